Background: an optimization exercise with open tools, aiming at small area and a short achievable clock period. Do not read the settings as production practice. At most, simulation tests tie the RTL to the original design; equivalence was not proved. The runs stand in the order in which they began. Some may have run side by side, so a run need not build on the results above it, and the first need not be the original design. Not every run is shown, and edits may drop behaviour that the tests do not exercise. Only the layout flow was run in runs 3 to 5, 7, 9 to 14, 16 to 21 and 25; the RTL was not checked for function there. Power figures rest on the tool's default switching activity, not on a simulated workload.

## config.mk

```make
export PLATFORM = sky130hd
export DESIGN_NAME = fused_multiply_add
export DESIGN_NICKNAME = fused_multiply_add
export VERILOG_FILES = /design/flow/design.v
export SDC_FILE = /design/flow/constraint.sdc
export NUM_CORES = 4
export LEC_CHECK = 0
export ABC_AREA = 1
export CAP_MARGIN = 20
export CORE_MARGIN = 2
export CORE_UTILIZATION = 40
export SLEW_MARGIN = 20
export SYNTH_HIERARCHICAL = 1
export SYNTH_MINIMUM_KEEP_SIZE = 0
```

## constraint.sdc

```tcl
create_clock -name core_clock -period 8.0 [get_ports {clk}]
set_input_delay 1.6000 -clock core_clock [delete_from_list [all_inputs] [get_ports {clk}]]
set_output_delay 1.6000 -clock core_clock [all_outputs]
set_load 0.01 [all_outputs]
```

## design.v

```verilog
module fused_multiply_add
(
     input                                   clk
   , input                                   rst
   , input                                   cntrl_load
   , input        [31:0]                     cntrl_init
   , input                                   pass
   , input        [15:0]                     m
   , input        [15:0]                     x
   , input        [15:0]                     c
   , output logic                            y_valid_r
   , output logic [31:0]                     y_w
);
  logic [31:0] ys_r, yc_r;
  wire [15:0] cg = {16{pass}} & c;
  wire [15:0] xg = {16{pass}} & x;
  wire [16:-1] xe = {1'b0, xg, 1'b0};
  wire [15:-1] me = {m, 1'b0};
  wire one0 = (me[0] ^ me[-1]);
  wire two0 = ((me[1] & ~me[0] & ~me[-1]) | (~me[1] & me[0] & me[-1]));
  wire neg0 = me[1];
  wire [16:0] pp0;
  assign pp0[0] = ((one0 & xe[0]) | (two0 & xe[-1])) ^ neg0;
  assign pp0[1] = ((one0 & xe[1]) | (two0 & xe[0])) ^ neg0;
  assign pp0[2] = ((one0 & xe[2]) | (two0 & xe[1])) ^ neg0;
  assign pp0[3] = ((one0 & xe[3]) | (two0 & xe[2])) ^ neg0;
  assign pp0[4] = ((one0 & xe[4]) | (two0 & xe[3])) ^ neg0;
  assign pp0[5] = ((one0 & xe[5]) | (two0 & xe[4])) ^ neg0;
  assign pp0[6] = ((one0 & xe[6]) | (two0 & xe[5])) ^ neg0;
  assign pp0[7] = ((one0 & xe[7]) | (two0 & xe[6])) ^ neg0;
  assign pp0[8] = ((one0 & xe[8]) | (two0 & xe[7])) ^ neg0;
  assign pp0[9] = ((one0 & xe[9]) | (two0 & xe[8])) ^ neg0;
  assign pp0[10] = ((one0 & xe[10]) | (two0 & xe[9])) ^ neg0;
  assign pp0[11] = ((one0 & xe[11]) | (two0 & xe[10])) ^ neg0;
  assign pp0[12] = ((one0 & xe[12]) | (two0 & xe[11])) ^ neg0;
  assign pp0[13] = ((one0 & xe[13]) | (two0 & xe[12])) ^ neg0;
  assign pp0[14] = ((one0 & xe[14]) | (two0 & xe[13])) ^ neg0;
  assign pp0[15] = ((one0 & xe[15]) | (two0 & xe[14])) ^ neg0;
  assign pp0[16] = ((one0 & xe[16]) | (two0 & xe[15])) ^ neg0;
  wire one1 = (me[2] ^ me[1]);
  wire two1 = ((me[3] & ~me[2] & ~me[1]) | (~me[3] & me[2] & me[1]));
  wire neg1 = me[3];
  wire [16:0] pp1;
  assign pp1[0] = ((one1 & xe[0]) | (two1 & xe[-1])) ^ neg1;
  assign pp1[1] = ((one1 & xe[1]) | (two1 & xe[0])) ^ neg1;
  assign pp1[2] = ((one1 & xe[2]) | (two1 & xe[1])) ^ neg1;
  assign pp1[3] = ((one1 & xe[3]) | (two1 & xe[2])) ^ neg1;
  assign pp1[4] = ((one1 & xe[4]) | (two1 & xe[3])) ^ neg1;
  assign pp1[5] = ((one1 & xe[5]) | (two1 & xe[4])) ^ neg1;
  assign pp1[6] = ((one1 & xe[6]) | (two1 & xe[5])) ^ neg1;
  assign pp1[7] = ((one1 & xe[7]) | (two1 & xe[6])) ^ neg1;
  assign pp1[8] = ((one1 & xe[8]) | (two1 & xe[7])) ^ neg1;
  assign pp1[9] = ((one1 & xe[9]) | (two1 & xe[8])) ^ neg1;
  assign pp1[10] = ((one1 & xe[10]) | (two1 & xe[9])) ^ neg1;
  assign pp1[11] = ((one1 & xe[11]) | (two1 & xe[10])) ^ neg1;
  assign pp1[12] = ((one1 & xe[12]) | (two1 & xe[11])) ^ neg1;
  assign pp1[13] = ((one1 & xe[13]) | (two1 & xe[12])) ^ neg1;
  assign pp1[14] = ((one1 & xe[14]) | (two1 & xe[13])) ^ neg1;
  assign pp1[15] = ((one1 & xe[15]) | (two1 & xe[14])) ^ neg1;
  assign pp1[16] = ((one1 & xe[16]) | (two1 & xe[15])) ^ neg1;
  wire one2 = (me[4] ^ me[3]);
  wire two2 = ((me[5] & ~me[4] & ~me[3]) | (~me[5] & me[4] & me[3]));
  wire neg2 = me[5];
  wire [16:0] pp2;
  assign pp2[0] = ((one2 & xe[0]) | (two2 & xe[-1])) ^ neg2;
  assign pp2[1] = ((one2 & xe[1]) | (two2 & xe[0])) ^ neg2;
  assign pp2[2] = ((one2 & xe[2]) | (two2 & xe[1])) ^ neg2;
  assign pp2[3] = ((one2 & xe[3]) | (two2 & xe[2])) ^ neg2;
  assign pp2[4] = ((one2 & xe[4]) | (two2 & xe[3])) ^ neg2;
  assign pp2[5] = ((one2 & xe[5]) | (two2 & xe[4])) ^ neg2;
  assign pp2[6] = ((one2 & xe[6]) | (two2 & xe[5])) ^ neg2;
  assign pp2[7] = ((one2 & xe[7]) | (two2 & xe[6])) ^ neg2;
  assign pp2[8] = ((one2 & xe[8]) | (two2 & xe[7])) ^ neg2;
  assign pp2[9] = ((one2 & xe[9]) | (two2 & xe[8])) ^ neg2;
  assign pp2[10] = ((one2 & xe[10]) | (two2 & xe[9])) ^ neg2;
  assign pp2[11] = ((one2 & xe[11]) | (two2 & xe[10])) ^ neg2;
  assign pp2[12] = ((one2 & xe[12]) | (two2 & xe[11])) ^ neg2;
  assign pp2[13] = ((one2 & xe[13]) | (two2 & xe[12])) ^ neg2;
  assign pp2[14] = ((one2 & xe[14]) | (two2 & xe[13])) ^ neg2;
  assign pp2[15] = ((one2 & xe[15]) | (two2 & xe[14])) ^ neg2;
  assign pp2[16] = ((one2 & xe[16]) | (two2 & xe[15])) ^ neg2;
  wire one3 = (me[6] ^ me[5]);
  wire two3 = ((me[7] & ~me[6] & ~me[5]) | (~me[7] & me[6] & me[5]));
  wire neg3 = me[7];
  wire [16:0] pp3;
  assign pp3[0] = ((one3 & xe[0]) | (two3 & xe[-1])) ^ neg3;
  assign pp3[1] = ((one3 & xe[1]) | (two3 & xe[0])) ^ neg3;
  assign pp3[2] = ((one3 & xe[2]) | (two3 & xe[1])) ^ neg3;
  assign pp3[3] = ((one3 & xe[3]) | (two3 & xe[2])) ^ neg3;
  assign pp3[4] = ((one3 & xe[4]) | (two3 & xe[3])) ^ neg3;
  assign pp3[5] = ((one3 & xe[5]) | (two3 & xe[4])) ^ neg3;
  assign pp3[6] = ((one3 & xe[6]) | (two3 & xe[5])) ^ neg3;
  assign pp3[7] = ((one3 & xe[7]) | (two3 & xe[6])) ^ neg3;
  assign pp3[8] = ((one3 & xe[8]) | (two3 & xe[7])) ^ neg3;
  assign pp3[9] = ((one3 & xe[9]) | (two3 & xe[8])) ^ neg3;
  assign pp3[10] = ((one3 & xe[10]) | (two3 & xe[9])) ^ neg3;
  assign pp3[11] = ((one3 & xe[11]) | (two3 & xe[10])) ^ neg3;
  assign pp3[12] = ((one3 & xe[12]) | (two3 & xe[11])) ^ neg3;
  assign pp3[13] = ((one3 & xe[13]) | (two3 & xe[12])) ^ neg3;
  assign pp3[14] = ((one3 & xe[14]) | (two3 & xe[13])) ^ neg3;
  assign pp3[15] = ((one3 & xe[15]) | (two3 & xe[14])) ^ neg3;
  assign pp3[16] = ((one3 & xe[16]) | (two3 & xe[15])) ^ neg3;
  wire one4 = (me[8] ^ me[7]);
  wire two4 = ((me[9] & ~me[8] & ~me[7]) | (~me[9] & me[8] & me[7]));
  wire neg4 = me[9];
  wire [16:0] pp4;
  assign pp4[0] = ((one4 & xe[0]) | (two4 & xe[-1])) ^ neg4;
  assign pp4[1] = ((one4 & xe[1]) | (two4 & xe[0])) ^ neg4;
  assign pp4[2] = ((one4 & xe[2]) | (two4 & xe[1])) ^ neg4;
  assign pp4[3] = ((one4 & xe[3]) | (two4 & xe[2])) ^ neg4;
  assign pp4[4] = ((one4 & xe[4]) | (two4 & xe[3])) ^ neg4;
  assign pp4[5] = ((one4 & xe[5]) | (two4 & xe[4])) ^ neg4;
  assign pp4[6] = ((one4 & xe[6]) | (two4 & xe[5])) ^ neg4;
  assign pp4[7] = ((one4 & xe[7]) | (two4 & xe[6])) ^ neg4;
  assign pp4[8] = ((one4 & xe[8]) | (two4 & xe[7])) ^ neg4;
  assign pp4[9] = ((one4 & xe[9]) | (two4 & xe[8])) ^ neg4;
  assign pp4[10] = ((one4 & xe[10]) | (two4 & xe[9])) ^ neg4;
  assign pp4[11] = ((one4 & xe[11]) | (two4 & xe[10])) ^ neg4;
  assign pp4[12] = ((one4 & xe[12]) | (two4 & xe[11])) ^ neg4;
  assign pp4[13] = ((one4 & xe[13]) | (two4 & xe[12])) ^ neg4;
  assign pp4[14] = ((one4 & xe[14]) | (two4 & xe[13])) ^ neg4;
  assign pp4[15] = ((one4 & xe[15]) | (two4 & xe[14])) ^ neg4;
  assign pp4[16] = ((one4 & xe[16]) | (two4 & xe[15])) ^ neg4;
  wire one5 = (me[10] ^ me[9]);
  wire two5 = ((me[11] & ~me[10] & ~me[9]) | (~me[11] & me[10] & me[9]));
  wire neg5 = me[11];
  wire [16:0] pp5;
  assign pp5[0] = ((one5 & xe[0]) | (two5 & xe[-1])) ^ neg5;
  assign pp5[1] = ((one5 & xe[1]) | (two5 & xe[0])) ^ neg5;
  assign pp5[2] = ((one5 & xe[2]) | (two5 & xe[1])) ^ neg5;
  assign pp5[3] = ((one5 & xe[3]) | (two5 & xe[2])) ^ neg5;
  assign pp5[4] = ((one5 & xe[4]) | (two5 & xe[3])) ^ neg5;
  assign pp5[5] = ((one5 & xe[5]) | (two5 & xe[4])) ^ neg5;
  assign pp5[6] = ((one5 & xe[6]) | (two5 & xe[5])) ^ neg5;
  assign pp5[7] = ((one5 & xe[7]) | (two5 & xe[6])) ^ neg5;
  assign pp5[8] = ((one5 & xe[8]) | (two5 & xe[7])) ^ neg5;
  assign pp5[9] = ((one5 & xe[9]) | (two5 & xe[8])) ^ neg5;
  assign pp5[10] = ((one5 & xe[10]) | (two5 & xe[9])) ^ neg5;
  assign pp5[11] = ((one5 & xe[11]) | (two5 & xe[10])) ^ neg5;
  assign pp5[12] = ((one5 & xe[12]) | (two5 & xe[11])) ^ neg5;
  assign pp5[13] = ((one5 & xe[13]) | (two5 & xe[12])) ^ neg5;
  assign pp5[14] = ((one5 & xe[14]) | (two5 & xe[13])) ^ neg5;
  assign pp5[15] = ((one5 & xe[15]) | (two5 & xe[14])) ^ neg5;
  assign pp5[16] = ((one5 & xe[16]) | (two5 & xe[15])) ^ neg5;
  wire one6 = (me[12] ^ me[11]);
  wire two6 = ((me[13] & ~me[12] & ~me[11]) | (~me[13] & me[12] & me[11]));
  wire neg6 = me[13];
  wire [16:0] pp6;
  assign pp6[0] = ((one6 & xe[0]) | (two6 & xe[-1])) ^ neg6;
  assign pp6[1] = ((one6 & xe[1]) | (two6 & xe[0])) ^ neg6;
  assign pp6[2] = ((one6 & xe[2]) | (two6 & xe[1])) ^ neg6;
  assign pp6[3] = ((one6 & xe[3]) | (two6 & xe[2])) ^ neg6;
  assign pp6[4] = ((one6 & xe[4]) | (two6 & xe[3])) ^ neg6;
  assign pp6[5] = ((one6 & xe[5]) | (two6 & xe[4])) ^ neg6;
  assign pp6[6] = ((one6 & xe[6]) | (two6 & xe[5])) ^ neg6;
  assign pp6[7] = ((one6 & xe[7]) | (two6 & xe[6])) ^ neg6;
  assign pp6[8] = ((one6 & xe[8]) | (two6 & xe[7])) ^ neg6;
  assign pp6[9] = ((one6 & xe[9]) | (two6 & xe[8])) ^ neg6;
  assign pp6[10] = ((one6 & xe[10]) | (two6 & xe[9])) ^ neg6;
  assign pp6[11] = ((one6 & xe[11]) | (two6 & xe[10])) ^ neg6;
  assign pp6[12] = ((one6 & xe[12]) | (two6 & xe[11])) ^ neg6;
  assign pp6[13] = ((one6 & xe[13]) | (two6 & xe[12])) ^ neg6;
  assign pp6[14] = ((one6 & xe[14]) | (two6 & xe[13])) ^ neg6;
  assign pp6[15] = ((one6 & xe[15]) | (two6 & xe[14])) ^ neg6;
  assign pp6[16] = ((one6 & xe[16]) | (two6 & xe[15])) ^ neg6;
  wire one7 = (me[14] ^ me[13]);
  wire two7 = ((me[15] & ~me[14] & ~me[13]) | (~me[15] & me[14] & me[13]));
  wire neg7 = me[15];
  wire [16:0] pp7;
  assign pp7[0] = ((one7 & xe[0]) | (two7 & xe[-1])) ^ neg7;
  assign pp7[1] = ((one7 & xe[1]) | (two7 & xe[0])) ^ neg7;
  assign pp7[2] = ((one7 & xe[2]) | (two7 & xe[1])) ^ neg7;
  assign pp7[3] = ((one7 & xe[3]) | (two7 & xe[2])) ^ neg7;
  assign pp7[4] = ((one7 & xe[4]) | (two7 & xe[3])) ^ neg7;
  assign pp7[5] = ((one7 & xe[5]) | (two7 & xe[4])) ^ neg7;
  assign pp7[6] = ((one7 & xe[6]) | (two7 & xe[5])) ^ neg7;
  assign pp7[7] = ((one7 & xe[7]) | (two7 & xe[6])) ^ neg7;
  assign pp7[8] = ((one7 & xe[8]) | (two7 & xe[7])) ^ neg7;
  assign pp7[9] = ((one7 & xe[9]) | (two7 & xe[8])) ^ neg7;
  assign pp7[10] = ((one7 & xe[10]) | (two7 & xe[9])) ^ neg7;
  assign pp7[11] = ((one7 & xe[11]) | (two7 & xe[10])) ^ neg7;
  assign pp7[12] = ((one7 & xe[12]) | (two7 & xe[11])) ^ neg7;
  assign pp7[13] = ((one7 & xe[13]) | (two7 & xe[12])) ^ neg7;
  assign pp7[14] = ((one7 & xe[14]) | (two7 & xe[13])) ^ neg7;
  assign pp7[15] = ((one7 & xe[15]) | (two7 & xe[14])) ^ neg7;
  assign pp7[16] = ((one7 & xe[16]) | (two7 & xe[15])) ^ neg7;
  wire s1, c2;
  fma_fa u_s1 (.a(ys_r[0]), .b(yc_r[0]), .ci(cg[0]), .s(s1), .co(c2));
  wire s3 = s1 ^ neg0;
  wire c4 = s1 & neg0;
  wire s5, c6;
  fma_fa u_s5 (.a(ys_r[1]), .b(yc_r[1]), .ci(cg[1]), .s(s5), .co(c6));
  wire s7, c8;
  fma_fa u_s7 (.a(c2), .b(s5), .ci(c4), .s(s7), .co(c8));
  wire s9, c10;
  fma_fa u_s9 (.a(ys_r[2]), .b(yc_r[2]), .ci(cg[2]), .s(s9), .co(c10));
  wire s11, c12;
  fma_fa u_s11 (.a(c6), .b(s9), .ci(neg1), .s(s11), .co(c12));
  wire s13, c14;
  fma_fa u_s13 (.a(pp0[2]), .b(pp1[0]), .ci(s11), .s(s13), .co(c14));
  wire s15, c16;
  fma_fa u_s15 (.a(ys_r[3]), .b(yc_r[3]), .ci(cg[3]), .s(s15), .co(c16));
  wire s17, c18;
  fma_fa u_s17 (.a(c10), .b(s15), .ci(pp0[3]), .s(s17), .co(c18));
  wire s19, c20;
  fma_fa u_s19 (.a(pp1[1]), .b(c12), .ci(s17), .s(s19), .co(c20));
  wire s21, c22;
  fma_fa u_s21 (.a(ys_r[4]), .b(yc_r[4]), .ci(cg[4]), .s(s21), .co(c22));
  wire s23, c24;
  fma_fa u_s23 (.a(c16), .b(s21), .ci(neg2), .s(s23), .co(c24));
  wire s25, c26;
  fma_fa u_s25 (.a(pp0[4]), .b(pp1[2]), .ci(pp2[0]), .s(s25), .co(c26));
  wire s27, c28;
  fma_fa u_s27 (.a(s23), .b(c18), .ci(s25), .s(s27), .co(c28));
  wire s29, c30;
  fma_fa u_s29 (.a(ys_r[5]), .b(yc_r[5]), .ci(cg[5]), .s(s29), .co(c30));
  wire s31, c32;
  fma_fa u_s31 (.a(c22), .b(s29), .ci(pp0[5]), .s(s31), .co(c32));
  wire s33, c34;
  fma_fa u_s33 (.a(pp1[3]), .b(pp2[1]), .ci(c24), .s(s33), .co(c34));
  wire s35, c36;
  fma_fa u_s35 (.a(c26), .b(s31), .ci(s33), .s(s35), .co(c36));
  wire s37, c38;
  fma_fa u_s37 (.a(ys_r[6]), .b(yc_r[6]), .ci(cg[6]), .s(s37), .co(c38));
  wire s39, c40;
  fma_fa u_s39 (.a(c30), .b(s37), .ci(neg3), .s(s39), .co(c40));
  wire s41, c42;
  fma_fa u_s41 (.a(pp0[6]), .b(pp1[4]), .ci(pp2[2]), .s(s41), .co(c42));
  wire s43, c44;
  fma_fa u_s43 (.a(pp3[0]), .b(s39), .ci(c32), .s(s43), .co(c44));
  wire s45, c46;
  fma_fa u_s45 (.a(s41), .b(c34), .ci(s43), .s(s45), .co(c46));
  wire s47, c48;
  fma_fa u_s47 (.a(ys_r[7]), .b(yc_r[7]), .ci(cg[7]), .s(s47), .co(c48));
  wire s49, c50;
  fma_fa u_s49 (.a(c38), .b(s47), .ci(pp0[7]), .s(s49), .co(c50));
  wire s51, c52;
  fma_fa u_s51 (.a(pp1[5]), .b(pp2[3]), .ci(pp3[1]), .s(s51), .co(c52));
  wire s53, c54;
  fma_fa u_s53 (.a(c40), .b(c42), .ci(s49), .s(s53), .co(c54));
  wire s55, c56;
  fma_fa u_s55 (.a(s51), .b(c44), .ci(s53), .s(s55), .co(c56));
  wire s57, c58;
  fma_fa u_s57 (.a(ys_r[8]), .b(yc_r[8]), .ci(cg[8]), .s(s57), .co(c58));
  wire s59, c60;
  fma_fa u_s59 (.a(c48), .b(s57), .ci(neg4), .s(s59), .co(c60));
  wire s61, c62;
  fma_fa u_s61 (.a(pp0[8]), .b(pp1[6]), .ci(pp2[4]), .s(s61), .co(c62));
  wire s63, c64;
  fma_fa u_s63 (.a(pp3[2]), .b(pp4[0]), .ci(s59), .s(s63), .co(c64));
  wire s65, c66;
  fma_fa u_s65 (.a(c50), .b(c52), .ci(s61), .s(s65), .co(c66));
  wire s67, c68;
  fma_fa u_s67 (.a(s63), .b(c54), .ci(s65), .s(s67), .co(c68));
  wire s69, c70;
  fma_fa u_s69 (.a(ys_r[9]), .b(yc_r[9]), .ci(cg[9]), .s(s69), .co(c70));
  wire s71, c72;
  fma_fa u_s71 (.a(c58), .b(s69), .ci(pp0[9]), .s(s71), .co(c72));
  wire s73, c74;
  fma_fa u_s73 (.a(pp1[7]), .b(pp2[5]), .ci(pp3[3]), .s(s73), .co(c74));
  wire s75, c76;
  fma_fa u_s75 (.a(pp4[1]), .b(c60), .ci(c62), .s(s75), .co(c76));
  wire s77, c78;
  fma_fa u_s77 (.a(s71), .b(s73), .ci(c64), .s(s77), .co(c78));
  wire s79, c80;
  fma_fa u_s79 (.a(s75), .b(c66), .ci(s77), .s(s79), .co(c80));
  wire s81, c82;
  fma_fa u_s81 (.a(ys_r[10]), .b(yc_r[10]), .ci(cg[10]), .s(s81), .co(c82));
  wire s83, c84;
  fma_fa u_s83 (.a(c70), .b(s81), .ci(neg5), .s(s83), .co(c84));
  wire s85, c86;
  fma_fa u_s85 (.a(pp0[10]), .b(pp1[8]), .ci(pp2[6]), .s(s85), .co(c86));
  wire s87, c88;
  fma_fa u_s87 (.a(pp3[4]), .b(pp4[2]), .ci(pp5[0]), .s(s87), .co(c88));
  wire s89, c90;
  fma_fa u_s89 (.a(s83), .b(c72), .ci(c74), .s(s89), .co(c90));
  wire s91, c92;
  fma_fa u_s91 (.a(s85), .b(s87), .ci(c76), .s(s91), .co(c92));
  wire s93, c94;
  fma_fa u_s93 (.a(s89), .b(c78), .ci(s91), .s(s93), .co(c94));
  wire s95, c96;
  fma_fa u_s95 (.a(ys_r[11]), .b(yc_r[11]), .ci(cg[11]), .s(s95), .co(c96));
  wire s97, c98;
  fma_fa u_s97 (.a(c82), .b(s95), .ci(pp0[11]), .s(s97), .co(c98));
  wire s99, c100;
  fma_fa u_s99 (.a(pp1[9]), .b(pp2[7]), .ci(pp3[5]), .s(s99), .co(c100));
  wire s101, c102;
  fma_fa u_s101 (.a(pp4[3]), .b(pp5[1]), .ci(c84), .s(s101), .co(c102));
  wire s103, c104;
  fma_fa u_s103 (.a(c86), .b(c88), .ci(s97), .s(s103), .co(c104));
  wire s105, c106;
  fma_fa u_s105 (.a(s99), .b(s101), .ci(c90), .s(s105), .co(c106));
  wire s107, c108;
  fma_fa u_s107 (.a(s103), .b(c92), .ci(s105), .s(s107), .co(c108));
  wire s109, c110;
  fma_fa u_s109 (.a(ys_r[12]), .b(yc_r[12]), .ci(cg[12]), .s(s109), .co(c110));
  wire s111, c112;
  fma_fa u_s111 (.a(c96), .b(s109), .ci(neg6), .s(s111), .co(c112));
  wire s113, c114;
  fma_fa u_s113 (.a(pp0[12]), .b(pp1[10]), .ci(pp2[8]), .s(s113), .co(c114));
  wire s115, c116;
  fma_fa u_s115 (.a(pp3[6]), .b(pp4[4]), .ci(pp5[2]), .s(s115), .co(c116));
  wire s117, c118;
  fma_fa u_s117 (.a(pp6[0]), .b(s111), .ci(c98), .s(s117), .co(c118));
  wire s119, c120;
  fma_fa u_s119 (.a(c100), .b(s113), .ci(s115), .s(s119), .co(c120));
  wire s121, c122;
  fma_fa u_s121 (.a(c102), .b(s117), .ci(c104), .s(s121), .co(c122));
  wire s123, c124;
  fma_fa u_s123 (.a(s119), .b(c106), .ci(s121), .s(s123), .co(c124));
  wire s125, c126;
  fma_fa u_s125 (.a(ys_r[13]), .b(yc_r[13]), .ci(cg[13]), .s(s125), .co(c126));
  wire s127, c128;
  fma_fa u_s127 (.a(c110), .b(s125), .ci(pp0[13]), .s(s127), .co(c128));
  wire s129, c130;
  fma_fa u_s129 (.a(pp1[11]), .b(pp2[9]), .ci(pp3[7]), .s(s129), .co(c130));
  wire s131, c132;
  fma_fa u_s131 (.a(pp4[5]), .b(pp5[3]), .ci(pp6[1]), .s(s131), .co(c132));
  wire s133, c134;
  fma_fa u_s133 (.a(c112), .b(c114), .ci(c116), .s(s133), .co(c134));
  wire s135, c136;
  fma_fa u_s135 (.a(s127), .b(s129), .ci(s131), .s(s135), .co(c136));
  wire s137, c138;
  fma_fa u_s137 (.a(c118), .b(s133), .ci(c120), .s(s137), .co(c138));
  wire s139, c140;
  fma_fa u_s139 (.a(s135), .b(c122), .ci(s137), .s(s139), .co(c140));
  wire s141, c142;
  fma_fa u_s141 (.a(ys_r[14]), .b(yc_r[14]), .ci(cg[14]), .s(s141), .co(c142));
  wire s143, c144;
  fma_fa u_s143 (.a(c126), .b(s141), .ci(neg7), .s(s143), .co(c144));
  wire s145, c146;
  fma_fa u_s145 (.a(pp0[14]), .b(pp1[12]), .ci(pp2[10]), .s(s145), .co(c146));
  wire s147, c148;
  fma_fa u_s147 (.a(pp3[8]), .b(pp4[6]), .ci(pp5[4]), .s(s147), .co(c148));
  wire s149, c150;
  fma_fa u_s149 (.a(pp6[2]), .b(pp7[0]), .ci(s143), .s(s149), .co(c150));
  wire s151, c152;
  fma_fa u_s151 (.a(c128), .b(c130), .ci(c132), .s(s151), .co(c152));
  wire s153, c154;
  fma_fa u_s153 (.a(s145), .b(s147), .ci(s149), .s(s153), .co(c154));
  wire s155, c156;
  fma_fa u_s155 (.a(c134), .b(s151), .ci(c136), .s(s155), .co(c156));
  wire s157, c158;
  fma_fa u_s157 (.a(s153), .b(c138), .ci(s155), .s(s157), .co(c158));
  wire s159, c160;
  fma_fa u_s159 (.a(ys_r[15]), .b(yc_r[15]), .ci(cg[15]), .s(s159), .co(c160));
  wire s161, c162;
  fma_fa u_s161 (.a(c142), .b(s159), .ci(pp0[15]), .s(s161), .co(c162));
  wire s163, c164;
  fma_fa u_s163 (.a(pp1[13]), .b(pp2[11]), .ci(pp3[9]), .s(s163), .co(c164));
  wire s165, c166;
  fma_fa u_s165 (.a(pp4[7]), .b(pp5[5]), .ci(pp6[3]), .s(s165), .co(c166));
  wire s167, c168;
  fma_fa u_s167 (.a(pp7[1]), .b(c144), .ci(c146), .s(s167), .co(c168));
  wire s169, c170;
  fma_fa u_s169 (.a(c148), .b(s161), .ci(s163), .s(s169), .co(c170));
  wire s171, c172;
  fma_fa u_s171 (.a(s165), .b(c150), .ci(c152), .s(s171), .co(c172));
  wire s173, c174;
  fma_fa u_s173 (.a(s167), .b(s169), .ci(c154), .s(s173), .co(c174));
  wire s175, c176;
  fma_fa u_s175 (.a(c156), .b(s171), .ci(s173), .s(s175), .co(c176));
  wire s177, c178;
  fma_fa u_s177 (.a(ys_r[16]), .b(yc_r[16]), .ci(c160), .s(s177), .co(c178));
  wire s179, c180;
  fma_fa u_s179 (.a(s177), .b(pp0[16]), .ci(pp1[14]), .s(s179), .co(c180));
  wire s181, c182;
  fma_fa u_s181 (.a(pp2[12]), .b(pp3[10]), .ci(pp4[8]), .s(s181), .co(c182));
  wire s183, c184;
  fma_fa u_s183 (.a(pp5[6]), .b(pp6[4]), .ci(pp7[2]), .s(s183), .co(c184));
  wire s185, c186;
  fma_fa u_s185 (.a(c162), .b(c164), .ci(c166), .s(s185), .co(c186));
  wire s187, c188;
  fma_fa u_s187 (.a(s179), .b(s181), .ci(s183), .s(s187), .co(c188));
  wire s189, c190;
  fma_fa u_s189 (.a(c168), .b(s185), .ci(c170), .s(s189), .co(c190));
  wire s191, c192;
  fma_fa u_s191 (.a(s187), .b(c172), .ci(s189), .s(s191), .co(c192));
  wire s193 = c174 ^ s191;
  wire c194 = c174 & s191;
  wire s195 = 1'b1 ^ ys_r[17] ^ yc_r[17];
  wire c196 = (1'b1 & ys_r[17]) | (1'b1 & yc_r[17]) | (ys_r[17] & yc_r[17]);
  wire s197, c198;
  fma_fa u_s197 (.a(s195), .b(~neg0), .ci(c178), .s(s197), .co(c198));
  wire s199, c200;
  fma_fa u_s199 (.a(pp1[15]), .b(pp2[13]), .ci(pp3[11]), .s(s199), .co(c200));
  wire s201, c202;
  fma_fa u_s201 (.a(pp4[9]), .b(pp5[7]), .ci(pp6[5]), .s(s201), .co(c202));
  wire s203, c204;
  fma_fa u_s203 (.a(pp7[3]), .b(s197), .ci(c180), .s(s203), .co(c204));
  wire s205, c206;
  fma_fa u_s205 (.a(c182), .b(c184), .ci(s199), .s(s205), .co(c206));
  wire s207, c208;
  fma_fa u_s207 (.a(s201), .b(c186), .ci(s203), .s(s207), .co(c208));
  wire s209, c210;
  fma_fa u_s209 (.a(c188), .b(s205), .ci(c190), .s(s209), .co(c210));
  wire s211, c212;
  fma_fa u_s211 (.a(s207), .b(c192), .ci(s209), .s(s211), .co(c212));
  wire s213 = 1'b1 ^ ys_r[18] ^ yc_r[18];
  wire c214 = (1'b1 & ys_r[18]) | (1'b1 & yc_r[18]) | (ys_r[18] & yc_r[18]);
  wire s215, c216;
  fma_fa u_s215 (.a(c196), .b(s213), .ci(pp1[16]), .s(s215), .co(c216));
  wire s217, c218;
  fma_fa u_s217 (.a(pp2[14]), .b(pp3[12]), .ci(pp4[10]), .s(s217), .co(c218));
  wire s219, c220;
  fma_fa u_s219 (.a(pp5[8]), .b(pp6[6]), .ci(pp7[4]), .s(s219), .co(c220));
  wire s221, c222;
  fma_fa u_s221 (.a(c198), .b(c200), .ci(c202), .s(s221), .co(c222));
  wire s223, c224;
  fma_fa u_s223 (.a(s215), .b(s217), .ci(s219), .s(s223), .co(c224));
  wire s225, c226;
  fma_fa u_s225 (.a(c204), .b(s221), .ci(c206), .s(s225), .co(c226));
  wire s227, c228;
  fma_fa u_s227 (.a(s223), .b(c208), .ci(s225), .s(s227), .co(c228));
  wire s229 = c210 ^ s227;
  wire c230 = c210 & s227;
  wire s231, c232;
  fma_fa u_s231 (.a(ys_r[19]), .b(yc_r[19]), .ci(c214), .s(s231), .co(c232));
  wire s233, c234;
  fma_fa u_s233 (.a(s231), .b(~neg1), .ci(pp2[15]), .s(s233), .co(c234));
  wire s235, c236;
  fma_fa u_s235 (.a(pp3[13]), .b(pp4[11]), .ci(pp5[9]), .s(s235), .co(c236));
  wire s237, c238;
  fma_fa u_s237 (.a(pp6[7]), .b(pp7[5]), .ci(c216), .s(s237), .co(c238));
  wire s239, c240;
  fma_fa u_s239 (.a(c218), .b(c220), .ci(s233), .s(s239), .co(c240));
  wire s241, c242;
  fma_fa u_s241 (.a(s235), .b(c222), .ci(s237), .s(s241), .co(c242));
  wire s243, c244;
  fma_fa u_s243 (.a(c224), .b(s239), .ci(c226), .s(s243), .co(c244));
  wire s245, c246;
  fma_fa u_s245 (.a(s241), .b(c228), .ci(s243), .s(s245), .co(c246));
  wire s247 = 1'b1 ^ ys_r[20] ^ yc_r[20];
  wire c248 = (1'b1 & ys_r[20]) | (1'b1 & yc_r[20]) | (ys_r[20] & yc_r[20]);
  wire s249, c250;
  fma_fa u_s249 (.a(s247), .b(c232), .ci(pp2[16]), .s(s249), .co(c250));
  wire s251, c252;
  fma_fa u_s251 (.a(pp3[14]), .b(pp4[12]), .ci(pp5[10]), .s(s251), .co(c252));
  wire s253, c254;
  fma_fa u_s253 (.a(pp6[8]), .b(pp7[6]), .ci(c234), .s(s253), .co(c254));
  wire s255, c256;
  fma_fa u_s255 (.a(c236), .b(s249), .ci(s251), .s(s255), .co(c256));
  wire s257, c258;
  fma_fa u_s257 (.a(c238), .b(s253), .ci(c240), .s(s257), .co(c258));
  wire s259, c260;
  fma_fa u_s259 (.a(s255), .b(c242), .ci(s257), .s(s259), .co(c260));
  wire s261 = c244 ^ s259;
  wire c262 = c244 & s259;
  wire s263, c264;
  fma_fa u_s263 (.a(ys_r[21]), .b(yc_r[21]), .ci(c248), .s(s263), .co(c264));
  wire s265, c266;
  fma_fa u_s265 (.a(s263), .b(~neg2), .ci(pp3[15]), .s(s265), .co(c266));
  wire s267, c268;
  fma_fa u_s267 (.a(pp4[13]), .b(pp5[11]), .ci(pp6[9]), .s(s267), .co(c268));
  wire s269, c270;
  fma_fa u_s269 (.a(pp7[7]), .b(c250), .ci(c252), .s(s269), .co(c270));
  wire s271, c272;
  fma_fa u_s271 (.a(s265), .b(s267), .ci(c254), .s(s271), .co(c272));
  wire s273, c274;
  fma_fa u_s273 (.a(s269), .b(c256), .ci(c258), .s(s273), .co(c274));
  wire s275, c276;
  fma_fa u_s275 (.a(s271), .b(c260), .ci(s273), .s(s275), .co(c276));
  wire s277 = 1'b1 ^ ys_r[22] ^ yc_r[22];
  wire c278 = (1'b1 & ys_r[22]) | (1'b1 & yc_r[22]) | (ys_r[22] & yc_r[22]);
  wire s279, c280;
  fma_fa u_s279 (.a(s277), .b(c264), .ci(pp3[16]), .s(s279), .co(c280));
  wire s281, c282;
  fma_fa u_s281 (.a(pp4[14]), .b(pp5[12]), .ci(pp6[10]), .s(s281), .co(c282));
  wire s283, c284;
  fma_fa u_s283 (.a(pp7[8]), .b(c266), .ci(c268), .s(s283), .co(c284));
  wire s285, c286;
  fma_fa u_s285 (.a(s279), .b(s281), .ci(c270), .s(s285), .co(c286));
  wire s287, c288;
  fma_fa u_s287 (.a(s283), .b(c272), .ci(s285), .s(s287), .co(c288));
  wire s289 = c274 ^ s287;
  wire c290 = c274 & s287;
  wire s291, c292;
  fma_fa u_s291 (.a(ys_r[23]), .b(yc_r[23]), .ci(c278), .s(s291), .co(c292));
  wire s293, c294;
  fma_fa u_s293 (.a(s291), .b(~neg3), .ci(pp4[15]), .s(s293), .co(c294));
  wire s295, c296;
  fma_fa u_s295 (.a(pp5[13]), .b(pp6[11]), .ci(pp7[9]), .s(s295), .co(c296));
  wire s297, c298;
  fma_fa u_s297 (.a(c280), .b(c282), .ci(s293), .s(s297), .co(c298));
  wire s299, c300;
  fma_fa u_s299 (.a(s295), .b(c284), .ci(s297), .s(s299), .co(c300));
  wire s301, c302;
  fma_fa u_s301 (.a(c286), .b(s299), .ci(c288), .s(s301), .co(c302));
  wire s303 = 1'b1 ^ ys_r[24] ^ yc_r[24];
  wire c304 = (1'b1 & ys_r[24]) | (1'b1 & yc_r[24]) | (ys_r[24] & yc_r[24]);
  wire s305, c306;
  fma_fa u_s305 (.a(s303), .b(c292), .ci(pp4[16]), .s(s305), .co(c306));
  wire s307, c308;
  fma_fa u_s307 (.a(pp5[14]), .b(pp6[12]), .ci(pp7[10]), .s(s307), .co(c308));
  wire s309, c310;
  fma_fa u_s309 (.a(c294), .b(c296), .ci(s305), .s(s309), .co(c310));
  wire s311, c312;
  fma_fa u_s311 (.a(s307), .b(c298), .ci(s309), .s(s311), .co(c312));
  wire s313 = c300 ^ s311;
  wire c314 = c300 & s311;
  wire s315, c316;
  fma_fa u_s315 (.a(ys_r[25]), .b(yc_r[25]), .ci(c304), .s(s315), .co(c316));
  wire s317, c318;
  fma_fa u_s317 (.a(s315), .b(~neg4), .ci(pp5[15]), .s(s317), .co(c318));
  wire s319, c320;
  fma_fa u_s319 (.a(pp6[13]), .b(pp7[11]), .ci(c306), .s(s319), .co(c320));
  wire s321, c322;
  fma_fa u_s321 (.a(c308), .b(s317), .ci(s319), .s(s321), .co(c322));
  wire s323, c324;
  fma_fa u_s323 (.a(c310), .b(c312), .ci(s321), .s(s323), .co(c324));
  wire s325 = 1'b1 ^ ys_r[26] ^ yc_r[26];
  wire c326 = (1'b1 & ys_r[26]) | (1'b1 & yc_r[26]) | (ys_r[26] & yc_r[26]);
  wire s327, c328;
  fma_fa u_s327 (.a(s325), .b(c316), .ci(pp5[16]), .s(s327), .co(c328));
  wire s329, c330;
  fma_fa u_s329 (.a(pp6[14]), .b(pp7[12]), .ci(c318), .s(s329), .co(c330));
  wire s331, c332;
  fma_fa u_s331 (.a(s327), .b(c320), .ci(s329), .s(s331), .co(c332));
  wire s333 = c322 ^ s331;
  wire c334 = c322 & s331;
  wire s335, c336;
  fma_fa u_s335 (.a(ys_r[27]), .b(yc_r[27]), .ci(c326), .s(s335), .co(c336));
  wire s337, c338;
  fma_fa u_s337 (.a(s335), .b(~neg5), .ci(pp6[15]), .s(s337), .co(c338));
  wire s339, c340;
  fma_fa u_s339 (.a(pp7[13]), .b(c328), .ci(s337), .s(s339), .co(c340));
  wire s341, c342;
  fma_fa u_s341 (.a(c330), .b(s339), .ci(c332), .s(s341), .co(c342));
  wire s343 = 1'b1 ^ ys_r[28] ^ yc_r[28];
  wire c344 = (1'b1 & ys_r[28]) | (1'b1 & yc_r[28]) | (ys_r[28] & yc_r[28]);
  wire s345, c346;
  fma_fa u_s345 (.a(s343), .b(c336), .ci(pp6[16]), .s(s345), .co(c346));
  wire s347, c348;
  fma_fa u_s347 (.a(pp7[14]), .b(c338), .ci(s345), .s(s347), .co(c348));
  wire s349 = c340 ^ s347;
  wire c350 = c340 & s347;
  wire s351, c352;
  fma_fa u_s351 (.a(ys_r[29]), .b(yc_r[29]), .ci(c344), .s(s351), .co(c352));
  wire s353, c354;
  fma_fa u_s353 (.a(s351), .b(~neg6), .ci(pp7[15]), .s(s353), .co(c354));
  wire s355, c356;
  fma_fa u_s355 (.a(c346), .b(s353), .ci(c348), .s(s355), .co(c356));
  wire s357 = 1'b1 ^ ys_r[30] ^ yc_r[30];
  wire c358 = (1'b1 & ys_r[30]) | (1'b1 & yc_r[30]) | (ys_r[30] & yc_r[30]);
  wire s359, c360;
  fma_fa u_s359 (.a(s357), .b(c352), .ci(pp7[16]), .s(s359), .co(c360));
  wire s361 = c354 ^ s359;
  wire c362 = c354 & s359;
  wire s363, c364;
  fma_fa u_s363 (.a(ys_r[31]), .b(yc_r[31]), .ci(c358), .s(s363), .co(c364));
  wire s365, c366;
  fma_fa u_s365 (.a(s363), .b(~neg7), .ci(c360), .s(s365), .co(c366));
  wire [31:0] r0 = {c362, c356, c350, c342, c334, c324, c314, c302, c290, c276, c262, c246, c230, c212, c194, c176, c158, c140, c124, c108, c94, c80, c68, c56, c46, c36, c28, c20, c14, c8, pp0[1], pp0[0]};
  wire [31:0] r1 = {s365, s361, s355, s349, s341, s333, s323, s313, s301, s289, s275, s261, s245, s229, s211, s193, s175, s157, s139, s123, s107, s93, s79, s67, s55, s45, s35, s27, s19, s13, s7, s3};
  always_ff @(posedge clk)
    if (rst) y_valid_r <= 1'b0;
    else     y_valid_r <= pass;
  always_ff @(posedge clk)
    if (cntrl_load) begin
      ys_r <= cntrl_init;
      yc_r <= 32'd0;
    end
    else begin
      ys_r <= r0;
      yc_r <= r1;
    end
  assign y_w = ys_r + yc_r;
endmodule
module fma_fa (input a, input b, input ci, output s, output co);
  assign s  = a ^ b ^ ci;
  assign co = (a & b) | (a & ci) | (b & ci);
endmodule
```

## flow/run.sh

```bash
#!/bin/bash
export BUFFER_PORTS_ARGS="-buffer_cell sky130_fd_sc_hd__buf_2"
bash standard.sh > standard.log 2>&1
```

## standard.sh

```bash
#!/bin/bash
# synth_recipe.tcl (not shown) runs the flow's synth.tcl, then flattens the netlist and writes it again
# the make line also repeats each setting of config.mk as NAME=value (left out here)
make -C /OpenROAD-flow-scripts/flow DESIGN_CONFIG=/design/flow/config.mk WORK_HOME=/design/flow/orfs CLKGATE_MAP_FILE= SYNTH_SCRIPT=/design/flow/synth_recipe.tcl "${@:-finish}"
```

==> results.py, run 1 <==
metrics = {
    "timing": {
        "min_period_over_period": 0.6972,
        "setup-tns-final_ns": 0,
        "timing.fmax_mhz": 179.3,
        "report.final.hold_viol_count": 0,
        "final_setup_violations": 0,
        "timing.clock.skew_ns": 0.006809,
        "tightestPinTransition_ns": 0.7759,
        "rsz_0062_raised_after_global_routing": "false",
        "max_slew_margin": 0.4815,
        "finalCriticalPeriod_ns": 5.578,
        "timing_max_transition_violations_final": 0,
    },
    "clock_tree": {
        "ctsRootBufferMaster": "clkbuf_16",
        "insertion_delay_ns": 0.33,
        "numClockSinks": 65,
        "cts_repair_resize_count": 0,
        "htreeDepth": 3,
        "tritoncts.num_buffers": 9,
        "cts_tree": "built",
        "cts_max_path_buffers": 2,
        "post_cts.repair.setup_buffers": 0,
        "worst_setup_hold_path_clk_slew_ns": 0.06,
        "cts.hold.buffers_added": 0,
    },
    "floorplan": {
        "die_width_um": 166.4,
        "core.rowCount": 59,
        "fp.coreArea_um2": 25980,
        "io_pins": 117,
        "die_h_um": 166.4,
        "initial_core_util": 0.4059,
        "design.die.area_um2": 27680,
    },
    "worst_setup_path": {
        "cp_launch_type": "primary input",
        "timing.critical_path.to_type": "register",
        "cp_max_fo": 23,
        "critPathKind": "in -> reg",
        "timing.critical_path.required_ns": 8.19,
        "worst-endpoint-arrival_ns": 5.77,
    },
    "logic_synthesis": {
        "netlist.top_cell.by_area": "fa_1",
        "synth-main-ff-cell": "dfxtp_1",
        "post_synth.cell_area_avg_um2": 7.721,
        "yosysWarnings": 7,
        "ys_seq_area_frac": 0.1234,
        "async_reset_ff_frac": 0,
        "netlist-cell-type-count": 26,
        "post_synth_instance_area_um2": 10550,
        "synthesis.instances": 1366,
        "synth_enable_flop_cells": 0,
        "synth.top_cell.area_share": 0.3170,
        "synth_seq_cells": 65,
        "synth_area_leaders": "fa_1 (32%), nand2_1 (14%), dfxtp_1 (12%), xor2_1 (12%), inv_1 (7.2%)",
    },
    "detailed_routing": {
        "route.detailed.drc": 0,
        "route.detailed.vias_per_inst": 5.151,
        "first_iter_violations": 867,
        "antenna_viol_nets_final": 0,
        "wl_um": 30570,
        "routedWlPerCell_um": 17.20,
        "vias": 9154,
        "drt_first_pass_iters": 7,
    },
    "placement": {
        "dp_hpwl_um": 24470,
        "port-buffer-count": 116,
        "place_congestion": 0.8786,
    },
    "min_path": {
        "hold_path.class": "reg -> reg",
    },
    "power": {
        "static_leakage_power_nw": 6.176,
        "power.density_cell_area_nw_per_um2": 518.1,
        "peakVddDrop_v": 0.0002106,
    },
    "finish": {
        "n_fill_cell": 2701,
        "area_growth_from_synthesis_to_final_layout_pct": 10.50,
        "nNetsFinal": 1736,
        "fraction_of_layout_instances_using_a_drive_strength_above_1": 0.09917,
        "multi_input_area_um2": 8182,
        "n_antenna_cell": 0,
        "seqCellArea_um2": 1301,
        "fin_util": 0.4485,
    },
    "global_route": {
        "grt_first_pass_wirelength_um": 49130,
        "antenna_violations_before_repair": 1,
        "globalRouteTotalUtil": 0.2236,
        "total_congestion_overflow_after_global_routing": 0,
        "number_of_global_route_vias_before_repair": 9068,
        "grt_max_degree": 65,
    },
    "flow_run": {
        "drv.max_cap_violation_count": 0,
    },
    "outcome": {
        "status": "timing/DRC/antenna clean",
    },
}
[per-stage QoR]
| step | total power [mW] | hold WS (ns) | setup WS (ns) | area [um2] | std cells |
|---|---|---|---|---|---|
| after detailed placement | 5.556 | 0.8295 | 1.873 | 11280 | 1761 |
| after CTS | 6.078 | 0.8905 | 2.209 | 11650 | 1777 |
| final | 6.038 | 0.8741 | 2.422 | 11650 | 1777 |
| after global placement | 5.461 | 0.8476 | 1.969 | 11280 | 1761 |
| after floorplan | 4.262 | 0.7273 | 2.956 | 10550 | 1366 |
| after global routing | 6.959 | 0.9394 | 2.193 | 11650 | 1777 |
[routing by layer]
metal,part of all wire,vias up,global-route usage
li1,-,4369,-
met1,0.48,4351,0.3445
met2,0.43,395,0.3329
met3,0.076,37,0.03098
met4,0.016,2,0.04948
met5,0.00043,-,0
[power breakdown]
| part | switching (mW) | total, mW | internal (mW) |
|---|---|---|---|
| Sequential | 0.128 | 0.644 | 0.515 |
| Combinational | 2.82 | 4.91 | 2.09 |
| Clock | 0.146 | 0.482 | 0.336 |
| Total | 3.10 | 6.04 | 2.94 |
[sequential cells by signal, indices dropped and copies added (netlist names)]
signal,flops
y_valid_r,1
yc_r,32
ys_r,32
[layout make-up]
class / count / share of cell area
clock buffer: 9 / 0.01933
clock inverter: 7 / 0.01224
multi-input combinational: 1037 / 0.7021
inverter: 202 / 0.06506
sequential: 65 / 0.1117
timing repair buffer: 122 / 0.05368
tap: 335 / 0.03597
[cells by family (layout without fill, tap and decap cells)]
kind of cell,after synthesis,count (layout),share of synthesized area
AO/OA/AOI/OAI,162,162,0.09289
buffers and inverters,264,340,0.1012
adder cells (fa/ha/maj),215,215,0.3739
flip-flops,65,65,0.1234
XOR/XNOR,142,142,0.1179
AND/OR/NAND/NOR,518,518,0.1907
[per-module statistics from Yosys, one instance, submodules excluded]
module | cell area (um2) | times used
fma_fa | 20.02 | 166
fused_multiply_add | 7223 | 1
[cell usage after synthesis, types with 2 or more instances]
master	n
nor2_1	91
inv_1	202
a21oi_1	27
nand2_2	3
o21ai_0	10
nand4_1	4
dfxtp_1	65
buf_1	4
nand3_1	27
o22ai_1	118
buf_2	28
o21bai_1	2
nand2_1	384
or2_1	2
buf_4	11
nor3_1	6
xor2_1	141
ha_1	48
fa_1	167
o31ai_1	2
clkbuf_1	19
[worst max-delay path: stages]
cell and delay (ns):
buf_2 0.56, nand2_1 0.20, nand2_1 0.10, nand2_1 0.36
o22ai_1 0.31, xor2_1 0.32, fa_1 0.50, fa_1 0.40
fa_1 0.39, fa_1 0.51, fa_1 0.40, inv_1 0.06
nor2_1 0.03
[path summary, 6_finish.rpt]
kind                                          from                  end  slack, ns  cells after the start
worst min-delay path            yc_r[0]$_SDFF_PP0_      ys_r[2]$_DFF_P_       0.87                      4
worst max register to register    ys_r[15]$_DFF_P_  yc_r[19]$_SDFF_PP0_       4.23                      9
worst min register to register  yc_r[0]$_SDFF_PP0_      ys_r[2]$_DFF_P_       0.87                      4
worst max-delay path                          m[5]  yc_r[17]$_SDFF_PP0_       2.42                     13
[placed cells by master, fill, tap and decap left out, types with 2 or more instances in the layout]
| master | instances |
|---|---|
| nand2_1 | 384 |
| inv_1 | 202 |
| fa_1 | 167 |
| xor2_1 | 141 |
| o22ai_1 | 118 |
| buf_2 | 116 |
| nor2_1 | 91 |
| dfxtp_1 | 65 |
| ha_1 | 48 |
| nand3_1 | 27 |
| a21oi_1 | 26 |
| o21ai_0 | 10 |
| clkbuf_16 | 9 |
| nor3_1 | 6 |
| buf_4 | 6 |
| nand4_1 | 4 |
| bufinv_16 | 4 |
| nand2_2 | 3 |
| o21bai_1 | 2 |
| or2_1 | 2 |
| o31ai_1 | 2 |
| clkinv_4 | 2 |
==> inputs of run 2 (changes only) <==
--- a/config.mk
+++ b/config.mk
@@ -10,4 +10,5 @@
 export CORE_MARGIN = 2
 export CORE_UTILIZATION = 40
+export SETUP_SLACK_MARGIN = 3.5
 export SLEW_MARGIN = 20
 export SYNTH_HIERARCHICAL = 1
==> run 2 against run 1 <==
Still clean. Fmax increased by 17%. Power increased by 10%. Clock skew increased by 0.0029 ns. Synthesized cell count unchanged. Critical path type unchanged. Largest cell class unchanged. Highest routed layer is now met4.
==> results.py, run 2 <==
metrics = {
    "outcome": {
        "status": "timing/DRC/antenna clean",
    },
    "detailed_routing": {
        "antenna_viol_nets_final": 0,
        "first_iter_violations": 726,
        "route.detailed.drc": 0,
        "drt_first_pass_iters": 5,
        "routedWlPerCell_um": 18.40,
        "vias": 9524,
        "route.detailed.vias_per_inst": 5.170,
        "wl_um": 33890,
    },
    "timing": {
        "finalCriticalPeriod_ns": 4.782,
        "tightestPinTransition_ns": 0.7056,
        "hold_slack_ns": 0.8671,
        "max_slew_margin": 0.5296,
        "report.final.hold_viol_count": 0,
        "final_setup_violations": 0,
        "min_period_over_period": 0.5978,
        "timing.fmax_mhz": 209.1,
        "timing.clock.skew_ns": 0.009728,
        "rsz_0062_raised_after_global_routing": "true",
        "setup-tns-final_ns": 0,
        "timing_max_transition_violations_final": 0,
    },
    "flow_run": {
        "drv.max_cap_violation_count": 0,
    },
    "clock_tree": {
        "htreeDepth": 3,
        "tritoncts.num_buffers": 9,
        "insertion_delay_ns": 0.33,
        "cts_tree": "built",
        "cts_max_path_buffers": 2,
        "ctsRootBufferMaster": "clkbuf_16",
        "worst_setup_hold_path_clk_slew_ns": 0.06,
        "numClockSinks": 65,
    },
    "worst_setup_path": {
        "cp_launch_type": "primary input",
        "timing.critical_path.to_type": "register",
        "worst-endpoint-arrival_ns": 4.97,
        "cp_max_fo": 8,
        "regToRegStartpoint": "ys_r[18]$_DFF_P_",
        "worstRegToRegCells": 11,
        "ff2ff_setup_slack_ns": 4.36,
        "timing.critical_path.required_ns": 8.19,
        "worst_r2r_endpoint": "yc_r[21]$_SDFF_PP0_",
        "critPathKind": "in -> reg",
    },
    "logic_synthesis": {
        "synth_xor_area_frac": 0.1179,
        "synth-main-ff-cell": "dfxtp_1",
        "synth_enable_flop_cells": 0,
        "yosysMostFrequentCell": "nand2_1",
        "synth_seq_cells": 65,
        "netlist-cell-type-count": 26,
        "yosysWarnings": 7,
        "post_synth_mux_area_share": 0,
        "yosys-top-cells-count": "nand2_1 (384), inv_1 (202), fa_1 (167)",
        "post_synth.cell_area_avg_um2": 7.721,
        "post_synth_instance_area_um2": 10550,
        "synth_top_family_by_area": "adder cells",
        "synthAdderAreaFrac": 0.3739,
        "synth_area_leaders": "fa_1 (32%), nand2_1 (14%), dfxtp_1 (12%), xor2_1 (12%), inv_1 (7.2%)",
        "synthesis.instances": 1366,
        "async_reset_ff_frac": 0,
        "netlist.top_cell.by_area": "fa_1",
        "synth-compound-area-share": 0.09289,
        "ys_seq_area_frac": 0.1234,
        "synthSimpleGateAreaFrac": 0.1907,
        "synth.top_cell.area_share": 0.3170,
    },
    "finish": {
        "most_frequent_cells_in_the_layout": "nand2_1 (346), inv_1 (197), xor2_1 (129)",
        "n_antenna_cell": 0,
        "nNetsFinal": 1801,
        "finish.cell_count_without_fillers": 1842,
        "area_growth_from_synthesis_to_final_layout_pct": 28.12,
        "fraction_of_layout_instances_using_a_drive_strength_above_1": 0.2541,
        "mostFrequentLayoutCell": "nand2_1",
        "reg_top3": "yc_r x32, ys_r x32, y_valid_r x1",
    },
    "global_route": {
        "globalRouteTotalUtil": 0.2388,
        "antenna_violations_before_repair": 0,
        "total_congestion_overflow_after_global_routing": 0,
        "number_of_global_route_vias_before_repair": 9323,
        "grt_first_pass_wirelength_um": 51740,
        "grt_max_degree": 65,
    },
    "power": {
        "power.density_cell_area_nw_per_um2": 493.5,
        "peakVddDrop_v": 0.0002714,
        "static_leakage_power_nw": 6.687,
    },
    "floorplan": {
        "fp.coreArea_um2": 25980,
        "die_h_um": 166.4,
        "die_width_um": 166.4,
        "design.die.area_um2": 27680,
        "initial_core_util": 0.4059,
        "io_pins": 117,
        "core.rowCount": 59,
    },
    "min_path": {
        "hold_path.class": "reg -> reg",
        "hold_path_startpoint": "yc_r[0]$_SDFF_PP0_",
        "min_delay_worst_endpoint": "ys_r[2]$_DFF_P_",
        "worst_hold_path.num_cells": 4,
    },
    "placement": {
        "place.detailed.instances": 1758,
        "port-buffer-count": 116,
        "dp_hpwl_um": 25630,
        "place_congestion": 0.8976,
    },
}
-- run 2: cell counts after synthesis --
Identical to the previous run, type by type.
-- run 2: worst max-delay path by stage --
stage	startpoint	endpoint	slack (ns)	cells past startpoint
2_1_floorplan	pass	yc_r[19]$_SDFF_PP0_	3.13	12
3_3_place_gp	pass	yc_r[19]$_SDFF_PP0_	2.32	12
3_5_place_dp	pass	yc_r[21]$_SDFF_PP0_	2.25	12
4_1_cts	pass	yc_r[19]$_SDFF_PP0_	3.22	13
5_1_grt	pass	yc_r[19]$_SDFF_PP0_	3.12	13
6_report	pass	yc_r[15]$_SDFF_PP0_	3.22	13
-- run 2: final cells by class --
class | instances | area (um2)
fill | 2438 | 12470
multi-input combinational | 1038 | 9254
timing repair buffer | 185 | 1423
sequential | 65 | 1301
inverter | 202 | 765.7
tap | 335 | 419.2
clock buffer | 10 | 229.0
clock inverter | 6 | 115.1
timing repair inverter | 1 | 5.005
-- run 2: repair_timing --
| action | CTS | global route |
|---|---|---|
| hold buffers | 0 | 0 |
| gates resized for setup | 108 | 122 |
| pin swaps | 26 | 34 |
| buffers inserted | 34 | 29 |
| setup endpoints to repair | 41 | 31 |
| cloned | 1 | 4 |
-- run 2: metrics by stage --
stage / instance area (um2) / power [mW] / utilization / worst slack, ns
floorplan: 10880 / 4.433 / - / 3.131
global placement: 11480 / 5.765 / 0.4420 / 2.318
detailed placement: 11480 / 5.863 / 0.4420 / 2.248
CTS: 12620 / 6.474 / 0.4858 / 3.220
global route: 13510 / 7.587 / 0.5200 / 3.119
finish: 13510 / 6.669 / 0.5200 / 3.218
-- run 2: logic make-up after synthesis --
kind of cell,count (synthesis)
DFF,65
AOI/OAI and AO/OA,162
buffers and inverters,264
adders and majority gates,215
and+or+nand+nor,518
xor gates and xnor gates,142
-- run 2: report_power, final --
group	leakage [nW]	internal [mW]	total, mW	switching (mW)
Clock	0.163	0.306	0.459	0.152
Combinational	5.98	2.47	5.58	3.11
Sequential	0.544	0.515	0.634	0.118
Total	6.69	3.29	6.67	3.38
-- run 2: per-module statistics from Yosys, one instance, submodules excluded --
| module | cells | flip-flops and latches |
|---|---|---|
| fused_multiply_add | 1200 | 65 |
| fma_fa | 1 | 0 |
-- run 2: worst max-delay path, stage by stage --
cell and delay [ns]:
buf_12 0.12, buf_16 0.15, buf_16 0.18, nand2_4 0.07, inv_2 0.04, fa_2 0.53
fa_2 0.44, fa_1 0.46, fa_2 0.35, fa_1 0.51, fa_2 0.43, inv_1 0.06
nor2_1 0.03
-- run 2: routing by layer --
layer  wire length, um  GRT usage
met5                 0          0
met1             15280     0.3454
met4               853    0.05247
met2             15250     0.3825
met3              2502    0.03241
==> inputs of run 3 (changes only) <==
==> design.v (replaced) <==
module fused_multiply_add
(
     input                                   clk
   , input                                   rst
   , input                                   cntrl_load
   , input        [31:0]                     cntrl_init
   , input                                   pass
   , input        [15:0]                     m
   , input        [15:0]                     x
   , input        [15:0]                     c
   , output logic                            y_valid_r
   , output logic [31:0]                     y_w
);
  logic [31:0] ys_r, yc_r;
  wire        opnd_en = pass;
  wire [15:0] cg = {16{opnd_en}} & c;
  wire [15:0] xg = {16{opnd_en}} & x;
  wire [16:-1] xe = {1'b0, xg, 1'b0};
  wire [15:-1] me = {m, 1'b0};
  wire one0 = me[0] ^ me[-1];
  wire two0 = (me[1] & ~me[0] & ~me[-1]) | (~me[1] & me[0] & me[-1]);
  wire neg0 = me[1];
  wire [16:0] pp0;
  fma_bsel u_b0_0 (.one(one0), .two(two0), .neg(neg0), .xa(xe[0]), .xb(xe[-1]), .p(pp0[0]));
  fma_bsel u_b0_1 (.one(one0), .two(two0), .neg(neg0), .xa(xe[1]), .xb(xe[0]), .p(pp0[1]));
  fma_bsel u_b0_2 (.one(one0), .two(two0), .neg(neg0), .xa(xe[2]), .xb(xe[1]), .p(pp0[2]));
  fma_bsel u_b0_3 (.one(one0), .two(two0), .neg(neg0), .xa(xe[3]), .xb(xe[2]), .p(pp0[3]));
  fma_bsel u_b0_4 (.one(one0), .two(two0), .neg(neg0), .xa(xe[4]), .xb(xe[3]), .p(pp0[4]));
  fma_bsel u_b0_5 (.one(one0), .two(two0), .neg(neg0), .xa(xe[5]), .xb(xe[4]), .p(pp0[5]));
  fma_bsel u_b0_6 (.one(one0), .two(two0), .neg(neg0), .xa(xe[6]), .xb(xe[5]), .p(pp0[6]));
  fma_bsel u_b0_7 (.one(one0), .two(two0), .neg(neg0), .xa(xe[7]), .xb(xe[6]), .p(pp0[7]));
  fma_bsel u_b0_8 (.one(one0), .two(two0), .neg(neg0), .xa(xe[8]), .xb(xe[7]), .p(pp0[8]));
  fma_bsel u_b0_9 (.one(one0), .two(two0), .neg(neg0), .xa(xe[9]), .xb(xe[8]), .p(pp0[9]));
  fma_bsel u_b0_10 (.one(one0), .two(two0), .neg(neg0), .xa(xe[10]), .xb(xe[9]), .p(pp0[10]));
  fma_bsel u_b0_11 (.one(one0), .two(two0), .neg(neg0), .xa(xe[11]), .xb(xe[10]), .p(pp0[11]));
  fma_bsel u_b0_12 (.one(one0), .two(two0), .neg(neg0), .xa(xe[12]), .xb(xe[11]), .p(pp0[12]));
  fma_bsel u_b0_13 (.one(one0), .two(two0), .neg(neg0), .xa(xe[13]), .xb(xe[12]), .p(pp0[13]));
  fma_bsel u_b0_14 (.one(one0), .two(two0), .neg(neg0), .xa(xe[14]), .xb(xe[13]), .p(pp0[14]));
  fma_bsel u_b0_15 (.one(one0), .two(two0), .neg(neg0), .xa(xe[15]), .xb(xe[14]), .p(pp0[15]));
  fma_bsel u_b0_16 (.one(one0), .two(two0), .neg(neg0), .xa(xe[16]), .xb(xe[15]), .p(pp0[16]));
  wire one1 = me[2] ^ me[1];
  wire two1 = (me[3] & ~me[2] & ~me[1]) | (~me[3] & me[2] & me[1]);
  wire neg1 = me[3];
  wire [16:0] pp1;
  fma_bsel u_b1_0 (.one(one1), .two(two1), .neg(neg1), .xa(xe[0]), .xb(xe[-1]), .p(pp1[0]));
  fma_bsel u_b1_1 (.one(one1), .two(two1), .neg(neg1), .xa(xe[1]), .xb(xe[0]), .p(pp1[1]));
  fma_bsel u_b1_2 (.one(one1), .two(two1), .neg(neg1), .xa(xe[2]), .xb(xe[1]), .p(pp1[2]));
  fma_bsel u_b1_3 (.one(one1), .two(two1), .neg(neg1), .xa(xe[3]), .xb(xe[2]), .p(pp1[3]));
  fma_bsel u_b1_4 (.one(one1), .two(two1), .neg(neg1), .xa(xe[4]), .xb(xe[3]), .p(pp1[4]));
  fma_bsel u_b1_5 (.one(one1), .two(two1), .neg(neg1), .xa(xe[5]), .xb(xe[4]), .p(pp1[5]));
  fma_bsel u_b1_6 (.one(one1), .two(two1), .neg(neg1), .xa(xe[6]), .xb(xe[5]), .p(pp1[6]));
  fma_bsel u_b1_7 (.one(one1), .two(two1), .neg(neg1), .xa(xe[7]), .xb(xe[6]), .p(pp1[7]));
  fma_bsel u_b1_8 (.one(one1), .two(two1), .neg(neg1), .xa(xe[8]), .xb(xe[7]), .p(pp1[8]));
  fma_bsel u_b1_9 (.one(one1), .two(two1), .neg(neg1), .xa(xe[9]), .xb(xe[8]), .p(pp1[9]));
  fma_bsel u_b1_10 (.one(one1), .two(two1), .neg(neg1), .xa(xe[10]), .xb(xe[9]), .p(pp1[10]));
  fma_bsel u_b1_11 (.one(one1), .two(two1), .neg(neg1), .xa(xe[11]), .xb(xe[10]), .p(pp1[11]));
  fma_bsel u_b1_12 (.one(one1), .two(two1), .neg(neg1), .xa(xe[12]), .xb(xe[11]), .p(pp1[12]));
  fma_bsel u_b1_13 (.one(one1), .two(two1), .neg(neg1), .xa(xe[13]), .xb(xe[12]), .p(pp1[13]));
  fma_bsel u_b1_14 (.one(one1), .two(two1), .neg(neg1), .xa(xe[14]), .xb(xe[13]), .p(pp1[14]));
  fma_bsel u_b1_15 (.one(one1), .two(two1), .neg(neg1), .xa(xe[15]), .xb(xe[14]), .p(pp1[15]));
  fma_bsel u_b1_16 (.one(one1), .two(two1), .neg(neg1), .xa(xe[16]), .xb(xe[15]), .p(pp1[16]));
  wire one2 = me[4] ^ me[3];
  wire two2 = (me[5] & ~me[4] & ~me[3]) | (~me[5] & me[4] & me[3]);
  wire neg2 = me[5];
  wire [16:0] pp2;
  fma_bsel u_b2_0 (.one(one2), .two(two2), .neg(neg2), .xa(xe[0]), .xb(xe[-1]), .p(pp2[0]));
  fma_bsel u_b2_1 (.one(one2), .two(two2), .neg(neg2), .xa(xe[1]), .xb(xe[0]), .p(pp2[1]));
  fma_bsel u_b2_2 (.one(one2), .two(two2), .neg(neg2), .xa(xe[2]), .xb(xe[1]), .p(pp2[2]));
  fma_bsel u_b2_3 (.one(one2), .two(two2), .neg(neg2), .xa(xe[3]), .xb(xe[2]), .p(pp2[3]));
  fma_bsel u_b2_4 (.one(one2), .two(two2), .neg(neg2), .xa(xe[4]), .xb(xe[3]), .p(pp2[4]));
  fma_bsel u_b2_5 (.one(one2), .two(two2), .neg(neg2), .xa(xe[5]), .xb(xe[4]), .p(pp2[5]));
  fma_bsel u_b2_6 (.one(one2), .two(two2), .neg(neg2), .xa(xe[6]), .xb(xe[5]), .p(pp2[6]));
  fma_bsel u_b2_7 (.one(one2), .two(two2), .neg(neg2), .xa(xe[7]), .xb(xe[6]), .p(pp2[7]));
  fma_bsel u_b2_8 (.one(one2), .two(two2), .neg(neg2), .xa(xe[8]), .xb(xe[7]), .p(pp2[8]));
  fma_bsel u_b2_9 (.one(one2), .two(two2), .neg(neg2), .xa(xe[9]), .xb(xe[8]), .p(pp2[9]));
  fma_bsel u_b2_10 (.one(one2), .two(two2), .neg(neg2), .xa(xe[10]), .xb(xe[9]), .p(pp2[10]));
  fma_bsel u_b2_11 (.one(one2), .two(two2), .neg(neg2), .xa(xe[11]), .xb(xe[10]), .p(pp2[11]));
  fma_bsel u_b2_12 (.one(one2), .two(two2), .neg(neg2), .xa(xe[12]), .xb(xe[11]), .p(pp2[12]));
  fma_bsel u_b2_13 (.one(one2), .two(two2), .neg(neg2), .xa(xe[13]), .xb(xe[12]), .p(pp2[13]));
  fma_bsel u_b2_14 (.one(one2), .two(two2), .neg(neg2), .xa(xe[14]), .xb(xe[13]), .p(pp2[14]));
  fma_bsel u_b2_15 (.one(one2), .two(two2), .neg(neg2), .xa(xe[15]), .xb(xe[14]), .p(pp2[15]));
  fma_bsel u_b2_16 (.one(one2), .two(two2), .neg(neg2), .xa(xe[16]), .xb(xe[15]), .p(pp2[16]));
  wire one3 = me[6] ^ me[5];
  wire two3 = (me[7] & ~me[6] & ~me[5]) | (~me[7] & me[6] & me[5]);
  wire neg3 = me[7];
  wire [16:0] pp3;
  fma_bsel u_b3_0 (.one(one3), .two(two3), .neg(neg3), .xa(xe[0]), .xb(xe[-1]), .p(pp3[0]));
  fma_bsel u_b3_1 (.one(one3), .two(two3), .neg(neg3), .xa(xe[1]), .xb(xe[0]), .p(pp3[1]));
  fma_bsel u_b3_2 (.one(one3), .two(two3), .neg(neg3), .xa(xe[2]), .xb(xe[1]), .p(pp3[2]));
  fma_bsel u_b3_3 (.one(one3), .two(two3), .neg(neg3), .xa(xe[3]), .xb(xe[2]), .p(pp3[3]));
  fma_bsel u_b3_4 (.one(one3), .two(two3), .neg(neg3), .xa(xe[4]), .xb(xe[3]), .p(pp3[4]));
  fma_bsel u_b3_5 (.one(one3), .two(two3), .neg(neg3), .xa(xe[5]), .xb(xe[4]), .p(pp3[5]));
  fma_bsel u_b3_6 (.one(one3), .two(two3), .neg(neg3), .xa(xe[6]), .xb(xe[5]), .p(pp3[6]));
  fma_bsel u_b3_7 (.one(one3), .two(two3), .neg(neg3), .xa(xe[7]), .xb(xe[6]), .p(pp3[7]));
  fma_bsel u_b3_8 (.one(one3), .two(two3), .neg(neg3), .xa(xe[8]), .xb(xe[7]), .p(pp3[8]));
  fma_bsel u_b3_9 (.one(one3), .two(two3), .neg(neg3), .xa(xe[9]), .xb(xe[8]), .p(pp3[9]));
  fma_bsel u_b3_10 (.one(one3), .two(two3), .neg(neg3), .xa(xe[10]), .xb(xe[9]), .p(pp3[10]));
  fma_bsel u_b3_11 (.one(one3), .two(two3), .neg(neg3), .xa(xe[11]), .xb(xe[10]), .p(pp3[11]));
  fma_bsel u_b3_12 (.one(one3), .two(two3), .neg(neg3), .xa(xe[12]), .xb(xe[11]), .p(pp3[12]));
  fma_bsel u_b3_13 (.one(one3), .two(two3), .neg(neg3), .xa(xe[13]), .xb(xe[12]), .p(pp3[13]));
  fma_bsel u_b3_14 (.one(one3), .two(two3), .neg(neg3), .xa(xe[14]), .xb(xe[13]), .p(pp3[14]));
  fma_bsel u_b3_15 (.one(one3), .two(two3), .neg(neg3), .xa(xe[15]), .xb(xe[14]), .p(pp3[15]));
  fma_bsel u_b3_16 (.one(one3), .two(two3), .neg(neg3), .xa(xe[16]), .xb(xe[15]), .p(pp3[16]));
  wire one4 = me[8] ^ me[7];
  wire two4 = (me[9] & ~me[8] & ~me[7]) | (~me[9] & me[8] & me[7]);
  wire neg4 = me[9];
  wire [16:0] pp4;
  fma_bsel u_b4_0 (.one(one4), .two(two4), .neg(neg4), .xa(xe[0]), .xb(xe[-1]), .p(pp4[0]));
  fma_bsel u_b4_1 (.one(one4), .two(two4), .neg(neg4), .xa(xe[1]), .xb(xe[0]), .p(pp4[1]));
  fma_bsel u_b4_2 (.one(one4), .two(two4), .neg(neg4), .xa(xe[2]), .xb(xe[1]), .p(pp4[2]));
  fma_bsel u_b4_3 (.one(one4), .two(two4), .neg(neg4), .xa(xe[3]), .xb(xe[2]), .p(pp4[3]));
  fma_bsel u_b4_4 (.one(one4), .two(two4), .neg(neg4), .xa(xe[4]), .xb(xe[3]), .p(pp4[4]));
  fma_bsel u_b4_5 (.one(one4), .two(two4), .neg(neg4), .xa(xe[5]), .xb(xe[4]), .p(pp4[5]));
  fma_bsel u_b4_6 (.one(one4), .two(two4), .neg(neg4), .xa(xe[6]), .xb(xe[5]), .p(pp4[6]));
  fma_bsel u_b4_7 (.one(one4), .two(two4), .neg(neg4), .xa(xe[7]), .xb(xe[6]), .p(pp4[7]));
  fma_bsel u_b4_8 (.one(one4), .two(two4), .neg(neg4), .xa(xe[8]), .xb(xe[7]), .p(pp4[8]));
  fma_bsel u_b4_9 (.one(one4), .two(two4), .neg(neg4), .xa(xe[9]), .xb(xe[8]), .p(pp4[9]));
  fma_bsel u_b4_10 (.one(one4), .two(two4), .neg(neg4), .xa(xe[10]), .xb(xe[9]), .p(pp4[10]));
  fma_bsel u_b4_11 (.one(one4), .two(two4), .neg(neg4), .xa(xe[11]), .xb(xe[10]), .p(pp4[11]));
  fma_bsel u_b4_12 (.one(one4), .two(two4), .neg(neg4), .xa(xe[12]), .xb(xe[11]), .p(pp4[12]));
  fma_bsel u_b4_13 (.one(one4), .two(two4), .neg(neg4), .xa(xe[13]), .xb(xe[12]), .p(pp4[13]));
  fma_bsel u_b4_14 (.one(one4), .two(two4), .neg(neg4), .xa(xe[14]), .xb(xe[13]), .p(pp4[14]));
  fma_bsel u_b4_15 (.one(one4), .two(two4), .neg(neg4), .xa(xe[15]), .xb(xe[14]), .p(pp4[15]));
  fma_bsel u_b4_16 (.one(one4), .two(two4), .neg(neg4), .xa(xe[16]), .xb(xe[15]), .p(pp4[16]));
  wire one5 = me[10] ^ me[9];
  wire two5 = (me[11] & ~me[10] & ~me[9]) | (~me[11] & me[10] & me[9]);
  wire neg5 = me[11];
  wire [16:0] pp5;
  fma_bsel u_b5_0 (.one(one5), .two(two5), .neg(neg5), .xa(xe[0]), .xb(xe[-1]), .p(pp5[0]));
  fma_bsel u_b5_1 (.one(one5), .two(two5), .neg(neg5), .xa(xe[1]), .xb(xe[0]), .p(pp5[1]));
  fma_bsel u_b5_2 (.one(one5), .two(two5), .neg(neg5), .xa(xe[2]), .xb(xe[1]), .p(pp5[2]));
  fma_bsel u_b5_3 (.one(one5), .two(two5), .neg(neg5), .xa(xe[3]), .xb(xe[2]), .p(pp5[3]));
  fma_bsel u_b5_4 (.one(one5), .two(two5), .neg(neg5), .xa(xe[4]), .xb(xe[3]), .p(pp5[4]));
  fma_bsel u_b5_5 (.one(one5), .two(two5), .neg(neg5), .xa(xe[5]), .xb(xe[4]), .p(pp5[5]));
  fma_bsel u_b5_6 (.one(one5), .two(two5), .neg(neg5), .xa(xe[6]), .xb(xe[5]), .p(pp5[6]));
  fma_bsel u_b5_7 (.one(one5), .two(two5), .neg(neg5), .xa(xe[7]), .xb(xe[6]), .p(pp5[7]));
  fma_bsel u_b5_8 (.one(one5), .two(two5), .neg(neg5), .xa(xe[8]), .xb(xe[7]), .p(pp5[8]));
  fma_bsel u_b5_9 (.one(one5), .two(two5), .neg(neg5), .xa(xe[9]), .xb(xe[8]), .p(pp5[9]));
  fma_bsel u_b5_10 (.one(one5), .two(two5), .neg(neg5), .xa(xe[10]), .xb(xe[9]), .p(pp5[10]));
  fma_bsel u_b5_11 (.one(one5), .two(two5), .neg(neg5), .xa(xe[11]), .xb(xe[10]), .p(pp5[11]));
  fma_bsel u_b5_12 (.one(one5), .two(two5), .neg(neg5), .xa(xe[12]), .xb(xe[11]), .p(pp5[12]));
  fma_bsel u_b5_13 (.one(one5), .two(two5), .neg(neg5), .xa(xe[13]), .xb(xe[12]), .p(pp5[13]));
  fma_bsel u_b5_14 (.one(one5), .two(two5), .neg(neg5), .xa(xe[14]), .xb(xe[13]), .p(pp5[14]));
  fma_bsel u_b5_15 (.one(one5), .two(two5), .neg(neg5), .xa(xe[15]), .xb(xe[14]), .p(pp5[15]));
  fma_bsel u_b5_16 (.one(one5), .two(two5), .neg(neg5), .xa(xe[16]), .xb(xe[15]), .p(pp5[16]));
  wire one6 = me[12] ^ me[11];
  wire two6 = (me[13] & ~me[12] & ~me[11]) | (~me[13] & me[12] & me[11]);
  wire neg6 = me[13];
  wire [16:0] pp6;
  fma_bsel u_b6_0 (.one(one6), .two(two6), .neg(neg6), .xa(xe[0]), .xb(xe[-1]), .p(pp6[0]));
  fma_bsel u_b6_1 (.one(one6), .two(two6), .neg(neg6), .xa(xe[1]), .xb(xe[0]), .p(pp6[1]));
  fma_bsel u_b6_2 (.one(one6), .two(two6), .neg(neg6), .xa(xe[2]), .xb(xe[1]), .p(pp6[2]));
  fma_bsel u_b6_3 (.one(one6), .two(two6), .neg(neg6), .xa(xe[3]), .xb(xe[2]), .p(pp6[3]));
  fma_bsel u_b6_4 (.one(one6), .two(two6), .neg(neg6), .xa(xe[4]), .xb(xe[3]), .p(pp6[4]));
  fma_bsel u_b6_5 (.one(one6), .two(two6), .neg(neg6), .xa(xe[5]), .xb(xe[4]), .p(pp6[5]));
  fma_bsel u_b6_6 (.one(one6), .two(two6), .neg(neg6), .xa(xe[6]), .xb(xe[5]), .p(pp6[6]));
  fma_bsel u_b6_7 (.one(one6), .two(two6), .neg(neg6), .xa(xe[7]), .xb(xe[6]), .p(pp6[7]));
  fma_bsel u_b6_8 (.one(one6), .two(two6), .neg(neg6), .xa(xe[8]), .xb(xe[7]), .p(pp6[8]));
  fma_bsel u_b6_9 (.one(one6), .two(two6), .neg(neg6), .xa(xe[9]), .xb(xe[8]), .p(pp6[9]));
  fma_bsel u_b6_10 (.one(one6), .two(two6), .neg(neg6), .xa(xe[10]), .xb(xe[9]), .p(pp6[10]));
  fma_bsel u_b6_11 (.one(one6), .two(two6), .neg(neg6), .xa(xe[11]), .xb(xe[10]), .p(pp6[11]));
  fma_bsel u_b6_12 (.one(one6), .two(two6), .neg(neg6), .xa(xe[12]), .xb(xe[11]), .p(pp6[12]));
  fma_bsel u_b6_13 (.one(one6), .two(two6), .neg(neg6), .xa(xe[13]), .xb(xe[12]), .p(pp6[13]));
  fma_bsel u_b6_14 (.one(one6), .two(two6), .neg(neg6), .xa(xe[14]), .xb(xe[13]), .p(pp6[14]));
  fma_bsel u_b6_15 (.one(one6), .two(two6), .neg(neg6), .xa(xe[15]), .xb(xe[14]), .p(pp6[15]));
  fma_bsel u_b6_16 (.one(one6), .two(two6), .neg(neg6), .xa(xe[16]), .xb(xe[15]), .p(pp6[16]));
  wire one7 = me[14] ^ me[13];
  wire two7 = (me[15] & ~me[14] & ~me[13]) | (~me[15] & me[14] & me[13]);
  wire neg7 = me[15];
  wire [16:0] pp7;
  fma_bsel u_b7_0 (.one(one7), .two(two7), .neg(neg7), .xa(xe[0]), .xb(xe[-1]), .p(pp7[0]));
  fma_bsel u_b7_1 (.one(one7), .two(two7), .neg(neg7), .xa(xe[1]), .xb(xe[0]), .p(pp7[1]));
  fma_bsel u_b7_2 (.one(one7), .two(two7), .neg(neg7), .xa(xe[2]), .xb(xe[1]), .p(pp7[2]));
  fma_bsel u_b7_3 (.one(one7), .two(two7), .neg(neg7), .xa(xe[3]), .xb(xe[2]), .p(pp7[3]));
  fma_bsel u_b7_4 (.one(one7), .two(two7), .neg(neg7), .xa(xe[4]), .xb(xe[3]), .p(pp7[4]));
  fma_bsel u_b7_5 (.one(one7), .two(two7), .neg(neg7), .xa(xe[5]), .xb(xe[4]), .p(pp7[5]));
  fma_bsel u_b7_6 (.one(one7), .two(two7), .neg(neg7), .xa(xe[6]), .xb(xe[5]), .p(pp7[6]));
  fma_bsel u_b7_7 (.one(one7), .two(two7), .neg(neg7), .xa(xe[7]), .xb(xe[6]), .p(pp7[7]));
  fma_bsel u_b7_8 (.one(one7), .two(two7), .neg(neg7), .xa(xe[8]), .xb(xe[7]), .p(pp7[8]));
  fma_bsel u_b7_9 (.one(one7), .two(two7), .neg(neg7), .xa(xe[9]), .xb(xe[8]), .p(pp7[9]));
  fma_bsel u_b7_10 (.one(one7), .two(two7), .neg(neg7), .xa(xe[10]), .xb(xe[9]), .p(pp7[10]));
  fma_bsel u_b7_11 (.one(one7), .two(two7), .neg(neg7), .xa(xe[11]), .xb(xe[10]), .p(pp7[11]));
  fma_bsel u_b7_12 (.one(one7), .two(two7), .neg(neg7), .xa(xe[12]), .xb(xe[11]), .p(pp7[12]));
  fma_bsel u_b7_13 (.one(one7), .two(two7), .neg(neg7), .xa(xe[13]), .xb(xe[12]), .p(pp7[13]));
  fma_bsel u_b7_14 (.one(one7), .two(two7), .neg(neg7), .xa(xe[14]), .xb(xe[13]), .p(pp7[14]));
  fma_bsel u_b7_15 (.one(one7), .two(two7), .neg(neg7), .xa(xe[15]), .xb(xe[14]), .p(pp7[15]));
  fma_bsel u_b7_16 (.one(one7), .two(two7), .neg(neg7), .xa(xe[16]), .xb(xe[15]), .p(pp7[16]));
  wire s1, c2;
  fma_fa u_s1 (.a(ys_r[0]), .b(yc_r[0]), .ci(cg[0]), .s(s1), .co(c2));
  wire s3 = neg0 ^ s1;
  wire c4 = neg0 & s1;
  wire s5, c6;
  fma_fa u_s5 (.a(ys_r[1]), .b(yc_r[1]), .ci(cg[1]), .s(s5), .co(c6));
  wire s7, c8;
  fma_fa u_s7 (.a(c2), .b(s5), .ci(c4), .s(s7), .co(c8));
  wire s9, c10;
  fma_fa u_s9 (.a(ys_r[2]), .b(yc_r[2]), .ci(cg[2]), .s(s9), .co(c10));
  wire s11, c12;
  fma_fa u_s11 (.a(neg1), .b(c6), .ci(s9), .s(s11), .co(c12));
  wire s13, c14;
  fma_fa u_s13 (.a(s11), .b(pp0[2]), .ci(pp1[0]), .s(s13), .co(c14));
  wire s15, c16;
  fma_fa u_s15 (.a(ys_r[3]), .b(yc_r[3]), .ci(cg[3]), .s(s15), .co(c16));
  wire s17, c18;
  fma_fa u_s17 (.a(c10), .b(s15), .ci(c12), .s(s17), .co(c18));
  wire s19, c20;
  fma_fa u_s19 (.a(pp0[3]), .b(pp1[1]), .ci(s17), .s(s19), .co(c20));
  wire s21, c22;
  fma_fa u_s21 (.a(ys_r[4]), .b(yc_r[4]), .ci(cg[4]), .s(s21), .co(c22));
  wire s23, c24;
  fma_fa u_s23 (.a(neg2), .b(c16), .ci(s21), .s(s23), .co(c24));
  wire s25, c26;
  fma_fa u_s25 (.a(s23), .b(pp0[4]), .ci(pp1[2]), .s(s25), .co(c26));
  wire s27, c28;
  fma_fa u_s27 (.a(pp2[0]), .b(c18), .ci(s25), .s(s27), .co(c28));
  wire s29, c30;
  fma_fa u_s29 (.a(ys_r[5]), .b(yc_r[5]), .ci(cg[5]), .s(s29), .co(c30));
  wire s31, c32;
  fma_fa u_s31 (.a(c22), .b(s29), .ci(c24), .s(s31), .co(c32));
  wire s33, c34;
  fma_fa u_s33 (.a(pp0[5]), .b(pp1[3]), .ci(pp2[1]), .s(s33), .co(c34));
  wire s35, c36;
  fma_fa u_s35 (.a(s31), .b(c26), .ci(s33), .s(s35), .co(c36));
  wire s37, c38;
  fma_fa u_s37 (.a(ys_r[6]), .b(yc_r[6]), .ci(cg[6]), .s(s37), .co(c38));
  wire s39, c40;
  fma_fa u_s39 (.a(neg3), .b(c30), .ci(s37), .s(s39), .co(c40));
  wire s41, c42;
  fma_fa u_s41 (.a(s39), .b(pp0[6]), .ci(pp1[4]), .s(s41), .co(c42));
  wire s43, c44;
  fma_fa u_s43 (.a(pp2[2]), .b(pp3[0]), .ci(c32), .s(s43), .co(c44));
  wire s45, c46;
  fma_fa u_s45 (.a(c34), .b(s41), .ci(s43), .s(s45), .co(c46));
  wire s47, c48;
  fma_fa u_s47 (.a(ys_r[7]), .b(yc_r[7]), .ci(cg[7]), .s(s47), .co(c48));
  wire s49, c50;
  fma_fa u_s49 (.a(c38), .b(s47), .ci(c40), .s(s49), .co(c50));
  wire s51, c52;
  fma_fa u_s51 (.a(pp0[7]), .b(pp1[5]), .ci(pp2[3]), .s(s51), .co(c52));
  wire s53, c54;
  fma_fa u_s53 (.a(pp3[1]), .b(s49), .ci(c42), .s(s53), .co(c54));
  wire s55, c56;
  fma_fa u_s55 (.a(s51), .b(c44), .ci(s53), .s(s55), .co(c56));
  wire s57, c58;
  fma_fa u_s57 (.a(ys_r[8]), .b(yc_r[8]), .ci(cg[8]), .s(s57), .co(c58));
  wire s59, c60;
  fma_fa u_s59 (.a(neg4), .b(c48), .ci(s57), .s(s59), .co(c60));
  wire s61, c62;
  fma_fa u_s61 (.a(s59), .b(pp0[8]), .ci(pp1[6]), .s(s61), .co(c62));
  wire s63, c64;
  fma_fa u_s63 (.a(pp2[4]), .b(pp3[2]), .ci(pp4[0]), .s(s63), .co(c64));
  wire s65, c66;
  fma_fa u_s65 (.a(c50), .b(c52), .ci(s61), .s(s65), .co(c66));
  wire s67, c68;
  fma_fa u_s67 (.a(s63), .b(c54), .ci(s65), .s(s67), .co(c68));
  wire s69, c70;
  fma_fa u_s69 (.a(ys_r[9]), .b(yc_r[9]), .ci(cg[9]), .s(s69), .co(c70));
  wire s71, c72;
  fma_fa u_s71 (.a(c58), .b(s69), .ci(c60), .s(s71), .co(c72));
  wire s73, c74;
  fma_fa u_s73 (.a(pp0[9]), .b(pp1[7]), .ci(pp2[5]), .s(s73), .co(c74));
  wire s75, c76;
  fma_fa u_s75 (.a(pp3[3]), .b(pp4[1]), .ci(s71), .s(s75), .co(c76));
  wire s77, c78;
  fma_fa u_s77 (.a(c62), .b(c64), .ci(s73), .s(s77), .co(c78));
  wire s79, c80;
  fma_fa u_s79 (.a(s75), .b(c66), .ci(s77), .s(s79), .co(c80));
  wire s81, c82;
  fma_fa u_s81 (.a(ys_r[10]), .b(yc_r[10]), .ci(cg[10]), .s(s81), .co(c82));
  wire s83, c84;
  fma_fa u_s83 (.a(neg5), .b(c70), .ci(s81), .s(s83), .co(c84));
  wire s85, c86;
  fma_fa u_s85 (.a(s83), .b(pp0[10]), .ci(pp1[8]), .s(s85), .co(c86));
  wire s87, c88;
  fma_fa u_s87 (.a(pp2[6]), .b(pp3[4]), .ci(pp4[2]), .s(s87), .co(c88));
  wire s89, c90;
  fma_fa u_s89 (.a(pp5[0]), .b(c72), .ci(c74), .s(s89), .co(c90));
  wire s91, c92;
  fma_fa u_s91 (.a(s85), .b(s87), .ci(c76), .s(s91), .co(c92));
  wire s93, c94;
  fma_fa u_s93 (.a(c78), .b(s89), .ci(s91), .s(s93), .co(c94));
  wire s95, c96;
  fma_fa u_s95 (.a(ys_r[11]), .b(yc_r[11]), .ci(cg[11]), .s(s95), .co(c96));
  wire s97, c98;
  fma_fa u_s97 (.a(c82), .b(s95), .ci(c84), .s(s97), .co(c98));
  wire s99, c100;
  fma_fa u_s99 (.a(pp0[11]), .b(pp1[9]), .ci(pp2[7]), .s(s99), .co(c100));
  wire s101, c102;
  fma_fa u_s101 (.a(pp3[5]), .b(pp4[3]), .ci(pp5[1]), .s(s101), .co(c102));
  wire s103, c104;
  fma_fa u_s103 (.a(s97), .b(c86), .ci(c88), .s(s103), .co(c104));
  wire s105, c106;
  fma_fa u_s105 (.a(s99), .b(s101), .ci(c90), .s(s105), .co(c106));
  wire s107, c108;
  fma_fa u_s107 (.a(s103), .b(c92), .ci(s105), .s(s107), .co(c108));
  wire s109, c110;
  fma_fa u_s109 (.a(ys_r[12]), .b(yc_r[12]), .ci(cg[12]), .s(s109), .co(c110));
  wire s111, c112;
  fma_fa u_s111 (.a(neg6), .b(c96), .ci(s109), .s(s111), .co(c112));
  wire s113, c114;
  fma_fa u_s113 (.a(s111), .b(pp0[12]), .ci(pp1[10]), .s(s113), .co(c114));
  wire s115, c116;
  fma_fa u_s115 (.a(pp2[8]), .b(pp3[6]), .ci(pp4[4]), .s(s115), .co(c116));
  wire s117, c118;
  fma_fa u_s117 (.a(pp5[2]), .b(pp6[0]), .ci(c98), .s(s117), .co(c118));
  wire s119, c120;
  fma_fa u_s119 (.a(c100), .b(c102), .ci(s113), .s(s119), .co(c120));
  wire s121, c122;
  fma_fa u_s121 (.a(s115), .b(s117), .ci(c104), .s(s121), .co(c122));
  wire s123, c124;
  fma_fa u_s123 (.a(s119), .b(c106), .ci(s121), .s(s123), .co(c124));
  wire s125, c126;
  fma_fa u_s125 (.a(ys_r[13]), .b(yc_r[13]), .ci(cg[13]), .s(s125), .co(c126));
  wire s127, c128;
  fma_fa u_s127 (.a(c110), .b(s125), .ci(c112), .s(s127), .co(c128));
  wire s129, c130;
  fma_fa u_s129 (.a(pp0[13]), .b(pp1[11]), .ci(pp2[9]), .s(s129), .co(c130));
  wire s131, c132;
  fma_fa u_s131 (.a(pp3[7]), .b(pp4[5]), .ci(pp5[3]), .s(s131), .co(c132));
  wire s133, c134;
  fma_fa u_s133 (.a(pp6[1]), .b(s127), .ci(c114), .s(s133), .co(c134));
  wire s135, c136;
  fma_fa u_s135 (.a(c116), .b(s129), .ci(s131), .s(s135), .co(c136));
  wire s137, c138;
  fma_fa u_s137 (.a(c118), .b(c120), .ci(s133), .s(s137), .co(c138));
  wire s139, c140;
  fma_fa u_s139 (.a(s135), .b(c122), .ci(s137), .s(s139), .co(c140));
  wire s141, c142;
  fma_fa u_s141 (.a(ys_r[14]), .b(yc_r[14]), .ci(cg[14]), .s(s141), .co(c142));
  wire s143, c144;
  fma_fa u_s143 (.a(neg7), .b(c126), .ci(s141), .s(s143), .co(c144));
  wire s145, c146;
  fma_fa u_s145 (.a(s143), .b(pp0[14]), .ci(pp1[12]), .s(s145), .co(c146));
  wire s147, c148;
  fma_fa u_s147 (.a(pp2[10]), .b(pp3[8]), .ci(pp4[6]), .s(s147), .co(c148));
  wire s149, c150;
  fma_fa u_s149 (.a(pp5[4]), .b(pp6[2]), .ci(pp7[0]), .s(s149), .co(c150));
  wire s151, c152;
  fma_fa u_s151 (.a(c128), .b(c130), .ci(c132), .s(s151), .co(c152));
  wire s153, c154;
  fma_fa u_s153 (.a(s145), .b(s147), .ci(s149), .s(s153), .co(c154));
  wire s155, c156;
  fma_fa u_s155 (.a(c134), .b(c136), .ci(s151), .s(s155), .co(c156));
  wire s157, c158;
  fma_fa u_s157 (.a(s153), .b(c138), .ci(s155), .s(s157), .co(c158));
  wire s159, c160;
  fma_fa u_s159 (.a(ys_r[15]), .b(yc_r[15]), .ci(cg[15]), .s(s159), .co(c160));
  wire s161, c162;
  fma_fa u_s161 (.a(c142), .b(s159), .ci(c144), .s(s161), .co(c162));
  wire s163, c164;
  fma_fa u_s163 (.a(pp0[15]), .b(pp1[13]), .ci(pp2[11]), .s(s163), .co(c164));
  wire s165, c166;
  fma_fa u_s165 (.a(pp3[9]), .b(pp4[7]), .ci(pp5[5]), .s(s165), .co(c166));
  wire s167, c168;
  fma_fa u_s167 (.a(pp6[3]), .b(pp7[1]), .ci(s161), .s(s167), .co(c168));
  wire s169, c170;
  fma_fa u_s169 (.a(c146), .b(c148), .ci(c150), .s(s169), .co(c170));
  wire s171, c172;
  fma_fa u_s171 (.a(s163), .b(s165), .ci(s167), .s(s171), .co(c172));
  wire s173, c174;
  fma_fa u_s173 (.a(c152), .b(c154), .ci(s169), .s(s173), .co(c174));
  wire s175, c176;
  fma_fa u_s175 (.a(s171), .b(c156), .ci(s173), .s(s175), .co(c176));
  wire s177, c178;
  fma_fa u_s177 (.a(ys_r[16]), .b(yc_r[16]), .ci(c160), .s(s177), .co(c178));
  wire s179, c180;
  fma_fa u_s179 (.a(s177), .b(pp0[16]), .ci(pp1[14]), .s(s179), .co(c180));
  wire s181, c182;
  fma_fa u_s181 (.a(pp2[12]), .b(pp3[10]), .ci(pp4[8]), .s(s181), .co(c182));
  wire s183, c184;
  fma_fa u_s183 (.a(pp5[6]), .b(pp6[4]), .ci(pp7[2]), .s(s183), .co(c184));
  wire s185, c186;
  fma_fa u_s185 (.a(c162), .b(c164), .ci(c166), .s(s185), .co(c186));
  wire s187, c188;
  fma_fa u_s187 (.a(s179), .b(s181), .ci(s183), .s(s187), .co(c188));
  wire s189, c190;
  fma_fa u_s189 (.a(c168), .b(c170), .ci(s185), .s(s189), .co(c190));
  wire s191, c192;
  fma_fa u_s191 (.a(s187), .b(c172), .ci(c174), .s(s191), .co(c192));
  wire s193, c194;
  fma_fa u_s193 (.a(s189), .b(c176), .ci(s191), .s(s193), .co(c194));
  wire s195 = 1'b1 ^ ys_r[17] ^ yc_r[17];
  wire c196 = (1'b1 & ys_r[17]) | (1'b1 & yc_r[17]) | (ys_r[17] & yc_r[17]);
  wire s197, c198;
  fma_fa u_s197 (.a(s195), .b(~neg0), .ci(c178), .s(s197), .co(c198));
  wire s199, c200;
  fma_fa u_s199 (.a(pp1[15]), .b(pp2[13]), .ci(pp3[11]), .s(s199), .co(c200));
  wire s201, c202;
  fma_fa u_s201 (.a(pp4[9]), .b(pp5[7]), .ci(pp6[5]), .s(s201), .co(c202));
  wire s203, c204;
  fma_fa u_s203 (.a(pp7[3]), .b(s197), .ci(c180), .s(s203), .co(c204));
  wire s205, c206;
  fma_fa u_s205 (.a(c182), .b(c184), .ci(s199), .s(s205), .co(c206));
  wire s207, c208;
  fma_fa u_s207 (.a(s201), .b(c186), .ci(c188), .s(s207), .co(c208));
  wire s209, c210;
  fma_fa u_s209 (.a(s203), .b(s205), .ci(c190), .s(s209), .co(c210));
  wire s211, c212;
  fma_fa u_s211 (.a(s207), .b(c192), .ci(s209), .s(s211), .co(c212));
  wire s213 = 1'b1 ^ ys_r[18] ^ yc_r[18];
  wire c214 = (1'b1 & ys_r[18]) | (1'b1 & yc_r[18]) | (ys_r[18] & yc_r[18]);
  wire s215, c216;
  fma_fa u_s215 (.a(c196), .b(s213), .ci(pp1[16]), .s(s215), .co(c216));
  wire s217, c218;
  fma_fa u_s217 (.a(pp2[14]), .b(pp3[12]), .ci(pp4[10]), .s(s217), .co(c218));
  wire s219, c220;
  fma_fa u_s219 (.a(pp5[8]), .b(pp6[6]), .ci(pp7[4]), .s(s219), .co(c220));
  wire s221, c222;
  fma_fa u_s221 (.a(c198), .b(c200), .ci(c202), .s(s221), .co(c222));
  wire s223, c224;
  fma_fa u_s223 (.a(s215), .b(s217), .ci(s219), .s(s223), .co(c224));
  wire s225, c226;
  fma_fa u_s225 (.a(c204), .b(c206), .ci(s221), .s(s225), .co(c226));
  wire s227, c228;
  fma_fa u_s227 (.a(s223), .b(c208), .ci(s225), .s(s227), .co(c228));
  wire s229 = c210 ^ s227;
  wire c230 = c210 & s227;
  wire s231, c232;
  fma_fa u_s231 (.a(ys_r[19]), .b(yc_r[19]), .ci(c214), .s(s231), .co(c232));
  wire s233, c234;
  fma_fa u_s233 (.a(s231), .b(~neg1), .ci(pp2[15]), .s(s233), .co(c234));
  wire s235, c236;
  fma_fa u_s235 (.a(pp3[13]), .b(pp4[11]), .ci(pp5[9]), .s(s235), .co(c236));
  wire s237, c238;
  fma_fa u_s237 (.a(pp6[7]), .b(pp7[5]), .ci(c216), .s(s237), .co(c238));
  wire s239, c240;
  fma_fa u_s239 (.a(c218), .b(c220), .ci(s233), .s(s239), .co(c240));
  wire s241, c242;
  fma_fa u_s241 (.a(s235), .b(c222), .ci(c224), .s(s241), .co(c242));
  wire s243, c244;
  fma_fa u_s243 (.a(s237), .b(s239), .ci(c226), .s(s243), .co(c244));
  wire s245, c246;
  fma_fa u_s245 (.a(s241), .b(c228), .ci(s243), .s(s245), .co(c246));
  wire s247 = 1'b1 ^ ys_r[20] ^ yc_r[20];
  wire c248 = (1'b1 & ys_r[20]) | (1'b1 & yc_r[20]) | (ys_r[20] & yc_r[20]);
  wire s249, c250;
  fma_fa u_s249 (.a(s247), .b(c232), .ci(pp2[16]), .s(s249), .co(c250));
  wire s251, c252;
  fma_fa u_s251 (.a(pp3[14]), .b(pp4[12]), .ci(pp5[10]), .s(s251), .co(c252));
  wire s253, c254;
  fma_fa u_s253 (.a(pp6[8]), .b(pp7[6]), .ci(c234), .s(s253), .co(c254));
  wire s255, c256;
  fma_fa u_s255 (.a(c236), .b(s249), .ci(s251), .s(s255), .co(c256));
  wire s257, c258;
  fma_fa u_s257 (.a(c238), .b(c240), .ci(s253), .s(s257), .co(c258));
  wire s259, c260;
  fma_fa u_s259 (.a(s255), .b(c242), .ci(s257), .s(s259), .co(c260));
  wire s261 = c244 ^ s259;
  wire c262 = c244 & s259;
  wire s263, c264;
  fma_fa u_s263 (.a(ys_r[21]), .b(yc_r[21]), .ci(c248), .s(s263), .co(c264));
  wire s265, c266;
  fma_fa u_s265 (.a(s263), .b(~neg2), .ci(pp3[15]), .s(s265), .co(c266));
  wire s267, c268;
  fma_fa u_s267 (.a(pp4[13]), .b(pp5[11]), .ci(pp6[9]), .s(s267), .co(c268));
  wire s269, c270;
  fma_fa u_s269 (.a(pp7[7]), .b(c250), .ci(c252), .s(s269), .co(c270));
  wire s271, c272;
  fma_fa u_s271 (.a(s265), .b(s267), .ci(c254), .s(s271), .co(c272));
  wire s273, c274;
  fma_fa u_s273 (.a(c256), .b(s269), .ci(c258), .s(s273), .co(c274));
  wire s275, c276;
  fma_fa u_s275 (.a(s271), .b(c260), .ci(s273), .s(s275), .co(c276));
  wire s277 = 1'b1 ^ ys_r[22] ^ yc_r[22];
  wire c278 = (1'b1 & ys_r[22]) | (1'b1 & yc_r[22]) | (ys_r[22] & yc_r[22]);
  wire s279, c280;
  fma_fa u_s279 (.a(s277), .b(c264), .ci(pp3[16]), .s(s279), .co(c280));
  wire s281, c282;
  fma_fa u_s281 (.a(pp4[14]), .b(pp5[12]), .ci(pp6[10]), .s(s281), .co(c282));
  wire s283, c284;
  fma_fa u_s283 (.a(pp7[8]), .b(c266), .ci(c268), .s(s283), .co(c284));
  wire s285, c286;
  fma_fa u_s285 (.a(s279), .b(s281), .ci(c270), .s(s285), .co(c286));
  wire s287, c288;
  fma_fa u_s287 (.a(s283), .b(c272), .ci(s285), .s(s287), .co(c288));
  wire s289 = c274 ^ s287;
  wire c290 = c274 & s287;
  wire s291, c292;
  fma_fa u_s291 (.a(ys_r[23]), .b(yc_r[23]), .ci(c278), .s(s291), .co(c292));
  wire s293, c294;
  fma_fa u_s293 (.a(s291), .b(~neg3), .ci(pp4[15]), .s(s293), .co(c294));
  wire s295, c296;
  fma_fa u_s295 (.a(pp5[13]), .b(pp6[11]), .ci(pp7[9]), .s(s295), .co(c296));
  wire s297, c298;
  fma_fa u_s297 (.a(c280), .b(c282), .ci(s293), .s(s297), .co(c298));
  wire s299, c300;
  fma_fa u_s299 (.a(s295), .b(c284), .ci(s297), .s(s299), .co(c300));
  wire s301, c302;
  fma_fa u_s301 (.a(c286), .b(s299), .ci(c288), .s(s301), .co(c302));
  wire s303 = 1'b1 ^ ys_r[24] ^ yc_r[24];
  wire c304 = (1'b1 & ys_r[24]) | (1'b1 & yc_r[24]) | (ys_r[24] & yc_r[24]);
  wire s305, c306;
  fma_fa u_s305 (.a(s303), .b(c292), .ci(pp4[16]), .s(s305), .co(c306));
  wire s307, c308;
  fma_fa u_s307 (.a(pp5[14]), .b(pp6[12]), .ci(pp7[10]), .s(s307), .co(c308));
  wire s309, c310;
  fma_fa u_s309 (.a(c294), .b(c296), .ci(s305), .s(s309), .co(c310));
  wire s311, c312;
  fma_fa u_s311 (.a(s307), .b(c298), .ci(s309), .s(s311), .co(c312));
  wire s313 = c300 ^ s311;
  wire c314 = c300 & s311;
  wire s315, c316;
  fma_fa u_s315 (.a(ys_r[25]), .b(yc_r[25]), .ci(c304), .s(s315), .co(c316));
  wire s317, c318;
  fma_fa u_s317 (.a(s315), .b(~neg4), .ci(pp5[15]), .s(s317), .co(c318));
  wire s319, c320;
  fma_fa u_s319 (.a(pp6[13]), .b(pp7[11]), .ci(c306), .s(s319), .co(c320));
  wire s321, c322;
  fma_fa u_s321 (.a(c308), .b(s317), .ci(c310), .s(s321), .co(c322));
  wire s323, c324;
  fma_fa u_s323 (.a(s319), .b(c312), .ci(s321), .s(s323), .co(c324));
  wire s325 = 1'b1 ^ ys_r[26] ^ yc_r[26];
  wire c326 = (1'b1 & ys_r[26]) | (1'b1 & yc_r[26]) | (ys_r[26] & yc_r[26]);
  wire s327, c328;
  fma_fa u_s327 (.a(s325), .b(c316), .ci(pp5[16]), .s(s327), .co(c328));
  wire s329, c330;
  fma_fa u_s329 (.a(pp6[14]), .b(pp7[12]), .ci(c318), .s(s329), .co(c330));
  wire s331, c332;
  fma_fa u_s331 (.a(s327), .b(c320), .ci(s329), .s(s331), .co(c332));
  wire s333 = c322 ^ s331;
  wire c334 = c322 & s331;
  wire s335, c336;
  fma_fa u_s335 (.a(ys_r[27]), .b(yc_r[27]), .ci(c326), .s(s335), .co(c336));
  wire s337, c338;
  fma_fa u_s337 (.a(s335), .b(~neg5), .ci(pp6[15]), .s(s337), .co(c338));
  wire s339, c340;
  fma_fa u_s339 (.a(pp7[13]), .b(c328), .ci(s337), .s(s339), .co(c340));
  wire s341, c342;
  fma_fa u_s341 (.a(c330), .b(s339), .ci(c332), .s(s341), .co(c342));
  wire s343 = 1'b1 ^ ys_r[28] ^ yc_r[28];
  wire c344 = (1'b1 & ys_r[28]) | (1'b1 & yc_r[28]) | (ys_r[28] & yc_r[28]);
  wire s345, c346;
  fma_fa u_s345 (.a(s343), .b(c336), .ci(pp6[16]), .s(s345), .co(c346));
  wire s347, c348;
  fma_fa u_s347 (.a(pp7[14]), .b(c338), .ci(s345), .s(s347), .co(c348));
  wire s349 = c340 ^ s347;
  wire c350 = c340 & s347;
  wire s351, c352;
  fma_fa u_s351 (.a(ys_r[29]), .b(yc_r[29]), .ci(c344), .s(s351), .co(c352));
  wire s353, c354;
  fma_fa u_s353 (.a(s351), .b(~neg6), .ci(pp7[15]), .s(s353), .co(c354));
  wire s355, c356;
  fma_fa u_s355 (.a(c346), .b(s353), .ci(c348), .s(s355), .co(c356));
  wire s357 = 1'b1 ^ ys_r[30] ^ yc_r[30];
  wire c358 = (1'b1 & ys_r[30]) | (1'b1 & yc_r[30]) | (ys_r[30] & yc_r[30]);
  wire s359, c360;
  fma_fa u_s359 (.a(s357), .b(c352), .ci(pp7[16]), .s(s359), .co(c360));
  wire s361 = c354 ^ s359;
  wire c362 = c354 & s359;
  wire s363, c364;
  fma_fa u_s363 (.a(ys_r[31]), .b(yc_r[31]), .ci(c358), .s(s363), .co(c364));
  wire s365, c366;
  fma_fa u_s365 (.a(s363), .b(~neg7), .ci(c360), .s(s365), .co(c366));
  wire [31:0] r0 = {c362, c356, c350, c342, c334, c324, c314, c302, c290, c276, c262, c246, c230, c212, c194, s193, c158, c140, c124, c108, c94, c80, c68, c56, c46, c36, c28, c20, c14, c8, pp0[1], pp0[0]};
  wire [31:0] r1 = {s365, s361, s355, s349, s341, s333, s323, s313, s301, s289, s275, s261, s245, s229, s211, 1'b0, s175, s157, s139, s123, s107, s93, s79, s67, s55, s45, s35, s27, s19, s13, s7, s3};
  always_ff @(posedge clk)
    if (rst) y_valid_r <= 1'b0;
    else     y_valid_r <= pass;
  wire [31:0] ya_g, ya_p, ya;
  fma_ha u_ya_h0 (.a(ys_r[0]), .b(yc_r[0]), .s(ya_p[0]), .co(ya_g[0]));
  fma_ha u_ya_h1 (.a(ys_r[1]), .b(yc_r[1]), .s(ya_p[1]), .co(ya_g[1]));
  fma_ha u_ya_h2 (.a(ys_r[2]), .b(yc_r[2]), .s(ya_p[2]), .co(ya_g[2]));
  fma_ha u_ya_h3 (.a(ys_r[3]), .b(yc_r[3]), .s(ya_p[3]), .co(ya_g[3]));
  fma_ha u_ya_h4 (.a(ys_r[4]), .b(yc_r[4]), .s(ya_p[4]), .co(ya_g[4]));
  fma_ha u_ya_h5 (.a(ys_r[5]), .b(yc_r[5]), .s(ya_p[5]), .co(ya_g[5]));
  fma_ha u_ya_h6 (.a(ys_r[6]), .b(yc_r[6]), .s(ya_p[6]), .co(ya_g[6]));
  fma_ha u_ya_h7 (.a(ys_r[7]), .b(yc_r[7]), .s(ya_p[7]), .co(ya_g[7]));
  fma_ha u_ya_h8 (.a(ys_r[8]), .b(yc_r[8]), .s(ya_p[8]), .co(ya_g[8]));
  fma_ha u_ya_h9 (.a(ys_r[9]), .b(yc_r[9]), .s(ya_p[9]), .co(ya_g[9]));
  fma_ha u_ya_h10 (.a(ys_r[10]), .b(yc_r[10]), .s(ya_p[10]), .co(ya_g[10]));
  fma_ha u_ya_h11 (.a(ys_r[11]), .b(yc_r[11]), .s(ya_p[11]), .co(ya_g[11]));
  fma_ha u_ya_h12 (.a(ys_r[12]), .b(yc_r[12]), .s(ya_p[12]), .co(ya_g[12]));
  fma_ha u_ya_h13 (.a(ys_r[13]), .b(yc_r[13]), .s(ya_p[13]), .co(ya_g[13]));
  fma_ha u_ya_h14 (.a(ys_r[14]), .b(yc_r[14]), .s(ya_p[14]), .co(ya_g[14]));
  fma_ha u_ya_h15 (.a(ys_r[15]), .b(yc_r[15]), .s(ya_p[15]), .co(ya_g[15]));
  fma_ha u_ya_h16 (.a(ys_r[16]), .b(yc_r[16]), .s(ya_p[16]), .co(ya_g[16]));
  fma_ha u_ya_h17 (.a(ys_r[17]), .b(yc_r[17]), .s(ya_p[17]), .co(ya_g[17]));
  fma_ha u_ya_h18 (.a(ys_r[18]), .b(yc_r[18]), .s(ya_p[18]), .co(ya_g[18]));
  fma_ha u_ya_h19 (.a(ys_r[19]), .b(yc_r[19]), .s(ya_p[19]), .co(ya_g[19]));
  fma_ha u_ya_h20 (.a(ys_r[20]), .b(yc_r[20]), .s(ya_p[20]), .co(ya_g[20]));
  fma_ha u_ya_h21 (.a(ys_r[21]), .b(yc_r[21]), .s(ya_p[21]), .co(ya_g[21]));
  fma_ha u_ya_h22 (.a(ys_r[22]), .b(yc_r[22]), .s(ya_p[22]), .co(ya_g[22]));
  fma_ha u_ya_h23 (.a(ys_r[23]), .b(yc_r[23]), .s(ya_p[23]), .co(ya_g[23]));
  fma_ha u_ya_h24 (.a(ys_r[24]), .b(yc_r[24]), .s(ya_p[24]), .co(ya_g[24]));
  fma_ha u_ya_h25 (.a(ys_r[25]), .b(yc_r[25]), .s(ya_p[25]), .co(ya_g[25]));
  fma_ha u_ya_h26 (.a(ys_r[26]), .b(yc_r[26]), .s(ya_p[26]), .co(ya_g[26]));
  fma_ha u_ya_h27 (.a(ys_r[27]), .b(yc_r[27]), .s(ya_p[27]), .co(ya_g[27]));
  fma_ha u_ya_h28 (.a(ys_r[28]), .b(yc_r[28]), .s(ya_p[28]), .co(ya_g[28]));
  fma_ha u_ya_h29 (.a(ys_r[29]), .b(yc_r[29]), .s(ya_p[29]), .co(ya_g[29]));
  fma_ha u_ya_h30 (.a(ys_r[30]), .b(yc_r[30]), .s(ya_p[30]), .co(ya_g[30]));
  fma_ha u_ya_h31 (.a(ys_r[31]), .b(yc_r[31]), .s(ya_p[31]), .co(ya_g[31]));
  wire ya_G1;
  fma_gc u_ya_n1 (.gh(ya_g[1]), .ph(ya_p[1]), .gl(ya_g[0]), .g(ya_G1));
  wire ya_G2, ya_P2;
  fma_gpc u_ya_n2 (.gh(ya_g[3]), .ph(ya_p[3]), .gl(ya_g[2]), .pl(ya_p[2]), .g(ya_G2), .p(ya_P2));
  wire ya_G3, ya_P3;
  fma_gpc u_ya_n3 (.gh(ya_g[5]), .ph(ya_p[5]), .gl(ya_g[4]), .pl(ya_p[4]), .g(ya_G3), .p(ya_P3));
  wire ya_G4, ya_P4;
  fma_gpc u_ya_n4 (.gh(ya_g[7]), .ph(ya_p[7]), .gl(ya_g[6]), .pl(ya_p[6]), .g(ya_G4), .p(ya_P4));
  wire ya_G5, ya_P5;
  fma_gpc u_ya_n5 (.gh(ya_g[9]), .ph(ya_p[9]), .gl(ya_g[8]), .pl(ya_p[8]), .g(ya_G5), .p(ya_P5));
  wire ya_G6, ya_P6;
  fma_gpc u_ya_n6 (.gh(ya_g[11]), .ph(ya_p[11]), .gl(ya_g[10]), .pl(ya_p[10]), .g(ya_G6), .p(ya_P6));
  wire ya_G7, ya_P7;
  fma_gpc u_ya_n7 (.gh(ya_g[13]), .ph(ya_p[13]), .gl(ya_g[12]), .pl(ya_p[12]), .g(ya_G7), .p(ya_P7));
  wire ya_G8, ya_P8;
  fma_gpc u_ya_n8 (.gh(ya_g[15]), .ph(ya_p[15]), .gl(ya_g[14]), .pl(ya_p[14]), .g(ya_G8), .p(ya_P8));
  wire ya_G9, ya_P9;
  fma_gpc u_ya_n9 (.gh(ya_g[17]), .ph(ya_p[17]), .gl(ya_g[16]), .pl(ya_p[16]), .g(ya_G9), .p(ya_P9));
  wire ya_G10, ya_P10;
  fma_gpc u_ya_n10 (.gh(ya_g[19]), .ph(ya_p[19]), .gl(ya_g[18]), .pl(ya_p[18]), .g(ya_G10), .p(ya_P10));
  wire ya_G11, ya_P11;
  fma_gpc u_ya_n11 (.gh(ya_g[21]), .ph(ya_p[21]), .gl(ya_g[20]), .pl(ya_p[20]), .g(ya_G11), .p(ya_P11));
  wire ya_G12, ya_P12;
  fma_gpc u_ya_n12 (.gh(ya_g[23]), .ph(ya_p[23]), .gl(ya_g[22]), .pl(ya_p[22]), .g(ya_G12), .p(ya_P12));
  wire ya_G13, ya_P13;
  fma_gpc u_ya_n13 (.gh(ya_g[25]), .ph(ya_p[25]), .gl(ya_g[24]), .pl(ya_p[24]), .g(ya_G13), .p(ya_P13));
  wire ya_G14, ya_P14;
  fma_gpc u_ya_n14 (.gh(ya_g[27]), .ph(ya_p[27]), .gl(ya_g[26]), .pl(ya_p[26]), .g(ya_G14), .p(ya_P14));
  wire ya_G15, ya_P15;
  fma_gpc u_ya_n15 (.gh(ya_g[29]), .ph(ya_p[29]), .gl(ya_g[28]), .pl(ya_p[28]), .g(ya_G15), .p(ya_P15));
  wire ya_G16, ya_P16;
  fma_gpc u_ya_n16 (.gh(ya_g[31]), .ph(ya_p[31]), .gl(ya_g[30]), .pl(ya_p[30]), .g(ya_G16), .p(ya_P16));
  wire ya_G17;
  fma_gc u_ya_n17 (.gh(ya_G2), .ph(ya_P2), .gl(ya_G1), .g(ya_G17));
  wire ya_G18, ya_P18;
  fma_gpc u_ya_n18 (.gh(ya_G4), .ph(ya_P4), .gl(ya_G3), .pl(ya_P3), .g(ya_G18), .p(ya_P18));
  wire ya_G19, ya_P19;
  fma_gpc u_ya_n19 (.gh(ya_G6), .ph(ya_P6), .gl(ya_G5), .pl(ya_P5), .g(ya_G19), .p(ya_P19));
  wire ya_G20, ya_P20;
  fma_gpc u_ya_n20 (.gh(ya_G8), .ph(ya_P8), .gl(ya_G7), .pl(ya_P7), .g(ya_G20), .p(ya_P20));
  wire ya_G21, ya_P21;
  fma_gpc u_ya_n21 (.gh(ya_G10), .ph(ya_P10), .gl(ya_G9), .pl(ya_P9), .g(ya_G21), .p(ya_P21));
  wire ya_G22, ya_P22;
  fma_gpc u_ya_n22 (.gh(ya_G12), .ph(ya_P12), .gl(ya_G11), .pl(ya_P11), .g(ya_G22), .p(ya_P22));
  wire ya_G23, ya_P23;
  fma_gpc u_ya_n23 (.gh(ya_G14), .ph(ya_P14), .gl(ya_G13), .pl(ya_P13), .g(ya_G23), .p(ya_P23));
  wire ya_G24, ya_P24;
  fma_gpc u_ya_n24 (.gh(ya_G16), .ph(ya_P16), .gl(ya_G15), .pl(ya_P15), .g(ya_G24), .p(ya_P24));
  wire ya_G25;
  fma_gc u_ya_n25 (.gh(ya_G18), .ph(ya_P18), .gl(ya_G17), .g(ya_G25));
  wire ya_G26, ya_P26;
  fma_gpc u_ya_n26 (.gh(ya_G20), .ph(ya_P20), .gl(ya_G19), .pl(ya_P19), .g(ya_G26), .p(ya_P26));
  wire ya_G27, ya_P27;
  fma_gpc u_ya_n27 (.gh(ya_G22), .ph(ya_P22), .gl(ya_G21), .pl(ya_P21), .g(ya_G27), .p(ya_P27));
  wire ya_G28, ya_P28;
  fma_gpc u_ya_n28 (.gh(ya_G24), .ph(ya_P24), .gl(ya_G23), .pl(ya_P23), .g(ya_G28), .p(ya_P28));
  wire ya_G29;
  fma_gc u_ya_n29 (.gh(ya_G26), .ph(ya_P26), .gl(ya_G25), .g(ya_G29));
  wire ya_G30, ya_P30;
  fma_gpc u_ya_n30 (.gh(ya_G28), .ph(ya_P28), .gl(ya_G27), .pl(ya_P27), .g(ya_G30), .p(ya_P30));
  wire ya_G31;
  fma_gc u_ya_n31 (.gh(ya_G30), .ph(ya_P30), .gl(ya_G29), .g(ya_G31));
  wire ya_G32;
  fma_gc u_ya_n32 (.gh(ya_G27), .ph(ya_P27), .gl(ya_G29), .g(ya_G32));
  wire ya_G33;
  fma_gc u_ya_n33 (.gh(ya_G19), .ph(ya_P19), .gl(ya_G25), .g(ya_G33));
  wire ya_G34;
  fma_gc u_ya_n34 (.gh(ya_G21), .ph(ya_P21), .gl(ya_G29), .g(ya_G34));
  wire ya_G35;
  fma_gc u_ya_n35 (.gh(ya_G23), .ph(ya_P23), .gl(ya_G32), .g(ya_G35));
  wire ya_G36;
  fma_gc u_ya_n36 (.gh(ya_G3), .ph(ya_P3), .gl(ya_G17), .g(ya_G36));
  wire ya_G37;
  fma_gc u_ya_n37 (.gh(ya_G5), .ph(ya_P5), .gl(ya_G25), .g(ya_G37));
  wire ya_G38;
  fma_gc u_ya_n38 (.gh(ya_G7), .ph(ya_P7), .gl(ya_G33), .g(ya_G38));
  wire ya_G39;
  fma_gc u_ya_n39 (.gh(ya_G9), .ph(ya_P9), .gl(ya_G29), .g(ya_G39));
  wire ya_G40;
  fma_gc u_ya_n40 (.gh(ya_G11), .ph(ya_P11), .gl(ya_G34), .g(ya_G40));
  wire ya_G41;
  fma_gc u_ya_n41 (.gh(ya_G13), .ph(ya_P13), .gl(ya_G32), .g(ya_G41));
  wire ya_G42;
  fma_gc u_ya_n42 (.gh(ya_G15), .ph(ya_P15), .gl(ya_G35), .g(ya_G42));
  wire ya_G43;
  fma_gc u_ya_n43 (.gh(ya_g[2]), .ph(ya_p[2]), .gl(ya_G1), .g(ya_G43));
  wire ya_G44;
  fma_gc u_ya_n44 (.gh(ya_g[4]), .ph(ya_p[4]), .gl(ya_G17), .g(ya_G44));
  wire ya_G45;
  fma_gc u_ya_n45 (.gh(ya_g[6]), .ph(ya_p[6]), .gl(ya_G36), .g(ya_G45));
  wire ya_G46;
  fma_gc u_ya_n46 (.gh(ya_g[8]), .ph(ya_p[8]), .gl(ya_G25), .g(ya_G46));
  wire ya_G47;
  fma_gc u_ya_n47 (.gh(ya_g[10]), .ph(ya_p[10]), .gl(ya_G37), .g(ya_G47));
  wire ya_G48;
  fma_gc u_ya_n48 (.gh(ya_g[12]), .ph(ya_p[12]), .gl(ya_G33), .g(ya_G48));
  wire ya_G49;
  fma_gc u_ya_n49 (.gh(ya_g[14]), .ph(ya_p[14]), .gl(ya_G38), .g(ya_G49));
  wire ya_G50;
  fma_gc u_ya_n50 (.gh(ya_g[16]), .ph(ya_p[16]), .gl(ya_G29), .g(ya_G50));
  wire ya_G51;
  fma_gc u_ya_n51 (.gh(ya_g[18]), .ph(ya_p[18]), .gl(ya_G39), .g(ya_G51));
  wire ya_G52;
  fma_gc u_ya_n52 (.gh(ya_g[20]), .ph(ya_p[20]), .gl(ya_G34), .g(ya_G52));
  wire ya_G53;
  fma_gc u_ya_n53 (.gh(ya_g[22]), .ph(ya_p[22]), .gl(ya_G40), .g(ya_G53));
  wire ya_G54;
  fma_gc u_ya_n54 (.gh(ya_g[24]), .ph(ya_p[24]), .gl(ya_G32), .g(ya_G54));
  wire ya_G55;
  fma_gc u_ya_n55 (.gh(ya_g[26]), .ph(ya_p[26]), .gl(ya_G41), .g(ya_G55));
  wire ya_G56;
  fma_gc u_ya_n56 (.gh(ya_g[28]), .ph(ya_p[28]), .gl(ya_G35), .g(ya_G56));
  wire ya_G57;
  fma_gc u_ya_n57 (.gh(ya_g[30]), .ph(ya_p[30]), .gl(ya_G42), .g(ya_G57));
  assign ya[0] = ya_p[0];
  assign ya[1] = ya_p[1] ^ ya_g[0];
  assign ya[2] = ya_p[2] ^ ya_G1;
  assign ya[3] = ya_p[3] ^ ya_G43;
  assign ya[4] = ya_p[4] ^ ya_G17;
  assign ya[5] = ya_p[5] ^ ya_G44;
  assign ya[6] = ya_p[6] ^ ya_G36;
  assign ya[7] = ya_p[7] ^ ya_G45;
  assign ya[8] = ya_p[8] ^ ya_G25;
  assign ya[9] = ya_p[9] ^ ya_G46;
  assign ya[10] = ya_p[10] ^ ya_G37;
  assign ya[11] = ya_p[11] ^ ya_G47;
  assign ya[12] = ya_p[12] ^ ya_G33;
  assign ya[13] = ya_p[13] ^ ya_G48;
  assign ya[14] = ya_p[14] ^ ya_G38;
  assign ya[15] = ya_p[15] ^ ya_G49;
  assign ya[16] = ya_p[16] ^ ya_G29;
  assign ya[17] = ya_p[17] ^ ya_G50;
  assign ya[18] = ya_p[18] ^ ya_G39;
  assign ya[19] = ya_p[19] ^ ya_G51;
  assign ya[20] = ya_p[20] ^ ya_G34;
  assign ya[21] = ya_p[21] ^ ya_G52;
  assign ya[22] = ya_p[22] ^ ya_G40;
  assign ya[23] = ya_p[23] ^ ya_G53;
  assign ya[24] = ya_p[24] ^ ya_G32;
  assign ya[25] = ya_p[25] ^ ya_G54;
  assign ya[26] = ya_p[26] ^ ya_G41;
  assign ya[27] = ya_p[27] ^ ya_G55;
  assign ya[28] = ya_p[28] ^ ya_G35;
  assign ya[29] = ya_p[29] ^ ya_G56;
  assign ya[30] = ya_p[30] ^ ya_G42;
  assign ya[31] = ya_p[31] ^ ya_G57;
  always_ff @(posedge clk)
    if (cntrl_load) begin
      ys_r <= cntrl_init;
      yc_r <= '0;
    end else begin
      ys_r <= r0;
      yc_r <= r1;
    end
  assign y_w = ya;
endmodule
module fma_fa (input a, input b, input ci, output s, output co);
  assign s  = a ^ b ^ ci;
  assign co = (a & b) | (a & ci) | (b & ci);
endmodule
module fma_ha (input a, input b, output s, output co);
  assign s  = a ^ b;
  assign co = a & b;
endmodule
module fma_gc (input gh, input ph, input gl, output g);
  assign g = gh | (ph & gl);
endmodule
module fma_gpc (input gh, input ph, input gl, input pl, output g, output p);
  assign g = gh | (ph & gl);
  assign p = ph & pl;
endmodule
module fma_bsel (input one, input two, input neg, input xa, input xb, output p);
  assign p = ((one & xa) | (two & xb)) ^ neg;
endmodule
==> flow/run.sh (replaced) <==
#!/bin/bash
# The standard layout (standard.sh), with two changes:
#  - synthesis maps logic with ABC's &nf mapper (flow/abc_map.script) in place of
#    ORFS's abc_area.script, which maps XOR-heavy logic to NAND2 trees;
#  - the port buffers are plain buf_2 cells instead of the default choice.
set -u
WORK=$(pwd)
rm -rf "$WORK/scripts"
cp -r "$FLOW_HOME/scripts" "$WORK/scripts"
cp "$WORK/flow/abc_map.script" "$WORK/scripts/abc_area.script"
export SCRIPTS_DIR="$WORK/scripts"
export BUFFER_PORTS_ARGS="-buffer_cell sky130_fd_sc_hd__buf_2"
bash standard.sh > standard.log 2>&1
==> flow/abc_map.script (new file) <==
strash
&get -n
&fraig -x
&put
scorr
dc2
dretime
strash
&get -n
&dch -f
&nf {D}
&put
--- a/config.mk
+++ b/config.mk
@@ -10,5 +10,5 @@
 export CORE_MARGIN = 2
 export CORE_UTILIZATION = 40
-export SETUP_SLACK_MARGIN = 3.5
+export SETUP_SLACK_MARGIN = 1.0
 export SLEW_MARGIN = 20
 export SYNTH_HIERARCHICAL = 1
==> run 3 against run 2 <==
Still clean. Final cell count decreased by 29%. Sequential cell count decreased by 1. Die area decreased by 11%. Critical path type unchanged. Critical endpoint is now ys_r[16]$_DFF_P_.
==> results.py, run 3 <==
metrics = {
    "outcome": {
        "status": "timing/DRC/antenna clean",
    },
    "clock_tree": {
        "htreeDepth": 3,
        "tritoncts.num_buffers": 9,
        "cts.hold.buffers_added": 0,
        "post_cts.repair.setup_buffers": 0,
        "cts_tree": "built",
        "insertion_delay_ns": 0.34,
        "worst_setup_hold_path_clk_slew_ns": 0.05,
        "cts_repair_resize_count": 0,
        "numClockSinks": 64,
        "cts_max_path_buffers": 2,
        "ctsRootBufferMaster": "clkbuf_16",
    },
    "logic_synthesis": {
        "synth.top_cell.area_share": 0.3580,
        "netlist-cell-type-count": 16,
        "synth_seq_cells": 64,
        "yosys-top-cells-count": "fa_1 (167), a22oi_1 (136), xnor2_1 (136)",
        "yosysMostFrequentCell": "fa_1",
        "post_synth_instance_area_um2": 9338,
        "synthesis.instances": 823,
        "ys_seq_area_frac": 0.1372,
        "synth-main-ff-cell": "dfxtp_1",
        "netlist.top_cell.by_area": "fa_1",
        "async_reset_ff_frac": 0,
        "synth_area_leaders": "fa_1 (36%), dfxtp_1 (14%), xnor2_1 (13%), a22oi_1 (11%), ha_1 (6.4%)",
        "synth_enable_flop_cells": 0,
        "yosysWarnings": 7,
        "post_synth.cell_area_avg_um2": 11.35,
    },
    "power": {
        "power_frac_clock": 0.077,
        "intPower_mw": 3.146,
        "switching_power_share_of_the_total": 0.4429,
        "static_leakage_power_nw": 4.635,
        "p_sw_mw": 2.502,
        "peakVddDrop_v": 0.0003246,
        "pwr-share-comb": 0.810,
        "power_mw": 5.648,
        "sequentialPowerShare": 0.113,
        "power.density_cell_area_nw_per_um2": 519.5,
    },
    "worst_setup_path": {
        "worstSetupEndpoint": "ys_r[16]$_DFF_P_",
        "critPathKind": "in -> reg",
        "cp_launch_type": "primary input",
        "cp_max_fo": 22,
        "timing.critical_path.required_ns": 8.23,
        "timing.critical_path.to_type": "register",
        "worstRegToRegCells": 8,
        "ff2ff_setup_slack_ns": 3.89,
        "worst_setup_path_start": "m[1]",
        "worst_r2r_endpoint": "ys_r[16]$_DFF_P_",
        "regToRegStartpoint": "ys_r[14]$_DFF_P_",
        "worst-endpoint-arrival_ns": 6.31,
    },
    "min_path": {
        "hold_path.class": "reg -> reg",
        "hold_path_startpoint": "yc_r[0]$_SDFF_PP0_",
    },
    "finish": {
        "nNetsFinal": 1289,
        "reg_top3": "ys_r x32, yc_r x31, y_valid_r x1",
        "area_growth_from_synthesis_to_final_layout_pct": 16.44,
        "registers.top_by_ff_count": "ys_r",
        "n_fill_cell": 2160,
        "mostFrequentLayoutCell": "fa_1",
        "most_frequent_cells_in_the_layout": "fa_1 (167), a22oi_1 (136), xnor2_1 (136)",
        "fraction_of_layout_instances_using_a_drive_strength_above_1": 0.1559,
        "largest_register_ff_count": 32,
    },
    "placement": {
        "port-buffer-count": 116,
        "dp_hpwl_um": 18400,
        "place_congestion": 0.8829,
    },
    "timing": {
        "timing_max_transition_violations_final": 0,
        "report.final.hold_viol_count": 0,
        "final_setup_violations": 0,
        "tightestPinTransition_ns": 1.086,
        "finalCriticalPeriod_ns": 6.089,
        "timing.fmax_mhz": 164.2,
        "rsz_0062_raised_after_global_routing": "false",
        "setup-tns-final_ns": 0,
        "timing.clock.skew_ns": 0.005160,
        "min_period_over_period": 0.7611,
        "max_slew_margin": 0.2759,
    },
    "floorplan": {
        "io_pins": 117,
        "fp.coreArea_um2": 22780,
        "die_width_um": 156.8,
        "initial_core_util": 0.4099,
        "die_h_um": 156.8,
        "core.rowCount": 55,
        "design.die.area_um2": 24580,
    },
    "global_route": {
        "total_congestion_overflow_after_global_routing": 0,
        "grt_first_pass_wirelength_um": 38370,
        "globalRouteTotalUtil": 0.2020,
        "grt_max_degree": 64,
        "number_of_global_route_vias_before_repair": 7219,
        "antenna_violations_before_repair": 2,
    },
    "detailed_routing": {
        "drt_first_pass_iters": 6,
        "routedWlPerCell_um": 18.07,
        "wl_um": 23640,
        "vias": 6853,
        "route.detailed.drc": 0,
        "route.detailed.vias_per_inst": 5.239,
        "first_iter_violations": 453,
        "antenna_viol_nets_final": 0,
    },
    "flow_run": {
        "drv.max_cap_violation_count": 0,
    },
}
==> run 3: cell types whose count changed in the layout (fill, tap and decap cells not counted), moves of 40 or more <==
cell and change:
a21o_1 +51, a22oi_1 +136, and2_0 +54, clkinv_1 +40, fa_1 +68, fa_2 -68, inv_1 -197, nand2_1 -346
nor2_1 -74, o22ai_1 -88, xnor2_1 +135, xor2_1 -91
==> run 3: area by class of cell <==
| cell class | instances | area [um2] | area share |
|---|---|---|---|
| multi-input combinational | 735 | 7965 | 0.7326 |
| sequential | 64 | 1281 | 0.1178 |
| timing repair buffer | 140 | 760.7 | 0.06997 |
| tap | 313 | 391.6 | 0.03602 |
| clock buffer | 12 | 256.5 | 0.02359 |
| inverter | 40 | 150.1 | 0.01381 |
| clock inverter | 3 | 65.06 | 0.005984 |
| antenna | 1 | 2.502 | 0.0002302 |
==> run 3: Yosys stat by module, one instance, submodules excluded <==
module              cell area [um2]  flip-flops and latches  copies in the design
fma_gc                        7.507                       0                    30
fused_multiply_add             2854                      64                     1
fma_fa                        20.02                       0                   167
fma_bsel                      16.27                       0                   136
fma_ha                        12.51                       0                    32
fma_gpc                       13.76                       0                    22
==> run 3: per-layer routing <==
layer / part of all wire / up-vias / track usage
met4: 0.020 / 2 / 0.05330
li1: - / 3171 / -
met2: 0.50 / 203 / 0.3415
met3: 0.050 / 38 / 0.03129
met1: 0.43 / 3439 / 0.2704
met5: 0.00047 / - / 0
==> run 3: through the flow <==
| step | hold WS [ns] | instance area, um2 | util | setup slack (ns) | cells |
|---|---|---|---|---|---|
| final | 0.8281 | 10870 | 0.4773 | 1.911 | 1308 |
| after global routing | 0.8958 | 10870 | 0.4773 | 1.664 | 1308 |
| after CTS | 0.8241 | 10860 | 0.4768 | 1.915 | 1306 |
| after detailed placement | 0.8080 | 10540 | 0.4627 | 1.586 | 1291 |
| after global placement | 0.8033 | 10540 | 0.4627 | 1.729 | 1291 |
| after floorplan | 0.7323 | 9402 | - | 2.671 | 840 |
==> run 3: logic make-up (layout without fill, tap and decap cells) <==
kind of cell               after synthesis  after routing  synth area share
AOI/OAI and AO/OA                      202            202            0.1605
xor gates and xnor gates               174            174            0.1632
adders and majority gates              215            215            0.4224
buffers and inverters                   41            195           0.01688
DFF                                     64             64            0.1372
muxes                                   32             32           0.03859
other                                    1             19         0.0004016
and+or+nand+nor                         94             94           0.06083
==> run 3: how the worst min path moves through the flow <==
stage	end	slack, ns	depth (start not counted)
floorplan	yc_r[0]$_SDFF_PP0_	0.73	3
global placement	yc_r[0]$_SDFF_PP0_	0.80	3
detailed placement	yc_r[0]$_SDFF_PP0_	0.81	3
CTS	yc_r[0]$_SDFF_PP0_	0.82	3
global route	yc_r[0]$_SDFF_PP0_	0.90	3
finish	yc_r[0]$_SDFF_PP0_	0.83	3
==> run 3: power by group through the flow <==
stage / Clock, mW / Combinational [mW] / Sequential, mW
3_3_place_gp: 0 / 4.61 / 0.647
3_5_place_dp: 0 / 4.67 / 0.649
6_report: 0.436 / 4.57 / 0.640
2_1_floorplan: 0 / 3.46 / 0.624
5_1_grt: 0.460 / 5.39 / 0.667
4_1_cts: 0.448 / 4.72 / 0.644
==> run 3: worst max-delay path, cell delays in order <==
cell,delay (ns)
buf_2,0.48
clkinv_1,0.25
nor2_1,0.87
a22oi_1,0.21
xnor2_1,0.29
fa_1,0.49
fa_1,0.46
fa_1,0.43
fa_1,0.52
fa_1,0.41
mux2_1,0.29
==> inputs of run 4 (changes only) <==
--- a/design.v
+++ b/design.v
@@ -623,117 +623,163 @@
   fma_gpc u_ya_n16 (.gh(ya_g[31]), .ph(ya_p[31]), .gl(ya_g[30]), .pl(ya_p[30]), .g(ya_G16), .p(ya_P16));
   wire ya_G17;
-  fma_gc u_ya_n17 (.gh(ya_G2), .ph(ya_P2), .gl(ya_G1), .g(ya_G17));
-  wire ya_G18, ya_P18;
-  fma_gpc u_ya_n18 (.gh(ya_G4), .ph(ya_P4), .gl(ya_G3), .pl(ya_P3), .g(ya_G18), .p(ya_P18));
+  fma_gc u_ya_n17 (.gh(ya_g[2]), .ph(ya_p[2]), .gl(ya_G1), .g(ya_G17));
+  wire ya_G18;
+  fma_gc u_ya_n18 (.gh(ya_G2), .ph(ya_P2), .gl(ya_G1), .g(ya_G18));
   wire ya_G19, ya_P19;
-  fma_gpc u_ya_n19 (.gh(ya_G6), .ph(ya_P6), .gl(ya_G5), .pl(ya_P5), .g(ya_G19), .p(ya_P19));
+  fma_gpc u_ya_n19 (.gh(ya_g[6]), .ph(ya_p[6]), .gl(ya_G3), .pl(ya_P3), .g(ya_G19), .p(ya_P19));
   wire ya_G20, ya_P20;
-  fma_gpc u_ya_n20 (.gh(ya_G8), .ph(ya_P8), .gl(ya_G7), .pl(ya_P7), .g(ya_G20), .p(ya_P20));
+  fma_gpc u_ya_n20 (.gh(ya_G4), .ph(ya_P4), .gl(ya_G3), .pl(ya_P3), .g(ya_G20), .p(ya_P20));
   wire ya_G21, ya_P21;
-  fma_gpc u_ya_n21 (.gh(ya_G10), .ph(ya_P10), .gl(ya_G9), .pl(ya_P9), .g(ya_G21), .p(ya_P21));
+  fma_gpc u_ya_n21 (.gh(ya_g[10]), .ph(ya_p[10]), .gl(ya_G5), .pl(ya_P5), .g(ya_G21), .p(ya_P21));
   wire ya_G22, ya_P22;
-  fma_gpc u_ya_n22 (.gh(ya_G12), .ph(ya_P12), .gl(ya_G11), .pl(ya_P11), .g(ya_G22), .p(ya_P22));
+  fma_gpc u_ya_n22 (.gh(ya_G6), .ph(ya_P6), .gl(ya_G5), .pl(ya_P5), .g(ya_G22), .p(ya_P22));
   wire ya_G23, ya_P23;
-  fma_gpc u_ya_n23 (.gh(ya_G14), .ph(ya_P14), .gl(ya_G13), .pl(ya_P13), .g(ya_G23), .p(ya_P23));
+  fma_gpc u_ya_n23 (.gh(ya_g[14]), .ph(ya_p[14]), .gl(ya_G7), .pl(ya_P7), .g(ya_G23), .p(ya_P23));
   wire ya_G24, ya_P24;
-  fma_gpc u_ya_n24 (.gh(ya_G16), .ph(ya_P16), .gl(ya_G15), .pl(ya_P15), .g(ya_G24), .p(ya_P24));
-  wire ya_G25;
-  fma_gc u_ya_n25 (.gh(ya_G18), .ph(ya_P18), .gl(ya_G17), .g(ya_G25));
+  fma_gpc u_ya_n24 (.gh(ya_G8), .ph(ya_P8), .gl(ya_G7), .pl(ya_P7), .g(ya_G24), .p(ya_P24));
+  wire ya_G25, ya_P25;
+  fma_gpc u_ya_n25 (.gh(ya_g[18]), .ph(ya_p[18]), .gl(ya_G9), .pl(ya_P9), .g(ya_G25), .p(ya_P25));
   wire ya_G26, ya_P26;
-  fma_gpc u_ya_n26 (.gh(ya_G20), .ph(ya_P20), .gl(ya_G19), .pl(ya_P19), .g(ya_G26), .p(ya_P26));
+  fma_gpc u_ya_n26 (.gh(ya_G10), .ph(ya_P10), .gl(ya_G9), .pl(ya_P9), .g(ya_G26), .p(ya_P26));
   wire ya_G27, ya_P27;
-  fma_gpc u_ya_n27 (.gh(ya_G22), .ph(ya_P22), .gl(ya_G21), .pl(ya_P21), .g(ya_G27), .p(ya_P27));
+  fma_gpc u_ya_n27 (.gh(ya_g[22]), .ph(ya_p[22]), .gl(ya_G11), .pl(ya_P11), .g(ya_G27), .p(ya_P27));
   wire ya_G28, ya_P28;
-  fma_gpc u_ya_n28 (.gh(ya_G24), .ph(ya_P24), .gl(ya_G23), .pl(ya_P23), .g(ya_G28), .p(ya_P28));
-  wire ya_G29;
-  fma_gc u_ya_n29 (.gh(ya_G26), .ph(ya_P26), .gl(ya_G25), .g(ya_G29));
+  fma_gpc u_ya_n28 (.gh(ya_G12), .ph(ya_P12), .gl(ya_G11), .pl(ya_P11), .g(ya_G28), .p(ya_P28));
+  wire ya_G29, ya_P29;
+  fma_gpc u_ya_n29 (.gh(ya_g[26]), .ph(ya_p[26]), .gl(ya_G13), .pl(ya_P13), .g(ya_G29), .p(ya_P29));
   wire ya_G30, ya_P30;
-  fma_gpc u_ya_n30 (.gh(ya_G28), .ph(ya_P28), .gl(ya_G27), .pl(ya_P27), .g(ya_G30), .p(ya_P30));
-  wire ya_G31;
-  fma_gc u_ya_n31 (.gh(ya_G30), .ph(ya_P30), .gl(ya_G29), .g(ya_G31));
-  wire ya_G32;
-  fma_gc u_ya_n32 (.gh(ya_G27), .ph(ya_P27), .gl(ya_G29), .g(ya_G32));
+  fma_gpc u_ya_n30 (.gh(ya_G14), .ph(ya_P14), .gl(ya_G13), .pl(ya_P13), .g(ya_G30), .p(ya_P30));
+  wire ya_G31, ya_P31;
+  fma_gpc u_ya_n31 (.gh(ya_g[30]), .ph(ya_p[30]), .gl(ya_G15), .pl(ya_P15), .g(ya_G31), .p(ya_P31));
+  wire ya_G32, ya_P32;
+  fma_gpc u_ya_n32 (.gh(ya_G16), .ph(ya_P16), .gl(ya_G15), .pl(ya_P15), .g(ya_G32), .p(ya_P32));
   wire ya_G33;
-  fma_gc u_ya_n33 (.gh(ya_G19), .ph(ya_P19), .gl(ya_G25), .g(ya_G33));
+  fma_gc u_ya_n33 (.gh(ya_g[4]), .ph(ya_p[4]), .gl(ya_G18), .g(ya_G33));
   wire ya_G34;
-  fma_gc u_ya_n34 (.gh(ya_G21), .ph(ya_P21), .gl(ya_G29), .g(ya_G34));
+  fma_gc u_ya_n34 (.gh(ya_G3), .ph(ya_P3), .gl(ya_G18), .g(ya_G34));
   wire ya_G35;
-  fma_gc u_ya_n35 (.gh(ya_G23), .ph(ya_P23), .gl(ya_G32), .g(ya_G35));
+  fma_gc u_ya_n35 (.gh(ya_G19), .ph(ya_P19), .gl(ya_G18), .g(ya_G35));
   wire ya_G36;
-  fma_gc u_ya_n36 (.gh(ya_G3), .ph(ya_P3), .gl(ya_G17), .g(ya_G36));
-  wire ya_G37;
-  fma_gc u_ya_n37 (.gh(ya_G5), .ph(ya_P5), .gl(ya_G25), .g(ya_G37));
-  wire ya_G38;
-  fma_gc u_ya_n38 (.gh(ya_G7), .ph(ya_P7), .gl(ya_G33), .g(ya_G38));
-  wire ya_G39;
-  fma_gc u_ya_n39 (.gh(ya_G9), .ph(ya_P9), .gl(ya_G29), .g(ya_G39));
-  wire ya_G40;
-  fma_gc u_ya_n40 (.gh(ya_G11), .ph(ya_P11), .gl(ya_G34), .g(ya_G40));
-  wire ya_G41;
-  fma_gc u_ya_n41 (.gh(ya_G13), .ph(ya_P13), .gl(ya_G32), .g(ya_G41));
-  wire ya_G42;
-  fma_gc u_ya_n42 (.gh(ya_G15), .ph(ya_P15), .gl(ya_G35), .g(ya_G42));
-  wire ya_G43;
-  fma_gc u_ya_n43 (.gh(ya_g[2]), .ph(ya_p[2]), .gl(ya_G1), .g(ya_G43));
-  wire ya_G44;
-  fma_gc u_ya_n44 (.gh(ya_g[4]), .ph(ya_p[4]), .gl(ya_G17), .g(ya_G44));
-  wire ya_G45;
-  fma_gc u_ya_n45 (.gh(ya_g[6]), .ph(ya_p[6]), .gl(ya_G36), .g(ya_G45));
-  wire ya_G46;
-  fma_gc u_ya_n46 (.gh(ya_g[8]), .ph(ya_p[8]), .gl(ya_G25), .g(ya_G46));
-  wire ya_G47;
-  fma_gc u_ya_n47 (.gh(ya_g[10]), .ph(ya_p[10]), .gl(ya_G37), .g(ya_G47));
-  wire ya_G48;
-  fma_gc u_ya_n48 (.gh(ya_g[12]), .ph(ya_p[12]), .gl(ya_G33), .g(ya_G48));
+  fma_gc u_ya_n36 (.gh(ya_G20), .ph(ya_P20), .gl(ya_G18), .g(ya_G36));
+  wire ya_G37, ya_P37;
+  fma_gpc u_ya_n37 (.gh(ya_g[12]), .ph(ya_p[12]), .gl(ya_G22), .pl(ya_P22), .g(ya_G37), .p(ya_P37));
+  wire ya_G38, ya_P38;
+  fma_gpc u_ya_n38 (.gh(ya_G7), .ph(ya_P7), .gl(ya_G22), .pl(ya_P22), .g(ya_G38), .p(ya_P38));
+  wire ya_G39, ya_P39;
+  fma_gpc u_ya_n39 (.gh(ya_G23), .ph(ya_P23), .gl(ya_G22), .pl(ya_P22), .g(ya_G39), .p(ya_P39));
+  wire ya_G40, ya_P40;
+  fma_gpc u_ya_n40 (.gh(ya_G24), .ph(ya_P24), .gl(ya_G22), .pl(ya_P22), .g(ya_G40), .p(ya_P40));
+  wire ya_G41, ya_P41;
+  fma_gpc u_ya_n41 (.gh(ya_g[20]), .ph(ya_p[20]), .gl(ya_G26), .pl(ya_P26), .g(ya_G41), .p(ya_P41));
+  wire ya_G42, ya_P42;
+  fma_gpc u_ya_n42 (.gh(ya_G11), .ph(ya_P11), .gl(ya_G26), .pl(ya_P26), .g(ya_G42), .p(ya_P42));
+  wire ya_G43, ya_P43;
+  fma_gpc u_ya_n43 (.gh(ya_G27), .ph(ya_P27), .gl(ya_G26), .pl(ya_P26), .g(ya_G43), .p(ya_P43));
+  wire ya_G44, ya_P44;
+  fma_gpc u_ya_n44 (.gh(ya_G28), .ph(ya_P28), .gl(ya_G26), .pl(ya_P26), .g(ya_G44), .p(ya_P44));
+  wire ya_G45, ya_P45;
+  fma_gpc u_ya_n45 (.gh(ya_g[28]), .ph(ya_p[28]), .gl(ya_G30), .pl(ya_P30), .g(ya_G45), .p(ya_P45));
+  wire ya_G46, ya_P46;
+  fma_gpc u_ya_n46 (.gh(ya_G15), .ph(ya_P15), .gl(ya_G30), .pl(ya_P30), .g(ya_G46), .p(ya_P46));
+  wire ya_G47, ya_P47;
+  fma_gpc u_ya_n47 (.gh(ya_G31), .ph(ya_P31), .gl(ya_G30), .pl(ya_P30), .g(ya_G47), .p(ya_P47));
+  wire ya_G48, ya_P48;
+  fma_gpc u_ya_n48 (.gh(ya_G32), .ph(ya_P32), .gl(ya_G30), .pl(ya_P30), .g(ya_G48), .p(ya_P48));
   wire ya_G49;
-  fma_gc u_ya_n49 (.gh(ya_g[14]), .ph(ya_p[14]), .gl(ya_G38), .g(ya_G49));
+  fma_gc u_ya_n49 (.gh(ya_g[8]), .ph(ya_p[8]), .gl(ya_G36), .g(ya_G49));
   wire ya_G50;
-  fma_gc u_ya_n50 (.gh(ya_g[16]), .ph(ya_p[16]), .gl(ya_G29), .g(ya_G50));
+  fma_gc u_ya_n50 (.gh(ya_G5), .ph(ya_P5), .gl(ya_G36), .g(ya_G50));
   wire ya_G51;
-  fma_gc u_ya_n51 (.gh(ya_g[18]), .ph(ya_p[18]), .gl(ya_G39), .g(ya_G51));
+  fma_gc u_ya_n51 (.gh(ya_G21), .ph(ya_P21), .gl(ya_G36), .g(ya_G51));
   wire ya_G52;
-  fma_gc u_ya_n52 (.gh(ya_g[20]), .ph(ya_p[20]), .gl(ya_G34), .g(ya_G52));
+  fma_gc u_ya_n52 (.gh(ya_G22), .ph(ya_P22), .gl(ya_G36), .g(ya_G52));
   wire ya_G53;
-  fma_gc u_ya_n53 (.gh(ya_g[22]), .ph(ya_p[22]), .gl(ya_G40), .g(ya_G53));
+  fma_gc u_ya_n53 (.gh(ya_G37), .ph(ya_P37), .gl(ya_G36), .g(ya_G53));
   wire ya_G54;
-  fma_gc u_ya_n54 (.gh(ya_g[24]), .ph(ya_p[24]), .gl(ya_G32), .g(ya_G54));
+  fma_gc u_ya_n54 (.gh(ya_G38), .ph(ya_P38), .gl(ya_G36), .g(ya_G54));
   wire ya_G55;
-  fma_gc u_ya_n55 (.gh(ya_g[26]), .ph(ya_p[26]), .gl(ya_G41), .g(ya_G55));
+  fma_gc u_ya_n55 (.gh(ya_G39), .ph(ya_P39), .gl(ya_G36), .g(ya_G55));
   wire ya_G56;
-  fma_gc u_ya_n56 (.gh(ya_g[28]), .ph(ya_p[28]), .gl(ya_G35), .g(ya_G56));
-  wire ya_G57;
-  fma_gc u_ya_n57 (.gh(ya_g[30]), .ph(ya_p[30]), .gl(ya_G42), .g(ya_G57));
+  fma_gc u_ya_n56 (.gh(ya_G40), .ph(ya_P40), .gl(ya_G36), .g(ya_G56));
+  wire ya_G57, ya_P57;
+  fma_gpc u_ya_n57 (.gh(ya_g[24]), .ph(ya_p[24]), .gl(ya_G44), .pl(ya_P44), .g(ya_G57), .p(ya_P57));
+  wire ya_G58, ya_P58;
+  fma_gpc u_ya_n58 (.gh(ya_G13), .ph(ya_P13), .gl(ya_G44), .pl(ya_P44), .g(ya_G58), .p(ya_P58));
+  wire ya_G59, ya_P59;
+  fma_gpc u_ya_n59 (.gh(ya_G29), .ph(ya_P29), .gl(ya_G44), .pl(ya_P44), .g(ya_G59), .p(ya_P59));
+  wire ya_G60, ya_P60;
+  fma_gpc u_ya_n60 (.gh(ya_G30), .ph(ya_P30), .gl(ya_G44), .pl(ya_P44), .g(ya_G60), .p(ya_P60));
+  wire ya_G61, ya_P61;
+  fma_gpc u_ya_n61 (.gh(ya_G45), .ph(ya_P45), .gl(ya_G44), .pl(ya_P44), .g(ya_G61), .p(ya_P61));
+  wire ya_G62, ya_P62;
+  fma_gpc u_ya_n62 (.gh(ya_G46), .ph(ya_P46), .gl(ya_G44), .pl(ya_P44), .g(ya_G62), .p(ya_P62));
+  wire ya_G63, ya_P63;
+  fma_gpc u_ya_n63 (.gh(ya_G47), .ph(ya_P47), .gl(ya_G44), .pl(ya_P44), .g(ya_G63), .p(ya_P63));
+  wire ya_G64, ya_P64;
+  fma_gpc u_ya_n64 (.gh(ya_G48), .ph(ya_P48), .gl(ya_G44), .pl(ya_P44), .g(ya_G64), .p(ya_P64));
+  wire ya_G65;
+  fma_gc u_ya_n65 (.gh(ya_g[16]), .ph(ya_p[16]), .gl(ya_G56), .g(ya_G65));
+  wire ya_G66;
+  fma_gc u_ya_n66 (.gh(ya_G9), .ph(ya_P9), .gl(ya_G56), .g(ya_G66));
+  wire ya_G67;
+  fma_gc u_ya_n67 (.gh(ya_G25), .ph(ya_P25), .gl(ya_G56), .g(ya_G67));
+  wire ya_G68;
+  fma_gc u_ya_n68 (.gh(ya_G26), .ph(ya_P26), .gl(ya_G56), .g(ya_G68));
+  wire ya_G69;
+  fma_gc u_ya_n69 (.gh(ya_G41), .ph(ya_P41), .gl(ya_G56), .g(ya_G69));
+  wire ya_G70;
+  fma_gc u_ya_n70 (.gh(ya_G42), .ph(ya_P42), .gl(ya_G56), .g(ya_G70));
+  wire ya_G71;
+  fma_gc u_ya_n71 (.gh(ya_G43), .ph(ya_P43), .gl(ya_G56), .g(ya_G71));
+  wire ya_G72;
+  fma_gc u_ya_n72 (.gh(ya_G44), .ph(ya_P44), .gl(ya_G56), .g(ya_G72));
+  wire ya_G73;
+  fma_gc u_ya_n73 (.gh(ya_G57), .ph(ya_P57), .gl(ya_G56), .g(ya_G73));
+  wire ya_G74;
+  fma_gc u_ya_n74 (.gh(ya_G58), .ph(ya_P58), .gl(ya_G56), .g(ya_G74));
+  wire ya_G75;
+  fma_gc u_ya_n75 (.gh(ya_G59), .ph(ya_P59), .gl(ya_G56), .g(ya_G75));
+  wire ya_G76;
+  fma_gc u_ya_n76 (.gh(ya_G60), .ph(ya_P60), .gl(ya_G56), .g(ya_G76));
+  wire ya_G77;
+  fma_gc u_ya_n77 (.gh(ya_G61), .ph(ya_P61), .gl(ya_G56), .g(ya_G77));
+  wire ya_G78;
+  fma_gc u_ya_n78 (.gh(ya_G62), .ph(ya_P62), .gl(ya_G56), .g(ya_G78));
+  wire ya_G79;
+  fma_gc u_ya_n79 (.gh(ya_G63), .ph(ya_P63), .gl(ya_G56), .g(ya_G79));
+  wire ya_G80;
+  fma_gc u_ya_n80 (.gh(ya_G64), .ph(ya_P64), .gl(ya_G56), .g(ya_G80));
   assign ya[0] = ya_p[0];
   assign ya[1] = ya_p[1] ^ ya_g[0];
   assign ya[2] = ya_p[2] ^ ya_G1;
-  assign ya[3] = ya_p[3] ^ ya_G43;
-  assign ya[4] = ya_p[4] ^ ya_G17;
-  assign ya[5] = ya_p[5] ^ ya_G44;
-  assign ya[6] = ya_p[6] ^ ya_G36;
-  assign ya[7] = ya_p[7] ^ ya_G45;
-  assign ya[8] = ya_p[8] ^ ya_G25;
-  assign ya[9] = ya_p[9] ^ ya_G46;
-  assign ya[10] = ya_p[10] ^ ya_G37;
-  assign ya[11] = ya_p[11] ^ ya_G47;
-  assign ya[12] = ya_p[12] ^ ya_G33;
-  assign ya[13] = ya_p[13] ^ ya_G48;
-  assign ya[14] = ya_p[14] ^ ya_G38;
-  assign ya[15] = ya_p[15] ^ ya_G49;
-  assign ya[16] = ya_p[16] ^ ya_G29;
-  assign ya[17] = ya_p[17] ^ ya_G50;
-  assign ya[18] = ya_p[18] ^ ya_G39;
-  assign ya[19] = ya_p[19] ^ ya_G51;
-  assign ya[20] = ya_p[20] ^ ya_G34;
-  assign ya[21] = ya_p[21] ^ ya_G52;
-  assign ya[22] = ya_p[22] ^ ya_G40;
-  assign ya[23] = ya_p[23] ^ ya_G53;
-  assign ya[24] = ya_p[24] ^ ya_G32;
-  assign ya[25] = ya_p[25] ^ ya_G54;
-  assign ya[26] = ya_p[26] ^ ya_G41;
-  assign ya[27] = ya_p[27] ^ ya_G55;
-  assign ya[28] = ya_p[28] ^ ya_G35;
-  assign ya[29] = ya_p[29] ^ ya_G56;
-  assign ya[30] = ya_p[30] ^ ya_G42;
-  assign ya[31] = ya_p[31] ^ ya_G57;
+  assign ya[3] = ya_p[3] ^ ya_G17;
+  assign ya[4] = ya_p[4] ^ ya_G18;
+  assign ya[5] = ya_p[5] ^ ya_G33;
+  assign ya[6] = ya_p[6] ^ ya_G34;
+  assign ya[7] = ya_p[7] ^ ya_G35;
+  assign ya[8] = ya_p[8] ^ ya_G36;
+  assign ya[9] = ya_p[9] ^ ya_G49;
+  assign ya[10] = ya_p[10] ^ ya_G50;
+  assign ya[11] = ya_p[11] ^ ya_G51;
+  assign ya[12] = ya_p[12] ^ ya_G52;
+  assign ya[13] = ya_p[13] ^ ya_G53;
+  assign ya[14] = ya_p[14] ^ ya_G54;
+  assign ya[15] = ya_p[15] ^ ya_G55;
+  assign ya[16] = ya_p[16] ^ ya_G56;
+  assign ya[17] = ya_p[17] ^ ya_G65;
+  assign ya[18] = ya_p[18] ^ ya_G66;
+  assign ya[19] = ya_p[19] ^ ya_G67;
+  assign ya[20] = ya_p[20] ^ ya_G68;
+  assign ya[21] = ya_p[21] ^ ya_G69;
+  assign ya[22] = ya_p[22] ^ ya_G70;
+  assign ya[23] = ya_p[23] ^ ya_G71;
+  assign ya[24] = ya_p[24] ^ ya_G72;
+  assign ya[25] = ya_p[25] ^ ya_G73;
+  assign ya[26] = ya_p[26] ^ ya_G74;
+  assign ya[27] = ya_p[27] ^ ya_G75;
+  assign ya[28] = ya_p[28] ^ ya_G76;
+  assign ya[29] = ya_p[29] ^ ya_G77;
+  assign ya[30] = ya_p[30] ^ ya_G78;
+  assign ya[31] = ya_p[31] ^ ya_G79;
   always_ff @(posedge clk)
     if (cntrl_load) begin
==> run 4 against run 3 <==
Still clean. Final cell count up 4.1%. Area after synthesis up 3.4%. Die area up 3.3%. Global-route usage down 0.12 points. Count of clock-buffer cells in the layout up 2. Fmax up 5.0%. Utilization down 0.27 points. Clock power down 2%. Largest cell class unchanged. Highest routed layer unchanged.
==> results.py, run 4 <==
metrics = {
    "timing": {
        "final_setup_violations": 0,
        "report.final.hold_viol_count": 0,
        "timing_max_transition_violations_final": 0,
        "setup-tns-final_ns": 0,
        "timing.clock.skew_ns": 0.005013,
        "max_slew_margin": 0.2911,
        "rsz_0062_raised_after_global_routing": "false",
        "finalCriticalPeriod_ns": 5.800,
        "tightestPinTransition_ns": 1.063,
        "min_period_over_period": 0.7250,
        "timing.fmax_mhz": 172.4,
    },
    "power": {
        "sequentialPowerShare": 0.112,
        "power_mw": 5.737,
        "switching_power_share_of_the_total": 0.4459,
        "static_leakage_power_nw": 4.903,
        "power.density_cell_area_nw_per_um2": 511.9,
        "pwr-share-comb": 0.814,
        "intPower_mw": 3.179,
        "p_sw_mw": 2.558,
        "peakVddDrop_v": 0.0002507,
        "power_frac_clock": 0.074,
    },
    "min_path": {
        "hold_path.class": "reg -> reg",
        "min_delay_worst_endpoint": "yc_r[0]$_SDFF_PP0_",
        "hold_path_startpoint": "yc_r[0]$_SDFF_PP0_",
        "worst_hold_path.num_cells": 3,
    },
    "worst_setup_path": {
        "worst_setup_path_start": "pass",
        "critPathKind": "in -> reg",
        "critPathBufInv": 1,
        "timing.critical_path.required_ns": 8.23,
        "cp_max_fo": 33,
        "timing.critical_path.to_type": "register",
        "ff2ff_setup_slack_ns": 3.96,
        "worstRegToRegCells": 8,
        "worst-endpoint-arrival_ns": 6.03,
        "critical_path_cell_by_cell": "buf_2 -> and2_0 -> a22oi_1 -> xnor2_1 -> fa_1 -> fa_1 -> fa_1 -> fa_1 -> fa_1 -> mux2_1",
        "crit_family": "adder cells",
        "cp_slowest_stage_delay_ns": 0.88,
        "critPathSlowestCell": "and2_0",
        "cp_launch_type": "primary input",
        "crit_path_frequent_cell": "fa_1",
        "regToRegStartpoint": "ys_r[14]$_DFF_P_",
        "worst_r2r_endpoint": "ys_r[16]$_DFF_P_",
    },
    "clock_tree": {
        "htreeDepth": 3,
        "cts_tree": "built",
        "cts_max_path_buffers": 2,
        "tritoncts.num_buffers": 9,
        "numClockSinks": 64,
        "post_cts.repair.setup_buffers": 0,
        "ctsRootBufferMaster": "clkbuf_16",
        "worst_setup_hold_path_clk_slew_ns": 0.06,
        "cts_repair_resize_count": 0,
        "insertion_delay_ns": 0.34,
        "cts.hold.buffers_added": 0,
    },
    "flow_run": {
        "drv.max_cap_violation_count": 0,
    },
    "finish": {
        "layout.cell_area.non_filler_um2": 11210,
        "finish.cell_count_without_fillers": 1361,
        "area_growth_from_synthesis_to_final_layout_pct": 16.08,
        "mostFrequentLayoutCell": "fa_1",
        "reg_top3": "ys_r x32, yc_r x31, y_valid_r x1",
        "n_fill_cell": 2233,
        "largest_register_ff_count": 32,
        "fraction_of_layout_instances_using_a_drive_strength_above_1": 0.1536,
        "n_antenna_cell": 0,
        "most_frequent_cells_in_the_layout": "fa_1 (167), a22oi_1 (136), xnor2_1 (136)",
        "nNetsFinal": 1336,
        "registers.top_by_ff_count": "ys_r",
    },
    "logic_synthesis": {
        "synth_xor_area_frac": 0.1579,
        "async_reset_ff_frac": 0,
        "synth.top_cell.area_share": 0.3463,
        "synth_seq_cells": 64,
        "post_synth_mux_area_share": 0.03733,
        "synth_top_family_by_area": "adder cells",
        "netlist.top_cell.by_area": "fa_1",
        "synth-main-ff-cell": "dfxtp_1",
        "yosysMostFrequentCell": "fa_1",
        "netlist-cell-type-count": 16,
        "synthAdderAreaFrac": 0.4085,
        "synthSimpleGateAreaFrac": 0.07374,
        "post_synth_instance_area_um2": 9654,
        "synth-compound-area-share": 0.1731,
        "ys_seq_area_frac": 0.1327,
        "synth_enable_flop_cells": 0,
        "post_synth.cell_area_avg_um2": 11.11,
        "yosysWarnings": 7,
        "synthesis.instances": 869,
        "yosys-top-cells-count": "fa_1 (167), a22oi_1 (136), xnor2_1 (136)",
        "synth_area_leaders": "fa_1 (35%), dfxtp_1 (13%), xnor2_1 (12%), a22oi_1 (11%), ha_1 (6.2%)",
    },
    "detailed_routing": {
        "antenna_viol_nets_final": 0,
        "first_iter_violations": 490,
        "routedWlPerCell_um": 17.99,
        "wl_um": 24490,
        "route.detailed.vias_per_inst": 5.170,
        "vias": 7036,
        "drt_first_pass_iters": 6,
        "route.detailed.drc": 0,
    },
    "outcome": {
        "status": "timing/DRC/antenna clean",
    },
    "placement": {
        "place_congestion": 0.8543,
        "place.detailed.instances": 1345,
        "port-buffer-count": 116,
        "dp_hpwl_um": 19050,
        "place_area_um2": 10880,
    },
    "floorplan": {
        "initial_core_util": 0.4089,
        "die_h_um": 159.4,
        "core.rowCount": 56,
        "fp.coreArea_um2": 23610,
        "design.die.area_um2": 25390,
        "io_pins": 117,
        "die_width_um": 159.4,
    },
    "global_route": {
        "grt_first_pass_wirelength_um": 40700,
        "number_of_global_route_vias_before_repair": 7589,
        "grt_max_degree": 64,
        "antenna_violations_before_repair": 1,
        "globalRouteTotalUtil": 0.2008,
        "total_congestion_overflow_after_global_routing": 0,
    },
}
## run 4: cell types whose count changed after synthesis
cell,previous run,this run
and2_0,54,77
a21o_1,52,75
## run 4: tightest hold or removal path: stages (launching register included)
cell and delay, ns:
dfxtp_1 0.37, fa_1 0.18, ha_1 0.11, nor2b_1 0.12
## run 4: through the flow
step,setup slack (ns),hold WS (ns),util
after global placement,1.737,0.7834,0.4607
after global routing,1.947,0.8617,0.4746
after floorplan,2.671,0.7323,-
after detailed placement,1.708,0.8169,0.4608
after CTS,2.072,0.8300,0.4743
final,2.200,0.8234,0.4746
## run 4: power by group through the flow
stage	clock [mW]	sequential (mW)	combinational, mW
2_1_floorplan	0	0.624	3.58
3_3_place_gp	0	0.646	4.71
3_5_place_dp	0	0.649	4.76
4_1_cts	0.436	0.645	4.82
5_1_grt	0.452	0.665	5.55
6_report	0.426	0.641	4.67
## run 4: modules after synthesis, one instance, submodules excluded
module | area, um2 | flip-flops and latches | copies in the design | cells
fma_gpc | 13.76 | 0 | 45 | 2
fma_bsel | 16.27 | 0 | 136 | 2
fma_ha | 12.51 | 0 | 32 | 1
fma_fa | 20.02 | 0 | 167 | 1
fused_multiply_add | 2854 | 64 | 1 | 278
fma_gc | 7.507 | 0 | 30 | 1
## run 4: area by class of cell
| class | instances | area [um2] | area share |
|---|---|---|---|
| inverters | 40 | 150.1 | 0.01340 |
| well taps | 319 | 399.1 | 0.03561 |
| flip-flops and latches | 64 | 1281 | 0.1143 |
| repair buffers | 141 | 768.2 | 0.06855 |
| multi-input cells | 781 | 8289 | 0.7396 |
| clock inverters | 2 | 35.03 | 0.003126 |
| clock buffers | 14 | 284.0 | 0.02534 |
## run 4: kinds of logic after synthesis
family | Yosys count
AOI/OAI and AO/OA | 225
xor gates and xnor gates | 174
adders and majority gates | 215
buffers and inverters | 41
DFF | 64
muxes | 32
other | 1
and+or+nand+nor | 117
## run 4: metal layers
| metal | part of all wire | wire, um | GRT usage |
|---|---|---|---|
| met1 | 0.45 | 11000 | 0.2696 |
| met2 | 0.49 | 12100 | 0.3435 |
| met3 | 0.041 | 992 | 0.02813 |
| met4 | 0.016 | 382 | 0.04959 |
| met5 | 0.00053 | 13 | 0 |
## run 4: how the worst max path moves through the flow
| stage | end | cells after the start |
|---|---|---|
| final | ys_r[16]$_DFF_P_ | 10 |
| after CTS | ys_r[16]$_DFF_P_ | 12 |
| after global routing | ys_r[16]$_DFF_P_ | 10 |
| after floorplan | ys_r[16]$_DFF_P_ | 9 |
| after detailed placement | ys_r[16]$_DFF_P_ | 11 |
| after global placement | ys_r[16]$_DFF_P_ | 11 |
==> run 5: too many edits to list; what changed since run 4 <==
design.v: 811 -> 778 lines; modules unchanged: 5
  fused_multiply_add: edited, 793 -> 755 lines, shown in part
  fma_benc: new, 5 lines
==> module fused_multiply_add, changes in run 5, first 27 of 597 lines <==
@@ -15,175 +15,183 @@
   wire        opnd_en = pass;
   wire [15:0] cg = {16{opnd_en}} & c;
-  wire [15:0] xg = {16{opnd_en}} & x;
+  wire [15:0] xg = x;
   wire [16:-1] xe = {1'b0, xg, 1'b0};
   wire [15:-1] me = {m, 1'b0};
-  wire one0 = me[0] ^ me[-1];
-  wire two0 = (me[1] & ~me[0] & ~me[-1]) | (~me[1] & me[0] & me[-1]);
-  wire neg0 = me[1];
+  wire [1:0] one0_d, two0_d, neg0_d;
+  fma_benc u_e0_0 (.en(pass), .b2(me[1]), .b1(me[0]), .b0(me[-1]), .one(one0_d[0]), .two(two0_d[0]), .neg(neg0_d[0]));
+  fma_benc u_e0_1 (.en(pass), .b2(me[1]), .b1(me[0]), .b0(me[-1]), .one(one0_d[1]), .two(two0_d[1]), .neg(neg0_d[1]));
+  wire neg0 = neg0_d[0];
   wire [16:0] pp0;
-  fma_bsel u_b0_0 (.one(one0), .two(two0), .neg(neg0), .xa(xe[0]), .xb(xe[-1]), .p(pp0[0]));
-  fma_bsel u_b0_1 (.one(one0), .two(two0), .neg(neg0), .xa(xe[1]), .xb(xe[0]), .p(pp0[1]));
-  fma_bsel u_b0_2 (.one(one0), .two(two0), .neg(neg0), .xa(xe[2]), .xb(xe[1]), .p(pp0[2]));
-  fma_bsel u_b0_3 (.one(one0), .two(two0), .neg(neg0), .xa(xe[3]), .xb(xe[2]), .p(pp0[3]));
-  fma_bsel u_b0_4 (.one(one0), .two(two0), .neg(neg0), .xa(xe[4]), .xb(xe[3]), .p(pp0[4]));
-  fma_bsel u_b0_5 (.one(one0), .two(two0), .neg(neg0), .xa(xe[5]), .xb(xe[4]), .p(pp0[5]));
-  fma_bsel u_b0_6 (.one(one0), .two(two0), .neg(neg0), .xa(xe[6]), .xb(xe[5]), .p(pp0[6]));
-  fma_bsel u_b0_7 (.one(one0), .two(two0), .neg(neg0), .xa(xe[7]), .xb(xe[6]), .p(pp0[7]));
-  fma_bsel u_b0_8 (.one(one0), .two(two0), .neg(neg0), .xa(xe[8]), .xb(xe[7]), .p(pp0[8]));
-  fma_bsel u_b0_9 (.one(one0), .two(two0), .neg(neg0), .xa(xe[9]), .xb(xe[8]), .p(pp0[9]));
-  fma_bsel u_b0_10 (.one(one0), .two(two0), .neg(neg0), .xa(xe[10]), .xb(xe[9]), .p(pp0[10]));
-  fma_bsel u_b0_11 (.one(one0), .two(two0), .neg(neg0), .xa(xe[11]), .xb(xe[10]), .p(pp0[11]));
==> module fma_benc as of run 5 <==
module fma_benc (input en, input b2, input b1, input b0, output one, output two, output neg);
  assign one = en & (b1 ^ b0);
  assign two = en & ((b2 & ~b1 & ~b0) | (~b2 & b1 & b0));
  assign neg = en & b2;
endmodule
--- a/config.mk
+++ b/config.mk
@@ -10,5 +10,5 @@
 export CORE_MARGIN = 2
 export CORE_UTILIZATION = 40
-export SETUP_SLACK_MARGIN = 1.0
+export SETUP_SLACK_MARGIN = 2.2
 export SLEW_MARGIN = 20
 export SYNTH_HIERARCHICAL = 1
==> run 5 against run 4 <==
Clock power fell by 8.0%. Clock skew rose by 0.0019 ns. Setup slack improved by 0.17 ns. Power fell by 8.1%. Routed wire length fell by 0.11%. Via count barely moved. Synthesized cell count rose by 0.58%. Critical path depth rose by 1. Register-to-register slack got worse by 0.05 ns. Utilization fell by 0.19 points.
==> results.py, run 5 <==
metrics = {
    "outcome": {
        "status": "timing/DRC/antenna clean",
    },
    "logic_synthesis": {
        "synth_area_leaders": "fa_1 (35%), dfxtp_1 (13%), xnor2_1 (12%), a22oi_1 (11%), ha_1 (6.3%)",
        "post_synth.cell_area_avg_um2": 10.98,
        "synth_enable_flop_cells": 0,
        "netlist.top_cell.by_area": "fa_1",
        "synthesis.instances": 874,
        "synth.top_cell.area_share": 0.3483,
        "yosysMostFrequentCell": "fa_1",
        "synth-main-ff-cell": "dfxtp_1",
        "ys_seq_area_frac": 0.1335,
        "post_synth_instance_area_um2": 9599,
        "yosysWarnings": 7,
        "netlist-cell-type-count": 18,
        "yosys-top-cells-count": "fa_1 (167), a22oi_1 (136), xnor2_1 (136)",
        "async_reset_ff_frac": 0,
        "synth_seq_cells": 64,
    },
    "clock_tree": {
        "insertion_delay_ns": 0.35,
        "numClockSinks": 64,
        "tritoncts.num_buffers": 9,
        "cts_tree": "built",
        "worst_setup_hold_path_clk_slew_ns": 0.06,
        "cts_max_path_buffers": 2,
        "cts.hold.buffers_added": 0,
        "htreeDepth": 3,
        "ctsRootBufferMaster": "clkbuf_16",
    },
    "worst_setup_path": {
        "timing.critical_path.required_ns": 8.23,
        "regToRegStartpoint": "ys_r[14]$_DFF_P_",
        "timing.critical_path.to_type": "register",
        "critical_path_cell_by_cell": "buf_4 -> buf_4 -> nand2_1 -> clkinvlp_4 -> fa_1 -> fa_1 -> fa_1 -> fa_1 -> fa_1 -> fa_1 -> mux2_1",
        "critPathBufInv": 3,
        "worst_r2r_endpoint": "ys_r[16]$_DFF_P_",
        "ff2ff_setup_slack_ns": 3.91,
        "cp_launch_type": "primary input",
        "crit_path_frequent_cell": "fa_1",
        "worst-endpoint-arrival_ns": 5.86,
        "critPathKind": "in -> reg",
        "crit_family": "adder cells",
        "worstRegToRegCells": 8,
        "critPathSlowestCell": "fa_1",
        "cp_max_fo": 40,
        "cp_slowest_stage_delay_ns": 0.63,
    },
    "placement": {
        "place_congestion": 0.8926,
        "port-buffer-count": 116,
        "pre_cts_slack_ns": 1.369,
        "place_area_um2": 10710,
        "dp_hpwl_um": 19690,
    },
    "finish": {
        "most_frequent_cells_in_the_layout": "fa_1 (167), a22oi_1 (136), xnor2_1 (136)",
        "area_growth_from_synthesis_to_final_layout_pct": 15.94,
        "nNetsFinal": 1330,
        "registers.top_by_ff_count": "ys_r",
        "fraction_of_layout_instances_using_a_drive_strength_above_1": 0.1469,
        "largest_register_ff_count": 32,
        "reg_top3": "ys_r x32, yc_r x31, y_valid_r x1",
        "mostFrequentLayoutCell": "fa_1",
        "fin_util": 0.4727,
        "layout.cell_area.non_filler_um2": 11130,
    },
    "timing": {
        "finalCriticalPeriod_ns": 5.632,
        "hold_slack_ns": 0.7930,
        "tightestPinTransition_ns": 1.125,
        "min_period_over_period": 0.7041,
        "timing_max_transition_violations_final": 0,
        "max_slew_margin": 0.2438,
        "setup-tns-final_ns": 0,
        "timing.fmax_mhz": 177.5,
        "least_setup_slack_across_all_paths_after_layout_ns": 2.368,
        "timing.clock.skew_ns": 0.006946,
        "rsz_0062_raised_after_global_routing": "false",
        "report.final.hold_viol_count": 0,
        "final_setup_violations": 0,
    },
    "detailed_routing": {
        "drt_first_pass_iters": 5,
        "route.detailed.vias_per_inst": 5.173,
        "antenna_viol_nets_final": 0,
        "route.detailed.drc": 0,
        "first_iter_violations": 540,
        "routedWlPerCell_um": 18.00,
        "wl_um": 24460,
        "vias": 7030,
    },
    "power": {
        "power.density_cell_area_nw_per_um2": 473.5,
        "peakVddDrop_v": 0.0002808,
        "static_leakage_power_nw": 4.722,
    },
    "flow_run": {
        "drv.max_cap_violation_count": 0,
    },
    "min_path": {
        "hold_path_startpoint": "yc_r[0]$_SDFF_PP0_",
        "worst_hold_path.num_cells": 3,
        "hold_path.class": "reg -> reg",
        "min_delay_worst_endpoint": "yc_r[0]$_SDFF_PP0_",
    },
    "global_route": {
        "groute.layer.met3.usage": 0.05303,
        "met2_usage": 0.3162,
        "globalRouteMet1Util": 0.2712,
        "layer_with_the_highest_usage_after_global_routing": "met2",
        "antenna_violations_before_repair": 5,
        "grt_max_degree": 64,
        "globalRouteTotalUtil": 0.2013,
        "grt_first_pass_wirelength_um": 39770,
        "total_congestion_overflow_after_global_routing": 0,
        "number_of_global_route_vias_before_repair": 7189,
    },
    "floorplan": {
        "design.die.area_um2": 25250,
        "initial_core_util": 0.4077,
        "die_h_um": 158.9,
        "fp.coreArea_um2": 23540,
        "io_pins": 117,
        "core.rowCount": 56,
        "die_width_um": 158.9,
    },
}
-- run 5: cell types whose count changed in the layout (fill, tap and decap cells not counted), moves of 8 or more --
| cell | before | now |
|---|---|---|
| a21o_1 | 75 | 52 |
| and2_0 | 77 | 38 |
| buf_4 | 25 | 7 |
| clkinv_1 | 40 | 55 |
| conb_1 | 18 | 26 |
| nand2_1 | 0 | 16 |
| nand4b_1 | 0 | 16 |
| o21ai_0 | 0 | 16 |
-- run 5: worst max-delay path by stage --
stage               startpoint               end  slack (ns)  cells after the start
floorplan                 pass  ys_r[16]$_DFF_P_        2.67                      9
global placement          pass  ys_r[16]$_DFF_P_        1.44                     12
detailed placement        pass  ys_r[16]$_DFF_P_        1.37                     12
CTS                       pass  ys_r[16]$_DFF_P_        2.20                     11
global route              pass  ys_r[16]$_DFF_P_        2.21                     12
finish                    pass  ys_r[16]$_DFF_P_        2.37                     11
-- run 5: layout make-up --
class	count	area, um2
antenna	5	12.51
clock buffer	13	280.3
clock inverter	2	12.51
fill	2252	12410
inverter	56	214.0
multi-input combinational	778	8302
sequential	64	1281
tap	319	399.1
timing repair buffer	122	628.1
-- run 5: cells by family after synthesis --
kind of cell             synth area share
AO/OA/AOI/OAI                      0.1762
adder cells (fa/ha/maj)            0.4108
XOR/XNOR                           0.1524
AND/OR/NAND/NOR                   0.06648
flip-flops                         0.1335
buffers and inverters             0.02268
multiplexers                      0.03754
other                           0.0003907
-- run 5: per-module statistics from Yosys, one instance, submodules excluded --
module	area, um2	flops+latches
fma_benc	33.78	0
fma_bsel	16.27	0
fma_gpc	13.76	0
fma_fa	20.02	0
fused_multiply_add	2575	64
fma_ha	12.51	0
fma_gc	7.507	0
-- run 5: stage by stage --
step | cells | power [mW]
after global placement | 1339 | 4.892
after detailed placement | 1339 | 4.967
final | 1359 | 5.270
after floorplan | 899 | 3.825
after CTS | 1354 | 5.420
after global routing | 1357 | 6.094
-- run 5: layer usage --
metal | part of all wire | up-vias
li1 | - | 3378
met5 | 0.00029 | -
met3 | 0.060 | 42
met1 | 0.46 | 3409
met4 | 0.029 | 2
met2 | 0.45 | 199
-- run 5: worst min-delay path: stages, from the launching register on --
cell	delay [ns]
dfxtp_1	0.35
fa_1	0.18
ha_1	0.12
nor2b_1	0.11
-- run 5: where the power goes --
group	internal, mW	switching, mW	leakage (nW)
Sequential	0.515	0.112	0.536
Clock	0.241	0.151	0.144
Combinational	2.17	2.08	4.04
Total	2.92	2.35	4.72
-- run 5: timing repair --
action	4_1_cts	5_1_grt
endpoints found under the setup margin	15	9
buffers inserted	0	0
gates resized for setup	8	13
==> inputs of run 6 (changes only) <==
==> design.v: back to that of run 1 <==
==> flow/run.sh (replaced) <==
#!/bin/bash
export BUFFER_PORTS_ARGS="-buffer_cell sky130_fd_sc_hd__buf_2"
bash standard.sh > standard.log 2>&1
--- a/config.mk
+++ b/config.mk
@@ -10,5 +10,5 @@
 export CORE_MARGIN = 2
 export CORE_UTILIZATION = 40
-export SETUP_SLACK_MARGIN = 2.2
+export SETUP_SLACK_MARGIN = 2.5
 export SLEW_MARGIN = 20
 export SYNTH_HIERARCHICAL = 1
removed: flow/abc_map.script
==> run 6 against run 5 <==
Critical path type unchanged. Clock power up 23%. Combinational power increased by 16%. Final area rose by 5.3%. Hold slack improved by 0.082 ns. Highest routed layer is now met4. Still clean.
==> results.py, run 6 <==
metrics = {
    "detailed_routing": {
        "vias": 9092,
        "antenna_viol_nets_final": 0,
        "route.detailed.vias_per_inst": 5.116,
        "routedWlPerCell_um": 17.20,
        "drt_first_pass_iters": 5,
        "first_iter_violations": 817,
        "route.detailed.drc": 0,
        "wl_um": 30570,
    },
    "global_route": {
        "antenna_violations_before_repair": 0,
        "met2_usage": 0.3333,
        "number_of_global_route_vias_before_repair": 9084,
        "grt_max_degree": 65,
        "grt_first_pass_wirelength_um": 49180,
        "globalRouteMet1Util": 0.3440,
        "layer_with_the_highest_usage_after_global_routing": "met1",
        "total_congestion_overflow_after_global_routing": 0,
        "groute.layer.met3.usage": 0.03027,
        "globalRouteTotalUtil": 0.2236,
    },
    "logic_synthesis": {
        "netlist-cell-type-count": 26,
        "async_reset_ff_frac": 0,
        "yosysWarnings": 7,
        "synth_seq_cells": 65,
        "yosys-top-cells-count": "nand2_1 (384), inv_1 (202), fa_1 (167)",
        "ys_seq_area_frac": 0.1234,
        "synthesis.instances": 1366,
        "post_synth.cell_area_avg_um2": 7.721,
        "synth_area_leaders": "fa_1 (32%), nand2_1 (14%), dfxtp_1 (12%), xor2_1 (12%), inv_1 (7.2%)",
        "post_synth_instance_area_um2": 10550,
        "synth-main-ff-cell": "dfxtp_1",
        "synth_enable_flop_cells": 0,
        "synth.top_cell.area_share": 0.3170,
        "yosysMostFrequentCell": "nand2_1",
        "netlist.top_cell.by_area": "fa_1",
    },
    "clock_tree": {
        "cts_tree": "built",
        "cts_max_path_buffers": 2,
        "numClockSinks": 65,
        "cts.hold.buffers_added": 0,
        "insertion_delay_ns": 0.33,
        "htreeDepth": 3,
        "worst_setup_hold_path_clk_slew_ns": 0.06,
        "ctsRootBufferMaster": "clkbuf_16",
        "tritoncts.num_buffers": 9,
    },
    "floorplan": {
        "initial_core_util": 0.4059,
        "die_width_um": 166.4,
        "fp.coreArea_um2": 25980,
        "io_pins": 117,
        "die_h_um": 166.4,
        "core.rowCount": 59,
        "design.die.area_um2": 27680,
    },
    "timing": {
        "timing_max_transition_violations_final": 0,
        "min_period_over_period": 0.6717,
        "setup-tns-final_ns": 0,
        "rsz_0062_raised_after_global_routing": "false",
        "finalCriticalPeriod_ns": 5.373,
        "timing.clock.skew_ns": 0.006676,
        "tightestPinTransition_ns": 0.6964,
        "timing.fmax_mhz": 186.1,
        "least_setup_slack_across_all_paths_after_layout_ns": 2.627,
        "max_slew_margin": 0.5346,
        "report.final.hold_viol_count": 0,
        "final_setup_violations": 0,
    },
    "min_path": {
        "hold_path.class": "reg -> reg",
        "worst_hold_path.num_cells": 4,
    },
    "placement": {
        "pre_cts_slack_ns": 1.873,
        "dp_hpwl_um": 24470,
        "place_congestion": 0.8786,
        "port-buffer-count": 116,
    },
    "worst_setup_path": {
        "cp_max_fo": 23,
        "worstRegToRegCells": 9,
        "timing.critical_path.to_type": "register",
        "timing.critical_path.required_ns": 8.19,
        "worstSetupEndpoint": "yc_r[17]$_SDFF_PP0_",
        "worst_setup_path_start": "m[5]",
        "ff2ff_setup_slack_ns": 4.23,
        "worst-endpoint-arrival_ns": 5.56,
        "regToRegStartpoint": "ys_r[15]$_DFF_P_",
        "critPathKind": "in -> reg",
        "cp_launch_type": "primary input",
        "worst_r2r_endpoint": "yc_r[19]$_SDFF_PP0_",
    },
    "finish": {
        "nNetsFinal": 1736,
        "reg_top3": "yc_r x32, ys_r x32, y_valid_r x1",
        "n_antenna_cell": 0,
        "area_growth_from_synthesis_to_final_layout_pct": 11.07,
        "fraction_of_layout_instances_using_a_drive_strength_above_1": 0.1082,
        "mostFrequentLayoutCell": "nand2_1",
        "n_fill_cell": 2697,
        "most_frequent_cells_in_the_layout": "nand2_1 (371), inv_1 (202), fa_1 (167)",
    },
    "outcome": {
        "status": "timing/DRC/antenna clean",
    },
    "power": {
        "static_leakage_power_nw": 6.188,
        "power.density_cell_area_nw_per_um2": 515.1,
        "peakVddDrop_v": 0.0002101,
    },
    "flow_run": {
        "drv.max_cap_violation_count": 0,
    },
}
[run 6: cell types whose count changed after synthesis, sizes merged, moves of 51 or more]
cell / before / now
inv: 0 / 202
clkinv: 56 / 0
nor2: 0 / 91
a22oi: 136 / 0
o22ai: 0 / 119
xor2: 31 / 141
nand2: 16 / 387
xnor2: 136 / 1
a21o: 52 / 1
[run 6: what timing repair did]
action | CTS | global route
gates resized for setup | 3 | 20
setup buffers | 0 | 0
pin swaps | 0 | 0
endpoints found under the setup margin | 11 | 10
[run 6: worst max-delay path, cell delays in order]
cell,delay [ns]
buf_4,0.36
or2_1,0.20
nand2_1,0.39
o22ai_1,0.36
xor2_1,0.33
fa_1,0.51
fa_1,0.39
fa_1,0.39
fa_1,0.51
fa_1,0.40
inv_1,0.06
nor2_1,0.03
[run 6: power breakdown]
part | switching [mW] | internal (mW) | total, mW
sequential | 0.129 | 0.515 | 0.644
clock | 0.146 | 0.336 | 0.482
combinational | 2.82 | 2.09 | 4.91
total | 3.09 | 2.94 | 6.03
[run 6: cell type report]
cell class / instances / area [um2] / share of cell area
multi-input combinational: 1037 / 8222 / 0.7019
timing repair buffer: 122 / 645.6 / 0.05512
clock inverter: 7 / 142.6 / 0.01218
clock buffer: 9 / 225.2 / 0.01923
sequential: 65 / 1301 / 0.1111
inverter: 202 / 758.2 / 0.06473
tap: 335 / 419.2 / 0.03578
[run 6: per-stage QoR]
stage | cells | area, um2 | utilization | total power [mW] | hold slack, ns
2_1_floorplan | 1366 | 10550 | - | 4.262 | 0.7273
3_3_place_gp | 1761 | 11280 | 0.4342 | 5.461 | 0.8476
3_5_place_dp | 1761 | 11280 | 0.4342 | 5.556 | 0.8295
4_1_cts | 1777 | 11660 | 0.4487 | 6.079 | 0.8905
5_1_grt | 1777 | 11710 | 0.4508 | 6.962 | 0.9394
6_report | 1777 | 11710 | 0.4508 | 6.033 | 0.8751
[run 6: cell families after synthesis]
group	Yosys count	synth area share
and+or+nand+nor	518	0.1907
buffers and inverters	264	0.1012
adders and majority gates	215	0.3739
AOI/OAI and AO/OA	162	0.09289
xor gates and xnor gates	142	0.1179
DFF	65	0.1234
[run 6: worst min path at each step]
stage / startpoint / endpoint / slack (ns)
after floorplan: yc_r[0]$_SDFF_PP0_ / yc_r[0]$_SDFF_PP0_ / 0.73
after global placement: yc_r[0]$_SDFF_PP0_ / ys_r[2]$_DFF_P_ / 0.85
after detailed placement: yc_r[0]$_SDFF_PP0_ / yc_r[0]$_SDFF_PP0_ / 0.83
after CTS: yc_r[0]$_SDFF_PP0_ / ys_r[2]$_DFF_P_ / 0.89
after global routing: yc_r[0]$_SDFF_PP0_ / ys_r[2]$_DFF_P_ / 0.94
final: yc_r[0]$_SDFF_PP0_ / ys_r[2]$_DFF_P_ / 0.88
[run 6: per-layer routing]
layer | up-vias | wire [um]
li1 | 4376 | -
met1 | 4297 | 14670
met2 | 377 | 13020
met3 | 42 | 2348
met4 | 0 | 530
met5 | - | 0
[run 6: Yosys stat by module (local to each module, per instance)]
module	cell area, um2	cells	flip-flops and latches	copies in the design
fma_fa	20.02	1	0	166
fused_multiply_add	7223	1200	65	1
--- run 7: outline of the changes from run 6 ---
design.v: 572 -> 778 lines; modules unchanged: 1
  fused_multiply_add: edited, 568 -> 755 lines, not shown
  fma_ha: new, 4 lines
  fma_gc: new, 3 lines
  fma_gpc: new, 4 lines
  fma_benc: new, 5 lines
  fma_bsel: new, 3 lines
==> module fma_ha as of run 7 <==
module fma_ha (input a, input b, output s, output co);
  assign s  = a ^ b;
  assign co = a & b;
endmodule
==> module fma_gc as of run 7 <==
module fma_gc (input gh, input ph, input gl, output g);
  assign g = gh | (ph & gl);
endmodule
==> module fma_gpc as of run 7 <==
module fma_gpc (input gh, input ph, input gl, input pl, output g, output p);
  assign g = gh | (ph & gl);
  assign p = ph & pl;
endmodule
==> module fma_benc as of run 7 <==
module fma_benc (input en, input b2, input b1, input b0, output one, output two, output neg);
  assign one = en & (b1 ^ b0);
  assign two = en & ((b2 & ~b1 & ~b0) | (~b2 & b1 & b0));
  assign neg = en & b2;
endmodule
==> module fma_bsel as of run 7 <==
module fma_bsel (input one, input two, input neg, input xa, input xb, output p);
  assign p = ((one & xa) | (two & xb)) ^ neg;
endmodule
==> flow/run.sh (replaced) <==
#!/bin/bash
# The standard layout (standard.sh), with two changes:
#  - synthesis maps logic with ABC's &nf mapper (flow/abc_map.script) in place of
#    ORFS's abc_area.script, which maps XOR-heavy logic to NAND2 trees;
#  - the port buffers are plain buf_2 cells instead of the default choice.
set -u
WORK=$(pwd)
rm -rf "$WORK/scripts"
cp -r "$FLOW_HOME/scripts" "$WORK/scripts"
cp "$WORK/flow/abc_map.script" "$WORK/scripts/abc_area.script"
export SCRIPTS_DIR="$WORK/scripts"
export BUFFER_PORTS_ARGS="-buffer_cell sky130_fd_sc_hd__buf_2"
bash standard.sh > standard.log 2>&1
==> flow/abc_map.script (new file) <==
strash
&get -n
&fraig -x
&put
scorr
dc2
dretime
strash
&get -n
&dch -f
&nf {D}
&put
--- a/config.mk
+++ b/config.mk
@@ -10,5 +10,5 @@
 export CORE_MARGIN = 2
 export CORE_UTILIZATION = 40
-export SETUP_SLACK_MARGIN = 2.5
+export SETUP_SLACK_MARGIN = 2.4
 export SLEW_MARGIN = 20
 export SYNTH_HIERARCHICAL = 1
==> run 7 against run 6 <==
Still clean on timing, DRC and antenna. Sequential cell count decreased by 1. Sequential share of layout area increased by 0.36 points. Combinational power decreased by about 20%. Fmax increased by 0.53%. Clock power decreased by about 20%. Largest power group unchanged.
==> results.py, run 7 <==
metrics = {
    "finish": {
        "reg_top3": "ys_r x32, yc_r x31, y_valid_r x1",
        "registers.top_by_ff_count": "ys_r",
        "area_growth_from_synthesis_to_final_layout_pct": 16.33,
        "fraction_of_layout_instances_using_a_drive_strength_above_1": 0.1506,
        "mostFrequentLayoutCell": "fa_1",
        "n_fill_cell": 2289,
        "finish.cell_count_without_fillers": 1356,
        "nNetsFinal": 1330,
        "most_frequent_cells_in_the_layout": "fa_1 (167), a22oi_1 (136), xnor2_1 (136)",
        "layout.cell_area.non_filler_um2": 11170,
        "largest_register_ff_count": 32,
    },
    "timing": {
        "finalCriticalPeriod_ns": 5.345,
        "least_setup_slack_across_all_paths_after_layout_ns": 2.655,
        "tightestPinTransition_ns": 0.9484,
        "final_setup_violations": 0,
        "timing.clock.skew_ns": 0.005346,
        "report.final.hold_viol_count": 0,
        "timing.fmax_mhz": 187.1,
        "rsz_0062_raised_after_global_routing": "false",
        "setup-tns-final_ns": 0,
        "min_period_over_period": 0.6681,
        "timing_max_transition_violations_final": 0,
        "max_slew_margin": 0.3623,
    },
    "logic_synthesis": {
        "netlist.top_cell.by_area": "fa_1",
        "synth-main-ff-cell": "dfxtp_1",
        "post_synth_instance_area_um2": 9599,
        "synth_enable_flop_cells": 0,
        "post_synth.cell_area_avg_um2": 10.98,
        "synthesis.instances": 874,
        "yosysWarnings": 7,
        "synth.top_cell.area_share": 0.3483,
        "yosysMostFrequentCell": "fa_1",
        "async_reset_ff_frac": 0,
        "ys_seq_area_frac": 0.1335,
        "netlist-cell-type-count": 18,
        "yosys-top-cells-count": "fa_1 (167), a22oi_1 (136), xnor2_1 (136)",
        "synth_seq_cells": 64,
        "synth_area_leaders": "fa_1 (35%), dfxtp_1 (13%), xnor2_1 (12%), a22oi_1 (11%), ha_1 (6.3%)",
    },
    "floorplan": {
        "die_width_um": 158.9,
        "die_h_um": 158.9,
        "io_pins": 117,
        "design.die.area_um2": 25250,
        "fp.coreArea_um2": 23540,
        "core.rowCount": 56,
        "initial_core_util": 0.4077,
    },
    "detailed_routing": {
        "antenna_viol_nets_final": 0,
        "met2_wirelength_um": 11920,
        "drt_first_pass_iters": 7,
        "first_iter_violations": 427,
        "route.detailed.vias_per_inst": 5.367,
        "dr_wl_met3_um": 1469,
        "wl_um": 24860,
        "top_layer_used": "met5",
        "routedWlPerCell_um": 18.33,
        "route.detailed.drc": 0,
        "vias": 7277,
        "met1Wirelength_um": 10980,
    },
    "min_path": {
        "hold_path.class": "reg -> reg",
        "hold_path_startpoint": "yc_r[1]$_SDFF_PP0_",
        "worst_hold_path.num_cells": 3,
        "min_delay_worst_endpoint": "ys_r[2]$_DFF_P_",
    },
    "power": {
        "pwr-share-comb": 0.794,
        "p_sw_mw": 2.202,
        "power_frac_clock": 0.078,
        "intPower_mw": 2.747,
        "peakVddDrop_v": 0.0002869,
        "power.density_cell_area_nw_per_um2": 443.2,
        "switching_power_share_of_the_total": 0.4450,
        "static_leakage_power_nw": 4.730,
        "sequentialPowerShare": 0.128,
    },
    "worst_setup_path": {
        "worstRegToRegCells": 10,
        "cp_max_fo": 12,
        "cp_launch_type": "primary input",
        "timing.critical_path.to_type": "register",
        "worst_r2r_endpoint": "ys_r[22]$_DFF_P_",
        "timing.critical_path.required_ns": 8.23,
        "ff2ff_setup_slack_ns": 4.24,
        "worst-endpoint-arrival_ns": 5.58,
        "critPathKind": "in -> reg",
        "regToRegStartpoint": "ys_r[18]$_DFF_P_",
    },
    "global_route": {
        "antenna_violations_before_repair": 2,
        "total_congestion_overflow_after_global_routing": 0,
        "globalRouteTotalUtil": 0.2052,
        "number_of_global_route_vias_before_repair": 7690,
        "grt_first_pass_wirelength_um": 41230,
        "grt_max_degree": 64,
    },
    "placement": {
        "place_congestion": 0.8542,
        "port-buffer-count": 116,
        "place.detailed.instances": 1339,
        "pre_cts_slack_ns": 1.549,
        "place_area_um2": 10720,
        "dp_hpwl_um": 19620,
    },
    "clock_tree": {
        "insertion_delay_ns": 0.35,
        "cts_max_path_buffers": 2,
        "htreeDepth": 3,
        "post_cts.repair.setup_buffers": 0,
        "tritoncts.num_buffers": 9,
        "ctsRootBufferMaster": "clkbuf_16",
        "worst_setup_hold_path_clk_slew_ns": 0.05,
        "cts_tree": "built",
        "numClockSinks": 64,
        "cts.hold.buffers_added": 0,
    },
    "flow_run": {
        "drv.max_cap_violation_count": 0,
    },
    "outcome": {
        "status": "timing/DRC/antenna clean",
    },
}
[run 7: repair_timing]
action,in CTS,in global routing
setup endpoints to repair,28,17
cloned,0,0
resized for setup,13,17
[run 7: worst max-delay path by stage]
| stage | startpoint | endpoint | slack, ns | cells past startpoint |
|---|---|---|---|---|
| floorplan | pass | ys_r[18]$_DFF_P_ | 2.83 | 10 |
| global placement | pass | ys_r[18]$_DFF_P_ | 1.62 | 12 |
| detailed placement | pass | ys_r[18]$_DFF_P_ | 1.55 | 12 |
| CTS | pass | ys_r[18]$_DFF_P_ | 2.42 | 12 |
| global route | m[7] | ys_r[18]$_DFF_P_ | 2.47 | 11 |
| finish | m[7] | ys_r[18]$_DFF_P_ | 2.66 | 11 |
[run 7: power by group through the flow]
stage	Clock [mW]	Sequential (mW)	Combinational, mW
2_1_floorplan	0	0.611	2.93
3_3_place_gp	0	0.641	3.91
3_5_place_dp	0	0.640	4.00
5_1_grt	0.411	0.655	4.60
6_report	0.388	0.631	3.93
4_1_cts	0.403	0.636	4.03
[run 7: cell type report]
cell class	instances	area, um2	area share
repair buffers	122	635.6	0.05692
multi-input cells	778	8353	0.7480
well taps	319	399.1	0.03574
inverters	56	214.0	0.01916
clock buffers	12	236.5	0.02118
diodes	1	2.502	0.0002241
flip-flops and latches	64	1281	0.1147
clock inverters	4	45.04	0.004034
[run 7: critical path: stages]
cell and delay (ns):
buf_2 0.28, nand2_1 0.14, o31ai_2 0.59, a22oi_1 0.17
xnor2_1 0.20, fa_1 0.51, fa_1 0.58, fa_1 0.43
fa_1 0.40, fa_1 0.40, mux2_1 0.29
[run 7: kinds of logic after synthesis]
logic type	Yosys count	share of synthesized area
buf+inv	57	0.02268
other cells	1	0.0003907
xor+xnor	167	0.1524
simple gates	102	0.06648
fa+ha+maj	215	0.4108
mux	32	0.03754
flops	64	0.1335
compound gates	236	0.1762
[run 7: through the flow]
step	power [mW]	utilization	hold WS, ns
floorplan	3.546	-	0.7855
global placement	4.552	0.4549	0.8423
detailed placement	4.641	0.4554	0.8447
CTS	5.068	0.4698	0.8608
global route	5.664	0.4742	0.9340
finish	4.949	0.4743	0.8512
[run 7: layer usage]
| metal | global-route usage | up-vias |
|---|---|---|
| met2 | 0.3398 | 204 |
| li1 | - | 3376 |
| met3 | 0.04101 | 34 |
| met1 | 0.2758 | 3661 |
| met5 | 0 | - |
| met4 | 0.05496 | 2 |
[run 7: modules after synthesis, one instance, submodules excluded]
module	flip-flops and latches	times used	cells inside
fma_benc	0	16	6
fma_bsel	0	136	2
fma_fa	0	167	1
fma_gc	0	30	1
fma_gpc	0	22	2
fma_ha	0	32	1
fused_multiply_add	64	1	233
## Run 8: large edit since run 7, in outline
design.v: 778 -> 820 lines; modules unchanged: 6
  fused_multiply_add: edited, 755 -> 797 lines, shown in part
==> module fused_multiply_add, changes in run 8, first 36 of 433 lines <==
@@ -13,4 +13,5 @@
 );
   logic [31:0] ys_r, yc_r;
+  logic [25:14] yt_r;
   wire        opnd_en = pass;
   wire [15:0] cg = {16{opnd_en}} & c;
@@ -335,195 +336,195 @@
   fma_fa u_s139 (.a(s135), .b(c122), .ci(s137), .s(s139), .co(c140));
   wire s141, c142;
-  fma_fa u_s141 (.a(ys_r[14]), .b(yc_r[14]), .ci(neg7), .s(s141), .co(c142));
+  fma_fa u_s141 (.a(ys_r[14]), .b(yc_r[14]), .ci(yt_r[14]), .s(s141), .co(c142));
   wire s143, c144;
-  fma_fa u_s143 (.a(cg[14]), .b(pp0[14]), .ci(pp1[12]), .s(s143), .co(c144));
+  fma_fa u_s143 (.a(s141), .b(neg7), .ci(cg[14]), .s(s143), .co(c144));
   wire s145, c146;
-  fma_fa u_s145 (.a(pp2[10]), .b(pp3[8]), .ci(pp4[6]), .s(s145), .co(c146));
+  fma_fa u_s145 (.a(pp0[14]), .b(pp1[12]), .ci(pp2[10]), .s(s145), .co(c146));
   wire s147, c148;
-  fma_fa u_s147 (.a(pp5[4]), .b(pp6[2]), .ci(pp7[0]), .s(s147), .co(c148));
+  fma_fa u_s147 (.a(pp3[8]), .b(pp4[6]), .ci(pp5[4]), .s(s147), .co(c148));
   wire s149, c150;
-  fma_fa u_s149 (.a(s141), .b(c126), .ci(c128), .s(s149), .co(c150));
+  fma_fa u_s149 (.a(pp6[2]), .b(pp7[0]), .ci(c126), .s(s149), .co(c150));
   wire s151, c152;
-  fma_fa u_s151 (.a(c130), .b(s143), .ci(s145), .s(s151), .co(c152));
+  fma_fa u_s151 (.a(s143), .b(c128), .ci(c130), .s(s151), .co(c152));
   wire s153, c154;
-  fma_fa u_s153 (.a(s147), .b(c132), .ci(c134), .s(s153), .co(c154));
+  fma_fa u_s153 (.a(s145), .b(s147), .ci(c132), .s(s153), .co(c154));
   wire s155, c156;
-  fma_fa u_s155 (.a(s149), .b(s151), .ci(c136), .s(s155), .co(c156));
+  fma_fa u_s155 (.a(s149), .b(c134), .ci(s151), .s(s155), .co(c156));
   wire s157, c158;
-  fma_fa u_s157 (.a(s153), .b(c138), .ci(s155), .s(s157), .co(c158));
+  fma_fa u_s157 (.a(c136), .b(s153), .ci(s155), .s(s157), .co(c158));
   wire s159, c160;
--- a/config.mk
+++ b/config.mk
@@ -10,5 +10,5 @@
 export CORE_MARGIN = 2
 export CORE_UTILIZATION = 40
-export SETUP_SLACK_MARGIN = 2.4
+export SETUP_SLACK_MARGIN = 2.8
 export SLEW_MARGIN = 20
 export SYNTH_HIERARCHICAL = 1
==> run 8 against run 7 <==
Die area grew 5.7%. Combinational power increased by about 20%. Critical path depth is 1 higher. Non-clock buffer count up 1. Count of clock-buffer cells in the layout down 1. Area after synthesis increased by 5.9%. Sequential share of layout area grew 0.64 points. Routed wire length rose by 3.1%. Hold slack worse by 0.017 ns. Critical endpoint is now y_w[31]. Largest cell class unchanged.
==> results.py, run 8 <==
metrics = {
    "finish": {
        "largest_register_ff_count": 32,
        "area_growth_from_synthesis_to_final_layout_pct": 17.19,
        "finish.cell_count_without_fillers": 1412,
        "registers.top_by_ff_count": "ys_r",
        "reg_top3": "ys_r x32, yc_r x31, yt_r x8",
        "nNetsFinal": 1393,
        "fraction_of_layout_instances_using_a_drive_strength_above_1": 0.1582,
        "most_frequent_cells_in_the_layout": "fa_1 (184), a22oi_1 (136), xnor2_1 (135)",
        "mostFrequentLayoutCell": "fa_1",
        "fin_util": 0.4757,
    },
    "timing": {
        "tightestPinTransition_ns": 0.8826,
        "min_period_over_period": 0.6311,
        "hold_slack_ns": 0.8344,
        "max_slew_margin": 0.4066,
        "timing_max_transition_violations_final": 0,
        "final_setup_violations": 0,
        "timing.fmax_mhz": 198.1,
        "rsz_0062_raised_after_global_routing": "true",
        "timing.clock.skew_ns": 0.007723,
        "report.final.hold_viol_count": 0,
        "finalCriticalPeriod_ns": 5.048,
        "setup-tns-final_ns": 0,
    },
    "floorplan": {
        "design.die.area_um2": 26700,
        "die_width_um": 163.4,
        "io_pins": 117,
        "fp.coreArea_um2": 25040,
        "core.rowCount": 58,
        "initial_core_util": 0.4059,
        "die_h_um": 163.4,
    },
    "worst_setup_path": {
        "critPathKind": "reg -> out",
        "critical_path_cell_by_cell": "fa_1 -> ha_4 -> and2_0 -> and2_1 -> and2_0 -> a21o_2 -> a21o_4 -> a21o_4 -> a21o_1 -> a21o_1 -> xor2_1 -> buf_2",
        "critPathSlowestCell": "fa_1",
        "cp_slowest_stage_delay_ns": 0.60,
        "critPathBufInv": 1,
        "worst-endpoint-arrival_ns": 3.45,
        "cp_max_fo": 5,
        "crit_family": "compound AO/OA/AOI/OAI gates",
        "cp_launch_type": "register",
        "timing.critical_path.to_type": "output port",
        "timing.critical_path.required_ns": 6.40,
    },
    "power": {
        "power.density_cell_area_nw_per_um2": 491.9,
        "static_leakage_power_nw": 5.012,
        "peakVddDrop_v": 0.0004493,
    },
    "clock_tree": {
        "tritoncts.num_buffers": 9,
        "htreeDepth": 3,
        "worst_setup_hold_path_clk_slew_ns": 0.06,
        "insertion_delay_ns": 0.36,
        "ctsRootBufferMaster": "clkbuf_16",
        "numClockSinks": 72,
        "cts_max_path_buffers": 2,
        "cts_tree": "built",
    },
    "global_route": {
        "number_of_global_route_vias_before_repair": 7702,
        "antenna_violations_before_repair": 1,
        "total_congestion_overflow_after_global_routing": 0,
        "globalRouteTotalUtil": 0.2031,
        "grt_max_degree": 72,
        "grt_first_pass_wirelength_um": 41810,
    },
    "placement": {
        "dp_hpwl_um": 20400,
        "place.detailed.instances": 1391,
        "place_congestion": 0.8796,
        "port-buffer-count": 116,
    },
    "logic_synthesis": {
        "post_synth_instance_area_um2": 10160,
        "synth.top_cell.area_share": 0.3625,
        "synth_seq_cells": 72,
        "synth-main-ff-cell": "dfxtp_1",
        "yosys-top-cells-count": "fa_1 (184), a22oi_1 (136), xnor2_1 (136)",
        "yosysWarnings": 7,
        "async_reset_ff_frac": 0,
        "yosysMostFrequentCell": "fa_1",
        "ys_seq_area_frac": 0.1418,
        "netlist-cell-type-count": 18,
        "synth_enable_flop_cells": 0,
        "post_synth.cell_area_avg_um2": 11.19,
        "synth_area_leaders": "fa_1 (36%), dfxtp_1 (14%), xnor2_1 (12%), a22oi_1 (10%), ha_1 (6.0%)",
        "netlist.top_cell.by_area": "fa_1",
        "synthesis.instances": 908,
    },
    "detailed_routing": {
        "route.detailed.drc": 0,
        "route.detailed.vias_per_inst": 5.255,
        "drt_first_pass_iters": 6,
        "vias": 7420,
        "routedWlPerCell_um": 18.15,
        "wl_um": 25630,
        "antenna_viol_nets_final": 0,
        "first_iter_violations": 470,
    },
    "flow_run": {
        "drv.max_cap_violation_count": 0,
    },
    "outcome": {
        "status": "timing/DRC/antenna clean",
    },
    "min_path": {
        "hold_path.class": "reg -> reg",
    },
}
==> run 8: cell types whose count changed after synthesis <==
cell	previous run	this run
nor2b_1	32	40
ha_1	48	49
fa_1	167	184
dfxtp_1	64	72
==> run 8: worst min-delay path: stages, from the launching register on <==
cell and delay (ns):
dfxtp_1 0.35, fa_1 0.19, fa_1 0.16, mux2_1 0.11
==> run 8: stage by stage <==
| step | setup slack, ns | cell area, um2 | power, mW |
|---|---|---|---|
| 4_1_cts | 2.818 | 11810 | 5.936 |
| 6_report | 2.952 | 11910 | 5.858 |
| 5_1_grt | 2.760 | 11910 | 6.709 |
| 3_3_place_gp | 1.983 | 11300 | 5.348 |
| 3_5_place_dp | 1.932 | 11300 | 5.424 |
| 2_1_floorplan | 3.273 | 10290 | 4.110 |
==> run 8: per-module statistics from Yosys (local to each module, per instance) <==
module / area (um2) / times used
fused_multiply_add: 2735 / 1
fma_bsel: 16.27 / 136
fma_ha: 12.51 / 37
fma_fa: 20.02 / 184
fma_gpc: 13.76 / 22
fma_benc: 33.78 / 16
fma_gc: 7.507 / 30
==> run 8: worst paths after layout <==
path,start,end,slack (ns),cells past startpoint
setup / recovery,yt_r[15]$_SDFF_PP0_,y_w[31],2.95,12
hold / removal,yc_r[1]$_SDFF_PP0_,ys_r[2]$_DFF_P_,0.83,3
setup reg to reg,ys_r[18]$_DFF_P_,yc_r[20]$_SDFF_PP0_,4.15,10
hold reg to reg,yc_r[1]$_SDFF_PP0_,ys_r[2]$_DFF_P_,0.83,3
==> run 8: metal layers <==
metal  share of wire  routed length, um  vias to the layer above  GRT usage
met1            0.46              11880                     3709     0.2897
met5               0                  0                        -          0
met4           0.012                312                        0    0.04666
met2            0.47              12040                      201     0.3213
met3           0.055               1399                       18    0.03784
li1                -                  -                     3492          -
==> run 8: final cells by class <==
type / count / area, um2
fillers: 2388 / 13130
inverters: 56 / 215.2
diodes: 1 / 2.502
clock buffers: 11 / 242.7
well taps: 330 / 412.9
clock inverters: 5 / 80.08
repair buffers: 123 / 651.9
multi-input cells: 814 / 8861
flip-flops and latches: 72 / 1443
==> run 8: cells by family after synthesis <==
logic type,share of synthesized area
multiplexers,0.03546
XOR/XNOR,0.1439
buffers and inverters,0.02142
AO/OA/AOI/OAI,0.1665
flip-flops,0.1418
AND/OR/NAND/NOR,0.06772
adder cells (fa/ha/maj),0.4228
other,0.0003690
==> run 8: repair_timing <==
item / CTS / global route
hold buffers: 0 / 0
pin swaps: 0 / 5
resized for setup: 36 / 10
buffers inserted: 0 / 4
hold endpoints to repair: 0 / 0
endpoints found under the setup margin: 36 / 37
==> run 8: power breakdown <==
part	switching, mW	internal (mW)
Combinational	2.33	2.37
Sequential	0.142	0.567
Clock	0.170	0.281
Total	2.64	3.22
==> inputs of run 9 (changes only) <==
--- a/design.v
+++ b/design.v
@@ -20,9 +20,13 @@
   wire [15:-1] me = {m, 1'b0};
   wire [1:0] one0_d, two0_d, neg0_d;
-  fma_benc u_e0_0 (.en(pass), .b2(me[1]), .b1(me[0]), .b0(me[-1]), .one(one0_d[0]), .two(two0_d[0]), .neg(neg0_d[0]));
-  fma_benc u_e0_1 (.en(pass), .b2(me[1]), .b1(me[0]), .b0(me[-1]), .one(one0_d[1]), .two(two0_d[1]), .neg(neg0_d[1]));
+  assign one0_d[0] = pass & (me[0] ^ 1'b0);
+  assign two0_d[0] = pass & ((me[1] & ~me[0] & ~1'b0) | (~me[1] & me[0] & 1'b0));
+  assign neg0_d[0] = pass & me[1];
+  assign one0_d[1] = pass & (me[0] ^ 1'b0);
+  assign two0_d[1] = pass & ((me[1] & ~me[0] & ~1'b0) | (~me[1] & me[0] & 1'b0));
+  assign neg0_d[1] = pass & me[1];
   wire neg0 = neg0_d[0];
   wire [16:0] pp0;
-  fma_bsel u_b0_0 (.one(one0_d[0]), .two(two0_d[0]), .neg(neg0_d[0]), .xa(xe[0]), .xb(xe[-1]), .p(pp0[0]));
+  assign pp0[0] = (one0_d[0] & xe[0]) ^ neg0_d[0];
   fma_bsel u_b0_1 (.one(one0_d[0]), .two(two0_d[0]), .neg(neg0_d[0]), .xa(xe[1]), .xb(xe[0]), .p(pp0[1]));
   fma_bsel u_b0_2 (.one(one0_d[0]), .two(two0_d[0]), .neg(neg0_d[0]), .xa(xe[2]), .xb(xe[1]), .p(pp0[2]));
@@ -40,5 +44,5 @@
   fma_bsel u_b0_14 (.one(one0_d[1]), .two(two0_d[1]), .neg(neg0_d[1]), .xa(xe[14]), .xb(xe[13]), .p(pp0[14]));
   fma_bsel u_b0_15 (.one(one0_d[1]), .two(two0_d[1]), .neg(neg0_d[1]), .xa(xe[15]), .xb(xe[14]), .p(pp0[15]));
-  fma_bsel u_b0_16 (.one(one0_d[1]), .two(two0_d[1]), .neg(neg0_d[1]), .xa(xe[16]), .xb(xe[15]), .p(pp0[16]));
+  assign pp0[16] = (two0_d[1] & xe[15]) ^ neg0_d[1];
   wire [1:0] one1_d, two1_d, neg1_d;
   fma_benc u_e1_0 (.en(pass), .b2(me[3]), .b1(me[2]), .b0(me[1]), .one(one1_d[0]), .two(two1_d[0]), .neg(neg1_d[0]));
@@ -46,5 +50,5 @@
   wire neg1 = neg1_d[0];
   wire [16:0] pp1;
-  fma_bsel u_b1_0 (.one(one1_d[0]), .two(two1_d[0]), .neg(neg1_d[0]), .xa(xe[0]), .xb(xe[-1]), .p(pp1[0]));
+  assign pp1[0] = (one1_d[0] & xe[0]) ^ neg1_d[0];
   fma_bsel u_b1_1 (.one(one1_d[0]), .two(two1_d[0]), .neg(neg1_d[0]), .xa(xe[1]), .xb(xe[0]), .p(pp1[1]));
   fma_bsel u_b1_2 (.one(one1_d[0]), .two(two1_d[0]), .neg(neg1_d[0]), .xa(xe[2]), .xb(xe[1]), .p(pp1[2]));
@@ -62,5 +66,5 @@
   fma_bsel u_b1_14 (.one(one1_d[1]), .two(two1_d[1]), .neg(neg1_d[1]), .xa(xe[14]), .xb(xe[13]), .p(pp1[14]));
   fma_bsel u_b1_15 (.one(one1_d[1]), .two(two1_d[1]), .neg(neg1_d[1]), .xa(xe[15]), .xb(xe[14]), .p(pp1[15]));
-  fma_bsel u_b1_16 (.one(one1_d[1]), .two(two1_d[1]), .neg(neg1_d[1]), .xa(xe[16]), .xb(xe[15]), .p(pp1[16]));
+  assign pp1[16] = (two1_d[1] & xe[15]) ^ neg1_d[1];
   wire [1:0] one2_d, two2_d, neg2_d;
   fma_benc u_e2_0 (.en(pass), .b2(me[5]), .b1(me[4]), .b0(me[3]), .one(one2_d[0]), .two(two2_d[0]), .neg(neg2_d[0]));
@@ -68,5 +72,5 @@
   wire neg2 = neg2_d[0];
   wire [16:0] pp2;
-  fma_bsel u_b2_0 (.one(one2_d[0]), .two(two2_d[0]), .neg(neg2_d[0]), .xa(xe[0]), .xb(xe[-1]), .p(pp2[0]));
+  assign pp2[0] = (one2_d[0] & xe[0]) ^ neg2_d[0];
   fma_bsel u_b2_1 (.one(one2_d[0]), .two(two2_d[0]), .neg(neg2_d[0]), .xa(xe[1]), .xb(xe[0]), .p(pp2[1]));
   fma_bsel u_b2_2 (.one(one2_d[0]), .two(two2_d[0]), .neg(neg2_d[0]), .xa(xe[2]), .xb(xe[1]), .p(pp2[2]));
@@ -84,5 +88,5 @@
   fma_bsel u_b2_14 (.one(one2_d[1]), .two(two2_d[1]), .neg(neg2_d[1]), .xa(xe[14]), .xb(xe[13]), .p(pp2[14]));
   fma_bsel u_b2_15 (.one(one2_d[1]), .two(two2_d[1]), .neg(neg2_d[1]), .xa(xe[15]), .xb(xe[14]), .p(pp2[15]));
-  fma_bsel u_b2_16 (.one(one2_d[1]), .two(two2_d[1]), .neg(neg2_d[1]), .xa(xe[16]), .xb(xe[15]), .p(pp2[16]));
+  assign pp2[16] = (two2_d[1] & xe[15]) ^ neg2_d[1];
   wire [1:0] one3_d, two3_d, neg3_d;
   fma_benc u_e3_0 (.en(pass), .b2(me[7]), .b1(me[6]), .b0(me[5]), .one(one3_d[0]), .two(two3_d[0]), .neg(neg3_d[0]));
@@ -90,5 +94,5 @@
   wire neg3 = neg3_d[0];
   wire [16:0] pp3;
-  fma_bsel u_b3_0 (.one(one3_d[0]), .two(two3_d[0]), .neg(neg3_d[0]), .xa(xe[0]), .xb(xe[-1]), .p(pp3[0]));
+  assign pp3[0] = (one3_d[0] & xe[0]) ^ neg3_d[0];
   fma_bsel u_b3_1 (.one(one3_d[0]), .two(two3_d[0]), .neg(neg3_d[0]), .xa(xe[1]), .xb(xe[0]), .p(pp3[1]));
   fma_bsel u_b3_2 (.one(one3_d[0]), .two(two3_d[0]), .neg(neg3_d[0]), .xa(xe[2]), .xb(xe[1]), .p(pp3[2]));
@@ -106,5 +110,5 @@
   fma_bsel u_b3_14 (.one(one3_d[1]), .two(two3_d[1]), .neg(neg3_d[1]), .xa(xe[14]), .xb(xe[13]), .p(pp3[14]));
   fma_bsel u_b3_15 (.one(one3_d[1]), .two(two3_d[1]), .neg(neg3_d[1]), .xa(xe[15]), .xb(xe[14]), .p(pp3[15]));
-  fma_bsel u_b3_16 (.one(one3_d[1]), .two(two3_d[1]), .neg(neg3_d[1]), .xa(xe[16]), .xb(xe[15]), .p(pp3[16]));
+  assign pp3[16] = (two3_d[1] & xe[15]) ^ neg3_d[1];
   wire [1:0] one4_d, two4_d, neg4_d;
   fma_benc u_e4_0 (.en(pass), .b2(me[9]), .b1(me[8]), .b0(me[7]), .one(one4_d[0]), .two(two4_d[0]), .neg(neg4_d[0]));
@@ -112,5 +116,5 @@
   wire neg4 = neg4_d[0];
   wire [16:0] pp4;
-  fma_bsel u_b4_0 (.one(one4_d[0]), .two(two4_d[0]), .neg(neg4_d[0]), .xa(xe[0]), .xb(xe[-1]), .p(pp4[0]));
+  assign pp4[0] = (one4_d[0] & xe[0]) ^ neg4_d[0];
   fma_bsel u_b4_1 (.one(one4_d[0]), .two(two4_d[0]), .neg(neg4_d[0]), .xa(xe[1]), .xb(xe[0]), .p(pp4[1]));
   fma_bsel u_b4_2 (.one(one4_d[0]), .two(two4_d[0]), .neg(neg4_d[0]), .xa(xe[2]), .xb(xe[1]), .p(pp4[2]));
@@ -128,5 +132,5 @@
   fma_bsel u_b4_14 (.one(one4_d[1]), .two(two4_d[1]), .neg(neg4_d[1]), .xa(xe[14]), .xb(xe[13]), .p(pp4[14]));
   fma_bsel u_b4_15 (.one(one4_d[1]), .two(two4_d[1]), .neg(neg4_d[1]), .xa(xe[15]), .xb(xe[14]), .p(pp4[15]));
-  fma_bsel u_b4_16 (.one(one4_d[1]), .two(two4_d[1]), .neg(neg4_d[1]), .xa(xe[16]), .xb(xe[15]), .p(pp4[16]));
+  assign pp4[16] = (two4_d[1] & xe[15]) ^ neg4_d[1];
   wire [1:0] one5_d, two5_d, neg5_d;
   fma_benc u_e5_0 (.en(pass), .b2(me[11]), .b1(me[10]), .b0(me[9]), .one(one5_d[0]), .two(two5_d[0]), .neg(neg5_d[0]));
@@ -134,5 +138,5 @@
   wire neg5 = neg5_d[0];
   wire [16:0] pp5;
-  fma_bsel u_b5_0 (.one(one5_d[0]), .two(two5_d[0]), .neg(neg5_d[0]), .xa(xe[0]), .xb(xe[-1]), .p(pp5[0]));
+  assign pp5[0] = (one5_d[0] & xe[0]) ^ neg5_d[0];
   fma_bsel u_b5_1 (.one(one5_d[0]), .two(two5_d[0]), .neg(neg5_d[0]), .xa(xe[1]), .xb(xe[0]), .p(pp5[1]));
   fma_bsel u_b5_2 (.one(one5_d[0]), .two(two5_d[0]), .neg(neg5_d[0]), .xa(xe[2]), .xb(xe[1]), .p(pp5[2]));
@@ -150,5 +154,5 @@
   fma_bsel u_b5_14 (.one(one5_d[1]), .two(two5_d[1]), .neg(neg5_d[1]), .xa(xe[14]), .xb(xe[13]), .p(pp5[14]));
   fma_bsel u_b5_15 (.one(one5_d[1]), .two(two5_d[1]), .neg(neg5_d[1]), .xa(xe[15]), .xb(xe[14]), .p(pp5[15]));
-  fma_bsel u_b5_16 (.one(one5_d[1]), .two(two5_d[1]), .neg(neg5_d[1]), .xa(xe[16]), .xb(xe[15]), .p(pp5[16]));
+  assign pp5[16] = (two5_d[1] & xe[15]) ^ neg5_d[1];
   wire [1:0] one6_d, two6_d, neg6_d;
   fma_benc u_e6_0 (.en(pass), .b2(me[13]), .b1(me[12]), .b0(me[11]), .one(one6_d[0]), .two(two6_d[0]), .neg(neg6_d[0]));
@@ -156,5 +160,5 @@
   wire neg6 = neg6_d[0];
   wire [16:0] pp6;
-  fma_bsel u_b6_0 (.one(one6_d[0]), .two(two6_d[0]), .neg(neg6_d[0]), .xa(xe[0]), .xb(xe[-1]), .p(pp6[0]));
+  assign pp6[0] = (one6_d[0] & xe[0]) ^ neg6_d[0];
   fma_bsel u_b6_1 (.one(one6_d[0]), .two(two6_d[0]), .neg(neg6_d[0]), .xa(xe[1]), .xb(xe[0]), .p(pp6[1]));
   fma_bsel u_b6_2 (.one(one6_d[0]), .two(two6_d[0]), .neg(neg6_d[0]), .xa(xe[2]), .xb(xe[1]), .p(pp6[2]));
@@ -172,5 +176,5 @@
   fma_bsel u_b6_14 (.one(one6_d[1]), .two(two6_d[1]), .neg(neg6_d[1]), .xa(xe[14]), .xb(xe[13]), .p(pp6[14]));
   fma_bsel u_b6_15 (.one(one6_d[1]), .two(two6_d[1]), .neg(neg6_d[1]), .xa(xe[15]), .xb(xe[14]), .p(pp6[15]));
-  fma_bsel u_b6_16 (.one(one6_d[1]), .two(two6_d[1]), .neg(neg6_d[1]), .xa(xe[16]), .xb(xe[15]), .p(pp6[16]));
+  assign pp6[16] = (two6_d[1] & xe[15]) ^ neg6_d[1];
   wire [1:0] one7_d, two7_d, neg7_d;
   fma_benc u_e7_0 (.en(pass), .b2(me[15]), .b1(me[14]), .b0(me[13]), .one(one7_d[0]), .two(two7_d[0]), .neg(neg7_d[0]));
@@ -178,5 +182,5 @@
   wire neg7 = neg7_d[0];
   wire [16:0] pp7;
-  fma_bsel u_b7_0 (.one(one7_d[0]), .two(two7_d[0]), .neg(neg7_d[0]), .xa(xe[0]), .xb(xe[-1]), .p(pp7[0]));
+  assign pp7[0] = (one7_d[0] & xe[0]) ^ neg7_d[0];
   fma_bsel u_b7_1 (.one(one7_d[0]), .two(two7_d[0]), .neg(neg7_d[0]), .xa(xe[1]), .xb(xe[0]), .p(pp7[1]));
   fma_bsel u_b7_2 (.one(one7_d[0]), .two(two7_d[0]), .neg(neg7_d[0]), .xa(xe[2]), .xb(xe[1]), .p(pp7[2]));
@@ -194,5 +198,5 @@
   fma_bsel u_b7_14 (.one(one7_d[1]), .two(two7_d[1]), .neg(neg7_d[1]), .xa(xe[14]), .xb(xe[13]), .p(pp7[14]));
   fma_bsel u_b7_15 (.one(one7_d[1]), .two(two7_d[1]), .neg(neg7_d[1]), .xa(xe[15]), .xb(xe[14]), .p(pp7[15]));
-  fma_bsel u_b7_16 (.one(one7_d[1]), .two(two7_d[1]), .neg(neg7_d[1]), .xa(xe[16]), .xb(xe[15]), .p(pp7[16]));
+  assign pp7[16] = (two7_d[1] & xe[15]) ^ neg7_d[1];
   wire s1, c2;
   fma_fa u_s1 (.a(ys_r[0]), .b(yc_r[0]), .ci(neg0), .s(s1), .co(c2));
--- a/config.mk
+++ b/config.mk
@@ -10,4 +10,5 @@
 export CORE_MARGIN = 2
 export CORE_UTILIZATION = 40
+export CTS_BUF_LIST = sky130_fd_sc_hd__clkbuf_4
 export SETUP_SLACK_MARGIN = 2.8
 export SLEW_MARGIN = 20
==> run 9 against run 8 <==
Count of clock-buffer cells in the layout is the same. Final area shrank 4.4%. Via count shrank 1.9%. First-iteration DRC count grew 16%. Clock skew grew 0.0098 ns. Still clean. Final cell count shrank 1.9%.
==> results.py, run 9 <==
metrics = {
    "finish": {
        "mostFrequentLayoutCell": "fa_1",
        "n_fill_cell": 2409,
        "nNetsFinal": 1364,
        "fraction_of_layout_instances_using_a_drive_strength_above_1": 0.1551,
        "most_frequent_cells_in_the_layout": "fa_1 (184), xnor2_1 (134), a22oi_1 (120)",
        "registers.top_by_ff_count": "ys_r",
        "area_growth_from_synthesis_to_final_layout_pct": 13.35,
        "finish.cell_count_without_fillers": 1385,
        "reg_top3": "ys_r x32, yc_r x31, yt_r x8",
        "seqCellArea_um2": 1444,
        "fin_util": 0.4575,
        "largest_register_ff_count": 32,
        "multi_input_area_um2": 8544,
    },
    "logic_synthesis": {
        "synth_area_leaders": "fa_1 (37%), dfxtp_1 (14%), xnor2_1 (12%), a22oi_1 (9.0%), ha_1 (6.1%)",
        "synthesis.instances": 899,
        "synth_seq_cells": 72,
        "synth-main-ff-cell": "dfxtp_1",
        "yosys-top-cells-count": "fa_1 (184), xnor2_1 (134), a22oi_1 (120)",
        "yosysWarnings": 7,
        "yosysMostFrequentCell": "fa_1",
        "netlist-cell-type-count": 21,
        "ys_seq_area_frac": 0.1435,
        "netlist.top_cell.by_area": "fa_1",
        "async_reset_ff_frac": 0,
        "post_synth.cell_area_avg_um2": 11.18,
        "post_synth_instance_area_um2": 10050,
        "synth_enable_flop_cells": 0,
        "synth.top_cell.area_share": 0.3666,
    },
    "placement": {
        "place_congestion": 0.8526,
        "place.detailed.instances": 1361,
        "port-buffer-count": 116,
        "pre_cts_slack_ns": 1.769,
        "dp_hpwl_um": 19950,
    },
    "detailed_routing": {
        "first_iter_violations": 547,
        "drt_first_pass_iters": 6,
        "routedWlPerCell_um": 17.74,
        "vias": 7280,
        "route.detailed.drc": 0,
        "wl_um": 24570,
        "antenna_viol_nets_final": 0,
        "route.detailed.vias_per_inst": 5.256,
    },
    "global_route": {
        "antenna_violations_before_repair": 8,
        "number_of_global_route_vias_before_repair": 7535,
        "grt_max_degree": 72,
        "total_congestion_overflow_after_global_routing": 0,
        "grt_first_pass_wirelength_um": 40250,
        "globalRouteTotalUtil": 0.1973,
    },
    "timing": {
        "tightestPinTransition_ns": 0.8321,
        "report.final.hold_viol_count": 0,
        "setup-tns-final_ns": 0,
        "least_setup_slack_across_all_paths_after_layout_ns": 2.951,
        "min_period_over_period": 0.6312,
        "timing.clock.skew_ns": 0.01753,
        "timing_max_transition_violations_final": 0,
        "finalCriticalPeriod_ns": 5.049,
        "max_slew_margin": 0.4405,
        "final_setup_violations": 0,
        "rsz_0062_raised_after_global_routing": "false",
        "timing.fmax_mhz": 198.0,
    },
    "power": {
        "power_mw": 5.579,
        "pwr-share-comb": 0.836,
        "p_sw_mw": 2.573,
        "sequentialPowerShare": 0.127,
        "intPower_mw": 3.006,
        "peakVddDrop_v": 0.0004463,
        "switching_power_share_of_the_total": 0.4612,
        "power.density_cell_area_nw_per_um2": 489.9,
        "static_leakage_power_nw": 4.837,
        "power_frac_clock": 0.037,
    },
    "floorplan": {
        "die_h_um": 162.5,
        "fp.coreArea_um2": 24890,
        "initial_core_util": 0.4036,
        "die_width_um": 162.5,
        "design.die.area_um2": 26400,
        "io_pins": 117,
        "core.rowCount": 58,
    },
    "worst_setup_path": {
        "cp_launch_type": "register",
        "critPathKind": "reg -> out",
        "timing.critical_path.required_ns": 6.40,
        "cp_max_fo": 4,
        "worst-endpoint-arrival_ns": 3.45,
        "timing.critical_path.to_type": "output port",
    },
    "clock_tree": {
        "tritoncts.num_buffers": 9,
        "numClockSinks": 72,
        "ctsRootBufferMaster": "clkbuf_4",
        "htreeDepth": 3,
        "insertion_delay_ns": 0.47,
        "cts.hold.buffers_added": 0,
        "cts_max_path_buffers": 2,
        "worst_setup_hold_path_clk_slew_ns": 0.12,
        "cts_tree": "built",
    },
    "flow_run": {
        "drv.max_cap_violation_count": 0,
    },
    "outcome": {
        "status": "timing/DRC/antenna clean",
    },
    "min_path": {
        "hold_path.class": "reg -> reg",
    },
}
==> run 9: cell count changes in the layout (fill, tap and decap cells not counted), moves of 3 or more <==
cell / previous run / this run
conb_1: 36 / 12
a22oi_1: 136 / 120
nand2_1: 16 / 29
clkbuf_4: 1 / 11
clkbuf_16: 9 / 0
o31ai_4: 9 / 0
a21oi_2: 11 / 3
a21oi_1: 5 / 12
buf_4: 5 / 12
o31ai_1: 2 / 6
diode_2: 1 / 4
o31ai_2: 5 / 8
==> run 9: final timing paths <==
kind / from / endpoint / slack [ns] / cells after the start
setup / recovery: yt_r[15]$_SDFF_PP0_ / y_w[31] / 2.95 / 12
hold / removal: yc_r[1]$_SDFF_PP0_ / ys_r[2]$_DFF_P_ / 0.86 / 3
setup reg to reg: ys_r[23]$_DFF_P_ / ys_r[28]$_DFF_P_ / 4.16 / 8
hold reg to reg: yc_r[1]$_SDFF_PP0_ / ys_r[2]$_DFF_P_ / 0.86 / 3
==> run 9: kinds of logic after synthesis <==
group           Yosys count  synth area share
fa+ha+maj               233            0.4276
mux                      33           0.03686
xor+xnor                165            0.1438
other cells               1         0.0003732
flops                    72            0.1435
buf+inv                  56           0.02130
compound gates          215            0.1534
simple gates            124           0.07310
==> run 9: area by class of cell <==
type | count | share of cell area
Multi-Input combinational cell | 782 | 0.7503
Sequential cell | 72 | 0.1268
Timing Repair Buffer | 127 | 0.05845
Tap cell | 330 | 0.03626
Inverter | 55 | 0.01813
Clock buffer | 11 | 0.007251
Clock inverter | 4 | 0.001978
Antenna cell | 4 | 0.0008789
==> run 9: modules after synthesis (local to each module, per instance) <==
module	area, um2	flops+latches
fma_fa	20.02	0
fma_benc	33.78	0
fma_bsel	16.27	0
fma_gc	7.507	0
fused_multiply_add	2948	72
fma_ha	12.51	0
fma_gpc	13.76	0
==> run 9: metrics by stage <==
step	hold slack, ns	area [um2]
3_5_place_dp	0.8710	11120
3_3_place_gp	0.8547	11120
2_1_floorplan	0.7855	10090
4_1_cts	0.8780	11290
5_1_grt	0.9112	11390
6_report	0.8571	11390
==> run 9: layer usage <==
| metal | track usage | part of all wire | vias to the layer above |
|---|---|---|---|
| met5 | 0 | 0.00085 | - |
| met4 | 0.05189 | 0.017 | 4 |
| met3 | 0.04074 | 0.060 | 31 |
| met2 | 0.3224 | 0.48 | 196 |
| met1 | 0.2684 | 0.44 | 3645 |
| li1 | - | - | 3404 |
==> run 9: repair_timing <==
action                                  4_1_cts  5_1_grt
resized for setup                            12       17
endpoints found under the setup margin       38       20
pin swaps                                     0        7
buffers inserted                              1        4
==> run 9: critical path, cell delays in order, from the launching register on <==
cell and delay (ns):
dfxtp_2 0.35, fa_1 0.60, ha_4 0.23, and2_4 0.16, and2_4 0.15, and2_1 0.15
a21o_4 0.23, a21o_4 0.25, a21o_4 0.24, a21o_1 0.19, a21o_1 0.16, xor2_1 0.13
buf_2 0.15
==> run 9: power groups by stage <==
stage               logic (mW)  clock network, mW  registers (mW)
floorplan                 3.37                  0           0.692
global placement          4.58                  0           0.718
detailed placement        4.66                  0           0.721
CTS                       4.75              0.216           0.712
global route              5.46              0.231           0.736
finish                    4.67              0.206           0.706
==> inputs of run 10 (changes only) <==
--- a/design.v
+++ b/design.v
@@ -607,41 +607,40 @@
   wire o31_0s, o31_0c;
   fma_fa u_ofo31_0 (.a(ys_r[31]), .b(yc_r[31]), .ci(oc30_1), .s(o31_0s), .co(o31_0c));
-  wire [31:0] oa = {o31_0s, oc29_1, oc28_1, oc27_1, oc26_1, o25_1c, o24_1c, o23_1c, o22_1c, o21_1c, o20_1c, o19_1c, o18_1c, o17_1c, o16_1c, o15_1c, o14_0c, o14_0s, ys_r[13], ys_r[12], ys_r[11], ys_r[10], ys_r[9], ys_r[8], ys_r[7], ys_r[6], ys_r[5], ys_r[4], ys_r[3], ys_r[2], ys_r[1], ys_r[0]};
-  wire [31:0] ob = {1'b0, os30_1, os29_1, os28_1, os27_1, os26_1, o25_1s, o24_1s, o23_1s, o22_1s, o21_1s, o20_1s, o19_1s, o18_1s, o17_1s, o16_1s, o15_1s, 1'b0, yc_r[13], yc_r[12], yc_r[11], yc_r[10], yc_r[9], yc_r[8], yc_r[7], yc_r[6], yc_r[5], yc_r[4], yc_r[3], yc_r[2], yc_r[1], yc_r[0]};
   wire [31:0] ya_g, ya_p, ya;
-  fma_ha u_ya_h0 (.a(oa[0]), .b(ob[0]), .s(ya_p[0]), .co(ya_g[0]));
-  fma_ha u_ya_h1 (.a(oa[1]), .b(ob[1]), .s(ya_p[1]), .co(ya_g[1]));
-  fma_ha u_ya_h2 (.a(oa[2]), .b(ob[2]), .s(ya_p[2]), .co(ya_g[2]));
-  fma_ha u_ya_h3 (.a(oa[3]), .b(ob[3]), .s(ya_p[3]), .co(ya_g[3]));
-  fma_ha u_ya_h4 (.a(oa[4]), .b(ob[4]), .s(ya_p[4]), .co(ya_g[4]));
-  fma_ha u_ya_h5 (.a(oa[5]), .b(ob[5]), .s(ya_p[5]), .co(ya_g[5]));
-  fma_ha u_ya_h6 (.a(oa[6]), .b(ob[6]), .s(ya_p[6]), .co(ya_g[6]));
-  fma_ha u_ya_h7 (.a(oa[7]), .b(ob[7]), .s(ya_p[7]), .co(ya_g[7]));
-  fma_ha u_ya_h8 (.a(oa[8]), .b(ob[8]), .s(ya_p[8]), .co(ya_g[8]));
-  fma_ha u_ya_h9 (.a(oa[9]), .b(ob[9]), .s(ya_p[9]), .co(ya_g[9]));
-  fma_ha u_ya_h10 (.a(oa[10]), .b(ob[10]), .s(ya_p[10]), .co(ya_g[10]));
-  fma_ha u_ya_h11 (.a(oa[11]), .b(ob[11]), .s(ya_p[11]), .co(ya_g[11]));
-  fma_ha u_ya_h12 (.a(oa[12]), .b(ob[12]), .s(ya_p[12]), .co(ya_g[12]));
-  fma_ha u_ya_h13 (.a(oa[13]), .b(ob[13]), .s(ya_p[13]), .co(ya_g[13]));
-  fma_ha u_ya_h14 (.a(oa[14]), .b(ob[14]), .s(ya_p[14]), .co(ya_g[14]));
-  fma_ha u_ya_h15 (.a(oa[15]), .b(ob[15]), .s(ya_p[15]), .co(ya_g[15]));
-  fma_ha u_ya_h16 (.a(oa[16]), .b(ob[16]), .s(ya_p[16]), .co(ya_g[16]));
-  fma_ha u_ya_h17 (.a(oa[17]), .b(ob[17]), .s(ya_p[17]), .co(ya_g[17]));
-  fma_ha u_ya_h18 (.a(oa[18]), .b(ob[18]), .s(ya_p[18]), .co(ya_g[18]));
-  fma_ha u_ya_h19 (.a(oa[19]), .b(ob[19]), .s(ya_p[19]), .co(ya_g[19]));
-  fma_ha u_ya_h20 (.a(oa[20]), .b(ob[20]), .s(ya_p[20]), .co(ya_g[20]));
-  fma_ha u_ya_h21 (.a(oa[21]), .b(ob[21]), .s(ya_p[21]), .co(ya_g[21]));
-  fma_ha u_ya_h22 (.a(oa[22]), .b(ob[22]), .s(ya_p[22]), .co(ya_g[22]));
-  fma_ha u_ya_h23 (.a(oa[23]), .b(ob[23]), .s(ya_p[23]), .co(ya_g[23]));
-  fma_ha u_ya_h24 (.a(oa[24]), .b(ob[24]), .s(ya_p[24]), .co(ya_g[24]));
-  fma_ha u_ya_h25 (.a(oa[25]), .b(ob[25]), .s(ya_p[25]), .co(ya_g[25]));
-  fma_ha u_ya_h26 (.a(oa[26]), .b(ob[26]), .s(ya_p[26]), .co(ya_g[26]));
-  fma_ha u_ya_h27 (.a(oa[27]), .b(ob[27]), .s(ya_p[27]), .co(ya_g[27]));
-  fma_ha u_ya_h28 (.a(oa[28]), .b(ob[28]), .s(ya_p[28]), .co(ya_g[28]));
-  fma_ha u_ya_h29 (.a(oa[29]), .b(ob[29]), .s(ya_p[29]), .co(ya_g[29]));
-  fma_ha u_ya_h30 (.a(oa[30]), .b(ob[30]), .s(ya_p[30]), .co(ya_g[30]));
-  fma_ha u_ya_h31 (.a(oa[31]), .b(ob[31]), .s(ya_p[31]), .co(ya_g[31]));
-  wire ya_G1;
-  fma_gc u_ya_n1 (.gh(ya_g[1]), .ph(ya_p[1]), .gl(ya_g[0]), .g(ya_G1));
+  assign ya_p[0] = ys_r[0];
+  assign ya_g[0] = 1'b0;
+  fma_ha u_ya_h1 (.a(ys_r[1]), .b(yc_r[1]), .s(ya_p[1]), .co(ya_g[1]));
+  fma_ha u_ya_h2 (.a(ys_r[2]), .b(yc_r[2]), .s(ya_p[2]), .co(ya_g[2]));
+  fma_ha u_ya_h3 (.a(ys_r[3]), .b(yc_r[3]), .s(ya_p[3]), .co(ya_g[3]));
+  fma_ha u_ya_h4 (.a(ys_r[4]), .b(yc_r[4]), .s(ya_p[4]), .co(ya_g[4]));
+  fma_ha u_ya_h5 (.a(ys_r[5]), .b(yc_r[5]), .s(ya_p[5]), .co(ya_g[5]));
+  fma_ha u_ya_h6 (.a(ys_r[6]), .b(yc_r[6]), .s(ya_p[6]), .co(ya_g[6]));
+  fma_ha u_ya_h7 (.a(ys_r[7]), .b(yc_r[7]), .s(ya_p[7]), .co(ya_g[7]));
+  fma_ha u_ya_h8 (.a(ys_r[8]), .b(yc_r[8]), .s(ya_p[8]), .co(ya_g[8]));
+  fma_ha u_ya_h9 (.a(ys_r[9]), .b(yc_r[9]), .s(ya_p[9]), .co(ya_g[9]));
+  fma_ha u_ya_h10 (.a(ys_r[10]), .b(yc_r[10]), .s(ya_p[10]), .co(ya_g[10]));
+  fma_ha u_ya_h11 (.a(ys_r[11]), .b(yc_r[11]), .s(ya_p[11]), .co(ya_g[11]));
+  fma_ha u_ya_h12 (.a(ys_r[12]), .b(yc_r[12]), .s(ya_p[12]), .co(ya_g[12]));
+  fma_ha u_ya_h13 (.a(ys_r[13]), .b(yc_r[13]), .s(ya_p[13]), .co(ya_g[13]));
+  assign ya_p[14] = o14_0s;
+  assign ya_g[14] = 1'b0;
+  fma_ha u_ya_h15 (.a(o14_0c), .b(o15_1s), .s(ya_p[15]), .co(ya_g[15]));
+  fma_ha u_ya_h16 (.a(o15_1c), .b(o16_1s), .s(ya_p[16]), .co(ya_g[16]));
+  fma_ha u_ya_h17 (.a(o16_1c), .b(o17_1s), .s(ya_p[17]), .co(ya_g[17]));
+  fma_ha u_ya_h18 (.a(o17_1c), .b(o18_1s), .s(ya_p[18]), .co(ya_g[18]));
+  fma_ha u_ya_h19 (.a(o18_1c), .b(o19_1s), .s(ya_p[19]), .co(ya_g[19]));
+  fma_ha u_ya_h20 (.a(o19_1c), .b(o20_1s), .s(ya_p[20]), .co(ya_g[20]));
+  fma_ha u_ya_h21 (.a(o20_1c), .b(o21_1s), .s(ya_p[21]), .co(ya_g[21]));
+  fma_ha u_ya_h22 (.a(o21_1c), .b(o22_1s), .s(ya_p[22]), .co(ya_g[22]));
+  fma_ha u_ya_h23 (.a(o22_1c), .b(o23_1s), .s(ya_p[23]), .co(ya_g[23]));
+  fma_ha u_ya_h24 (.a(o23_1c), .b(o24_1s), .s(ya_p[24]), .co(ya_g[24]));
+  fma_ha u_ya_h25 (.a(o24_1c), .b(o25_1s), .s(ya_p[25]), .co(ya_g[25]));
+  fma_ha u_ya_h26 (.a(o25_1c), .b(os26_1), .s(ya_p[26]), .co(ya_g[26]));
+  fma_ha u_ya_h27 (.a(oc26_1), .b(os27_1), .s(ya_p[27]), .co(ya_g[27]));
+  fma_ha u_ya_h28 (.a(oc27_1), .b(os28_1), .s(ya_p[28]), .co(ya_g[28]));
+  fma_ha u_ya_h29 (.a(oc28_1), .b(os29_1), .s(ya_p[29]), .co(ya_g[29]));
+  fma_ha u_ya_h30 (.a(oc29_1), .b(os30_1), .s(ya_p[30]), .co(ya_g[30]));
+  assign ya_p[31] = o31_0s;
+  assign ya_g[31] = 1'b0;
   wire ya_G2, ya_P2;
   fma_gpc u_ya_n2 (.gh(ya_g[3]), .ph(ya_p[3]), .gl(ya_g[2]), .pl(ya_p[2]), .g(ya_G2), .p(ya_P2));
@@ -656,6 +655,5 @@
   wire ya_G7, ya_P7;
   fma_gpc u_ya_n7 (.gh(ya_g[13]), .ph(ya_p[13]), .gl(ya_g[12]), .pl(ya_p[12]), .g(ya_G7), .p(ya_P7));
-  wire ya_G8, ya_P8;
-  fma_gpc u_ya_n8 (.gh(ya_g[15]), .ph(ya_p[15]), .gl(ya_g[14]), .pl(ya_p[14]), .g(ya_G8), .p(ya_P8));
+  wire ya_P8 = ya_p[15] & ya_p[14];
   wire ya_G9, ya_P9;
   fma_gpc u_ya_n9 (.gh(ya_g[17]), .ph(ya_p[17]), .gl(ya_g[16]), .pl(ya_p[16]), .g(ya_G9), .p(ya_P9));
@@ -672,120 +670,166 @@
   wire ya_G15, ya_P15;
   fma_gpc u_ya_n15 (.gh(ya_g[29]), .ph(ya_p[29]), .gl(ya_g[28]), .pl(ya_p[28]), .g(ya_G15), .p(ya_P15));
-  wire ya_G16, ya_P16;
-  fma_gpc u_ya_n16 (.gh(ya_g[31]), .ph(ya_p[31]), .gl(ya_g[30]), .pl(ya_p[30]), .g(ya_G16), .p(ya_P16));
+  wire ya_P16 = ya_p[31] & ya_p[30];
+  wire ya_G16 = ya_p[31] & ya_g[30];
   wire ya_G17;
-  fma_gc u_ya_n17 (.gh(ya_G2), .ph(ya_P2), .gl(ya_G1), .g(ya_G17));
-  wire ya_G18, ya_P18;
-  fma_gpc u_ya_n18 (.gh(ya_G4), .ph(ya_P4), .gl(ya_G3), .pl(ya_P3), .g(ya_G18), .p(ya_P18));
+  fma_gc u_ya_n17 (.gh(ya_g[2]), .ph(ya_p[2]), .gl(ya_g[1]), .g(ya_G17));
+  wire ya_G18;
+  fma_gc u_ya_n18 (.gh(ya_G2), .ph(ya_P2), .gl(ya_g[1]), .g(ya_G18));
   wire ya_G19, ya_P19;
-  fma_gpc u_ya_n19 (.gh(ya_G6), .ph(ya_P6), .gl(ya_G5), .pl(ya_P5), .g(ya_G19), .p(ya_P19));
+  fma_gpc u_ya_n19 (.gh(ya_g[6]), .ph(ya_p[6]), .gl(ya_G3), .pl(ya_P3), .g(ya_G19), .p(ya_P19));
   wire ya_G20, ya_P20;
-  fma_gpc u_ya_n20 (.gh(ya_G8), .ph(ya_P8), .gl(ya_G7), .pl(ya_P7), .g(ya_G20), .p(ya_P20));
+  fma_gpc u_ya_n20 (.gh(ya_G4), .ph(ya_P4), .gl(ya_G3), .pl(ya_P3), .g(ya_G20), .p(ya_P20));
   wire ya_G21, ya_P21;
-  fma_gpc u_ya_n21 (.gh(ya_G10), .ph(ya_P10), .gl(ya_G9), .pl(ya_P9), .g(ya_G21), .p(ya_P21));
+  fma_gpc u_ya_n21 (.gh(ya_g[10]), .ph(ya_p[10]), .gl(ya_G5), .pl(ya_P5), .g(ya_G21), .p(ya_P21));
   wire ya_G22, ya_P22;
-  fma_gpc u_ya_n22 (.gh(ya_G12), .ph(ya_P12), .gl(ya_G11), .pl(ya_P11), .g(ya_G22), .p(ya_P22));
-  wire ya_G23, ya_P23;
-  fma_gpc u_ya_n23 (.gh(ya_G14), .ph(ya_P14), .gl(ya_G13), .pl(ya_P13), .g(ya_G23), .p(ya_P23));
+  fma_gpc u_ya_n22 (.gh(ya_G6), .ph(ya_P6), .gl(ya_G5), .pl(ya_P5), .g(ya_G22), .p(ya_P22));
+  wire ya_P23 = ya_p[14] & ya_P7;
+  wire ya_G23 = ya_p[14] & ya_G7;
   wire ya_G24, ya_P24;
-  fma_gpc u_ya_n24 (.gh(ya_G16), .ph(ya_P16), .gl(ya_G15), .pl(ya_P15), .g(ya_G24), .p(ya_P24));
-  wire ya_G25;
-  fma_gc u_ya_n25 (.gh(ya_G18), .ph(ya_P18), .gl(ya_G17), .g(ya_G25));
+  fma_gpc u_ya_n24 (.gh(ya_g[15]), .ph(ya_P8), .gl(ya_G7), .pl(ya_P7), .g(ya_G24), .p(ya_P24));
+  wire ya_G25, ya_P25;
+  fma_gpc u_ya_n25 (.gh(ya_g[18]), .ph(ya_p[18]), .gl(ya_G9), .pl(ya_P9), .g(ya_G25), .p(ya_P25));
   wire ya_G26, ya_P26;
-  fma_gpc u_ya_n26 (.gh(ya_G20), .ph(ya_P20), .gl(ya_G19), .pl(ya_P19), .g(ya_G26), .p(ya_P26));
+  fma_gpc u_ya_n26 (.gh(ya_G10), .ph(ya_P10), .gl(ya_G9), .pl(ya_P9), .g(ya_G26), .p(ya_P26));
   wire ya_G27, ya_P27;
-  fma_gpc u_ya_n27 (.gh(ya_G22), .ph(ya_P22), .gl(ya_G21), .pl(ya_P21), .g(ya_G27), .p(ya_P27));
+  fma_gpc u_ya_n27 (.gh(ya_g[22]), .ph(ya_p[22]), .gl(ya_G11), .pl(ya_P11), .g(ya_G27), .p(ya_P27));
   wire ya_G28, ya_P28;
-  fma_gpc u_ya_n28 (.gh(ya_G24), .ph(ya_P24), .gl(ya_G23), .pl(ya_P23), .g(ya_G28), .p(ya_P28));
-  wire ya_G29;
-  fma_gc u_ya_n29 (.gh(ya_G26), .ph(ya_P26), .gl(ya_G25), .g(ya_G29));
+  fma_gpc u_ya_n28 (.gh(ya_G12), .ph(ya_P12), .gl(ya_G11), .pl(ya_P11), .g(ya_G28), .p(ya_P28));
+  wire ya_G29, ya_P29;
+  fma_gpc u_ya_n29 (.gh(ya_g[26]), .ph(ya_p[26]), .gl(ya_G13), .pl(ya_P13), .g(ya_G29), .p(ya_P29));
   wire ya_G30, ya_P30;
-  fma_gpc u_ya_n30 (.gh(ya_G28), .ph(ya_P28), .gl(ya_G27), .pl(ya_P27), .g(ya_G30), .p(ya_P30));
-  wire ya_G31;
-  fma_gc u_ya_n31 (.gh(ya_G30), .ph(ya_P30), .gl(ya_G29), .g(ya_G31));
-  wire ya_G32;
-  fma_gc u_ya_n32 (.gh(ya_G27), .ph(ya_P27), .gl(ya_G29), .g(ya_G32));
+  fma_gpc u_ya_n30 (.gh(ya_G14), .ph(ya_P14), .gl(ya_G13), .pl(ya_P13), .g(ya_G30), .p(ya_P30));
+  wire ya_G31, ya_P31;
+  fma_gpc u_ya_n31 (.gh(ya_g[30]), .ph(ya_p[30]), .gl(ya_G15), .pl(ya_P15), .g(ya_G31), .p(ya_P31));
+  wire ya_G32, ya_P32;
+  fma_gpc u_ya_n32 (.gh(ya_G16), .ph(ya_P16), .gl(ya_G15), .pl(ya_P15), .g(ya_G32), .p(ya_P32));
   wire ya_G33;
-  fma_gc u_ya_n33 (.gh(ya_G19), .ph(ya_P19), .gl(ya_G25), .g(ya_G33));
+  fma_gc u_ya_n33 (.gh(ya_g[4]), .ph(ya_p[4]), .gl(ya_G18), .g(ya_G33));
   wire ya_G34;
-  fma_gc u_ya_n34 (.gh(ya_G21), .ph(ya_P21), .gl(ya_G29), .g(ya_G34));
+  fma_gc u_ya_n34 (.gh(ya_G3), .ph(ya_P3), .gl(ya_G18), .g(ya_G34));
   wire ya_G35;
-  fma_gc u_ya_n35 (.gh(ya_G23), .ph(ya_P23), .gl(ya_G32), .g(ya_G35));
+  fma_gc u_ya_n35 (.gh(ya_G19), .ph(ya_P19), .gl(ya_G18), .g(ya_G35));
   wire ya_G36;
-  fma_gc u_ya_n36 (.gh(ya_G3), .ph(ya_P3), .gl(ya_G17), .g(ya_G36));
-  wire ya_G37;
-  fma_gc u_ya_n37 (.gh(ya_G5), .ph(ya_P5), .gl(ya_G25), .g(ya_G37));
-  wire ya_G38;
-  fma_gc u_ya_n38 (.gh(ya_G7), .ph(ya_P7), .gl(ya_G33), .g(ya_G38));
-  wire ya_G39;
-  fma_gc u_ya_n39 (.gh(ya_G9), .ph(ya_P9), .gl(ya_G29), .g(ya_G39));
-  wire ya_G40;
-  fma_gc u_ya_n40 (.gh(ya_G11), .ph(ya_P11), .gl(ya_G34), .g(ya_G40));
-  wire ya_G41;
-  fma_gc u_ya_n41 (.gh(ya_G13), .ph(ya_P13), .gl(ya_G32), .g(ya_G41));
-  wire ya_G42;
-  fma_gc u_ya_n42 (.gh(ya_G15), .ph(ya_P15), .gl(ya_G35), .g(ya_G42));
-  wire ya_G43;
-  fma_gc u_ya_n43 (.gh(ya_g[2]), .ph(ya_p[2]), .gl(ya_G1), .g(ya_G43));
-  wire ya_G44;
-  fma_gc u_ya_n44 (.gh(ya_g[4]), .ph(ya_p[4]), .gl(ya_G17), .g(ya_G44));
-  wire ya_G45;
-  fma_gc u_ya_n45 (.gh(ya_g[6]), .ph(ya_p[6]), .gl(ya_G36), .g(ya_G45));
-  wire ya_G46;
-  fma_gc u_ya_n46 (.gh(ya_g[8]), .ph(ya_p[8]), .gl(ya_G25), .g(ya_G46));
-  wire ya_G47;
-  fma_gc u_ya_n47 (.gh(ya_g[10]), .ph(ya_p[10]), .gl(ya_G37), .g(ya_G47));
-  wire ya_G48;
-  fma_gc u_ya_n48 (.gh(ya_g[12]), .ph(ya_p[12]), .gl(ya_G33), .g(ya_G48));
+  fma_gc u_ya_n36 (.gh(ya_G20), .ph(ya_P20), .gl(ya_G18), .g(ya_G36));
+  wire ya_G37, ya_P37;
+  fma_gpc u_ya_n37 (.gh(ya_g[12]), .ph(ya_p[12]), .gl(ya_G22), .pl(ya_P22), .g(ya_G37), .p(ya_P37));
+  wire ya_G38, ya_P38;
+  fma_gpc u_ya_n38 (.gh(ya_G7), .ph(ya_P7), .gl(ya_G22), .pl(ya_P22), .g(ya_G38), .p(ya_P38));
+  wire ya_G39, ya_P39;
+  fma_gpc u_ya_n39 (.gh(ya_G23), .ph(ya_P23), .gl(ya_G22), .pl(ya_P22), .g(ya_G39), .p(ya_P39));
+  wire ya_G40, ya_P40;
+  fma_gpc u_ya_n40 (.gh(ya_G24), .ph(ya_P24), .gl(ya_G22), .pl(ya_P22), .g(ya_G40), .p(ya_P40));
+  wire ya_G41, ya_P41;
+  fma_gpc u_ya_n41 (.gh(ya_g[20]), .ph(ya_p[20]), .gl(ya_G26), .pl(ya_P26), .g(ya_G41), .p(ya_P41));
+  wire ya_G42, ya_P42;
+  fma_gpc u_ya_n42 (.gh(ya_G11), .ph(ya_P11), .gl(ya_G26), .pl(ya_P26), .g(ya_G42), .p(ya_P42));
+  wire ya_G43, ya_P43;
+  fma_gpc u_ya_n43 (.gh(ya_G27), .ph(ya_P27), .gl(ya_G26), .pl(ya_P26), .g(ya_G43), .p(ya_P43));
+  wire ya_G44, ya_P44;
+  fma_gpc u_ya_n44 (.gh(ya_G28), .ph(ya_P28), .gl(ya_G26), .pl(ya_P26), .g(ya_G44), .p(ya_P44));
+  wire ya_G45, ya_P45;
+  fma_gpc u_ya_n45 (.gh(ya_g[28]), .ph(ya_p[28]), .gl(ya_G30), .pl(ya_P30), .g(ya_G45), .p(ya_P45));
+  wire ya_G46, ya_P46;
+  fma_gpc u_ya_n46 (.gh(ya_G15), .ph(ya_P15), .gl(ya_G30), .pl(ya_P30), .g(ya_G46), .p(ya_P46));
+  wire ya_G47, ya_P47;
+  fma_gpc u_ya_n47 (.gh(ya_G31), .ph(ya_P31), .gl(ya_G30), .pl(ya_P30), .g(ya_G47), .p(ya_P47));
+  wire ya_G48, ya_P48;
+  fma_gpc u_ya_n48 (.gh(ya_G32), .ph(ya_P32), .gl(ya_G30), .pl(ya_P30), .g(ya_G48), .p(ya_P48));
   wire ya_G49;
-  fma_gc u_ya_n49 (.gh(ya_g[14]), .ph(ya_p[14]), .gl(ya_G38), .g(ya_G49));
+  fma_gc u_ya_n49 (.gh(ya_g[8]), .ph(ya_p[8]), .gl(ya_G36), .g(ya_G49));
   wire ya_G50;
-  fma_gc u_ya_n50 (.gh(ya_g[16]), .ph(ya_p[16]), .gl(ya_G29), .g(ya_G50));
+  fma_gc u_ya_n50 (.gh(ya_G5), .ph(ya_P5), .gl(ya_G36), .g(ya_G50));
   wire ya_G51;
-  fma_gc u_ya_n51 (.gh(ya_g[18]), .ph(ya_p[18]), .gl(ya_G39), .g(ya_G51));
+  fma_gc u_ya_n51 (.gh(ya_G21), .ph(ya_P21), .gl(ya_G36), .g(ya_G51));
   wire ya_G52;
-  fma_gc u_ya_n52 (.gh(ya_g[20]), .ph(ya_p[20]), .gl(ya_G34), .g(ya_G52));
+  fma_gc u_ya_n52 (.gh(ya_G22), .ph(ya_P22), .gl(ya_G36), .g(ya_G52));
   wire ya_G53;
-  fma_gc u_ya_n53 (.gh(ya_g[22]), .ph(ya_p[22]), .gl(ya_G40), .g(ya_G53));
+  fma_gc u_ya_n53 (.gh(ya_G37), .ph(ya_P37), .gl(ya_G36), .g(ya_G53));
   wire ya_G54;
-  fma_gc u_ya_n54 (.gh(ya_g[24]), .ph(ya_p[24]), .gl(ya_G32), .g(ya_G54));
+  fma_gc u_ya_n54 (.gh(ya_G38), .ph(ya_P38), .gl(ya_G36), .g(ya_G54));
   wire ya_G55;
-  fma_gc u_ya_n55 (.gh(ya_g[26]), .ph(ya_p[26]), .gl(ya_G41), .g(ya_G55));
+  fma_gc u_ya_n55 (.gh(ya_G39), .ph(ya_P39), .gl(ya_G36), .g(ya_G55));
   wire ya_G56;
-  fma_gc u_ya_n56 (.gh(ya_g[28]), .ph(ya_p[28]), .gl(ya_G35), .g(ya_G56));
-  wire ya_G57;
-  fma_gc u_ya_n57 (.gh(ya_g[30]), .ph(ya_p[30]), .gl(ya_G42), .g(ya_G57));
+  fma_gc u_ya_n56 (.gh(ya_G40), .ph(ya_P40), .gl(ya_G36), .g(ya_G56));
+  wire ya_G57, ya_P57;
+  fma_gpc u_ya_n57 (.gh(ya_g[24]), .ph(ya_p[24]), .gl(ya_G44), .pl(ya_P44), .g(ya_G57), .p(ya_P57));
+  wire ya_G58, ya_P58;
+  fma_gpc u_ya_n58 (.gh(ya_G13), .ph(ya_P13), .gl(ya_G44), .pl(ya_P44), .g(ya_G58), .p(ya_P58));
+  wire ya_G59, ya_P59;
+  fma_gpc u_ya_n59 (.gh(ya_G29), .ph(ya_P29), .gl(ya_G44), .pl(ya_P44), .g(ya_G59), .p(ya_P59));
+  wire ya_G60, ya_P60;
+  fma_gpc u_ya_n60 (.gh(ya_G30), .ph(ya_P30), .gl(ya_G44), .pl(ya_P44), .g(ya_G60), .p(ya_P60));
+  wire ya_G61, ya_P61;
+  fma_gpc u_ya_n61 (.gh(ya_G45), .ph(ya_P45), .gl(ya_G44), .pl(ya_P44), .g(ya_G61), .p(ya_P61));
+  wire ya_G62, ya_P62;
+  fma_gpc u_ya_n62 (.gh(ya_G46), .ph(ya_P46), .gl(ya_G44), .pl(ya_P44), .g(ya_G62), .p(ya_P62));
+  wire ya_G63, ya_P63;
+  fma_gpc u_ya_n63 (.gh(ya_G47), .ph(ya_P47), .gl(ya_G44), .pl(ya_P44), .g(ya_G63), .p(ya_P63));
+  wire ya_G64, ya_P64;
+  fma_gpc u_ya_n64 (.gh(ya_G48), .ph(ya_P48), .gl(ya_G44), .pl(ya_P44), .g(ya_G64), .p(ya_P64));
+  wire ya_G65;
+  fma_gc u_ya_n65 (.gh(ya_g[16]), .ph(ya_p[16]), .gl(ya_G56), .g(ya_G65));
+  wire ya_G66;
+  fma_gc u_ya_n66 (.gh(ya_G9), .ph(ya_P9), .gl(ya_G56), .g(ya_G66));
+  wire ya_G67;
+  fma_gc u_ya_n67 (.gh(ya_G25), .ph(ya_P25), .gl(ya_G56), .g(ya_G67));
+  wire ya_G68;
+  fma_gc u_ya_n68 (.gh(ya_G26), .ph(ya_P26), .gl(ya_G56), .g(ya_G68));
+  wire ya_G69;
+  fma_gc u_ya_n69 (.gh(ya_G41), .ph(ya_P41), .gl(ya_G56), .g(ya_G69));
+  wire ya_G70;
+  fma_gc u_ya_n70 (.gh(ya_G42), .ph(ya_P42), .gl(ya_G56), .g(ya_G70));
+  wire ya_G71;
+  fma_gc u_ya_n71 (.gh(ya_G43), .ph(ya_P43), .gl(ya_G56), .g(ya_G71));
+  wire ya_G72;
+  fma_gc u_ya_n72 (.gh(ya_G44), .ph(ya_P44), .gl(ya_G56), .g(ya_G72));
+  wire ya_G73;
+  fma_gc u_ya_n73 (.gh(ya_G57), .ph(ya_P57), .gl(ya_G56), .g(ya_G73));
+  wire ya_G74;
+  fma_gc u_ya_n74 (.gh(ya_G58), .ph(ya_P58), .gl(ya_G56), .g(ya_G74));
+  wire ya_G75;
+  fma_gc u_ya_n75 (.gh(ya_G59), .ph(ya_P59), .gl(ya_G56), .g(ya_G75));
+  wire ya_G76;
+  fma_gc u_ya_n76 (.gh(ya_G60), .ph(ya_P60), .gl(ya_G56), .g(ya_G76));
+  wire ya_G77;
+  fma_gc u_ya_n77 (.gh(ya_G61), .ph(ya_P61), .gl(ya_G56), .g(ya_G77));
+  wire ya_G78;
+  fma_gc u_ya_n78 (.gh(ya_G62), .ph(ya_P62), .gl(ya_G56), .g(ya_G78));
+  wire ya_G79;
+  fma_gc u_ya_n79 (.gh(ya_G63), .ph(ya_P63), .gl(ya_G56), .g(ya_G79));
+  wire ya_G80;
+  fma_gc u_ya_n80 (.gh(ya_G64), .ph(ya_P64), .gl(ya_G56), .g(ya_G80));
   assign ya[0] = ya_p[0];
-  assign ya[1] = ya_p[1] ^ ya_g[0];
-  assign ya[2] = ya_p[2] ^ ya_G1;
-  assign ya[3] = ya_p[3] ^ ya_G43;
-  assign ya[4] = ya_p[4] ^ ya_G17;
-  assign ya[5] = ya_p[5] ^ ya_G44;
-  assign ya[6] = ya_p[6] ^ ya_G36;
-  assign ya[7] = ya_p[7] ^ ya_G45;
-  assign ya[8] = ya_p[8] ^ ya_G25;
-  assign ya[9] = ya_p[9] ^ ya_G46;
-  assign ya[10] = ya_p[10] ^ ya_G37;
-  assign ya[11] = ya_p[11] ^ ya_G47;
-  assign ya[12] = ya_p[12] ^ ya_G33;
-  assign ya[13] = ya_p[13] ^ ya_G48;
-  assign ya[14] = ya_p[14] ^ ya_G38;
-  assign ya[15] = ya_p[15] ^ ya_G49;
-  assign ya[16] = ya_p[16] ^ ya_G29;
-  assign ya[17] = ya_p[17] ^ ya_G50;
-  assign ya[18] = ya_p[18] ^ ya_G39;
-  assign ya[19] = ya_p[19] ^ ya_G51;
-  assign ya[20] = ya_p[20] ^ ya_G34;
-  assign ya[21] = ya_p[21] ^ ya_G52;
-  assign ya[22] = ya_p[22] ^ ya_G40;
-  assign ya[23] = ya_p[23] ^ ya_G53;
-  assign ya[24] = ya_p[24] ^ ya_G32;
-  assign ya[25] = ya_p[25] ^ ya_G54;
-  assign ya[26] = ya_p[26] ^ ya_G41;
-  assign ya[27] = ya_p[27] ^ ya_G55;
-  assign ya[28] = ya_p[28] ^ ya_G35;
-  assign ya[29] = ya_p[29] ^ ya_G56;
-  assign ya[30] = ya_p[30] ^ ya_G42;
-  assign ya[31] = ya_p[31] ^ ya_G57;
+  assign ya[1] = ya_p[1];
+  assign ya[2] = ya_p[2] ^ ya_g[1];
+  assign ya[3] = ya_p[3] ^ ya_G17;
+  assign ya[4] = ya_p[4] ^ ya_G18;
+  assign ya[5] = ya_p[5] ^ ya_G33;
+  assign ya[6] = ya_p[6] ^ ya_G34;
+  assign ya[7] = ya_p[7] ^ ya_G35;
+  assign ya[8] = ya_p[8] ^ ya_G36;
+  assign ya[9] = ya_p[9] ^ ya_G49;
+  assign ya[10] = ya_p[10] ^ ya_G50;
+  assign ya[11] = ya_p[11] ^ ya_G51;
+  assign ya[12] = ya_p[12] ^ ya_G52;
+  assign ya[13] = ya_p[13] ^ ya_G53;
+  assign ya[14] = ya_p[14] ^ ya_G54;
+  assign ya[15] = ya_p[15] ^ ya_G55;
+  assign ya[16] = ya_p[16] ^ ya_G56;
+  assign ya[17] = ya_p[17] ^ ya_G65;
+  assign ya[18] = ya_p[18] ^ ya_G66;
+  assign ya[19] = ya_p[19] ^ ya_G67;
+  assign ya[20] = ya_p[20] ^ ya_G68;
+  assign ya[21] = ya_p[21] ^ ya_G69;
+  assign ya[22] = ya_p[22] ^ ya_G70;
+  assign ya[23] = ya_p[23] ^ ya_G71;
+  assign ya[24] = ya_p[24] ^ ya_G72;
+  assign ya[25] = ya_p[25] ^ ya_G73;
+  assign ya[26] = ya_p[26] ^ ya_G74;
+  assign ya[27] = ya_p[27] ^ ya_G75;
+  assign ya[28] = ya_p[28] ^ ya_G76;
+  assign ya[29] = ya_p[29] ^ ya_G77;
+  assign ya[30] = ya_p[30] ^ ya_G78;
+  assign ya[31] = ya_p[31] ^ ya_G79;
   always_ff @(posedge clk)
     if (cntrl_load) begin
--- a/config.mk
+++ b/config.mk
@@ -10,5 +10,5 @@
 export CORE_MARGIN = 2
 export CORE_UTILIZATION = 40
-export CTS_BUF_LIST = sky130_fd_sc_hd__clkbuf_4
+export CTS_BUF_LIST = sky130_fd_sc_hd__clkbuf_8
 export SETUP_SLACK_MARGIN = 2.8
 export SLEW_MARGIN = 20
==> run 10 against run 9 <==
Clock skew is 0.0023 ns higher. Setup slack better by 0.062 ns. Via count is 2.9% higher. Register-to-register slack hardly changed. Sequential share of layout area is 0.35 points lower. Combinational power hardly changed. Fmax is 1.3% higher. Power is 3.1% higher. Non-clock buffer count is 8 lower. Area after synthesis is 2.6% higher. Global-route usage is 0.59 points higher. First-iteration DRC count is 11% lower. Largest power group unchanged.
==> results.py, run 10 <==
metrics = {
    "global_route": {
        "number_of_global_route_vias_before_repair": 7825,
        "grt_first_pass_wirelength_um": 42290,
        "grt_max_degree": 72,
        "globalRouteTotalUtil": 0.2032,
        "total_congestion_overflow_after_global_routing": 0,
        "antenna_violations_before_repair": 10,
    },
    "worst_setup_path": {
        "crit_family": "adder cells",
        "timing.critical_path.required_ns": 8.27,
        "critical_path_cell_by_cell": "clkbuf_4 -> nand2_1 -> clkinv_1 -> fa_1 -> fa_1 -> fa_1 -> fa_1 -> fa_1 -> mux2_1",
        "worst-path-stages": 9,
        "ff2ff_setup_slack_ns": 4.17,
        "cp_launch_type": "primary input",
        "critPathBufInv": 2,
        "crit_path_frequent_cell": "fa_1",
        "critPathKind": "in -> reg",
        "cp_slowest_stage_delay_ns": 0.64,
        "worstRegToRegCells": 8,
        "regToRegStartpoint": "ys_r[23]$_DFF_P_",
        "timing.critical_path.to_type": "register",
        "worstSetupEndpoint": "ys_r[12]$_DFF_P_",
        "worst_setup_path_start": "pass",
        "critPathSlowestCell": "fa_1",
        "worst-endpoint-arrival_ns": 5.26,
        "cp_max_fo": 43,
        "worst_r2r_endpoint": "ys_r[28]$_DFF_P_",
    },
    "finish": {
        "nNetsFinal": 1390,
        "fraction_of_layout_instances_using_a_drive_strength_above_1": 0.1415,
        "most_frequent_cells_in_the_layout": "fa_1 (184), xnor2_1 (134), a22oi_1 (120)",
        "largest_register_ff_count": 32,
        "fin_util": 0.4628,
        "area_growth_from_synthesis_to_final_layout_pct": 13.38,
        "finish.cell_count_without_fillers": 1416,
        "mostFrequentLayoutCell": "fa_1",
        "registers.top_by_ff_count": "ys_r",
        "reg_top3": "ys_r x32, yc_r x31, yt_r x8",
    },
    "power": {
        "power.density_cell_area_nw_per_um2": 492.3,
        "static_leakage_power_nw": 5.060,
        "power_mw": 5.754,
        "peakVddDrop_v": 0.0003907,
    },
    "logic_synthesis": {
        "synth-main-ff-cell": "dfxtp_1",
        "synthesis.instances": 940,
        "yosys-top-cells-count": "fa_1 (184), xnor2_1 (134), a22oi_1 (120)",
        "netlist.top_cell.by_area": "fa_1",
        "ys_seq_area_frac": 0.1398,
        "yosysWarnings": 7,
        "netlist-cell-type-count": 21,
        "async_reset_ff_frac": 0,
        "synth.top_cell.area_share": 0.3573,
        "synth_seq_cells": 72,
        "post_synth_instance_area_um2": 10310,
        "yosysMostFrequentCell": "fa_1",
        "synth_area_leaders": "fa_1 (36%), dfxtp_1 (14%), xnor2_1 (11%), a22oi_1 (8.7%), ha_1 (5.6%)",
        "synth_enable_flop_cells": 0,
        "post_synth.cell_area_avg_um2": 10.97,
    },
    "detailed_routing": {
        "wl_um": 25780,
        "antenna_viol_nets_final": 0,
        "route.detailed.vias_per_inst": 5.290,
        "first_iter_violations": 489,
        "route.detailed.drc": 0,
        "routedWlPerCell_um": 18.20,
        "drt_first_pass_iters": 6,
        "vias": 7490,
    },
    "timing": {
        "setup-tns-final_ns": 0,
        "min_period_over_period": 0.6234,
        "timing.fmax_mhz": 200.5,
        "least_setup_slack_across_all_paths_after_layout_ns": 3.013,
        "max_slew_margin": 0.3295,
        "tightestPinTransition_ns": 0.9972,
        "rsz_0062_raised_after_global_routing": "false",
        "finalCriticalPeriod_ns": 4.987,
        "report.final.hold_viol_count": 0,
        "final_setup_violations": 0,
        "timing.clock.skew_ns": 0.01987,
        "timing_max_transition_violations_final": 0,
    },
    "flow_run": {
        "drv.max_cap_violation_count": 0,
    },
    "outcome": {
        "status": "timing/DRC/antenna clean",
    },
    "clock_tree": {
        "cts_max_path_buffers": 2,
        "htreeDepth": 3,
        "insertion_delay_ns": 0.39,
        "tritoncts.num_buffers": 9,
        "post_cts.repair.setup_buffers": 0,
        "ctsRootBufferMaster": "clkbuf_8",
        "numClockSinks": 72,
        "cts_tree": "built",
        "worst_setup_hold_path_clk_slew_ns": 0.08,
    },
    "min_path": {
        "hold_path.class": "reg -> reg",
    },
    "placement": {
        "port-buffer-count": 116,
        "place.detailed.instances": 1395,
        "dp_hpwl_um": 20710,
        "place_congestion": 0.8414,
        "pre_cts_slack_ns": 2.133,
    },
    "floorplan": {
        "die_width_um": 164.5,
        "io_pins": 117,
        "die_h_um": 164.5,
        "design.die.area_um2": 27070,
        "initial_core_util": 0.4082,
        "fp.coreArea_um2": 25250,
        "core.rowCount": 58,
    },
}
## run 10: cell count changes after synthesis, sizes merged
cell	change
and2	+24
a21o	+20
ha	-3
buf	+1
xor2	-1
## run 10: report_power, final
| group | internal [mW] | total, mW | switching (mW) |
|---|---|---|---|
| registers | 0.564 | 0.706 | 0.142 |
| logic | 2.34 | 4.69 | 2.34 |
| clock network | 0.201 | 0.361 | 0.160 |
| total | 3.11 | 5.75 | 2.65 |
## run 10: tightest hold or removal path, stage by stage, from the launching register on
cell and delay [ns]:
dfxtp_1 0.36, fa_1 0.19, fa_1 0.15, nor2b_1 0.12
## run 10: layout make-up
type | instances | area [um2]
Antenna cell | 5 | 12.51
Clock buffer | 12 | 165.2
Clock inverter | 4 | 75.07
Fill cell | 2401 | 13570
Inverter | 55 | 210.2
Multi-Input combinational cell | 819 | 8765
Sequential cell | 72 | 1441
Tap cell | 330 | 412.9
Timing Repair Buffer | 119 | 605.6
## run 10: per-layer routing
metal | GRT usage | vias to the layer above | wire [um]
met1 | 0.2729 | 3715 | 11390
met3 | 0.04169 | 38 | 1386
met5 | 0 | - | 57
met2 | 0.3317 | 202 | 12410
li1 | - | 3525 | -
met4 | 0.06166 | 10 | 538
## run 10: repair_timing
item                       in CTS  in global routing
setup endpoints to repair      23                 26
resized for setup               9                 12
pin swaps                       0                  0
hold buffers                    0                  0
## run 10: cell families (layout without fill, tap and decap cells)
kind of cell / Yosys count / in the layout / synth area share
AND/OR/NAND/NOR: 148 / 148 / 0.08581
multiplexers: 33 / 33 / 0.03593
AO/OA/AOI/OAI: 235 / 235 / 0.1641
buffers and inverters: 57 / 190 / 0.02148
adder cells (fa/ha/maj): 230 / 230 / 0.4132
XOR/XNOR: 164 / 164 / 0.1393
flip-flops: 72 / 72 / 0.1398
other: 1 / 14 / 0.0003638
## run 10: modules after synthesis (local to each module, per instance)
module | flops+latches | cells | area, um2
fma_gpc | 0 | 2 | 13.76
fma_gc | 0 | 1 | 7.507
fused_multiply_add | 72 | 283 | 2965
fma_fa | 0 | 1 | 20.02
fma_benc | 0 | 6 | 33.78
fma_bsel | 0 | 2 | 16.27
fma_ha | 0 | 1 | 12.51
## run 10: how the worst min path moves through the flow
stage / startpoint / to / slack, ns / depth (start not counted)
final: yc_r[1]$_SDFF_PP0_ / yc_r[1]$_SDFF_PP0_ / 0.86 / 3
after global placement: yc_r[1]$_SDFF_PP0_ / yc_r[1]$_SDFF_PP0_ / 0.83 / 3
after CTS: yc_r[1]$_SDFF_PP0_ / ys_r[2]$_DFF_P_ / 0.87 / 3
after detailed placement: yc_r[1]$_SDFF_PP0_ / yc_r[1]$_SDFF_PP0_ / 0.84 / 3
after global routing: yc_r[1]$_SDFF_PP0_ / yc_r[2]$_SDFF_PP0_ / 0.91 / 3
after floorplan: yc_r[1]$_SDFF_PP0_ / ys_r[2]$_DFF_P_ / 0.79 / 3
## run 10: metrics by stage
| step | area, um2 | hold slack [ns] |
|---|---|---|
| finish | 11690 | 0.8600 |
| global route | 11680 | 0.9117 |
| CTS | 11620 | 0.8742 |
| detailed placement | 11340 | 0.8393 |
| global placement | 11340 | 0.8301 |
| floorplan | 10340 | 0.7855 |
==> inputs of run 11 (changes only) <==
--- a/design.v
+++ b/design.v
@@ -673,163 +673,116 @@
   wire ya_G16 = ya_p[31] & ya_g[30];
   wire ya_G17;
-  fma_gc u_ya_n17 (.gh(ya_g[2]), .ph(ya_p[2]), .gl(ya_g[1]), .g(ya_G17));
-  wire ya_G18;
-  fma_gc u_ya_n18 (.gh(ya_G2), .ph(ya_P2), .gl(ya_g[1]), .g(ya_G18));
+  fma_gc u_ya_n17 (.gh(ya_G2), .ph(ya_P2), .gl(ya_g[1]), .g(ya_G17));
+  wire ya_G18, ya_P18;
+  fma_gpc u_ya_n18 (.gh(ya_G4), .ph(ya_P4), .gl(ya_G3), .pl(ya_P3), .g(ya_G18), .p(ya_P18));
   wire ya_G19, ya_P19;
-  fma_gpc u_ya_n19 (.gh(ya_g[6]), .ph(ya_p[6]), .gl(ya_G3), .pl(ya_P3), .g(ya_G19), .p(ya_P19));
+  fma_gpc u_ya_n19 (.gh(ya_G6), .ph(ya_P6), .gl(ya_G5), .pl(ya_P5), .g(ya_G19), .p(ya_P19));
   wire ya_G20, ya_P20;
-  fma_gpc u_ya_n20 (.gh(ya_G4), .ph(ya_P4), .gl(ya_G3), .pl(ya_P3), .g(ya_G20), .p(ya_P20));
+  fma_gpc u_ya_n20 (.gh(ya_g[15]), .ph(ya_P8), .gl(ya_G7), .pl(ya_P7), .g(ya_G20), .p(ya_P20));
   wire ya_G21, ya_P21;
-  fma_gpc u_ya_n21 (.gh(ya_g[10]), .ph(ya_p[10]), .gl(ya_G5), .pl(ya_P5), .g(ya_G21), .p(ya_P21));
+  fma_gpc u_ya_n21 (.gh(ya_G10), .ph(ya_P10), .gl(ya_G9), .pl(ya_P9), .g(ya_G21), .p(ya_P21));
   wire ya_G22, ya_P22;
-  fma_gpc u_ya_n22 (.gh(ya_G6), .ph(ya_P6), .gl(ya_G5), .pl(ya_P5), .g(ya_G22), .p(ya_P22));
-  wire ya_P23 = ya_p[14] & ya_P7;
-  wire ya_G23 = ya_p[14] & ya_G7;
+  fma_gpc u_ya_n22 (.gh(ya_G12), .ph(ya_P12), .gl(ya_G11), .pl(ya_P11), .g(ya_G22), .p(ya_P22));
+  wire ya_G23, ya_P23;
+  fma_gpc u_ya_n23 (.gh(ya_G14), .ph(ya_P14), .gl(ya_G13), .pl(ya_P13), .g(ya_G23), .p(ya_P23));
   wire ya_G24, ya_P24;
-  fma_gpc u_ya_n24 (.gh(ya_g[15]), .ph(ya_P8), .gl(ya_G7), .pl(ya_P7), .g(ya_G24), .p(ya_P24));
-  wire ya_G25, ya_P25;
-  fma_gpc u_ya_n25 (.gh(ya_g[18]), .ph(ya_p[18]), .gl(ya_G9), .pl(ya_P9), .g(ya_G25), .p(ya_P25));
+  fma_gpc u_ya_n24 (.gh(ya_G16), .ph(ya_P16), .gl(ya_G15), .pl(ya_P15), .g(ya_G24), .p(ya_P24));
+  wire ya_G25;
+  fma_gc u_ya_n25 (.gh(ya_G18), .ph(ya_P18), .gl(ya_G17), .g(ya_G25));
   wire ya_G26, ya_P26;
-  fma_gpc u_ya_n26 (.gh(ya_G10), .ph(ya_P10), .gl(ya_G9), .pl(ya_P9), .g(ya_G26), .p(ya_P26));
+  fma_gpc u_ya_n26 (.gh(ya_G20), .ph(ya_P20), .gl(ya_G19), .pl(ya_P19), .g(ya_G26), .p(ya_P26));
   wire ya_G27, ya_P27;
-  fma_gpc u_ya_n27 (.gh(ya_g[22]), .ph(ya_p[22]), .gl(ya_G11), .pl(ya_P11), .g(ya_G27), .p(ya_P27));
+  fma_gpc u_ya_n27 (.gh(ya_G22), .ph(ya_P22), .gl(ya_G21), .pl(ya_P21), .g(ya_G27), .p(ya_P27));
   wire ya_G28, ya_P28;
-  fma_gpc u_ya_n28 (.gh(ya_G12), .ph(ya_P12), .gl(ya_G11), .pl(ya_P11), .g(ya_G28), .p(ya_P28));
-  wire ya_G29, ya_P29;
-  fma_gpc u_ya_n29 (.gh(ya_g[26]), .ph(ya_p[26]), .gl(ya_G13), .pl(ya_P13), .g(ya_G29), .p(ya_P29));
+  fma_gpc u_ya_n28 (.gh(ya_G24), .ph(ya_P24), .gl(ya_G23), .pl(ya_P23), .g(ya_G28), .p(ya_P28));
+  wire ya_G29;
+  fma_gc u_ya_n29 (.gh(ya_G26), .ph(ya_P26), .gl(ya_G25), .g(ya_G29));
   wire ya_G30, ya_P30;
-  fma_gpc u_ya_n30 (.gh(ya_G14), .ph(ya_P14), .gl(ya_G13), .pl(ya_P13), .g(ya_G30), .p(ya_P30));
-  wire ya_G31, ya_P31;
-  fma_gpc u_ya_n31 (.gh(ya_g[30]), .ph(ya_p[30]), .gl(ya_G15), .pl(ya_P15), .g(ya_G31), .p(ya_P31));
-  wire ya_G32, ya_P32;
-  fma_gpc u_ya_n32 (.gh(ya_G16), .ph(ya_P16), .gl(ya_G15), .pl(ya_P15), .g(ya_G32), .p(ya_P32));
+  fma_gpc u_ya_n30 (.gh(ya_G28), .ph(ya_P28), .gl(ya_G27), .pl(ya_P27), .g(ya_G30), .p(ya_P30));
+  wire ya_G31;
+  fma_gc u_ya_n31 (.gh(ya_G30), .ph(ya_P30), .gl(ya_G29), .g(ya_G31));
+  wire ya_G32;
+  fma_gc u_ya_n32 (.gh(ya_G27), .ph(ya_P27), .gl(ya_G29), .g(ya_G32));
   wire ya_G33;
-  fma_gc u_ya_n33 (.gh(ya_g[4]), .ph(ya_p[4]), .gl(ya_G18), .g(ya_G33));
+  fma_gc u_ya_n33 (.gh(ya_G19), .ph(ya_P19), .gl(ya_G25), .g(ya_G33));
   wire ya_G34;
-  fma_gc u_ya_n34 (.gh(ya_G3), .ph(ya_P3), .gl(ya_G18), .g(ya_G34));
+  fma_gc u_ya_n34 (.gh(ya_G21), .ph(ya_P21), .gl(ya_G29), .g(ya_G34));
   wire ya_G35;
-  fma_gc u_ya_n35 (.gh(ya_G19), .ph(ya_P19), .gl(ya_G18), .g(ya_G35));
+  fma_gc u_ya_n35 (.gh(ya_G23), .ph(ya_P23), .gl(ya_G32), .g(ya_G35));
   wire ya_G36;
-  fma_gc u_ya_n36 (.gh(ya_G20), .ph(ya_P20), .gl(ya_G18), .g(ya_G36));
-  wire ya_G37, ya_P37;
-  fma_gpc u_ya_n37 (.gh(ya_g[12]), .ph(ya_p[12]), .gl(ya_G22), .pl(ya_P22), .g(ya_G37), .p(ya_P37));
-  wire ya_G38, ya_P38;
-  fma_gpc u_ya_n38 (.gh(ya_G7), .ph(ya_P7), .gl(ya_G22), .pl(ya_P22), .g(ya_G38), .p(ya_P38));
-  wire ya_G39, ya_P39;
-  fma_gpc u_ya_n39 (.gh(ya_G23), .ph(ya_P23), .gl(ya_G22), .pl(ya_P22), .g(ya_G39), .p(ya_P39));
-  wire ya_G40, ya_P40;
-  fma_gpc u_ya_n40 (.gh(ya_G24), .ph(ya_P24), .gl(ya_G22), .pl(ya_P22), .g(ya_G40), .p(ya_P40));
-  wire ya_G41, ya_P41;
-  fma_gpc u_ya_n41 (.gh(ya_g[20]), .ph(ya_p[20]), .gl(ya_G26), .pl(ya_P26), .g(ya_G41), .p(ya_P41));
-  wire ya_G42, ya_P42;
-  fma_gpc u_ya_n42 (.gh(ya_G11), .ph(ya_P11), .gl(ya_G26), .pl(ya_P26), .g(ya_G42), .p(ya_P42));
-  wire ya_G43, ya_P43;
-  fma_gpc u_ya_n43 (.gh(ya_G27), .ph(ya_P27), .gl(ya_G26), .pl(ya_P26), .g(ya_G43), .p(ya_P43));
-  wire ya_G44, ya_P44;
-  fma_gpc u_ya_n44 (.gh(ya_G28), .ph(ya_P28), .gl(ya_G26), .pl(ya_P26), .g(ya_G44), .p(ya_P44));
-  wire ya_G45, ya_P45;
-  fma_gpc u_ya_n45 (.gh(ya_g[28]), .ph(ya_p[28]), .gl(ya_G30), .pl(ya_P30), .g(ya_G45), .p(ya_P45));
-  wire ya_G46, ya_P46;
-  fma_gpc u_ya_n46 (.gh(ya_G15), .ph(ya_P15), .gl(ya_G30), .pl(ya_P30), .g(ya_G46), .p(ya_P46));
-  wire ya_G47, ya_P47;
-  fma_gpc u_ya_n47 (.gh(ya_G31), .ph(ya_P31), .gl(ya_G30), .pl(ya_P30), .g(ya_G47), .p(ya_P47));
-  wire ya_G48, ya_P48;
-  fma_gpc u_ya_n48 (.gh(ya_G32), .ph(ya_P32), .gl(ya_G30), .pl(ya_P30), .g(ya_G48), .p(ya_P48));
-  wire ya_G49;
-  fma_gc u_ya_n49 (.gh(ya_g[8]), .ph(ya_p[8]), .gl(ya_G36), .g(ya_G49));
+  fma_gc u_ya_n36 (.gh(ya_G3), .ph(ya_P3), .gl(ya_G17), .g(ya_G36));
+  wire ya_G37;
+  fma_gc u_ya_n37 (.gh(ya_G5), .ph(ya_P5), .gl(ya_G25), .g(ya_G37));
+  wire ya_G38;
+  fma_gc u_ya_n38 (.gh(ya_G7), .ph(ya_P7), .gl(ya_G33), .g(ya_G38));
+  wire ya_G39;
+  fma_gc u_ya_n39 (.gh(ya_G9), .ph(ya_P9), .gl(ya_G29), .g(ya_G39));
+  wire ya_G40;
+  fma_gc u_ya_n40 (.gh(ya_G11), .ph(ya_P11), .gl(ya_G34), .g(ya_G40));
+  wire ya_G41;
+  fma_gc u_ya_n41 (.gh(ya_G13), .ph(ya_P13), .gl(ya_G32), .g(ya_G41));
+  wire ya_G42;
+  fma_gc u_ya_n42 (.gh(ya_G15), .ph(ya_P15), .gl(ya_G35), .g(ya_G42));
+  wire ya_G43;
+  fma_gc u_ya_n43 (.gh(ya_g[2]), .ph(ya_p[2]), .gl(ya_g[1]), .g(ya_G43));
+  wire ya_G44;
+  fma_gc u_ya_n44 (.gh(ya_g[4]), .ph(ya_p[4]), .gl(ya_G17), .g(ya_G44));
+  wire ya_G45;
+  fma_gc u_ya_n45 (.gh(ya_g[6]), .ph(ya_p[6]), .gl(ya_G36), .g(ya_G45));
+  wire ya_G46;
+  fma_gc u_ya_n46 (.gh(ya_g[8]), .ph(ya_p[8]), .gl(ya_G25), .g(ya_G46));
+  wire ya_G47;
+  fma_gc u_ya_n47 (.gh(ya_g[10]), .ph(ya_p[10]), .gl(ya_G37), .g(ya_G47));
+  wire ya_G48;
+  fma_gc u_ya_n48 (.gh(ya_g[12]), .ph(ya_p[12]), .gl(ya_G33), .g(ya_G48));
+  wire ya_G49 = ya_p[14] & ya_G38;
   wire ya_G50;
-  fma_gc u_ya_n50 (.gh(ya_G5), .ph(ya_P5), .gl(ya_G36), .g(ya_G50));
+  fma_gc u_ya_n50 (.gh(ya_g[16]), .ph(ya_p[16]), .gl(ya_G29), .g(ya_G50));
   wire ya_G51;
-  fma_gc u_ya_n51 (.gh(ya_G21), .ph(ya_P21), .gl(ya_G36), .g(ya_G51));
+  fma_gc u_ya_n51 (.gh(ya_g[18]), .ph(ya_p[18]), .gl(ya_G39), .g(ya_G51));
   wire ya_G52;
-  fma_gc u_ya_n52 (.gh(ya_G22), .ph(ya_P22), .gl(ya_G36), .g(ya_G52));
+  fma_gc u_ya_n52 (.gh(ya_g[20]), .ph(ya_p[20]), .gl(ya_G34), .g(ya_G52));
   wire ya_G53;
-  fma_gc u_ya_n53 (.gh(ya_G37), .ph(ya_P37), .gl(ya_G36), .g(ya_G53));
+  fma_gc u_ya_n53 (.gh(ya_g[22]), .ph(ya_p[22]), .gl(ya_G40), .g(ya_G53));
   wire ya_G54;
-  fma_gc u_ya_n54 (.gh(ya_G38), .ph(ya_P38), .gl(ya_G36), .g(ya_G54));
+  fma_gc u_ya_n54 (.gh(ya_g[24]), .ph(ya_p[24]), .gl(ya_G32), .g(ya_G54));
   wire ya_G55;
-  fma_gc u_ya_n55 (.gh(ya_G39), .ph(ya_P39), .gl(ya_G36), .g(ya_G55));
+  fma_gc u_ya_n55 (.gh(ya_g[26]), .ph(ya_p[26]), .gl(ya_G41), .g(ya_G55));
   wire ya_G56;
-  fma_gc u_ya_n56 (.gh(ya_G40), .ph(ya_P40), .gl(ya_G36), .g(ya_G56));
-  wire ya_G57, ya_P57;
-  fma_gpc u_ya_n57 (.gh(ya_g[24]), .ph(ya_p[24]), .gl(ya_G44), .pl(ya_P44), .g(ya_G57), .p(ya_P57));
-  wire ya_G58, ya_P58;
-  fma_gpc u_ya_n58 (.gh(ya_G13), .ph(ya_P13), .gl(ya_G44), .pl(ya_P44), .g(ya_G58), .p(ya_P58));
-  wire ya_G59, ya_P59;
-  fma_gpc u_ya_n59 (.gh(ya_G29), .ph(ya_P29), .gl(ya_G44), .pl(ya_P44), .g(ya_G59), .p(ya_P59));
-  wire ya_G60, ya_P60;
-  fma_gpc u_ya_n60 (.gh(ya_G30), .ph(ya_P30), .gl(ya_G44), .pl(ya_P44), .g(ya_G60), .p(ya_P60));
-  wire ya_G61, ya_P61;
-  fma_gpc u_ya_n61 (.gh(ya_G45), .ph(ya_P45), .gl(ya_G44), .pl(ya_P44), .g(ya_G61), .p(ya_P61));
-  wire ya_G62, ya_P62;
-  fma_gpc u_ya_n62 (.gh(ya_G46), .ph(ya_P46), .gl(ya_G44), .pl(ya_P44), .g(ya_G62), .p(ya_P62));
-  wire ya_G63, ya_P63;
-  fma_gpc u_ya_n63 (.gh(ya_G47), .ph(ya_P47), .gl(ya_G44), .pl(ya_P44), .g(ya_G63), .p(ya_P63));
-  wire ya_G64, ya_P64;
-  fma_gpc u_ya_n64 (.gh(ya_G48), .ph(ya_P48), .gl(ya_G44), .pl(ya_P44), .g(ya_G64), .p(ya_P64));
-  wire ya_G65;
-  fma_gc u_ya_n65 (.gh(ya_g[16]), .ph(ya_p[16]), .gl(ya_G56), .g(ya_G65));
-  wire ya_G66;
-  fma_gc u_ya_n66 (.gh(ya_G9), .ph(ya_P9), .gl(ya_G56), .g(ya_G66));
-  wire ya_G67;
-  fma_gc u_ya_n67 (.gh(ya_G25), .ph(ya_P25), .gl(ya_G56), .g(ya_G67));
-  wire ya_G68;
-  fma_gc u_ya_n68 (.gh(ya_G26), .ph(ya_P26), .gl(ya_G56), .g(ya_G68));
-  wire ya_G69;
-  fma_gc u_ya_n69 (.gh(ya_G41), .ph(ya_P41), .gl(ya_G56), .g(ya_G69));
-  wire ya_G70;
-  fma_gc u_ya_n70 (.gh(ya_G42), .ph(ya_P42), .gl(ya_G56), .g(ya_G70));
-  wire ya_G71;
-  fma_gc u_ya_n71 (.gh(ya_G43), .ph(ya_P43), .gl(ya_G56), .g(ya_G71));
-  wire ya_G72;
-  fma_gc u_ya_n72 (.gh(ya_G44), .ph(ya_P44), .gl(ya_G56), .g(ya_G72));
-  wire ya_G73;
-  fma_gc u_ya_n73 (.gh(ya_G57), .ph(ya_P57), .gl(ya_G56), .g(ya_G73));
-  wire ya_G74;
-  fma_gc u_ya_n74 (.gh(ya_G58), .ph(ya_P58), .gl(ya_G56), .g(ya_G74));
-  wire ya_G75;
-  fma_gc u_ya_n75 (.gh(ya_G59), .ph(ya_P59), .gl(ya_G56), .g(ya_G75));
-  wire ya_G76;
-  fma_gc u_ya_n76 (.gh(ya_G60), .ph(ya_P60), .gl(ya_G56), .g(ya_G76));
-  wire ya_G77;
-  fma_gc u_ya_n77 (.gh(ya_G61), .ph(ya_P61), .gl(ya_G56), .g(ya_G77));
-  wire ya_G78;
-  fma_gc u_ya_n78 (.gh(ya_G62), .ph(ya_P62), .gl(ya_G56), .g(ya_G78));
-  wire ya_G79;
-  fma_gc u_ya_n79 (.gh(ya_G63), .ph(ya_P63), .gl(ya_G56), .g(ya_G79));
-  wire ya_G80;
-  fma_gc u_ya_n80 (.gh(ya_G64), .ph(ya_P64), .gl(ya_G56), .g(ya_G80));
+  fma_gc u_ya_n56 (.gh(ya_g[28]), .ph(ya_p[28]), .gl(ya_G35), .g(ya_G56));
+  wire ya_G57;
+  fma_gc u_ya_n57 (.gh(ya_g[30]), .ph(ya_p[30]), .gl(ya_G42), .g(ya_G57));
   assign ya[0] = ya_p[0];
   assign ya[1] = ya_p[1];
   assign ya[2] = ya_p[2] ^ ya_g[1];
-  assign ya[3] = ya_p[3] ^ ya_G17;
-  assign ya[4] = ya_p[4] ^ ya_G18;
-  assign ya[5] = ya_p[5] ^ ya_G33;
-  assign ya[6] = ya_p[6] ^ ya_G34;
-  assign ya[7] = ya_p[7] ^ ya_G35;
-  assign ya[8] = ya_p[8] ^ ya_G36;
-  assign ya[9] = ya_p[9] ^ ya_G49;
-  assign ya[10] = ya_p[10] ^ ya_G50;
-  assign ya[11] = ya_p[11] ^ ya_G51;
-  assign ya[12] = ya_p[12] ^ ya_G52;
-  assign ya[13] = ya_p[13] ^ ya_G53;
-  assign ya[14] = ya_p[14] ^ ya_G54;
-  assign ya[15] = ya_p[15] ^ ya_G55;
-  assign ya[16] = ya_p[16] ^ ya_G56;
-  assign ya[17] = ya_p[17] ^ ya_G65;
-  assign ya[18] = ya_p[18] ^ ya_G66;
-  assign ya[19] = ya_p[19] ^ ya_G67;
-  assign ya[20] = ya_p[20] ^ ya_G68;
-  assign ya[21] = ya_p[21] ^ ya_G69;
-  assign ya[22] = ya_p[22] ^ ya_G70;
-  assign ya[23] = ya_p[23] ^ ya_G71;
-  assign ya[24] = ya_p[24] ^ ya_G72;
-  assign ya[25] = ya_p[25] ^ ya_G73;
-  assign ya[26] = ya_p[26] ^ ya_G74;
-  assign ya[27] = ya_p[27] ^ ya_G75;
-  assign ya[28] = ya_p[28] ^ ya_G76;
-  assign ya[29] = ya_p[29] ^ ya_G77;
-  assign ya[30] = ya_p[30] ^ ya_G78;
-  assign ya[31] = ya_p[31] ^ ya_G79;
+  assign ya[3] = ya_p[3] ^ ya_G43;
+  assign ya[4] = ya_p[4] ^ ya_G17;
+  assign ya[5] = ya_p[5] ^ ya_G44;
+  assign ya[6] = ya_p[6] ^ ya_G36;
+  assign ya[7] = ya_p[7] ^ ya_G45;
+  assign ya[8] = ya_p[8] ^ ya_G25;
+  assign ya[9] = ya_p[9] ^ ya_G46;
+  assign ya[10] = ya_p[10] ^ ya_G37;
+  assign ya[11] = ya_p[11] ^ ya_G47;
+  assign ya[12] = ya_p[12] ^ ya_G33;
+  assign ya[13] = ya_p[13] ^ ya_G48;
+  assign ya[14] = ya_p[14] ^ ya_G38;
+  assign ya[15] = ya_p[15] ^ ya_G49;
+  assign ya[16] = ya_p[16] ^ ya_G29;
+  assign ya[17] = ya_p[17] ^ ya_G50;
+  assign ya[18] = ya_p[18] ^ ya_G39;
+  assign ya[19] = ya_p[19] ^ ya_G51;
+  assign ya[20] = ya_p[20] ^ ya_G34;
+  assign ya[21] = ya_p[21] ^ ya_G52;
+  assign ya[22] = ya_p[22] ^ ya_G40;
+  assign ya[23] = ya_p[23] ^ ya_G53;
+  assign ya[24] = ya_p[24] ^ ya_G32;
+  assign ya[25] = ya_p[25] ^ ya_G54;
+  assign ya[26] = ya_p[26] ^ ya_G41;
+  assign ya[27] = ya_p[27] ^ ya_G55;
+  assign ya[28] = ya_p[28] ^ ya_G35;
+  assign ya[29] = ya_p[29] ^ ya_G56;
+  assign ya[30] = ya_p[30] ^ ya_G42;
+  assign ya[31] = ya_p[31] ^ ya_G57;
   always_ff @(posedge clk)
     if (cntrl_load) begin
==> run 11 against run 10 <==
Power decreased by 4.3%. Still clean on timing, DRC and antenna. Largest power group unchanged. Fmax decreased by 1.1%. Die area decreased by 3.0%.
==> results.py, run 11 <==
metrics = {
    "timing": {
        "finalCriticalPeriod_ns": 5.045,
        "final_setup_violations": 0,
        "tightestPinTransition_ns": 1.051,
        "timing.fmax_mhz": 198.2,
        "report.final.hold_viol_count": 0,
        "rsz_0062_raised_after_global_routing": "false",
        "timing.clock.skew_ns": 0.01109,
        "setup-tns-final_ns": 0,
        "hold_slack_ns": 0.8527,
        "least_setup_slack_across_all_paths_after_layout_ns": 2.955,
        "min_period_over_period": 0.6306,
        "max_slew_margin": 0.2934,
        "timing_max_transition_violations_final": 0,
    },
    "placement": {
        "dp_hpwl_um": 19780,
        "place_area_um2": 11010,
        "port-buffer-count": 116,
        "pre_cts_slack_ns": 1.791,
        "place.detailed.instances": 1341,
        "place_congestion": 0.8642,
    },
    "power": {
        "peakVddDrop_v": 0.0004776,
        "power_frac_clock": 0.053,
        "intPower_mw": 2.987,
        "power.density_cell_area_nw_per_um2": 483.1,
        "static_leakage_power_nw": 4.779,
        "power_mw": 5.506,
        "pwr-share-comb": 0.818,
        "sequentialPowerShare": 0.128,
        "switching_power_share_of_the_total": 0.4574,
        "p_sw_mw": 2.518,
    },
    "finish": {
        "fraction_of_layout_instances_using_a_drive_strength_above_1": 0.1531,
        "n_fill_cell": 2358,
        "mostFrequentLayoutCell": "fa_1",
        "reg_top3": "ys_r x32, yc_r x31, yt_r x8",
        "registers.top_by_ff_count": "ys_r",
        "most_frequent_cells_in_the_layout": "fa_1 (184), xnor2_1 (134), a22oi_1 (120)",
        "fin_util": 0.4673,
        "area_growth_from_synthesis_to_final_layout_pct": 14.09,
        "layout.cell_area.non_filler_um2": 11400,
        "finish.cell_count_without_fillers": 1357,
        "largest_register_ff_count": 32,
        "nNetsFinal": 1343,
    },
    "outcome": {
        "status": "timing/DRC/antenna clean",
    },
    "worst_setup_path": {
        "critPathKind": "reg -> out",
        "cp_max_fo": 5,
        "critical_path_cell_by_cell": "fa_1 -> ha_4 -> and2_0 -> and2_0 -> and2_0 -> a21o_4 -> a21o_4 -> a21o_4 -> a21o_1 -> a21o_1 -> xor2_1 -> buf_2",
        "cp_launch_type": "register",
        "timing.critical_path.required_ns": 6.40,
        "critPathSlowestCell": "fa_1",
        "worst-endpoint-arrival_ns": 3.44,
        "cp_slowest_stage_delay_ns": 0.61,
        "crit_family": "compound AO/OA/AOI/OAI gates",
        "critPathBufInv": 1,
        "timing.critical_path.to_type": "output port",
    },
    "global_route": {
        "total_congestion_overflow_after_global_routing": 0,
        "number_of_global_route_vias_before_repair": 7605,
        "grt_max_degree": 72,
        "globalRouteTotalUtil": 0.1983,
        "grt_first_pass_wirelength_um": 40700,
        "antenna_violations_before_repair": 3,
    },
    "clock_tree": {
        "tritoncts.num_buffers": 9,
        "cts_tree": "built",
        "cts_max_path_buffers": 2,
        "insertion_delay_ns": 0.37,
        "ctsRootBufferMaster": "clkbuf_8",
        "worst_setup_hold_path_clk_slew_ns": 0.08,
        "htreeDepth": 3,
        "cts.hold.buffers_added": 0,
        "numClockSinks": 72,
    },
    "floorplan": {
        "fp.coreArea_um2": 24390,
        "die_width_um": 162.0,
        "core.rowCount": 57,
        "initial_core_util": 0.4096,
        "die_h_um": 162.0,
        "io_pins": 117,
        "design.die.area_um2": 26250,
    },
    "detailed_routing": {
        "first_iter_violations": 464,
        "route.detailed.drc": 0,
        "drt_first_pass_iters": 7,
        "route.detailed.vias_per_inst": 5.304,
        "met1Wirelength_um": 11300,
        "met2_wirelength_um": 11800,
        "routedWlPerCell_um": 18.30,
        "antenna_viol_nets_final": 0,
        "vias": 7197,
        "wl_um": 24840,
        "dr_wl_met3_um": 1465,
        "top_layer_used": "met5",
    },
    "logic_synthesis": {
        "synth_seq_cells": 72,
        "ys_seq_area_frac": 0.1443,
        "async_reset_ff_frac": 0,
        "post_synth.cell_area_avg_um2": 11.19,
        "yosysWarnings": 7,
        "synth-main-ff-cell": "dfxtp_1",
        "synthesis.instances": 893,
        "synth_enable_flop_cells": 0,
        "yosys-top-cells-count": "fa_1 (184), xnor2_1 (134), a22oi_1 (120)",
        "synth_area_leaders": "fa_1 (37%), dfxtp_1 (14%), xnor2_1 (12%), a22oi_1 (9.0%), ha_1 (5.9%)",
        "netlist.top_cell.by_area": "fa_1",
        "synth.top_cell.area_share": 0.3687,
        "post_synth_instance_area_um2": 9990,
        "netlist-cell-type-count": 21,
        "yosysMostFrequentCell": "fa_1",
    },
    "flow_run": {
        "drv.max_cap_violation_count": 0,
    },
    "min_path": {
        "hold_path.class": "reg -> reg",
    },
}
## run 11: cell types whose count changed after synthesis
| cell | before | now |
|---|---|---|
| a21o_1 | 72 | 49 |
| xor2_1 | 30 | 29 |
| and2_0 | 63 | 39 |
| ha_1 | 46 | 47 |
## run 11: path summary, 6_finish.rpt
check | cells after the start | end | slack, ns | startpoint
worst min-delay path | 3 | ys_r[2]$_DFF_P_ | 0.85 | yc_r[1]$_SDFF_PP0_
worst max register to register | 8 | ys_r[28]$_DFF_P_ | 4.17 | ys_r[23]$_DFF_P_
worst min register to register | 3 | ys_r[2]$_DFF_P_ | 0.85 | yc_r[1]$_SDFF_PP0_
worst max-delay path | 12 | y_w[31] | 2.96 | ys_r[15]$_DFF_P_
## run 11: logic make-up (layout without fill, tap and decap cells)
| kind of cell | count (synthesis) | after routing | share of synthesized area |
|---|---|---|---|
| buf+inv | 57 | 188 | 0.02217 |
| flops | 72 | 72 | 0.1443 |
| mux | 33 | 33 | 0.03707 |
| other cells | 1 | 10 | 0.0003754 |
| xor+xnor | 163 | 163 | 0.1429 |
| fa+ha+maj | 231 | 231 | 0.4276 |
| compound gates | 212 | 212 | 0.1521 |
| simple gates | 124 | 124 | 0.07352 |
## run 11: power by group through the flow
| stage | Combinational [mW] | Sequential, mW | Clock (mW) |
|---|---|---|---|
| after global routing | 5.30 | 0.737 | 0.317 |
| after floorplan | 3.31 | 0.692 | 0 |
| after global placement | 4.50 | 0.716 | 0 |
| final | 4.50 | 0.707 | 0.294 |
| after CTS | 4.61 | 0.713 | 0.307 |
| after detailed placement | 4.56 | 0.721 | 0 |
## run 11: layout make-up
class | count | area [um2] | share of cell area
multi-input combinational | 772 | 8549 | 0.7501
sequential | 72 | 1441 | 0.1265
timing repair buffer | 118 | 601.8 | 0.05280
tap | 324 | 405.4 | 0.03557
inverter | 55 | 210.2 | 0.01844
clock buffer | 10 | 137.6 | 0.01208
clock inverter | 5 | 48.80 | 0.004281
antenna | 1 | 2.502 | 0.0002196
## run 11: Yosys stat by module (local to each module, per instance)
module              cell area, um2  cells  copies in the design  flip-flops and latches
fma_gpc                      13.76      2                    21                       0
fma_benc                     33.78      6                    14                       0
fma_bsel                     16.27      2                   120                       0
fma_gc                       7.507      1                    28                       0
fma_fa                       20.02      1                   184                       0
fma_ha                       12.51      1                    34                       0
fused_multiply_add            2957    281                     1                      72
## run 11: layer usage
| metal | global-route usage | up-vias |
|---|---|---|
| met5 | 0 | - |
| met4 | 0.04023 | 4 |
| met3 | 0.03958 | 24 |
| met1 | 0.2768 | 3607 |
| met2 | 0.3226 | 206 |
| li1 | - | 3356 |
## run 11: repair_timing
item | CTS | global route
setup endpoints to repair | 41 | 26
resized for setup | 10 | 28
buffers inserted | 0 | 0
## run 11: tightest hold or removal path, stage by stage, from the launching register on
cell	delay (ns)
dfxtp_1	0.36
fa_1	0.19
fa_1	0.16
mux2_1	0.11
==> inputs of run 12 (changes only) <==
--- a/design.v
+++ b/design.v
@@ -16,14 +16,14 @@
   wire        opnd_en = pass;
   wire [15:0] cg = {16{opnd_en}} & c;
-  wire [15:0] xg = x;
+  wire [15:0] xg = {16{opnd_en}} & x;
   wire [16:-1] xe = {1'b0, xg, 1'b0};
   wire [15:-1] me = {m, 1'b0};
   wire [1:0] one0_d, two0_d, neg0_d;
-  assign one0_d[0] = pass & (me[0] ^ 1'b0);
-  assign two0_d[0] = pass & ((me[1] & ~me[0] & ~1'b0) | (~me[1] & me[0] & 1'b0));
-  assign neg0_d[0] = pass & me[1];
-  assign one0_d[1] = pass & (me[0] ^ 1'b0);
-  assign two0_d[1] = pass & ((me[1] & ~me[0] & ~1'b0) | (~me[1] & me[0] & 1'b0));
-  assign neg0_d[1] = pass & me[1];
+  assign one0_d[0] = (me[0] ^ 1'b0);
+  assign two0_d[0] = ((me[1] & ~me[0] & ~1'b0) | (~me[1] & me[0] & 1'b0));
+  assign neg0_d[0] = me[1];
+  assign one0_d[1] = (me[0] ^ 1'b0);
+  assign two0_d[1] = ((me[1] & ~me[0] & ~1'b0) | (~me[1] & me[0] & 1'b0));
+  assign neg0_d[1] = me[1];
   wire neg0 = neg0_d[0];
   wire [16:0] pp0;
@@ -46,6 +46,6 @@
   assign pp0[16] = (two0_d[1] & xe[15]) ^ neg0_d[1];
   wire [1:0] one1_d, two1_d, neg1_d;
-  fma_benc u_e1_0 (.en(pass), .b2(me[3]), .b1(me[2]), .b0(me[1]), .one(one1_d[0]), .two(two1_d[0]), .neg(neg1_d[0]));
-  fma_benc u_e1_1 (.en(pass), .b2(me[3]), .b1(me[2]), .b0(me[1]), .one(one1_d[1]), .two(two1_d[1]), .neg(neg1_d[1]));
+  fma_benc1 u_e1_0 (.b2(me[3]), .b1(me[2]), .b0(me[1]), .one(one1_d[0]), .two(two1_d[0]), .neg(neg1_d[0]));
+  fma_benc1 u_e1_1 (.b2(me[3]), .b1(me[2]), .b0(me[1]), .one(one1_d[1]), .two(two1_d[1]), .neg(neg1_d[1]));
   wire neg1 = neg1_d[0];
   wire [16:0] pp1;
@@ -68,6 +68,6 @@
   assign pp1[16] = (two1_d[1] & xe[15]) ^ neg1_d[1];
   wire [1:0] one2_d, two2_d, neg2_d;
-  fma_benc u_e2_0 (.en(pass), .b2(me[5]), .b1(me[4]), .b0(me[3]), .one(one2_d[0]), .two(two2_d[0]), .neg(neg2_d[0]));
-  fma_benc u_e2_1 (.en(pass), .b2(me[5]), .b1(me[4]), .b0(me[3]), .one(one2_d[1]), .two(two2_d[1]), .neg(neg2_d[1]));
+  fma_benc1 u_e2_0 (.b2(me[5]), .b1(me[4]), .b0(me[3]), .one(one2_d[0]), .two(two2_d[0]), .neg(neg2_d[0]));
+  fma_benc1 u_e2_1 (.b2(me[5]), .b1(me[4]), .b0(me[3]), .one(one2_d[1]), .two(two2_d[1]), .neg(neg2_d[1]));
   wire neg2 = neg2_d[0];
   wire [16:0] pp2;
@@ -90,6 +90,6 @@
   assign pp2[16] = (two2_d[1] & xe[15]) ^ neg2_d[1];
   wire [1:0] one3_d, two3_d, neg3_d;
-  fma_benc u_e3_0 (.en(pass), .b2(me[7]), .b1(me[6]), .b0(me[5]), .one(one3_d[0]), .two(two3_d[0]), .neg(neg3_d[0]));
-  fma_benc u_e3_1 (.en(pass), .b2(me[7]), .b1(me[6]), .b0(me[5]), .one(one3_d[1]), .two(two3_d[1]), .neg(neg3_d[1]));
+  fma_benc1 u_e3_0 (.b2(me[7]), .b1(me[6]), .b0(me[5]), .one(one3_d[0]), .two(two3_d[0]), .neg(neg3_d[0]));
+  fma_benc1 u_e3_1 (.b2(me[7]), .b1(me[6]), .b0(me[5]), .one(one3_d[1]), .two(two3_d[1]), .neg(neg3_d[1]));
   wire neg3 = neg3_d[0];
   wire [16:0] pp3;
@@ -112,6 +112,6 @@
   assign pp3[16] = (two3_d[1] & xe[15]) ^ neg3_d[1];
   wire [1:0] one4_d, two4_d, neg4_d;
-  fma_benc u_e4_0 (.en(pass), .b2(me[9]), .b1(me[8]), .b0(me[7]), .one(one4_d[0]), .two(two4_d[0]), .neg(neg4_d[0]));
-  fma_benc u_e4_1 (.en(pass), .b2(me[9]), .b1(me[8]), .b0(me[7]), .one(one4_d[1]), .two(two4_d[1]), .neg(neg4_d[1]));
+  fma_benc1 u_e4_0 (.b2(me[9]), .b1(me[8]), .b0(me[7]), .one(one4_d[0]), .two(two4_d[0]), .neg(neg4_d[0]));
+  fma_benc1 u_e4_1 (.b2(me[9]), .b1(me[8]), .b0(me[7]), .one(one4_d[1]), .two(two4_d[1]), .neg(neg4_d[1]));
   wire neg4 = neg4_d[0];
   wire [16:0] pp4;
@@ -134,6 +134,6 @@
   assign pp4[16] = (two4_d[1] & xe[15]) ^ neg4_d[1];
   wire [1:0] one5_d, two5_d, neg5_d;
-  fma_benc u_e5_0 (.en(pass), .b2(me[11]), .b1(me[10]), .b0(me[9]), .one(one5_d[0]), .two(two5_d[0]), .neg(neg5_d[0]));
-  fma_benc u_e5_1 (.en(pass), .b2(me[11]), .b1(me[10]), .b0(me[9]), .one(one5_d[1]), .two(two5_d[1]), .neg(neg5_d[1]));
+  fma_benc1 u_e5_0 (.b2(me[11]), .b1(me[10]), .b0(me[9]), .one(one5_d[0]), .two(two5_d[0]), .neg(neg5_d[0]));
+  fma_benc1 u_e5_1 (.b2(me[11]), .b1(me[10]), .b0(me[9]), .one(one5_d[1]), .two(two5_d[1]), .neg(neg5_d[1]));
   wire neg5 = neg5_d[0];
   wire [16:0] pp5;
@@ -156,6 +156,6 @@
   assign pp5[16] = (two5_d[1] & xe[15]) ^ neg5_d[1];
   wire [1:0] one6_d, two6_d, neg6_d;
-  fma_benc u_e6_0 (.en(pass), .b2(me[13]), .b1(me[12]), .b0(me[11]), .one(one6_d[0]), .two(two6_d[0]), .neg(neg6_d[0]));
-  fma_benc u_e6_1 (.en(pass), .b2(me[13]), .b1(me[12]), .b0(me[11]), .one(one6_d[1]), .two(two6_d[1]), .neg(neg6_d[1]));
+  fma_benc1 u_e6_0 (.b2(me[13]), .b1(me[12]), .b0(me[11]), .one(one6_d[0]), .two(two6_d[0]), .neg(neg6_d[0]));
+  fma_benc1 u_e6_1 (.b2(me[13]), .b1(me[12]), .b0(me[11]), .one(one6_d[1]), .two(two6_d[1]), .neg(neg6_d[1]));
   wire neg6 = neg6_d[0];
   wire [16:0] pp6;
@@ -178,6 +178,6 @@
   assign pp6[16] = (two6_d[1] & xe[15]) ^ neg6_d[1];
   wire [1:0] one7_d, two7_d, neg7_d;
-  fma_benc u_e7_0 (.en(pass), .b2(me[15]), .b1(me[14]), .b0(me[13]), .one(one7_d[0]), .two(two7_d[0]), .neg(neg7_d[0]));
-  fma_benc u_e7_1 (.en(pass), .b2(me[15]), .b1(me[14]), .b0(me[13]), .one(one7_d[1]), .two(two7_d[1]), .neg(neg7_d[1]));
+  fma_benc1 u_e7_0 (.b2(me[15]), .b1(me[14]), .b0(me[13]), .one(one7_d[0]), .two(two7_d[0]), .neg(neg7_d[0]));
+  fma_benc1 u_e7_1 (.b2(me[15]), .b1(me[14]), .b0(me[13]), .one(one7_d[1]), .two(two7_d[1]), .neg(neg7_d[1]));
   wire neg7 = neg7_d[0];
   wire [16:0] pp7;
@@ -812,4 +812,9 @@
   assign p = ph & pl;
 endmodule
+module fma_benc1 (input b2, input b1, input b0, output one, output two, output neg);
+  assign one = b1 ^ b0;
+  assign two = (b2 & ~b1 & ~b0) | (~b2 & b1 & b0);
+  assign neg = b2;
+endmodule
 module fma_benc (input en, input b2, input b1, input b0, output one, output two, output neg);
   assign one = en & (b1 ^ b0);
--- a/config.mk
+++ b/config.mk
@@ -11,5 +11,5 @@
 export CORE_UTILIZATION = 40
 export CTS_BUF_LIST = sky130_fd_sc_hd__clkbuf_8
-export SETUP_SLACK_MARGIN = 2.8
+export SETUP_SLACK_MARGIN = 3.0
 export SLEW_MARGIN = 20
 export SYNTH_HIERARCHICAL = 1
==> run 12 against run 11 <==
Hold slack barely moved. Critical endpoint is now yc_r[13]$_SDFF_PP0_. Still clean on timing, DRC and antenna. Clock skew decreased by 0.0020 ns. Power increased by 8.0%. Sequential share of layout area barely moved. Count of clock-buffer cells in the layout grew 1. Synthesized cell count is the same. Highest routed layer is now met4.
==> results.py, run 12 <==
metrics = {
    "timing": {
        "report.final.hold_viol_count": 0,
        "hold_slack_ns": 0.8529,
        "timing.fmax_mhz": 204.6,
        "rsz_0062_raised_after_global_routing": "true",
        "max_slew_margin": 0.4112,
        "min_period_over_period": 0.6110,
        "setup-tns-final_ns": 0,
        "final_setup_violations": 0,
        "finalCriticalPeriod_ns": 4.888,
        "timing_max_transition_violations_final": 0,
        "tightestPinTransition_ns": 0.8832,
        "timing.clock.skew_ns": 0.009105,
    },
    "global_route": {
        "grt_first_pass_wirelength_um": 41250,
        "grt_max_degree": 72,
        "number_of_global_route_vias_before_repair": 7659,
        "antenna_violations_before_repair": 1,
        "total_congestion_overflow_after_global_routing": 0,
        "globalRouteTotalUtil": 0.2018,
    },
    "logic_synthesis": {
        "netlist-cell-type-count": 17,
        "synthesis.instances": 893,
        "yosysMostFrequentCell": "fa_1",
        "yosysWarnings": 7,
        "synth_enable_flop_cells": 0,
        "yosys-top-cells-count": "fa_1 (184), xnor2_1 (135), a22oi_1 (120)",
        "synth.top_cell.area_share": 0.3655,
        "ys_seq_area_frac": 0.1430,
        "netlist.top_cell.by_area": "fa_1",
        "synth_seq_cells": 72,
        "synth-main-ff-cell": "dfxtp_1",
        "synth_area_leaders": "fa_1 (37%), dfxtp_1 (14%), xnor2_1 (12%), a22oi_1 (8.9%), ha_1 (5.8%)",
        "post_synth_instance_area_um2": 10080,
        "post_synth.cell_area_avg_um2": 11.29,
        "async_reset_ff_frac": 0,
    },
    "detailed_routing": {
        "first_iter_violations": 515,
        "route.detailed.drc": 0,
        "wl_um": 24810,
        "route.detailed.vias_per_inst": 5.249,
        "antenna_viol_nets_final": 0,
        "vias": 7123,
        "routedWlPerCell_um": 18.29,
        "drt_first_pass_iters": 6,
    },
    "worst_setup_path": {
        "timing.critical_path.required_ns": 8.24,
        "worst-endpoint-arrival_ns": 5.13,
        "timing.critical_path.to_type": "register",
        "ff2ff_setup_slack_ns": 4.19,
        "worstRegToRegCells": 8,
        "cp_launch_type": "primary input",
        "regToRegStartpoint": "ys_r[23]$_DFF_P_",
        "critPathKind": "in -> reg",
        "worst_setup_path_start": "m[9]",
        "worst_r2r_endpoint": "ys_r[28]$_DFF_P_",
        "worstSetupEndpoint": "yc_r[13]$_SDFF_PP0_",
        "cp_max_fo": 29,
    },
    "finish": {
        "area_growth_from_synthesis_to_final_layout_pct": 12.86,
        "reg_top3": "ys_r x32, yc_r x31, yt_r x8",
        "fraction_of_layout_instances_using_a_drive_strength_above_1": 0.1628,
        "nNetsFinal": 1336,
        "registers.top_by_ff_count": "ys_r",
        "mostFrequentLayoutCell": "fa_1",
        "most_frequent_cells_in_the_layout": "fa_1 (183), xnor2_1 (135), a22oi_1 (120)",
        "largest_register_ff_count": 32,
    },
    "clock_tree": {
        "cts_max_path_buffers": 2,
        "htreeDepth": 3,
        "cts_tree": "built",
        "numClockSinks": 72,
        "worst_setup_hold_path_clk_slew_ns": 0.08,
        "ctsRootBufferMaster": "clkbuf_8",
        "tritoncts.num_buffers": 9,
        "insertion_delay_ns": 0.39,
    },
    "floorplan": {
        "design.die.area_um2": 26480,
        "core.rowCount": 58,
        "die_width_um": 162.7,
        "die_h_um": 162.7,
        "io_pins": 117,
        "fp.coreArea_um2": 24960,
        "initial_core_util": 0.4037,
    },
    "min_path": {
        "worst_hold_path.num_cells": 3,
        "hold_path.class": "reg -> reg",
    },
    "placement": {
        "port-buffer-count": 116,
        "place_congestion": 0.8981,
        "dp_hpwl_um": 19610,
    },
    "power": {
        "static_leakage_power_nw": 4.753,
        "power.density_cell_area_nw_per_um2": 522.7,
        "peakVddDrop_v": 0.0003962,
    },
    "outcome": {
        "status": "timing/DRC/antenna clean",
    },
    "flow_run": {
        "drv.max_cap_violation_count": 0,
    },
}
-- run 12: metal layers --
layer	wire [um]	share of wire	track usage	up-vias
met5	0	0	0	-
met4	471	0.019	0.05873	0
met3	1441	0.058	0.04125	32
met2	11750	0.47	0.3213	250
met1	11150	0.45	0.2792	3549
li1	-	-	-	3292
-- run 12: layout make-up --
type	instances	area (um2)
Antenna cell	1	2.502
Timing Repair Buffer	125	665.6
Multi-Input combinational cell	772	8497
Clock buffer	11	151.4
Fill cell	2448	13590
Clock inverter	5	47.55
Tap cell	330	412.9
Inverter	41	153.9
Sequential cell	72	1444
-- run 12: logic make-up (layout without fill, tap and decap cells) --
logic type | count (synthesis) | in the layout | share of synthesized area
other | 1 | 10 | 0.0003721
xor gates and xnor gates | 178 | 178 | 0.1547
buffers and inverters | 57 | 182 | 0.02719
adders and majority gates | 231 | 231 | 0.4238
and+or+nand+nor | 124 | 124 | 0.07138
DFF | 72 | 72 | 0.1430
muxes | 32 | 32 | 0.03575
AOI/OAI and AO/OA | 198 | 198 | 0.1438
-- run 12: repair_timing --
action | 4_1_cts | 5_1_grt
buffers inserted | 5 | 2
hold buffers | 0 | 0
pin swaps | 9 | 5
endpoints found under the setup margin | 33 | 22
gates resized for setup | 38 | 16
-- run 12: worst min-delay path by stage --
stage                             from               to  slack (ns)
floorplan           yc_r[1]$_SDFF_PP0_  ys_r[2]$_DFF_P_        0.79
global placement    yc_r[1]$_SDFF_PP0_  ys_r[2]$_DFF_P_        0.81
detailed placement     ys_r[0]$_DFF_P_  ys_r[0]$_DFF_P_        0.83
CTS                    ys_r[0]$_DFF_P_  ys_r[0]$_DFF_P_        0.86
global route           ys_r[0]$_DFF_P_  ys_r[0]$_DFF_P_        0.91
finish              yc_r[1]$_SDFF_PP0_  ys_r[2]$_DFF_P_        0.85
-- run 12: critical path: stages --
cell	delay [ns]
buf_4	0.39
a21oi_1	0.14
nor2_1	0.53
a22oi_1	0.22
xnor2_1	0.21
fa_1	0.54
fa_1	0.40
fa_1	0.52
fa_1	0.42
nor2b_1	0.14
-- run 12: per-module statistics from Yosys, one instance, submodules excluded, a selection --
module,cell area (um2),flip-flops and latches
fused_multiply_add,3063,72
fma_fa,20.02,0
fma_gc,7.507,0
fma_benc1,32.53,0
fma_bsel,16.27,0
fma_ha,12.51,0
-- run 12: report_power, final --
part	switching, mW	internal [mW]	total [mW]
Clock	0.150	0.158	0.308
Combinational	2.41	2.51	4.92
Sequential	0.144	0.574	0.718
-- run 12: metrics by stage --
step                  util  std cells  setup WS, ns  power [mW]  instance area [um2]
global route        0.4555       1356         2.976       6.788                11370
finish              0.4556       1357         3.112       5.945                11370
CTS                 0.4540       1354         3.005       6.104                11330
detailed placement  0.4405       1333         2.183       5.639                11000
global placement    0.4405       1333         2.281       5.560                11000
floorplan                -        901         3.300       4.271                10110
==> inputs of run 13 (changes only) <==
--- a/design.v
+++ b/design.v
@@ -14,7 +14,6 @@
   logic [31:0] ys_r, yc_r;
   logic [25:14] yt_r;
-  wire        opnd_en = pass;
-  wire [15:0] cg = {16{opnd_en}} & c;
-  wire [15:0] xg = {16{opnd_en}} & x;
+  wire [15:0] cg = c;
+  wire [15:0] xg = x;
   wire [16:-1] xe = {1'b0, xg, 1'b0};
   wire [15:-1] me = {m, 1'b0};
@@ -200,47 +199,47 @@
   assign pp7[16] = (two7_d[1] & xe[15]) ^ neg7_d[1];
   wire s1, c2;
-  fma_fa u_s1 (.a(ys_r[0]), .b(yc_r[0]), .ci(neg0), .s(s1), .co(c2));
-  wire s3, c4;
-  fma_fa u_s3 (.a(cg[0]), .b(pp0[0]), .ci(s1), .s(s3), .co(c4));
+  fma_fa u_s1 (.a(ys_r[0]), .b(yc_r[0]), .ci(cg[0]), .s(s1), .co(c2));
+  wire s3 = neg0 ^ s1;
+  wire c4 = neg0 & s1;
   wire s5, c6;
   fma_fa u_s5 (.a(ys_r[1]), .b(yc_r[1]), .ci(cg[1]), .s(s5), .co(c6));
   wire s7, c8;
-  fma_fa u_s7 (.a(pp0[1]), .b(c2), .ci(s5), .s(s7), .co(c8));
+  fma_fa u_s7 (.a(c2), .b(s5), .ci(c4), .s(s7), .co(c8));
   wire s9, c10;
-  fma_fa u_s9 (.a(ys_r[2]), .b(yc_r[2]), .ci(neg1), .s(s9), .co(c10));
+  fma_fa u_s9 (.a(ys_r[2]), .b(yc_r[2]), .ci(cg[2]), .s(s9), .co(c10));
   wire s11, c12;
-  fma_fa u_s11 (.a(cg[2]), .b(pp0[2]), .ci(pp1[0]), .s(s11), .co(c12));
+  fma_fa u_s11 (.a(neg1), .b(c6), .ci(s9), .s(s11), .co(c12));
   wire s13, c14;
-  fma_fa u_s13 (.a(s9), .b(c6), .ci(s11), .s(s13), .co(c14));
+  fma_fa u_s13 (.a(pp0[2]), .b(pp1[0]), .ci(s11), .s(s13), .co(c14));
   wire s15, c16;
   fma_fa u_s15 (.a(ys_r[3]), .b(yc_r[3]), .ci(cg[3]), .s(s15), .co(c16));
   wire s17, c18;
-  fma_fa u_s17 (.a(pp0[3]), .b(pp1[1]), .ci(c10), .s(s17), .co(c18));
+  fma_fa u_s17 (.a(c10), .b(s15), .ci(pp0[3]), .s(s17), .co(c18));
   wire s19, c20;
-  fma_fa u_s19 (.a(s15), .b(c12), .ci(s17), .s(s19), .co(c20));
+  fma_fa u_s19 (.a(pp1[1]), .b(c12), .ci(s17), .s(s19), .co(c20));
   wire s21, c22;
-  fma_fa u_s21 (.a(ys_r[4]), .b(yc_r[4]), .ci(neg2), .s(s21), .co(c22));
+  fma_fa u_s21 (.a(ys_r[4]), .b(yc_r[4]), .ci(cg[4]), .s(s21), .co(c22));
   wire s23, c24;
-  fma_fa u_s23 (.a(cg[4]), .b(pp0[4]), .ci(pp1[2]), .s(s23), .co(c24));
+  fma_fa u_s23 (.a(neg2), .b(c16), .ci(s21), .s(s23), .co(c24));
   wire s25, c26;
-  fma_fa u_s25 (.a(pp2[0]), .b(s21), .ci(c16), .s(s25), .co(c26));
+  fma_fa u_s25 (.a(pp0[4]), .b(pp1[2]), .ci(pp2[0]), .s(s25), .co(c26));
   wire s27, c28;
-  fma_fa u_s27 (.a(c18), .b(s23), .ci(s25), .s(s27), .co(c28));
+  fma_fa u_s27 (.a(s23), .b(c18), .ci(s25), .s(s27), .co(c28));
   wire s29, c30;
   fma_fa u_s29 (.a(ys_r[5]), .b(yc_r[5]), .ci(cg[5]), .s(s29), .co(c30));
   wire s31, c32;
-  fma_fa u_s31 (.a(pp0[5]), .b(pp1[3]), .ci(pp2[1]), .s(s31), .co(c32));
+  fma_fa u_s31 (.a(c22), .b(s29), .ci(pp0[5]), .s(s31), .co(c32));
   wire s33, c34;
-  fma_fa u_s33 (.a(c22), .b(s29), .ci(c24), .s(s33), .co(c34));
+  fma_fa u_s33 (.a(pp1[3]), .b(pp2[1]), .ci(c24), .s(s33), .co(c34));
   wire s35, c36;
-  fma_fa u_s35 (.a(s31), .b(c26), .ci(s33), .s(s35), .co(c36));
+  fma_fa u_s35 (.a(c26), .b(s31), .ci(s33), .s(s35), .co(c36));
   wire s37, c38;
-  fma_fa u_s37 (.a(ys_r[6]), .b(yc_r[6]), .ci(neg3), .s(s37), .co(c38));
+  fma_fa u_s37 (.a(ys_r[6]), .b(yc_r[6]), .ci(cg[6]), .s(s37), .co(c38));
   wire s39, c40;
-  fma_fa u_s39 (.a(cg[6]), .b(pp0[6]), .ci(pp1[4]), .s(s39), .co(c40));
+  fma_fa u_s39 (.a(neg3), .b(c30), .ci(s37), .s(s39), .co(c40));
   wire s41, c42;
-  fma_fa u_s41 (.a(pp2[2]), .b(pp3[0]), .ci(s37), .s(s41), .co(c42));
+  fma_fa u_s41 (.a(pp0[6]), .b(pp1[4]), .ci(pp2[2]), .s(s41), .co(c42));
   wire s43, c44;
-  fma_fa u_s43 (.a(c30), .b(c32), .ci(s39), .s(s43), .co(c44));
+  fma_fa u_s43 (.a(pp3[0]), .b(s39), .ci(c32), .s(s43), .co(c44));
   wire s45, c46;
   fma_fa u_s45 (.a(s41), .b(c34), .ci(s43), .s(s45), .co(c46));
@@ -248,21 +247,21 @@
   fma_fa u_s47 (.a(ys_r[7]), .b(yc_r[7]), .ci(cg[7]), .s(s47), .co(c48));
   wire s49, c50;
-  fma_fa u_s49 (.a(pp0[7]), .b(pp1[5]), .ci(pp2[3]), .s(s49), .co(c50));
+  fma_fa u_s49 (.a(c38), .b(s47), .ci(pp0[7]), .s(s49), .co(c50));
   wire s51, c52;
-  fma_fa u_s51 (.a(pp3[1]), .b(c38), .ci(s47), .s(s51), .co(c52));
+  fma_fa u_s51 (.a(pp1[5]), .b(pp2[3]), .ci(pp3[1]), .s(s51), .co(c52));
   wire s53, c54;
-  fma_fa u_s53 (.a(c40), .b(s49), .ci(c42), .s(s53), .co(c54));
+  fma_fa u_s53 (.a(c40), .b(c42), .ci(s49), .s(s53), .co(c54));
   wire s55, c56;
   fma_fa u_s55 (.a(s51), .b(c44), .ci(s53), .s(s55), .co(c56));
   wire s57, c58;
-  fma_fa u_s57 (.a(ys_r[8]), .b(yc_r[8]), .ci(neg4), .s(s57), .co(c58));
+  fma_fa u_s57 (.a(ys_r[8]), .b(yc_r[8]), .ci(cg[8]), .s(s57), .co(c58));
   wire s59, c60;
-  fma_fa u_s59 (.a(cg[8]), .b(pp0[8]), .ci(pp1[6]), .s(s59), .co(c60));
+  fma_fa u_s59 (.a(neg4), .b(c48), .ci(s57), .s(s59), .co(c60));
   wire s61, c62;
-  fma_fa u_s61 (.a(pp2[4]), .b(pp3[2]), .ci(pp4[0]), .s(s61), .co(c62));
+  fma_fa u_s61 (.a(pp0[8]), .b(pp1[6]), .ci(pp2[4]), .s(s61), .co(c62));
   wire s63, c64;
-  fma_fa u_s63 (.a(s57), .b(c48), .ci(c50), .s(s63), .co(c64));
+  fma_fa u_s63 (.a(pp3[2]), .b(pp4[0]), .ci(s59), .s(s63), .co(c64));
   wire s65, c66;
-  fma_fa u_s65 (.a(s59), .b(s61), .ci(c52), .s(s65), .co(c66));
+  fma_fa u_s65 (.a(c50), .b(c52), .ci(s61), .s(s65), .co(c66));
   wire s67, c68;
   fma_fa u_s67 (.a(s63), .b(c54), .ci(s65), .s(s67), .co(c68));
@@ -270,23 +269,23 @@
   fma_fa u_s69 (.a(ys_r[9]), .b(yc_r[9]), .ci(cg[9]), .s(s69), .co(c70));
   wire s71, c72;
-  fma_fa u_s71 (.a(pp0[9]), .b(pp1[7]), .ci(pp2[5]), .s(s71), .co(c72));
+  fma_fa u_s71 (.a(c58), .b(s69), .ci(pp0[9]), .s(s71), .co(c72));
   wire s73, c74;
-  fma_fa u_s73 (.a(pp3[3]), .b(pp4[1]), .ci(c58), .s(s73), .co(c74));
+  fma_fa u_s73 (.a(pp1[7]), .b(pp2[5]), .ci(pp3[3]), .s(s73), .co(c74));
   wire s75, c76;
-  fma_fa u_s75 (.a(s69), .b(c60), .ci(c62), .s(s75), .co(c76));
+  fma_fa u_s75 (.a(pp4[1]), .b(c60), .ci(c62), .s(s75), .co(c76));
   wire s77, c78;
   fma_fa u_s77 (.a(s71), .b(s73), .ci(c64), .s(s77), .co(c78));
   wire s79, c80;
-  fma_fa u_s79 (.a(s75), .b(c66), .ci(s77), .s(s79), .co(c80));
+  fma_fa u_s79 (.a(c66), .b(s75), .ci(s77), .s(s79), .co(c80));
   wire s81, c82;
-  fma_fa u_s81 (.a(ys_r[10]), .b(yc_r[10]), .ci(neg5), .s(s81), .co(c82));
+  fma_fa u_s81 (.a(ys_r[10]), .b(yc_r[10]), .ci(cg[10]), .s(s81), .co(c82));
   wire s83, c84;
-  fma_fa u_s83 (.a(cg[10]), .b(pp0[10]), .ci(pp1[8]), .s(s83), .co(c84));
+  fma_fa u_s83 (.a(neg5), .b(c70), .ci(s81), .s(s83), .co(c84));
   wire s85, c86;
-  fma_fa u_s85 (.a(pp2[6]), .b(pp3[4]), .ci(pp4[2]), .s(s85), .co(c86));
+  fma_fa u_s85 (.a(pp0[10]), .b(pp1[8]), .ci(pp2[6]), .s(s85), .co(c86));
   wire s87, c88;
-  fma_fa u_s87 (.a(pp5[0]), .b(s81), .ci(c70), .s(s87), .co(c88));
+  fma_fa u_s87 (.a(pp3[4]), .b(pp4[2]), .ci(pp5[0]), .s(s87), .co(c88));
   wire s89, c90;
-  fma_fa u_s89 (.a(c72), .b(c74), .ci(s83), .s(s89), .co(c90));
+  fma_fa u_s89 (.a(s83), .b(c72), .ci(c74), .s(s89), .co(c90));
   wire s91, c92;
   fma_fa u_s91 (.a(s85), .b(s87), .ci(c76), .s(s91), .co(c92));
@@ -296,27 +295,27 @@
   fma_fa u_s95 (.a(ys_r[11]), .b(yc_r[11]), .ci(cg[11]), .s(s95), .co(c96));
   wire s97, c98;
-  fma_fa u_s97 (.a(pp0[11]), .b(pp1[9]), .ci(pp2[7]), .s(s97), .co(c98));
+  fma_fa u_s97 (.a(c82), .b(s95), .ci(pp0[11]), .s(s97), .co(c98));
   wire s99, c100;
-  fma_fa u_s99 (.a(pp3[5]), .b(pp4[3]), .ci(pp5[1]), .s(s99), .co(c100));
+  fma_fa u_s99 (.a(pp1[9]), .b(pp2[7]), .ci(pp3[5]), .s(s99), .co(c100));
   wire s101, c102;
-  fma_fa u_s101 (.a(c82), .b(s95), .ci(c84), .s(s101), .co(c102));
+  fma_fa u_s101 (.a(pp4[3]), .b(pp5[1]), .ci(c84), .s(s101), .co(c102));
   wire s103, c104;
-  fma_fa u_s103 (.a(c86), .b(s97), .ci(s99), .s(s103), .co(c104));
+  fma_fa u_s103 (.a(c86), .b(c88), .ci(s97), .s(s103), .co(c104));
   wire s105, c106;
-  fma_fa u_s105 (.a(c88), .b(c90), .ci(s101), .s(s105), .co(c106));
+  fma_fa u_s105 (.a(s99), .b(s101), .ci(c90), .s(s105), .co(c106));
   wire s107, c108;
   fma_fa u_s107 (.a(s103), .b(c92), .ci(s105), .s(s107), .co(c108));
   wire s109, c110;
-  fma_fa u_s109 (.a(ys_r[12]), .b(yc_r[12]), .ci(neg6), .s(s109), .co(c110));
+  fma_fa u_s109 (.a(ys_r[12]), .b(yc_r[12]), .ci(cg[12]), .s(s109), .co(c110));
   wire s111, c112;
-  fma_fa u_s111 (.a(cg[12]), .b(pp0[12]), .ci(pp1[10]), .s(s111), .co(c112));
+  fma_fa u_s111 (.a(neg6), .b(c96), .ci(s109), .s(s111), .co(c112));
   wire s113, c114;
-  fma_fa u_s113 (.a(pp2[8]), .b(pp3[6]), .ci(pp4[4]), .s(s113), .co(c114));
+  fma_fa u_s113 (.a(pp0[12]), .b(pp1[10]), .ci(pp2[8]), .s(s113), .co(c114));
   wire s115, c116;
-  fma_fa u_s115 (.a(pp5[2]), .b(pp6[0]), .ci(s109), .s(s115), .co(c116));
+  fma_fa u_s115 (.a(pp3[6]), .b(pp4[4]), .ci(pp5[2]), .s(s115), .co(c116));
   wire s117, c118;
-  fma_fa u_s117 (.a(c96), .b(c98), .ci(c100), .s(s117), .co(c118));
+  fma_fa u_s117 (.a(pp6[0]), .b(s111), .ci(c98), .s(s117), .co(c118));
   wire s119, c120;
-  fma_fa u_s119 (.a(s111), .b(s113), .ci(s115), .s(s119), .co(c120));
+  fma_fa u_s119 (.a(c100), .b(s113), .ci(s115), .s(s119), .co(c120));
   wire s121, c122;
   fma_fa u_s121 (.a(c102), .b(c104), .ci(s117), .s(s121), .co(c122));
@@ -326,15 +325,15 @@
   fma_fa u_s125 (.a(ys_r[13]), .b(yc_r[13]), .ci(cg[13]), .s(s125), .co(c126));
   wire s127, c128;
-  fma_fa u_s127 (.a(pp0[13]), .b(pp1[11]), .ci(pp2[9]), .s(s127), .co(c128));
+  fma_fa u_s127 (.a(c110), .b(s125), .ci(pp0[13]), .s(s127), .co(c128));
   wire s129, c130;
-  fma_fa u_s129 (.a(pp3[7]), .b(pp4[5]), .ci(pp5[3]), .s(s129), .co(c130));
+  fma_fa u_s129 (.a(pp1[11]), .b(pp2[9]), .ci(pp3[7]), .s(s129), .co(c130));
   wire s131, c132;
-  fma_fa u_s131 (.a(pp6[1]), .b(c110), .ci(s125), .s(s131), .co(c132));
+  fma_fa u_s131 (.a(pp4[5]), .b(pp5[3]), .ci(pp6[1]), .s(s131), .co(c132));
   wire s133, c134;
-  fma_fa u_s133 (.a(c112), .b(c114), .ci(s127), .s(s133), .co(c134));
+  fma_fa u_s133 (.a(c112), .b(c114), .ci(c116), .s(s133), .co(c134));
   wire s135, c136;
-  fma_fa u_s135 (.a(s129), .b(c116), .ci(s131), .s(s135), .co(c136));
+  fma_fa u_s135 (.a(s127), .b(s129), .ci(s131), .s(s135), .co(c136));
   wire s137, c138;
-  fma_fa u_s137 (.a(c118), .b(s133), .ci(c120), .s(s137), .co(c138));
+  fma_fa u_s137 (.a(c118), .b(c120), .ci(s133), .s(s137), .co(c138));
   wire s139, c140;
   fma_fa u_s139 (.a(s135), .b(c122), .ci(s137), .s(s139), .co(c140));
@@ -342,19 +341,19 @@
   fma_fa u_s141 (.a(ys_r[14]), .b(yc_r[14]), .ci(yt_r[14]), .s(s141), .co(c142));
   wire s143, c144;
-  fma_fa u_s143 (.a(s141), .b(neg7), .ci(cg[14]), .s(s143), .co(c144));
+  fma_fa u_s143 (.a(s141), .b(cg[14]), .ci(neg7), .s(s143), .co(c144));
   wire s145, c146;
-  fma_fa u_s145 (.a(pp0[14]), .b(pp1[12]), .ci(pp2[10]), .s(s145), .co(c146));
+  fma_fa u_s145 (.a(c126), .b(pp0[14]), .ci(pp1[12]), .s(s145), .co(c146));
   wire s147, c148;
-  fma_fa u_s147 (.a(pp3[8]), .b(pp4[6]), .ci(pp5[4]), .s(s147), .co(c148));
+  fma_fa u_s147 (.a(pp2[10]), .b(pp3[8]), .ci(pp4[6]), .s(s147), .co(c148));
   wire s149, c150;
-  fma_fa u_s149 (.a(pp6[2]), .b(pp7[0]), .ci(c126), .s(s149), .co(c150));
+  fma_fa u_s149 (.a(pp5[4]), .b(pp6[2]), .ci(pp7[0]), .s(s149), .co(c150));
   wire s151, c152;
   fma_fa u_s151 (.a(s143), .b(c128), .ci(c130), .s(s151), .co(c152));
   wire s153, c154;
-  fma_fa u_s153 (.a(s145), .b(s147), .ci(c132), .s(s153), .co(c154));
+  fma_fa u_s153 (.a(c132), .b(s145), .ci(s147), .s(s153), .co(c154));
   wire s155, c156;
-  fma_fa u_s155 (.a(s149), .b(c134), .ci(s151), .s(s155), .co(c156));
+  fma_fa u_s155 (.a(s149), .b(c134), .ci(c136), .s(s155), .co(c156));
   wire s157, c158;
-  fma_fa u_s157 (.a(c136), .b(s153), .ci(s155), .s(s157), .co(c158));
+  fma_fa u_s157 (.a(s151), .b(s153), .ci(c138), .s(s157), .co(c158));
   wire s159, c160;
   fma_fa u_s159 (.a(ys_r[15]), .b(yc_r[15]), .ci(yt_r[15]), .s(s159), .co(c160));
@@ -362,35 +361,35 @@
   fma_fa u_s161 (.a(c142), .b(s159), .ci(cg[15]), .s(s161), .co(c162));
   wire s163, c164;
-  fma_fa u_s163 (.a(pp0[15]), .b(pp1[13]), .ci(pp2[11]), .s(s163), .co(c164));
+  fma_fa u_s163 (.a(s161), .b(pp0[15]), .ci(pp1[13]), .s(s163), .co(c164));
   wire s165, c166;
-  fma_fa u_s165 (.a(pp3[9]), .b(pp4[7]), .ci(pp5[5]), .s(s165), .co(c166));
+  fma_fa u_s165 (.a(pp2[11]), .b(pp3[9]), .ci(pp4[7]), .s(s165), .co(c166));
   wire s167, c168;
-  fma_fa u_s167 (.a(pp6[3]), .b(pp7[1]), .ci(c144), .s(s167), .co(c168));
+  fma_fa u_s167 (.a(pp5[5]), .b(pp6[3]), .ci(pp7[1]), .s(s167), .co(c168));
   wire s169, c170;
-  fma_fa u_s169 (.a(s161), .b(c146), .ci(c148), .s(s169), .co(c170));
+  fma_fa u_s169 (.a(c144), .b(c146), .ci(c148), .s(s169), .co(c170));
   wire s171, c172;
-  fma_fa u_s171 (.a(s163), .b(s165), .ci(c150), .s(s171), .co(c172));
+  fma_fa u_s171 (.a(c150), .b(s163), .ci(s165), .s(s171), .co(c172));
   wire s173, c174;
-  fma_fa u_s173 (.a(s167), .b(c152), .ci(s169), .s(s173), .co(c174));
+  fma_fa u_s173 (.a(s167), .b(c152), .ci(c154), .s(s173), .co(c174));
   wire s175, c176;
-  fma_fa u_s175 (.a(c154), .b(s171), .ci(c156), .s(s175), .co(c176));
+  fma_fa u_s175 (.a(s169), .b(s171), .ci(c156), .s(s175), .co(c176));
   wire s177, c178;
   fma_fa u_s177 (.a(ys_r[16]), .b(yc_r[16]), .ci(yt_r[16]), .s(s177), .co(c178));
   wire s179, c180;
-  fma_fa u_s179 (.a(c160), .b(s177), .ci(pp0[16]), .s(s179), .co(c180));
+  fma_fa u_s179 (.a(c160), .b(s177), .ci(c162), .s(s179), .co(c180));
   wire s181, c182;
-  fma_fa u_s181 (.a(pp1[14]), .b(pp2[12]), .ci(pp3[10]), .s(s181), .co(c182));
+  fma_fa u_s181 (.a(pp0[16]), .b(pp1[14]), .ci(pp2[12]), .s(s181), .co(c182));
   wire s183, c184;
-  fma_fa u_s183 (.a(pp4[8]), .b(pp5[6]), .ci(pp6[4]), .s(s183), .co(c184));
+  fma_fa u_s183 (.a(pp3[10]), .b(pp4[8]), .ci(pp5[6]), .s(s183), .co(c184));
   wire s185, c186;
-  fma_fa u_s185 (.a(pp7[2]), .b(c162), .ci(c164), .s(s185), .co(c186));
+  fma_fa u_s185 (.a(pp6[4]), .b(pp7[2]), .ci(s179), .s(s185), .co(c186));
   wire s187, c188;
-  fma_fa u_s187 (.a(c166), .b(s179), .ci(s181), .s(s187), .co(c188));
+  fma_fa u_s187 (.a(c164), .b(c166), .ci(c168), .s(s187), .co(c188));
   wire s189, c190;
-  fma_fa u_s189 (.a(s183), .b(c168), .ci(c170), .s(s189), .co(c190));
+  fma_fa u_s189 (.a(s181), .b(s183), .ci(s185), .s(s189), .co(c190));
   wire s191, c192;
-  fma_fa u_s191 (.a(s185), .b(s187), .ci(c172), .s(s191), .co(c192));
-  wire s193 = c174 ^ s189;
-  wire c194 = c174 & s189;
+  fma_fa u_s191 (.a(c170), .b(c172), .ci(s187), .s(s191), .co(c192));
+  wire s193, c194;
+  fma_fa u_s193 (.a(s189), .b(c174), .ci(s191), .s(s193), .co(c194));
   wire s195 = 1'b1 ^ ys_r[17] ^ yc_r[17];
   wire c196 = (1'b1 & ys_r[17]) | (1'b1 & yc_r[17]) | (ys_r[17] & yc_r[17]);
@@ -410,5 +409,5 @@
   fma_fa u_s209 (.a(c186), .b(c188), .ci(s205), .s(s209), .co(c210));
   wire s211, c212;
-  fma_fa u_s211 (.a(s207), .b(c190), .ci(s209), .s(s211), .co(c212));
+  fma_fa u_s211 (.a(s207), .b(c190), .ci(c192), .s(s211), .co(c212));
   wire s213 = 1'b1 ^ ys_r[18] ^ yc_r[18];
   wire c214 = (1'b1 & ys_r[18]) | (1'b1 & yc_r[18]) | (ys_r[18] & yc_r[18]);
@@ -565,7 +564,7 @@
   wire s365, c366;
   fma_fa u_s365 (.a(s363), .b(~neg7), .ci(c360), .s(s365), .co(c366));
-  wire [25:14] r2 = {s323, 1'b0, s301, 1'b0, s275, 1'b0, s245, 1'b0, s211, s193, s175, s157};
-  wire [31:0] r0 = {c362, c356, c350, c342, c334, c324, s321, c302, c288, c276, s273, c246, s243, c212, c192, s191, s173, c138, c124, c108, c94, c80, c68, c56, c46, c36, c28, c20, c14, c8, c4, s3};
-  wire [31:0] r1 = {s365, s361, s355, s349, s341, s333, c314, s313, c290, s289, c262, s261, c230, s229, c194, c176, c158, c140, s139, s123, s107, s93, s79, s67, s55, s45, s35, s27, s19, s13, s7, 1'b0};
+  wire [25:14] r2 = {s323, 1'b0, s301, 1'b0, s275, 1'b0, s245, 1'b0, s211, 1'b0, s175, s157};
+  wire [31:0] r0 = {c362, c356, c350, c342, c334, c324, s321, c302, c288, c276, s273, c246, s243, c212, s209, c176, s173, s155, c124, c108, c94, c80, c68, c56, c46, c36, c28, c20, c14, c8, pp0[1], pp0[0]};
+  wire [31:0] r1 = {s365, s361, s355, s349, s341, s333, c314, s313, c290, s289, c262, s261, c230, s229, c194, s193, c158, c140, s139, s123, s107, s93, s79, s67, s55, s45, s35, s27, s19, s13, s7, s3};
   always_ff @(posedge clk)
     if (rst) y_valid_r <= 1'b0;
@@ -608,6 +607,5 @@
   fma_fa u_ofo31_0 (.a(ys_r[31]), .b(yc_r[31]), .ci(oc30_1), .s(o31_0s), .co(o31_0c));
   wire [31:0] ya_g, ya_p, ya;
-  assign ya_p[0] = ys_r[0];
-  assign ya_g[0] = 1'b0;
+  fma_ha u_ya_h0 (.a(ys_r[0]), .b(yc_r[0]), .s(ya_p[0]), .co(ya_g[0]));
   fma_ha u_ya_h1 (.a(ys_r[1]), .b(yc_r[1]), .s(ya_p[1]), .co(ya_g[1]));
   fma_ha u_ya_h2 (.a(ys_r[2]), .b(yc_r[2]), .s(ya_p[2]), .co(ya_g[2]));
@@ -643,4 +641,6 @@
   assign ya_p[31] = o31_0s;
   assign ya_g[31] = 1'b0;
+  wire ya_G1;
+  fma_gc u_ya_n1 (.gh(ya_g[1]), .ph(ya_p[1]), .gl(ya_g[0]), .g(ya_G1));
   wire ya_G2, ya_P2;
   fma_gpc u_ya_n2 (.gh(ya_g[3]), .ph(ya_p[3]), .gl(ya_g[2]), .pl(ya_p[2]), .g(ya_G2), .p(ya_P2));
@@ -673,5 +673,5 @@
   wire ya_G16 = ya_p[31] & ya_g[30];
   wire ya_G17;
-  fma_gc u_ya_n17 (.gh(ya_G2), .ph(ya_P2), .gl(ya_g[1]), .g(ya_G17));
+  fma_gc u_ya_n17 (.gh(ya_G2), .ph(ya_P2), .gl(ya_G1), .g(ya_G17));
   wire ya_G18, ya_P18;
   fma_gpc u_ya_n18 (.gh(ya_G4), .ph(ya_P4), .gl(ya_G3), .pl(ya_P3), .g(ya_G18), .p(ya_P18));
@@ -725,5 +725,5 @@
   fma_gc u_ya_n42 (.gh(ya_G15), .ph(ya_P15), .gl(ya_G35), .g(ya_G42));
   wire ya_G43;
-  fma_gc u_ya_n43 (.gh(ya_g[2]), .ph(ya_p[2]), .gl(ya_g[1]), .g(ya_G43));
+  fma_gc u_ya_n43 (.gh(ya_g[2]), .ph(ya_p[2]), .gl(ya_G1), .g(ya_G43));
   wire ya_G44;
   fma_gc u_ya_n44 (.gh(ya_g[4]), .ph(ya_p[4]), .gl(ya_G17), .g(ya_G44));
@@ -754,6 +754,6 @@
   fma_gc u_ya_n57 (.gh(ya_g[30]), .ph(ya_p[30]), .gl(ya_G42), .g(ya_G57));
   assign ya[0] = ya_p[0];
-  assign ya[1] = ya_p[1];
-  assign ya[2] = ya_p[2] ^ ya_g[1];
+  assign ya[1] = ya_p[1] ^ ya_g[0];
+  assign ya[2] = ya_p[2] ^ ya_G1;
   assign ya[3] = ya_p[3] ^ ya_G43;
   assign ya[4] = ya_p[4] ^ ya_G17;
@@ -790,5 +790,5 @@
       yc_r <= '0;
       yt_r <= '0;
-    end else begin
+    end else if (pass) begin
       ys_r <= r0;
       yc_r <= r1;
==> run 13 against run 12 <==
Hold slack worse by 0.31 ns. Still clean. Power down 1.2%. Final cell count up 1.6%. Clock power down 4%. Highest routed layer unchanged. Combinational power down 2%.
==> results.py, run 13 <==
metrics = {
    "outcome": {
        "status": "timing/DRC/antenna clean",
    },
    "global_route": {
        "globalRouteTotalUtil": 0.1916,
        "number_of_global_route_vias_before_repair": 7646,
        "grt_first_pass_wirelength_um": 42210,
        "grt_max_degree": 38,
        "total_congestion_overflow_after_global_routing": 0,
        "antenna_violations_before_repair": 0,
    },
    "logic_synthesis": {
        "synth.top_cell.area_share": 0.3508,
        "post_synth.cell_area_avg_um2": 11.63,
        "synth_area_leaders": "fa_1 (35%), xnor2_1 (11%), edfxtp_1 (9.2%), a22oi_1 (8.6%), dfxtp_1 (7.6%)",
        "async_reset_ff_frac": 0,
        "synth-main-ff-cell": "dfxtp_1",
        "netlist-cell-type-count": 20,
        "post_synth_instance_area_um2": 10500,
        "synthesis.instances": 903,
        "yosysMostFrequentCell": "fa_1",
        "netlist.top_cell.by_area": "fa_1",
        "yosys-top-cells-count": "fa_1 (184), xnor2_1 (135), a22oi_1 (120)",
        "synth_enable_flop_cells": 32,
        "yosysWarnings": 7,
        "ys_seq_area_frac": 0.1678,
        "synth_seq_cells": 72,
    },
    "timing": {
        "rsz_0062_raised_after_global_routing": "true",
        "timing.fmax_mhz": 203.0,
        "finalCriticalPeriod_ns": 4.926,
        "report.final.hold_viol_count": 0,
        "setup-tns-final_ns": 0,
        "tightestPinTransition_ns": 0.7040,
        "min_period_over_period": 0.6158,
        "final_setup_violations": 0,
        "max_slew_margin": 0.5291,
        "timing_max_transition_violations_final": 0,
        "timing.clock.skew_ns": 0.01257,
    },
    "power": {
        "power.density_cell_area_nw_per_um2": 494.7,
        "power_frac_clock": 0.051,
        "intPower_mw": 3.134,
        "sequentialPowerShare": 0.126,
        "static_leakage_power_nw": 5.087,
        "switching_power_share_of_the_total": 0.4664,
        "p_sw_mw": 2.740,
        "pwr-share-comb": 0.823,
        "peakVddDrop_v": 0.0003055,
    },
    "finish": {
        "nNetsFinal": 1355,
        "n_antenna_cell": 0,
        "multi_input_area_um2": 8637,
        "mostFrequentLayoutCell": "fa_1",
        "finish.cell_count_without_fillers": 1379,
        "fraction_of_layout_instances_using_a_drive_strength_above_1": 0.1638,
        "most_frequent_cells_in_the_layout": "fa_1 (183), xnor2_1 (135), a22oi_1 (120)",
        "area_growth_from_synthesis_to_final_layout_pct": 13.07,
        "reg_top3": "yc_r x32, ys_r x32, yt_r x7",
        "n_fill_cell": 2425,
        "seqCellArea_um2": 1763,
    },
    "floorplan": {
        "core.rowCount": 59,
        "die_h_um": 166.0,
        "design.die.area_um2": 27560,
        "io_pins": 117,
        "die_width_um": 166.0,
        "initial_core_util": 0.4052,
        "fp.coreArea_um2": 25910,
    },
    "detailed_routing": {
        "first_iter_violations": 524,
        "wl_um": 25320,
        "route.detailed.drc": 0,
        "drt_first_pass_iters": 5,
        "vias": 7363,
        "route.detailed.vias_per_inst": 5.339,
        "antenna_viol_nets_final": 0,
        "routedWlPerCell_um": 18.36,
    },
    "placement": {
        "dp_hpwl_um": 19930,
        "place.detailed.instances": 1353,
        "port-buffer-count": 116,
        "place_congestion": 0.8198,
    },
    "worst_setup_path": {
        "cp_launch_type": "primary input",
        "cp_max_fo": 29,
        "critPathKind": "in -> reg",
        "worst-endpoint-arrival_ns": 5.05,
        "timing.critical_path.required_ns": 8.12,
        "timing.critical_path.to_type": "register",
    },
    "clock_tree": {
        "ctsRootBufferMaster": "clkbuf_8",
        "cts_tree": "built",
        "tritoncts.num_buffers": 9,
        "insertion_delay_ns": 0.37,
        "cts.hold.buffers_added": 0,
        "htreeDepth": 3,
        "cts_max_path_buffers": 2,
        "worst_setup_hold_path_clk_slew_ns": 0.08,
        "numClockSinks": 72,
    },
    "min_path": {
        "hold_path.class": "reg -> reg",
    },
    "flow_run": {
        "drv.max_cap_violation_count": 0,
    },
}
[run 13: cell types whose count changed in the layout (fill, tap and decap cells not counted), moves of 7 or more]
cell / previous run / this run
mux2i_1: 0 / 39
nor2b_1: 40 / 1
edfxtp_1: 0 / 32
dfxtp_1: 70 / 39
nor2_1: 13 / 44
and2_0: 37 / 18
nand2_1: 0 / 15
nand3_1: 15 / 0
and2_2: 13 / 0
nor2_2: 1 / 9
buf_4: 15 / 22
[run 13: power by group through the flow]
stage                     clock network (mW)  registers (mW)  logic (mW)
after floorplan                            0           0.727        3.48
after global placement                     0           0.752        4.70
after detailed placement                   0           0.757        4.81
after CTS                              0.308           0.748        4.92
after global routing                   0.320           0.767        5.64
final                                  0.297           0.740        4.84
[run 13: repair_timing]
| action | CTS | global route |
|---|---|---|
| gates resized for setup | 22 | 18 |
| pin swaps | 10 | 6 |
| setup buffers | 6 | 4 |
| endpoints found under the setup margin | 35 | 17 |
| hold endpoints to repair | 0 | 0 |
[run 13: cells by family after synthesis]
kind of cell	synth area share
and+or+nand+nor	0.03897
other	0.0003571
muxes	0.07150
xor gates and xnor gates	0.1493
DFF	0.1678
buffers and inverters	0.02538
AOI/OAI and AO/OA	0.1387
adders and majority gates	0.4080
[run 13: worst paths after layout]
check | end | cells past startpoint | slack (ns) | start
setup / recovery | ys_r[20]$_DFFE_PP_ | 9 | 3.07 | m[13]
hold / removal | yc_r[15]$_SDFFE_PP0P_ | 2 | 0.54 | yc_r[15]$_SDFFE_PP0P_
setup reg to reg | ys_r[28]$_DFFE_PP_ | 9 | 3.79 | ys_r[23]$_DFFE_PP_
hold reg to reg | yc_r[15]$_SDFFE_PP0P_ | 2 | 0.54 | yc_r[15]$_SDFFE_PP0P_
[run 13: modules after synthesis (local to each module, per instance)]
module	cell area [um2]	copies in the design
fma_fa	20.02	184
fma_gc	7.507	29
fma_gpc	13.76	21
fma_ha	12.51	35
fused_multiply_add	3465	1
fma_bsel	16.27	120
fma_benc1	32.53	14
[run 13: per-stage QoR]
| stage | utilization | cell area [um2] | setup slack (ns) | hold WS, ns | power, mW |
|---|---|---|---|---|---|
| detailed placement | 0.4422 | 11460 | 2.048 | 0.5360 | 5.567 |
| floorplan | - | 10530 | 3.202 | 0.4952 | 4.207 |
| global route | 0.4582 | 11870 | 2.944 | 0.5662 | 6.725 |
| finish | 0.4582 | 11870 | 3.074 | 0.5389 | 5.873 |
| global placement | 0.4422 | 11460 | 2.096 | 0.5238 | 5.455 |
| CTS | 0.4545 | 11780 | 2.953 | 0.5503 | 5.971 |
[run 13: final cells by class]
type / instances / area share
Clock buffer: 9 / 0.01043
Clock inverter: 7 / 0.005269
Inverter: 41 / 0.01296
Multi-Input combinational cell: 784 / 0.7275
Sequential cell: 72 / 0.1485
Tap cell: 335 / 0.03530
Timing Repair Buffer: 131 / 0.06007
[run 13: metal layers]
layer  wire length, um  global-route usage  vias to the layer above
met1             11360              0.2750                     3743
met2             12540              0.3126                      214
met3              1193             0.02836                       11
li1                  -                   -                     3395
met5                 0                   0                        -
met4               233             0.03516                        0
[run 13: critical path, stage by stage]
cell and delay (ns):
buf_4 0.37, xor2_1 0.62, a22oi_1 0.22, xnor2_1 0.23, fa_1 0.48, fa_1 0.41, fa_1 0.42, fa_1 0.40
mux2_1 0.29
==> inputs of run 14 (changes only) <==
==> design.v: back to that of run 12 <==
==> flow/run.sh (replaced) <==
#!/bin/bash
# The standard layout (standard.sh), with two changes:
#  - synthesis maps logic with ABC's &nf mapper (flow/abc_map.script) in place of
#    ORFS's abc_area.script, which maps XOR-heavy logic to NAND2 trees;
#  - the port buffers are plain buf_1 cells instead of the default choice.
set -u
WORK=$(pwd)
rm -rf "$WORK/scripts"
cp -r "$FLOW_HOME/scripts" "$WORK/scripts"
cp "$WORK/flow/abc_map.script" "$WORK/scripts/abc_area.script"
export SCRIPTS_DIR="$WORK/scripts"
export BUFFER_PORTS_ARGS="-buffer_cell sky130_fd_sc_hd__buf_1"
bash standard.sh > standard.log 2>&1
--- a/config.mk
+++ b/config.mk
@@ -9,5 +9,5 @@
 export CAP_MARGIN = 20
 export CORE_MARGIN = 2
-export CORE_UTILIZATION = 40
+export CORE_UTILIZATION = 60
 export CTS_BUF_LIST = sky130_fd_sc_hd__clkbuf_8
 export SETUP_SLACK_MARGIN = 3.0
==> run 14 against run 13 <==
Sequential share of layout area shrank 1.9 points. Die area shrank 35%. Hold slack gained 0.32 ns. Fmax grew 0.30%. Via count shrank 1.5%. Critical path depth grew 3. Combinational power is essentially flat. Routed wire length shrank 7.6%. Largest cell class unchanged. Power grew 0.74%. Area after synthesis shrank 4.0%. Final area shrank 6.0%. Register-to-register slack gained 0.34 ns.
==> results.py, run 14 <==
metrics = {
    "finish": {
        "nNetsFinal": 1337,
        "most_frequent_cells_in_the_layout": "fa_1 (184), xnor2_1 (135), a22oi_1 (120)",
        "area_growth_from_synthesis_to_final_layout_pct": 10.75,
        "largest_register_ff_count": 32,
        "mostFrequentLayoutCell": "fa_1",
        "n_fill_cell": 1368,
        "seqCellArea_um2": 1444,
        "n_antenna_cell": 0,
        "reg_top3": "ys_r x32, yc_r x31, yt_r x8",
        "multi_input_area_um2": 8521,
        "fraction_of_layout_instances_using_a_drive_strength_above_1": 0.06816,
        "fin_util": 0.6755,
        "registers.top_by_ff_count": "ys_r",
    },
    "logic_synthesis": {
        "yosys-top-cells-count": "fa_1 (184), xnor2_1 (135), a22oi_1 (120)",
        "netlist.top_cell.by_area": "fa_1",
        "synth_top_family_by_area": "adder cells",
        "synth_seq_cells": 72,
        "synth_xor_area_frac": 0.1547,
        "synth-compound-area-share": 0.1438,
        "async_reset_ff_frac": 0,
        "synth.top_cell.area_share": 0.3655,
        "yosysMostFrequentCell": "fa_1",
        "synthesis.instances": 893,
        "synth_area_leaders": "fa_1 (37%), dfxtp_1 (14%), xnor2_1 (12%), a22oi_1 (8.9%), ha_1 (5.8%)",
        "synth_enable_flop_cells": 0,
        "post_synth.cell_area_avg_um2": 11.29,
        "yosysWarnings": 7,
        "synthSimpleGateAreaFrac": 0.07138,
        "post_synth_instance_area_um2": 10080,
        "ys_seq_area_frac": 0.1430,
        "synthAdderAreaFrac": 0.4238,
        "netlist-cell-type-count": 17,
        "synth-main-ff-cell": "dfxtp_1",
        "post_synth_mux_area_share": 0.03575,
    },
    "placement": {
        "dp_hpwl_um": 18060,
        "port-buffer-count": 116,
        "place_congestion": 0.8904,
    },
    "timing": {
        "report.final.hold_viol_count": 0,
        "finalCriticalPeriod_ns": 4.911,
        "rsz_0062_raised_after_global_routing": "true",
        "tightestPinTransition_ns": 0.8706,
        "final_setup_violations": 0,
        "timing.fmax_mhz": 203.6,
        "setup-tns-final_ns": 0,
        "max_slew_margin": 0.4196,
        "timing_max_transition_violations_final": 0,
        "min_period_over_period": 0.6139,
        "timing.clock.skew_ns": 0.009974,
    },
    "min_path": {
        "hold_path.class": "reg -> reg",
        "worst_hold_path.num_cells": 3,
    },
    "clock_tree": {
        "cts_max_path_buffers": 2,
        "worst_setup_hold_path_clk_slew_ns": 0.08,
        "htreeDepth": 3,
        "cts_tree": "built",
        "ctsRootBufferMaster": "clkbuf_8",
        "numClockSinks": 72,
        "tritoncts.num_buffers": 9,
        "cts.hold.buffers_added": 0,
        "insertion_delay_ns": 0.39,
    },
    "power": {
        "intPower_mw": 3.184,
        "power.density_cell_area_nw_per_um2": 530.1,
        "pwr-share-comb": 0.819,
        "sequentialPowerShare": 0.122,
        "switching_power_share_of_the_total": 0.4618,
        "static_leakage_power_nw": 4.470,
        "power_frac_clock": 0.058,
        "peakVddDrop_v": 0.0004757,
        "power_mw": 5.917,
        "p_sw_mw": 2.733,
    },
    "global_route": {
        "grt_max_degree": 72,
        "antenna_violations_before_repair": 0,
        "grt_first_pass_wirelength_um": 39470,
        "total_congestion_overflow_after_global_routing": 0,
        "globalRouteTotalUtil": 0.2868,
        "number_of_global_route_vias_before_repair": 7684,
    },
    "worst_setup_path": {
        "timing.critical_path.required_ns": 6.40,
        "timing.critical_path.to_type": "output port",
        "worst-endpoint-arrival_ns": 3.31,
        "ff2ff_setup_slack_ns": 4.13,
        "critPathKind": "reg -> out",
        "worstRegToRegCells": 8,
        "cp_max_fo": 3,
        "cp_launch_type": "register",
    },
    "floorplan": {
        "fp.coreArea_um2": 16520,
        "core.rowCount": 47,
        "die_width_um": 133.6,
        "die_h_um": 133.6,
        "initial_core_util": 0.6099,
        "design.die.area_um2": 17850,
        "io_pins": 117,
    },
    "detailed_routing": {
        "route.detailed.vias_per_inst": 5.814,
        "wl_um": 23390,
        "antenna_viol_nets_final": 0,
        "first_iter_violations": 542,
        "route.detailed.drc": 0,
        "drt_first_pass_iters": 7,
        "vias": 7250,
        "routedWlPerCell_um": 18.76,
    },
    "flow_run": {
        "drv.max_cap_violation_count": 0,
    },
    "outcome": {
        "status": "timing/DRC/antenna clean",
    },
}
## run 14: routing by layer
metal  share of wire  vias up  track usage
met5               0        -            0
met4           0.028        0       0.1017
met3           0.044       39      0.03234
met2            0.50      253       0.4857
met1            0.42     3667       0.3854
li1                -     3291            -
## run 14: cell families (layout without fill, tap and decap cells)
logic type / Yosys count / count (layout)
fa+ha+maj: 231 / 231
buf+inv: 57 / 183
other cells: 1 / 9
xor+xnor: 178 / 178
mux: 32 / 32
flops: 72 / 72
compound gates: 198 / 198
simple gates: 124 / 124
## run 14: final cells by class
cell class / instances / area share
multi-input cells: 772 / 0.7634
flip-flops and latches: 72 / 0.1294
repair buffers: 126 / 0.04809
well taps: 220 / 0.02466
inverters: 41 / 0.01379
clock buffers: 11 / 0.01356
clock inverters: 5 / 0.007174
## run 14: power by group through the flow
| stage | clock network [mW] | logic (mW) | registers (mW) |
|---|---|---|---|
| 2_1_floorplan | 0 | 3.57 | 0.704 |
| 3_3_place_gp | 0 | 4.72 | 0.733 |
| 4_1_cts | 0.357 | 4.93 | 0.728 |
| 3_5_place_dp | 0 | 4.77 | 0.735 |
| 6_report | 0.345 | 4.85 | 0.724 |
| 5_1_grt | 0.368 | 5.66 | 0.753 |
## run 14: repair_timing
| action | 4_1_cts | 5_1_grt |
|---|---|---|
| setup buffers | 5 | 0 |
| cloned | 0 | 0 |
| endpoints found under the setup margin | 39 | 24 |
| pin swaps | 11 | 5 |
| resized for setup | 35 | 29 |
## run 14: per-stage QoR
stage               cell area (um2)  worst slack (ns)  hold WS, ns  std cells
global placement              10750             2.129       0.8341       1226
detailed placement            10750             2.063       0.8397       1226
finish                        11160             3.089       0.8580       1247
floorplan                     10110             3.300       0.7855        901
global route                  11160             2.979       0.9111       1247
CTS                           11080             3.011       0.8718       1247
## run 14: path summary, 6_finish.rpt
| path | startpoint | endpoint |
|---|---|---|
| worst min-delay path | ys_r[0]$_DFF_P_ | ys_r[0]$_DFF_P_ |
| worst max-delay path | ys_r[15]$_DFF_P_ | y_w[31] |
| worst max register to register | ys_r[23]$_DFF_P_ | ys_r[28]$_DFF_P_ |
| worst min register to register | ys_r[0]$_DFF_P_ | ys_r[0]$_DFF_P_ |
## run 14: per-module statistics from Yosys, one instance, submodules excluded
module / flops+latches / area, um2
fma_bsel: 0 / 16.27
fma_gc: 0 / 7.507
fma_ha: 0 / 12.51
fma_fa: 0 / 20.02
fma_benc1: 0 / 32.53
fused_multiply_add: 72 / 3063
fma_gpc: 0 / 13.76
## run 14: critical path, cell delays in order (launching register included)
cell     delay [ns]
dfxtp_2        0.35
fa_1           0.60
ha_4           0.22
and2_4         0.13
and2_4         0.15
a21o_1         0.18
a21o_4         0.21
a21o_4         0.23
a21o_4         0.24
a21o_1         0.17
a21o_1         0.17
xor2_1         0.13
buf_2          0.13
==> inputs of run 15 (changes only) <==
--- a/design.v
+++ b/design.v
@@ -673,116 +673,163 @@
   wire ya_G16 = ya_p[31] & ya_g[30];
   wire ya_G17;
-  fma_gc u_ya_n17 (.gh(ya_G2), .ph(ya_P2), .gl(ya_g[1]), .g(ya_G17));
-  wire ya_G18, ya_P18;
-  fma_gpc u_ya_n18 (.gh(ya_G4), .ph(ya_P4), .gl(ya_G3), .pl(ya_P3), .g(ya_G18), .p(ya_P18));
+  fma_gc u_ya_n17 (.gh(ya_g[2]), .ph(ya_p[2]), .gl(ya_g[1]), .g(ya_G17));
+  wire ya_G18;
+  fma_gc u_ya_n18 (.gh(ya_G2), .ph(ya_P2), .gl(ya_g[1]), .g(ya_G18));
   wire ya_G19, ya_P19;
-  fma_gpc u_ya_n19 (.gh(ya_G6), .ph(ya_P6), .gl(ya_G5), .pl(ya_P5), .g(ya_G19), .p(ya_P19));
+  fma_gpc u_ya_n19 (.gh(ya_g[6]), .ph(ya_p[6]), .gl(ya_G3), .pl(ya_P3), .g(ya_G19), .p(ya_P19));
   wire ya_G20, ya_P20;
-  fma_gpc u_ya_n20 (.gh(ya_g[15]), .ph(ya_P8), .gl(ya_G7), .pl(ya_P7), .g(ya_G20), .p(ya_P20));
+  fma_gpc u_ya_n20 (.gh(ya_G4), .ph(ya_P4), .gl(ya_G3), .pl(ya_P3), .g(ya_G20), .p(ya_P20));
   wire ya_G21, ya_P21;
-  fma_gpc u_ya_n21 (.gh(ya_G10), .ph(ya_P10), .gl(ya_G9), .pl(ya_P9), .g(ya_G21), .p(ya_P21));
+  fma_gpc u_ya_n21 (.gh(ya_g[10]), .ph(ya_p[10]), .gl(ya_G5), .pl(ya_P5), .g(ya_G21), .p(ya_P21));
   wire ya_G22, ya_P22;
-  fma_gpc u_ya_n22 (.gh(ya_G12), .ph(ya_P12), .gl(ya_G11), .pl(ya_P11), .g(ya_G22), .p(ya_P22));
-  wire ya_G23, ya_P23;
-  fma_gpc u_ya_n23 (.gh(ya_G14), .ph(ya_P14), .gl(ya_G13), .pl(ya_P13), .g(ya_G23), .p(ya_P23));
+  fma_gpc u_ya_n22 (.gh(ya_G6), .ph(ya_P6), .gl(ya_G5), .pl(ya_P5), .g(ya_G22), .p(ya_P22));
+  wire ya_P23 = ya_p[14] & ya_P7;
+  wire ya_G23 = ya_p[14] & ya_G7;
   wire ya_G24, ya_P24;
-  fma_gpc u_ya_n24 (.gh(ya_G16), .ph(ya_P16), .gl(ya_G15), .pl(ya_P15), .g(ya_G24), .p(ya_P24));
-  wire ya_G25;
-  fma_gc u_ya_n25 (.gh(ya_G18), .ph(ya_P18), .gl(ya_G17), .g(ya_G25));
+  fma_gpc u_ya_n24 (.gh(ya_g[15]), .ph(ya_P8), .gl(ya_G7), .pl(ya_P7), .g(ya_G24), .p(ya_P24));
+  wire ya_G25, ya_P25;
+  fma_gpc u_ya_n25 (.gh(ya_g[18]), .ph(ya_p[18]), .gl(ya_G9), .pl(ya_P9), .g(ya_G25), .p(ya_P25));
   wire ya_G26, ya_P26;
-  fma_gpc u_ya_n26 (.gh(ya_G20), .ph(ya_P20), .gl(ya_G19), .pl(ya_P19), .g(ya_G26), .p(ya_P26));
+  fma_gpc u_ya_n26 (.gh(ya_G10), .ph(ya_P10), .gl(ya_G9), .pl(ya_P9), .g(ya_G26), .p(ya_P26));
   wire ya_G27, ya_P27;
-  fma_gpc u_ya_n27 (.gh(ya_G22), .ph(ya_P22), .gl(ya_G21), .pl(ya_P21), .g(ya_G27), .p(ya_P27));
+  fma_gpc u_ya_n27 (.gh(ya_g[22]), .ph(ya_p[22]), .gl(ya_G11), .pl(ya_P11), .g(ya_G27), .p(ya_P27));
   wire ya_G28, ya_P28;
-  fma_gpc u_ya_n28 (.gh(ya_G24), .ph(ya_P24), .gl(ya_G23), .pl(ya_P23), .g(ya_G28), .p(ya_P28));
-  wire ya_G29;
-  fma_gc u_ya_n29 (.gh(ya_G26), .ph(ya_P26), .gl(ya_G25), .g(ya_G29));
+  fma_gpc u_ya_n28 (.gh(ya_G12), .ph(ya_P12), .gl(ya_G11), .pl(ya_P11), .g(ya_G28), .p(ya_P28));
+  wire ya_G29, ya_P29;
+  fma_gpc u_ya_n29 (.gh(ya_g[26]), .ph(ya_p[26]), .gl(ya_G13), .pl(ya_P13), .g(ya_G29), .p(ya_P29));
   wire ya_G30, ya_P30;
-  fma_gpc u_ya_n30 (.gh(ya_G28), .ph(ya_P28), .gl(ya_G27), .pl(ya_P27), .g(ya_G30), .p(ya_P30));
-  wire ya_G31;
-  fma_gc u_ya_n31 (.gh(ya_G30), .ph(ya_P30), .gl(ya_G29), .g(ya_G31));
-  wire ya_G32;
-  fma_gc u_ya_n32 (.gh(ya_G27), .ph(ya_P27), .gl(ya_G29), .g(ya_G32));
+  fma_gpc u_ya_n30 (.gh(ya_G14), .ph(ya_P14), .gl(ya_G13), .pl(ya_P13), .g(ya_G30), .p(ya_P30));
+  wire ya_G31, ya_P31;
+  fma_gpc u_ya_n31 (.gh(ya_g[30]), .ph(ya_p[30]), .gl(ya_G15), .pl(ya_P15), .g(ya_G31), .p(ya_P31));
+  wire ya_G32, ya_P32;
+  fma_gpc u_ya_n32 (.gh(ya_G16), .ph(ya_P16), .gl(ya_G15), .pl(ya_P15), .g(ya_G32), .p(ya_P32));
   wire ya_G33;
-  fma_gc u_ya_n33 (.gh(ya_G19), .ph(ya_P19), .gl(ya_G25), .g(ya_G33));
+  fma_gc u_ya_n33 (.gh(ya_g[4]), .ph(ya_p[4]), .gl(ya_G18), .g(ya_G33));
   wire ya_G34;
-  fma_gc u_ya_n34 (.gh(ya_G21), .ph(ya_P21), .gl(ya_G29), .g(ya_G34));
+  fma_gc u_ya_n34 (.gh(ya_G3), .ph(ya_P3), .gl(ya_G18), .g(ya_G34));
   wire ya_G35;
-  fma_gc u_ya_n35 (.gh(ya_G23), .ph(ya_P23), .gl(ya_G32), .g(ya_G35));
+  fma_gc u_ya_n35 (.gh(ya_G19), .ph(ya_P19), .gl(ya_G18), .g(ya_G35));
   wire ya_G36;
-  fma_gc u_ya_n36 (.gh(ya_G3), .ph(ya_P3), .gl(ya_G17), .g(ya_G36));
-  wire ya_G37;
-  fma_gc u_ya_n37 (.gh(ya_G5), .ph(ya_P5), .gl(ya_G25), .g(ya_G37));
-  wire ya_G38;
-  fma_gc u_ya_n38 (.gh(ya_G7), .ph(ya_P7), .gl(ya_G33), .g(ya_G38));
-  wire ya_G39;
-  fma_gc u_ya_n39 (.gh(ya_G9), .ph(ya_P9), .gl(ya_G29), .g(ya_G39));
-  wire ya_G40;
-  fma_gc u_ya_n40 (.gh(ya_G11), .ph(ya_P11), .gl(ya_G34), .g(ya_G40));
-  wire ya_G41;
-  fma_gc u_ya_n41 (.gh(ya_G13), .ph(ya_P13), .gl(ya_G32), .g(ya_G41));
-  wire ya_G42;
-  fma_gc u_ya_n42 (.gh(ya_G15), .ph(ya_P15), .gl(ya_G35), .g(ya_G42));
-  wire ya_G43;
-  fma_gc u_ya_n43 (.gh(ya_g[2]), .ph(ya_p[2]), .gl(ya_g[1]), .g(ya_G43));
-  wire ya_G44;
-  fma_gc u_ya_n44 (.gh(ya_g[4]), .ph(ya_p[4]), .gl(ya_G17), .g(ya_G44));
-  wire ya_G45;
-  fma_gc u_ya_n45 (.gh(ya_g[6]), .ph(ya_p[6]), .gl(ya_G36), .g(ya_G45));
-  wire ya_G46;
-  fma_gc u_ya_n46 (.gh(ya_g[8]), .ph(ya_p[8]), .gl(ya_G25), .g(ya_G46));
-  wire ya_G47;
-  fma_gc u_ya_n47 (.gh(ya_g[10]), .ph(ya_p[10]), .gl(ya_G37), .g(ya_G47));
-  wire ya_G48;
-  fma_gc u_ya_n48 (.gh(ya_g[12]), .ph(ya_p[12]), .gl(ya_G33), .g(ya_G48));
-  wire ya_G49 = ya_p[14] & ya_G38;
+  fma_gc u_ya_n36 (.gh(ya_G20), .ph(ya_P20), .gl(ya_G18), .g(ya_G36));
+  wire ya_G37, ya_P37;
+  fma_gpc u_ya_n37 (.gh(ya_g[12]), .ph(ya_p[12]), .gl(ya_G22), .pl(ya_P22), .g(ya_G37), .p(ya_P37));
+  wire ya_G38, ya_P38;
+  fma_gpc u_ya_n38 (.gh(ya_G7), .ph(ya_P7), .gl(ya_G22), .pl(ya_P22), .g(ya_G38), .p(ya_P38));
+  wire ya_G39, ya_P39;
+  fma_gpc u_ya_n39 (.gh(ya_G23), .ph(ya_P23), .gl(ya_G22), .pl(ya_P22), .g(ya_G39), .p(ya_P39));
+  wire ya_G40, ya_P40;
+  fma_gpc u_ya_n40 (.gh(ya_G24), .ph(ya_P24), .gl(ya_G22), .pl(ya_P22), .g(ya_G40), .p(ya_P40));
+  wire ya_G41, ya_P41;
+  fma_gpc u_ya_n41 (.gh(ya_g[20]), .ph(ya_p[20]), .gl(ya_G26), .pl(ya_P26), .g(ya_G41), .p(ya_P41));
+  wire ya_G42, ya_P42;
+  fma_gpc u_ya_n42 (.gh(ya_G11), .ph(ya_P11), .gl(ya_G26), .pl(ya_P26), .g(ya_G42), .p(ya_P42));
+  wire ya_G43, ya_P43;
+  fma_gpc u_ya_n43 (.gh(ya_G27), .ph(ya_P27), .gl(ya_G26), .pl(ya_P26), .g(ya_G43), .p(ya_P43));
+  wire ya_G44, ya_P44;
+  fma_gpc u_ya_n44 (.gh(ya_G28), .ph(ya_P28), .gl(ya_G26), .pl(ya_P26), .g(ya_G44), .p(ya_P44));
+  wire ya_G45, ya_P45;
+  fma_gpc u_ya_n45 (.gh(ya_g[28]), .ph(ya_p[28]), .gl(ya_G30), .pl(ya_P30), .g(ya_G45), .p(ya_P45));
+  wire ya_G46, ya_P46;
+  fma_gpc u_ya_n46 (.gh(ya_G15), .ph(ya_P15), .gl(ya_G30), .pl(ya_P30), .g(ya_G46), .p(ya_P46));
+  wire ya_G47, ya_P47;
+  fma_gpc u_ya_n47 (.gh(ya_G31), .ph(ya_P31), .gl(ya_G30), .pl(ya_P30), .g(ya_G47), .p(ya_P47));
+  wire ya_G48, ya_P48;
+  fma_gpc u_ya_n48 (.gh(ya_G32), .ph(ya_P32), .gl(ya_G30), .pl(ya_P30), .g(ya_G48), .p(ya_P48));
+  wire ya_G49;
+  fma_gc u_ya_n49 (.gh(ya_g[8]), .ph(ya_p[8]), .gl(ya_G36), .g(ya_G49));
   wire ya_G50;
-  fma_gc u_ya_n50 (.gh(ya_g[16]), .ph(ya_p[16]), .gl(ya_G29), .g(ya_G50));
+  fma_gc u_ya_n50 (.gh(ya_G5), .ph(ya_P5), .gl(ya_G36), .g(ya_G50));
   wire ya_G51;
-  fma_gc u_ya_n51 (.gh(ya_g[18]), .ph(ya_p[18]), .gl(ya_G39), .g(ya_G51));
+  fma_gc u_ya_n51 (.gh(ya_G21), .ph(ya_P21), .gl(ya_G36), .g(ya_G51));
   wire ya_G52;
-  fma_gc u_ya_n52 (.gh(ya_g[20]), .ph(ya_p[20]), .gl(ya_G34), .g(ya_G52));
+  fma_gc u_ya_n52 (.gh(ya_G22), .ph(ya_P22), .gl(ya_G36), .g(ya_G52));
   wire ya_G53;
-  fma_gc u_ya_n53 (.gh(ya_g[22]), .ph(ya_p[22]), .gl(ya_G40), .g(ya_G53));
+  fma_gc u_ya_n53 (.gh(ya_G37), .ph(ya_P37), .gl(ya_G36), .g(ya_G53));
   wire ya_G54;
-  fma_gc u_ya_n54 (.gh(ya_g[24]), .ph(ya_p[24]), .gl(ya_G32), .g(ya_G54));
+  fma_gc u_ya_n54 (.gh(ya_G38), .ph(ya_P38), .gl(ya_G36), .g(ya_G54));
   wire ya_G55;
-  fma_gc u_ya_n55 (.gh(ya_g[26]), .ph(ya_p[26]), .gl(ya_G41), .g(ya_G55));
+  fma_gc u_ya_n55 (.gh(ya_G39), .ph(ya_P39), .gl(ya_G36), .g(ya_G55));
   wire ya_G56;
-  fma_gc u_ya_n56 (.gh(ya_g[28]), .ph(ya_p[28]), .gl(ya_G35), .g(ya_G56));
-  wire ya_G57;
-  fma_gc u_ya_n57 (.gh(ya_g[30]), .ph(ya_p[30]), .gl(ya_G42), .g(ya_G57));
+  fma_gc u_ya_n56 (.gh(ya_G40), .ph(ya_P40), .gl(ya_G36), .g(ya_G56));
+  wire ya_G57, ya_P57;
+  fma_gpc u_ya_n57 (.gh(ya_g[24]), .ph(ya_p[24]), .gl(ya_G44), .pl(ya_P44), .g(ya_G57), .p(ya_P57));
+  wire ya_G58, ya_P58;
+  fma_gpc u_ya_n58 (.gh(ya_G13), .ph(ya_P13), .gl(ya_G44), .pl(ya_P44), .g(ya_G58), .p(ya_P58));
+  wire ya_G59, ya_P59;
+  fma_gpc u_ya_n59 (.gh(ya_G29), .ph(ya_P29), .gl(ya_G44), .pl(ya_P44), .g(ya_G59), .p(ya_P59));
+  wire ya_G60, ya_P60;
+  fma_gpc u_ya_n60 (.gh(ya_G30), .ph(ya_P30), .gl(ya_G44), .pl(ya_P44), .g(ya_G60), .p(ya_P60));
+  wire ya_G61, ya_P61;
+  fma_gpc u_ya_n61 (.gh(ya_G45), .ph(ya_P45), .gl(ya_G44), .pl(ya_P44), .g(ya_G61), .p(ya_P61));
+  wire ya_G62, ya_P62;
+  fma_gpc u_ya_n62 (.gh(ya_G46), .ph(ya_P46), .gl(ya_G44), .pl(ya_P44), .g(ya_G62), .p(ya_P62));
+  wire ya_G63, ya_P63;
+  fma_gpc u_ya_n63 (.gh(ya_G47), .ph(ya_P47), .gl(ya_G44), .pl(ya_P44), .g(ya_G63), .p(ya_P63));
+  wire ya_G64, ya_P64;
+  fma_gpc u_ya_n64 (.gh(ya_G48), .ph(ya_P48), .gl(ya_G44), .pl(ya_P44), .g(ya_G64), .p(ya_P64));
+  wire ya_G65;
+  fma_gc u_ya_n65 (.gh(ya_g[16]), .ph(ya_p[16]), .gl(ya_G56), .g(ya_G65));
+  wire ya_G66;
+  fma_gc u_ya_n66 (.gh(ya_G9), .ph(ya_P9), .gl(ya_G56), .g(ya_G66));
+  wire ya_G67;
+  fma_gc u_ya_n67 (.gh(ya_G25), .ph(ya_P25), .gl(ya_G56), .g(ya_G67));
+  wire ya_G68;
+  fma_gc u_ya_n68 (.gh(ya_G26), .ph(ya_P26), .gl(ya_G56), .g(ya_G68));
+  wire ya_G69;
+  fma_gc u_ya_n69 (.gh(ya_G41), .ph(ya_P41), .gl(ya_G56), .g(ya_G69));
+  wire ya_G70;
+  fma_gc u_ya_n70 (.gh(ya_G42), .ph(ya_P42), .gl(ya_G56), .g(ya_G70));
+  wire ya_G71;
+  fma_gc u_ya_n71 (.gh(ya_G43), .ph(ya_P43), .gl(ya_G56), .g(ya_G71));
+  wire ya_G72;
+  fma_gc u_ya_n72 (.gh(ya_G44), .ph(ya_P44), .gl(ya_G56), .g(ya_G72));
+  wire ya_G73;
+  fma_gc u_ya_n73 (.gh(ya_G57), .ph(ya_P57), .gl(ya_G56), .g(ya_G73));
+  wire ya_G74;
+  fma_gc u_ya_n74 (.gh(ya_G58), .ph(ya_P58), .gl(ya_G56), .g(ya_G74));
+  wire ya_G75;
+  fma_gc u_ya_n75 (.gh(ya_G59), .ph(ya_P59), .gl(ya_G56), .g(ya_G75));
+  wire ya_G76;
+  fma_gc u_ya_n76 (.gh(ya_G60), .ph(ya_P60), .gl(ya_G56), .g(ya_G76));
+  wire ya_G77;
+  fma_gc u_ya_n77 (.gh(ya_G61), .ph(ya_P61), .gl(ya_G56), .g(ya_G77));
+  wire ya_G78;
+  fma_gc u_ya_n78 (.gh(ya_G62), .ph(ya_P62), .gl(ya_G56), .g(ya_G78));
+  wire ya_G79;
+  fma_gc u_ya_n79 (.gh(ya_G63), .ph(ya_P63), .gl(ya_G56), .g(ya_G79));
+  wire ya_G80;
+  fma_gc u_ya_n80 (.gh(ya_G64), .ph(ya_P64), .gl(ya_G56), .g(ya_G80));
   assign ya[0] = ya_p[0];
   assign ya[1] = ya_p[1];
   assign ya[2] = ya_p[2] ^ ya_g[1];
-  assign ya[3] = ya_p[3] ^ ya_G43;
-  assign ya[4] = ya_p[4] ^ ya_G17;
-  assign ya[5] = ya_p[5] ^ ya_G44;
-  assign ya[6] = ya_p[6] ^ ya_G36;
-  assign ya[7] = ya_p[7] ^ ya_G45;
-  assign ya[8] = ya_p[8] ^ ya_G25;
-  assign ya[9] = ya_p[9] ^ ya_G46;
-  assign ya[10] = ya_p[10] ^ ya_G37;
-  assign ya[11] = ya_p[11] ^ ya_G47;
-  assign ya[12] = ya_p[12] ^ ya_G33;
-  assign ya[13] = ya_p[13] ^ ya_G48;
-  assign ya[14] = ya_p[14] ^ ya_G38;
-  assign ya[15] = ya_p[15] ^ ya_G49;
-  assign ya[16] = ya_p[16] ^ ya_G29;
-  assign ya[17] = ya_p[17] ^ ya_G50;
-  assign ya[18] = ya_p[18] ^ ya_G39;
-  assign ya[19] = ya_p[19] ^ ya_G51;
-  assign ya[20] = ya_p[20] ^ ya_G34;
-  assign ya[21] = ya_p[21] ^ ya_G52;
-  assign ya[22] = ya_p[22] ^ ya_G40;
-  assign ya[23] = ya_p[23] ^ ya_G53;
-  assign ya[24] = ya_p[24] ^ ya_G32;
-  assign ya[25] = ya_p[25] ^ ya_G54;
-  assign ya[26] = ya_p[26] ^ ya_G41;
-  assign ya[27] = ya_p[27] ^ ya_G55;
-  assign ya[28] = ya_p[28] ^ ya_G35;
-  assign ya[29] = ya_p[29] ^ ya_G56;
-  assign ya[30] = ya_p[30] ^ ya_G42;
-  assign ya[31] = ya_p[31] ^ ya_G57;
+  assign ya[3] = ya_p[3] ^ ya_G17;
+  assign ya[4] = ya_p[4] ^ ya_G18;
+  assign ya[5] = ya_p[5] ^ ya_G33;
+  assign ya[6] = ya_p[6] ^ ya_G34;
+  assign ya[7] = ya_p[7] ^ ya_G35;
+  assign ya[8] = ya_p[8] ^ ya_G36;
+  assign ya[9] = ya_p[9] ^ ya_G49;
+  assign ya[10] = ya_p[10] ^ ya_G50;
+  assign ya[11] = ya_p[11] ^ ya_G51;
+  assign ya[12] = ya_p[12] ^ ya_G52;
+  assign ya[13] = ya_p[13] ^ ya_G53;
+  assign ya[14] = ya_p[14] ^ ya_G54;
+  assign ya[15] = ya_p[15] ^ ya_G55;
+  assign ya[16] = ya_p[16] ^ ya_G56;
+  assign ya[17] = ya_p[17] ^ ya_G65;
+  assign ya[18] = ya_p[18] ^ ya_G66;
+  assign ya[19] = ya_p[19] ^ ya_G67;
+  assign ya[20] = ya_p[20] ^ ya_G68;
+  assign ya[21] = ya_p[21] ^ ya_G69;
+  assign ya[22] = ya_p[22] ^ ya_G70;
+  assign ya[23] = ya_p[23] ^ ya_G71;
+  assign ya[24] = ya_p[24] ^ ya_G72;
+  assign ya[25] = ya_p[25] ^ ya_G73;
+  assign ya[26] = ya_p[26] ^ ya_G74;
+  assign ya[27] = ya_p[27] ^ ya_G75;
+  assign ya[28] = ya_p[28] ^ ya_G76;
+  assign ya[29] = ya_p[29] ^ ya_G77;
+  assign ya[30] = ya_p[30] ^ ya_G78;
+  assign ya[31] = ya_p[31] ^ ya_G79;
   always_ff @(posedge clk)
     if (cntrl_load) begin
==> flow/run.sh (replaced) <==
#!/bin/bash
# The standard layout (standard.sh), with two changes:
#  - synthesis maps logic with ABC's &nf mapper (flow/abc_map.script) in place of
#    ORFS's abc_area.script, which maps XOR-heavy logic to NAND2 trees;
#  - the port buffers are plain buf_2 cells instead of the default choice.
set -u
WORK=$(pwd)
rm -rf "$WORK/scripts"
cp -r "$FLOW_HOME/scripts" "$WORK/scripts"
cp "$WORK/flow/abc_map.script" "$WORK/scripts/abc_area.script"
export SCRIPTS_DIR="$WORK/scripts"
export BUFFER_PORTS_ARGS="-buffer_cell sky130_fd_sc_hd__buf_2"
bash standard.sh > standard.log 2>&1
--- a/config.mk
+++ b/config.mk
@@ -9,7 +9,7 @@
 export CAP_MARGIN = 20
 export CORE_MARGIN = 2
-export CORE_UTILIZATION = 60
+export CORE_UTILIZATION = 40
 export CTS_BUF_LIST = sky130_fd_sc_hd__clkbuf_8
-export SETUP_SLACK_MARGIN = 3.0
+export SETUP_SLACK_MARGIN = 3.3
 export SLEW_MARGIN = 20
 export SYNTH_HIERARCHICAL = 1
==> run 15 against run 14 <==
Still clean on timing, DRC and antenna. Sequential cell count unchanged. Register-to-register slack improved by 0.04 ns. Setup slack improved by 0.29 ns. Final area grew 5.5%. Critical path type is now in -> reg. Critical endpoint is now ys_r[18]$_DFF_P_.
==> results.py, run 15 <==
metrics = {
    "outcome": {
        "status": "timing/DRC/antenna clean",
    },
    "floorplan": {
        "io_pins": 117,
        "initial_core_util": 0.4036,
        "design.die.area_um2": 27300,
        "fp.coreArea_um2": 25760,
        "die_h_um": 165.2,
        "core.rowCount": 59,
        "die_width_um": 165.2,
    },
    "worst_setup_path": {
        "cp_max_fo": 29,
        "cp_slowest_stage_delay_ns": 0.53,
        "timing.critical_path.to_type": "register",
        "crit_path_frequent_cell": "fa_1",
        "critPathBufInv": 1,
        "timing.critical_path.required_ns": 8.26,
        "critical_path_cell_by_cell": "buf_4 -> a21oi_1 -> nor2_2 -> a22oi_1 -> xnor2_1 -> fa_1 -> fa_1 -> fa_1 -> fa_1 -> mux2_1",
        "worst-endpoint-arrival_ns": 4.88,
        "critPathSlowestCell": "fa_1",
        "crit_family": "adder cells",
        "cp_launch_type": "primary input",
        "critPathKind": "in -> reg",
    },
    "power": {
        "pwr-share-comb": 0.838,
        "power_frac_clock": 0.044,
        "switching_power_share_of_the_total": 0.4655,
        "power.density_cell_area_nw_per_um2": 515.7,
        "p_sw_mw": 2.826,
        "power_mw": 6.071,
        "sequentialPowerShare": 0.119,
        "intPower_mw": 3.245,
        "static_leakage_power_nw": 5.019,
        "peakVddDrop_v": 0.0003495,
    },
    "finish": {
        "fraction_of_layout_instances_using_a_drive_strength_above_1": 0.1648,
        "reg_top3": "ys_r x32, yc_r x31, yt_r x8",
        "registers.top_by_ff_count": "ys_r",
        "most_frequent_cells_in_the_layout": "fa_1 (184), xnor2_1 (135), a22oi_1 (120)",
        "mostFrequentLayoutCell": "fa_1",
        "area_growth_from_synthesis_to_final_layout_pct": 13.22,
        "nNetsFinal": 1377,
        "largest_register_ff_count": 32,
        "n_fill_cell": 2430,
    },
    "logic_synthesis": {
        "synthSimpleGateAreaFrac": 0.08363,
        "post_synth_instance_area_um2": 10400,
        "synth_top_family_by_area": "adder cells",
        "synth-main-ff-cell": "dfxtp_1",
        "yosys-top-cells-count": "fa_1 (184), xnor2_1 (135), a22oi_1 (120)",
        "async_reset_ff_frac": 0,
        "post_synth_mux_area_share": 0.03466,
        "yosysWarnings": 7,
        "netlist-cell-type-count": 17,
        "synth_xor_area_frac": 0.1508,
        "netlist.top_cell.by_area": "fa_1",
        "synth-compound-area-share": 0.1560,
        "synth.top_cell.area_share": 0.3543,
        "synthAdderAreaFrac": 0.4096,
        "synth_area_leaders": "fa_1 (35%), dfxtp_1 (14%), xnor2_1 (11%), a22oi_1 (8.7%), ha_1 (5.5%)",
        "synth_seq_cells": 72,
        "post_synth.cell_area_avg_um2": 11.06,
        "synthesis.instances": 940,
        "yosysMostFrequentCell": "fa_1",
        "synth_enable_flop_cells": 0,
        "ys_seq_area_frac": 0.1386,
    },
    "global_route": {
        "met2_usage": 0.3311,
        "number_of_global_route_vias_before_repair": 7948,
        "grt_first_pass_wirelength_um": 42480,
        "total_congestion_overflow_after_global_routing": 0,
        "globalRouteMet1Util": 0.2703,
        "layer_with_the_highest_usage_after_global_routing": "met2",
        "grt_max_degree": 72,
        "groute.layer.met3.usage": 0.03771,
        "antenna_violations_before_repair": 4,
        "globalRouteTotalUtil": 0.2000,
    },
    "timing": {
        "timing.fmax_mhz": 216.4,
        "rsz_0062_raised_after_global_routing": "true",
        "max_slew_margin": 0.4062,
        "timing.clock.skew_ns": 0.01194,
        "tightestPinTransition_ns": 0.8907,
        "final_setup_violations": 0,
        "setup-tns-final_ns": 0,
        "report.final.hold_viol_count": 0,
        "timing_max_transition_violations_final": 0,
        "min_period_over_period": 0.5775,
        "finalCriticalPeriod_ns": 4.620,
    },
    "detailed_routing": {
        "route.detailed.drc": 0,
        "antenna_viol_nets_final": 0,
        "routedWlPerCell_um": 18.21,
        "route.detailed.vias_per_inst": 5.307,
        "drt_first_pass_iters": 6,
        "vias": 7457,
        "first_iter_violations": 484,
        "wl_um": 25590,
    },
    "min_path": {
        "hold_path.class": "reg -> reg",
    },
    "clock_tree": {
        "ctsRootBufferMaster": "clkbuf_8",
        "insertion_delay_ns": 0.37,
        "htreeDepth": 3,
        "cts_tree": "built",
        "cts.hold.buffers_added": 0,
        "cts_max_path_buffers": 2,
        "tritoncts.num_buffers": 9,
        "numClockSinks": 72,
        "worst_setup_hold_path_clk_slew_ns": 0.09,
    },
    "flow_run": {
        "drv.max_cap_violation_count": 0,
    },
    "placement": {
        "port-buffer-count": 116,
        "place_congestion": 0.8476,
        "dp_hpwl_um": 20100,
    },
}
run 15: cell count changes after synthesis, sizes merged:
cell	change
a21o	+23
and2	+24
ha	-1
xor2	+1
run 15: layer usage:
metal	up-vias	share of wire
met5	-	0.0011
met1	3724	0.44
met2	255	0.48
li1	3432	-
met3	42	0.066
met4	4	0.020
run 15: cells by family after synthesis:
logic type,Yosys count
simple gates,148
buf+inv,57
other cells,1
mux,32
fa+ha+maj,230
compound gates,221
flops,72
xor+xnor,179
run 15: area by class of cell:
cell class / count / area [um2] / area share
sequential: 72 / 1441 / 0.1224
multi-input combinational: 820 / 8931 / 0.7586
clock inverter: 6 / 28.78 / 0.002444
clock buffer: 10 / 137.6 / 0.01169
timing repair buffer: 119 / 651.9 / 0.05537
inverter: 41 / 157.7 / 0.01339
tap: 335 / 419.2 / 0.03560
antenna: 2 / 5.005 / 0.0004251
run 15: final timing paths:
kind,start,cells past startpoint,slack (ns),end
max reg2reg,ys_r[23]$_DFF_P_,8,4.17,ys_r[28]$_DFF_P_
max,m[9],10,3.38,ys_r[18]$_DFF_P_
min reg2reg,yc_r[1]$_SDFF_PP0_,3,0.85,ys_r[2]$_DFF_P_
min,yc_r[1]$_SDFF_PP0_,3,0.85,ys_r[2]$_DFF_P_
run 15: metrics by stage:
| stage | util | cells | hold WS (ns) | area [um2] | setup WS [ns] |
|---|---|---|---|---|---|
| floorplan | - | 948 | 0.7855 | 10430 | 3.300 |
| finish | 0.4569 | 1405 | 0.8486 | 11770 | 3.380 |
| global placement | 0.4392 | 1384 | 0.8131 | 11310 | 2.126 |
| CTS | 0.4520 | 1402 | 0.8563 | 11640 | 3.257 |
| detailed placement | 0.4392 | 1384 | 0.8403 | 11310 | 2.109 |
| global route | 0.4569 | 1404 | 0.9047 | 11770 | 3.256 |
run 15: power by group through the flow:
stage	Sequential (mW)	Clock, mW	Combinational, mW
after global routing	0.751	0.292	5.98
after CTS	0.726	0.275	5.19
after detailed placement	0.733	0	5.13
after floorplan	0.704	0	3.74
after global placement	0.729	0	5.05
final	0.720	0.265	5.09
run 15: timing repair:
item,4_1_cts,5_1_grt
cloned,0,1
endpoints found under the setup margin,66,39
setup buffers,2,0
gates resized for setup,64,35
pin swaps,1,1
run 15: per-module statistics from Yosys (local to each module, per instance), a selection:
module     cells inside  area [um2]  copies in the design
fma_ha                1       12.51                    34
fma_benc1             5       32.53                    14
fma_bsel              2       16.27                   120
fma_gc                1       7.507                    29
fma_fa                1       20.02                   184
fma_gpc               2       13.76                    43
run 15: worst reg2reg max path, stage by stage, from the launching register on:
cell and delay [ns]:
dfxtp_1 0.35, fa_1 0.45, fa_1 0.42, fa_1 0.39, fa_1 0.43, fa_1 0.54, fa_1 0.45, fa_1 0.39
mux2_1 0.30
==> inputs of run 16 (changes only) <==
--- a/design.v
+++ b/design.v
@@ -201,10 +201,10 @@
   wire s1, c2;
   fma_fa u_s1 (.a(ys_r[0]), .b(yc_r[0]), .ci(neg0), .s(s1), .co(c2));
-  wire s3, c4;
-  fma_fa u_s3 (.a(cg[0]), .b(pp0[0]), .ci(s1), .s(s3), .co(c4));
+  wire s3 = cg[0] ^ pp0[0];
+  wire c4 = cg[0] & pp0[0];
   wire s5, c6;
   fma_fa u_s5 (.a(ys_r[1]), .b(yc_r[1]), .ci(cg[1]), .s(s5), .co(c6));
   wire s7, c8;
-  fma_fa u_s7 (.a(pp0[1]), .b(c2), .ci(s5), .s(s7), .co(c8));
+  fma_fa u_s7 (.a(pp0[1]), .b(c2), .ci(c4), .s(s7), .co(c8));
   wire s9, c10;
   fma_fa u_s9 (.a(ys_r[2]), .b(yc_r[2]), .ci(neg1), .s(s9), .co(c10));
@@ -427,6 +427,6 @@
   wire s227, c228;
   fma_fa u_s227 (.a(c206), .b(c208), .ci(s223), .s(s227), .co(c228));
-  wire s229, c230;
-  fma_fa u_s229 (.a(s225), .b(c210), .ci(s227), .s(s229), .co(c230));
+  wire s229 = s225 ^ c210;
+  wire c230 = s225 & c210;
   wire s231, c232;
   fma_fa u_s231 (.a(ys_r[19]), .b(yc_r[19]), .ci(yt_r[19]), .s(s231), .co(c232));
@@ -459,6 +459,6 @@
   wire s259, c260;
   fma_fa u_s259 (.a(c240), .b(c242), .ci(s255), .s(s259), .co(c260));
-  wire s261, c262;
-  fma_fa u_s261 (.a(s257), .b(c244), .ci(s259), .s(s261), .co(c262));
+  wire s261 = s257 ^ c244;
+  wire c262 = s257 & c244;
   wire s263, c264;
   fma_fa u_s263 (.a(ys_r[21]), .b(yc_r[21]), .ci(yt_r[21]), .s(s263), .co(c264));
@@ -487,6 +487,6 @@
   wire s287, c288;
   fma_fa u_s287 (.a(s281), .b(s283), .ci(c272), .s(s287), .co(c288));
-  wire s289, c290;
-  fma_fa u_s289 (.a(s285), .b(c274), .ci(s287), .s(s289), .co(c290));
+  wire s289 = s285 ^ c274;
+  wire c290 = s285 & c274;
   wire s291, c292;
   fma_fa u_s291 (.a(ys_r[23]), .b(yc_r[23]), .ci(yt_r[23]), .s(s291), .co(c292));
@@ -511,6 +511,6 @@
   wire s311, c312;
   fma_fa u_s311 (.a(c296), .b(c298), .ci(s307), .s(s311), .co(c312));
-  wire s313, c314;
-  fma_fa u_s313 (.a(s309), .b(c300), .ci(s311), .s(s313), .co(c314));
+  wire s313 = s309 ^ c300;
+  wire c314 = s309 & c300;
   wire s315, c316;
   fma_fa u_s315 (.a(ys_r[25]), .b(yc_r[25]), .ci(yt_r[25]), .s(s315), .co(c316));
@@ -565,7 +565,7 @@
   wire s365, c366;
   fma_fa u_s365 (.a(s363), .b(~neg7), .ci(c360), .s(s365), .co(c366));
-  wire [25:14] r2 = {s323, 1'b0, s301, 1'b0, s275, 1'b0, s245, 1'b0, s211, s193, s175, s157};
-  wire [31:0] r0 = {c362, c356, c350, c342, c334, c324, s321, c302, c288, c276, s273, c246, s243, c212, c192, s191, s173, c138, c124, c108, c94, c80, c68, c56, c46, c36, c28, c20, c14, c8, c4, s3};
-  wire [31:0] r1 = {s365, s361, s355, s349, s341, s333, c314, s313, c290, s289, c262, s261, c230, s229, c194, c176, c158, c140, s139, s123, s107, s93, s79, s67, s55, s45, s35, s27, s19, s13, s7, 1'b0};
+  wire [25:14] r2 = {s323, s313, s301, s289, s275, s261, s245, s229, s211, s193, s175, s157};
+  wire [31:0] r0 = {c362, c356, c350, c342, c334, c324, s321, s311, c288, s287, s273, s259, s243, s227, c192, s191, s173, c138, c124, c108, c94, c80, c68, c56, c46, c36, c28, c20, c14, c8, s5, s1};
+  wire [31:0] r1 = {s365, s361, s355, s349, s341, s333, c314, c302, c290, c276, c262, c246, c230, c212, c194, c176, c158, c140, s139, s123, s107, s93, s79, s67, s55, s45, s35, s27, s19, s13, s7, s3};
   always_ff @(posedge clk)
     if (rst) y_valid_r <= 1'b0;
@@ -608,6 +608,5 @@
   fma_fa u_ofo31_0 (.a(ys_r[31]), .b(yc_r[31]), .ci(oc30_1), .s(o31_0s), .co(o31_0c));
   wire [31:0] ya_g, ya_p, ya;
-  assign ya_p[0] = ys_r[0];
-  assign ya_g[0] = 1'b0;
+  fma_ha u_ya_h0 (.a(ys_r[0]), .b(yc_r[0]), .s(ya_p[0]), .co(ya_g[0]));
   fma_ha u_ya_h1 (.a(ys_r[1]), .b(yc_r[1]), .s(ya_p[1]), .co(ya_g[1]));
   fma_ha u_ya_h2 (.a(ys_r[2]), .b(yc_r[2]), .s(ya_p[2]), .co(ya_g[2]));
@@ -643,4 +642,6 @@
   assign ya_p[31] = o31_0s;
   assign ya_g[31] = 1'b0;
+  wire ya_G1;
+  fma_gc u_ya_n1 (.gh(ya_g[1]), .ph(ya_p[1]), .gl(ya_g[0]), .g(ya_G1));
   wire ya_G2, ya_P2;
   fma_gpc u_ya_n2 (.gh(ya_g[3]), .ph(ya_p[3]), .gl(ya_g[2]), .pl(ya_p[2]), .g(ya_G2), .p(ya_P2));
@@ -673,7 +674,7 @@
   wire ya_G16 = ya_p[31] & ya_g[30];
   wire ya_G17;
-  fma_gc u_ya_n17 (.gh(ya_g[2]), .ph(ya_p[2]), .gl(ya_g[1]), .g(ya_G17));
+  fma_gc u_ya_n17 (.gh(ya_g[2]), .ph(ya_p[2]), .gl(ya_G1), .g(ya_G17));
   wire ya_G18;
-  fma_gc u_ya_n18 (.gh(ya_G2), .ph(ya_P2), .gl(ya_g[1]), .g(ya_G18));
+  fma_gc u_ya_n18 (.gh(ya_G2), .ph(ya_P2), .gl(ya_G1), .g(ya_G18));
   wire ya_G19, ya_P19;
   fma_gpc u_ya_n19 (.gh(ya_g[6]), .ph(ya_p[6]), .gl(ya_G3), .pl(ya_P3), .g(ya_G19), .p(ya_P19));
@@ -801,6 +802,6 @@
   fma_gc u_ya_n80 (.gh(ya_G64), .ph(ya_P64), .gl(ya_G56), .g(ya_G80));
   assign ya[0] = ya_p[0];
-  assign ya[1] = ya_p[1];
-  assign ya[2] = ya_p[2] ^ ya_g[1];
+  assign ya[1] = ya_p[1] ^ ya_g[0];
+  assign ya[2] = ya_p[2] ^ ya_G1;
   assign ya[3] = ya_p[3] ^ ya_G17;
   assign ya[4] = ya_p[4] ^ ya_G18;
@@ -860,6 +861,7 @@
 endmodule
 module fma_benc1 (input b2, input b1, input b0, output one, output two, output neg);
-  assign one = b1 ^ b0;
-  assign two = (b2 & ~b1 & ~b0) | (~b2 & b1 & b0);
+  wire   o = b1 ^ b0;
+  assign one = o;
+  assign two = ~o & (b2 ^ b1);
   assign neg = b2;
 endmodule
==> flow/run.sh (replaced) <==
#!/bin/bash
# The standard layout (standard.sh), with two changes:
#  - synthesis maps logic with ABC's &nf mapper (flow/abc_map.script) in place of
#    ORFS's abc_area.script, which maps XOR-heavy logic to NAND2 trees;
#  - the port buffers are plain buf_1 cells instead of the default choice.
set -u
WORK=$(pwd)
rm -rf "$WORK/scripts"
cp -r "$FLOW_HOME/scripts" "$WORK/scripts"
cp "$WORK/flow/abc_map.script" "$WORK/scripts/abc_area.script"
export SCRIPTS_DIR="$WORK/scripts"
export BUFFER_PORTS_ARGS="-buffer_cell sky130_fd_sc_hd__buf_1"
bash standard.sh > standard.log 2>&1
--- a/config.mk
+++ b/config.mk
@@ -9,7 +9,7 @@
 export CAP_MARGIN = 20
 export CORE_MARGIN = 2
-export CORE_UTILIZATION = 40
+export CORE_UTILIZATION = 60
 export CTS_BUF_LIST = sky130_fd_sc_hd__clkbuf_8
-export SETUP_SLACK_MARGIN = 3.3
+export SETUP_SLACK_MARGIN = 3.7
 export SLEW_MARGIN = 20
 export SYNTH_HIERARCHICAL = 1
==> run 16 against run 15 <==
Still clean. Global-route usage rose by 9.4 points. Die area shrank 32%. Utilization rose by 31 points. Final cell count fell by 1.6%. Sequential power is 5.7% higher. Sequential share of layout area down 0.41 points. Combinational power increased by 4.5%. Non-clock buffer count is 84 higher. Critical path type is now reg -> out. Largest power group unchanged.
==> results.py, run 16 <==
metrics = {
    "outcome": {
        "status": "timing/DRC/antenna clean",
    },
    "worst_setup_path": {
        "ff2ff_setup_slack_ns": 4.09,
        "critPathBufInv": 1,
        "timing.critical_path.to_type": "output port",
        "cp_slowest_stage_delay_ns": 0.60,
        "worst-endpoint-arrival_ns": 2.85,
        "cp_max_fo": 8,
        "worst-path-stages": 9,
        "critical_path_cell_by_cell": "fa_2 -> ha_4 -> and2_4 -> and2_4 -> a21o_4 -> a21o_4 -> a21o_1 -> xor2_1 -> buf_2",
        "worst_setup_path_start": "ys_r[15]$_DFF_P_",
        "worst_r2r_endpoint": "ys_r[28]$_DFF_P_",
        "critPathKind": "reg -> out",
        "critPathSlowestCell": "fa_2",
        "regToRegStartpoint": "ys_r[23]$_DFF_P_",
        "timing.critical_path.required_ns": 6.40,
        "crit_family": "adder cells",
        "worstRegToRegCells": 8,
        "cp_launch_type": "register",
        "worstSetupEndpoint": "y_w[27]",
    },
    "timing": {
        "max_slew_margin": 0.3894,
        "final_setup_violations": 0,
        "tightestPinTransition_ns": 0.9159,
        "hold_slack_ns": 0.6729,
        "timing.fmax_mhz": 224.5,
        "setup-tns-final_ns": 0,
        "rsz_0062_raised_after_global_routing": "true",
        "min_period_over_period": 0.5567,
        "finalCriticalPeriod_ns": 4.454,
        "timing.clock.skew_ns": 0.01066,
        "report.final.hold_viol_count": 0,
        "timing_max_transition_violations_final": 0,
    },
    "global_route": {
        "antenna_violations_before_repair": 0,
        "grt_max_degree": 77,
        "globalRouteTotalUtil": 0.2942,
        "total_congestion_overflow_after_global_routing": 0,
        "number_of_global_route_vias_before_repair": 7998,
        "grt_first_pass_wirelength_um": 41590,
    },
    "min_path": {
        "hold_path.class": "reg -> reg",
    },
    "floorplan": {
        "initial_core_util": 0.6097,
        "die_h_um": 136.3,
        "fp.coreArea_um2": 17240,
        "die_width_um": 136.3,
        "design.die.area_um2": 18590,
        "io_pins": 117,
        "core.rowCount": 48,
    },
    "power": {
        "sequentialPowerShare": 0.119,
        "power_frac_clock": 0.053,
        "power.density_cell_area_nw_per_um2": 485.9,
        "pwr-share-comb": 0.828,
        "intPower_mw": 3.500,
        "static_leakage_power_nw": 5.537,
        "p_sw_mw": 2.924,
        "switching_power_share_of_the_total": 0.4552,
        "peakVddDrop_v": 0.0004852,
    },
    "logic_synthesis": {
        "synth_enable_flop_cells": 0,
        "synth_seq_cells": 77,
        "post_synth.cell_area_avg_um2": 11.05,
        "yosysMostFrequentCell": "fa_1",
        "async_reset_ff_frac": 0,
        "yosysWarnings": 7,
        "netlist.top_cell.by_area": "fa_1",
        "yosys-top-cells-count": "fa_1 (179), xnor2_1 (135), a22oi_1 (120)",
        "ys_seq_area_frac": 0.1467,
        "post_synth_instance_area_um2": 10510,
        "netlist-cell-type-count": 16,
        "synth_area_leaders": "fa_1 (34%), dfxtp_1 (15%), xnor2_1 (11%), a22oi_1 (8.6%), ha_1 (6.2%)",
        "synth-main-ff-cell": "dfxtp_1",
        "synthesis.instances": 951,
        "synth.top_cell.area_share": 0.3410,
    },
    "detailed_routing": {
        "drt_first_pass_iters": 9,
        "wl_um": 28940,
        "route.detailed.drc": 0,
        "route.detailed.vias_per_inst": 6.025,
        "first_iter_violations": 1000,
        "antenna_viol_nets_final": 0,
        "routedWlPerCell_um": 20.92,
        "vias": 8332,
    },
    "finish": {
        "multi_input_area_um2": 9548,
        "nNetsFinal": 1468,
        "finish.cell_count_without_fillers": 1383,
        "layout.cell_area.non_filler_um2": 13220,
        "fin_util": 0.7669,
        "reg_top3": "yc_r x32, ys_r x32, yt_r x12",
        "seqCellArea_um2": 1564,
        "area_growth_from_synthesis_to_final_layout_pct": 25.79,
        "fraction_of_layout_instances_using_a_drive_strength_above_1": 0.2539,
        "n_fill_cell": 1174,
        "most_frequent_cells_in_the_layout": "fa_1 (146), xnor2_1 (120), a22oi_1 (97)",
        "mostFrequentLayoutCell": "fa_1",
        "n_antenna_cell": 0,
    },
    "clock_tree": {
        "htreeDepth": 3,
        "tritoncts.num_buffers": 9,
        "numClockSinks": 77,
        "insertion_delay_ns": 0.38,
        "cts_tree": "built",
        "worst_setup_hold_path_clk_slew_ns": 0.09,
        "ctsRootBufferMaster": "clkbuf_8",
        "cts_max_path_buffers": 2,
    },
    "placement": {
        "dp_hpwl_um": 19040,
        "place.detailed.instances": 1279,
        "place_area_um2": 11300,
        "port-buffer-count": 116,
        "place_congestion": 0.8598,
    },
    "flow_run": {
        "drv.max_cap_violation_count": 0,
    },
}
run 16: cell types whose count changed in the layout (fill, tap and decap cells not counted), sizes merged, moves of 5 or more:
cell	previous run	this run
nor2b	40	45
conb	9	0
clkbuf	10	23
ha	46	52
dfxtp	72	77
fa	184	179
buf	119	191
run 16: worst min path at each step:
stage | from | to | slack [ns] | depth (start not counted)
after floorplan | yc_r[0]$_SDFF_PP0_ | ys_r[0]$_DFF_P_ | 0.62 | 2
after global placement | yc_r[0]$_SDFF_PP0_ | ys_r[0]$_DFF_P_ | 0.65 | 2
after detailed placement | yc_r[0]$_SDFF_PP0_ | ys_r[0]$_DFF_P_ | 0.66 | 2
after CTS | yc_r[0]$_SDFF_PP0_ | ys_r[0]$_DFF_P_ | 0.68 | 2
after global routing | yc_r[0]$_SDFF_PP0_ | ys_r[0]$_DFF_P_ | 0.70 | 2
final | yc_r[0]$_SDFF_PP0_ | ys_r[0]$_DFF_P_ | 0.67 | 2
run 16: cell families (layout without fill, tap and decap cells):
group	count (synthesis)	after routing	share of synthesized area
multiplexers	32	32	0.03429
AO/OA/AOI/OAI	222	223	0.1550
adder cells (fa/ha/maj)	231	231	0.4029
XOR/XNOR	180	180	0.1500
AND/OR/NAND/NOR	153	155	0.08572
flip-flops	77	77	0.1467
buffers and inverters	56	260	0.02536
run 16: through the flow:
| stage | setup slack (ns) | power (mW) |
|---|---|---|
| detailed placement | 2.538 | 5.570 |
| floorplan | 3.698 | 4.294 |
| global placement | 2.576 | 5.472 |
| CTS | 3.546 | 6.286 |
| global route | 3.463 | 7.231 |
| finish | 3.546 | 6.423 |
run 16: power by group through the flow:
stage | sequential, mW | clock [mW] | combinational [mW]
floorplan | 0.731 | 0 | 3.56
global placement | 0.760 | 0 | 4.71
detailed placement | 0.763 | 0 | 4.81
CTS | 0.759 | 0.353 | 5.17
global route | 0.788 | 0.366 | 6.08
finish | 0.761 | 0.342 | 5.32
run 16: repair_timing:
item,4_1_cts,5_1_grt
gates resized for setup,123,127
pin swaps,38,105
buffers inserted,17,61
gates cloned,3,7
setup endpoints to repair,75,37
hold buffers,0,0
run 16: Yosys stat by module (local to each module, per instance):
| module | cell area [um2] | cells inside | flip-flops and latches |
|---|---|---|---|
| fused_multiply_add | 3263 | 311 | 77 |
| fma_benc1 | 32.53 | 5 | 0 |
| fma_fa | 20.02 | 1 | 0 |
| fma_bsel | 16.27 | 2 | 0 |
| fma_gpc | 13.76 | 2 | 0 |
| fma_ha | 12.51 | 1 | 0 |
| fma_gc | 7.507 | 1 | 0 |
run 16: worst reg2reg max path: cells and delay by family, from the launching register on:
kind                       cells  cell delay [ns]
adders and majority gates      7             3.17
DFF                            1             0.34
muxes                          1             0.28
run 16: final cells by class:
class                      instances  share of cell area
multi-input combinational        821              0.7223
timing repair buffer             203              0.1090
tap                              225             0.02130
inverter                          41             0.01202
sequential                        77              0.1183
clock buffer                      11             0.01145
clock inverter                     5            0.005584
run 16: layer usage:
| metal | share of wire | GRT usage | up-vias | routed length, um |
|---|---|---|---|---|
| met3 | 0.074 | 0.04623 | 117 | 2132 |
| met2 | 0.49 | 0.4936 | 436 | 14110 |
| met1 | 0.40 | 0.3972 | 4116 | 11470 |
| li1 | - | - | 3663 | - |
| met5 | 0 | 0 | - | 0 |
| met4 | 0.042 | 0.08333 | 0 | 1228 |
==> inputs of run 17 (changes only) <==
--- a/config.mk
+++ b/config.mk
@@ -7,10 +7,10 @@
 export LEC_CHECK = 0
 export ABC_AREA = 1
-export CAP_MARGIN = 20
+export CAP_MARGIN = 5
 export CORE_MARGIN = 2
 export CORE_UTILIZATION = 60
 export CTS_BUF_LIST = sky130_fd_sc_hd__clkbuf_8
-export SETUP_SLACK_MARGIN = 3.7
-export SLEW_MARGIN = 20
+export SETUP_SLACK_MARGIN = 3.4
+export SLEW_MARGIN = 5
 export SYNTH_HIERARCHICAL = 1
 export SYNTH_MINIMUM_KEEP_SIZE = 0
==> run 17 against run 16 <==
Via count is 7.4% lower. Area after synthesis did not move. Fmax decreased by 1.0%. Final area decreased by 9.2%. Setup slack got worse by 0.047 ns. Die area unchanged. Combinational power is 7.9% lower. Clock power is 13% higher. Sequential share of layout area rose by 1.1 points.
==> results.py, run 17 <==
metrics = {
    "outcome": {
        "status": "timing/DRC/antenna clean",
    },
    "logic_synthesis": {
        "synth_area_leaders": "fa_1 (34%), dfxtp_1 (15%), xnor2_1 (11%), a22oi_1 (8.6%), ha_1 (6.2%)",
        "synth.top_cell.area_share": 0.3410,
        "netlist.top_cell.by_area": "fa_1",
        "post_synth.cell_area_avg_um2": 11.05,
        "post_synth_mux_area_share": 0.03429,
        "post_synth_instance_area_um2": 10510,
        "synthAdderAreaFrac": 0.4029,
        "synth_seq_cells": 77,
        "async_reset_ff_frac": 0,
        "synth_xor_area_frac": 0.1500,
        "synth_top_family_by_area": "adder cells",
        "synthesis.instances": 951,
        "ys_seq_area_frac": 0.1467,
        "yosysWarnings": 7,
        "synth-main-ff-cell": "dfxtp_1",
        "synth-compound-area-share": 0.1550,
        "synth_enable_flop_cells": 0,
        "synthSimpleGateAreaFrac": 0.08572,
        "netlist-cell-type-count": 16,
        "yosysMostFrequentCell": "fa_1",
        "yosys-top-cells-count": "fa_1 (179), xnor2_1 (135), a22oi_1 (120)",
    },
    "clock_tree": {
        "numClockSinks": 77,
        "insertion_delay_ns": 0.38,
        "htreeDepth": 3,
        "cts_max_path_buffers": 2,
        "cts_tree": "built",
        "worst_setup_hold_path_clk_slew_ns": 0.09,
        "ctsRootBufferMaster": "clkbuf_8",
        "tritoncts.num_buffers": 9,
        "cts.hold.buffers_added": 0,
    },
    "worst_setup_path": {
        "worst_r2r_endpoint": "ys_r[28]$_DFF_P_",
        "worst_setup_path_start": "yc_r[15]$_SDFF_PP0_",
        "worstSetupEndpoint": "y_w[31]",
        "worst-endpoint-arrival_ns": 2.90,
        "timing.critical_path.to_type": "output port",
        "worstRegToRegCells": 8,
        "critPathKind": "reg -> out",
        "ff2ff_setup_slack_ns": 4.12,
        "cp_slowest_stage_delay_ns": 0.58,
        "cp_max_fo": 8,
        "cp_launch_type": "register",
        "crit_path_frequent_cell": "a21o_4",
        "critical_path_cell_by_cell": "fa_1 -> ha_4 -> and2_0 -> and2_4 -> a21o_4 -> a21o_4 -> a21o_1 -> xor2_1 -> buf_2",
        "regToRegStartpoint": "ys_r[23]$_DFF_P_",
        "critPathSlowestCell": "fa_1",
        "timing.critical_path.required_ns": 6.40,
    },
    "timing": {
        "report.final.hold_viol_count": 0,
        "rsz_0062_raised_after_global_routing": "true",
        "tightestPinTransition_ns": 0.9320,
        "hold_slack_ns": 0.6964,
        "min_period_over_period": 0.5625,
        "final_setup_violations": 0,
        "setup-tns-final_ns": 0,
        "max_slew_margin": 0.3786,
        "timing.clock.skew_ns": 0.009927,
        "finalCriticalPeriod_ns": 4.500,
        "timing.fmax_mhz": 222.2,
        "timing_max_transition_violations_final": 0,
    },
    "floorplan": {
        "design.die.area_um2": 18590,
        "die_width_um": 136.3,
        "io_pins": 117,
        "fp.coreArea_um2": 17240,
        "core.rowCount": 48,
        "initial_core_util": 0.6097,
        "die_h_um": 136.3,
    },
    "detailed_routing": {
        "wl_um": 25310,
        "drt_first_pass_iters": 5,
        "vias": 7712,
        "antenna_viol_nets_final": 0,
        "first_iter_violations": 525,
        "route.detailed.vias_per_inst": 5.865,
        "routedWlPerCell_um": 19.25,
        "route.detailed.drc": 0,
    },
    "placement": {
        "dp_hpwl_um": 18980,
        "place_area_um2": 11170,
        "place_congestion": 0.8618,
        "port-buffer-count": 116,
    },
    "finish": {
        "n_antenna_cell": 0,
        "fraction_of_layout_instances_using_a_drive_strength_above_1": 0.1037,
        "layout.cell_area.non_filler_um2": 12000,
        "nNetsFinal": 1400,
        "most_frequent_cells_in_the_layout": "fa_1 (179), xnor2_1 (135), a22oi_1 (120)",
        "mostFrequentLayoutCell": "fa_1",
        "reg_top3": "yc_r x32, ys_r x32, yt_r x12",
        "area_growth_from_synthesis_to_final_layout_pct": 14.17,
    },
    "global_route": {
        "grt_max_degree": 77,
        "globalRouteTotalUtil": 0.2852,
        "grt_first_pass_wirelength_um": 40470,
        "number_of_global_route_vias_before_repair": 7912,
        "total_congestion_overflow_after_global_routing": 0,
        "antenna_violations_before_repair": 0,
    },
    "flow_run": {
        "drv.max_cap_violation_count": 0,
    },
    "power": {
        "static_leakage_power_nw": 5.001,
        "peakVddDrop_v": 0.0005231,
        "power.density_cell_area_nw_per_um2": 504.1,
        "power_mw": 6.048,
    },
    "min_path": {
        "hold_path.class": "reg -> reg",
    },
}
## run 17: changes by cell type in the layout (fill, tap and decap cells not counted), moves of 16 or more
cell / delta
a22oi_1: +23
a22oi_2: -23
buf_1: +16
buf_4: -51
fa_1: +33
fa_2: -33
## run 17: timing repair
| action | CTS | global route |
|---|---|---|
| resized for setup | 79 | 69 |
| endpoints found under the setup margin | 59 | 34 |
| gates cloned | 0 | 1 |
| pin swaps | 2 | 11 |
| setup buffers | 5 | 10 |
## run 17: power breakdown
part	internal [mW]	switching (mW)	total (mW)	leakage, nW
registers	0.601	0.155	0.756	0.646
logic	2.42	2.48	4.90	4.22
clock network	0.232	0.156	0.388	0.134
total	3.25	2.79	6.05	5.00
## run 17: critical path, delay by kind of cell (launching register included)
family / cells / cell delay, ns
xor gates and xnor gates: 1 / 0.14
adders and majority gates: 2 / 0.79
DFF: 1 / 0.36
AOI/OAI and AO/OA: 3 / 0.74
buffers and inverters: 1 / 0.14
and+or+nand+nor: 2 / 0.33
## run 17: worst min-delay path by stage
| stage | from | endpoint | slack [ns] | cells after the start |
|---|---|---|---|---|
| after global routing | yc_r[0]$_SDFF_PP0_ | ys_r[0]$_DFF_P_ | 0.73 | 2 |
| final | yc_r[1]$_SDFF_PP0_ | ys_r[1]$_DFF_P_ | 0.70 | 2 |
| after detailed placement | yc_r[1]$_SDFF_PP0_ | ys_r[1]$_DFF_P_ | 0.67 | 2 |
| after CTS | yc_r[1]$_SDFF_PP0_ | ys_r[1]$_DFF_P_ | 0.70 | 2 |
| after global placement | yc_r[1]$_SDFF_PP0_ | ys_r[1]$_DFF_P_ | 0.65 | 2 |
| after floorplan | yc_r[0]$_SDFF_PP0_ | ys_r[0]$_DFF_P_ | 0.62 | 2 |
## run 17: layout make-up
class                   instances  area (um2)
fillers                      1350        5239
well taps                     225       281.5
clock buffers                  12       165.2
repair buffers                137       681.9
multi-input cells             819        9066
flip-flops and latches         77        1551
inverters                      41       157.7
clock inverters                 4       93.84
## run 17: metal layers
layer | up-vias | share of wire | track usage
met2 | 249 | 0.48 | 0.4618
li1 | 3516 | - | -
met1 | 3896 | 0.43 | 0.3975
met5 | - | 0 | 0
met3 | 51 | 0.055 | 0.03766
met4 | 0 | 0.028 | 0.09954
## run 17: per-module statistics from Yosys, one instance, submodules excluded
module / area, um2 / cells / copies in the design
fma_gc: 7.507 / 1 / 30
fma_fa: 20.02 / 1 / 179
fused_multiply_add: 3263 / 311 / 1
fma_bsel: 16.27 / 2 / 120
fma_benc1: 32.53 / 5 / 14
fma_ha: 12.51 / 1 / 35
fma_gpc: 13.76 / 2 / 43
## run 17: cells by family (layout without fill, tap and decap cells)
logic type	Yosys count	in the layout
multiplexers	32	32
XOR/XNOR	180	180
flip-flops	77	77
adder cells (fa/ha/maj)	231	231
AO/OA/AOI/OAI	222	223
AND/OR/NAND/NOR	153	153
buffers and inverters	56	194
## run 17: metrics by stage
step / util / worst slack, ns / cells
after CTS: 0.6771 / 3.390 / 1304
after floorplan: - / 3.435 / 951
final: 0.6961 / 3.500 / 1315
after detailed placement: 0.6481 / 2.270 / 1283
after global routing: 0.6961 / 3.381 / 1315
after global placement: 0.6481 / 2.341 / 1283
==> run 18: too many edits to list; what changed since run 17 <==
design.v: 875 -> 885 lines; modules unchanged: 7
  fused_multiply_add: edited, 846 -> 856 lines, shown in part
==> module fused_multiply_add, changes in run 18, first 26 of 242 lines <==
@@ -19,5 +19,5 @@
   wire [16:-1] xe = {1'b0, xg, 1'b0};
   wire [15:-1] me = {m, 1'b0};
-  wire [1:0] one0_d, two0_d, neg0_d;
+  wire [2:0] one0_d, two0_d, neg0_d;
   assign one0_d[0] = (me[0] ^ 1'b0);
   assign two0_d[0] = ((me[1] & ~me[0] & ~1'b0) | (~me[1] & me[0] & 1'b0));
@@ -26,4 +26,7 @@
   assign two0_d[1] = ((me[1] & ~me[0] & ~1'b0) | (~me[1] & me[0] & 1'b0));
   assign neg0_d[1] = me[1];
+  assign one0_d[2] = (me[0] ^ 1'b0);
+  assign two0_d[2] = ((me[1] & ~me[0] & ~1'b0) | (~me[1] & me[0] & 1'b0));
+  assign neg0_d[2] = me[1];
   wire neg0 = neg0_d[0];
   wire [16:0] pp0;
@@ -34,18 +37,19 @@
   fma_bsel u_b0_4 (.one(one0_d[0]), .two(two0_d[0]), .neg(neg0_d[0]), .xa(xe[4]), .xb(xe[3]), .p(pp0[4]));
   fma_bsel u_b0_5 (.one(one0_d[0]), .two(two0_d[0]), .neg(neg0_d[0]), .xa(xe[5]), .xb(xe[4]), .p(pp0[5]));
-  fma_bsel u_b0_6 (.one(one0_d[0]), .two(two0_d[0]), .neg(neg0_d[0]), .xa(xe[6]), .xb(xe[5]), .p(pp0[6]));
-  fma_bsel u_b0_7 (.one(one0_d[0]), .two(two0_d[0]), .neg(neg0_d[0]), .xa(xe[7]), .xb(xe[6]), .p(pp0[7]));
-  fma_bsel u_b0_8 (.one(one0_d[0]), .two(two0_d[0]), .neg(neg0_d[0]), .xa(xe[8]), .xb(xe[7]), .p(pp0[8]));
+  fma_bsel u_b0_6 (.one(one0_d[1]), .two(two0_d[1]), .neg(neg0_d[1]), .xa(xe[6]), .xb(xe[5]), .p(pp0[6]));
+  fma_bsel u_b0_7 (.one(one0_d[1]), .two(two0_d[1]), .neg(neg0_d[1]), .xa(xe[7]), .xb(xe[6]), .p(pp0[7]));
+  fma_bsel u_b0_8 (.one(one0_d[1]), .two(two0_d[1]), .neg(neg0_d[1]), .xa(xe[8]), .xb(xe[7]), .p(pp0[8]));
   fma_bsel u_b0_9 (.one(one0_d[1]), .two(two0_d[1]), .neg(neg0_d[1]), .xa(xe[9]), .xb(xe[8]), .p(pp0[9]));
   fma_bsel u_b0_10 (.one(one0_d[1]), .two(two0_d[1]), .neg(neg0_d[1]), .xa(xe[10]), .xb(xe[9]), .p(pp0[10]));
--- a/config.mk
+++ b/config.mk
@@ -7,10 +7,10 @@
 export LEC_CHECK = 0
 export ABC_AREA = 1
-export CAP_MARGIN = 5
+export CAP_MARGIN = 20
 export CORE_MARGIN = 2
 export CORE_UTILIZATION = 60
 export CTS_BUF_LIST = sky130_fd_sc_hd__clkbuf_8
 export SETUP_SLACK_MARGIN = 3.4
-export SLEW_MARGIN = 5
+export SLEW_MARGIN = 20
 export SYNTH_HIERARCHICAL = 1
 export SYNTH_MINIMUM_KEEP_SIZE = 0
==> run 18 against run 17 <==
Still clean on timing, DRC and antenna. Combinational power about the same. Global-route usage about the same. First-iteration DRC count up 18%. Die area up 2.1%. Sequential share of layout area about the same. Clock power down 13%. Clock skew up 0.0051 ns. Sequential cell count unchanged. Register-to-register slack about the same. Routed wire length up 0.60%. Non-clock buffer count down 2. Utilization down 0.78 points. Critical endpoint is now y_w[30].
==> results.py, run 18 <==
metrics = {
    "finish": {
        "nNetsFinal": 1425,
        "area_growth_from_synthesis_to_final_layout_pct": 11.65,
        "finish.cell_count_without_fillers": 1339,
        "fin_util": 0.6883,
        "mostFrequentLayoutCell": "fa_1",
        "fraction_of_layout_instances_using_a_drive_strength_above_1": 0.08797,
        "n_antenna_cell": 0,
        "reg_top3": "yc_r x32, ys_r x32, yt_r x12",
        "most_frequent_cells_in_the_layout": "fa_1 (178), xnor2_1 (135), a22oi_1 (120)",
        "layout.cell_area.non_filler_um2": 11990,
    },
    "logic_synthesis": {
        "synth_area_leaders": "fa_1 (33%), dfxtp_1 (14%), xnor2_1 (11%), a22oi_1 (8.4%), ha_1 (6.1%)",
        "post_synth_instance_area_um2": 10740,
        "synthesis.instances": 986,
        "yosysMostFrequentCell": "fa_1",
        "synth_seq_cells": 77,
        "ys_seq_area_frac": 0.1436,
        "post_synth.cell_area_avg_um2": 10.89,
        "synth-main-ff-cell": "dfxtp_1",
        "synth_enable_flop_cells": 0,
        "yosysWarnings": 7,
        "netlist-cell-type-count": 16,
        "netlist.top_cell.by_area": "fa_1",
        "synth.top_cell.area_share": 0.3338,
        "yosys-top-cells-count": "fa_1 (179), xnor2_1 (135), a22oi_1 (120)",
        "async_reset_ff_frac": 0,
    },
    "outcome": {
        "status": "timing/DRC/antenna clean",
    },
    "timing": {
        "tightestPinTransition_ns": 0.9041,
        "max_slew_margin": 0.3973,
        "final_setup_violations": 0,
        "rsz_0062_raised_after_global_routing": "true",
        "finalCriticalPeriod_ns": 4.550,
        "timing_max_transition_violations_final": 0,
        "setup-tns-final_ns": 0,
        "min_period_over_period": 0.5688,
        "timing.fmax_mhz": 219.8,
        "report.final.hold_viol_count": 0,
        "timing.clock.skew_ns": 0.01507,
        "least_setup_slack_across_all_paths_after_layout_ns": 3.450,
    },
    "global_route": {
        "number_of_global_route_vias_before_repair": 7934,
        "antenna_violations_before_repair": 0,
        "globalRouteTotalUtil": 0.2854,
        "total_congestion_overflow_after_global_routing": 0,
        "grt_max_degree": 77,
        "grt_first_pass_wirelength_um": 40910,
    },
    "worst_setup_path": {
        "cp_launch_type": "register",
        "ff2ff_setup_slack_ns": 4.12,
        "cp_slowest_stage_delay_ns": 0.60,
        "worst-endpoint-arrival_ns": 2.95,
        "critPathSlowestCell": "fa_1",
        "critical_path_cell_by_cell": "fa_1 -> ha_4 -> a21o_1 -> a21o_1 -> a21o_4 -> a21o_1 -> a21o_1 -> xor2_1 -> clkbuf_2",
        "cp_max_fo": 8,
        "crit_path_frequent_cell": "a21o_1",
        "timing.critical_path.to_type": "output port",
        "timing.critical_path.required_ns": 6.40,
        "worstRegToRegCells": 8,
        "critPathKind": "reg -> out",
    },
    "detailed_routing": {
        "wl_um": 25460,
        "drt_first_pass_iters": 6,
        "first_iter_violations": 617,
        "route.detailed.vias_per_inst": 5.811,
        "antenna_viol_nets_final": 0,
        "routedWlPerCell_um": 19.02,
        "route.detailed.drc": 0,
        "vias": 7781,
    },
    "power": {
        "power_frac_clock": 0.056,
        "sequentialPowerShare": 0.125,
        "intPower_mw": 3.221,
        "static_leakage_power_nw": 4.993,
        "power.density_cell_area_nw_per_um2": 501.2,
        "p_sw_mw": 2.788,
        "switching_power_share_of_the_total": 0.4640,
        "peakVddDrop_v": 0.0004638,
        "pwr-share-comb": 0.819,
    },
    "placement": {
        "pre_cts_slack_ns": 2.555,
        "place.detailed.instances": 1315,
        "port-buffer-count": 116,
        "place_area_um2": 11380,
        "dp_hpwl_um": 19320,
        "place_congestion": 0.8797,
    },
    "clock_tree": {
        "cts_max_path_buffers": 2,
        "worst_setup_hold_path_clk_slew_ns": 0.08,
        "ctsRootBufferMaster": "clkbuf_8",
        "numClockSinks": 77,
        "htreeDepth": 3,
        "insertion_delay_ns": 0.39,
        "cts.hold.buffers_added": 0,
        "tritoncts.num_buffers": 9,
        "cts_tree": "built",
    },
    "min_path": {
        "hold_path.class": "reg -> reg",
        "worst_hold_path.num_cells": 2,
    },
    "floorplan": {
        "io_pins": 117,
        "design.die.area_um2": 18980,
        "core.rowCount": 48,
        "fp.coreArea_um2": 17420,
        "die_width_um": 137.8,
        "initial_core_util": 0.6165,
        "die_h_um": 137.8,
    },
    "flow_run": {
        "drv.max_cap_violation_count": 0,
    },
}
run 18: cell count changes after synthesis, sizes merged:
cell   before  now
a21oi      15   22
o21a       14   21
buf        15   22
nor2       15   22
xor2       45   52
run 18: per-module statistics from Yosys (local to each module, per instance):
module | flip-flops and latches | cell area (um2) | cells inside
fma_ha | 0 | 12.51 | 1
fma_bsel | 0 | 16.27 | 2
fused_multiply_add | 77 | 3263 | 311
fma_gc | 0 | 7.507 | 1
fma_fa | 0 | 20.02 | 1
fma_benc1 | 0 | 32.53 | 5
fma_gpc | 0 | 13.76 | 2
run 18: critical path: cells and delay by family, from the launching register on:
family / cells / cell delay, ns
AOI/OAI and AO/OA: 5 / 1.06
adders and majority gates: 2 / 0.83
DFF: 1 / 0.36
xor gates and xnor gates: 1 / 0.17
buffers and inverters: 1 / 0.16
run 18: path summary, 6_finish.rpt:
path / from / end
setup reg to reg: ys_r[23]$_DFF_P_ / ys_r[28]$_DFF_P_
hold reg to reg: yc_r[0]$_SDFF_PP0_ / ys_r[0]$_DFF_P_
hold / removal: yc_r[0]$_SDFF_PP0_ / ys_r[0]$_DFF_P_
setup / recovery: yt_r[17]$_SDFF_PP0_ / y_w[30]
run 18: power groups by stage:
stage	clock (mW)	combinational [mW]	sequential (mW)
after CTS	0.347	4.88	0.753
final	0.339	4.92	0.750
after global placement	0	4.73	0.760
after detailed placement	0	4.79	0.760
after floorplan	0	3.56	0.731
after global routing	0.357	5.70	0.779
run 18: logic make-up after synthesis:
logic type	after synthesis	synth area share
multiplexers	32	0.03356
AND/OR/NAND/NOR	160	0.08635
adder cells (fa/ha/maj)	231	0.3944
buffers and inverters	63	0.02972
AO/OA/AOI/OAI	236	0.1599
XOR/XNOR	187	0.1525
flip-flops	77	0.1436
run 18: through the flow:
| step | hold slack, ns | power [mW] |
|---|---|---|
| after CTS | 0.6856 | 5.980 |
| after global placement | 0.6451 | 5.495 |
| final | 0.6870 | 6.008 |
| after floorplan | 0.6162 | 4.292 |
| after global routing | 0.7129 | 6.834 |
| after detailed placement | 0.6562 | 5.548 |
run 18: layer usage:
layer | track usage | wire length, um | up-vias
met3 | 0.04673 | 1070 | 48
li1 | - | - | 3606
met4 | 0.08730 | 675 | 0
met5 | 0 | 0 | -
met2 | 0.4842 | 12630 | 195
met1 | 0.3771 | 11080 | 3932
run 18: repair_timing:
action,in CTS,in global routing
gates resized for setup,53,58
pin swaps,1,13
gates cloned,0,1
setup endpoints to repair,53,27
buffers inserted,3,5
run 18: cell type report:
type / instances / area (um2)
Multi-Input combinational cell: 846 / 9097
Fill cell: 1443 / 5429
Sequential cell: 77 / 1550
Timing Repair Buffer: 135 / 688.2
Tap cell: 225 / 281.5
Inverter: 41 / 157.7
Clock buffer: 10 / 137.6
Clock inverter: 5 / 75.07
==> run 19: too many edits to list; what changed since run 18 <==
design.v: 885 -> 879 lines; modules unchanged: 7
  fused_multiply_add: edited, 856 -> 850 lines, shown in part
==> module fused_multiply_add, changes in run 19, first 32 of 431 lines <==
@@ -13,5 +13,5 @@
 );
   logic [31:0] ys_r, yc_r;
-  logic [25:14] yt_r;
+  logic [25:12] yt_r;
   wire        opnd_en = pass;
   wire [15:0] cg = {16{opnd_en}} & c;
@@ -19,5 +19,5 @@
   wire [16:-1] xe = {1'b0, xg, 1'b0};
   wire [15:-1] me = {m, 1'b0};
-  wire [2:0] one0_d, two0_d, neg0_d;
+  wire [1:0] one0_d, two0_d, neg0_d;
   assign one0_d[0] = (me[0] ^ 1'b0);
   assign two0_d[0] = ((me[1] & ~me[0] & ~1'b0) | (~me[1] & me[0] & 1'b0));
@@ -26,7 +26,4 @@
   assign two0_d[1] = ((me[1] & ~me[0] & ~1'b0) | (~me[1] & me[0] & 1'b0));
   assign neg0_d[1] = me[1];
-  assign one0_d[2] = (me[0] ^ 1'b0);
-  assign two0_d[2] = ((me[1] & ~me[0] & ~1'b0) | (~me[1] & me[0] & 1'b0));
-  assign neg0_d[2] = me[1];
   wire neg0 = neg0_d[0];
   wire [16:0] pp0;
@@ -37,19 +34,18 @@
   fma_bsel u_b0_4 (.one(one0_d[0]), .two(two0_d[0]), .neg(neg0_d[0]), .xa(xe[4]), .xb(xe[3]), .p(pp0[4]));
   fma_bsel u_b0_5 (.one(one0_d[0]), .two(two0_d[0]), .neg(neg0_d[0]), .xa(xe[5]), .xb(xe[4]), .p(pp0[5]));
-  fma_bsel u_b0_6 (.one(one0_d[1]), .two(two0_d[1]), .neg(neg0_d[1]), .xa(xe[6]), .xb(xe[5]), .p(pp0[6]));
-  fma_bsel u_b0_7 (.one(one0_d[1]), .two(two0_d[1]), .neg(neg0_d[1]), .xa(xe[7]), .xb(xe[6]), .p(pp0[7]));
-  fma_bsel u_b0_8 (.one(one0_d[1]), .two(two0_d[1]), .neg(neg0_d[1]), .xa(xe[8]), .xb(xe[7]), .p(pp0[8]));
+  fma_bsel u_b0_6 (.one(one0_d[0]), .two(two0_d[0]), .neg(neg0_d[0]), .xa(xe[6]), .xb(xe[5]), .p(pp0[6]));
+  fma_bsel u_b0_7 (.one(one0_d[0]), .two(two0_d[0]), .neg(neg0_d[0]), .xa(xe[7]), .xb(xe[6]), .p(pp0[7]));
+  fma_bsel u_b0_8 (.one(one0_d[0]), .two(two0_d[0]), .neg(neg0_d[0]), .xa(xe[8]), .xb(xe[7]), .p(pp0[8]));
   fma_bsel u_b0_9 (.one(one0_d[1]), .two(two0_d[1]), .neg(neg0_d[1]), .xa(xe[9]), .xb(xe[8]), .p(pp0[9]));
==> run 19 against run 18 <==
Area after synthesis fell by 1.3%. Via count fell by 1.9%. Highest routed layer unchanged. Critical path type unchanged. Critical endpoint is now y_w[31]. Global-route usage fell by 0.74 points. Count of clock-buffer cells in the layout rose by 1. Still clean.
==> results.py, run 19 <==
metrics = {
    "outcome": {
        "status": "timing/DRC/antenna clean",
    },
    "clock_tree": {
        "cts_max_path_buffers": 2,
        "cts_tree": "built",
        "worst_setup_hold_path_clk_slew_ns": 0.09,
        "numClockSinks": 79,
        "ctsRootBufferMaster": "clkbuf_8",
        "insertion_delay_ns": 0.39,
        "cts.hold.buffers_added": 0,
        "tritoncts.num_buffers": 9,
        "htreeDepth": 3,
    },
    "finish": {
        "n_antenna_cell": 0,
        "area_growth_from_synthesis_to_final_layout_pct": 12.62,
        "fraction_of_layout_instances_using_a_drive_strength_above_1": 0.09275,
        "nNetsFinal": 1401,
        "most_frequent_cells_in_the_layout": "fa_1 (180), xnor2_1 (135), a22oi_1 (120)",
        "mostFrequentLayoutCell": "fa_1",
        "n_fill_cell": 1406,
        "reg_top3": "yc_r x32, ys_r x32, yt_r x14",
    },
    "logic_synthesis": {
        "async_reset_ff_frac": 0,
        "synth_seq_cells": 79,
        "synth.top_cell.area_share": 0.3418,
        "netlist.top_cell.by_area": "fa_1",
        "synthesis.instances": 957,
        "netlist-cell-type-count": 16,
        "synth_enable_flop_cells": 0,
        "post_synth.cell_area_avg_um2": 11.08,
        "synth_area_leaders": "fa_1 (34%), dfxtp_1 (15%), xnor2_1 (11%), a22oi_1 (8.5%), ha_1 (6.1%)",
        "ys_seq_area_frac": 0.1492,
        "yosys-top-cells-count": "fa_1 (181), xnor2_1 (135), a22oi_1 (120)",
        "post_synth_instance_area_um2": 10600,
        "yosysMostFrequentCell": "fa_1",
        "yosysWarnings": 7,
        "synth-main-ff-cell": "dfxtp_1",
    },
    "global_route": {
        "grt_max_degree": 79,
        "globalRouteTotalUtil": 0.2779,
        "total_congestion_overflow_after_global_routing": 0,
        "antenna_violations_before_repair": 0,
        "number_of_global_route_vias_before_repair": 7834,
        "grt_first_pass_wirelength_um": 40010,
    },
    "timing": {
        "timing_max_transition_violations_final": 0,
        "finalCriticalPeriod_ns": 4.529,
        "final_setup_violations": 0,
        "min_period_over_period": 0.5661,
        "rsz_0062_raised_after_global_routing": "false",
        "timing.fmax_mhz": 220.8,
        "max_slew_margin": 0.3618,
        "tightestPinTransition_ns": 0.9573,
        "report.final.hold_viol_count": 0,
        "setup-tns-final_ns": 0,
        "timing.clock.skew_ns": 0.005636,
    },
    "placement": {
        "place_congestion": 0.9055,
        "port-buffer-count": 116,
        "dp_hpwl_um": 18890,
    },
    "min_path": {
        "hold_path_startpoint": "yc_r[0]$_SDFF_PP0_",
        "min_delay_worst_endpoint": "ys_r[0]$_DFF_P_",
        "hold_path.class": "reg -> reg",
        "worst_hold_path.num_cells": 2,
    },
    "worst_setup_path": {
        "regToRegStartpoint": "ys_r[23]$_DFF_P_",
        "worst-endpoint-arrival_ns": 2.93,
        "crit_path_frequent_cell": "a21o_4",
        "worstRegToRegCells": 8,
        "critPathSlowestCell": "fa_1",
        "timing.critical_path.required_ns": 6.40,
        "critPathKind": "reg -> out",
        "cp_launch_type": "register",
        "critical_path_cell_by_cell": "fa_1 -> ha_4 -> and2_1 -> and2_4 -> a21o_4 -> a21o_4 -> a21o_1 -> xor2_1 -> buf_2",
        "ff2ff_setup_slack_ns": 4.08,
        "cp_slowest_stage_delay_ns": 0.59,
        "timing.critical_path.to_type": "output port",
        "worst_r2r_endpoint": "ys_r[28]$_DFF_P_",
        "cp_max_fo": 8,
    },
    "detailed_routing": {
        "first_iter_violations": 660,
        "drt_first_pass_iters": 6,
        "route.detailed.vias_per_inst": 5.810,
        "vias": 7634,
        "routedWlPerCell_um": 19.05,
        "wl_um": 25040,
        "antenna_viol_nets_final": 0,
        "route.detailed.drc": 0,
    },
    "floorplan": {
        "fp.coreArea_um2": 17300,
        "die_width_um": 136.9,
        "design.die.area_um2": 18750,
        "initial_core_util": 0.6129,
        "die_h_um": 136.9,
        "core.rowCount": 48,
        "io_pins": 117,
    },
    "power": {
        "peakVddDrop_v": 0.0004545,
        "static_leakage_power_nw": 4.952,
        "power_mw": 6.170,
        "power.density_cell_area_nw_per_um2": 516.8,
    },
    "flow_run": {
        "drv.max_cap_violation_count": 0,
    },
}
run 19: final cells by class:
cell class,instances,area (um2),share of cell area
well taps,225,281.5,0.02358
clock inverters,5,50.05,0.004192
inverters,41,155.1,0.01300
repair buffers,130,620.6,0.05198
multi-input cells,823,9091,0.7615
clock buffers,11,151.4,0.01268
flip-flops and latches,79,1589,0.1331
run 19: worst max path at each step:
stage	end	startpoint	cells after the start
6_report	y_w[31]	ys_r[13]$_DFF_P_	9
5_1_grt	yt_r[17]$_SDFF_PP0_	m[12]	10
4_1_cts	yc_r[11]$_SDFF_PP0_	m[5]	10
3_5_place_dp	yc_r[11]$_SDFF_PP0_	pass	10
3_3_place_gp	yc_r[11]$_SDFF_PP0_	pass	10
2_1_floorplan	yc_r[11]$_SDFF_PP0_	x[9]	8
run 19: per-stage QoR:
| step | instances | hold WS [ns] | area [um2] | setup slack, ns | utilization |
|---|---|---|---|---|---|
| after detailed placement | 1292 | 0.6557 | 11290 | 2.369 | 0.6525 |
| after global placement | 1292 | 0.6484 | 11290 | 2.446 | 0.6525 |
| final | 1314 | 0.6766 | 11940 | 3.471 | 0.6902 |
| after floorplan | 957 | 0.6162 | 10600 | 3.521 | - |
| after global routing | 1314 | 0.7249 | 11940 | 3.398 | 0.6902 |
| after CTS | 1312 | 0.6765 | 11690 | 3.355 | 0.6757 |
run 19: per-module statistics from Yosys, one instance, submodules excluded:
module,flops+latches,cells
fma_benc1,0,5
fma_bsel,0,2
fused_multiply_add,79,315
fma_ha,0,1
fma_fa,0,1
fma_gc,0,1
fma_gpc,0,2
run 19: routing by layer:
metal / vias to the layer above / wire length, um / track usage
met2: 280 / 12410 / 0.4693
met1: 3786 / 10390 / 0.3766
li1: 3518 / - / -
met5: - / 0 / 0
met4: 0 / 708 / 0.08018
met3: 50 / 1529 / 0.03667
run 19: critical path, delay by kind of cell (launching register included):
family | cells | cell delay [ns]
AO/OA/AOI/OAI | 3 | 0.75
XOR/XNOR | 1 | 0.16
adder cells (fa/ha/maj) | 2 | 0.81
buffers and inverters | 1 | 0.14
flip-flops | 1 | 0.34
AND/OR/NAND/NOR | 2 | 0.34
run 19: where the power goes:
| part | switching (mW) | internal (mW) |
|---|---|---|
| registers | 0.158 | 0.614 |
| clock network | 0.158 | 0.159 |
| logic | 2.58 | 2.50 |
| total | 2.89 | 3.28 |
run 19: kinds of logic (layout without fill, tap and decap cells):
kind of cell             Yosys count  count (layout)  synth area share
AO/OA/AOI/OAI                    222             223            0.1537
XOR/XNOR                         180             180            0.1487
adder cells (fa/ha/maj)          233             233            0.4032
buffers and inverters             56             187           0.02514
flip-flops                        79              79            0.1492
multiplexers                      32              32           0.03399
AND/OR/NAND/NOR                  155             155           0.08616
run 19: what timing repair did:
action                                  CTS  global route
pin swaps                                 1             4
resized for setup                        70            61
gates cloned                              0             1
endpoints found under the setup margin   61            35
setup buffers                             4             1
==> inputs of run 20 (changes only) <==
==> design.v: back to that of run 16 <==
--- a/config.mk
+++ b/config.mk
@@ -11,5 +11,5 @@
 export CORE_UTILIZATION = 60
 export CTS_BUF_LIST = sky130_fd_sc_hd__clkbuf_8
-export SETUP_SLACK_MARGIN = 3.4
+export SETUP_SLACK_MARGIN = 3.55
 export SLEW_MARGIN = 20
 export SYNTH_HIERARCHICAL = 1
==> run 20 against run 19 <==
Largest cell class unchanged. Final area is 6.5% higher. Die area is 0.85% lower. Critical path type is now in -> reg. Clock skew is 0.010 ns higher. Power is 1.2% higher. First-iteration DRC count is 12% higher. Via count is 6.3% higher.
==> results.py, run 20 <==
metrics = {
    "logic_synthesis": {
        "netlist-cell-type-count": 16,
        "yosysWarnings": 7,
        "ys_seq_area_frac": 0.1467,
        "async_reset_ff_frac": 0,
        "synth.top_cell.area_share": 0.3410,
        "yosysMostFrequentCell": "fa_1",
        "synth-main-ff-cell": "dfxtp_1",
        "synth_seq_cells": 77,
        "netlist.top_cell.by_area": "fa_1",
        "synthesis.instances": 951,
        "post_synth_instance_area_um2": 10510,
        "yosys-top-cells-count": "fa_1 (179), xnor2_1 (135), a22oi_1 (120)",
        "synth_enable_flop_cells": 0,
        "synth_area_leaders": "fa_1 (34%), dfxtp_1 (15%), xnor2_1 (11%), a22oi_1 (8.6%), ha_1 (6.2%)",
        "post_synth.cell_area_avg_um2": 11.05,
    },
    "placement": {
        "place_congestion": 0.8750,
        "port-buffer-count": 116,
        "dp_hpwl_um": 19230,
        "place_area_um2": 11180,
        "pre_cts_slack_ns": 2.347,
    },
    "detailed_routing": {
        "route.detailed.drc": 0,
        "routedWlPerCell_um": 20.22,
        "antenna_viol_nets_final": 0,
        "first_iter_violations": 736,
        "wl_um": 27660,
        "vias": 8118,
        "drt_first_pass_iters": 8,
        "route.detailed.vias_per_inst": 5.934,
    },
    "worst_setup_path": {
        "cp_slowest_stage_delay_ns": 0.49,
        "timing.critical_path.to_type": "register",
        "cp_launch_type": "primary input",
        "worst-endpoint-arrival_ns": 4.69,
        "cp_max_fo": 13,
        "crit_path_frequent_cell": "fa_1",
        "ff2ff_setup_slack_ns": 4.15,
        "critPathSlowestCell": "fa_1",
        "critPathKind": "in -> reg",
        "critical_path_cell_by_cell": "clkbuf_4 -> buf_12 -> and2_4 -> a22oi_1 -> xnor2_1 -> fa_1 -> fa_1 -> fa_1 -> fa_1 -> mux2_1",
        "timing.critical_path.required_ns": 8.25,
    },
    "finish": {
        "layout.cell_area.non_filler_um2": 12710,
        "reg_top3": "yc_r x32, ys_r x32, yt_r x12",
        "n_fill_cell": 1280,
        "area_growth_from_synthesis_to_final_layout_pct": 20.99,
        "fraction_of_layout_instances_using_a_drive_strength_above_1": 0.1837,
        "mostFrequentLayoutCell": "fa_1",
        "nNetsFinal": 1454,
        "n_antenna_cell": 0,
        "most_frequent_cells_in_the_layout": "fa_1 (173), xnor2_1 (130), a22oi_1 (115)",
    },
    "timing": {
        "max_slew_margin": 0.3612,
        "timing.clock.skew_ns": 0.01597,
        "tightestPinTransition_ns": 0.9583,
        "timing_max_transition_violations_final": 0,
        "final_setup_violations": 0,
        "least_setup_slack_across_all_paths_after_layout_ns": 3.563,
        "finalCriticalPeriod_ns": 4.437,
        "setup-tns-final_ns": 0,
        "timing.fmax_mhz": 225.4,
        "report.final.hold_viol_count": 0,
        "rsz_0062_raised_after_global_routing": "true",
        "min_period_over_period": 0.5546,
    },
    "power": {
        "power.density_cell_area_nw_per_um2": 490.9,
        "peakVddDrop_v": 0.0005490,
        "power_mw": 6.241,
        "static_leakage_power_nw": 5.381,
    },
    "min_path": {
        "hold_path.class": "reg -> reg",
    },
    "clock_tree": {
        "tritoncts.num_buffers": 9,
        "worst_setup_hold_path_clk_slew_ns": 0.09,
        "numClockSinks": 77,
        "cts_max_path_buffers": 2,
        "ctsRootBufferMaster": "clkbuf_8",
        "htreeDepth": 3,
        "cts_tree": "built",
        "insertion_delay_ns": 0.37,
    },
    "global_route": {
        "number_of_global_route_vias_before_repair": 8154,
        "grt_max_degree": 77,
        "grt_first_pass_wirelength_um": 42170,
        "total_congestion_overflow_after_global_routing": 0,
        "globalRouteTotalUtil": 0.2983,
        "antenna_violations_before_repair": 0,
    },
    "floorplan": {
        "io_pins": 117,
        "core.rowCount": 48,
        "initial_core_util": 0.6097,
        "fp.coreArea_um2": 17240,
        "die_h_um": 136.3,
        "design.die.area_um2": 18590,
        "die_width_um": 136.3,
    },
    "flow_run": {
        "drv.max_cap_violation_count": 0,
    },
    "outcome": {
        "status": "timing/DRC/antenna clean",
    },
}
[run 20: changes by cell type after synthesis, sizes merged]
cell,previous run,this run
nor2b,47,45
dfxtp,79,77
fa,181,179
[run 20: cell type report]
cell class / instances / area (um2) / share of cell area
Multi-Input combinational cell: 820 / 9241 / 0.7268
Clock buffer: 10 / 137.6 / 0.01082
Timing Repair Buffer: 190 / 1267 / 0.09969
Clock inverter: 5 / 76.32 / 0.006003
Tap cell: 225 / 281.5 / 0.02214
Inverter: 41 / 155.1 / 0.01220
Sequential cell: 77 / 1555 / 0.1223
[run 20: per-stage QoR]
stage,util,cells,hold WS [ns]
after global routing,0.7377,1368,0.7136
after CTS,0.6985,1321,0.6778
after detailed placement,0.6485,1283,0.6451
final,0.7377,1368,0.6733
after global placement,0.6485,1283,0.6520
after floorplan,-,951,0.6162
[run 20: power breakdown]
part	switching (mW)	internal, mW	total (mW)
Sequential	0.153	0.603	0.756
Clock	0.152	0.181	0.333
Combinational	2.56	2.60	5.15
[run 20: repair_timing]
| item | CTS | global route |
|---|---|---|
| hold buffers | 0 | 0 |
| setup buffers | 22 | 41 |
| pin swaps | 24 | 45 |
| gates cloned | 1 | 6 |
| setup endpoints to repair | 66 | 31 |
| gates resized for setup | 138 | 66 |
[run 20: cell families after synthesis]
logic type,after synthesis,share of synthesized area
multiplexers,32,0.03429
AND/OR/NAND/NOR,153,0.08572
buffers and inverters,56,0.02536
AO/OA/AOI/OAI,222,0.1550
adder cells (fa/ha/maj),231,0.4029
XOR/XNOR,180,0.1500
flip-flops,77,0.1467
[run 20: per-module statistics from Yosys, one instance, submodules excluded, excerpt]
module	flops+latches	cells	copies in the design	cell area [um2]
fma_gpc	0	2	43	13.76
fma_fa	0	1	179	20.02
fma_bsel	0	2	120	16.27
fma_gc	0	1	30	7.507
fma_benc1	0	5	14	32.53
fused_multiply_add	77	311	1	3263
[run 20: final timing paths]
kind,startpoint,to,cells after the start
worst max-delay path,pass,ys_r[12]$_DFF_P_,10
worst min-delay path,yc_r[0]$_SDFF_PP0_,ys_r[0]$_DFF_P_,2
worst max register to register,ys_r[23]$_DFF_P_,ys_r[28]$_DFF_P_,8
worst min register to register,yc_r[0]$_SDFF_PP0_,ys_r[0]$_DFF_P_,2
[run 20: critical path: cells and delay by family]
family,cells,cell delay (ns)
AO/OA/AOI/OAI,1,0.29
XOR/XNOR,1,0.17
adder cells (fa/ha/maj),4,1.80
buffers and inverters,2,0.33
multiplexers,1,0.28
AND/OR/NAND/NOR,1,0.20
[run 20: layer usage]
| metal | global-route usage | vias up | routed length [um] |
|---|---|---|---|
| met1 | 0.4010 | 4047 | 11380 |
| met4 | 0.06771 | 0 | 829 |
| met2 | 0.5142 | 368 | 13530 |
| met5 | 0 | - | 0 |
| met3 | 0.04213 | 74 | 1917 |
| li1 | - | 3629 | - |
==> inputs of run 21 (changes only) <==
--- a/config.mk
+++ b/config.mk
@@ -9,7 +9,7 @@
 export CAP_MARGIN = 20
 export CORE_MARGIN = 2
-export CORE_UTILIZATION = 60
+export CORE_UTILIZATION = 72
 export CTS_BUF_LIST = sky130_fd_sc_hd__clkbuf_8
-export SETUP_SLACK_MARGIN = 3.55
+export SETUP_SLACK_MARGIN = 3.4
 export SLEW_MARGIN = 20
 export SYNTH_HIERARCHICAL = 1
==> run 21 against run 20 <==
First-iteration DRC count grew 23%. Still clean. Critical path depth down 1. Power down 1.1%. Sequential cell count is the same. Final area decreased by 6.9%. Area after synthesis is the same. Largest cell class unchanged. Register-to-register slack lost 0.02 ns. Clock skew down 0.0018 ns. Sequential share of layout area is 0.88 points higher. Setup slack worse by 0.079 ns.
==> results.py, run 21 <==
metrics = {
    "outcome": {
        "status": "timing/DRC/antenna clean",
    },
    "clock_tree": {
        "numClockSinks": 77,
        "cts.hold.buffers_added": 0,
        "ctsRootBufferMaster": "clkbuf_8",
        "insertion_delay_ns": 0.40,
        "htreeDepth": 3,
        "worst_setup_hold_path_clk_slew_ns": 0.08,
        "tritoncts.num_buffers": 9,
        "cts_tree": "built",
        "cts_max_path_buffers": 2,
    },
    "finish": {
        "reg_top3": "yc_r x32, ys_r x32, yt_r x12",
        "n_antenna_cell": 0,
        "fraction_of_layout_instances_using_a_drive_strength_above_1": 0.09991,
        "fin_util": 0.8239,
        "area_growth_from_synthesis_to_final_layout_pct": 12.66,
        "most_frequent_cells_in_the_layout": "fa_1 (179), xnor2_1 (135), a22oi_1 (120)",
        "mostFrequentLayoutCell": "fa_1",
        "layout.cell_area.non_filler_um2": 11840,
        "nNetsFinal": 1391,
    },
    "worst_setup_path": {
        "cp_max_fo": 8,
        "critPathBufInv": 1,
        "worst-endpoint-arrival_ns": 2.92,
        "regToRegStartpoint": "ys_r[23]$_DFF_P_",
        "crit_family": "adder cells",
        "critPathSlowestCell": "fa_1",
        "timing.critical_path.required_ns": 6.40,
        "critical_path_cell_by_cell": "fa_1 -> ha_4 -> and2_1 -> and2_4 -> a21o_4 -> a21o_4 -> a21o_1 -> xor2_1 -> buf_2",
        "ff2ff_setup_slack_ns": 4.13,
        "cp_launch_type": "register",
        "critPathKind": "reg -> out",
        "timing.critical_path.to_type": "output port",
        "cp_slowest_stage_delay_ns": 0.59,
        "crit_path_frequent_cell": "a21o_4",
        "worst_setup_path_start": "yc_r[15]$_SDFF_PP0_",
    },
    "logic_synthesis": {
        "post_synth.cell_area_avg_um2": 11.05,
        "async_reset_ff_frac": 0,
        "synth_seq_cells": 77,
        "synth-main-ff-cell": "dfxtp_1",
        "synth.top_cell.area_share": 0.3410,
        "netlist-cell-type-count": 16,
        "yosysWarnings": 7,
        "yosysMostFrequentCell": "fa_1",
        "synthesis.instances": 951,
        "ys_seq_area_frac": 0.1467,
        "yosys-top-cells-count": "fa_1 (179), xnor2_1 (135), a22oi_1 (120)",
        "post_synth_instance_area_um2": 10510,
        "netlist.top_cell.by_area": "fa_1",
        "synth_enable_flop_cells": 0,
        "synth_area_leaders": "fa_1 (34%), dfxtp_1 (15%), xnor2_1 (11%), a22oi_1 (8.6%), ha_1 (6.2%)",
    },
    "timing": {
        "tightestPinTransition_ns": 0.8851,
        "max_slew_margin": 0.4099,
        "timing.clock.skew_ns": 0.01413,
        "timing.fmax_mhz": 221.4,
        "min_period_over_period": 0.5645,
        "final_setup_violations": 0,
        "rsz_0062_raised_after_global_routing": "true",
        "finalCriticalPeriod_ns": 4.516,
        "timing_max_transition_violations_final": 0,
        "report.final.hold_viol_count": 0,
        "setup-tns-final_ns": 0,
        "hold_slack_ns": 0.6742,
    },
    "power": {
        "peakVddDrop_v": 0.0005425,
        "power_mw": 6.175,
        "static_leakage_power_nw": 4.914,
        "power.density_cell_area_nw_per_um2": 521.6,
    },
    "floorplan": {
        "initial_core_util": 0.7314,
        "io_pins": 117,
        "core.rowCount": 44,
        "fp.coreArea_um2": 14370,
        "die_h_um": 124.8,
        "die_width_um": 124.8,
        "design.die.area_um2": 15580,
    },
    "detailed_routing": {
        "routedWlPerCell_um": 20.10,
        "wl_um": 25430,
        "drt_first_pass_iters": 8,
        "antenna_viol_nets_final": 0,
        "vias": 7875,
        "route.detailed.drc": 0,
        "first_iter_violations": 904,
        "route.detailed.vias_per_inst": 6.225,
    },
    "placement": {
        "place_congestion": 0.9232,
        "place_area_um2": 11120,
        "dp_hpwl_um": 18850,
        "port-buffer-count": 116,
    },
    "min_path": {
        "hold_path.class": "reg -> reg",
        "hold_path_startpoint": "ys_r[0]$_DFF_P_",
    },
    "global_route": {
        "grt_max_degree": 77,
        "grt_first_pass_wirelength_um": 41500,
        "antenna_violations_before_repair": 0,
        "globalRouteTotalUtil": 0.3373,
        "total_congestion_overflow_after_global_routing": 0,
        "number_of_global_route_vias_before_repair": 8239,
    },
    "flow_run": {
        "drv.max_cap_violation_count": 0,
    },
}
-- run 21: per-stage QoR --
stage          setup slack, ns  cells
2_1_floorplan            3.435    951
3_3_place_gp             2.327   1242
3_5_place_dp             2.269   1242
4_1_cts                  3.403   1262
5_1_grt                  3.388   1265
6_report                 3.484   1265
-- run 21: worst register-to-register path: stages, from the launching register on --
cell and delay, ns:
dfxtp_1 0.35, fa_1 0.47, fa_1 0.43, fa_1 0.40, fa_1 0.42, fa_1 0.54, fa_1 0.46, fa_1 0.41
mux2_1 0.29
-- run 21: modules after synthesis, one instance, submodules excluded --
module | times used | cells inside | cell area, um2
fma_benc1 | 14 | 5 | 32.53
fused_multiply_add | 1 | 311 | 3263
fma_fa | 179 | 1 | 20.02
fma_bsel | 120 | 2 | 16.27
fma_gpc | 43 | 2 | 13.76
fma_ha | 35 | 1 | 12.51
fma_gc | 30 | 1 | 7.507
-- run 21: final timing paths --
path | endpoint | cells after the start
max | y_w[31] | 9
min | ys_r[0]$_DFF_P_ | 2
max reg2reg | ys_r[28]$_DFF_P_ | 8
min reg2reg | ys_r[0]$_DFF_P_ | 2
-- run 21: layout make-up --
class | instances | area (um2)
clock inverters | 6 | 86.33
fillers | 899 | 2530
repair buffers | 128 | 603.1
flip-flops and latches | 77 | 1553
well taps | 184 | 230.2
clock buffers | 10 | 137.6
inverters | 41 | 157.7
multi-input cells | 819 | 9071
-- run 21: logic make-up after synthesis --
family / count (synthesis) / synth area share
flip-flops: 77 / 0.1467
AND/OR/NAND/NOR: 153 / 0.08572
multiplexers: 32 / 0.03429
XOR/XNOR: 180 / 0.1500
adder cells (fa/ha/maj): 231 / 0.4029
AO/OA/AOI/OAI: 222 / 0.1550
buffers and inverters: 56 / 0.02536
-- run 21: power breakdown --
part	leakage [nW]	switching [mW]	internal, mW
clock network	0.112	0.163	0.183
registers	0.646	0.154	0.601
logic	4.16	2.58	2.50
total	4.91	2.89	3.28
-- run 21: layer usage --
| metal | up-vias | wire, um | global-route usage |
|---|---|---|---|
| met1 | 3941 | 10240 | 0.4609 |
| met5 | - | 0 | 0 |
| met3 | 59 | 1872 | 0.04768 |
| li1 | 3506 | - | - |
| met4 | 0 | 788 | 0.1170 |
| met2 | 369 | 12530 | 0.5593 |
-- run 21: repair_timing --
action,4_1_cts,5_1_grt
endpoints found under the setup margin,58,33
pin swaps,1,9
gates resized for setup,75,71
setup buffers,4,2
gates cloned,0,1
==> inputs of run 22 (changes only) <==
--- a/design.v
+++ b/design.v
@@ -201,10 +201,10 @@
   wire s1, c2;
   fma_fa u_s1 (.a(ys_r[0]), .b(yc_r[0]), .ci(neg0), .s(s1), .co(c2));
-  wire s3 = cg[0] ^ pp0[0];
-  wire c4 = cg[0] & pp0[0];
+  wire s3, c4;
+  fma_fa u_s3 (.a(cg[0]), .b(pp0[0]), .ci(s1), .s(s3), .co(c4));
   wire s5, c6;
   fma_fa u_s5 (.a(ys_r[1]), .b(yc_r[1]), .ci(cg[1]), .s(s5), .co(c6));
   wire s7, c8;
-  fma_fa u_s7 (.a(pp0[1]), .b(c2), .ci(c4), .s(s7), .co(c8));
+  fma_fa u_s7 (.a(pp0[1]), .b(c2), .ci(s5), .s(s7), .co(c8));
   wire s9, c10;
   fma_fa u_s9 (.a(ys_r[2]), .b(yc_r[2]), .ci(neg1), .s(s9), .co(c10));
@@ -427,6 +427,6 @@
   wire s227, c228;
   fma_fa u_s227 (.a(c206), .b(c208), .ci(s223), .s(s227), .co(c228));
-  wire s229 = s225 ^ c210;
-  wire c230 = s225 & c210;
+  wire s229, c230;
+  fma_fa u_s229 (.a(s225), .b(c210), .ci(s227), .s(s229), .co(c230));
   wire s231, c232;
   fma_fa u_s231 (.a(ys_r[19]), .b(yc_r[19]), .ci(yt_r[19]), .s(s231), .co(c232));
@@ -459,6 +459,6 @@
   wire s259, c260;
   fma_fa u_s259 (.a(c240), .b(c242), .ci(s255), .s(s259), .co(c260));
-  wire s261 = s257 ^ c244;
-  wire c262 = s257 & c244;
+  wire s261, c262;
+  fma_fa u_s261 (.a(s257), .b(c244), .ci(s259), .s(s261), .co(c262));
   wire s263, c264;
   fma_fa u_s263 (.a(ys_r[21]), .b(yc_r[21]), .ci(yt_r[21]), .s(s263), .co(c264));
@@ -487,6 +487,6 @@
   wire s287, c288;
   fma_fa u_s287 (.a(s281), .b(s283), .ci(c272), .s(s287), .co(c288));
-  wire s289 = s285 ^ c274;
-  wire c290 = s285 & c274;
+  wire s289, c290;
+  fma_fa u_s289 (.a(s285), .b(c274), .ci(s287), .s(s289), .co(c290));
   wire s291, c292;
   fma_fa u_s291 (.a(ys_r[23]), .b(yc_r[23]), .ci(yt_r[23]), .s(s291), .co(c292));
@@ -511,6 +511,6 @@
   wire s311, c312;
   fma_fa u_s311 (.a(c296), .b(c298), .ci(s307), .s(s311), .co(c312));
-  wire s313 = s309 ^ c300;
-  wire c314 = s309 & c300;
+  wire s313, c314;
+  fma_fa u_s313 (.a(s309), .b(c300), .ci(s311), .s(s313), .co(c314));
   wire s315, c316;
   fma_fa u_s315 (.a(ys_r[25]), .b(yc_r[25]), .ci(yt_r[25]), .s(s315), .co(c316));
@@ -565,7 +565,7 @@
   wire s365, c366;
   fma_fa u_s365 (.a(s363), .b(~neg7), .ci(c360), .s(s365), .co(c366));
-  wire [25:14] r2 = {s323, s313, s301, s289, s275, s261, s245, s229, s211, s193, s175, s157};
-  wire [31:0] r0 = {c362, c356, c350, c342, c334, c324, s321, s311, c288, s287, s273, s259, s243, s227, c192, s191, s173, c138, c124, c108, c94, c80, c68, c56, c46, c36, c28, c20, c14, c8, s5, s1};
-  wire [31:0] r1 = {s365, s361, s355, s349, s341, s333, c314, c302, c290, c276, c262, c246, c230, c212, c194, c176, c158, c140, s139, s123, s107, s93, s79, s67, s55, s45, s35, s27, s19, s13, s7, s3};
+  wire [25:14] r2 = {s323, 1'b0, s301, 1'b0, s275, 1'b0, s245, 1'b0, s211, s193, s175, s157};
+  wire [31:0] r0 = {c362, c356, c350, c342, c334, c324, s321, c302, c288, c276, s273, c246, s243, c212, c192, s191, s173, c138, c124, c108, c94, c80, c68, c56, c46, c36, c28, c20, c14, c8, c4, s3};
+  wire [31:0] r1 = {s365, s361, s355, s349, s341, s333, c314, s313, c290, s289, c262, s261, c230, s229, c194, c176, c158, c140, s139, s123, s107, s93, s79, s67, s55, s45, s35, s27, s19, s13, s7, 1'b0};
   always_ff @(posedge clk)
     if (rst) y_valid_r <= 1'b0;
@@ -608,5 +608,6 @@
   fma_fa u_ofo31_0 (.a(ys_r[31]), .b(yc_r[31]), .ci(oc30_1), .s(o31_0s), .co(o31_0c));
   wire [31:0] ya_g, ya_p, ya;
-  fma_ha u_ya_h0 (.a(ys_r[0]), .b(yc_r[0]), .s(ya_p[0]), .co(ya_g[0]));
+  assign ya_p[0] = ys_r[0];
+  assign ya_g[0] = 1'b0;
   fma_ha u_ya_h1 (.a(ys_r[1]), .b(yc_r[1]), .s(ya_p[1]), .co(ya_g[1]));
   fma_ha u_ya_h2 (.a(ys_r[2]), .b(yc_r[2]), .s(ya_p[2]), .co(ya_g[2]));
@@ -642,6 +643,4 @@
   assign ya_p[31] = o31_0s;
   assign ya_g[31] = 1'b0;
-  wire ya_G1;
-  fma_gc u_ya_n1 (.gh(ya_g[1]), .ph(ya_p[1]), .gl(ya_g[0]), .g(ya_G1));
   wire ya_G2, ya_P2;
   fma_gpc u_ya_n2 (.gh(ya_g[3]), .ph(ya_p[3]), .gl(ya_g[2]), .pl(ya_p[2]), .g(ya_G2), .p(ya_P2));
@@ -674,7 +673,7 @@
   wire ya_G16 = ya_p[31] & ya_g[30];
   wire ya_G17;
-  fma_gc u_ya_n17 (.gh(ya_g[2]), .ph(ya_p[2]), .gl(ya_G1), .g(ya_G17));
+  fma_gc u_ya_n17 (.gh(ya_g[2]), .ph(ya_p[2]), .gl(ya_g[1]), .g(ya_G17));
   wire ya_G18;
-  fma_gc u_ya_n18 (.gh(ya_G2), .ph(ya_P2), .gl(ya_G1), .g(ya_G18));
+  fma_gc u_ya_n18 (.gh(ya_G2), .ph(ya_P2), .gl(ya_g[1]), .g(ya_G18));
   wire ya_G19, ya_P19;
   fma_gpc u_ya_n19 (.gh(ya_g[6]), .ph(ya_p[6]), .gl(ya_G3), .pl(ya_P3), .g(ya_G19), .p(ya_P19));
@@ -802,6 +801,6 @@
   fma_gc u_ya_n80 (.gh(ya_G64), .ph(ya_P64), .gl(ya_G56), .g(ya_G80));
   assign ya[0] = ya_p[0];
-  assign ya[1] = ya_p[1] ^ ya_g[0];
-  assign ya[2] = ya_p[2] ^ ya_G1;
+  assign ya[1] = ya_p[1];
+  assign ya[2] = ya_p[2] ^ ya_g[1];
   assign ya[3] = ya_p[3] ^ ya_G17;
   assign ya[4] = ya_p[4] ^ ya_G18;
--- a/config.mk
+++ b/config.mk
@@ -9,5 +9,5 @@
 export CAP_MARGIN = 20
 export CORE_MARGIN = 2
-export CORE_UTILIZATION = 72
+export CORE_UTILIZATION = 60
 export CTS_BUF_LIST = sky130_fd_sc_hd__clkbuf_8
 export SETUP_SLACK_MARGIN = 3.4
==> run 22 against run 21 <==
Non-clock buffer count up 3. Still clean on timing, DRC and antenna. Sequential power fell by 3.8%. Clock skew down 0.0015 ns. Critical endpoint is now yc_r[13]$_SDFF_PP0_. Sequential share of layout area is 0.93 points lower. Critical path depth rose by 2. Clock power down 2%. Largest power group unchanged.
==> results.py, run 22 <==
metrics = {
    "global_route": {
        "globalRouteTotalUtil": 0.2861,
        "number_of_global_route_vias_before_repair": 7789,
        "grt_first_pass_wirelength_um": 40520,
        "antenna_violations_before_repair": 0,
        "grt_max_degree": 72,
        "total_congestion_overflow_after_global_routing": 0,
    },
    "timing": {
        "report.final.hold_viol_count": 0,
        "max_slew_margin": 0.3892,
        "finalCriticalPeriod_ns": 4.527,
        "timing_max_transition_violations_final": 0,
        "rsz_0062_raised_after_global_routing": "true",
        "setup-tns-final_ns": 0,
        "timing.fmax_mhz": 220.9,
        "hold_slack_ns": 0.8730,
        "final_setup_violations": 0,
        "tightestPinTransition_ns": 0.9163,
        "timing.clock.skew_ns": 0.01258,
        "min_period_over_period": 0.5659,
    },
    "detailed_routing": {
        "first_iter_violations": 573,
        "route.detailed.vias_per_inst": 5.793,
        "drt_first_pass_iters": 6,
        "wl_um": 24770,
        "routedWlPerCell_um": 18.99,
        "vias": 7554,
        "antenna_viol_nets_final": 0,
        "route.detailed.drc": 0,
    },
    "finish": {
        "mostFrequentLayoutCell": "fa_1",
        "multi_input_area_um2": 9097,
        "most_frequent_cells_in_the_layout": "fa_1 (182), xnor2_1 (135), a22oi_1 (119)",
        "seqCellArea_um2": 1448,
        "nNetsFinal": 1388,
        "fin_util": 0.6943,
        "n_antenna_cell": 0,
        "fraction_of_layout_instances_using_a_drive_strength_above_1": 0.09731,
        "largest_register_ff_count": 32,
        "reg_top3": "ys_r x32, yc_r x31, yt_r x8",
        "area_growth_from_synthesis_to_final_layout_pct": 14.30,
        "n_fill_cell": 1384,
        "registers.top_by_ff_count": "ys_r",
    },
    "clock_tree": {
        "cts_tree": "built",
        "ctsRootBufferMaster": "clkbuf_8",
        "cts_max_path_buffers": 2,
        "worst_setup_hold_path_clk_slew_ns": 0.08,
        "cts.hold.buffers_added": 0,
        "tritoncts.num_buffers": 9,
        "htreeDepth": 3,
        "insertion_delay_ns": 0.39,
        "numClockSinks": 72,
    },
    "worst_setup_path": {
        "critPathSlowestCell": "fa_1",
        "regToRegStartpoint": "ys_r[23]$_DFF_P_",
        "cp_max_fo": 10,
        "crit_path_frequent_cell": "fa_1",
        "cp_slowest_stage_delay_ns": 0.55,
        "critPathKind": "in -> reg",
        "critical_path_cell_by_cell": "buf_4 -> buf_12 -> o21a_1 -> nor2_4 -> a22oi_1 -> xnor2_1 -> fa_1 -> fa_2 -> fa_1 -> fa_1 -> nor2b_1",
        "ff2ff_setup_slack_ns": 4.12,
        "critPathBufInv": 2,
        "worst-endpoint-arrival_ns": 4.76,
        "worstRegToRegCells": 8,
        "cp_launch_type": "primary input",
        "worst_r2r_endpoint": "ys_r[28]$_DFF_P_",
        "timing.critical_path.required_ns": 8.24,
        "timing.critical_path.to_type": "register",
        "crit_family": "adder cells",
    },
    "floorplan": {
        "design.die.area_um2": 18400,
        "die_width_um": 135.6,
        "initial_core_util": 0.6075,
        "io_pins": 117,
        "fp.coreArea_um2": 17120,
        "die_h_um": 135.6,
        "core.rowCount": 48,
    },
    "power": {
        "static_leakage_power_nw": 4.871,
        "power_mw": 6.135,
        "peakVddDrop_v": 0.0005144,
        "power.density_cell_area_nw_per_um2": 516.2,
    },
    "placement": {
        "place_congestion": 0.8526,
        "dp_hpwl_um": 18790,
        "port-buffer-count": 116,
    },
    "logic_synthesis": {
        "netlist.top_cell.by_area": "fa_1",
        "ys_seq_area_frac": 0.1386,
        "synth_seq_cells": 72,
        "synth.top_cell.area_share": 0.3543,
        "post_synth_instance_area_um2": 10400,
        "synthesis.instances": 940,
        "yosysWarnings": 7,
        "netlist-cell-type-count": 17,
        "synth_area_leaders": "fa_1 (35%), dfxtp_1 (14%), xnor2_1 (11%), a22oi_1 (8.7%), ha_1 (5.5%)",
        "synth-main-ff-cell": "dfxtp_1",
        "yosys-top-cells-count": "fa_1 (184), xnor2_1 (135), a22oi_1 (120)",
        "yosysMostFrequentCell": "fa_1",
        "async_reset_ff_frac": 0,
        "synth_enable_flop_cells": 0,
        "post_synth.cell_area_avg_um2": 11.06,
    },
    "min_path": {
        "hold_path.class": "reg -> reg",
        "worst_hold_path.num_cells": 3,
        "min_delay_worst_endpoint": "yc_r[3]$_SDFF_PP0_",
        "hold_path_startpoint": "ys_r[3]$_DFF_P_",
    },
    "outcome": {
        "status": "timing/DRC/antenna clean",
    },
    "flow_run": {
        "drv.max_cap_violation_count": 0,
    },
}
run 22: cell types whose count changed in the layout (fill, tap and decap cells not counted), sizes merged:
cell / delta
a21o: -2
buf: -2
clkbuf: +4
clkdlybuf4s15: +1
clkinv: -1
conb: +9
dfxtp: -5
fa: +5
ha: -6
inv: +1
nor2b: -5
xor2: -1
run 22: cells by family after synthesis:
kind of cell,Yosys count,share of synthesized area
xor+xnor,179,0.1508
buf+inv,57,0.02635
flops,72,0.1386
fa+ha+maj,230,0.4096
simple gates,148,0.08363
other cells,1,0.0003607
mux,32,0.03466
compound gates,221,0.1560
run 22: metal layers:
metal,global-route usage,wire length [um]
met5,0,0
met4,0.08044,493
met3,0.04415,1357
met2,0.4798,12260
met1,0.3887,10660
run 22: timing repair:
item | 4_1_cts | 5_1_grt
pin swaps | 2 | 12
resized for setup | 88 | 63
buffers inserted | 3 | 6
hold endpoints to repair | 0 | 0
endpoints found under the setup margin | 66 | 40
run 22: through the flow:
stage	cells	worst slack [ns]	instance area [um2]
2_1_floorplan	948	3.435	10430
3_3_place_gp	1279	2.287	11080
3_5_place_dp	1279	2.290	11080
4_1_cts	1298	3.361	11580
5_1_grt	1304	3.385	11880
6_report	1304	3.473	11880
run 22: area by class of cell:
class | count | area share
flip-flops and latches | 72 | 0.1218
repair buffers | 131 | 0.05738
inverters | 41 | 0.01295
multi-input cells | 819 | 0.7655
clock buffers | 10 | 0.01158
clock inverters | 6 | 0.007054
well taps | 225 | 0.02369
run 22: report_power, final:
| part | switching, mW | internal (mW) | leakage, nW |
|---|---|---|---|
| combinational | 2.54 | 2.52 | 4.16 |
| clock | 0.157 | 0.182 | 0.110 |
| sequential | 0.152 | 0.576 | 0.604 |
run 22: per-module statistics from Yosys (local to each module, per instance):
module	times used	cell area (um2)	cells inside
fma_benc1	14	32.53	5
fma_bsel	120	16.27	2
fma_ha	34	12.51	1
fma_fa	184	20.02	1
fused_multiply_add	1	3072	297
fma_gpc	43	13.76	2
fma_gc	29	7.507	1
run 22: worst max path at each step:
| stage | start | end | depth (start not counted) |
|---|---|---|---|
| after detailed placement | pass | ys_r[13]$_DFF_P_ | 10 |
| after global placement | pass | ys_r[12]$_DFF_P_ | 10 |
| final | m[1] | yc_r[13]$_SDFF_PP0_ | 11 |
| after CTS | pass | ys_r[18]$_DFF_P_ | 10 |
| after floorplan | x[9] | ys_r[13]$_DFF_P_ | 8 |
| after global routing | ys_r[14]$_DFF_P_ | y_w[29] | 9 |
run 22: worst min-delay path, stage by stage, from the launching register on:
cell	delay [ns]
dfxtp_1	0.37
fa_1	0.21
fa_1	0.16
nor2b_1	0.11
==> inputs of run 23 (changes only) <==
==> flow/abc_map.script (replaced) <==
strash
&get -n
&fraig -x
&put
scorr
dc2
strash
&get -n
&dch -f
&nf -R 1000
&put
==> run 23 against run 22 <==
Still clean on timing, DRC and antenna. Non-clock buffer count up 11. Hold slack worse by 0.0038 ns. Clock skew down 0.0038 ns. Routed wire length is 2.7% higher. Final cell count grew 2.0%. Count of clock-buffer cells in the layout increased by 2. Sequential share of layout area is 0.090 points higher. Critical endpoint is now y_w[31]. Largest cell class unchanged. Highest routed layer unchanged.
==> results.py, run 23 <==
metrics = {
    "finish": {
        "area_growth_from_synthesis_to_final_layout_pct": 13.85,
        "fraction_of_layout_instances_using_a_drive_strength_above_1": 0.09692,
        "finish.cell_count_without_fillers": 1330,
        "largest_register_ff_count": 32,
        "most_frequent_cells_in_the_layout": "fa_1 (184), xnor2_1 (135), a22oi_1 (120)",
        "mostFrequentLayoutCell": "fa_1",
        "fin_util": 0.6904,
        "n_fill_cell": 1431,
        "nNetsFinal": 1415,
        "reg_top3": "ys_r x32, yc_r x31, yt_r x8",
        "registers.top_by_ff_count": "ys_r",
    },
    "timing": {
        "timing_max_transition_violations_final": 0,
        "report.final.hold_viol_count": 0,
        "finalCriticalPeriod_ns": 4.508,
        "timing.clock.skew_ns": 0.008767,
        "setup-tns-final_ns": 0,
        "hold_slack_ns": 0.8692,
        "tightestPinTransition_ns": 0.8777,
        "max_slew_margin": 0.4149,
        "timing.fmax_mhz": 221.8,
        "rsz_0062_raised_after_global_routing": "true",
        "min_period_over_period": 0.5636,
        "final_setup_violations": 0,
    },
    "min_path": {
        "hold_path.class": "reg -> reg",
        "worst_hold_path.num_cells": 3,
        "min_delay_worst_endpoint": "ys_r[2]$_DFF_P_",
        "hold_path_startpoint": "yc_r[1]$_SDFF_PP0_",
    },
    "logic_synthesis": {
        "synth_area_leaders": "fa_1 (36%), dfxtp_1 (14%), xnor2_1 (11%), a22oi_1 (8.7%), ha_1 (5.6%)",
        "synth_seq_cells": 72,
        "ys_seq_area_frac": 0.1393,
        "post_synth_instance_area_um2": 10340,
        "synthesis.instances": 954,
        "synth-main-ff-cell": "dfxtp_1",
        "netlist.top_cell.by_area": "fa_1",
        "post_synth.cell_area_avg_um2": 10.84,
        "synth.top_cell.area_share": 0.3561,
        "yosysWarnings": 7,
        "async_reset_ff_frac": 0,
        "yosysMostFrequentCell": "fa_1",
        "yosys-top-cells-count": "fa_1 (184), xnor2_1 (135), a22oi_1 (120)",
        "synth_enable_flop_cells": 0,
        "netlist-cell-type-count": 17,
    },
    "global_route": {
        "globalRouteTotalUtil": 0.2867,
        "grt_max_degree": 72,
        "total_congestion_overflow_after_global_routing": 0,
        "grt_first_pass_wirelength_um": 40410,
        "antenna_violations_before_repair": 1,
        "number_of_global_route_vias_before_repair": 7872,
    },
    "power": {
        "sequentialPowerShare": 0.119,
        "switching_power_share_of_the_total": 0.4712,
        "power.density_cell_area_nw_per_um2": 518.5,
        "intPower_mw": 3.229,
        "pwr-share-comb": 0.836,
        "power_mw": 6.106,
        "static_leakage_power_nw": 4.896,
        "power_frac_clock": 0.045,
        "p_sw_mw": 2.877,
        "peakVddDrop_v": 0.0005193,
    },
    "detailed_routing": {
        "route.detailed.vias_per_inst": 5.750,
        "first_iter_violations": 605,
        "vias": 7648,
        "drt_first_pass_iters": 8,
        "antenna_viol_nets_final": 0,
        "wl_um": 25440,
        "route.detailed.drc": 0,
        "routedWlPerCell_um": 19.13,
    },
    "worst_setup_path": {
        "timing.critical_path.required_ns": 6.40,
        "ff2ff_setup_slack_ns": 4.11,
        "worst-endpoint-arrival_ns": 2.91,
        "regToRegStartpoint": "ys_r[23]$_DFF_P_",
        "worstRegToRegCells": 8,
        "cp_launch_type": "register",
        "critPathKind": "reg -> out",
        "timing.critical_path.to_type": "output port",
        "cp_max_fo": 8,
        "worst_r2r_endpoint": "ys_r[28]$_DFF_P_",
    },
    "flow_run": {
        "drv.max_cap_violation_count": 0,
    },
    "floorplan": {
        "initial_core_util": 0.6064,
        "fp.coreArea_um2": 17060,
        "io_pins": 117,
        "die_h_um": 135.3,
        "die_width_um": 135.3,
        "design.die.area_um2": 18310,
        "core.rowCount": 48,
    },
    "placement": {
        "port-buffer-count": 116,
        "dp_hpwl_um": 19160,
        "place.detailed.instances": 1303,
        "place_congestion": 0.8616,
    },
    "clock_tree": {
        "insertion_delay_ns": 0.37,
        "cts_tree": "built",
        "numClockSinks": 72,
        "htreeDepth": 3,
        "tritoncts.num_buffers": 9,
        "worst_setup_hold_path_clk_slew_ns": 0.08,
        "cts.hold.buffers_added": 0,
        "ctsRootBufferMaster": "clkbuf_8",
        "cts_max_path_buffers": 2,
    },
    "outcome": {
        "status": "timing/DRC/antenna clean",
    },
}
run 23: cells by family after synthesis:
family	after synthesis	synth area share
buffers and inverters	57	0.02649
AOI/OAI and AO/OA	207	0.1466
xor gates and xnor gates	165	0.1397
DFF	72	0.1393
adders and majority gates	230	0.4118
muxes	32	0.03484
other	1	0.0003625
and+or+nand+nor	190	0.1009
run 23: timing repair:
action | CTS | global route
setup endpoints to repair | 66 | 44
buffers inserted | 2 | 8
resized for setup | 92 | 74
pin swaps | 1 | 7
cloned | 1 | 1
run 23: cell type report:
class | count | area, um2 | share of cell area
antenna | 1 | 2.502 | 0.0002125
clock buffer | 12 | 165.2 | 0.01402
clock inverter | 2 | 7.507 | 0.0006375
inverter | 41 | 155.1 | 0.01317
multi-input combinational | 835 | 8987 | 0.7632
sequential | 72 | 1445 | 0.1227
tap | 225 | 281.5 | 0.02391
timing repair buffer | 142 | 732.0 | 0.06215
run 23: Yosys stat by module, one instance, submodules excluded:
module              times used  cells inside
fma_benc1                   14             6
fma_bsel                   120             2
fma_fa                     184             1
fma_gc                      29             1
fma_gpc                     43             2
fma_ha                      34             1
fused_multiply_add           1           297
run 23: worst max-delay path by stage:
stage                           from             endpoint  slack [ns]
CTS                             m[3]     ys_r[13]$_DFF_P_        3.40
global placement                m[3]  yc_r[20]$_SDFF_PP0_        2.17
detailed placement              m[5]     ys_r[18]$_DFF_P_        2.16
global route                    m[8]     ys_r[13]$_DFF_P_        3.35
finish              ys_r[18]$_DFF_P_              y_w[31]        3.49
floorplan                       m[4]     ys_r[13]$_DFF_P_        3.42
run 23: metrics by stage:
| stage | area (um2) | setup slack, ns |
|---|---|---|
| after floorplan | 10380 | 3.421 |
| after global placement | 11090 | 2.170 |
| after detailed placement | 11090 | 2.161 |
| after CTS | 11440 | 3.401 |
| after global routing | 11770 | 3.346 |
| final | 11780 | 3.492 |
run 23: power groups by stage:
| stage | Combinational, mW | Sequential (mW) | Clock [mW] |
|---|---|---|---|
| after global routing | 5.92 | 0.755 | 0.293 |
| after floorplan | 3.69 | 0.703 | 0 |
| after global placement | 4.88 | 0.733 | 0 |
| after detailed placement | 4.92 | 0.734 | 0 |
| final | 5.10 | 0.727 | 0.274 |
| after CTS | 5.01 | 0.728 | 0.281 |
run 23: worst max-delay path: stages, from the launching register on:
cell     delay [ns]
dfxtp_1        0.37
fa_1           0.61
ha_4           0.23
and2_0         0.14
a21o_1         0.24
a21o_4         0.28
a21o_1         0.18
a21o_1         0.17
xor2_1         0.14
buf_1          0.16
run 23: layer usage:
layer | global-route usage | routed length [um] | up-vias
li1 | - | - | 3517
met1 | 0.3917 | 10840 | 3844
met2 | 0.4769 | 12600 | 242
met3 | 0.04340 | 1368 | 45
met4 | 0.08796 | 623 | 0
met5 | 0 | 0 | -
==> inputs of run 24 (changes only) <==
--- a/flow/run.sh
+++ b/flow/run.sh
@@ -1,5 +1,5 @@
 #!/bin/bash
 # The standard layout (standard.sh), with two changes:
-#  - synthesis maps logic with ABC's &nf mapper (flow/abc_map.script) in place of
+#  - synthesis maps logic with ABC's &nf mapper in area-recovery mode (flow/abc_map.script) in place of
 #    ORFS's abc_area.script, which maps XOR-heavy logic to NAND2 trees;
 #  - the port buffers are plain buf_1 cells instead of the default choice.
==> run 24 against run 23 <==
Global-route usage unchanged. Final area unchanged. Synthesized cell count did not move. Sequential share of layout area is the same. Utilization unchanged. Count of clock-buffer cells in the layout stayed put. Routed wire length is the same. Area after synthesis is the same. Power stayed put. Highest routed layer unchanged.
==> results.py, run 24 <==
metrics = {
    "outcome": {
        "status": "timing/DRC/antenna clean",
    },
    "placement": {
        "place_congestion": 0.8616,
        "dp_hpwl_um": 19160,
        "port-buffer-count": 116,
        "pre_cts_slack_ns": 2.161,
    },
    "worst_setup_path": {
        "critPathKind": "reg -> out",
        "worst-path-stages": 9,
        "cp_launch_type": "register",
        "timing.critical_path.to_type": "output port",
        "critPathSlowestCell": "fa_1",
        "worstRegToRegCells": 8,
        "critical_path_cell_by_cell": "fa_1 -> ha_4 -> and2_0 -> a21o_1 -> a21o_4 -> a21o_1 -> a21o_1 -> xor2_1 -> buf_1",
        "worst_r2r_endpoint": "ys_r[28]$_DFF_P_",
        "ff2ff_setup_slack_ns": 4.11,
        "cp_slowest_stage_delay_ns": 0.61,
        "worst-endpoint-arrival_ns": 2.91,
        "cp_max_fo": 8,
        "regToRegStartpoint": "ys_r[23]$_DFF_P_",
        "timing.critical_path.required_ns": 6.40,
        "crit_family": "compound AO/OA/AOI/OAI gates",
        "crit_path_frequent_cell": "a21o_1",
        "critPathBufInv": 1,
    },
    "logic_synthesis": {
        "synth-main-ff-cell": "dfxtp_1",
        "yosys-top-cells-count": "fa_1 (184), xnor2_1 (135), a22oi_1 (120)",
        "yosysMostFrequentCell": "fa_1",
        "yosysWarnings": 7,
        "ys_seq_area_frac": 0.1393,
        "synth_enable_flop_cells": 0,
        "post_synth.cell_area_avg_um2": 10.84,
        "synth_seq_cells": 72,
        "synthesis.instances": 954,
        "netlist-cell-type-count": 17,
        "synth.top_cell.area_share": 0.3561,
        "post_synth_instance_area_um2": 10340,
        "synth_area_leaders": "fa_1 (36%), dfxtp_1 (14%), xnor2_1 (11%), a22oi_1 (8.7%), ha_1 (5.6%)",
        "async_reset_ff_frac": 0,
        "netlist.top_cell.by_area": "fa_1",
    },
    "timing": {
        "least_setup_slack_across_all_paths_after_layout_ns": 3.492,
        "setup-tns-final_ns": 0,
        "min_period_over_period": 0.5636,
        "hold_slack_ns": 0.8692,
        "timing_max_transition_violations_final": 0,
        "max_slew_margin": 0.4149,
        "tightestPinTransition_ns": 0.8777,
        "timing.clock.skew_ns": 0.008767,
        "report.final.hold_viol_count": 0,
        "final_setup_violations": 0,
        "timing.fmax_mhz": 221.8,
        "finalCriticalPeriod_ns": 4.508,
        "rsz_0062_raised_after_global_routing": "true",
    },
    "flow_run": {
        "drv.max_cap_violation_count": 0,
    },
    "finish": {
        "n_fill_cell": 1431,
        "reg_top3": "ys_r x32, yc_r x31, yt_r x8",
        "area_growth_from_synthesis_to_final_layout_pct": 13.85,
        "mostFrequentLayoutCell": "fa_1",
        "fin_util": 0.6904,
        "most_frequent_cells_in_the_layout": "fa_1 (184), xnor2_1 (135), a22oi_1 (120)",
        "fraction_of_layout_instances_using_a_drive_strength_above_1": 0.09692,
        "nNetsFinal": 1415,
        "registers.top_by_ff_count": "ys_r",
        "largest_register_ff_count": 32,
    },
    "clock_tree": {
        "worst_setup_hold_path_clk_slew_ns": 0.08,
        "cts.hold.buffers_added": 0,
        "numClockSinks": 72,
        "cts_tree": "built",
        "insertion_delay_ns": 0.37,
        "htreeDepth": 3,
        "tritoncts.num_buffers": 9,
        "ctsRootBufferMaster": "clkbuf_8",
        "cts_max_path_buffers": 2,
    },
    "floorplan": {
        "die_width_um": 135.3,
        "design.die.area_um2": 18310,
        "die_h_um": 135.3,
        "core.rowCount": 48,
        "initial_core_util": 0.6064,
        "io_pins": 117,
        "fp.coreArea_um2": 17060,
    },
    "min_path": {
        "hold_path.class": "reg -> reg",
        "min_delay_worst_endpoint": "ys_r[2]$_DFF_P_",
        "worst_hold_path.num_cells": 3,
        "hold_path_startpoint": "yc_r[1]$_SDFF_PP0_",
    },
    "global_route": {
        "total_congestion_overflow_after_global_routing": 0,
        "globalRouteTotalUtil": 0.2867,
        "number_of_global_route_vias_before_repair": 7872,
        "grt_max_degree": 72,
        "grt_first_pass_wirelength_um": 40410,
        "antenna_violations_before_repair": 1,
    },
    "detailed_routing": {
        "top_layer_used": "met4",
        "first_iter_violations": 605,
        "route.detailed.vias_per_inst": 5.750,
        "route.detailed.drc": 0,
        "dr_wl_met3_um": 1368,
        "antenna_viol_nets_final": 0,
        "vias": 7648,
        "met1Wirelength_um": 10840,
        "drt_first_pass_iters": 8,
        "met2_wirelength_um": 12600,
        "routedWlPerCell_um": 19.13,
        "wl_um": 25440,
    },
    "power": {
        "power.density_cell_area_nw_per_um2": 518.5,
        "peakVddDrop_v": 0.0005193,
        "static_leakage_power_nw": 4.896,
    },
}
[run 24: cells by family after synthesis]
family | after synthesis | share of synthesized area
buf+inv | 57 | 0.02649
other cells | 1 | 0.0003625
simple gates | 190 | 0.1009
flops | 72 | 0.1393
compound gates | 207 | 0.1466
fa+ha+maj | 230 | 0.4118
xor+xnor | 165 | 0.1397
mux | 32 | 0.03484
[run 24: how the worst max path moves through the flow]
stage                     startpoint                  end
floorplan                       m[4]     ys_r[13]$_DFF_P_
global placement                m[3]  yc_r[20]$_SDFF_PP0_
detailed placement              m[5]     ys_r[18]$_DFF_P_
CTS                             m[3]     ys_r[13]$_DFF_P_
global route                    m[8]     ys_r[13]$_DFF_P_
finish              ys_r[18]$_DFF_P_              y_w[31]
[run 24: layout make-up]
type                            count  area (um2)  share of cell area
Inverter                           41       155.1             0.01317
Timing Repair Buffer              142       732.0             0.06215
Sequential cell                    72        1445              0.1227
Multi-Input combinational cell    835        8987              0.7632
Clock inverter                      2       7.507           0.0006375
Clock buffer                       12       165.2             0.01402
Tap cell                          225       281.5             0.02391
Antenna cell                        1       2.502           0.0002125
[run 24: power breakdown]
group          leakage (nW)  switching, mW  internal [mW]
combinational          4.20           2.58           2.52
sequential            0.604          0.154          0.574
clock                0.0969          0.141          0.133
total                  4.90           2.88           3.23
[run 24: per-module statistics from Yosys (local to each module, per instance)]
module              cells inside  times used  flip-flops and latches
fma_benc1                      6          14                       0
fma_bsel                       2         120                       0
fma_fa                         1         184                       0
fma_gc                         1          29                       0
fma_gpc                        2          43                       0
fma_ha                         1          34                       0
fused_multiply_add           297           1                      72
[run 24: per-layer routing]
metal | vias up | track usage
met2 | 242 | 0.4769
met4 | 0 | 0.08796
li1 | 3517 | -
met1 | 3844 | 0.3917
met3 | 45 | 0.04340
met5 | - | 0
[run 24: what timing repair did]
action                                  4_1_cts  5_1_grt
endpoints found under the setup margin       66       44
gates cloned                                  1        1
hold endpoints to repair                      0        0
resized for setup                            92       74
pin swaps                                     1        7
buffers inserted                              2        8
[run 24: metrics by stage]
| step | total power [mW] | instances | cell area, um2 |
|---|---|---|---|
| 2_1_floorplan | 4.390 | 962 | 10380 |
| 3_3_place_gp | 5.610 | 1303 | 11090 |
| 3_5_place_dp | 5.650 | 1303 | 11090 |
| 4_1_cts | 6.018 | 1320 | 11440 |
| 5_1_grt | 6.967 | 1329 | 11770 |
| 6_report | 6.106 | 1330 | 11780 |
[run 24: tightest hold or removal path, delay by kind of cell, from the launching register on]
| kind | cells | cell delay [ns] |
|---|---|---|
| mux | 1 | 0.12 |
| flops | 1 | 0.37 |
| fa+ha+maj | 2 | 0.35 |
==> inputs of run 25 (changes only) <==
==> design.v: back to that of run 16 <==
--- a/flow/run.sh
+++ b/flow/run.sh
@@ -1,5 +1,5 @@
 #!/bin/bash
 # The standard layout (standard.sh), with two changes:
-#  - synthesis maps logic with ABC's &nf mapper in area-recovery mode (flow/abc_map.script) in place of
+#  - synthesis maps logic with ABC's &nf mapper (flow/abc_map.script) in place of
 #    ORFS's abc_area.script, which maps XOR-heavy logic to NAND2 trees;
 #  - the port buffers are plain buf_1 cells instead of the default choice.
==> run 25 against run 24 <==
Still clean on timing, DRC and antenna. Utilization up 0.78 points. Sequential cell count up 5. Combinational power down 5.1%. Routed wire length down 0.17%. Synthesized cell count up 1.2%. Die area up 1.0%. Non-clock buffer count up 7. Count of clock-buffer cells in the layout down 1. Hold slack worse by 0.19 ns. Critical path depth up 4. Via count up 0.37%. Critical endpoint is now yt_r[17]$_SDFF_PP0_. Largest power group unchanged. Highest routed layer unchanged.
==> results.py, run 25 <==
metrics = {
    "logic_synthesis": {
        "post_synth_instance_area_um2": 10460,
        "netlist.top_cell.by_area": "fa_1",
        "synth.top_cell.area_share": 0.3427,
        "post_synth.cell_area_avg_um2": 10.83,
        "yosys-top-cells-count": "fa_1 (179), xnor2_1 (135), a22oi_1 (120)",
        "yosysWarnings": 7,
        "synth-main-ff-cell": "dfxtp_1",
        "synth_enable_flop_cells": 0,
        "synthesis.instances": 965,
        "async_reset_ff_frac": 0,
        "synth_area_leaders": "fa_1 (34%), dfxtp_1 (15%), xnor2_1 (11%), a22oi_1 (8.6%), ha_1 (6.2%)",
        "netlist-cell-type-count": 16,
        "synth_seq_cells": 77,
        "yosysMostFrequentCell": "fa_1",
        "ys_seq_area_frac": 0.1474,
    },
    "detailed_routing": {
        "drt_first_pass_iters": 6,
        "first_iter_violations": 644,
        "route.detailed.vias_per_inst": 5.720,
        "dr_wl_met3_um": 1228,
        "routedWlPerCell_um": 18.92,
        "vias": 7676,
        "route.detailed.drc": 0,
        "met1Wirelength_um": 11040,
        "antenna_viol_nets_final": 0,
        "wl_um": 25390,
        "met2_wirelength_um": 12520,
        "top_layer_used": "met4",
    },
    "worst_setup_path": {
        "critPathSlowestCell": "fa_1",
        "worst-path-stages": 13,
        "cp_max_fo": 11,
        "critPathBufInv": 3,
        "crit_path_frequent_cell": "fa_1",
        "critical_path_cell_by_cell": "clkbuf_2 -> buf_12 -> nor2_2 -> nand2_1 -> o21ai_4 -> buf_4 -> a22oi_1 -> xnor2_1 -> fa_1 -> fa_1 -> fa_1 -> fa_1 -> nor2b_1",
        "crit_family": "adder cells",
        "timing.critical_path.required_ns": 8.25,
        "worst-endpoint-arrival_ns": 4.80,
        "cp_launch_type": "primary input",
        "worstRegToRegCells": 8,
        "timing.critical_path.to_type": "register",
        "cp_slowest_stage_delay_ns": 0.53,
        "critPathKind": "in -> reg",
    },
    "placement": {
        "place_congestion": 0.9117,
        "place_area_um2": 11190,
        "dp_hpwl_um": 19140,
        "port-buffer-count": 116,
    },
    "finish": {
        "layout.cell_area.non_filler_um2": 11990,
        "fraction_of_layout_instances_using_a_drive_strength_above_1": 0.1138,
        "most_frequent_cells_in_the_layout": "fa_1 (179), xnor2_1 (133), a22oi_1 (120)",
        "n_fill_cell": 1427,
        "reg_top3": "yc_r x32, ys_r x32, yt_r x12",
        "nNetsFinal": 1426,
        "area_growth_from_synthesis_to_final_layout_pct": 14.71,
        "mostFrequentLayoutCell": "fa_1",
    },
    "clock_tree": {
        "htreeDepth": 3,
        "insertion_delay_ns": 0.39,
        "worst_setup_hold_path_clk_slew_ns": 0.09,
        "ctsRootBufferMaster": "clkbuf_8",
        "cts.hold.buffers_added": 0,
        "tritoncts.num_buffers": 9,
        "cts_max_path_buffers": 2,
        "cts_tree": "built",
        "numClockSinks": 77,
    },
    "global_route": {
        "antenna_violations_before_repair": 1,
        "grt_max_degree": 77,
        "total_congestion_overflow_after_global_routing": 0,
        "number_of_global_route_vias_before_repair": 7773,
        "globalRouteTotalUtil": 0.2831,
        "grt_first_pass_wirelength_um": 39940,
    },
    "timing": {
        "max_slew_margin": 0.3894,
        "rsz_0062_raised_after_global_routing": "true",
        "timing_max_transition_violations_final": 0,
        "final_setup_violations": 0,
        "timing.clock.skew_ns": 0.006383,
        "finalCriticalPeriod_ns": 4.550,
        "tightestPinTransition_ns": 0.9159,
        "report.final.hold_viol_count": 0,
        "setup-tns-final_ns": 0,
        "timing.fmax_mhz": 219.8,
        "min_period_over_period": 0.5687,
    },
    "floorplan": {
        "die_width_um": 136.0,
        "core.rowCount": 48,
        "initial_core_util": 0.6087,
        "fp.coreArea_um2": 17180,
        "io_pins": 117,
        "design.die.area_um2": 18500,
        "die_h_um": 136.0,
    },
    "power": {
        "static_leakage_power_nw": 5.080,
        "power.density_cell_area_nw_per_um2": 496.2,
        "peakVddDrop_v": 0.0004390,
    },
    "flow_run": {
        "drv.max_cap_violation_count": 0,
    },
    "outcome": {
        "status": "timing/DRC/antenna clean",
    },
    "min_path": {
        "worst_hold_path.num_cells": 2,
        "hold_path.class": "reg -> reg",
    },
}
run 25: cell count changes after synthesis:
| cell | previous run | this run |
|---|---|---|
| ha_1 | 46 | 52 |
| fa_1 | 184 | 179 |
| dfxtp_1 | 72 | 77 |
| buf_4 | 16 | 15 |
| xor2_1 | 30 | 31 |
| a21o_1 | 72 | 73 |
| conb_1 | 1 | 0 |
| nor2b_1 | 54 | 59 |
run 25: cells by family after synthesis:
kind of cell | count (synthesis) | share of synthesized area
AOI/OAI and AO/OA | 208 | 0.1458
xor gates and xnor gates | 166 | 0.1391
adders and majority gates | 231 | 0.4050
DFF | 77 | 0.1474
muxes | 32 | 0.03447
and+or+nand+nor | 195 | 0.1028
buffers and inverters | 56 | 0.02549
run 25: worst paths after layout:
path / from / to / slack, ns
min: yc_r[1]$_SDFF_PP0_ / ys_r[1]$_DFF_P_ / 0.68
min reg2reg: yc_r[1]$_SDFF_PP0_ / ys_r[1]$_DFF_P_ / 0.68
max reg2reg: ys_r[23]$_DFF_P_ / ys_r[28]$_DFF_P_ / 4.12
max: m[1] / yt_r[17]$_SDFF_PP0_ / 3.45
run 25: power by group:
part | total, mW | switching [mW] | internal [mW]
Combinational | 4.84 | 2.44 | 2.40
Clock | 0.357 | 0.165 | 0.193
Sequential | 0.752 | 0.152 | 0.600
Total | 5.95 | 2.75 | 3.20
run 25: area by class of cell:
| cell class | count | area, um2 | area share |
|---|---|---|---|
| antenna | 1 | 2.502 | 0.0002087 |
| clock buffer | 11 | 151.4 | 0.01262 |
| clock inverter | 5 | 82.58 | 0.006886 |
| inverter | 41 | 155.1 | 0.01294 |
| multi-input combinational | 833 | 8956 | 0.7468 |
| sequential | 77 | 1551 | 0.1294 |
| tap | 225 | 281.5 | 0.02347 |
| timing repair buffer | 149 | 812.0 | 0.06771 |
run 25: through the flow:
| step | setup WS (ns) | std cells | util | total power [mW] | hold WS, ns |
|---|---|---|---|---|---|
| 2_1_floorplan | 3.421 | 965 | - | 4.231 | 0.6162 |
| 3_3_place_gp | 2.325 | 1308 | 0.6515 | 5.384 | 0.6528 |
| 3_5_place_dp | 2.284 | 1308 | 0.6515 | 5.444 | 0.6597 |
| 4_1_cts | 3.373 | 1327 | 0.6730 | 5.899 | 0.6844 |
| 5_1_grt | 3.371 | 1342 | 0.6982 | 6.764 | 0.7187 |
| 6_report | 3.450 | 1342 | 0.6982 | 5.951 | 0.6772 |
run 25: layer usage:
layer  GRT usage  vias to the layer above
li1            -                     3569
met1      0.3797                     3835
met3     0.04586                       46
met4     0.09259                        0
met2      0.4712                      226
met5           0                        -
run 25: what timing repair did:
item,4_1_cts,5_1_grt
pin swaps,1,16
resized for setup,71,90
endpoints found under the hold margin,0,0
buffers inserted,3,10
gates cloned,0,4
setup endpoints to repair,59,33
run 25: tightest hold or removal path, cell delays in order, from the launching register on:
cell and delay, ns:
dfxtp_1 0.37, fa_1 0.17, mux2_1 0.11
run 25: modules after synthesis (local to each module, per instance), a selection:
| module | flip-flops and latches | cell area, um2 | times used | cells inside |
|---|---|---|---|---|
| fused_multiply_add | 77 | 3244 | 1 | 311 |
| fma_bsel | 0 | 16.27 | 120 | 2 |
| fma_gc | 0 | 7.507 | 30 | 1 |
| fma_benc1 | 0 | 30.03 | 14 | 6 |
| fma_fa | 0 | 20.02 | 179 | 1 |
| fma_ha | 0 | 12.51 | 35 | 1 |
==> inputs of run 26 (changes only) <==
==> design.v: back to that of run 22 <==
--- a/config.mk
+++ b/config.mk
@@ -11,5 +11,5 @@
 export CORE_UTILIZATION = 60
 export CTS_BUF_LIST = sky130_fd_sc_hd__clkbuf_8
-export SETUP_SLACK_MARGIN = 3.4
+export SETUP_SLACK_MARGIN = 3.2
 export SLEW_MARGIN = 20
 export SYNTH_HIERARCHICAL = 1
==> run 26 against run 25 <==
Still clean on timing, DRC and antenna. Fmax shrank 3.3%. Count of clock-buffer cells in the layout is 1 higher. Register-to-register slack about the same. Global-route usage fell by 0.78 points. Utilization decreased by 2.8 points. Area after synthesis is 1.1% lower. Final area shrank 4.7%. Synthesized cell count shrank 1.1%. Largest power group unchanged.
==> results.py, run 26 <==
metrics = {
    "clock_tree": {
        "worst_setup_hold_path_clk_slew_ns": 0.08,
        "cts.hold.buffers_added": 0,
        "ctsRootBufferMaster": "clkbuf_8",
        "tritoncts.num_buffers": 9,
        "cts_max_path_buffers": 2,
        "insertion_delay_ns": 0.37,
        "htreeDepth": 3,
        "numClockSinks": 72,
        "cts_tree": "built",
    },
    "power": {
        "static_leakage_power_nw": 4.731,
        "power.density_cell_area_nw_per_um2": 512.6,
        "p_sw_mw": 2.741,
        "pwr-share-comb": 0.824,
        "sequentialPowerShare": 0.123,
        "intPower_mw": 3.117,
        "switching_power_share_of_the_total": 0.4679,
        "power_frac_clock": 0.053,
        "peakVddDrop_v": 0.0004467,
    },
    "timing": {
        "finalCriticalPeriod_ns": 4.705,
        "timing_max_transition_violations_final": 0,
        "setup-tns-final_ns": 0,
        "least_setup_slack_across_all_paths_after_layout_ns": 3.295,
        "report.final.hold_viol_count": 0,
        "min_period_over_period": 0.5881,
        "rsz_0062_raised_after_global_routing": "true",
        "max_slew_margin": 0.4202,
        "final_setup_violations": 0,
        "timing.clock.skew_ns": 0.01065,
        "tightestPinTransition_ns": 0.8698,
        "timing.fmax_mhz": 212.6,
    },
    "logic_synthesis": {
        "synth_area_leaders": "fa_1 (36%), dfxtp_1 (14%), xnor2_1 (11%), a22oi_1 (8.7%), ha_1 (5.6%)",
        "post_synth_instance_area_um2": 10340,
        "yosysWarnings": 7,
        "synth_seq_cells": 72,
        "synthesis.instances": 954,
        "synth.top_cell.area_share": 0.3561,
        "netlist-cell-type-count": 17,
        "synth-compound-area-share": 0.1466,
        "ys_seq_area_frac": 0.1393,
        "netlist.top_cell.by_area": "fa_1",
        "synth_enable_flop_cells": 0,
        "synth_top_family_by_area": "adder cells",
        "synth-main-ff-cell": "dfxtp_1",
        "synthSimpleGateAreaFrac": 0.1009,
        "synthAdderAreaFrac": 0.4118,
        "yosys-top-cells-count": "fa_1 (184), xnor2_1 (135), a22oi_1 (120)",
        "yosysMostFrequentCell": "fa_1",
        "post_synth_mux_area_share": 0.03484,
        "synth_xor_area_frac": 0.1397,
        "post_synth.cell_area_avg_um2": 10.84,
        "async_reset_ff_frac": 0,
    },
    "placement": {
        "port-buffer-count": 116,
        "dp_hpwl_um": 18400,
        "place_congestion": 0.8693,
        "pre_cts_slack_ns": 2.156,
    },
    "detailed_routing": {
        "wl_um": 23250,
        "antenna_viol_nets_final": 0,
        "route.detailed.drc": 0,
        "drt_first_pass_iters": 6,
        "first_iter_violations": 488,
        "route.detailed.vias_per_inst": 5.629,
        "vias": 7424,
        "routedWlPerCell_um": 17.62,
    },
    "floorplan": {
        "die_width_um": 135.3,
        "initial_core_util": 0.6064,
        "die_h_um": 135.3,
        "core.rowCount": 48,
        "io_pins": 117,
        "design.die.area_um2": 18310,
        "fp.coreArea_um2": 17060,
    },
    "worst_setup_path": {
        "timing.critical_path.required_ns": 8.23,
        "critPathKind": "in -> reg",
        "cp_max_fo": 27,
        "worst-endpoint-arrival_ns": 4.94,
        "cp_launch_type": "primary input",
        "timing.critical_path.to_type": "register",
    },
    "finish": {
        "reg_top3": "ys_r x32, yc_r x31, yt_r x8",
        "mostFrequentLayoutCell": "fa_1",
        "largest_register_ff_count": 32,
        "nNetsFinal": 1403,
        "most_frequent_cells_in_the_layout": "fa_1 (184), xnor2_1 (135), a22oi_1 (120)",
        "registers.top_by_ff_count": "ys_r",
        "fraction_of_layout_instances_using_a_drive_strength_above_1": 0.06221,
        "area_growth_from_synthesis_to_final_layout_pct": 10.48,
    },
    "global_route": {
        "number_of_global_route_vias_before_repair": 7667,
        "grt_max_degree": 72,
        "total_congestion_overflow_after_global_routing": 0,
        "antenna_violations_before_repair": 1,
        "grt_first_pass_wirelength_um": 38930,
        "globalRouteTotalUtil": 0.2753,
    },
    "outcome": {
        "status": "timing/DRC/antenna clean",
    },
    "flow_run": {
        "drv.max_cap_violation_count": 0,
    },
    "min_path": {
        "hold_path.class": "reg -> reg",
    },
}
-- run 26: changes by cell type after synthesis, sizes merged --
cell   previous run  this run
xor2             31        30
buf              15        16
ha               52        46
dfxtp            77        72
a21o             73        72
fa              179       184
conb              0         1
nor2b            59        54
-- run 26: path summary, 6_finish.rpt --
kind,endpoint,slack (ns),depth (start not counted),from
worst max-delay path,yc_r[18]$_SDFF_PP0_,3.30,11,m[11]
worst min-delay path,ys_r[2]$_DFF_P_,0.85,3,yc_r[1]$_SDFF_PP0_
worst max register to register,ys_r[28]$_DFF_P_,4.13,8,ys_r[23]$_DFF_P_
worst min register to register,ys_r[2]$_DFF_P_,0.85,3,yc_r[1]$_SDFF_PP0_
-- run 26: per-module statistics from Yosys (local to each module, per instance) --
module	cells inside	flops+latches	area, um2
fma_gc	1	0	7.507
fused_multiply_add	297	72	3053
fma_bsel	2	0	16.27
fma_benc1	6	0	30.03
fma_fa	1	0	20.02
fma_gpc	2	0	13.76
fma_ha	1	0	12.51
-- run 26: cells by family (layout without fill, tap and decap cells) --
logic type,count (synthesis),in the layout
other cells,1,10
fa+ha+maj,230,230
simple gates,190,190
flops,72,72
mux,32,32
xor+xnor,165,165
compound gates,207,207
buf+inv,57,188
-- run 26: metrics by stage --
stage | power (mW) | hold WS (ns) | utilization | area, um2 | std cells
2_1_floorplan | 4.390 | 0.7855 | - | 10370 | 962
5_1_grt | 6.720 | 0.9100 | 0.6700 | 11430 | 1319
3_5_place_dp | 5.602 | 0.8346 | 0.6494 | 11080 | 1301
6_report | 5.858 | 0.8465 | 0.6700 | 11430 | 1319
4_1_cts | 5.982 | 0.8489 | 0.6642 | 11330 | 1316
3_3_place_gp | 5.578 | 0.8281 | 0.6494 | 11080 | 1301
-- run 26: layer usage --
metal,track usage,wire (um),vias to the layer above,share of wire
met4,0.09144,476,0,0.020
li1,-,-,3487,-
met3,0.04003,1023,32,0.044
met1,0.3802,10250,3673,0.44
met5,0,0,-,0
met2,0.4504,11500,232,0.49
-- run 26: power groups by stage --
stage	registers, mW	logic (mW)	clock network [mW]
3_5_place_dp	0.732	4.87	0
6_report	0.721	4.83	0.311
4_1_cts	0.726	4.93	0.321
5_1_grt	0.752	5.63	0.340
2_1_floorplan	0.703	3.69	0
3_3_place_gp	0.731	4.85	0
-- run 26: critical path, cell delays in order --
cell and delay [ns]:
buf_1 0.08, buf_4 0.38, nor2_1 0.14, nor2b_2 0.39, a22oi_1 0.17, xnor2_1 0.22
fa_1 0.46, fa_1 0.41, fa_1 0.54, fa_1 0.40, nor2b_1 0.13
-- run 26: final cells by class --
cell class                 count  area (um2)
timing repair buffer         132       588.1
fill                        1462        5629
antenna                        1       2.502
clock buffer                  12       165.2
tap                          225       281.5
inverter                      41       153.9
multi-input combinational    833        8753
sequential                    72        1441
clock inverter                 3       41.29
-- run 26: what timing repair did --
item / in CTS / in global routing
endpoints found under the setup margin: 44 / 40
cloned: 0 / 0
hold endpoints to repair: 0 / 0
buffers inserted: 0 / 2
resized for setup: 47 / 27
pin swaps: 0 / 1
==> inputs of run 27 (changes only) <==
--- a/config.mk
+++ b/config.mk
@@ -11,5 +11,5 @@
 export CORE_UTILIZATION = 60
 export CTS_BUF_LIST = sky130_fd_sc_hd__clkbuf_8
-export SETUP_SLACK_MARGIN = 3.2
+export SETUP_SLACK_MARGIN = 3.3
 export SLEW_MARGIN = 20
 export SYNTH_HIERARCHICAL = 1
==> run 27 against run 26 <==
Highest routed layer unchanged. Hold slack improved by 0.0013 ns. Register-to-register slack barely moved. Global-route usage barely moved. Synthesized cell count did not move. Combinational power barely moved. Largest cell class unchanged. Final area rose by 1.0%. Count of clock-buffer cells in the layout did not move.
==> results.py, run 27 <==
metrics = {
    "logic_synthesis": {
        "async_reset_ff_frac": 0,
        "synth_area_leaders": "fa_1 (36%), dfxtp_1 (14%), xnor2_1 (11%), a22oi_1 (8.7%), ha_1 (5.6%)",
        "ys_seq_area_frac": 0.1393,
        "synth_top_family_by_area": "adder cells",
        "yosys-top-cells-count": "fa_1 (184), xnor2_1 (135), a22oi_1 (120)",
        "synth-compound-area-share": 0.1466,
        "synthSimpleGateAreaFrac": 0.1009,
        "synthAdderAreaFrac": 0.4118,
        "synth_seq_cells": 72,
        "synth_enable_flop_cells": 0,
        "post_synth_instance_area_um2": 10340,
        "post_synth_mux_area_share": 0.03484,
        "synth.top_cell.area_share": 0.3561,
        "yosysWarnings": 7,
        "yosysMostFrequentCell": "fa_1",
        "synth_xor_area_frac": 0.1397,
        "netlist-cell-type-count": 17,
        "synth-main-ff-cell": "dfxtp_1",
        "netlist.top_cell.by_area": "fa_1",
        "post_synth.cell_area_avg_um2": 10.84,
        "synthesis.instances": 954,
    },
    "floorplan": {
        "die_h_um": 135.3,
        "design.die.area_um2": 18310,
        "io_pins": 117,
        "die_width_um": 135.3,
        "initial_core_util": 0.6064,
        "fp.coreArea_um2": 17060,
        "core.rowCount": 48,
    },
    "power": {
        "static_leakage_power_nw": 4.794,
        "intPower_mw": 3.138,
        "power_frac_clock": 0.053,
        "peakVddDrop_v": 0.0004842,
        "p_sw_mw": 2.751,
        "power_mw": 5.888,
        "sequentialPowerShare": 0.123,
        "power.density_cell_area_nw_per_um2": 510.0,
        "pwr-share-comb": 0.825,
        "switching_power_share_of_the_total": 0.4671,
    },
    "clock_tree": {
        "tritoncts.num_buffers": 9,
        "cts.hold.buffers_added": 0,
        "cts_tree": "built",
        "ctsRootBufferMaster": "clkbuf_8",
        "cts_max_path_buffers": 2,
        "numClockSinks": 72,
        "worst_setup_hold_path_clk_slew_ns": 0.08,
        "insertion_delay_ns": 0.37,
        "htreeDepth": 3,
    },
    "detailed_routing": {
        "first_iter_violations": 457,
        "route.detailed.drc": 0,
        "drt_first_pass_iters": 6,
        "route.detailed.vias_per_inst": 5.650,
        "vias": 7452,
        "antenna_viol_nets_final": 0,
        "routedWlPerCell_um": 17.69,
        "wl_um": 23330,
    },
    "worst_setup_path": {
        "critPathSlowestCell": "o21ai_0",
        "worst-endpoint-arrival_ns": 4.84,
        "cp_slowest_stage_delay_ns": 0.70,
        "timing.critical_path.required_ns": 8.23,
        "critPathKind": "in -> reg",
        "timing.critical_path.to_type": "register",
        "crit_family": "adder cells",
        "cp_launch_type": "primary input",
        "critical_path_cell_by_cell": "buf_1 -> buf_4 -> o21ai_0 -> a22oi_1 -> xnor2_1 -> fa_1 -> fa_1 -> fa_1 -> nor2b_1",
        "crit_path_frequent_cell": "fa_1",
        "critPathBufInv": 2,
        "cp_max_fo": 16,
    },
    "global_route": {
        "number_of_global_route_vias_before_repair": 7692,
        "antenna_violations_before_repair": 1,
        "grt_first_pass_wirelength_um": 38910,
        "globalRouteTotalUtil": 0.2748,
        "total_congestion_overflow_after_global_routing": 0,
        "grt_max_degree": 72,
    },
    "timing": {
        "report.final.hold_viol_count": 0,
        "max_slew_margin": 0.4196,
        "timing.clock.skew_ns": 0.01114,
        "timing.fmax_mhz": 216.7,
        "min_period_over_period": 0.5769,
        "rsz_0062_raised_after_global_routing": "true",
        "timing_max_transition_violations_final": 0,
        "finalCriticalPeriod_ns": 4.615,
        "final_setup_violations": 0,
        "setup-tns-final_ns": 0,
        "tightestPinTransition_ns": 0.8705,
    },
    "finish": {
        "mostFrequentLayoutCell": "fa_1",
        "n_fill_cell": 1441,
        "reg_top3": "ys_r x32, yc_r x31, yt_r x8",
        "layout.cell_area.non_filler_um2": 11550,
        "fin_util": 0.6769,
        "largest_register_ff_count": 32,
        "most_frequent_cells_in_the_layout": "fa_1 (184), xnor2_1 (135), a22oi_1 (120)",
        "fraction_of_layout_instances_using_a_drive_strength_above_1": 0.07045,
        "area_growth_from_synthesis_to_final_layout_pct": 11.62,
        "registers.top_by_ff_count": "ys_r",
        "nNetsFinal": 1403,
    },
    "placement": {
        "port-buffer-count": 116,
        "dp_hpwl_um": 18400,
        "place_congestion": 0.8693,
        "place_area_um2": 11080,
    },
    "flow_run": {
        "drv.max_cap_violation_count": 0,
    },
    "outcome": {
        "status": "timing/DRC/antenna clean",
    },
    "min_path": {
        "hold_path.class": "reg -> reg",
    },
}
==> run 27: worst reg2reg max path: stages (launching register included) <==
cell and delay (ns):
dfxtp_1 0.34, fa_1 0.47, fa_1 0.45, fa_1 0.41, fa_1 0.43, fa_1 0.54
fa_1 0.45, fa_1 0.41, mux2_1 0.28
==> run 27: per-stage QoR <==
stage,hold slack (ns),instances,worst slack [ns]
detailed placement,0.8346,1301,2.156
floorplan,0.7855,962,3.300
CTS,0.8489,1318,3.276
global route,0.9100,1319,3.280
global placement,0.8281,1301,2.178
finish,0.8479,1319,3.385
==> run 27: worst paths after layout <==
kind | slack (ns) | cells after the start | to | startpoint
max reg2reg | 4.13 | 8 | ys_r[28]$_DFF_P_ | ys_r[23]$_DFF_P_
min reg2reg | 0.85 | 3 | ys_r[2]$_DFF_P_ | yc_r[1]$_SDFF_PP0_
max | 3.38 | 9 | yc_r[24]$_SDFF_PP0_ | m[15]
min | 0.85 | 3 | ys_r[2]$_DFF_P_ | yc_r[1]$_SDFF_PP0_
==> run 27: Yosys stat by module (local to each module, per instance) <==
module	cells inside	area [um2]
fma_ha	1	12.51
fma_benc1	6	30.03
fma_bsel	2	16.27
fma_gpc	2	13.76
fused_multiply_add	297	3053
fma_fa	1	20.02
fma_gc	1	7.507
==> run 27: kinds of logic after synthesis <==
group	after synthesis
mux	32
compound gates	207
buf+inv	57
flops	72
xor+xnor	165
other cells	1
fa+ha+maj	230
simple gates	190
==> run 27: area by class of cell <==
| class | instances | area, um2 | area share |
|---|---|---|---|
| tap | 225 | 281.5 | 0.02438 |
| inverter | 41 | 153.9 | 0.01333 |
| timing repair buffer | 132 | 603.1 | 0.05223 |
| clock buffer | 12 | 165.2 | 0.01430 |
| antenna | 1 | 2.502 | 0.0002167 |
| multi-input combinational | 833 | 8855 | 0.7669 |
| clock inverter | 3 | 41.29 | 0.003576 |
| sequential | 72 | 1444 | 0.1251 |
==> run 27: routing by layer <==
metal	track usage	part of all wire
met5	0	0
met4	0.09549	0.021
met3	0.04003	0.048
met2	0.4478	0.50
met1	0.3793	0.44
==> run 27: power by group through the flow <==
stage	clock [mW]	combinational (mW)	sequential (mW)
3_5_place_dp	0	4.87	0.732
3_3_place_gp	0	4.85	0.731
2_1_floorplan	0	3.69	0.703
5_1_grt	0.340	5.66	0.753
6_report	0.312	4.86	0.721
4_1_cts	0.321	4.94	0.726
==> run 27: what timing repair did <==
action / 4_1_cts / 5_1_grt
hold endpoints to repair: 0 / 0
gates resized for setup: 62 / 52
gates cloned: 0 / 0
setup endpoints to repair: 58 / 33
buffers inserted: 2 / 0
pin swaps: 1 / 0

## separate check: timing with driven ports
In the flow no input, the clock included, has a driving cell. The finished layouts below were timed again as built, in two steps. Step 1, drivers: a clkbuf_16 drives clk and a buf_2 each remaining input, both assumed. Step 2 times the ports against the registers' clock, not the clock port: input delays grow and output delays shrink by t, the midpoint of the rising clock arrivals with the driver on. Three values: no drivers, after step 1, after step 2; two values: the first two.
run	t, ns	setup WS [ns]	latest minus earliest clock arrival (ns)
run 1	0.367	2.422 / 2.444 / 2.077	0.007 / 0.007
run 2	0.370	3.218 / 3.201 / 2.830	0.012 / 0.011
run 3	0.383	1.911 / 1.912 / 1.529	0.007 / 0.006
run 4	0.386	2.200 / 2.218 / 1.832	0.006 / 0.006
run 5	0.391	2.368 / 2.394 / 2.003	0.009 / 0.009
run 6	0.367	2.627 / 2.648 / 2.280	0.007 / 0.007
run 7	0.390	2.655 / 2.642 / 2.253	0.006 / 0.005
run 8	0.397	2.952 / 2.908 / 2.648	0.009 / 0.009
run 9	0.506	2.951 / 2.908 / 2.468	0.018 / 0.018
run 10	0.425	3.013 / 3.037 / 2.611	0.020 / 0.019
run 11	0.411	2.955 / 2.912 / 2.670	0.016 / 0.016
run 12	0.424	3.112 / 3.091 / 2.708	0.010 / 0.010
run 13	0.400	3.074 / 3.042 / 2.679	0.014 / 0.014
run 14	0.425	3.089 / 3.048 / 2.766	0.012 / 0.012
run 15	0.409	3.380 / 3.389 / 2.980	0.013 / 0.013
run 16	0.416	3.546 / 3.503 / 3.124	0.014 / 0.014
run 17	0.419	3.500 / 3.458 / 3.076	0.010 / 0.010
run 18	0.423	3.450 / 3.409 / 3.048	0.015 / 0.015
run 19	0.424	3.471 / 3.432 / 3.068	0.009 / 0.009
run 20	0.409	3.563 / 3.522 / 3.175	0.016 / 0.016
run 21	0.430	3.484 / 3.444 / 3.054	0.014 / 0.014
run 22	0.422	3.473 / 3.464 / 3.066	0.012 / 0.013
run 23	0.415	3.492 / 3.447 / 3.096	0.012 / 0.012
run 24	0.415	3.492 / 3.447 / 3.096	0.012 / 0.012
run 25	0.433	3.450 / 3.439 / 3.038	0.009 / 0.008
run 26	0.410	3.295 / 3.316 / 2.905	0.011 / 0.011
run 27	0.410	3.385 / 3.403 / 2.993	0.011 / 0.011
After both steps setup and hold are still met in every run listed. For run 9, which loses most, drivers alone change the setup slack by -0.043 ns; drivers and shift together by -0.483 ns.
